Context: an optimization exercise on an open-source flow, tuned for small area, a short achievable clock period and few clock cycles per item. The choices shown serve that exercise and are no tape-out recipe. At most, simulation tests tie the RTL to the original design; equivalence was not proved. The runs stand in the order in which they began. Some may have run side by side, so a run need not build on the results above it, and the first need not be the original design. The series may have gaps, and a smaller design here may also do less where the tests do not look. The RTL of runs 2 to 11, 13 and 26 was laid out without a check of its function. Power and IR drop assume default switching activity.

`flow/run.sh`:
```
#!/bin/bash
# synth_recipe.tcl (not shown) runs the flow's synth.tcl, then flattens the netlist and writes it again
# the make line also repeats each setting of config.mk as NAME=value (left out here)
make -C /OpenROAD-flow-scripts/flow DESIGN_CONFIG=/design/flow/config.mk WORK_HOME=/design/flow/orfs CLKGATE_MAP_FILE= SYNTH_SCRIPT=/design/flow/synth_recipe.tcl finish
```
`flow/design.v`:
```
`timescale 1ns / 1ps
module round_function (
  input  reg [31:0] input_text,      
  input reg [15:0] round_key,        
  output wire [31:0] output_text     
);
  assign output_text = 	{(({input_text[30:16],input_text[31]} & 		 
                           {input_text[23:16],input_text[31:24]}) ^ 
                          input_text[15:0] ^ 
                          {input_text[29:16],input_text[31:30]} ^ 
                          round_key),
                         input_text[31:16]};
endmodule
`timescale 1ns / 1ps
module key_schedule (
  input  reg [3:0][15:0] previous_four_keys,     
  output wire [63:0] next_key,                   
  input  reg [4:0]   round_counter               
);
  wire [15:0] temp, temp2;
  localparam z = 62'b01100111000011010100100010111110110011100001101010010001011111;
  localparam c = 64'hfffffffffffffffc;
  assign temp = {previous_four_keys[3][2:0],previous_four_keys[3][15:3]} ^ previous_four_keys[1];
  assign temp2 = temp ^ {temp[0],temp[15:1]};
  assign next_key = {temp2 ^ previous_four_keys[0] ^ (z[round_counter] & 1) ^c, previous_four_keys[3],previous_four_keys[2],previous_four_keys[1]};
endmodule
`timescale 1ns / 1ps
module SIMON_iterative_cipher_core (
  input  logic           clk,          
  input  logic           rst,          
  input  logic           load,         
  input  logic [31:0]    plaintext,    
  input  logic [63:0]    key,          
  input  logic [4:0]     count,        
  output logic [31:0]    ciphertext    
);
  reg [31:0] current_state;
  reg [63:0] current_key;
  wire[31:0] next_state;
  wire[63:0] next_key;
  always @ (posedge clk) begin
      if (!rst) begin
          current_state <= '0;
          current_key <= '0;
      end else begin
          if (load) begin
              current_state <= plaintext;
              current_key <= key;  
          end else begin
              current_state <= next_state;
              current_key <= next_key;
          end
      end
  end
  key_schedule current_keys (
    .previous_four_keys(current_key),
    .next_key (next_key),
    .round_counter(count)
  );
  round_function current_round(
    .input_text(current_state),
    .round_key(current_key[15:0]),
    .output_text(next_state)
  );
  assign ciphertext = next_state;
endmodule
`timescale 1ns / 1ps
module SIMON_iterative_cipher_core_ctrl(
   input  logic           clk,                   
   input  logic           rst,                   
   input  logic           ctrl_in_begin,         
   input  logic [10:0]    ctrl_in_num_blocks,    
   output logic           done_intr,             
   input  logic [63:0]    ctrl_in_key,           
   output logic           pt_clka,      
   output logic           pt_rsta,      
   output logic [31:0]    pt_addra,     
   output logic [31:0]    pt_wr_data,   
   input  logic [31:0]    pt_rd_data,   
   output logic           pt_ena,       
   output logic [3:0]     pt_wea,       
   output logic           ct_clka,      
   output logic           ct_rsta,      
   output logic [31:0]    ct_addra,     
   output logic [31:0]    ct_wr_data,   
   input  logic [31:0]    ct_rd_data,   
   output logic           ct_ena,       
   output logic [3:0]     ct_wea,       
   output logic           core_load,
   output logic [31:0]    core_plaintext,
   output logic [63:0]    core_key,
   output logic [4:0]     core_count,
   input  logic [31:0]    core_ciphertext
);
localparam START = 3'b000;
localparam READ  = 3'b001;
localparam LOAD  = 3'b010;
localparam COUNT = 3'b011;
localparam WRITE = 3'b100;
localparam DONE  = 3'b101;
reg [2:0]  current_state;
reg [2:0]  next_state;
reg [4:0]  cnt;
reg [10:0] current_block;
reg [31:0] current_addr;
reg        enable_counter;
reg        incr_block_count;
assign core_count     = cnt;
assign core_key       = ctrl_in_key;        
assign core_plaintext = pt_rd_data;
assign pt_clka    = clk;         
assign pt_rsta    = ~rst;      
assign pt_wr_data = '0;          
assign pt_ena     = 1'b1;        
assign pt_wea     = '0;          
assign ct_clka    = clk;         
assign ct_rsta    = ~rst;      
assign ct_ena     = 1'b1;        
always @ (posedge clk) begin
   if (rst == 1'b0) begin
       current_state <= START;
   end else begin
       current_state <= next_state;
   end
end
always @ (*) begin
   next_state = current_state;
   case (current_state)
       START: begin
           if (ctrl_in_begin == 1'b1) begin
               next_state = READ;    
           end else begin 
               next_state = START;          
           end
       end
       READ: begin
           next_state = LOAD;        
       end
       LOAD: begin
           next_state = COUNT;              
       end
       COUNT: begin
           if (cnt == 5'b11110) begin
               next_state = WRITE;   
           end else begin
               next_state = COUNT;          
           end
       end
       WRITE: begin
           if (current_block != ctrl_in_num_blocks - 1) begin
               next_state = READ;    
           end else begin
               next_state = DONE;          
           end
       end
       DONE: begin
           next_state = START;              
       end
   endcase
end
always @ (*) begin
   enable_counter   = 1'b0;
   core_load        = 1'b0;
   incr_block_count = 1'b0;
   done_intr        = 1'b0;
   pt_addra       = current_addr;
   ct_addra       = current_addr;
   ct_wr_data     = '0;
   ct_wea         = '0;
   case (current_state)
       START: begin
       end
       READ: begin
           pt_addra = current_addr;
       end
       LOAD: begin
           core_load = 1'b1;
       end
       COUNT: begin
           enable_counter = 1'b1;
       end
       WRITE: begin
           ct_addra         = current_addr;
           ct_wr_data       = core_ciphertext;
           ct_wea           = '1;
           incr_block_count = 1'b1;
       end
       DONE: begin
           done_intr = 1'b1;
       end     
   endcase
end
always @ (posedge clk) begin
   if (rst == 1'b0) begin
       cnt <= 5'b00000;
   end else if (enable_counter == 1'b0) begin
       cnt <= 5'b00000;
   end else if (enable_counter == 1'b1) begin
       cnt <= cnt + 1;
   end
end
always @ (posedge clk) begin
   if ((rst == 1'b0) || (current_state == START)) begin
       current_block <= 11'b0;
       current_addr <= 'b0;
   end else if (incr_block_count) begin
       current_block <= current_block + 1;
       current_addr <= current_addr + 4;
   end
end
endmodule
`timescale 1ns / 1ps
module simon_engine (
  input  logic           clk,                  
  input  logic           rst,                  
  input  logic           ctrl_in_begin,        
  input  logic [10:0]    ctrl_in_num_blocks,   
  input  logic [63:0]    ctrl_in_key,          
  output logic           done_intr,            
  output logic [31:0]    pt_addra,
  input  logic [31:0]    pt_rd_data,
  output logic [31:0]    ct_addra,
  output logic [31:0]    ct_wr_data,
  output logic [3:0]     ct_wea
);
  logic        core_load;
  logic [31:0] core_plaintext;
  logic [63:0] core_key;
  logic [4:0]  core_count;
  logic [31:0] core_ciphertext;
  SIMON_iterative_cipher_core_ctrl u_ctrl (
    .clk                (clk),
    .rst                (rst),
    .ctrl_in_begin      (ctrl_in_begin),
    .ctrl_in_num_blocks (ctrl_in_num_blocks),
    .done_intr          (done_intr),
    .ctrl_in_key        (ctrl_in_key),
    .pt_clka            (),
    .pt_rsta            (),
    .pt_addra           (pt_addra),
    .pt_wr_data         (),
    .pt_rd_data         (pt_rd_data),
    .pt_ena             (),
    .pt_wea             (),
    .ct_clka            (),
    .ct_rsta            (),
    .ct_addra           (ct_addra),
    .ct_wr_data         (ct_wr_data),
    .ct_rd_data         (32'h0),
    .ct_ena             (),
    .ct_wea             (ct_wea),
    .core_load          (core_load),
    .core_plaintext     (core_plaintext),
    .core_key           (core_key),
    .core_count         (core_count),
    .core_ciphertext    (core_ciphertext)
  );
  SIMON_iterative_cipher_core u_core (
    .clk        (clk),
    .rst        (rst),
    .load       (core_load),
    .plaintext  (core_plaintext),
    .key        (core_key),
    .count      (core_count),
    .ciphertext (core_ciphertext)
  );
endmodule
```
`flow/constraint.sdc`:
```
create_clock -name core_clock -period 4.0 [get_ports {clk}]
set_input_delay 0.8000 -clock core_clock [delete_from_list [all_inputs] [get_ports {clk}]]
set_output_delay 0.8000 -clock core_clock [all_outputs]
set_load 0.01 [all_outputs]
```
`flow/config.mk`:
```
export PLATFORM = sky130hd
export DESIGN_NAME = simon_engine
export DESIGN_NICKNAME = simon_engine
export VERILOG_FILES = /design/flow/design.v
export SDC_FILE = /design/flow/constraint.sdc
export NUM_CORES = 4
export LEC_CHECK = 0
export CAP_MARGIN = 20
export CORE_MARGIN = 2
export CORE_UTILIZATION = 40
export SLEW_MARGIN = 20
```
==> results of run 1 <==
[layout make-up]
type,instances,area [sq um]
Multi-Input combinational cell,655,3870
Inverter,18,67.6
Timing Repair Buffer,212,2120
Clock inverter,14,180
Tap cell,229,287
Sequential cell,145,2900
Clock buffer,18,439
Fill cell,1754,8040
[metrics by stage]
step / cells / util [%] / cell area [sq um] / setup slack (ps)
2_1_floorplan: 907 / - / 7300 / 1090
3_3_place_gp: 1259 / 51.6 / 9240 / 535
3_5_place_dp: 1259 / 51.6 / 9240 / 491
4_1_cts: 1291 / 55.1 / 9860 / 432
5_1_grt: 1291 / 55.1 / 9860 / 291
6_report: 1291 / 55.1 / 9860 / 463
[power by group through the flow]
stage	Sequential, uW	Combinational [uW]	Clock [uW]
after detailed placement	1960	1350	0
after floorplan	1850	1050	0
final	1920	1350	1650
after CTS	1930	1360	1690
after global routing	1950	1490	1750
after global placement	1950	1350	0
[state kept, by name, indices dropped and copies added, names as in the netlist]
name / cells
u_core.current_state: 32
u_ctrl.current_state: 3
u_ctrl.current_addr: 30
u_core.current_key: 64
u_ctrl.current_block: 11
u_ctrl.cnt: 5
[worst max-delay path by stage]
| stage | depth (start not counted) | slack (ps) | endpoint | from |
|---|---|---|---|---|
| CTS | 5 | 430 | ct_wr_data[9] | u_ctrl.current_state[2] |
| floorplan | 9 | 1090 | u_ctrl.current_state[2] | ctrl_in_num_blocks[0] |
| detailed placement | 8 | 490 | u_ctrl.current_state[2] | ctrl_in_num_blocks[0] |
| global placement | 8 | 530 | u_ctrl.current_state[2] | ctrl_in_num_blocks[0] |
| finish | 5 | 460 | ct_wr_data[13] | u_ctrl.current_state[2] |
| global route | 5 | 290 | ct_wr_data[13] | u_ctrl.current_state[2] |
[worst max-delay path: cells and delay by family, from the launching register on]
family        cells  cell delay (ps)
buf+inv           3             1060
flops             1              510
simple gates      2              730
[kinds of logic after synthesis]
family / share of synthesized area [%]
other cells: 0.0515
fa+ha+maj: 1.03
buf+inv: 7.54
compound gates: 10.9
simple gates: 22.1
mux: 0.739
xor+xnor: 17.8
flops: 39.8
[cell usage in the layout (no fill, tap or decap), types with 3 or more instances in the layout]
cell type / instances
ha_1: 6
clkdlybuf4s50_1: 206
nand2_1: 170
nand3_1: 13
and2_1: 17
o21ai_0: 14
clkinv_4: 6
a21oi_1: 76
nor3_1: 13
and3_1: 4
bufinv_16: 3
xnor2_1: 110
or3_1: 9
clkbuf_16: 17
or4_1: 7
nor4_1: 8
and4_1: 3
nor2_1: 95
buf_4: 5
nand4_1: 11
a211oi_1: 31
dfxtp_1: 145
conb_1: 4
inv_1: 17
xor2_1: 33
[layer usage]
layer	GRT usage [%]	wire length (um)
met4	7.39	417
met2	33.5	9420
met1	27.7	9270
met3	4.52	1190
met5	0	0
==> notes.md, run 1 <==
Outcome:
- The run finished with no timing, DRC or antenna violations.

Power:
- Power spread over the standard cell area amounts to 499 nW/um^2.
- Of the total power, the share spent switching nets is 31.0%.
- In this run, the clock network consumes between 30% and 40% of the power.
- The static leakage is 0.00341 uW.
- Across the VDD grid, the largest voltage drop is 0.000320 V.
- The internal portion of the total power is about 3400 uW.
- In this run the power spent charging and discharging nets is 1520 uW.
- The power consumption is 4920 uW.
- The part of the total power dissipated in combinational logic is between 20% and 30%.
- Sequential cells burn 39.1% of the power.

Floorplanning:
- The overall die area is 19300 sq um.
- The boundary pin count is 211.
- The standard cell core area is 17900 sq um.
- For this configuration, the core starts out at a cell density of 40.7%.
- The initialized floorplan defines 49 standard-cell rows.
- The die extent in y is 139 um.
- The floorplan die width is 139 um.

STA:
- After layout, the minimum clock period comes to between 3000 and 4000 ps.
- The final-report setup violation count is 0.
- For this run, the top clock speed supported by timing is 283 MHz.
- Setup repair after global routing left no endpoint under its margin.
- The final-report hold violation count is 0.
- The worst slew margin relative to its limit is between 40 and 50%.
- The clock arrives with 8.71 ps of skew.
- At the pin with the least slew margin, the transition time is 852 ps.
- For the final routed database, the setup TNS stands at 0 ps.
- Hold is met by 445 ps.
- The share of the clock period used by the worst path after layout is roughly nine tenths.
- The number of pins with negative max-slew slack in the final report is 0.

Critical path:
- The biggest cell delay along the critical path is 570 ps.
- The data arrival time at the worst-slack endpoint is 2740 ps.
- Measured in cells, the most critical reg-to-reg path has a length of 5.
- STA puts the critical path data required time at 3200 ps.
- The worst-path maximum fanout is 23.
- The worst register-to-register path ends at u_ctrl.current_addr[29].
- The worst flop-to-flop path startpoint is u_ctrl.current_state[2].
- The worst setup path is of the register to output pin kind.
- The startpoint type of the worst setup path is a register.
- The library cell contributing the largest single delay on the critical path is or3b_4.
- Walking the worst path, the cells encountered are or3b_4 -> inv_1 -> buf_4 -> and2_1 -> clkdlybuf4s50_1.
- The nature of the critical path endpoint is an output pin.
- The worst setup slack for register-to-register paths is roughly 1200 ps.

Worst hold path:
- The type of the most critical hold path is register to register.
- The worst hold path passes through 2 cells.
- The worst hold path startpoint is u_core.current_key[40].
- For hold timing, the worst endpoint is u_core.current_key[24].

Detailed routing:
- After detailed routing, the average wire length per cell comes to 15.7 um.
- The via count is 6352.
- Once detail routing completed, the nets flagged for antenna violations numbered 0.
- The first routing iteration left 260 violations.
- The number of optimization iterations in the first detailed-route pass is 5.
- The remaining routing DRC violations is 0.
- The wire length reported by the detailed router is 20.3 mm.
- In the routed layout, each cell is associated on average with a via count of between 4 and 5.

Synthesis:
- The commonest cells after synthesis are nand2_1, dfxtp_1, xnor2_1.
- The synthesized flop and latch total is 145.
- By instance count, the leading cell after synthesis is nand2_1.
- The leading register cell type out of synthesis is dfxtp_1.
- Sorting the synthesized cells by area gives the leading types as dfxtp_1, xnor2_1, nand2_1.
- Yosys printed 2 warnings.
- In this run the cell area of the synthesized design comes to between 7000 and 8000 sq um.
- Of all flip-flops after synthesis, the portion carrying an async set or reset was 0%.
- After synthesis, the netlist uses between 40 and 50 different library cells.
- The average cell area after synthesis is ~8 sq um.
- The fraction of the yosys area taken by sequential cells is roughly two fifths.
- The portion of synthesized cell area occupied by the leading cell type is between 30% and 40%.
- Synthesis produced a netlist whose cell count is 904.
- The cell type with the largest total area after synthesis is dfxtp_1.
- Yosys mapped a number of flops with a built-in enable equal to 0.

Global route:
- The number of global-route vias before repair is 6045.
- Entering global routing, the biggest net connects a little under 100 pins.
- The number of antenna violations at the first check in global routing is 0.
- The wire length of the first global-routing pass is 31.9 mm.
- Summed over all layers, the global routing overflow is 0.
- Across every metal layer, demand over resource in global routing totals between 20% and 30%.

Finish:
- Cells with a size suffix above 1 make up 4.80% of the layout.
- The net total in the final layout is 1165.
- The repair_antennas step left the layout with diodes totalling 0.
- The growth of design area from synthesis to finish is 35.4%.

Placement:
- The detailed-placement wirelength estimate is 15.0 mm.
- Routability-driven placement finished with a final weighted congestion of 0.825.
- During placement, the flow inserted port buffers numbering 206.

Clocking:
- Clock-pin slew was measured on the worst setup and hold paths at 70 ps.
- The clock latency at the later pin of the worst-skew pair is 420 ps.
- TritonCTS built the clock tree.
- The number of buffers created by CTS is 17.
- The clock passes through at most 2 buffers.
- Post-CTS timing repair inserted 0 buffers for setup.
- After clock tree synthesis, the flow added hold-fix buffers numbering 0.
- CTS saw about 150 sinks.
- In this run, post-CTS repair resized a total of 0 instances.
- The H-tree generated during clock tree synthesis spans 4 levels.
- Clock tree synthesis selected as its root buffer the cell clkbuf_16.

Job:
- The max-cap check violation count is 0.
Testbench counts, summed over its fixed seeds: cycles 133,434, blocks 3,917.
==> inputs of run 2 (changes only) <==
==> flow/design.v (replaced) <==
`timescale 1ns / 1ps
module simon_engine (
  input  logic           clk,                  
  input  logic           rst,                  
  input  logic           ctrl_in_begin,        
  input  logic [10:0]    ctrl_in_num_blocks,   
  input  logic [63:0]    ctrl_in_key,          
  output logic           done_intr,            
  output logic [31:0]    pt_addra,
  input  logic [31:0]    pt_rd_data,
  output logic [31:0]    ct_addra,
  output logic [31:0]    ct_wr_data,
  output logic [3:0]     ct_wea
);
  localparam int NL  = 4;          
  localparam int R   = 4;         
  localparam int NR  = 32 / R;           
  localparam int CW  = (NL > NR) ? $clog2(NL) : $clog2(NR);
  localparam logic [61:0] Z = 62'b01100111000011010100100010111110110011100001101010010001011111;
  localparam logic [1:0] IDLE = 2'd0, SHIFT = 2'd1, ROUND = 2'd2, DRAIN = 2'd3;
  logic [1:0]    st;
  logic [CW-1:0] cnt;
  logic [10:0]   rd;       
  logic [10:0]   wr;       
  logic [10:0]   left;     
  logic          hp;       
  logic          wea_r, done_r;
  logic [1:0]    st_n;
  logic [CW-1:0] cnt_n;
  logic [10:0]   rd_n, wr_n, left_n;
  logic          hp_n, wea_n, done_n;
  wire more = (left > NL);    
  always_comb begin
    st_n   = st;
    cnt_n  = cnt + 1'b1;
    rd_n   = rd;
    wr_n   = wea_r ? wr + 1'b1 : wr;
    left_n = wea_r ? left - 1'b1 : left;
    hp_n   = hp;
    wea_n  = 1'b0;
    done_n = 1'b0;
    case (st)
      IDLE: begin
        cnt_n = '0;
        rd_n  = '0;
        if (ctrl_in_begin) begin
          st_n   = SHIFT;
          rd_n   = 11'd1;
          wr_n   = '0;
          left_n = ctrl_in_num_blocks;
          hp_n   = 1'b0;
        end
      end
      SHIFT: begin
        if (cnt == CW'(NL - 1)) begin
          st_n  = ROUND;
          cnt_n = '0;
        end else begin
          rd_n  = rd + 1'b1;
          wea_n = hp;
        end
      end
      ROUND: begin
        if (cnt == CW'(NR - 1)) begin
          cnt_n = '0;
          wea_n = 1'b1;
          if (more) begin
            st_n = SHIFT;
            rd_n = rd + 1'b1;
            hp_n = 1'b1;
          end else begin
            st_n   = DRAIN;
            done_n = (left == 11'd1);
          end
        end
      end
      DRAIN: begin
        rd_n   = '0;
        wea_n  = (left != 11'd1);
        done_n = (left == 11'd2);
        if (left == 11'd1) st_n = IDLE;
      end
    endcase
  end
  always_ff @(posedge clk) begin
    if (!rst) begin
      st     <= IDLE;
      cnt    <= '0;
      rd     <= '0;
      wea_r  <= 1'b0;
      done_r <= 1'b0;
    end else begin
      st     <= st_n;
      cnt    <= cnt_n;
      rd     <= rd_n;
      wea_r  <= wea_n;
      done_r <= done_n;
    end
    wr   <= wr_n;
    left <= left_n;
    hp   <= hp_n;
  end
  wire shift = (st == SHIFT) || (st == DRAIN);
  logic [15:0] key [0:3];
  logic [15:0] kx  [0:3+R];
  function automatic logic [15:0] ror(input logic [15:0] v, input int s);
    ror = (v >> s) | (v << (16 - s));
  endfunction
  always_comb begin
    for (int j = 0; j < 4; j++) kx[j] = key[j];
    for (int j = 0; j < R; j++) begin
      logic [15:0] t;
      t = ror(kx[j+3], 3) ^ kx[j+1];
      kx[j+4] = kx[j] ^ t ^ ror(t, 1) ^ 16'hfffc ^ {15'd0, Z[R*cnt + j]};
    end
  end
  always_ff @(posedge clk) begin
    for (int j = 0; j < 4; j++)
      key[j] <= shift ? ctrl_in_key[16*j +: 16] : kx[j+R];
  end
  logic [32*NL-1:0] lanes;
  function automatic logic [31:0] rounds(input logic [31:0] b, input logic [16*R-1:0] k);
    logic [15:0] x, y, t;
    x = b[31:16];
    y = b[15:0];
    for (int j = 0; j < R; j++) begin
      t = x;
      x = y ^ ({x[14:0], x[15]} & {x[7:0], x[15:8]}) ^ {x[13:0], x[15:14]} ^ k[16*j +: 16];
      y = t;
    end
    rounds = {x, y};
  endfunction
  logic [16*R-1:0] rk;
  always_comb for (int j = 0; j < R; j++) rk[16*j +: 16] = key[j];
  for (genvar b = 0; b < NL; b++) begin : g_lane
    wire [31:0] prev = (b == 0) ? pt_rd_data : lanes[32*b-1 -: 32];
    always_ff @(posedge clk)
      lanes[32*b +: 32] <= shift ? prev : rounds(lanes[32*b +: 32], rk);
  end
  assign pt_addra   = {19'd0, rd, 2'b00};
  assign ct_addra   = {19'd0, wr, 2'b00};
  assign ct_wr_data = lanes[32*(NL-1) +: 32];
  assign ct_wea     = {4{wea_r}};
  assign done_intr  = done_r;
endmodule
==> notes.md, run 2 <==
Finish:
- The commonest non-fill, non-tap cell in the layout is xnor2_1.
- The count of fill cells added during filler insertion is 5059 (+190%).
- The number of flip-flops in the largest register is 128 (+100%).
- The multi-input logic area is 16300 sq um (+320%).
- The area growth from synthesis to layout is 14.8%.
- The register with the most flip-flops in the final layout is lanes.
- The final core utilization came to 46.5% (-8.5 points).
- The largest registers in the layout are lanes x128, key x64.
- In the layout the commonest cells are xnor2_1, nand2_1, xor2_1.
- The non-filler instance count after layout is 3077 (+140%).
- The area of all sequential standard cells came to 4670 sq um (+61%).
- The ratio of cells with drive above 1 in the final layout is 8.49% (+3.7 points).
- The net total in the final layout is 2485 (+110%).

Global route:
- The leftover overflow at the end of global routing is 0 (unchanged).
- The pin count of the biggest net entering global routing was 68 (-31%).
- The met2 track demand over resource is 48.3% (+15 points).
- The number of antenna violations at the first check in global routing is 0 (unchanged).
- The wire length of the first global-routing pass is 122 mm (+280%).
- The number of global-route vias before repair is 17100 (+180%).
- The met3 global-route usage is 5.99% (+1.5 points).
- In this run the most used layer during global routing was met2.
- The total global-route track usage is 30.2% (+9.4 points).
- The met1 routing resource usage after global routing came to 38.8% (+11 points).

Clocking:
- The number of buffers on the longest clock path is 3 (+1).
- The quantity of hold-fixing buffers added after cts is 0 (unchanged).
- TritonCTS built the clock tree.
- The H-tree depth reported by CTS is 1 (-3).
- The post-CTS resize count is 0 (unchanged).
- The clock latency at the later pin of the worst-skew pair is 600 ps (+180 ps).
- The number of setup buffers added after CTS came to 0 (unchanged).
- The clock-pin slew on the worst setup and hold paths was 60 ps (about the same).
- The master cell of the clock root buffer is clkbuf_16.
- The number of clock sinks seen by CTS is 233 (+61%).
- The number of buffers created by CTS was 29 (+12).

Floorplanning:
- The boundary pin count is 211 (unchanged).
- The initial core utilization was 40.5% (-0.15 points).
- The standard cell core area came to 53900 sq um (+200%).
- The floorplan die width was 238 um (+71%).
- The overall die area is 56500 sq um (+190%).
- The die extent in y is 238 um (+71%).
- The floorplan row count is 85 (+73%).

STA:
- The final-report hold violation count is 0 (unchanged).
- The number of pins with negative max-slew slack in the final report was 0 (unchanged).
- The worst slew margin relative to its limit was 26.9% (-16 points).
- The share of the clock period used by the worst path after layout is 91.3% (+2.8 points).
- Setup repair after global routing left no endpoint under its margin.
- The transition time at the pin with the least slew margin was 1090 ps (+243 ps).
- The final-report setup violation count is 0 (unchanged).
- The highest achievable clock rate is 274 MHz (-3.1%).
- The setup TNS is 0 ps (unchanged).
- The final critical-path required period came to 3650 ps (+113 ps).
- The setup clock skew after layout was 12.4 ps (+3.65 ps).

Placement:
- The number of placed cells counting well taps is 3023 (+140%).
- The detailed-placement wirelength estimate was 67.3 mm (+350%).
- The last weighted congestion value of the routability-driven placer is 1.00 (+21%).
- The number of I/O port buffers is 168 (-18%).

Critical path:
- The biggest cell delay along the critical path is 960 ps (+390 ps).
- The worst setup path is captured at a register.
- The dominant cell type by count on the critical path is xnor2_1.
- The required time of the worst setup path was 4480 ps (+1280 ps).
- The data arrival time at the worst-slack endpoint came to 4130 ps (+1390 ps).
- The worst setup path is launched from a register.
- The critical path class is register to register.
- The worst-path maximum fanout is 8 (-65%).
- The library cell contributing the largest single delay on the critical path is dfxtp_1.
- The critical path goes through xor3_1 -> xnor2_1 -> xnor3_1 -> xnor2_1 -> xnor2_1 -> xor2_1 -> xnor2_1 -> o21ai_1.

Synthesis:
- The yosys synthesis warning count is 3 (+1).
- Yosys attributes the largest share of cell area to xnor3_1, dfxtp_1, xnor2_1.
- The number of flops mapped to enable cells by yosys is 1 (+1).
- The post-synthesis instance area was 21900 sq um (+200%).
- The fraction of registers with async set or reset after synthesis was 0% (unchanged).
- The synthesized design spends more area on one cell type than any other, namely xnor3_1.
- The portion of synthesized cell area occupied by the leading cell type is 22.0% (-18 points).
- The average cell area after synthesis is 9.82 sq um (+22%).
- The leading register cell type out of synthesis is dfxtp_1.
- The fraction of the yosys area taken by sequential cells is 21.4% (-18 points).
- The commonest cells after synthesis are xnor2_1, nand2_1, xor2_1.
- The leading cell type by number of instances after synthesis is xnor2_1.
- The synthesized flop and latch total is 233 (+61%).
- The count of different cell masters after synthesis is 53 (+13%).
- The cell count after synthesis was 2227 (+150%).

Detailed routing:
- The routed length per instance is 28.0 um (+78%).
- The remaining routing DRC violations was 0 (unchanged).
- The number of optimization iterations in the first detailed-route pass is 5 (unchanged).
- The via count normalized by instance count was 5.49 (+12%).
- The post-detailed-route count of antenna-violating nets is 0 (unchanged).
- The number of DRC violations after detailed-routing iteration 0 is 1764 (+580%).
- The via count is 16900 (+170%).
- The wire length reported by the detailed router came to 86.1 mm (+320%).

Outcome:
- The run finished with no timing, DRC or antenna violations.

Job:
- The max-cap check violation count came to 0 (unchanged).

Worst hold path:
- The type of the most critical hold path is register to register.
==> run 2: final cells by class <==
class	instances	share of cell area, %
Clock buffer	41	3.27
Multi-Input combinational cell	1837	65.1
Sequential cell	233	18.6
Clock inverter	12	0.319
Tap cell	696	3.47
Timing Repair Buffer	239	8.97
Antenna cell	1	0.00997
Inverter	18	0.269
==> run 2: final timing paths <==
kind	startpoint	endpoint	slack, ps	cells after the start
setup / recovery	key[1][15]	key[3][4]	350	8
hold / removal	cnt[0]	cnt[0]	470	1
setup reg to reg	key[1][15]	key[3][4]	350	8
hold reg to reg	cnt[0]	cnt[0]	470	1
==> run 2: metal layers <==
layer / vias up / part of all wire (%)
met5: - / 0.15
met4: 2 / 5.6
met3: 197 / 9.0
met2: 882 / 45
met1: 8247 / 40
li1: 7574 / -
==> run 2: stage by stage <==
step	cell area (sq um)	hold WS, ps	worst slack [ps]
floorplan	22000	433	1330
global placement	24200	444	411
detailed placement	24200	457	414
CTS	25100	474	349
global route	25100	490	236
finish	25100	469	350
==> run 2: kinds of logic (layout without fill, tap and decap cells) <==
logic type / after synthesis / in the layout / share of synthesized area, %
xor gates and xnor gates: 909 / 909 / 51.8
and+or+nand+nor: 581 / 581 / 12.4
AOI/OAI and AO/OA: 234 / 234 / 5.64
DFF: 233 / 233 / 21.4
buffers and inverters: 198 / 310 / 4.96
muxes: 54 / 54 / 2.76
adders and majority gates: 17 / 17 / 0.973
other: 1 / 43 / 0.0172
==> run 2: critical path: cells and delay by family, from the launching register on <==
| family | cells | cell delay (ps) |
|---|---|---|
| AO/OA/AOI/OAI | 1 | 70 |
| XOR/XNOR | 7 | 2490 |
| flip-flops | 1 | 960 |
Power of run 2 is not shown: default switching activity piles up to over one toggle a cycle in this logic, so the estimate is an artifact.
==> inputs of run 3 (changes only) <==
--- a/flow/design.v
+++ b/flow/design.v
@@ -13,6 +13,6 @@
   output logic [3:0]     ct_wea
 );
-  localparam int NL  = 4;          
-  localparam int R   = 4;         
+  localparam int NL  = 8;          
+  localparam int R   = 2;         
   localparam int NR  = 32 / R;           
   localparam int CW  = (NL > NR) ? $clog2(NL) : $clog2(NR);
==> notes.md, run 3 <==
Outcome:
- The flow ran to the end and the layout has no timing, DRC or antenna violations.

Critical path:
- The library cell contributing the largest single delay on the critical path is dfxtp_1.
- The worst-path maximum fanout is 14 (+6).
- The required time of the worst setup path was 3200 ps (-1280 ps).
- The data arrival time at the worst-slack endpoint was 1880 ps (-2250 ps).
- Walking the worst path, the cells encountered are clkdlybuf4s50_1.
- The depth of the most critical reg-to-reg path is 7 (-1).
- STA classifies the critical path startpoint as a register.
- The biggest cell delay along the critical path is 670 ps (-290 ps).
- The buffer and inverter count on the worst path was 1 (+1).
- The nature of the critical path endpoint is an output pin.
- The kind of cell with the highest combined delay along the critical path is flip-flops.
- The cell count along the critical path is 1 (-7).
- The critical path class is register to output pin.

Detailed routing:
- The via count is 15400 (-8.9%).
- The remaining routing DRC violations is 0 (unchanged).
- The via count normalized by instance count is 5.02 (-8.6%).
- The wire length reported by the detailed router was 66.9 mm (-22%).
- The number of DRC violations after detailed-routing iteration 0 was 1065 (-40%).
- The number of optimization iterations in the first detailed-route pass is 4 (-1).
- The post-detailed-route count of antenna-violating nets is 0 (unchanged).
- The routed length per instance is 21.8 um (-22%).

Finish:
- The growth of design area from synthesis to finish is 15.6%.
- Leaving out fill and tap cells, the most frequent cells in the layout are nand2_1, dfxtp_1, xnor2_1.
- The net total in the final layout is 2455 (-1.2%).
- The register ranked first by flip-flop count is lanes.
- The largest registers in the layout are lanes x256, key x64.
- The ratio of cells with drive above 1 in the final layout is 10.9% (+2.4 points).
- The number of flip-flops in the largest register came to 256 (+100%).
- The count of fill cells added during filler insertion came to 5214 (+3.1%).
- The multi-input logic area is 14200 sq um (-13%).
- Leaving out fill and tap cells, the most frequent cell in the layout is nand2_1.
- The non-filler instance count after layout is 3067 (-0.32%).
- The area of all sequential standard cells was 7260 sq um (+55%).

Synthesis:
- The area share of fa/ha/maj cells after synthesis was 0.961% (-0.012 points).
- The multiplexer area fraction after synthesis is 8.53% (+5.8 points).
- The post-synthesis instance area came to 22100 sq um (+1.2%).
- The yosys synthesis warning count is 3 (unchanged).
- The number of flops mapped to enable cells by yosys is 1 (unchanged).
- The cell count after synthesis is 2197 (-1.3%).
- The post-synthesis compound-gate area fraction came to 4.88% (-0.76 points).
- The fraction of the yosys area taken by sequential cells was 32.8% (+11 points).
- The count of different cell masters after synthesis is 52 (-1.9%).
- The synthesized flop and latch total is 362 (+55%).
- By area the synthesized netlist is led by dfxtp_1, xnor3_1, xnor2_1.
- The simple-gate area share of the yosys netlist is 9.64% (-2.8 points).
- The portion of synthesized cell area occupied by the leading cell type is 32.7% (+11 points).
- The fraction of registers with async set or reset after synthesis is 0% (unchanged).
- The leading cell type by number of instances after synthesis is nand2_1.
- By count the netlist is led by nand2_1, dfxtp_1, xnor2_1.
- The area share of xor/xnor cells in the synthesized design was 39.3% (-12 points).
- The biggest area contributor in the post-synthesis netlist is dfxtp_1.
- The main combinational cell family by area after synthesis is XOR/XNOR gates.
- The average cell area after synthesis is 10.1 sq um (+2.6%).
- The leading register cell type out of synthesis is dfxtp_1.

Placement:
- The post-place setup slack is 1450 ps (+1040 ps).
- The number of placed cells counting well taps is 2988 (-1.2%).
- The number of I/O port buffers is 168 (unchanged).
- The last weighted congestion value of the routability-driven placer is 0.884 (-12%).
- The detailed-placement wirelength estimate is 48.7 mm (-28%).

Worst hold path:
- The type of the most critical hold path is register to register.
- The cell depth of the worst min-delay path is 1 (unchanged).

Global route:
- The number of global-route vias before repair is 15700 (-8.3%).
- The number of antenna violations at the first check in global routing is 5 (+5).
- The leftover overflow at the end of global routing was 0 (unchanged).
- The pin count of the biggest net entering global routing is 147 (+120%).
- The wire length of the first global-routing pass is 99.6 mm (-18%).
- The total global-route track usage is 23.4% (-6.7 points).

STA:
- The final-report hold violation count is 0 (unchanged).
- The final-report setup violation count came to 0 (unchanged).
- The transition time at the pin with the least slew margin is 1160 ps (+60.8 ps).
- The number of pins with negative max-slew slack in the final report came to 0 (unchanged).
- The post-layout worst setup margin came to 1320 ps (+970 ps).
- The setup clock skew after layout was 18.4 ps (+6.07 ps).
- The worst slew margin relative to its limit is 22.9% (-4.0 points).
- The share of the clock period used by the worst path after layout was 67.0% (-24 points).
- The final critical-path required period is 2680 ps (-970 ps).
- The setup TNS is 0 ps (unchanged).
- The highest achievable clock rate is 373 MHz (+36%).
- Setup repair after global routing left no endpoint under its margin.

Floorplanning:
- The die extent in y came to 239 um (+0.59%).
- The overall die area is 57200 sq um (+1.2%).
- The floorplan die width was 239 um (+0.59%).
- The standard cell core area is 54900 sq um (+1.8%).
- The floorplan row count is 86 (+1.2%).
- The initial core utilization is 40.3% (-0.23 points).
- The boundary pin count came to 211 (unchanged).

Clocking:
- The number of setup buffers added after CTS is 0 (unchanged).
- The clock-pin slew on the worst setup and hold paths was 60 ps (about the same).
- Clock tree synthesis selected as its root buffer the cell clkbuf_16.
- The post-CTS resize count is 0 (unchanged).
- The TritonCTS clock tree is yes.
- The H-tree depth reported by CTS came to 2 (+1).
- The quantity of hold-fixing buffers added after cts was 0 (unchanged).
- The number of buffers on the longest clock path is 3 (unchanged).
- The number of buffers created by CTS is 42 (+45%).
- The clock latency at the later pin of the worst-skew pair is 580 ps (-20 ps).
- The number of clock sinks seen by CTS is 362 (+55%).

Job:
- The max-cap check violation count was 0 (unchanged).
[run 3: cell types whose count changed after synthesis, moves of 48 or more]
cell     change
or3_1       -57
xnor2_1     -80
nand2_1    +122
mux2_2     +115
o21ai_1     -69
dfxtp_1    +129
nand4_1     -53
o21ai_0     +48
xnor3_1     -74
[run 3: path summary, 6_finish.rpt]
| check | from | to | slack [ps] |
|---|---|---|---|
| hold / removal | lanes[206] | lanes[238] | 500 |
| setup / recovery | wea_r | ct_wea[3] | 1320 |
| hold reg to reg | lanes[206] | lanes[238] | 500 |
| setup reg to reg | st[1] | rd[4] | 1500 |
[run 3: through the flow]
stage | hold slack, ps | instance area (sq um) | util, %
6_report | 499 | 25600 | 46.6
5_1_grt | 521 | 25600 | 46.6
4_1_cts | 508 | 25600 | 46.6
3_5_place_dp | 490 | 24200 | 44.2
3_3_place_gp | 478 | 24200 | 44.2
2_1_floorplan | 459 | 22300 | -
[run 3: final cells by class]
cell class | instances | share of cell area (%)
repair buffers | 189 | 7.39
clock buffers | 64 | 4.78
multi-input cells | 1722 | 55.4
clock inverters | 11 | 0.386
inverters | 11 | 0.161
well taps | 704 | 3.44
diodes | 4 | 0.0391
flip-flops and latches | 362 | 28.4
[run 3: per-layer routing]
layer  track usage [%]  routed length (um)  vias to the layer above
li1                  -                   -                     7375
met1              32.0               29900                     7417
met2              37.7               30800                      491
met3              3.09                3940                      107
met4              9.00                2290                        0
met5                 0                   0                        -
[run 3: kinds of logic (layout without fill, tap and decap cells)]
group           count (synthesis)  count (layout)
fa+ha+maj                      17              17
flops                         362             362
mux                           168             168
xor+xnor                      760             760
other cells                     1              46
compound gates                209             209
simple gates                  526             526
buf+inv                       154             275
Power of run 3 is left out for the same reason.
==> inputs of run 4 (changes only) <==
--- a/flow/config.mk
+++ b/flow/config.mk
@@ -6,6 +6,8 @@
 export NUM_CORES = 4
 export LEC_CHECK = 0
+export ABC_CLOCK_PERIOD_IN_PS = 1800
 export CAP_MARGIN = 20
 export CORE_MARGIN = 2
 export CORE_UTILIZATION = 40
+export SETUP_SLACK_MARGIN = 2.2
 export SLEW_MARGIN = 20
==> notes.md, run 4 <==
Critical path:
- The critical path class is register to output pin.
- The required time of the worst setup path is 3200 ps (about the same).
- The biggest cell delay along the critical path is 360 ps (-310 ps).
- The buffer and inverter count on the worst path is 2 (+1).
- The worst setup path is launched from a register.
- The signal on the critical path passes through buf_8 -> buf_6.
- The cell family contributing the most delay on the critical path is flip-flops.
- The worst setup path is captured at an output pin.
- The data arrival time at the worst-slack endpoint came to 1150 ps (-730 ps).
- The library cell contributing the largest single delay on the critical path is dfxtp_4.
- The worst-path maximum fanout is 4 (-10).

Finish:
- Leaving out fill and tap cells, the most frequent cells in the layout are nand2_1, xnor2_1, xor2_1.
- The area of all sequential standard cells is 7510 sq um (+3.4%).
- The count of fill cells added during filler insertion is 4936 (-5.3%).
- The multi-input logic area is 14600 sq um (+3.0%).
- The net total in the final layout is 2581 (+5.1%).
- Leaving out fill and tap cells, the most frequent cell in the layout is nand2_1.
- The growth of design area from synthesis to finish is 26.7%.
- The summed area of non-filler cells in the final layout is 28000 sq um (+9.6%).
- The register ranked first by flip-flop count is lanes.
- The largest registers in the layout are lanes x256, key x64.
- The number of flip-flops in the largest register is 256 (unchanged).
- The ratio of cells with drive above 1 in the final layout is 24.6% (+14 points).

Synthesis:
- The most common cell in the synthesized netlist is nand2_1.
- The fraction of registers with async set or reset after synthesis is 0% (unchanged).
- The count of different cell masters after synthesis is 52 (unchanged).
- In the synthesized netlist the dominant register cell turns out to be dfxtp_1.
- The cell count after synthesis is 2197 (unchanged).
- The yosys synthesis warning count was 3 (unchanged).
- The average cell area after synthesis is 10.1 sq um (unchanged).
- The synthesized flop and latch total is 362 (unchanged).
- The commonest cells after synthesis are nand2_1, dfxtp_1, xnor2_1.
- The synthesized design spends more area on one cell type than any other, namely dfxtp_1.
- The fraction of the yosys area taken by sequential cells is 32.8% (unchanged).
- The post-synthesis instance area is 22100 sq um (unchanged).
- In the post-synthesis netlist, the biggest area contributors are dfxtp_1, xnor3_1, xnor2_1.
- The number of flops mapped to enable cells by yosys came to 1 (unchanged).
- The portion of synthesized cell area occupied by the leading cell type is 32.7% (unchanged).

Clocking:
- The number of buffers on the longest clock path is 3 (unchanged).
- The number of clock sinks seen by CTS is 362 (unchanged).
- The clock-pin slew on the worst setup and hold paths is 60 ps (about the same).
- The H-tree depth reported by CTS is 2 (unchanged).
- The quantity of hold-fixing buffers added after cts came to 0 (unchanged).
- The number of buffers created by CTS is 42 (unchanged).
- Clock tree synthesis selected as its root buffer the cell clkbuf_16.
- The clock latency at the later pin of the worst-skew pair was 590 ps (about the same).
- TritonCTS built the clock tree.

STA:
- The number of pins with negative max-slew slack in the final report is 0 (unchanged).
- Setup repair after global routing could not meet its margin everywhere.
- The setup clock skew after layout is 25.3 ps (+6.88 ps).
- The share of the clock period used by the worst path after layout was 48.8% (-18 points).
- The transition time at the pin with the least slew margin is 653 ps (-503 ps).
- The worst slew margin relative to its limit is 56.2% (+33 points).
- The final critical-path required period is 1950 ps (-728 ps).
- The highest achievable clock rate is 512 MHz (+37%).
- The final-report hold violation count is 0 (unchanged).
- The final-report setup violation count is 0 (unchanged).
- The setup TNS came to 0 ps (unchanged).

Floorplanning:
- The die extent in y is 239 um (unchanged).
- The standard cell core area is 54900 sq um (unchanged).
- The initial core utilization is 40.3% (unchanged).
- The floorplan die width came to 239 um (unchanged).
- The floorplan row count is 86 (unchanged).
- The boundary pin count is 211 (unchanged).
- The overall die area is 57200 sq um (unchanged).

Global route:
- The layer with the highest usage is met2.
- The wire length of the first global-routing pass came to 105 mm (+5.2%).
- The total global-route track usage is 24.7% (+1.3 points).
- The met2 track demand over resource is 40.6% (+3.0 points).
- The pin count of the biggest net entering global routing is 56 (-62%).
- The number of antenna violations at the first check in global routing is 4 (-1).
- The met1 routing resource usage after global routing is 32.6% (+0.58 points).
- The leftover overflow at the end of global routing was 0 (unchanged).
- The met3 global-route usage came to 3.13% (+0.046 points).
- The number of global-route vias before repair is 16500 (+5.5%).

Detailed routing:
- The via count came to 16500 (+7.4%).
- The number of optimization iterations in the first detailed-route pass was 5 (+1).
- The post-detailed-route count of antenna-violating nets was 0 (unchanged).
- The routed length per instance is 23.5 um (+7.9%).
- The via count normalized by instance count is 5.17 (+3.1%).
- The remaining routing DRC violations is 0 (unchanged).
- The number of DRC violations after detailed-routing iteration 0 is 1284 (+21%).
- The wire length reported by the detailed router is 75.2 mm (+12%).

Placement:
- The last weighted congestion value of the routability-driven placer is 0.849 (-4.0%).
- The area of placed instances is 24300 sq um (+0.13%).
- The number of I/O port buffers was 168 (unchanged).
- The detailed-placement wirelength estimate is 48.8 mm (+0.13%).

Job:
- The max-cap check violation count is 0 (unchanged).

Worst hold path:
- The worst hold path belongs to the class register to register.

Outcome:
- The run finished with no timing, DRC or antenna violations.
-- run 4: cell type report --
| cell class | instances | area share (%) |
|---|---|---|
| multi-input combinational | 1723 | 52.1 |
| sequential | 362 | 26.8 |
| timing repair buffer | 314 | 12.7 |
| clock buffer | 63 | 4.39 |
| tap | 704 | 3.14 |
| clock inverter | 14 | 0.719 |
| inverter | 11 | 0.156 |
| antenna | 4 | 0.0357 |
-- run 4: final timing paths --
| path | startpoint | depth (start not counted) | slack (ps) | to |
|---|---|---|---|---|
| max | wea_r | 2 | 2050 | ct_wea[1] |
| min | cnt[0] | 1 | 490 | cnt[0] |
| max reg2reg | left[7] | 6 | 2080 | rd[10] |
| min reg2reg | cnt[0] | 1 | 490 | cnt[0] |
-- run 4: cell families (layout without fill, tap and decap cells) --
group	count (synthesis)	in the layout	synth area share (%)
simple gates	526	527	9.64
flops	362	362	32.8
buf+inv	154	402	3.84
xor+xnor	760	760	39.3
other cells	1	46	0.0169
fa+ha+maj	17	17	0.961
compound gates	209	209	4.88
mux	168	168	8.53
-- run 4: stage by stage --
step,std cells,setup WS (ps),hold WS (ps),util (%)
after global placement,2987,1540,475,44.2
after floorplan,2238,2190,459,-
final,3195,2050,489,51.1
after global routing,3195,2020,502,51.1
after CTS,3141,2010,481,49.2
after detailed placement,2987,1510,486,44.2
-- run 4: metal layers --
metal,vias up,part of all wire (%)
met5,-,0
li1,7648,-
met4,0,4.4
met1,8111,42
met2,610,47
met3,163,5.7
-- run 4: timing repair --
| item | 4_1_cts | 5_1_grt |
|---|---|---|
| gates resized for setup | 492 | 86 |
| buffers inserted | 72 | 23 |
| hold endpoints to repair | 0 | 0 |
| cloned | 5 | 27 |
| setup endpoints to repair | 401 | 268 |
| pin swaps | 32 | 29 |
Power of run 4 is left out for the same reason.
==> inputs of run 5 (changes only) <==
==> flow/design.v (replaced) <==
`timescale 1ns / 1ps
module simon_engine (
  input  logic           clk,                  
  input  logic           rst,                  
  input  logic           ctrl_in_begin,        
  input  logic [10:0]    ctrl_in_num_blocks,   
  input  logic [63:0]    ctrl_in_key,          
  output logic           done_intr,            
  output logic [31:0]    pt_addra,
  input  logic [31:0]    pt_rd_data,
  output logic [31:0]    ct_addra,
  output logic [31:0]    ct_wr_data,
  output logic [3:0]     ct_wea
);
  localparam int R  = 2;         
  localparam int NS = 32 / R;           
  localparam int CW = $clog2(NS);
  localparam logic [61:0] Z = 62'b01100111000011010100100010111110110011100001101010010001011111;
  logic          run;      
  logic [CW-1:0] cnt;      
  logic [10:0]   rd;       
  logic [10:0]   wr;       
  logic [10:0]   left;     
  logic          wea_r, done_r;
  logic          run_n;
  logic [CW-1:0] cnt_n;
  logic [10:0]   rd_n, wr_n, left_n;
  logic          wea_n, done_n;
  always_comb begin
    run_n  = run;
    cnt_n  = cnt;
    rd_n   = rd + 1'b1;
    wr_n   = wr + 1'b1;
    left_n = left - 1'b1;
    wea_n  = 1'b0;
    done_n = 1'b0;
    if (!run) begin
      cnt_n  = '0;
      rd_n   = '0;
      wr_n   = '0;
      left_n = ctrl_in_num_blocks;
      if (ctrl_in_begin) begin
        run_n = 1'b1;
        rd_n  = 11'd1;
      end
    end else if (wea_r) begin
      wea_n  = (left != 11'd1);
      done_n = (left == 11'd2);
      if (left == 11'd1) begin
        run_n = 1'b0;
        rd_n  = '0;
      end
    end else begin
      wr_n   = wr;
      left_n = left;
      if (cnt == CW'(NS - 1)) begin
        wea_n  = 1'b1;
        done_n = (left == 11'd1);
      end else begin
        cnt_n = cnt + 1'b1;
      end
    end
  end
  always_ff @(posedge clk) begin
    if (!rst) begin
      run    <= 1'b0;
      rd     <= '0;
      wea_r  <= 1'b0;
      done_r <= 1'b0;
    end else begin
      run    <= run_n;
      rd     <= rd_n;
      wea_r  <= wea_n;
      done_r <= done_n;
    end
    cnt  <= cnt_n;
    wr   <= wr_n;
    left <= left_n;
  end
  function automatic logic [15:0] ror(input logic [15:0] v, input int s);
    ror = (v >> s) | (v << (16 - s));
  endfunction
  function automatic logic [63:0] kstep(input logic [63:0] k, input int i);
    logic [15:0] kx [0:3+R];
    logic [15:0] t;
    for (int j = 0; j < 4; j++) kx[j] = k[16*j +: 16];
    for (int j = 0; j < R; j++) begin
      t = ror(kx[j+3], 3) ^ kx[j+1];
      kx[j+4] = kx[j] ^ t ^ ror(t, 1) ^ 16'hfffc ^ {15'd0, Z[i + j]};
    end
    for (int j = 0; j < 4; j++) kstep[16*j +: 16] = kx[j+R];
  endfunction
  logic [63:0] ks;
  logic [63:0] ks_next;
  always_comb begin
    ks_next = '0;
    for (int c = 0; c < NS; c++)
      if (cnt == CW'(c)) ks_next = kstep(ks, R * c);
  end
  always_ff @(posedge clk)
    ks <= run ? ks_next : ctrl_in_key;
  logic [16*R-1:0] rk [0:NS-1];
  assign rk[0] = ctrl_in_key[16*R-1:0];
  for (genvar s = 1; s < NS; s++) begin : g_rk
    always_ff @(posedge clk)
      if (run && !wea_r && cnt == CW'(s - 1)) rk[s] <= ks_next[16*R-1:0];
  end
  function automatic logic [31:0] rounds(input logic [31:0] b, input logic [16*R-1:0] k);
    logic [15:0] x, y, t;
    x = b[31:16];
    y = b[15:0];
    for (int j = 0; j < R; j++) begin
      t = x;
      x = y ^ ({x[14:0], x[15]} & {x[7:0], x[15:8]}) ^ {x[13:0], x[15:14]} ^ k[16*j +: 16];
      y = t;
    end
    rounds = {x, y};
  endfunction
  logic [31:0] d [0:NS];
  assign d[0] = pt_rd_data;
  for (genvar s = 0; s < NS; s++) begin : g_stage
    always_ff @(posedge clk)
      d[s+1] <= rounds(d[s], rk[s]);
  end
  assign pt_addra   = {19'd0, rd, 2'b00};
  assign ct_addra   = {19'd0, wr, 2'b00};
  assign ct_wr_data = d[NS];
  assign ct_wea     = {4{wea_r}};
  assign done_intr  = done_r;
endmodule
--- a/flow/config.mk
+++ b/flow/config.mk
@@ -6,8 +6,6 @@
 export NUM_CORES = 4
 export LEC_CHECK = 0
-export ABC_CLOCK_PERIOD_IN_PS = 1800
 export CAP_MARGIN = 20
 export CORE_MARGIN = 2
 export CORE_UTILIZATION = 40
-export SETUP_SLACK_MARGIN = 2.2
 export SLEW_MARGIN = 20
==> notes.md, run 5 <==
Clocking:
- The number of buffers created by CTS was 112 (+170%).
- The quantity of hold-fixing buffers added after cts was 0 (unchanged).
- The H-tree depth reported by CTS is 3 (+1).
- In this run the clock root is driven by a clkbuf_16.
- The number of setup buffers added after CTS is 0 (-100%).
- The clock-pin slew on the worst setup and hold paths is 60 ps (about the same).
- The number of clock sinks seen by CTS was 1096 (+200%).
- The clock latency at the later pin of the worst-skew pair is 710 ps (+120 ps).
- The number of buffers on the longest clock path is 3 (unchanged).
- The post-CTS resize count is 0 (-100%).
- TritonCTS built the clock tree.

Synthesis:
- The leading register cell type out of synthesis is dfxtp_1.
- The yosys synthesis warning count was 19 (+16).
- The fraction of the yosys area taken by sequential cells is 58.6% (+26 points).
- The count of different cell masters after synthesis is 45 (-13%).
- The fraction of registers with async set or reset after synthesis is 0% (unchanged).
- Sorting the synthesized cells by area gives the leading types as edfxtp_1, xnor2_1, dfxtp_1.
- By count the netlist is led by xnor2_1, dfxtp_1, nand2_1.
- The synthesized flop and latch total is 1096 (+200%).
- The biggest area contributor in the post-synthesis netlist is edfxtp_1.
- The cell count after synthesis is 3621 (+65%).
- The portion of synthesized cell area occupied by the leading cell type is 32.2% (-0.48 points).
- The post-synthesis instance area is 45800 sq um (+110%).
- The number of flops mapped to enable cells by yosys is 491 (+490).
- The average cell area after synthesis came to 12.7 sq um (+26%).
- The leading cell type by number of instances after synthesis is xnor2_1.

Critical path:
- The biggest cell delay along the critical path is 520 ps (+160 ps).
- STA classifies the critical path startpoint as a register.
- The critical path in this run is classified as register to register.
- The worst-path maximum fanout came to 20 (+16).
- The data arrival time at the worst-slack endpoint is 3570 ps (+2420 ps).
- Grouping stages by cell kind, the critical path spends the most delay in simple AND/OR/NAND/NOR gates.
- The worst setup path is captured at a register.
- For this design, the slowest cell found on the critical path is and2_1.
- The required time of the worst setup path came to 4580 ps (+1380 ps).
- The signal on the critical path passes through inv_1 -> ha_1 -> nor3_1 -> nand2_1 -> buf_4 -> and2_1 -> mux2_2.
- The buffer and inverter count on the worst path came to 2 (unchanged).

Finish:
- The commonest non-fill, non-tap cell in the layout is xnor2_1.
- The growth of design area from synthesis to finish is 16.3%.
- The count of fill cells added during filler insertion is 10200 (+110%).
- The multi-input logic area is 18700 sq um (+28%).
- The ratio of cells with drive above 1 in the final layout is 6.84% (-18 points).
- The area of all sequential standard cells is 26900 sq um (+260%).
- In the layout the commonest cells are xnor2_1, dfxtp_1, nand2_1.
- The register with the most flip-flops in the final layout is d.
- The number of flip-flops in the largest register is 512 (+100%).
- The summed area of non-filler cells in the final layout was 53300 sq um (+90%).
- In the final layout, the registers with the most flip-flops are d x512, rk x480, ks x64.
- The net total in the final layout is 4038 (+56%).

Global route:
- The wire length of the first global-routing pass is 181 mm (+73%).
- The pin count of the biggest net entering global routing is 46 (-18%).
- The leftover overflow at the end of global routing was 0 (unchanged).
- The total global-route track usage is 21.4% (-3.3 points).
- The number of global-route vias before repair is 25600 (+55%).
- The number of antenna violations at the first check in global routing is 9 (+5).

STA:
- The worst slew margin relative to its limit came to 21.9% (-34 points).
- The final-report hold violation count is 0 (unchanged).
- The transition time at the pin with the least slew margin was 1170 ps (+518 ps).
- The highest achievable clock rate is 335 MHz (-35%).
- The final-report setup violation count was 0 (unchanged).
- The setup clock skew after layout came to 29.1 ps (+3.80 ps).
- The share of the clock period used by the worst path after layout is 74.6% (+26 points).
- Setup repair after global routing left no endpoint under its margin.
- The number of pins with negative max-slew slack in the final report is 0 (unchanged).
- The final critical-path required period is 2990 ps (+1030 ps).

Detailed routing:
- The wire length reported by the detailed router is 126 mm (+68%).
- The highest layer touched by signal routing is met5.
- The total met2 wirelength after detailed routing came to 58.5 mm (+64%).
- The via count is 25600 (+55%).
- The wire length on met3 was 7.52 mm (+75%).
- The post-detailed-route count of antenna-violating nets is 0 (unchanged).
- The via count normalized by instance count came to 4.62 (-11%).
- The number of optimization iterations in the first detailed-route pass is 5 (unchanged).
- The routed length per instance is 22.8 um (-3.1%).
- The remaining routing DRC violations is 0 (unchanged).
- The number of DRC violations after detailed-routing iteration 0 is 2060 (+60%).
- The routed metal-1 wire length was 57.9 mm (+81%).

Worst hold path:
- The type of the most critical hold path is register to register.

Floorplanning:
- The overall die area came to 117000 sq um (+100%).
- The standard cell core area is 114000 sq um (+110%).
- The boundary pin count is 211 (unchanged).
- The floorplan row count came to 124 (+44%).
- The initial core utilization was 40.2% (-0.14 points).
- The die extent in y came to 342 um (+43%).
- The floorplan die width is 342 um (+43%).

Outcome:
- The run finished with no timing, DRC or antenna violations.

Placement:
- The number of I/O port buffers was 168 (unchanged).
- The area of placed instances is 49500 sq um (+100%).
- The last weighted congestion value of the routability-driven placer was 0.867 (+2.1%).
- The detailed-placement wirelength estimate is 89.6 mm (+84%).

Job:
- The max-cap check violation count was 0 (unchanged).
## run 5: changes by cell type in the layout (fill, tap and decap cells not counted), sizes merged, moves of 21 or more
cell           previous run  this run
xnor2                   330      1619
edfxtp                    1       491
xor2                    285        29
dfxtp                   361       605
o21ai                   180        12
buf                     185        46
xnor3                   140         9
mux2                    165        36
nand2                   436       536
clkbuf                   83       168
clkdlybuf4s50           109       168
and2                      5        40
clkinv                    8        29
o2bb2ai                   0        21
## run 5: worst register-to-register path, delay by kind of cell (launching register included)
| family | cells | cell delay (ps) |
|---|---|---|
| and+or+nand+nor | 3 | 1230 |
| muxes | 1 | 450 |
| buffers and inverters | 2 | 430 |
| DFF | 1 | 410 |
| adders and majority gates | 1 | 340 |
## run 5: cells by family (layout without fill, tap and decap cells)
family | count (synthesis) | after routing | synth area share, %
AND/OR/NAND/NOR | 669 | 669 | 5.96
other | 1 | 45 | 0.00819
AO/OA/AOI/OAI | 60 | 60 | 0.899
XOR/XNOR | 1660 | 1660 | 32.2
multiplexers | 42 | 42 | 1.02
flip-flops | 1096 | 1096 | 58.6
buffers and inverters | 84 | 441 | 1.09
adder cells (fa/ha/maj) | 9 | 9 | 0.246
## run 5: layer usage
| layer | GRT usage (%) | up-vias |
|---|---|---|
| li1 | - | 12200 |
| met5 | 0 | - |
| met4 | 4.77 | 2 |
| met3 | 3.49 | 152 |
| met2 | 34.3 | 695 |
| met1 | 30.3 | 12500 |
## run 5: cell type report
cell class	instances	area share [%]
sequential	1096	50.4
multi-input combinational	2482	35.0
clock buffer	168	6.10
timing repair buffer	214	3.80
tap	1512	3.55
clock inverter	46	1.01
inverter	13	0.0916
antenna	3	0.0141
## run 5: path summary, 6_finish.rpt
path	slack, ps	from	to	cells past startpoint
setup reg to reg	1010	cnt[0]	ks[16]	7
hold reg to reg	510	wr[5]	wr[5]	2
hold / removal	510	wr[5]	wr[5]	2
setup / recovery	1010	cnt[0]	ks[16]	7
## run 5: through the flow
stage / setup TNS (ps) / worst slack (ps) / utilization (%) / hold WS [ps] / instances
2_1_floorplan: -54530 / -568 / - / 473 / 3662
3_3_place_gp: 0 / 1090 / 43.4 / 478 / 5317
3_5_place_dp: 0 / 1070 / 43.4 / 493 / 5317
4_1_cts: 0 / 1020 / 46.7 / 506 / 5531
5_1_grt: 0 / 845 / 46.7 / 544 / 5531
6_report: 0 / 1010 / 46.7 / 508 / 5534
Power of run 5 is not shown: the default activity estimate is doubtful for this run.
==> inputs of run 6 (changes only) <==
--- a/flow/design.v
+++ b/flow/design.v
@@ -13,6 +13,7 @@
   output logic [3:0]     ct_wea
 );
-  localparam int R  = 2;         
-  localparam int NS = 32 / R;           
+  localparam int R  = 3;         
+  localparam int NS = (32 + R - 1) / R;  
+  localparam int RL = 32 - R * (NS - 1);  
   localparam int CW = $clog2(NS);
   localparam logic [61:0] Z = 62'b01100111000011010100100010111110110011100001101010010001011111;
@@ -106,9 +107,9 @@
       if (run && !wea_r && cnt == CW'(s - 1)) rk[s] <= ks_next[16*R-1:0];
   end
-  function automatic logic [31:0] rounds(input logic [31:0] b, input logic [16*R-1:0] k);
+  function automatic logic [31:0] rounds(input logic [31:0] b, input logic [16*R-1:0] k, input int n);
     logic [15:0] x, y, t;
     x = b[31:16];
     y = b[15:0];
-    for (int j = 0; j < R; j++) begin
+    for (int j = 0; j < n; j++) begin
       t = x;
       x = y ^ ({x[14:0], x[15]} & {x[7:0], x[15:8]}) ^ {x[13:0], x[15:14]} ^ k[16*j +: 16];
@@ -121,5 +122,5 @@
   for (genvar s = 0; s < NS; s++) begin : g_stage
     always_ff @(posedge clk)
-      d[s+1] <= rounds(d[s], rk[s]);
+      d[s+1] <= rounds(d[s], rk[s], (s == NS - 1) ? RL : R);
   end
   assign pt_addra   = {19'd0, rd, 2'b00};
--- a/flow/config.mk
+++ b/flow/config.mk
@@ -6,6 +6,8 @@
 export NUM_CORES = 4
 export LEC_CHECK = 0
+export ABC_CLOCK_PERIOD_IN_PS = 1800
 export CAP_MARGIN = 20
 export CORE_MARGIN = 2
 export CORE_UTILIZATION = 40
+export SETUP_SLACK_MARGIN = 2.2
 export SLEW_MARGIN = 20
==> notes.md, run 6 <==
Synthesis:
- The area share of fa/ha/maj cells after synthesis was 0.262% (+0.016 points).
- The multiplexer area fraction after synthesis is 1.55% (+0.54 points).
- By count the netlist is led by xnor2_1, nand2_1, edfxtp_1.
- The yosys synthesis warning count is 14 (-5).
- The post-synthesis instance area was 43000 sq um (-6.1%).
- The number of flops mapped to enable cells by yosys is 475 (-3.3%).
- The fraction of registers with async set or reset after synthesis is 0% (unchanged).
- The average cell area after synthesis was 12.1 sq um (-4.1%).
- By area, the combinational part of the netlist is dominated by XOR/XNOR gates.
- The area share of xor/xnor cells in the synthesized design is 36.0% (+3.8 points).
- The post-synthesis compound-gate area fraction is 0.706% (-0.19 points).
- The simple-gate area share of the yosys netlist is 6.41% (+0.45 points).
- The leading cell type by number of instances after synthesis is xnor2_1.
- The fraction of the yosys area taken by sequential cells was 53.8% (-4.8 points).
- The portion of synthesized cell area occupied by the leading cell type is 34.0% (+1.8 points).
- After synthesis, the cell types taking the most area are xnor2_1, edfxtp_1, dfxtp_1.
- The cell count after synthesis is 3548 (-2.0%).
- The leading register cell type out of synthesis is edfxtp_1.
- The cell type with the largest total area after synthesis is xnor2_1.
- The synthesized flop and latch total is 920 (-16%).
- The count of different cell masters after synthesis was 51 (+13%).

Detailed routing:
- The routed length per instance is 27.6 um (+21%).
- The via count normalized by instance count came to 5.20 (+12%).
- The number of optimization iterations in the first detailed-route pass is 5 (unchanged).
- The number of DRC violations after detailed-routing iteration 0 is 3134 (+52%).
- The post-detailed-route count of antenna-violating nets was 0 (unchanged).
- The via count was 32200 (+26%).
- The wire length reported by the detailed router was 171 mm (+36%).
- The remaining routing DRC violations is 0 (unchanged).

Global route:
- The met3 global-route usage is 4.69% (+1.2 points).
- The number of global-route vias before repair is 31000 (+21%).
- After global routing, the most crowded layer is met2.
- The wire length of the first global-routing pass is 222 mm (+23%).
- The total global-route track usage is 28.0% (+6.6 points).
- The pin count of the biggest net entering global routing is 66 (+43%).
- The met2 track demand over resource is 45.3% (+11 points).
- The number of antenna violations at the first check in global routing is 29 (+20).
- The met1 routing resource usage after global routing is 36.8% (+6.5 points).
- The leftover overflow at the end of global routing is 0 (unchanged).

Placement:
- The last weighted congestion value of the routability-driven placer came to 0.911 (+5.1%).
- The number of I/O port buffers was 168 (unchanged).
- The detailed-placement wirelength estimate is 90.9 mm (+1.4%).

Clocking:
- The number of buffers created by CTS was 100 (-11%).
- The H-tree depth reported by CTS came to 3 (unchanged).
- TritonCTS built the clock tree.
- The clock-pin slew on the worst setup and hold paths is 70 ps (about the same).
- The clock latency at the later pin of the worst-skew pair is 740 ps (+30 ps).
- The number of buffers on the longest clock path is 3 (unchanged).
- The number of clock sinks seen by CTS is 920 (-16%).
- The master cell of the clock root buffer is clkbuf_16.
- The quantity of hold-fixing buffers added after cts is 0 (unchanged).

Floorplanning:
- The floorplan die width is 332 um (-3.0%).
- The initial core utilization is 40.3% (+0.083 points).
- The die extent in y came to 332 um (-3.0%).
- The boundary pin count is 211 (unchanged).
- The floorplan row count is 120 (-3.2%).
- The overall die area is 110000 sq um (-6.0%).
- The standard cell core area is 107000 sq um (-6.3%).

STA:
- Setup repair after global routing could not meet its margin everywhere.
- The final-report setup violation count came to 0 (unchanged).
- The worst slew margin relative to its limit is 38.3% (+16 points).
- The number of pins with negative max-slew slack in the final report is 0 (unchanged).
- The setup TNS is 0 ps (unchanged).
- The highest achievable clock rate is 379 MHz (+13%).
- The share of the clock period used by the worst path after layout came to 65.9% (-8.7 points).
- The setup clock skew after layout was 70.8 ps (+41.7 ps).
- The transition time at the pin with the least slew margin is 926 ps (-245 ps).
- The final critical-path required period is 2640 ps (-349 ps).
- The final-report hold violation count is 0 (unchanged).

Worst hold path:
- The tightest min-delay check is of the input port to register type.

Finish:
- The number of flip-flops in the largest register was 464 (-9.4%).
- Leaving out fill and tap cells, the most frequent cell in the layout is xnor2_2.
- The net total in the final layout is 4812 (+19%).
- The largest registers in the layout are rk x464, d x352, ks x64.
- Leaving out fill and tap cells, the most frequent cells in the layout are xnor2_2, xnor2_1, buf_4.
- Counting flops per register, the top entry is rk.
- The ratio of cells with drive above 1 in the final layout is 57.0% (+50 points).
- From synthesis to final layout, the design area changed by 65.8%.

Critical path:
- The worst-path maximum fanout came to 3 (-85%).
- The critical path class is register to register.
- Walking the worst path, the cells encountered are xnor3_2 -> xnor2_4 -> xor2_4 -> buf_6 -> xnor2_2 -> xnor2_1 -> mux2i_1 -> mux2_4.
- The top cell family by delay on the critical path is XOR/XNOR gates.
- The biggest cell delay along the critical path is 490 ps (-30 ps).
- The buffer and inverter count on the worst path is 1 (-1).
- The data arrival time at the worst-slack endpoint was 3270 ps (-300 ps).
- The worst setup path is launched from a register.
- The required time of the worst setup path was 4640 ps (+60 ps).
- STA classifies the critical path endpoint as a register.
- The library cell contributing the largest single delay on the critical path is mux2i_1.

Job:
- The max-cap check violation count is 0 (unchanged).

Outcome:
- The run finished with no timing, DRC or antenna violations.
run 6: metal layers:
metal,wire length (um),vias up
met4,11900,8
met1,63900,16100
li1,-,13800
met3,14900,571
met5,56,-
met2,80600,1726
run 6: layout make-up:
| type | count | area (sq um) |
|---|---|---|
| fillers | 6798 | 35500 |
| multi-input cells | 2620 | 31900 |
| flip-flops and latches | 920 | 23600 |
| repair buffers | 1030 | 10500 |
| clock buffers | 144 | 2930 |
| well taps | 1403 | 1760 |
| clock inverters | 46 | 474 |
| inverters | 21 | 93.8 |
| diodes | 15 | 37.5 |
run 6: logic make-up (layout without fill, tap and decap cells):
kind of cell             after synthesis  after routing
XOR/XNOR                            1738           1738
flip-flops                           920            920
AND/OR/NAND/NOR                      674            719
buffers and inverters                 94           1241
multiplexers                          60             60
AO/OA/AOI/OAI                         52             52
adder cells (fa/ha/maj)                9              9
other                                  1             57
run 6: through the flow:
| stage | instances | utilization [%] | setup slack, ps | hold WS [ps] | cell area [sq um] |
|---|---|---|---|---|---|
| floorplan | 3589 | - | 1280 | 488 | 43700 |
| global placement | 5140 | 44.0 | 890 | 504 | 47000 |
| detailed placement | 5140 | 44.0 | 841 | 518 | 47000 |
| CTS | 5999 | 61.2 | 1620 | 353 | 65500 |
| global route | 6190 | 66.7 | 1380 | 384 | 71300 |
| finish | 6199 | 66.8 | 1360 | 393 | 71400 |
run 6: path summary, 6_finish.rpt:
check	start	endpoint	slack [ps]	cells past startpoint
min	ctrl_in_key[6]	ks[6]	390	2
max	ks[16]	ks[56]	1360	8
min reg2reg	wr[5]	wr[5]	530	2
max reg2reg	ks[16]	ks[56]	1360	8
run 6: timing repair:
| action | 4_1_cts | 5_1_grt |
|---|---|---|
| setup endpoints to repair | 1396 | 1280 |
| gates cloned | 46 | 18 |
| buffers inserted | 623 | 167 |
| resized for setup | 1970 | 786 |
| pin swaps | 765 | 733 |
Power of run 6 is left out: the tool's default activity adds up to more than one toggle a clock period on the data nets, which glitch-free logic cannot reach.
==> inputs of run 7 (changes only) <==
--- a/flow/design.v
+++ b/flow/design.v
@@ -13,5 +13,5 @@
   output logic [3:0]     ct_wea
 );
-  localparam int R  = 3;         
+  localparam int R  = 4;         
   localparam int NS = (32 + R - 1) / R;  
   localparam int RL = 32 - R * (NS - 1);  
==> notes.md, run 7 <==
Outcome:
- The run finished with no timing, DRC or antenna violations.

STA:
- The setup clock skew after layout was 58.2 ps (-12.6 ps).
- The share of the clock period used by the worst path after layout was 83.5% (+18 points).
- The post-layout worst setup margin is 661 ps (-702 ps).
- The worst slew margin relative to its limit is 37.9% (-0.40 points).
- The final worst hold slack came to 369 ps (-24.0 ps).
- The highest achievable clock rate is 300 MHz (-21%).
- The final-report hold violation count is 0 (unchanged).
- The final critical-path required period came to 3340 ps (+702 ps).
- The number of pins with negative max-slew slack in the final report is 0 (unchanged).
- The transition time at the pin with the least slew margin is 925 ps (-0.636 ps).
- The final-report setup violation count is 0 (unchanged).
- Setup repair after global routing could not meet its margin everywhere.

Placement:
- The number of I/O port buffers was 168 (unchanged).
- The post-place setup slack came to -15.7 ps (-857 ps).
- The last weighted congestion value of the routability-driven placer is 0.931 (+2.3%).
- The detailed-placement wirelength estimate is 116 mm (+28%).
- The number of placed cells counting well taps is 5140 (unchanged).

Detailed routing:
- The via count came to 38000 (+18%).
- The routed length per instance is 34.4 um (+24%).
- The via count normalized by instance count was 5.83 (+12%).
- The wire length reported by the detailed router is 224 mm (+31%).
- The number of optimization iterations in the first detailed-route pass is 6 (+1).
- The remaining routing DRC violations is 0 (unchanged).
- The number of DRC violations after detailed-routing iteration 0 is 4360 (+39%).
- The post-detailed-route count of antenna-violating nets is 0 (unchanged).

Floorplanning:
- The die extent in y is 342 um (+3.1%).
- The overall die area is 117000 sq um (+6.4%).
- The floorplan row count is 124 (+3.3%).
- The standard cell core area is 114000 sq um (+6.7%).
- The floorplan die width is 342 um (+3.1%).
- The initial core utilization is 40.2% (-0.084 points).
- The boundary pin count was 211 (unchanged).

Finish:
- The growth of design area from synthesis to finish is 75.4%.
- The largest registers in the layout are rk x448, d x256, ks x64.
- The non-filler instance count after layout is 6515 (+5.1%).
- The ratio of cells with drive above 1 in the final layout is 67.1% (+10 points).
- The count of fill cells added during filler insertion was 6092 (-10%).
- The final core utilization is 70.5% (+3.7 points).
- The net total in the final layout was 4998 (+3.9%).
- In the layout the commonest cells are buf_4, buf_6, edfxtp_1.
- The number of flip-flops in the largest register is 448 (-3.4%).
- Leaving out fill and tap cells, the most frequent cell in the layout is buf_4.
- More flip-flops sit in one register than any other, and that register is rk.

Synthesis:
- The count of different cell masters after synthesis is 46 (-9.8%).
- For this run, the leading register cell type out of synthesis is edfxtp_1.
- The average cell area after synthesis is 13.6 sq um (+12%).
- By area the synthesized netlist is led by edfxtp_1, xnor3_1, dfxtp_1.
- The leading cell type by number of instances after synthesis is xnor2_1.
- The multiplexer area fraction after synthesis is 1.60% (+0.043 points).
- The simple-gate area share of the yosys netlist is 8.25% (+1.8 points).
- The area share of xor/xnor cells in the synthesized design is 41.4% (+5.4 points).
- The portion of synthesized cell area occupied by the leading cell type is 30.1% (-3.9 points).
- The largest total area in the synthesized netlist belongs to edfxtp_1.
- The cell count after synthesis is 3370 (-5.0%).
- The post-synthesis instance area is 45800 sq um (+6.4%).
- The synthesized flop and latch total is 807 (-12%).
- After synthesis, the largest family of logic cells by area is XOR/XNOR gates.
- The fraction of the yosys area taken by sequential cells was 45.3% (-8.5 points).
- The yosys synthesis warning count is 11 (-3).
- The post-synthesis compound-gate area fraction came to 1.92% (+1.2 points).
- The fraction of registers with async set or reset after synthesis is 0% (unchanged).
- The area share of fa/ha/maj cells after synthesis is 0.300% (+0.039 points).
- The number of flops mapped to enable cells by yosys is 459 (-3.4%).
- In the synthesized netlist, the cells that appear most often are xnor2_1, edfxtp_1, xnor3_1.

Job:
- The max-cap check violation count is 0 (unchanged).

Clocking:
- The quantity of hold-fixing buffers added after cts was 0 (unchanged).
- The number of buffers on the longest clock path was 3 (unchanged).
- The number of buffers created by CTS was 87 (-13%).
- TritonCTS built the clock tree.
- The tree is rooted in a clkbuf_16.
- The number of clock sinks seen by CTS was 807 (-12%).
- The clock latency at the later pin of the worst-skew pair is 700 ps (-40 ps).
- The clock-pin slew on the worst setup and hold paths is 70 ps (about the same).
- The H-tree depth reported by CTS is 3 (unchanged).

Critical path:
- The worst setup path is launched from a register.
- The critical path class is register to register.
- The required time of the worst setup path came to 4620 ps (-20 ps).
- The worst-path maximum fanout is 4 (+1).
- The worst setup path is captured at a register.
- The data arrival time at the worst-slack endpoint is 3950 ps (+680 ps).

Worst hold path:
- In this run the worst hold path is classified as input port to register.

Global route:
- The total global-route track usage is 31.5% (+3.4 points).
- The pin count of the biggest net entering global routing is 62 (-6.1%).
- The wire length of the first global-routing pass is 260 mm (+17%).
- The number of global-route vias before repair is 34300 (+11%).
- The number of antenna violations at the first check in global routing is 40 (+38%).
- The leftover overflow at the end of global routing is 0 (unchanged).
## run 7: cell count changes after synthesis, moves of 130 or more
cell     change
and3_1     +130
nand2_1    -252
nor2_1     +151
xnor2_1   -1046
xnor3_1    +417
xor2_1     +260
## run 7: cells by family (layout without fill, tap and decap cells)
kind of cell,count (synthesis),count (layout)
DFF,807,807
adders and majority gates,11,11
other,1,94
buffers and inverters,102,1636
AOI/OAI and AO/OA,167,167
xor gates and xnor gates,1425,1425
and+or+nand+nor,791,797
muxes,66,66
## run 7: final cells by class
type | count | area (sq um) | share of cell area, %
multi-input cells | 2508 | 38300 | 47.7
well taps | 1512 | 1890 | 2.35
flip-flops and latches | 807 | 21300 | 26.5
clock inverters | 44 | 463 | 0.576
diodes | 52 | 130 | 0.162
repair buffers | 1454 | 15600 | 19.4
inverters | 19 | 86.3 | 0.107
clock buffers | 119 | 2560 | 3.18
## run 7: timing repair
item / CTS / global route
setup endpoints to repair: 1290 / 1102
pin swaps: 716 / 561
gates resized for setup: 2937 / 808
setup buffers: 668 / 475
cloned: 13 / 4
## run 7: metrics by stage
step	TNS, ps	cell area [sq um]
2_1_floorplan	0	46400
4_1_cts	0	72000
6_report	0	80300
3_5_place_dp	-15.7	50700
5_1_grt	0	80200
3_3_place_gp	0	50700
## run 7: final timing paths
kind                                      start      to  slack, ps  cells past startpoint
worst max-delay path                     ks[31]  ks[56]        660                      8
worst min register to register            wr[9]   wr[9]        510                      2
worst max register to register           ks[31]  ks[56]        660                      8
worst min-delay path            ctrl_in_key[10]  ks[10]        370                      2
## run 7: worst max-delay path: stages, from the launching register on
cell	delay, ps
dfxtp_2	430
xor2_1	630
xnor3_1	510
xnor3_2	570
xnor2_2	240
xnor2_2	150
mux2i_2	310
buf_6	250
mux2_4	170
## run 7: layer usage
layer / vias to the layer above / wire length [um] / GRT usage (%)
met5: - / 171 / 0
met4: 20 / 22000 / 17.5
met3: 1078 / 24600 / 5.68
met2: 3152 / 102000 / 50.4
met1: 19000 / 75300 / 40.4
li1: 14700 / - / -
Power of run 7 is left out for the same reason.
==> inputs of run 8 (changes only) <==
--- a/flow/design.v
+++ b/flow/design.v
@@ -13,5 +13,5 @@
   output logic [3:0]     ct_wea
 );
-  localparam int R  = 4;         
+  localparam int R  = 3;         
   localparam int NS = (32 + R - 1) / R;  
   localparam int RL = 32 - R * (NS - 1);  
@@ -82,28 +82,30 @@
     ror = (v >> s) | (v << (16 - s));
   endfunction
-  function automatic logic [63:0] kstep(input logic [63:0] k, input int i);
+  function automatic logic [R-1:0] zbits(input logic [CW-1:0] c);
+    zbits = '0;
+    for (int n = 0; n < NS; n++)
+      if (c == CW'(n)) zbits = Z[R*n +: R];
+  endfunction
+  function automatic logic [63:0] kstep(input logic [63:0] k, input logic [R-1:0] zb);
     logic [15:0] kx [0:3+R];
-    logic [15:0] t;
     for (int j = 0; j < 4; j++) kx[j] = k[16*j +: 16];
-    for (int j = 0; j < R; j++) begin
-      t = ror(kx[j+3], 3) ^ kx[j+1];
-      kx[j+4] = kx[j] ^ t ^ ror(t, 1) ^ 16'hfffc ^ {15'd0, Z[i + j]};
-    end
+    for (int j = 0; j < R; j++)
+      kx[j+4] = (kx[j] ^ kx[j+1] ^ ror(kx[j+1], 1) ^ 16'hfffc ^ {15'd0, zb[j]})
+              ^ (ror(kx[j+3], 3) ^ ror(kx[j+3], 4));
     for (int j = 0; j < 4; j++) kstep[16*j +: 16] = kx[j+R];
   endfunction
   logic [63:0] ks;
-  logic [63:0] ks_next;
-  always_comb begin
-    ks_next = '0;
-    for (int c = 0; c < NS; c++)
-      if (cnt == CW'(c)) ks_next = kstep(ks, R * c);
-  end
+  wire  [63:0] ks_next = kstep(ks, zbits(cnt));
   always_ff @(posedge clk)
     ks <= run ? ks_next : ctrl_in_key;
+  localparam int ND = 4 / R;
   logic [16*R-1:0] rk [0:NS-1];
-  assign rk[0] = ctrl_in_key[16*R-1:0];
-  for (genvar s = 1; s < NS; s++) begin : g_rk
-    always_ff @(posedge clk)
-      if (run && !wea_r && cnt == CW'(s - 1)) rk[s] <= ks_next[16*R-1:0];
+  for (genvar s = 0; s < NS; s++) begin : g_rk
+    if (s < ND) begin : g_direct
+      assign rk[s] = ctrl_in_key[16*R*s +: 16*R];
+    end else begin : g_reg
+      always_ff @(posedge clk)
+        if (run && !wea_r && cnt == CW'(s - 1)) rk[s] <= ks_next[16*R-1:0];
+    end
   end
   function automatic logic [31:0] rounds(input logic [31:0] b, input logic [16*R-1:0] k, input int n);
--- a/flow/config.mk
+++ b/flow/config.mk
@@ -6,8 +6,8 @@
 export NUM_CORES = 4
 export LEC_CHECK = 0
-export ABC_CLOCK_PERIOD_IN_PS = 1800
+export ABC_CLOCK_PERIOD_IN_PS = 2100
 export CAP_MARGIN = 20
 export CORE_MARGIN = 2
 export CORE_UTILIZATION = 40
-export SETUP_SLACK_MARGIN = 2.2
+export SETUP_SLACK_MARGIN = 1.9
 export SLEW_MARGIN = 20
==> notes.md, run 8 <==
Global route:
- The pin count of the biggest net entering global routing came to 74 (+19%).
- The number of global-route vias before repair is 25500 (-26%).
- The wire length of the first global-routing pass is 191 mm (-26%).
- The total global-route track usage is 24.4% (-7.0 points).
- The number of antenna violations at the first check in global routing is 31 (-23%).
- The leftover overflow at the end of global routing is 0 (unchanged).

STA:
- The highest achievable clock rate is 438 MHz (+46%).
- The worst slew margin relative to its limit is 41.8% (+4.0 points).
- The final-report hold violation count is 0 (unchanged).
- The final critical-path required period was 2280 ps (-1050 ps).
- The setup TNS is 0 ps (unchanged).
- Setup repair after global routing could not meet its margin everywhere.
- The share of the clock period used by the worst path after layout came to 57.1% (-26 points).
- The transition time at the pin with the least slew margin is 873 ps (-52.8 ps).
- The number of pins with negative max-slew slack in the final report is 0 (unchanged).
- The setup clock skew after layout came to 48.7 ps (-9.44 ps).
- The final-report setup violation count was 0 (unchanged).

Synthesis:
- The portion of synthesized cell area occupied by the leading cell type is 32.7% (+2.6 points).
- The synthesized flop and latch total is 920 (+14%).
- The average cell area after synthesis is 13.2 sq um (-2.7%).
- The largest total area in the synthesized netlist belongs to edfxtp_1.
- The count of different cell masters after synthesis is 47 (+2.2%).
- By area the synthesized netlist is led by edfxtp_1, xnor2_1, dfxtp_1.
- In the post-synthesis netlist, the cell with the most instances is xnor2_1.
- The fraction of registers with async set or reset after synthesis is 0% (unchanged).
- In the synthesized netlist the dominant register cell turns out to be edfxtp_1.
- The yosys synthesis warning count is 4 (-7).
- The post-synthesis instance area was 43600 sq um (-4.7%).
- The fraction of the yosys area taken by sequential cells is 53.1% (+7.8 points).
- The number of flops mapped to enable cells by yosys came to 475 (+3.5%).
- The cell count after synthesis is 3300 (-2.1%).
- The commonest cells after synthesis are xnor2_1, nand2_1, edfxtp_1.

Floorplanning:
- The overall die area is 112000 sq um (-4.7%).
- The boundary pin count is 211 (unchanged).
- The floorplan row count is 121 (-2.4%).
- The initial core utilization is 40.2% (about the same).
- The standard cell core area is 109000 sq um (-4.8%).
- The die extent in y was 334 um (-2.4%).
- The floorplan die width is 334 um (-2.4%).

Finish:
- The library cells used most frequently in the layout, excluding fill and tap cells, are xnor2_1, nand2_1, edfxtp_1.
- In the final layout, the registers with the most flip-flops are rk x464, d x352, ks x64.
- The non-filler instance count after layout is 5317 (-18%).
- Leaving out fill and tap cells, the most frequent cell in the layout is xnor2_1.
- The number of flip-flops in the largest register came to 464 (+3.6%).
- Ranked by flip-flop count, first place goes to rk.
- The growth of design area from synthesis to finish is 27.6%.
- The net total in the final layout is 3920 (-22%).
- The ratio of cells with drive above 1 in the final layout was 25.5% (-42 points).

Critical path:
- The destination of the critical timing path is rk[1][32].
- The critical path goes through ha_4 -> nand2b_1 -> a31oi_1 -> a21oi_2 -> buf_4 -> xnor2_2 -> xnor2_4 -> buf_8.
- The biggest cell delay along the critical path was 390 ps (-240 ps).
- The worst setup path is captured at a register.
- The worst setup path is launched from a register.
- The worst setup slack for register-to-register paths is 1720 ps (+1050 ps).
- The worst register-to-register path ends at rk[1][32].
- On the critical path, the stage with the largest delay is an instance of dfxtp_4.
- The depth of the most critical reg-to-reg path is 8 (unchanged).
- The worst-path maximum fanout came to 10 (+6).
- The data arrival time at the worst-slack endpoint is 2690 ps (-1260 ps).
- The required time of the worst setup path came to 4400 ps (-220 ps).
- The launching instance or port of the critical path is cnt[0].
- The worst setup path is of the register to register kind.
- The worst flop-to-flop path startpoint is cnt[0].

Placement:
- The number of I/O port buffers is 168 (unchanged).
- The number of placed cells counting well taps came to 4910 (-4.5%).
- The last weighted congestion value of the routability-driven placer came to 0.883 (-5.2%).
- The detailed-placement wirelength estimate is 90.7 mm (-22%).

Outcome:
- The flow ran to the end and the layout has no timing, DRC or antenna violations.

Detailed routing:
- The via count normalized by instance count is 4.93 (-15%).
- The routed length per instance is 26.2 um (-24%).
- The wire length reported by the detailed router is 139 mm (-38%).
- The remaining routing DRC violations is 0 (unchanged).
- The number of DRC violations after detailed-routing iteration 0 is 2662 (-39%).
- The number of optimization iterations in the first detailed-route pass was 7 (+1).
- The post-detailed-route count of antenna-violating nets is 0 (unchanged).
- The via count was 26200 (-31%).

Clocking:
- The TritonCTS clock tree is yes.
- The H-tree depth reported by CTS came to 3 (unchanged).
- The master cell of the clock root buffer is clkbuf_16.
- The number of clock sinks seen by CTS is 920 (+14%).
- The clock-pin slew on the worst setup and hold paths was 70 ps (about the same).
- The clock latency at the later pin of the worst-skew pair was 700 ps (about the same).
- The number of buffers created by CTS is 98 (+13%).
- The number of buffers on the longest clock path was 3 (unchanged).

Worst hold path:
- In this run the worst hold path is classified as input port to register.

Job:
- The max-cap check violation count is 0 (unchanged).
[run 8: final cells by class]
class / instances / area, sq um
multi-input cells: 2343 / 23100
repair inverters: 1 / 7.51
clock buffers: 132 / 2900
inverters: 18 / 96.3
flip-flops and latches: 920 / 23300
fillers: 9134 / 52900
clock inverters: 52 / 522
diodes: 18 / 45.0
repair buffers: 419 / 3970
well taps: 1414 / 1770
[run 8: through the flow]
step                      hold WS [ps]  setup slack (ps)  area [sq um]  utilization (%)
after floorplan                    477              1190         44000                -
after global placement             509               890         47500             43.8
after detailed placement           505               859         47600             43.9
after CTS                          513              1670         54000             49.7
after global routing               462              1680         55700             51.3
final                              473              1720         55700             51.3
[run 8: per-layer routing]
metal | vias up | global-route usage [%] | share of wire [%]
met5 | - | 0 | 0.029
met4 | 6 | 9.26 | 3.4
met3 | 240 | 5.99 | 8.5
met2 | 1081 | 37.8 | 46
met1 | 13100 | 33.2 | 42
li1 | 11800 | - | -
[run 8: worst min path at each step]
stage | to | from | depth (start not counted)
after global placement | rd[10] | rd[10] | 2
after CTS | rd[10] | rd[10] | 2
after detailed placement | rd[10] | rd[10] | 2
after global routing | ks[9] | ctrl_in_key[9] | 2
after floorplan | rk[10][9] | ks[57] | 0
final | ks[9] | ctrl_in_key[9] | 2
[run 8: timing repair]
item	CTS	global route
pin swaps	52	89
hold buffers	0	0
endpoints found under the setup margin	882	387
cloned	10	1
setup buffers	118	76
gates resized for setup	492	213
[run 8: logic make-up (layout without fill, tap and decap cells)]
| group | Yosys count | count (layout) | share of synthesized area [%] |
|---|---|---|---|
| DFF | 920 | 920 | 53.1 |
| muxes | 47 | 47 | 1.22 |
| xor gates and xnor gates | 1561 | 1561 | 37.9 |
| and+or+nand+nor | 632 | 640 | 5.78 |
| other | 1 | 60 | 0.00859 |
| AOI/OAI and AO/OA | 44 | 44 | 0.539 |
| adders and majority gates | 9 | 9 | 0.258 |
| buffers and inverters | 86 | 622 | 1.20 |
[run 8: worst max-delay path, delay by kind of cell (launching register included)]
family	cells	cell delay, ps
AOI/OAI and AO/OA	2	360
buffers and inverters	2	350
DFF	1	390
adders and majority gates	1	290
and+or+nand+nor	1	170
xor gates and xnor gates	2	410
Power of run 8 is left out for the same reason.
==> inputs of run 9 (changes only) <==
--- a/flow/design.v
+++ b/flow/design.v
@@ -82,8 +82,6 @@
     ror = (v >> s) | (v << (16 - s));
   endfunction
-  function automatic logic [R-1:0] zbits(input logic [CW-1:0] c);
-    zbits = '0;
-    for (int n = 0; n < NS; n++)
-      if (c == CW'(n)) zbits = Z[R*n +: R];
+  function automatic logic [R-1:0] zbits(input int n);
+    zbits = Z[R*n +: R];
   endfunction
   function automatic logic [63:0] kstep(input logic [63:0] k, input logic [R-1:0] zb);
@@ -95,8 +93,13 @@
     for (int j = 0; j < 4; j++) kstep[16*j +: 16] = kx[j+R];
   endfunction
-  logic [63:0] ks;
-  wire  [63:0] ks_next = kstep(ks, zbits(cnt));
-  always_ff @(posedge clk)
-    ks <= run ? ks_next : ctrl_in_key;
+  logic [63:0]  ks;
+  logic [R-1:0] zr;
+  always_ff @(posedge clk) begin
+    if (!run)                    ks <= kstep(ctrl_in_key, zbits(0));
+    else if (cnt < CW'(NS - 2))  ks <= kstep(ks, zr);
+    zr <= zbits(0);
+    for (int n = 0; n < NS - 1; n++)
+      if (run_n && cnt_n == CW'(n)) zr <= zbits(n + 1);
+  end
   localparam int ND = 4 / R;
   logic [16*R-1:0] rk [0:NS-1];
@@ -104,7 +107,9 @@
     if (s < ND) begin : g_direct
       assign rk[s] = ctrl_in_key[16*R*s +: 16*R];
+    end else if (s == NS - 1) begin : g_last
+      assign rk[s] = ks[16*R-1:0];
     end else begin : g_reg
       always_ff @(posedge clk)
-        if (run && !wea_r && cnt == CW'(s - 1)) rk[s] <= ks_next[16*R-1:0];
+        if (run && !wea_r && cnt == CW'(s - 1)) rk[s] <= ks[16*R-1:0];
     end
   end
--- a/flow/config.mk
+++ b/flow/config.mk
@@ -6,8 +6,8 @@
 export NUM_CORES = 4
 export LEC_CHECK = 0
-export ABC_CLOCK_PERIOD_IN_PS = 2100
+export ABC_CLOCK_PERIOD_IN_PS = 2000
 export CAP_MARGIN = 20
 export CORE_MARGIN = 2
 export CORE_UTILIZATION = 40
-export SETUP_SLACK_MARGIN = 1.9
+export SETUP_SLACK_MARGIN = 2.0
 export SLEW_MARGIN = 20
==> notes.md, run 9 <==
Detailed routing:
- The number of optimization iterations in the first detailed-route pass is 5 (-2).
- The routed length per instance is 25.5 um (-2.7%).
- The wire length reported by the detailed router was 145 mm (+4.5%).
- The post-detailed-route count of antenna-violating nets is 0 (unchanged).
- The number of DRC violations after detailed-routing iteration 0 is 2731 (+2.6%).
- The via count normalized by instance count is 4.93 (about the same).
- The via count is 28100 (+7.4%).
- The remaining routing DRC violations is 0 (unchanged).

Finish:
- The number of flip-flops in the largest register is 432 (-6.9%).
- The growth of design area from synthesis to finish is 31.7%.
- The largest registers in the layout are rk x432, d x352, ks x64.
- The register ranked first by flip-flop count is rk.
- Leaving out fill and tap cells, the most frequent cell in the layout is xnor2_1.
- The non-filler instance count after layout is 5711 (+7.4%).
- The net total in the final layout is 4235 (+8.0%).
- The ratio of cells with drive above 1 in the final layout was 34.5% (+9.0 points).
- In the layout the commonest cells are xnor2_1, nand2_1, edfxtp_1.

Global route:
- The number of antenna violations at the first check in global routing was 17 (-45%).
- The total global-route track usage came to 24.5% (+0.059 points).
- The pin count of the biggest net entering global routing is 85 (+15%).
- The leftover overflow at the end of global routing is 0 (unchanged).
- The number of global-route vias before repair is 27500 (+7.9%).
- The wire length of the first global-routing pass is 202 mm (+5.7%).

Clocking:
- The clock latency at the later pin of the worst-skew pair was 680 ps (-20 ps).
- The number of clock sinks seen by CTS is 891 (-3.2%).
- The root buffer cell chosen for the clock tree is clkbuf_16.
- The number of buffers created by CTS was 94 (-4.1%).
- The number of buffers on the longest clock path is 3 (unchanged).
- The clock-pin slew on the worst setup and hold paths is 60 ps (about the same).
- The quantity of hold-fixing buffers added after cts came to 0 (unchanged).
- The H-tree depth reported by CTS was 3 (unchanged).
- The TritonCTS clock tree is yes.

Critical path:
- The biggest cell delay along the critical path is 440 ps (+50 ps).
- The top cell family by delay on the critical path is XOR/XNOR gates.
- The data arrival time at the worst-slack endpoint is 2750 ps (+60 ps).
- The worst register-to-register path begins at ks[12].
- The slowest stage of the critical path is the edfxtp_1 cell.
- The worst-path maximum fanout is 2 (-8).
- The cell count along the critical path is 7 (-1).
- The depth of the most critical reg-to-reg path is 7 (-1).
- The endpoint identified for the worst register-to-register timing path is ks[54].
- The worst setup slack for register-to-register paths is 1660 ps (-50 ps).
- The buffer and inverter count on the worst path came to 1 (-1).
- The required time of the worst setup path is 4410 ps (about the same).
- In this design, the critical path's most frequently occurring cell is xor2_2.
- The destination of the critical timing path is ks[54].
- STA classifies the critical path startpoint as a register.
- Walking the worst path, the cells encountered are buf_12 -> xnor3_1 -> xnor2_2 -> xor2_2 -> xor2_2 -> xnor2_1 -> mux2_2.
- The critical path is of the register to register type.
- The launching instance or port of the critical path is ks[12].
- The nature of the critical path endpoint is a register.

Floorplanning:
- The overall die area is 115000 sq um (+3.1%).
- The floorplan row count is 123 (+1.7%).
- The floorplan die width is 339 um (+1.5%).
- The die extent in y is 339 um (+1.5%).
- The boundary pin count came to 211 (unchanged).
- The standard cell core area is 112000 sq um (+3.2%).
- The initial core utilization was 40.2% (about the same).

Worst hold path:
- The cell depth of the worst min-delay path came to 0 (-2).
- The min-delay analysis places its worst path in the category register to register.
- The worst hold path startpoint is ks[41].

STA:
- The transition time at the pin with the least slew margin is 1030 ps (+156 ps).
- The share of the clock period used by the worst path after layout was 58.5% (+1.3 points).
- The number of pins with negative max-slew slack in the final report came to 0 (unchanged).
- The setup clock skew after layout is 36.7 ps (-12.1 ps).
- The setup TNS is 0 ps (unchanged).
- The worst slew margin relative to its limit is 31.4% (-10 points).
- Setup repair after global routing could not meet its margin everywhere.
- The final-report hold violation count was 0 (unchanged).
- The final critical-path required period is 2340 ps (+53.6 ps).
- The highest achievable clock rate is 428 MHz (-2.3%).
- The final-report setup violation count came to 0 (unchanged).

Synthesis:
- The synthesized flop and latch total is 891 (-3.2%).
- The number of flops mapped to enable cells by yosys is 507 (+6.7%).
- The cell type with the largest total area after synthesis is edfxtp_1.
- After synthesis, the cell types taking the most area are edfxtp_1, xnor2_1, dfxtp_1.
- By instance count, the leading cell after synthesis is xnor2_1.
- The fraction of the yosys area taken by sequential cells was 50.9% (-2.2 points).
- The cell count after synthesis is 3475 (+5.3%).
- The post-synthesis instance area is 45000 sq um (+3.1%).
- The fraction of registers with async set or reset after synthesis is 0% (unchanged).
- The portion of synthesized cell area occupied by the leading cell type is 33.8% (+1.1 points).
- The average cell area after synthesis is 13.0 sq um (-2.1%).
- For this run, the leading register cell type out of synthesis is edfxtp_1.
- The count of different cell masters after synthesis is 45 (-4.3%).
- The yosys synthesis warning count is 6 (+2).
- By count the netlist is led by xnor2_1, nand2_1, edfxtp_1.

Placement:
- The number of I/O port buffers is 168 (unchanged).
- The detailed-placement wirelength estimate is 96.9 mm (+6.8%).
- The last weighted congestion value of the routability-driven placer is 0.859 (-2.7%).
- The number of placed cells counting well taps is 5164 (+5.2%).

Job:
- The max-cap check violation count is 0 (unchanged).

Outcome:
- The run finished with no timing, DRC or antenna violations.
-- run 9: cell families after synthesis --
group	Yosys count	share of synthesized area, %
AND/OR/NAND/NOR	647	5.67
adder cells (fa/ha/maj)	9	0.250
XOR/XNOR	1746	40.5
multiplexers	38	0.901
buffers and inverters	95	1.23
other	1	0.00833
AO/OA/AOI/OAI	48	0.553
flip-flops	891	50.9
-- run 9: metrics by stage --
stage	util (%)	instance area [sq um]	setup WS (ps)	hold WS [ps]
after detailed placement	43.8	49100	552	433
after floorplan	-	45700	1290	544
final	52.9	59300	1660	451
after global placement	43.8	49100	583	440
after global routing	52.9	59300	1600	459
after CTS	50.4	56500	1600	451
-- run 9: worst min path at each step --
stage,slack [ps],end
global route,460,rk[1][41]
CTS,450,rk[1][41]
floorplan,540,rd[10]
finish,450,rk[1][41]
global placement,440,rk[1][41]
detailed placement,430,rk[1][41]
-- run 9: final cells by class --
type	count	area [sq um]
diodes	13	32.5
clock buffers	135	2740
clock inverters	43	427
fillers	9465	52800
inverters	10	55.1
multi-input cells	2532	26100
flip-flops and latches	891	23100
well taps	1500	1880
repair buffers	587	4910
-- run 9: timing repair --
item	CTS	global route
setup buffers	212	141
pin swaps	179	184
setup endpoints to repair	697	479
gates cloned	0	3
resized for setup	889	399
-- run 9: routing by layer --
metal,part of all wire [%],wire length (um),GRT usage [%]
met1,42,60900,34.2
met2,47,67700,39.0
met3,7.5,10900,3.28
met4,4.0,5850,9.24
met5,0.025,37,0
Power of run 9 is left out for the same reason.
==> inputs of run 10 (changes only) <==
--- a/flow/config.mk
+++ b/flow/config.mk
@@ -6,8 +6,8 @@
 export NUM_CORES = 4
 export LEC_CHECK = 0
-export ABC_CLOCK_PERIOD_IN_PS = 2000
+export ABC_CLOCK_PERIOD_IN_PS = 2100
 export CAP_MARGIN = 20
 export CORE_MARGIN = 2
 export CORE_UTILIZATION = 40
-export SETUP_SLACK_MARGIN = 2.0
+export SETUP_SLACK_MARGIN = 1.9
 export SLEW_MARGIN = 20
==> notes.md, run 10 <==
Outcome:
- The run finished with no timing, DRC or antenna violations.

Floorplanning:
- The standard cell core area is 112000 sq um (unchanged).
- The initial core utilization is 40.2% (unchanged).
- The overall die area is 115000 sq um (unchanged).
- The floorplan row count is 123 (unchanged).
- The boundary pin count is 211 (unchanged).
- The die extent in y was 339 um (unchanged).
- The floorplan die width is 339 um (unchanged).

Detailed routing:
- The number of optimization iterations in the first detailed-route pass is 5 (unchanged).
- The post-detailed-route count of antenna-violating nets is 0 (unchanged).
- The via count normalized by instance count is 4.91 (-0.41%).
- The number of DRC violations after detailed-routing iteration 0 was 2695 (-1.3%).
- The via count is 27400 (-2.6%).
- The wire length reported by the detailed router came to 143 mm (-1.5%).
- The routed length per instance is 25.6 um (+0.73%).
- The remaining routing DRC violations was 0 (unchanged).

Finish:
- The final core utilization came to 51.4% (-1.5 points).
- The growth of design area from synthesis to finish is 27.9%.
- The multi-input logic area is 25300 sq um (-3.1%).
- The area of all sequential standard cells is 23000 sq um (-0.46%).
- The commonest non-fill, non-tap cell in the layout is xnor2_1.
- In the layout the commonest cells are xnor2_1, nand2_1, edfxtp_1.
- The net total in the final layout is 4119 (-2.7%).
- The largest registers in the layout are rk x432, d x352, ks x64.
- The summed area of non-filler cells in the final layout came to 57600 sq um (-2.9%).
- The number of flip-flops in the largest register came to 432 (unchanged).
- The count of fill cells added during filler insertion is 9641 (+1.9%).
- The register with the most flip-flops in the final layout is rk.
- The ratio of cells with drive above 1 in the final layout was 25.4% (-9.1 points).

Job:
- The max-cap check violation count came to 0 (unchanged).

Global route:
- The number of global-route vias before repair came to 27100 (-1.5%).
- The pin count of the biggest net entering global routing was 87 (+2.4%).
- The total global-route track usage is 24.3% (-0.22 points).
- The number of antenna violations at the first check in global routing was 16 (-1).
- The leftover overflow at the end of global routing is 0 (unchanged).
- The wire length of the first global-routing pass was 200 mm (-1.1%).

Clocking:
- The H-tree depth reported by CTS is 3 (unchanged).
- The clock-pin slew on the worst setup and hold paths is 70 ps (about the same).
- The number of buffers on the longest clock path is 3 (unchanged).
- TritonCTS built the clock tree.
- The quantity of hold-fixing buffers added after cts is 0 (unchanged).
- The clock latency at the later pin of the worst-skew pair was 680 ps (about the same).
- The root buffer cell chosen for the clock tree is clkbuf_16.
- The number of buffers created by CTS is 92 (-2.1%).
- The number of clock sinks seen by CTS is 891 (unchanged).

Synthesis:
- The leading register cell type out of synthesis is edfxtp_1.
- By area the synthesized netlist is led by edfxtp_1, xnor2_1, dfxtp_1.
- The fraction of the yosys area taken by sequential cells is 50.9% (unchanged).
- The average cell area after synthesis is 13.0 sq um (unchanged).
- In the post-synthesis netlist, the cell with the most instances is xnor2_1.
- The portion of synthesized cell area occupied by the leading cell type was 33.8% (unchanged).
- The post-synthesis instance area was 45000 sq um (unchanged).
- The cell count after synthesis is 3475 (unchanged).
- The number of flops mapped to enable cells by yosys was 507 (unchanged).
- The count of different cell masters after synthesis is 45 (unchanged).
- The synthesized flop and latch total came to 891 (unchanged).
- The fraction of registers with async set or reset after synthesis is 0% (unchanged).
- The cell type with the largest total area after synthesis is edfxtp_1.
- The yosys synthesis warning count is 6 (unchanged).
- The commonest cells after synthesis are xnor2_1, nand2_1, edfxtp_1.

STA:
- The number of pins with negative max-slew slack in the final report is 0 (unchanged).
- The worst slew margin relative to its limit is 31.4% (about the same).
- Setup repair after global routing could not meet its margin everywhere.
- The transition time at the pin with the least slew margin is 1030 ps (-0.124 ps).
- The final-report hold violation count is 0 (unchanged).
- The setup clock skew after layout was 42.1 ps (+5.40 ps).
- The final critical-path required period was 2310 ps (-25.2 ps).
- The final-report setup violation count is 0 (unchanged).
- The share of the clock period used by the worst path after layout is 57.8% (-0.63 points).
- The setup TNS is 0 ps (unchanged).
- The highest achievable clock rate came to 432 MHz (+1.1%).

Worst hold path:
- The cell depth of the worst min-delay path was 2 (+2).
- The worst hold path belongs to the class register to register.

Critical path:
- Traced cell by cell, the critical path runs through xnor3_1 -> xnor2_2 -> xor2_2 -> xor2_2 -> xnor2_1 -> mux2_2.
- The worst-path maximum fanout is 2 (unchanged).
- The worst setup path is launched from a register.
- The critical path class is register to register.
- The data arrival time at the worst-slack endpoint is 2720 ps (-30 ps).
- The depth of the most critical reg-to-reg path is 6 (-1).
- The dominant cell type by count on the critical path is xor2_2.
- The biggest cell delay along the critical path came to 530 ps (+90 ps).
- The worst setup path is captured at a register.
- The required time of the worst setup path came to 4400 ps (about the same).
- For this design, the slowest cell found on the critical path is edfxtp_1.

Placement:
- The detailed-placement wirelength estimate is 97.0 mm (+0.11%).
- The area of placed instances is 49100 sq um (about the same).
- The number of I/O port buffers was 168 (unchanged).
- The last weighted congestion value of the routability-driven placer was 0.874 (+1.7%).
run 10: cell counts after synthesis:
No cell type changed its count.
run 10: repair_timing:
item                       4_1_cts  5_1_grt
gates resized for setup        600      264
setup endpoints to repair      551      505
buffers inserted               161       74
pin swaps                      113      122
gates cloned                     2        3
run 10: worst paths after layout:
path | start | to | slack (ps)
hold reg to reg | wr[7] | wr[7] | 520
hold / removal | wr[7] | wr[7] | 520
setup reg to reg | ks[12] | ks[54] | 1690
setup / recovery | ks[12] | ks[54] | 1690
run 10: cells by family (layout without fill, tap and decap cells):
logic type	after synthesis	after routing	synth area share, %
compound gates	48	48	0.553
xor+xnor	1746	1746	40.5
fa+ha+maj	9	9	0.250
buf+inv	95	654	1.23
flops	891	891	50.9
mux	38	38	0.901
other cells	1	46	0.00833
simple gates	647	651	5.67
run 10: metal layers:
layer	global-route usage [%]	vias up	wire (um)
li1	-	12300	-
met1	34.1	13700	60800
met2	38.8	1113	65900
met3	3.30	242	10600
met4	8.16	0	5930
met5	0	-	0
run 10: area by class of cell:
| cell class | instances | area share, % |
|---|---|---|
| timing repair buffer | 471 | 7.25 |
| inverter | 10 | 0.0739 |
| multi-input combinational | 2534 | 44.0 |
| clock inverter | 31 | 0.626 |
| antenna | 4 | 0.0174 |
| clock buffer | 142 | 4.84 |
| sequential | 891 | 39.9 |
| tap | 1500 | 3.26 |
run 10: critical path, delay by kind of cell (launching register included):
kind      cells  cell delay [ps]
flops         1              530
xor+xnor      5             1260
mux           1              260
run 10: per-stage QoR:
step / setup slack [ps] / hold slack (ps) / instances
after CTS: 1650 / 518 / 5502
after detailed placement: 679 / 498 / 5166
after global placement: 670 / 501 / 5166
final: 1690 / 517 / 5583
after floorplan: 1290 / 544 / 3516
after global routing: 1600 / 556 / 5579
Power of run 10 is left out for the same reason.
==> inputs of run 11 (changes only) <==
--- a/flow/design.v
+++ b/flow/design.v
@@ -46,7 +46,7 @@
       end
     end else if (wea_r) begin
-      wea_n  = (left != 11'd1);
+      wea_n  = !done_r;
       done_n = (left == 11'd2);
-      if (left == 11'd1) begin
+      if (done_r) begin
         run_n = 1'b0;
         rd_n  = '0;
@@ -96,20 +96,27 @@
   logic [R-1:0] zr;
   always_ff @(posedge clk) begin
-    if (!run)                    ks <= kstep(ctrl_in_key, zbits(0));
-    else if (cnt < CW'(NS - 2))  ks <= kstep(ks, zr);
+    ks <= run ? kstep(ks, zr) : kstep(ctrl_in_key, zbits(0));
     zr <= zbits(0);
     for (int n = 0; n < NS - 1; n++)
       if (run_n && cnt_n == CW'(n)) zr <= zbits(n + 1);
   end
-  localparam int ND = 4 / R;
+  logic [15:0] rkey [0:31];
+  for (genvar j = 0; j < 32; j++) begin : g_key
+    localparam int S = j / R;
+    if (j < 4) begin : g_in
+      assign rkey[j] = ctrl_in_key[16*j +: 16];
+    end else begin : g_reg
+      always_ff @(posedge clk)
+        if (run && !wea_r && cnt == CW'(S - 1)) rkey[j] <= ks[16*(j - R*S) +: 16];
+    end
+  end
   logic [16*R-1:0] rk [0:NS-1];
   for (genvar s = 0; s < NS; s++) begin : g_rk
-    if (s < ND) begin : g_direct
-      assign rk[s] = ctrl_in_key[16*R*s +: 16*R];
-    end else if (s == NS - 1) begin : g_last
-      assign rk[s] = ks[16*R-1:0];
-    end else begin : g_reg
-      always_ff @(posedge clk)
-        if (run && !wea_r && cnt == CW'(s - 1)) rk[s] <= ks[16*R-1:0];
+    for (genvar j = 0; j < R; j++) begin : g_j
+      if (R*s + j < 32) begin : g_v
+        assign rk[s][16*j +: 16] = rkey[R*s + j];
+      end else begin : g_x
+        assign rk[s][16*j +: 16] = '0;
+      end
     end
   end
==> notes.md, run 11 <==
Finish:
- The commonest non-fill, non-tap cell in the layout is xnor2_1.
- The net total in the final layout is 4040 (-1.9%).
- The register with the most flip-flops in the final layout is rkey.
- The area of all sequential standard cells came to 22900 sq um (-0.39%).
- The ratio of cells with drive above 1 in the final layout is 22.4% (-3.0 points).
- The count of fill cells added during filler insertion is 9687 (+0.48%).
- The number of flip-flops in the largest register is 448 (+3.7%).
- From synthesis to final layout, the design area changed by 25.2%.
- The largest registers in the layout are rkey x448, d x352, ks x64.
- The top cell types in the final layout, fill and taps aside, are xnor2_1, nand2_1, edfxtp_1.
- The multi-input logic area came to 24400 sq um (-3.9%).

Synthesis:
- The most used flip-flop cell after synthesis is edfxtp_1.
- The number of flops mapped to enable cells by yosys is 459 (-9.5%).
- The fraction of the yosys area taken by sequential cells is 50.8% (-0.12 points).
- Among all cell types in the netlist, the one instantiated most often is xnor2_1.
- The post-synthesis instance area came to 44800 sq um (-0.46%).
- The fraction of registers with async set or reset after synthesis came to 0% (unchanged).
- The count of different cell masters after synthesis is 47 (+4.4%).
- The cell count after synthesis came to 3472 (-0.086%).
- The commonest cells after synthesis are xnor2_1, nand2_1, edfxtp_1.
- The portion of synthesized cell area occupied by the leading cell type was 30.8% (-3.1 points).
- The average cell area after synthesis is 12.9 sq um (-0.37%).
- After synthesis, the cell types taking the most area are edfxtp_1, xnor2_1, dfxtp_1.
- The yosys synthesis warning count came to 6 (unchanged).
- The largest total area in the synthesized netlist belongs to edfxtp_1.
- The synthesized flop and latch total is 907 (+1.8%).

STA:
- The transition time at the pin with the least slew margin is 860 ps (-169 ps).
- The final-report setup violation count was 0 (unchanged).
- The final critical-path required period is 2330 ps (+20.3 ps).
- The number of pins with negative max-slew slack in the final report is 0 (unchanged).
- The setup clock skew after layout came to 36.3 ps (-5.79 ps).
- The highest achievable clock rate is 429 MHz (-0.87%).
- The final-report hold violation count is 0 (unchanged).
- Setup repair after global routing could not meet its margin everywhere.
- The worst slew margin relative to its limit is 42.7% (+11 points).
- The share of the clock period used by the worst path after layout is 58.3% (+0.51 points).
- The setup TNS is 0 ps (unchanged).

Detailed routing:
- The remaining routing DRC violations is 0 (unchanged).
- The wire length reported by the detailed router is 139 mm (-3.0%).
- The via count normalized by instance count is 4.86 (-1.0%).
- The via count is 26700 (-2.5%).
- The routed length per instance is 25.3 um (-1.5%).
- The number of DRC violations after detailed-routing iteration 0 was 2653 (-1.6%).
- The post-detailed-route count of antenna-violating nets is 0 (unchanged).
- The number of optimization iterations in the first detailed-route pass is 7 (+2).

Worst hold path:
- The end of the worst hold path is done_r.
- The startpoint identified for the worst hold timing path is left[10].
- The cell depth of the worst min-delay path was 1 (-1).
- The type of the most critical hold path is register to register.

Floorplanning:
- The boundary pin count is 211 (unchanged).
- The floorplan die width is 339 um (-0.23%).
- The overall die area is 115000 sq um (-0.45%).
- The die extent in y is 339 um (-0.23%).
- The floorplan row count came to 122 (-0.81%).
- The initial core utilization came to 40.4% (+0.26 points).
- The standard cell core area is 111000 sq um (-1.1%).

Critical path:
- The startpoint type of the worst setup path is a register.
- The critical path in this run is classified as register to register.
- The worst setup slack for register-to-register paths is 1670 ps (-20 ps).
- The capture point of the worst reg-to-reg path is ks[57].
- The biggest cell delay along the critical path is 490 ps (-40 ps).
- The library cell contributing the largest single delay on the critical path is xor3_2.
- Walking the worst path, the cells encountered are xor3_2 -> xnor3_2 -> xor2_4 -> xnor3_1 -> xor2_1 -> mux2_4.
- The data arrival time at the worst-slack endpoint was 2880 ps (+160 ps).
- The required time of the worst setup path came to 4540 ps (+140 ps).
- The depth of the most critical reg-to-reg path is 6 (unchanged).
- The worst flop-to-flop path startpoint is ks[15].
- The worst-path maximum fanout was 2 (unchanged).
- The worst setup path is captured at a register.

Clocking:
- The number of clock sinks seen by CTS is 907 (+1.8%).
- The clock-pin slew on the worst setup and hold paths is 60 ps (about the same).
- The TritonCTS clock tree is yes.
- The clock latency at the later pin of the worst-skew pair is 690 ps (about the same).
- The H-tree depth reported by CTS is 3 (unchanged).
- The number of buffers created by CTS is 96 (+4.3%).
- The number of buffers on the longest clock path is 3 (unchanged).
- CTS placed an instance of clkbuf_16 at the clock tree root.

Global route:
- The number of antenna violations at the first check in global routing is 28 (+12).
- The total global-route track usage was 23.7% (-0.53 points).
- The wire length of the first global-routing pass is 194 mm (-3.3%).
- The leftover overflow at the end of global routing is 0 (unchanged).
- The pin count of the biggest net entering global routing came to 82 (-5.7%).
- The number of global-route vias before repair is 26100 (-3.7%).

Placement:
- The number of I/O port buffers came to 168 (unchanged).
- The last weighted congestion value of the routability-driven placer is 0.928 (+6.2%).
- The detailed-placement wirelength estimate was 94.5 mm (-2.6%).

Outcome:
- The flow ran to the end and the layout has no timing, DRC or antenna violations.

Job:
- The max-cap check violation count is 0 (unchanged).
==> run 11: worst max path at each step <==
stage,from,to,slack [ps],depth (start not counted)
floorplan,wea_r,rkey[6][0],1570,4
global placement,ctrl_in_key[48],ks[54],510,7
detailed placement,ctrl_in_key[48],ks[54],520,7
CTS,ks[15],ks[56],1710,6
global route,ks[15],ks[57],1650,6
finish,ks[15],ks[57],1670,6
==> run 11: area by class of cell <==
cell class | instances | share of cell area [%]
Antenna cell | 5 | 0.0223
Clock buffer | 156 | 5.46
Clock inverter | 26 | 0.473
Inverter | 9 | 0.107
Multi-Input combinational cell | 2522 | 43.4
Sequential cell | 907 | 40.8
Tap cell | 1488 | 3.32
Timing Repair Buffer | 385 | 6.36
==> run 11: metrics by stage <==
| stage | util (%) | cell area [sq um] | hold WS (ps) | cells | setup slack (ps) |
|---|---|---|---|---|---|
| 2_1_floorplan | - | 45400 | 438 | 3513 | 1570 |
| 3_3_place_gp | 44.1 | 48900 | 452 | 5159 | 512 |
| 3_5_place_dp | 44.1 | 48900 | 459 | 5159 | 519 |
| 4_1_cts | 49.2 | 54500 | 460 | 5408 | 1710 |
| 5_1_grt | 50.6 | 56100 | 485 | 5494 | 1650 |
| 6_report | 50.6 | 56100 | 455 | 5498 | 1670 |
==> run 11: kinds of logic (layout without fill, tap and decap cells) <==
| logic type | Yosys count | count (layout) | share of synthesized area, % |
|---|---|---|---|
| buffers and inverters | 84 | 576 | 1.09 |
| and+or+nand+nor | 646 | 646 | 5.61 |
| AOI/OAI and AO/OA | 56 | 56 | 0.681 |
| xor gates and xnor gates | 1733 | 1733 | 40.7 |
| muxes | 36 | 36 | 0.877 |
| adders and majority gates | 9 | 9 | 0.251 |
| other | 1 | 47 | 0.00837 |
| DFF | 907 | 907 | 50.8 |
==> run 11: routing by layer <==
layer / up-vias / share of wire, % / global-route usage, %
met2: 1094 / 47 / 38.1
met4: 0 / 3.4 / 7.82
met3: 237 / 7.8 / 4.46
li1: 12200 / - / -
met5: - / 0 / 0
met1: 13200 / 42 / 32.4
==> run 11: what timing repair did <==
item,4_1_cts,5_1_grt
pin swaps,78,82
setup endpoints to repair,708,504
gates resized for setup,551,246
hold buffers,0,0
buffers inserted,66,85
gates cloned,1,0
==> run 11: worst max-delay path, delay by kind of cell (launching register included) <==
kind	cells	cell delay, ps
flops	1	370
mux	1	260
xor+xnor	5	1570
Power of run 11 is left out for the same reason.
==> inputs of run 12 (changes only) <==
==> flow/design.v (replaced) <==
`timescale 1ns / 1ps
module simon_engine (
  input  logic           clk,                  
  input  logic           rst,                  
  input  logic           ctrl_in_begin,        
  input  logic [10:0]    ctrl_in_num_blocks,   
  input  logic [63:0]    ctrl_in_key,          
  output logic           done_intr,            
  output logic [31:0]    pt_addra,
  input  logic [31:0]    pt_rd_data,
  output logic [31:0]    ct_addra,
  output logic [31:0]    ct_wr_data,
  output logic [3:0]     ct_wea
);
  localparam int NL  = 8;          
  localparam int R   = 2;         
  localparam int NR  = 32 / R;           
  localparam int CW  = 4;                 
  localparam logic [61:0] Z = 62'b01100111000011010100100010111110110011100001101010010001011111;
  localparam logic [1:0] IDLE = 2'd0, SHIFT = 2'd1, ROUND = 2'd2, DRAIN = 2'd3;
  logic [1:0]    st;
  logic [CW-1:0] cnt;
  logic [10:0]   rd;       
  logic [10:0]   wr;       
  logic [10:0]   left;     
  logic          hp;       
  logic          wea_r, done_r;
  logic [1:0]    st_n;
  logic [CW-1:0] cnt_n;
  logic [10:0]   rd_n, wr_n, left_n;
  logic          hp_n, wea_n, done_n;
  wire more = (left > NL);    
  always_comb begin
    st_n   = st;
    cnt_n  = cnt + 1'b1;
    rd_n   = rd;
    wr_n   = wea_r ? wr + 1'b1 : wr;
    left_n = wea_r ? left - 1'b1 : left;
    hp_n   = hp;
    wea_n  = 1'b0;
    done_n = 1'b0;
    case (st)
      IDLE: begin
        cnt_n = '0;
        rd_n  = '0;
        if (ctrl_in_begin) begin
          st_n   = SHIFT;
          rd_n   = 11'd1;
          wr_n   = '0;
          left_n = ctrl_in_num_blocks;
          hp_n   = 1'b0;
        end
      end
      SHIFT: begin
        if (cnt == CW'(NL - 1)) begin
          st_n  = ROUND;
          cnt_n = '0;
        end else begin
          rd_n  = rd + 1'b1;
          wea_n = hp;
        end
      end
      ROUND: begin
        if (cnt == CW'(NR - 1)) begin
          cnt_n = '0;
          wea_n = 1'b1;
          if (more) begin
            st_n = SHIFT;
            rd_n = rd + 1'b1;
            hp_n = 1'b1;
          end else begin
            st_n   = DRAIN;
            done_n = (left == 11'd1);
          end
        end
      end
      DRAIN: begin
        rd_n   = '0;
        wea_n  = (left != 11'd1);
        done_n = (left == 11'd2);
        if (left == 11'd1) st_n = IDLE;
      end
    endcase
  end
  always_ff @(posedge clk) begin
    if (!rst) begin
      st     <= IDLE;
      cnt    <= '0;
      rd     <= '0;
      wea_r  <= 1'b0;
      done_r <= 1'b0;
    end else begin
      st     <= st_n;
      cnt    <= cnt_n;
      rd     <= rd_n;
      wea_r  <= wea_n;
      done_r <= done_n;
    end
    wr   <= wr_n;
    left <= left_n;
    hp   <= hp_n;
  end
  wire shift = (st == SHIFT) || (st == DRAIN);
  logic [15:0] key [0:3];
  logic [15:0] kx  [0:3+R];
  function automatic logic [15:0] ror(input logic [15:0] v, input int s);
    ror = (v >> s) | (v << (16 - s));
  endfunction
  always_comb begin
    for (int j = 0; j < 4; j++) kx[j] = key[j];
    for (int j = 0; j < R; j++) begin
      logic [15:0] t;
      t = ror(kx[j+3], 3) ^ kx[j+1];
      kx[j+4] = kx[j] ^ t ^ ror(t, 1) ^ 16'hfffc ^ {15'd0, Z[R*cnt + j]};
    end
  end
  always_ff @(posedge clk) begin
    for (int j = 0; j < 4; j++)
      key[j] <= shift ? ctrl_in_key[16*j +: 16] : kx[j+R];
  end
  logic [32*NL-1:0] lanes;
  function automatic logic [31:0] rounds(input logic [31:0] b, input logic [16*R-1:0] k);
    logic [15:0] x, y, t;
    x = b[31:16];
    y = b[15:0];
    for (int j = 0; j < R; j++) begin
      t = x;
      x = y ^ ({x[14:0], x[15]} & {x[7:0], x[15:8]}) ^ {x[13:0], x[15:14]} ^ k[16*j +: 16];
      y = t;
    end
    rounds = {x, y};
  endfunction
  logic [16*R-1:0] rk;
  always_comb for (int j = 0; j < R; j++) rk[16*j +: 16] = key[j];
  for (genvar b = 0; b < NL; b++) begin : g_lane
    wire [31:0] prev = (b == 0) ? pt_rd_data : lanes[32*b-1 -: 32];
    always_ff @(posedge clk)
      lanes[32*b +: 32] <= shift ? prev : rounds(lanes[32*b +: 32], rk);
  end
  assign pt_addra   = {19'd0, rd, 2'b00};
  assign ct_addra   = {19'd0, wr, 2'b00};
  assign ct_wr_data = lanes[32*(NL-1) +: 32];
  assign ct_wea     = {4{wea_r}};
  assign done_intr  = done_r;
endmodule
--- a/flow/config.mk
+++ b/flow/config.mk
@@ -6,8 +6,8 @@
 export NUM_CORES = 4
 export LEC_CHECK = 0
-export ABC_CLOCK_PERIOD_IN_PS = 2100
+export ABC_CLOCK_PERIOD_IN_PS = 1800
 export CAP_MARGIN = 20
 export CORE_MARGIN = 2
 export CORE_UTILIZATION = 40
-export SETUP_SLACK_MARGIN = 1.9
+export SETUP_SLACK_MARGIN = 2.2
 export SLEW_MARGIN = 20
==> notes.md, run 12 <==
Placement:
- The area of placed instances is 24300 sq um (-50%).
- The number of placed cells counting well taps came to 2987 (-42%).
- The number of I/O port buffers is 168 (unchanged).
- The detailed-placement wirelength estimate was 48.8 mm (-48%).
- The last weighted congestion value of the routability-driven placer is 0.849 (-8.5%).
- The post-place setup slack is 1510 ps (+993 ps).

STA:
- The final-report setup violation count is 0 (unchanged).
- The final-report hold violation count is 0 (unchanged).
- The setup TNS was 0 ps (unchanged).
- The final critical-path required period is 1950 ps (-381 ps).
- Setup repair after global routing could not meet its margin everywhere.
- The transition time at the pin with the least slew margin is 653 ps (-207 ps).
- The worst slew margin relative to its limit came to 56.2% (+13 points).
- The post-layout worst setup margin is 2050 ps (+381 ps).
- The number of pins with negative max-slew slack in the final report is 0 (unchanged).
- The share of the clock period used by the worst path after layout came to 48.8% (-9.5 points).
- The setup clock skew after layout was 25.3 ps (-11.0 ps).
- The highest achievable clock rate is 512 MHz (+20%).

Synthesis:
- The post-synthesis instance area was 22100 sq um (-51%).
- The fraction of the yosys area taken by sequential cells was 32.8% (-18 points).
- Yosys attributes the largest share of cell area to dfxtp_1, xnor3_1, xnor2_1.
- The cell count after synthesis is 2197 (-37%).
- The yosys synthesis warning count came to 3 (-3).
- The portion of synthesized cell area occupied by the leading cell type came to 32.7% (+1.9 points).
- The fraction of registers with async set or reset after synthesis is 0% (unchanged).
- The number of flops mapped to enable cells by yosys is 1 (-99.8%).
- The leading register cell type out of synthesis is dfxtp_1.
- The count of different cell masters after synthesis is 52 (+11%).
- The commonest cells after synthesis are nand2_1, dfxtp_1, xnor2_1.
- The biggest area contributor in the post-synthesis netlist is dfxtp_1.
- The average cell area after synthesis is 10.1 sq um (-22%).
- The leading cell type by number of instances after synthesis is nand2_1.
- The synthesized flop and latch total is 362 (-60%).

Detailed routing:
- The via count is 16500 (-38%).
- The routed length per instance was 23.5 um (-6.8%).
- The number of optimization iterations in the first detailed-route pass is 5 (-2).
- The number of DRC violations after detailed-routing iteration 0 came to 1284 (-52%).
- The wire length reported by the detailed router is 75.2 mm (-46%).
- The via count normalized by instance count is 5.17 (+6.6%).
- The post-detailed-route count of antenna-violating nets was 0 (unchanged).
- The remaining routing DRC violations is 0 (unchanged).

Critical path:
- The critical path class is register to output pin.
- The worst setup slack for register-to-register paths was 2080 ps (+410 ps).
- The required time of the worst setup path is 3200 ps (-1340 ps).
- In this run the worst setup path begins at wea_r.
- The depth of the most critical reg-to-reg path came to 6 (unchanged).
- The startpoint type of the worst setup path is a register.
- The worst setup path is captured at an output pin.
- The data arrival time at the worst-slack endpoint is 1150 ps (-1730 ps).
- The destination of the critical timing path is ct_wea[1].
- In this run the critical register-to-register path is captured at rd[10].
- The worst flop-to-flop path startpoint is left[7].
- The worst-path maximum fanout is 4 (+2).

Clocking:
- The TritonCTS clock tree is yes.
- The number of buffers created by CTS is 42 (-56%).
- The number of clock sinks seen by CTS is 362 (-60%).
- The clock latency at the later pin of the worst-skew pair is 590 ps (-100 ps).
- The clock-pin slew on the worst setup and hold paths is 60 ps (about the same).
- The quantity of hold-fixing buffers added after cts came to 0 (unchanged).
- The H-tree depth reported by CTS is 2 (-1).
- The number of buffers on the longest clock path came to 3 (unchanged).
- The master cell of the clock root buffer is clkbuf_16.

Finish:
- Leaving out fill and tap cells, the most frequent cells in the layout are nand2_1, xnor2_1, xor2_1.
- The summed area of non-filler cells in the final layout is 28000 sq um (-50%).
- The non-filler instance count after layout is 3195 (-42%).
- From synthesis to final layout, the design area changed by 26.7%.
- The ratio of cells with drive above 1 in the final layout came to 24.6% (+2.2 points).
- The register ranked first by flip-flop count is lanes.
- The commonest non-fill, non-tap cell in the layout is nand2_1.
- The number of flip-flops in the largest register is 256 (-43%).
- The net total in the final layout is 2581 (-36%).
- The largest registers in the layout are lanes x256, key x64.
- The count of fill cells added during filler insertion is 4936 (-49%).

Floorplanning:
- The initial core utilization is 40.3% (-0.11 points).
- The floorplan die width is 239 um (-29%).
- The floorplan row count is 86 (-30%).
- The boundary pin count came to 211 (unchanged).
- The overall die area came to 57200 sq um (-50%).
- The standard cell core area is 54900 sq um (-50%).
- The die extent in y is 239 um (-29%).

Job:
- The max-cap check violation count is 0 (unchanged).

Worst hold path:
- The tightest min-delay check is of the register to register type.
- In this run the most critical hold path is launched from cnt[0].

Global route:
- The total global-route track usage was 24.7% (+0.99 points).
- The leftover overflow at the end of global routing came to 0 (unchanged).
- The number of antenna violations at the first check in global routing is 4 (-86%).
- The pin count of the biggest net entering global routing is 56 (-32%).
- The number of global-route vias before repair came to 16500 (-37%).
- The wire length of the first global-routing pass is 105 mm (-46%).

Outcome:
- The run finished with no timing, DRC or antenna violations.
-- run 12: cell types whose count changed after synthesis, moves of 42 or more --
cell      previous run  this run
mux2_2              22       165
xor2_1             242       284
xnor3_1            197       140
nand2_1            538       436
o21ai_0              4       178
dfxtp_1            448       361
xnor2_1           1267       328
edfxtp_1           459         1
-- run 12: critical path: stages, from the launching register on --
cell and delay [ps]:
dfxtp_4 360, buf_8 110, buf_6 110
-- run 12: through the flow --
step,hold slack [ps],util [%]
3_3_place_gp,475,44.2
5_1_grt,502,51.1
6_report,489,51.1
3_5_place_dp,486,44.2
4_1_cts,481,49.2
2_1_floorplan,459,-
-- run 12: cell type report --
| cell class | count | area, sq um | area share [%] |
|---|---|---|---|
| Multi-Input combinational cell | 1723 | 14600 | 52.1 |
| Sequential cell | 362 | 7510 | 26.8 |
| Clock inverter | 14 | 201 | 0.719 |
| Clock buffer | 63 | 1230 | 4.39 |
| Timing Repair Buffer | 314 | 3550 | 12.7 |
| Antenna cell | 4 | 10.0 | 0.0357 |
| Tap cell | 704 | 881 | 3.14 |
| Inverter | 11 | 43.8 | 0.156 |
-- run 12: timing repair --
action	4_1_cts	5_1_grt
pin swaps	32	29
hold endpoints to repair	0	0
cloned	5	27
endpoints found under the setup margin	401	268
buffers inserted	72	23
resized for setup	492	86
-- run 12: cell families (layout without fill, tap and decap cells) --
family,count (synthesis),in the layout,synth area share [%]
other,1,46,0.0169
adders and majority gates,17,17,0.961
muxes,168,168,8.53
buffers and inverters,154,402,3.84
AOI/OAI and AO/OA,209,209,4.88
and+or+nand+nor,526,527,9.64
DFF,362,362,32.8
xor gates and xnor gates,760,760,39.3
-- run 12: how the worst min path moves through the flow --
stage / end / depth (start not counted) / slack, ps
after floorplan: cnt[0] / 1 / 460
after global placement: rd[10] / 2 / 470
after detailed placement: rd[1] / 2 / 490
after CTS: rd[1] / 2 / 480
after global routing: cnt[0] / 1 / 500
final: cnt[0] / 1 / 490
-- run 12: routing by layer --
| metal | GRT usage (%) | up-vias | wire (um) |
|---|---|---|---|
| met5 | 0 | - | 0 |
| met1 | 32.6 | 8111 | 31900 |
| li1 | - | 7648 | - |
| met4 | 10.9 | 0 | 3300 |
| met3 | 3.13 | 163 | 4310 |
| met2 | 40.6 | 610 | 35700 |
Testbench counts for the RTL of run 12, summed over its fixed seeds: cycles 13,789, blocks 3,917.
Power of run 12 is left out for the same reason.
==> inputs of run 13 (changes only) <==
==> flow/design.v (replaced) <==
`timescale 1ns / 1ps
module simon_engine (
  input  logic           clk,                  
  input  logic           rst,                  
  input  logic           ctrl_in_begin,        
  input  logic [10:0]    ctrl_in_num_blocks,   
  input  logic [63:0]    ctrl_in_key,          
  output logic           done_intr,            
  output logic [31:0]    pt_addra,
  input  logic [31:0]    pt_rd_data,
  output logic [31:0]    ct_addra,
  output logic [31:0]    ct_wr_data,
  output logic [3:0]     ct_wea
);
  localparam int R  = 3;         
  localparam int NS = (32 + R - 1) / R;  
  localparam int RL = 32 - R * (NS - 1);  
  localparam int CW = 4;                
  localparam logic [61:0] Z = 62'b01100111000011010100100010111110110011100001101010010001011111;
  logic          run;      
  logic [CW-1:0] cnt;      
  logic [10:0]   rd;       
  logic [10:0]   wr;       
  logic [10:0]   left;     
  logic          wea_r, done_r;
  logic          run_n;
  logic [CW-1:0] cnt_n;
  logic [10:0]   rd_n, wr_n, left_n;
  logic          wea_n, done_n;
  always_comb begin
    run_n  = run;
    cnt_n  = cnt;
    rd_n   = rd + 1'b1;
    wr_n   = wr + 1'b1;
    left_n = left - 1'b1;
    wea_n  = 1'b0;
    done_n = 1'b0;
    if (!run) begin
      cnt_n  = '0;
      rd_n   = '0;
      wr_n   = '0;
      left_n = ctrl_in_num_blocks;
      if (ctrl_in_begin) begin
        run_n = 1'b1;
        rd_n  = 11'd1;
      end
    end else if (wea_r) begin
      wea_n  = !done_r;
      done_n = (left == 11'd2);
      if (done_r) begin
        run_n = 1'b0;
        rd_n  = '0;
      end
    end else begin
      wr_n   = wr;
      left_n = left;
      if (cnt == CW'(NS - 1)) begin
        wea_n  = 1'b1;
        done_n = (left == 11'd1);
      end else begin
        cnt_n = cnt + 1'b1;
      end
    end
  end
  always_ff @(posedge clk) begin
    if (!rst) begin
      run    <= 1'b0;
      rd     <= '0;
      wea_r  <= 1'b0;
      done_r <= 1'b0;
    end else begin
      run    <= run_n;
      rd     <= rd_n;
      wea_r  <= wea_n;
      done_r <= done_n;
    end
    cnt  <= cnt_n;
    wr   <= wr_n;
    left <= left_n;
  end
  function automatic logic [15:0] ror(input logic [15:0] v, input int s);
    ror = (v >> s) | (v << (16 - s));
  endfunction
  function automatic logic [R-1:0] zbits(input int n);
    zbits = Z[R*n +: R];
  endfunction
  localparam logic [64*67-1:0] KM = {
    67'h8f01801401ec00a0,
    67'hc780400a00f60050,
    67'h263c02005007b0028,
    67'h231e09002803d0014,
    67'h18f04801c01e000a,
    67'h10c78a400600f0005,
    67'h63c5200b0078002,
    67'h1031e2900d8034001,
    67'h18f1480ec01a000,
    67'h80c70a40f6005000,
    67'hc06305207b002800,
    67'he03102903d801400,
    67'hf01801481ec00a00,
    67'h780c00a40f600500,
    67'h3c06005207b00280,
    67'h41e03002903d80140,
    67'ha080018014000c,
    67'h50c000400a0006,
    67'h10028600020050003,
    67'h10014300090028001,
    67'ha18004801c000,
    67'h50c00a4006000,
    67'h8002060052003000,
    67'h4001030029001800,
    67'ha000018014800c00,
    67'h500000c00a400600,
    67'h2800006005200300,
    67'h1400003002900180,
    67'ha000018014800c0,
    67'h500000c00a40060,
    67'h280000600520030,
    67'h20140000300290018,
    67'hc000080018000,
    67'h60000c0004000,
    67'h3000060002000,
    67'h8001000030001000,
    67'hc000000018000800,
    67'h600000000c000400,
    67'h3000000006000200,
    67'h1800000003000100,
    67'hc00000001800080,
    67'h600000000c00040,
    67'h300000000600020,
    67'h180000000300010,
    67'hc0000000180008,
    67'h600000000c0004,
    67'h30000000060002,
    67'h10018000000030001,
    67'h8000000000000000,
    67'h4000000000000000,
    67'h2000000000000000,
    67'h1000000000000000,
    67'h800000000000000,
    67'h400000000000000,
    67'h200000000000000,
    67'h100000000000000,
    67'h80000000000000,
    67'h40000000000000,
    67'h20000000000000,
    67'h10000000000000,
    67'h8000000000000,
    67'h4000000000000,
    67'h2000000000000,
    67'h1000000000000
  };
  localparam logic [63:0] KC = 64'ha0fcaffcfffc0000;
  function automatic logic [63:0] kstep(input logic [63:0] k, input logic [R-1:0] zb);
    for (int b = 0; b < 64; b++) kstep[b] = ^({zb, k} & KM[(R+64)*b +: R+64]) ^ KC[b];
  endfunction
  logic [63:0]  ks;
  logic [R-1:0] zr;
  always_ff @(posedge clk) begin
    ks <= kstep(run ? ks : ctrl_in_key, zr);
    zr <= zbits(0);
    for (int n = 0; n < NS - 1; n++)
      if (rst && run_n && cnt_n == CW'(n)) zr <= zbits(n + 1);
  end
  logic [15:0] rkey [0:31];
  for (genvar j = 0; j < 32; j++) begin : g_key
    localparam int S = j / R;
    if (j < 4) begin : g_in
      assign rkey[j] = ctrl_in_key[16*j +: 16];
    end else begin : g_reg
      always_ff @(posedge clk)
        if (run && !wea_r && cnt == CW'(S - 1)) rkey[j] <= ks[16*(j - R*S) +: 16];
    end
  end
  logic [16*R-1:0] rk [0:NS-1];
  for (genvar s = 0; s < NS; s++) begin : g_rk
    for (genvar j = 0; j < R; j++) begin : g_j
      if (R*s + j < 32) begin : g_v
        assign rk[s][16*j +: 16] = rkey[R*s + j];
      end else begin : g_x
        assign rk[s][16*j +: 16] = '0;
      end
    end
  end
  function automatic logic [31:0] rounds(input logic [31:0] b, input logic [16*R-1:0] k, input int n);
    logic [15:0] x, y, t;
    x = b[31:16];
    y = b[15:0];
    for (int j = 0; j < n; j++) begin
      t = x;
      x = y ^ ({x[14:0], x[15]} & {x[7:0], x[15:8]}) ^ {x[13:0], x[15:14]} ^ k[16*j +: 16];
      y = t;
    end
    rounds = {x, y};
  endfunction
  logic [31:0] d [0:NS];
  assign d[0] = pt_rd_data;
  for (genvar s = 0; s < NS; s++) begin : g_stage
    always_ff @(posedge clk)
      d[s+1] <= rounds(d[s], rk[s], (s == NS - 1) ? RL : R);
  end
  assign pt_addra   = {19'd0, rd, 2'b00};
  assign ct_addra   = {19'd0, wr, 2'b00};
  assign ct_wr_data = d[NS];
  assign ct_wea     = {4{wea_r}};
  assign done_intr  = done_r;
endmodule
--- a/flow/config.mk
+++ b/flow/config.mk
@@ -6,8 +6,8 @@
 export NUM_CORES = 4
 export LEC_CHECK = 0
-export ABC_CLOCK_PERIOD_IN_PS = 1800
+export ABC_CLOCK_PERIOD_IN_PS = 2100
 export CAP_MARGIN = 20
 export CORE_MARGIN = 2
 export CORE_UTILIZATION = 40
-export SETUP_SLACK_MARGIN = 2.2
+export SETUP_SLACK_MARGIN = 1.9
 export SLEW_MARGIN = 20
==> notes.md, run 13 <==
Outcome:
- The run finished with no timing, DRC or antenna violations.

Synthesis:
- The post-synthesis compound-gate area fraction is 0.608% (-4.3 points).
- The multiplexer area fraction after synthesis is 2.31% (-6.2 points).
- The area share of fa/ha/maj cells after synthesis came to 0.251% (-0.71 points).
- The synthesized flop and latch total is 907 (+150%).
- By count the netlist is led by xnor2_1, nand2_1, edfxtp_1.
- The main combinational cell family by area after synthesis is XOR/XNOR gates.
- The leading cell type by number of instances after synthesis is xnor2_1.
- The yosys synthesis warning count is 4 (+1).
- The area share of xor/xnor cells in the synthesized design is 38.9% (-0.43 points).
- The fraction of registers with async set or reset after synthesis came to 0% (unchanged).
- The fraction of the yosys area taken by sequential cells is 50.7% (+18 points).
- Of all cell types, the one taking the most synthesized area is edfxtp_1.
- Sorting the synthesized cells by area gives the leading types as edfxtp_1, xnor2_1, dfxtp_1.
- The simple-gate area share of the yosys netlist is 5.69% (-3.9 points).
- The number of flops mapped to enable cells by yosys came to 459 (+458).
- The post-synthesis instance area is 44900 sq um (+100%).
- The cell count after synthesis was 3526 (+60%).
- The count of different cell masters after synthesis is 48 (-7.7%).
- The average cell area after synthesis is 12.7 sq um (+26%).
- The leading register cell type out of synthesis is edfxtp_1.
- The portion of synthesized cell area occupied by the leading cell type was 30.7% (-1.9 points).

Global route:
- The pin count of the biggest net entering global routing is 36 (-36%).
- The number of global-route vias before repair is 26400 (+60%).
- The total global-route track usage is 25.1% (+0.36 points).
- The number of antenna violations at the first check in global routing came to 28 (+24).
- The wire length of the first global-routing pass is 203 mm (+94%).
- The leftover overflow at the end of global routing was 0 (unchanged).

Critical path:
- The buffer and inverter count on the worst path is 1 (-1).
- The required time of the worst setup path is 4590 ps (+1390 ps).
- STA classifies the critical path endpoint as a register.
- The dominant cell type by count on the critical path is xnor2_1.
- The setup path with the least slack is of type input port to register.
- The biggest cell delay along the critical path is 590 ps (+230 ps).
- For this design, the slowest cell found on the critical path is clkdlybuf4s50_1.
- The startpoint type of the worst setup path is an input port.
- The worst-path maximum fanout is 3 (-1).
- Walking the worst path, the cells encountered are clkdlybuf4s50_1 -> xnor2_1 -> nor2_1 -> a21oi_2 -> xnor2_1 -> xnor2_1 -> xnor2_1.
- The data arrival time at the worst-slack endpoint is 2740 ps (+1590 ps).
- The top cell family by delay on the critical path is XOR/XNOR gates.

Placement:
- The post-place setup slack is 465 ps (-1050 ps).
- The detailed-placement wirelength estimate came to 98.2 mm (+100%).
- The number of placed cells counting well taps is 5213 (+75%).
- The number of I/O port buffers is 168 (unchanged).
- The last weighted congestion value of the routability-driven placer is 0.939 (+11%).

Finish:
- The register ranked first by flip-flop count is rkey.
- The non-filler instance count after layout is 5563 (+74%).
- The growth of design area from synthesis to finish is 24.5%.
- The library cell used most frequently in the layout, excluding fill and tap cells, is xnor2_1.
- The ratio of cells with drive above 1 in the final layout was 20.9% (-3.8 points).
- The count of fill cells added during filler insertion is 9712 (+97%).
- The largest registers in the layout are rkey x448, d x352, ks x64.
- The net total in the final layout is 4094 (+59%).
- The library cells used most frequently in the layout, excluding fill and tap cells, are xnor2_1, nand2_1, edfxtp_1.
- The number of flip-flops in the largest register is 448 (+75%).

STA:
- The post-layout worst setup margin came to 1850 ps (-201 ps).
- The final worst hold slack is 485 ps (-4.11 ps).
- The transition time at the pin with the least slew margin is 876 ps (+223 ps).
- The final-report setup violation count was 0 (unchanged).
- The final-report hold violation count came to 0 (unchanged).
- The number of pins with negative max-slew slack in the final report is 0 (unchanged).
- The worst slew margin relative to its limit is 41.5% (-15 points).
- Setup repair after global routing could not meet its margin everywhere.
- The setup TNS is 0 ps (unchanged).
- The share of the clock period used by the worst path after layout is 53.8% (+5.0 points).
- The setup clock skew after layout is 25.1 ps (-0.240 ps).
- The final critical-path required period is 2150 ps (+201 ps).
- The highest achievable clock rate was 464 MHz (-9.3%).

Clocking:
- The number of buffers created by CTS is 97 (+130%).
- The clock-pin slew on the worst setup and hold paths came to 60 ps (about the same).
- The H-tree depth reported by CTS is 3 (+1).
- The clock latency at the later pin of the worst-skew pair is 690 ps (+100 ps).
- The TritonCTS clock tree is yes.
- The number of buffers on the longest clock path is 3 (unchanged).
- The master cell of the clock root buffer is clkbuf_16.
- The quantity of hold-fixing buffers added after cts was 0 (unchanged).
- The number of clock sinks seen by CTS is 907 (+150%).

Floorplanning:
- The floorplan die width is 339 um (+42%).
- The overall die area is 115000 sq um (+100%).
- The floorplan row count is 122 (+42%).
- The initial core utilization is 40.4% (+0.11 points).
- The standard cell core area is 111000 sq um (+100%).
- The boundary pin count is 211 (unchanged).
- The die extent in y is 339 um (+42%).

Detailed routing:
- The number of optimization iterations in the first detailed-route pass is 6 (+1).
- The via count normalized by instance count is 4.92 (-4.8%).
- The number of DRC violations after detailed-routing iteration 0 is 2845 (+120%).
- The via count came to 27400 (+66%).
- The remaining routing DRC violations was 0 (unchanged).
- The post-detailed-route count of antenna-violating nets was 0 (unchanged).
- The wire length reported by the detailed router is 148 mm (+96%).
- The routed length per instance is 26.6 um (+13%).

Job:
- The max-cap check violation count is 0 (unchanged).

Worst hold path:
- The worst hold path belongs to the class register to register.
-- run 13: what timing repair did --
| item | CTS | global route |
|---|---|---|
| gates cloned | 17 | 8 |
| endpoints found under the hold margin | 0 | 0 |
| setup buffers | 55 | 71 |
| setup endpoints to repair | 737 | 451 |
| pin swaps | 36 | 67 |
| gates resized for setup | 471 | 233 |
-- run 13: worst paths after layout --
path | slack (ps) | to | cells after the start | start
setup / recovery | 1850 | ks[52] | 7 | ctrl_in_key[39]
hold / removal | 480 | rd[0] | 1 | rd[0]
setup reg to reg | 1870 | rkey[30][15] | 2 | cnt[0]
hold reg to reg | 480 | rd[0] | 1 | rd[0]
-- run 13: metrics by stage --
stage                     area [sq um]  utilization [%]
after floorplan                  45100                -
after global placement           48600             43.8
after detailed placement         48600             43.8
after CTS                        54200             48.9
after global routing             55800             50.3
final                            55800             50.3
-- run 13: cell type report --
cell class | count | area (sq um) | area share (%)
well taps | 1488 | 1860 | 3.33
inverters | 21 | 81.3 | 0.146
flip-flops and latches | 907 | 22800 | 40.9
repair buffers | 371 | 3500 | 6.27
diodes | 17 | 42.5 | 0.0762
clock buffers | 133 | 2790 | 5.00
multi-input cells | 2577 | 24200 | 43.3
clock inverters | 49 | 552 | 0.988
-- run 13: cell families after synthesis --
family,Yosys count
flops,907
buf+inv,103
mux,86
compound gates,50
simple gates,641
xor+xnor,1729
fa+ha+maj,9
other cells,1
-- run 13: worst register-to-register path: cells and delay by family, from the launching register on --
| kind | cells | cell delay (ps) |
|---|---|---|
| flip-flops | 1 | 460 |
| AND/OR/NAND/NOR | 1 | 650 |
| adder cells (fa/ha/maj) | 1 | 590 |
-- run 13: routing by layer --
| layer | GRT usage [%] | wire length, um |
|---|---|---|
| met5 | 0 | 13 |
| met2 | 38.6 | 66600 |
| met1 | 34.2 | 61600 |
| met3 | 6.51 | 14500 |
| met4 | 8.64 | 5010 |
Power of run 13 is left out for the same reason.
==> inputs of run 14 (changes only) <==
--- a/flow/design.v
+++ b/flow/design.v
@@ -13,69 +13,39 @@
   output logic [3:0]     ct_wea
 );
-  localparam int R  = 3;         
-  localparam int NS = (32 + R - 1) / R;  
-  localparam int RL = 32 - R * (NS - 1);  
-  localparam int CW = 4;                
+  localparam int R  = 3;                
+  localparam int NS = (32 + R - 1) / R;         
+  localparam int R0 = 32 - R * (NS - 1);        
   localparam logic [61:0] Z = 62'b01100111000011010100100010111110110011100001101010010001011111;
   logic          run;      
-  logic [CW-1:0] cnt;      
+  logic [NS:1]   tok;      
   logic [10:0]   rd;       
   logic [10:0]   wr;       
   logic [10:0]   left;     
   logic          wea_r, done_r;
-  logic          run_n;
-  logic [CW-1:0] cnt_n;
-  logic [10:0]   rd_n, wr_n, left_n;
-  logic          wea_n, done_n;
-  always_comb begin
-    run_n  = run;
-    cnt_n  = cnt;
-    rd_n   = rd + 1'b1;
-    wr_n   = wr + 1'b1;
-    left_n = left - 1'b1;
-    wea_n  = 1'b0;
-    done_n = 1'b0;
-    if (!run) begin
-      cnt_n  = '0;
-      rd_n   = '0;
-      wr_n   = '0;
-      left_n = ctrl_in_num_blocks;
-      if (ctrl_in_begin) begin
-        run_n = 1'b1;
-        rd_n  = 11'd1;
-      end
-    end else if (wea_r) begin
-      wea_n  = !done_r;
-      done_n = (left == 11'd2);
-      if (done_r) begin
-        run_n = 1'b0;
-        rd_n  = '0;
-      end
-    end else begin
-      wr_n   = wr;
-      left_n = left;
-      if (cnt == CW'(NS - 1)) begin
-        wea_n  = 1'b1;
-        done_n = (left == 11'd1);
-      end else begin
-        cnt_n = cnt + 1'b1;
-      end
-    end
-  end
+  wire start = !run && ctrl_in_begin;
   always_ff @(posedge clk) begin
     if (!rst) begin
       run    <= 1'b0;
+      tok    <= '0;
       rd     <= '0;
       wea_r  <= 1'b0;
       done_r <= 1'b0;
     end else begin
-      run    <= run_n;
-      rd     <= rd_n;
-      wea_r  <= wea_n;
-      done_r <= done_n;
+      tok    <= {tok[NS-1:1], start};
+      if (start)
+        run <= 1'b1;
+      else if (done_r)
+        run <= 1'b0;
+      rd     <= (run && !done_r) ? rd + 1'b1 : {10'd0, start};
+      wea_r  <= tok[NS] || (wea_r && !done_r);
+      done_r <= (tok[NS] && left == 11'd1) || (wea_r && left == 11'd2);
     end
-    cnt  <= cnt_n;
-    wr   <= wr_n;
-    left <= left_n;
+    if (!run) begin
+      wr   <= '0;
+      left <= ctrl_in_num_blocks;
+    end else if (wea_r) begin
+      wr   <= wr + 1'b1;
+      left <= left - 1'b1;
+    end
   end
   function automatic logic [15:0] ror(input logic [15:0] v, input int s);
@@ -157,28 +127,26 @@
   logic [63:0]  ks;
   logic [R-1:0] zr;
+  wire  [63:0]  kn = kstep(ks, zr);
   always_ff @(posedge clk) begin
-    ks <= kstep(run ? ks : ctrl_in_key, zr);
+    ks <= run ? kn : ctrl_in_key;
     zr <= zbits(0);
-    for (int n = 0; n < NS - 1; n++)
-      if (rst && run_n && cnt_n == CW'(n)) zr <= zbits(n + 1);
+    for (int s = 1; s < NS; s++)
+      if (tok[s]) zr <= zbits(s);
   end
+  function automatic int stage_of(input int j);
+    stage_of = (j < R0) ? 0 : 1 + (j - R0) / R;
+  endfunction
   logic [15:0] rkey [0:31];
   for (genvar j = 0; j < 32; j++) begin : g_key
-    localparam int S = j / R;
+    localparam int S = stage_of(j);
+    localparam int O = j - R * (S - 1);
     if (j < 4) begin : g_in
       assign rkey[j] = ctrl_in_key[16*j +: 16];
-    end else begin : g_reg
+    end else if (O < 4) begin : g_ks
       always_ff @(posedge clk)
-        if (run && !wea_r && cnt == CW'(S - 1)) rkey[j] <= ks[16*(j - R*S) +: 16];
-    end
-  end
-  logic [16*R-1:0] rk [0:NS-1];
-  for (genvar s = 0; s < NS; s++) begin : g_rk
-    for (genvar j = 0; j < R; j++) begin : g_j
-      if (R*s + j < 32) begin : g_v
-        assign rk[s][16*j +: 16] = rkey[R*s + j];
-      end else begin : g_x
-        assign rk[s][16*j +: 16] = '0;
-      end
+        if (tok[S]) rkey[j] <= ks[16*O +: 16];
+    end else begin : g_kn
+      always_ff @(posedge clk)
+        if (tok[S]) rkey[j] <= kn[16*(O-R) +: 16];
     end
   end
@@ -197,6 +165,16 @@
   assign d[0] = pt_rd_data;
   for (genvar s = 0; s < NS; s++) begin : g_stage
+    localparam int F = (s == 0) ? 0 : R0 + R * (s - 1);    
+    localparam int N = (s == 0) ? R0 : R;                  
+    logic [16*R-1:0] k;
+    for (genvar j = 0; j < R; j++) begin : g_k
+      if (j < N) begin : g_v
+        assign k[16*j +: 16] = rkey[F + j];
+      end else begin : g_x
+        assign k[16*j +: 16] = '0;
+      end
+    end
     always_ff @(posedge clk)
-      d[s+1] <= rounds(d[s], rk[s], (s == NS - 1) ? RL : R);
+      d[s+1] <= rounds(d[s], k, N);
   end
   assign pt_addra   = {19'd0, rd, 2'b00};
--- a/flow/config.mk
+++ b/flow/config.mk
@@ -6,8 +6,8 @@
 export NUM_CORES = 4
 export LEC_CHECK = 0
-export ABC_CLOCK_PERIOD_IN_PS = 2100
+export ABC_CLOCK_PERIOD_IN_PS = 1900
 export CAP_MARGIN = 20
 export CORE_MARGIN = 2
 export CORE_UTILIZATION = 40
-export SETUP_SLACK_MARGIN = 1.9
+export SETUP_SLACK_MARGIN = 2.0
 export SLEW_MARGIN = 20
==> notes.md, run 14 <==
Outcome:
- The run finished with no timing, DRC or antenna violations.

Synthesis:
- The cell type with the largest total area after synthesis is edfxtp_1.
- The multiplexer area fraction after synthesis is 1.06% (-1.3 points).
- The post-synthesis compound-gate area fraction is 0.519% (-0.089 points).
- The simple-gate area share of the yosys netlist is 5.76% (+0.071 points).
- The count of different cell masters after synthesis came to 40 (-17%).
- The leading register cell type out of synthesis is edfxtp_1.
- The fraction of the yosys area taken by sequential cells is 52.7% (+2.0 points).
- After synthesis, the most frequently instantiated cells are xnor2_1, nand2_1, edfxtp_1.
- The post-synthesis instance area is 43400 sq um (-3.3%).
- The average cell area after synthesis came to 12.9 sq um (+1.8%).
- The number of flops mapped to enable cells by yosys came to 459 (unchanged).
- The area share of fa/ha/maj cells after synthesis is 0.144% (-0.11 points).
- The area share of xor/xnor cells in the synthesized design came to 38.7% (-0.25 points).
- The portion of synthesized cell area occupied by the leading cell type is 31.8% (+1.0 points).
- The cell count after synthesis is 3352 (-4.9%).
- By area the synthesized netlist is led by edfxtp_1, xnor2_1, dfxtp_1.
- The main combinational cell family by area after synthesis is XOR/XNOR gates.
- The fraction of registers with async set or reset after synthesis is 0% (unchanged).
- The leading cell type by number of instances after synthesis is xnor2_1.
- The synthesized flop and latch total is 914 (+0.77%).
- The yosys synthesis warning count was 3 (-1).

Global route:
- The met2 track demand over resource is 39.5% (+0.86 points).
- The met3 global-route usage is 4.09% (-2.4 points).
- The total global-route track usage is 24.2% (-0.91 points).
- After global routing, the most crowded layer is met2.
- The wire length of the first global-routing pass came to 189 mm (-6.9%).
- The leftover overflow at the end of global routing came to 0 (unchanged).
- The number of global-route vias before repair was 25100 (-5.3%).
- The met1 routing resource usage after global routing is 32.5% (-1.7 points).
- The pin count of the biggest net entering global routing came to 76 (+110%).
- The number of antenna violations at the first check in global routing was 20 (-29%).

Clocking:
- TritonCTS built the clock tree.
- The number of clock sinks seen by CTS was 914 (+0.77%).
- The clock latency at the later pin of the worst-skew pair is 680 ps (about the same).
- The quantity of hold-fixing buffers added after cts came to 0 (unchanged).
- The H-tree depth reported by CTS is 3 (unchanged).
- The master cell of the clock root buffer is clkbuf_16.
- The number of buffers created by CTS is 97 (unchanged).
- The clock-pin slew on the worst setup and hold paths is 60 ps (about the same).
- The number of buffers on the longest clock path is 3 (unchanged).

Detailed routing:
- The routed length per instance is 25.7 um (-3.4%).
- The via count is 26100 (-4.7%).
- The post-detailed-route count of antenna-violating nets came to 0 (unchanged).
- The number of DRC violations after detailed-routing iteration 0 is 2644 (-7.1%).
- The number of optimization iterations in the first detailed-route pass was 5 (-1).
- The wire length reported by the detailed router is 137 mm (-7.1%).
- The via count normalized by instance count is 4.88 (-0.85%).
- The remaining routing DRC violations is 0 (unchanged).

Critical path:
- The critical path class is register to output pin.
- The required time of the worst setup path is 3200 ps (-1390 ps).
- The worst setup slack for register-to-register paths is 2020 ps (+150 ps).
- The launching instance or port of the critical path is wea_r.
- The worst setup path is launched from a register.
- The worst setup path is captured at an output pin.
- The data arrival time at the worst-slack endpoint is 1290 ps (-1450 ps).
- In this run the critical register-to-register path is captured at ks[58].
- The depth of the most critical reg-to-reg path is 6 (+4).
- The worst-path maximum fanout is 4 (+1).
- The worst flop-to-flop path startpoint is ks[58].

Worst hold path:
- The cell depth of the worst min-delay path was 2 (+1).
- The path class of the tightest hold or removal check is input port to register.
- The end of the worst hold path is ks[33].
- The worst hold path begins at ctrl_in_key[33].

Placement:
- The number of I/O port buffers is 168 (unchanged).
- The last weighted congestion value of the routability-driven placer is 0.895 (-4.7%).
- The detailed-placement wirelength estimate is 92.6 mm (-5.7%).

Finish:
- Leaving out fill and tap cells, the most frequent cell in the layout is xnor2_1.
- The count of fill cells added during filler insertion is 9083 (-6.5%).
- The net total in the final layout is 3962 (-3.2%).
- The number of flip-flops in the largest register came to 448 (unchanged).
- The register with the most flip-flops in the final layout is rkey.
- Relative to the synthesized area, the layout overhead comes to 27.2%.
- The ratio of cells with drive above 1 in the final layout is 29.4% (+8.5 points).
- In the final layout, the registers with the most flip-flops are rkey x448, d x352, ks x64.
- In the layout the commonest cells are xnor2_1, nand2_1, edfxtp_1.

Floorplanning:
- The floorplan die width was 333 um (-1.6%).
- The boundary pin count is 211 (unchanged).
- The die extent in y is 333 um (-1.6%).
- The standard cell core area is 107000 sq um (-3.3%).
- The floorplan row count came to 120 (-1.6%).
- The overall die area is 111000 sq um (-3.2%).
- The initial core utilization is 40.4% (about the same).

STA:
- The share of the clock period used by the worst path after layout came to 52.2% (-1.6 points).
- The final-report setup violation count is 0 (unchanged).
- The setup TNS was 0 ps (unchanged).
- The final critical-path required period is 2090 ps (-65.9 ps).
- The worst slew margin relative to its limit is 23.6% (-18 points).
- The transition time at the pin with the least slew margin was 1150 ps (+270 ps).
- Setup repair after global routing could not meet its margin everywhere.
- The setup clock skew after layout is 31.9 ps (+6.85 ps).
- The final-report hold violation count is 0 (unchanged).
- The highest achievable clock rate came to 479 MHz (+3.2%).
- The number of pins with negative max-slew slack in the final report is 0 (unchanged).

Job:
- The max-cap check violation count came to 0 (unchanged).
==> run 14: critical path, stage by stage (launching register included) <==
cell     delay, ps
dfxtp_4        370
buf_6          130
buf_6          110
==> run 14: cell type report <==
class	instances	area, sq um	share of cell area (%)
sequential	914	23100	41.9
tap	1403	1760	3.18
timing repair buffer	423	3750	6.79
multi-input combinational	2405	23200	42.0
antenna	11	27.5	0.0499
clock inverter	46	400	0.725
clock buffer	138	2960	5.36
inverter	6	22.5	0.0408
==> run 14: per-layer routing <==
metal	vias to the layer above	share of wire [%]
li1	11800	-
met1	13100	42
met2	1012	48
met3	191	6.8
met4	2	3.0
met5	-	0.0095
==> run 14: cells by family after synthesis <==
family / count (synthesis)
AOI/OAI and AO/OA: 42
xor gates and xnor gates: 1642
DFF: 914
adders and majority gates: 5
and+or+nand+nor: 633
other: 1
muxes: 41
buffers and inverters: 74
==> run 14: worst max-delay path by stage <==
stage                        to  slack (ps)
global route          ct_wea[0]        1870
floorplan                 zr[1]        1900
CTS                   ct_wea[2]        1820
finish                ct_wea[0]        1910
global placement    rkey[31][4]        1120
detailed placement     d[2][24]        1080
==> run 14: timing repair <==
item | 4_1_cts | 5_1_grt
resized for setup | 592 | 281
pin swaps | 54 | 122
buffers inserted | 105 | 92
setup endpoints to repair | 430 | 188
==> run 14: stage by stage <==
| step | cells | instance area (sq um) | hold WS, ps | utilization [%] | setup WS (ps) |
|---|---|---|---|---|---|
| floorplan | 3393 | 43700 | 439 | - | 1900 |
| global placement | 4952 | 47200 | 461 | 44.0 | 1120 |
| global route | 5338 | 55200 | 449 | 51.4 | 1870 |
| detailed placement | 4953 | 47300 | 460 | 44.1 | 1080 |
| CTS | 5242 | 53200 | 464 | 49.6 | 1820 |
| finish | 5346 | 55200 | 443 | 51.4 | 1910 |
Testbench counts for the RTL of run 14, summed over its fixed seeds: cycles 5,453, blocks 3,917.
Power of run 14 is left out for the same reason.
==> inputs of run 15 (changes only) <==
--- a/flow/config.mk
+++ b/flow/config.mk
@@ -6,8 +6,8 @@
 export NUM_CORES = 4
 export LEC_CHECK = 0
-export ABC_CLOCK_PERIOD_IN_PS = 1900
+export ABC_CLOCK_PERIOD_IN_PS = 2100
 export CAP_MARGIN = 20
 export CORE_MARGIN = 2
 export CORE_UTILIZATION = 40
-export SETUP_SLACK_MARGIN = 2.0
+export SETUP_SLACK_MARGIN = 1.9
 export SLEW_MARGIN = 20
==> notes.md, run 15 <==
Global route:
- The total global-route track usage was 24.0% (-0.16 points).
- The number of global-route vias before repair is 25000 (-0.33%).
- The pin count of the biggest net entering global routing is 66 (-13%).
- The wire length of the first global-routing pass is 189 mm (-0.14%).
- The leftover overflow at the end of global routing is 0 (unchanged).
- The number of antenna violations at the first check in global routing came to 19 (-5.0%).

STA:
- The highest achievable clock rate is 479 MHz (about the same).
- The setup clock skew after layout is 29.8 ps (-2.09 ps).
- The final-report hold violation count was 0 (unchanged).
- The transition time at the pin with the least slew margin is 806 ps (-339 ps).
- The share of the clock period used by the worst path after layout is 52.2% (about the same).
- The post-layout worst setup margin was 1910 ps (-1.66 ps).
- The worst slew margin relative to its limit came to 46.3% (+23 points).
- The final-report setup violation count is 0 (unchanged).
- The setup TNS was 0 ps (unchanged).
- The number of pins with negative max-slew slack in the final report was 0 (unchanged).
- The final critical-path required period was 2090 ps (+1.66 ps).
- Setup repair after global routing could not meet its margin everywhere.

Finish:
- The top cell types in the final layout, fill and taps aside, are xnor2_1, nand2_1, edfxtp_1.
- The number of flip-flops in the largest register is 448 (unchanged).
- The non-filler instance count after layout is 5213 (-2.5%).
- Leaving out fill and tap cells, the most frequent cell in the layout is xnor2_1.
- The growth of design area from synthesis to finish is 22.1%.
- The largest registers in the layout are rkey x448, d x352, ks x64.
- The register ranked first by flip-flop count is rkey.
- The final core utilization is 49.4% (-2.1 points).
- The net total in the final layout is 3833 (-3.3%).
- The ratio of cells with drive above 1 in the final layout was 19.8% (-9.6 points).
- The count of fill cells added during filler insertion is 9361 (+3.1%).

Detailed routing:
- The wire length reported by the detailed router came to 136 mm (-0.95%).
- The number of optimization iterations in the first detailed-route pass is 5 (unchanged).
- The number of DRC violations after detailed-routing iteration 0 came to 2455 (-7.1%).
- The post-detailed-route count of antenna-violating nets is 0 (unchanged).
- The via count was 25500 (-2.4%).
- The remaining routing DRC violations is 0 (unchanged).
- The routed length per instance is 26.1 um (+1.6%).
- The via count normalized by instance count was 4.89 (+0.11%).

Synthesis:
- Yosys attributes the largest share of cell area to edfxtp_1, xnor2_1, dfxtp_1.
- The number of flops mapped to enable cells by yosys came to 459 (unchanged).
- The count of different cell masters after synthesis is 40 (unchanged).
- The average cell area after synthesis is 12.9 sq um (unchanged).
- Counting instances in the post-synthesis netlist gives the leading cell types as xnor2_1, nand2_1, edfxtp_1.
- The post-synthesis instance area is 43400 sq um (unchanged).
- The fraction of the yosys area taken by sequential cells was 52.7% (unchanged).
- The leading cell type by number of instances after synthesis is xnor2_1.
- The fraction of registers with async set or reset after synthesis is 0% (unchanged).
- The leading register cell type out of synthesis is edfxtp_1.
- The yosys synthesis warning count is 3 (unchanged).
- The portion of synthesized cell area occupied by the leading cell type came to 31.8% (unchanged).
- The synthesized flop and latch total is 914 (unchanged).
- The cell type with the largest total area after synthesis is edfxtp_1.
- The cell count after synthesis is 3352 (unchanged).

Critical path:
- The critical path class is register to register.
- The worst setup path is launched from a register.
- The nature of the critical path endpoint is a register.
- The worst-path maximum fanout is 13 (+9).
- The data arrival time at the worst-slack endpoint was 2640 ps (+1350 ps).
- The required time of the worst setup path was 4560 ps (+1360 ps).

Placement:
- The last weighted congestion value of the routability-driven placer was 0.912 (+1.9%).
- The number of I/O port buffers came to 168 (unchanged).
- The post-place setup slack is 1100 ps (+14.9 ps).
- The number of placed cells counting well taps is 4961 (+0.16%).
- The detailed-placement wirelength estimate came to 95.0 mm (+2.6%).

Floorplanning:
- The floorplan row count is 120 (unchanged).
- The boundary pin count is 211 (unchanged).
- The floorplan die width is 333 um (unchanged).
- The standard cell core area is 107000 sq um (unchanged).
- The initial core utilization is 40.4% (unchanged).
- The overall die area came to 111000 sq um (unchanged).
- The die extent in y is 333 um (unchanged).

Clocking:
- The TritonCTS clock tree is yes.
- The H-tree depth reported by CTS was 3 (unchanged).
- The tree is rooted in a clkbuf_16.
- The clock latency at the later pin of the worst-skew pair is 690 ps (about the same).
- The number of buffers created by CTS came to 98 (+1.0%).
- The number of clock sinks seen by CTS is 914 (unchanged).
- The quantity of hold-fixing buffers added after cts was 0 (unchanged).
- The number of buffers on the longest clock path came to 3 (unchanged).
- The clock-pin slew on the worst setup and hold paths is 60 ps (about the same).

Worst hold path:
- The type of the most critical hold path is register to register.

Outcome:
- The flow ran to the end and the layout has no timing, DRC or antenna violations.

Job:
- The max-cap check violation count is 0 (unchanged).
## run 15: cell count changes in the layout (fill, tap and decap cells not counted), sizes merged, moves of 4 or more
cell           previous run  this run
diode                    11         6
clkdlybuf4s50            95       109
dlygate4sd2               0        19
bufinv                    4         8
buf                     312       134
clkdlybuf4s15             0        29
dlymetal6s2s             14         0
## run 15: cell type report
cell class	instances	area (sq um)	share of cell area (%)
diodes	6	15.0	0.0283
clock buffers	136	2820	5.32
clock inverters	50	548	1.03
inverters	6	26.3	0.0496
multi-input cells	2405	22100	41.7
flip-flops and latches	914	23000	43.4
well taps	1403	1760	3.31
repair buffers	293	2710	5.11
## run 15: worst max-delay path: stages, from the launching register on
cell and delay (ps):
dfxtp_1 480, buf_8 320, xnor2_1 130, xnor2_1 230, xnor2_1 160, xor2_1 180, xnor2_1 150, mux2_2 300
## run 15: cells by family (layout without fill, tap and decap cells)
logic type	after synthesis	in the layout	synth area share [%]
xor+xnor	1642	1642	38.7
fa+ha+maj	5	5	0.144
compound gates	42	42	0.519
flops	914	914	52.7
buf+inv	74	485	1.11
mux	41	41	1.06
simple gates	633	633	5.76
other cells	1	48	0.00864
## run 15: per-stage QoR
stage,hold slack (ps),instance area [sq um]
final,469,53000
after global routing,512,53000
after CTS,477,51800
after detailed placement,464,47200
after global placement,464,47100
after floorplan,439,43600
## run 15: layer usage
| layer | part of all wire (%) | vias up | track usage, % |
|---|---|---|---|
| li1 | - | 11600 | - |
| met1 | 41 | 12600 | 32.9 |
| met2 | 48 | 1077 | 39.5 |
| met3 | 7.8 | 215 | 3.56 |
| met4 | 3.1 | 0 | 7.07 |
| met5 | 0 | - | 0 |
## run 15: path summary, 6_finish.rpt
| path | start | cells past startpoint | slack [ps] | end |
|---|---|---|---|---|
| worst max-delay path | ks[62] | 7 | 1910 | ks[62] |
| worst min-delay path | left[10] | 1 | 470 | done_r |
| worst max register to register | ks[62] | 7 | 1910 | ks[62] |
| worst min register to register | left[10] | 1 | 470 | done_r |
## run 15: timing repair
item | in CTS | in global routing
setup endpoints to repair | 349 | 203
resized for setup | 303 | 179
pin swaps | 10 | 25
buffers inserted | 27 | 33
Power of run 15 is left out for the same reason.
==> inputs of run 16 (changes only) <==
--- a/flow/config.mk
+++ b/flow/config.mk
@@ -9,5 +9,5 @@
 export CAP_MARGIN = 20
 export CORE_MARGIN = 2
-export CORE_UTILIZATION = 40
+export CORE_UTILIZATION = 60
 export SETUP_SLACK_MARGIN = 1.9
 export SLEW_MARGIN = 20
==> notes.md, run 16 <==
Outcome:
- The run finished with no timing, DRC or antenna violations.

Clocking:
- The H-tree depth reported by CTS is 3 (unchanged).
- The clock latency at the later pin of the worst-skew pair was 670 ps (-20 ps).
- The number of buffers on the longest clock path is 3 (unchanged).
- The clock-pin slew on the worst setup and hold paths is 60 ps (about the same).
- The number of buffers created by CTS is 94 (-4.1%).
- The number of clock sinks seen by CTS was 914 (unchanged).
- CTS placed an instance of clkbuf_16 at the clock tree root.
- The TritonCTS clock tree is yes.

Synthesis:
- The yosys synthesis warning count is 3 (unchanged).
- The cell count after synthesis is 3352 (unchanged).
- The synthesized flop and latch total came to 914 (unchanged).
- The simple-gate area share of the yosys netlist is 5.76% (unchanged).
- The portion of synthesized cell area occupied by the leading cell type is 31.8% (unchanged).
- In the post-synthesis netlist, the cell with the most instances is xnor2_1.
- The main combinational cell family by area after synthesis is XOR/XNOR gates.
- By count the netlist is led by xnor2_1, nand2_1, edfxtp_1.
- The post-synthesis compound-gate area fraction is 0.519% (unchanged).
- The post-synthesis instance area came to 43400 sq um (unchanged).
- The fraction of the yosys area taken by sequential cells is 52.7% (unchanged).
- The multiplexer area fraction after synthesis came to 1.06% (unchanged).
- The area share of fa/ha/maj cells after synthesis is 0.144% (unchanged).
- The area share of xor/xnor cells in the synthesized design is 38.7% (unchanged).
- The average cell area after synthesis is 12.9 sq um (unchanged).
- For this run, the leading register cell type out of synthesis is edfxtp_1.
- The cell type with the largest total area after synthesis is edfxtp_1.
- By area the synthesized netlist is led by edfxtp_1, xnor2_1, dfxtp_1.
- The count of different cell masters after synthesis is 40 (unchanged).
- The number of flops mapped to enable cells by yosys was 459 (unchanged).
- The fraction of registers with async set or reset after synthesis was 0% (unchanged).

STA:
- The worst slew margin relative to its limit is 26.5% (-20 points).
- The final critical-path required period was 2130 ps (+45.0 ps).
- The final-report setup violation count came to 0 (unchanged).
- The setup TNS was 0 ps (unchanged).
- The transition time at the pin with the least slew margin is 1100 ps (+295 ps).
- Setup repair after global routing could not meet its margin everywhere.
- The share of the clock period used by the worst path after layout is 53.3% (+1.1 points).
- The setup clock skew after layout is 40.6 ps (+10.8 ps).
- The highest achievable clock rate was 469 MHz (-2.1%).
- The final-report hold violation count is 0 (unchanged).
- The number of pins with negative max-slew slack in the final report is 0 (unchanged).

Critical path:
- The biggest cell delay along the critical path is 510 ps (+30 ps).
- The library cell contributing the largest single delay on the critical path is dfxtp_1.
- The critical path starts at d[4][27].
- The critical path class is register to register.
- Counting stages on the worst path, the most repeated cell is xnor2_1.
- The most critical setup path has its endpoint at d[5][17].
- The worst-path maximum fanout was 4 (-9).
- The worst setup slack for register-to-register paths is 1870 ps (-50 ps).
- The required time of the worst setup path is 4590 ps (+30 ps).
- In this run the critical register-to-register path is captured at d[5][17].
- The worst flop-to-flop path startpoint is d[4][27].
- The nature of the critical path endpoint is a register.
- The depth of the most critical reg-to-reg path is 7 (unchanged).
- The startpoint type of the worst setup path is a register.
- The data arrival time at the worst-slack endpoint is 2730 ps (+90 ps).
- The critical path goes through xor2_1 -> xnor3_1 -> xnor2_1 -> xnor2_2 -> buf_4 -> xnor2_1 -> xnor2_1.

Floorplanning:
- The boundary pin count came to 211 (unchanged).
- The overall die area is 74500 sq um (-33%).
- The standard cell core area is 71600 sq um (-33%).
- The floorplan row count is 98 (-18%).
- The die extent in y came to 273 um (-18%).
- The initial core utilization was 60.6% (+20 points).
- The floorplan die width was 273 um (-18%).

Finish:
- Leaving out fill and tap cells, the most frequent cells in the layout are xnor2_1, nand2_1, edfxtp_1.
- The number of flip-flops in the largest register is 448 (unchanged).
- The ratio of cells with drive above 1 in the final layout is 19.0% (-0.76 points).
- The net total in the final layout is 3811 (-0.57%).
- The library cell used most frequently in the layout, excluding fill and tap cells, is xnor2_1.
- The largest registers in the layout are rkey x448, d x352, ks x64.
- Compared with the post-synthesis result, the final layout area differs by 20.8%.
- rkey holds more flip-flops than any other register.

Job:
- The max-cap check violation count came to 0 (unchanged).

Detailed routing:
- The routed metal-1 wire length is 50.8 mm (-9.7%).
- The via count is 26000 (+2.2%).
- The routed length per instance is 27.4 um (+5.1%).
- The post-detailed-route count of antenna-violating nets is 0 (unchanged).
- The top routing layer in use is met5.
- The via count normalized by instance count is 5.50 (+13%).
- The wire length reported by the detailed router was 130 mm (-4.5%).
- The number of DRC violations after detailed-routing iteration 0 came to 2761 (+12%).
- The total met2 wirelength after detailed routing came to 63.1 mm (-2.5%).
- The number of optimization iterations in the first detailed-route pass was 5 (unchanged).
- The wire length on met3 is 10.5 mm (-1.2%).
- The remaining routing DRC violations came to 0 (unchanged).

Global route:
- The total global-route track usage was 34.8% (+11 points).
- The leftover overflow at the end of global routing came to 0 (unchanged).
- The number of antenna violations at the first check in global routing is 19 (unchanged).
- The number of global-route vias before repair is 26300 (+5.5%).
- The pin count of the biggest net entering global routing is 75 (+14%).
- The wire length of the first global-routing pass is 184 mm (-2.5%).

Placement:
- The detailed-placement wirelength estimate was 88.8 mm (-6.6%).
- The number of I/O port buffers came to 168 (unchanged).
- The last weighted congestion value of the routability-driven placer was 0.906 (-0.63%).

Worst hold path:
- In this run the worst hold path is classified as input port to register.
run 16: critical path: cells and delay by family, from the launching register on:
kind | cells | cell delay, ps
xor gates and xnor gates | 6 | 1370
DFF | 1 | 510
buffers and inverters | 1 | 170
run 16: stage by stage:
stage | util (%) | cells | cell area, sq um | setup WS (ps) | hold WS (ps)
3_5_place_dp | 65.1 | 4501 | 46700 | 945 | 464
3_3_place_gp | 65.0 | 4499 | 46600 | 943 | 466
2_1_floorplan | - | 3393 | 43600 | 1900 | 439
6_report | 73.2 | 4737 | 52400 | 1870 | 482
4_1_cts | 71.4 | 4696 | 51100 | 1890 | 488
5_1_grt | 73.2 | 4727 | 52400 | 1830 | 502
run 16: cell type report:
class	instances	area, sq um
multi-input combinational	2405	22200
clock buffer	126	2710
tap	950	1190
inverter	6	22.5
antenna	10	25.0
sequential	914	23000
clock inverter	51	694
fill	4777	19200
timing repair buffer	275	2660
run 16: per-layer routing:
metal	vias up	GRT usage (%)
met5	-	0
met4	2	13.5
met3	277	4.53
met2	1241	57.8
met1	13000	46.6
li1	11500	-
run 16: cell families after synthesis:
kind of cell | Yosys count
flip-flops | 914
buffers and inverters | 74
AO/OA/AOI/OAI | 42
adder cells (fa/ha/maj) | 5
multiplexers | 41
XOR/XNOR | 1642
AND/OR/NAND/NOR | 633
other | 1
run 16: worst min-delay path by stage:
stage	start	to	slack, ps	cells after the start
5_1_grt	ctrl_in_key[45]	ks[45]	500	2
4_1_cts	tok[11]	wea_r	490	1
3_3_place_gp	tok[11]	wea_r	470	1
2_1_floorplan	left[10]	done_r	440	1
6_report	ctrl_in_key[45]	ks[45]	480	2
3_5_place_dp	tok[11]	wea_r	460	1
run 16: repair_timing:
action	4_1_cts	5_1_grt
pin swaps	12	37
setup endpoints to repair	344	203
gates resized for setup	242	198
endpoints found under the hold margin	0	0
buffers inserted	18	31
hold buffers	0	0
Power of run 16 is left out for the same reason.
==> inputs of run 17 (changes only) <==
--- a/flow/design.v
+++ b/flow/design.v
@@ -19,9 +19,9 @@
   logic          run;      
   logic [NS:1]   tok;      
-  logic [10:0]   rd;       
+  logic [11:0]   rd;       
   logic [10:0]   wr;       
-  logic [10:0]   left;     
   logic          wea_r, done_r;
   wire start = !run && ctrl_in_begin;
+  wire [11:0] last = {1'b0, ctrl_in_num_blocks} + 12'(NS - 1);
   always_ff @(posedge clk) begin
     if (!rst) begin
@@ -37,15 +37,12 @@
       else if (done_r)
         run <= 1'b0;
-      rd     <= (run && !done_r) ? rd + 1'b1 : {10'd0, start};
+      rd     <= (run && !done_r) ? rd + 1'b1 : {11'd0, start};
       wea_r  <= tok[NS] || (wea_r && !done_r);
-      done_r <= (tok[NS] && left == 11'd1) || (wea_r && left == 11'd2);
+      done_r <= run && (rd == last);
     end
-    if (!run) begin
-      wr   <= '0;
-      left <= ctrl_in_num_blocks;
-    end else if (wea_r) begin
-      wr   <= wr + 1'b1;
-      left <= left - 1'b1;
-    end
+    if (!run)
+      wr <= '0;
+    else if (wea_r)
+      wr <= wr + 1'b1;
   end
   function automatic logic [15:0] ror(input logic [15:0] v, input int s);
@@ -178,5 +175,5 @@
       d[s+1] <= rounds(d[s], k, N);
   end
-  assign pt_addra   = {19'd0, rd, 2'b00};
+  assign pt_addra   = {19'd0, rd[10:0], 2'b00};
   assign ct_addra   = {19'd0, wr, 2'b00};
   assign ct_wr_data = d[NS];
--- a/flow/config.mk
+++ b/flow/config.mk
@@ -9,5 +9,7 @@
 export CAP_MARGIN = 20
 export CORE_MARGIN = 2
-export CORE_UTILIZATION = 60
+export CORE_UTILIZATION = 40
+export CTS_CLUSTER_DIAMETER = 120
+export CTS_CLUSTER_SIZE = 24
 export SETUP_SLACK_MARGIN = 1.9
 export SLEW_MARGIN = 20
==> notes.md, run 17 <==
Outcome:
- The flow ran to the end and the layout has no timing, DRC or antenna violations.

Clocking:
- The quantity of hold-fixing buffers added after cts is 0 (unchanged).
- The number of buffers on the longest clock path was 3 (unchanged).
- TritonCTS built the clock tree.
- The number of clock sinks seen by CTS was 904 (-1.1%).
- The master cell of the clock root buffer is clkbuf_16.
- The H-tree depth reported by CTS was 2 (-1).
- The clock latency at the later pin of the worst-skew pair came to 650 ps (-20 ps).
- The clock-pin slew on the worst setup and hold paths is 100 ps (+40 ps).
- The number of buffers created by CTS is 43 (-54%).

Critical path:
- The required time of the worst setup path is 4560 ps (-30 ps).
- The buffer and inverter count on the worst path is 1 (unchanged).
- The worst-path maximum fanout came to 4 (unchanged).
- The biggest cell delay along the critical path came to 520 ps (about the same).
- The startpoint type of the worst setup path is an input port.
- The startpoint identified for the worst register-to-register timing path is ks[49].
- The data arrival time at the worst-slack endpoint came to 2680 ps (-50 ps).
- The critical path class is input port to register.
- The worst setup slack for register-to-register paths was 1920 ps (+50 ps).
- The endpoint identified for the worst register-to-register timing path is ks[56].
- The depth of the most critical reg-to-reg path is 7 (unchanged).
- Traced cell by cell, the critical path runs through clkdlybuf4s50_1 -> xor2_1 -> xnor3_2 -> xnor2_2 -> xnor2_2 -> xnor2_1 -> xnor2_1.
- Broken down by cell family, the worst path's largest delay share belongs to XOR/XNOR gates.
- The library cell contributing the largest single delay on the critical path is clkdlybuf4s50_1.
- STA classifies the critical path endpoint as a register.

Synthesis:
- The number of flops mapped to enable cells by yosys was 448 (-2.4%).
- The count of different cell masters after synthesis is 44 (+10%).
- The area share of xor/xnor cells in the synthesized design is 40.5% (+1.9 points).
- The fraction of the yosys area taken by sequential cells came to 50.9% (-1.9 points).
- The area share of fa/ha/maj cells after synthesis was 0.0846% (-0.060 points).
- The cell count after synthesis was 3363 (+0.33%).
- The main combinational cell family by area after synthesis is XOR/XNOR gates.
- The post-synthesis instance area is 44400 sq um (+2.2%).
- The simple-gate area share of the yosys netlist was 5.64% (-0.12 points).
- The post-synthesis compound-gate area fraction is 0.623% (+0.10 points).
- Ranked by total cell area, the synthesized netlist is headed by edfxtp_1, xnor2_1, dfxtp_1.
- Yosys instantiated no cell more often than xnor2_1.
- The fraction of registers with async set or reset after synthesis is 0% (unchanged).
- Summed over all instances, the cell type with the most area after synthesis is edfxtp_1.
- In the synthesized netlist the dominant register cell turns out to be dfxtp_1.
- The average cell area after synthesis is 13.2 sq um (+1.9%).
- After synthesis, the most frequently instantiated cells are xnor2_1, nand2_1, dfxtp_1.
- The yosys synthesis warning count is 3 (unchanged).
- The synthesized flop and latch total is 904 (-1.1%).
- The multiplexer area fraction after synthesis is 1.02% (-0.040 points).
- The portion of synthesized cell area occupied by the leading cell type came to 30.3% (-1.4 points).

Detailed routing:
- The number of DRC violations after detailed-routing iteration 0 is 2339 (-15%).
- The remaining routing DRC violations is 0 (unchanged).
- The wire length on met3 is 8.98 mm (-14%).
- The routed length per instance is 25.5 um (-6.9%).
- The via count normalized by instance count came to 4.82 (-12%).
- The routed metal-1 wire length was 56.9 mm (+12%).
- The post-detailed-route count of antenna-violating nets is 0 (unchanged).
- The wire length reported by the detailed router was 133 mm (+2.3%).
- The total met2 wirelength after detailed routing is 64.1 mm (+1.5%).
- The via count came to 25100 (-3.7%).
- The number of optimization iterations in the first detailed-route pass is 5 (unchanged).
- The top routing layer in use is met5.

Global route:
- The wire length of the first global-routing pass is 184 mm (+0.26%).
- The leftover overflow at the end of global routing is 0 (unchanged).
- The total global-route track usage was 23.1% (-12 points).
- The pin count of the biggest net entering global routing is 53 (-29%).
- The number of antenna violations at the first check in global routing is 26 (+7).
- The number of global-route vias before repair is 24100 (-8.6%).

Finish:
- In the layout the commonest cells are xnor2_1, nand2_1, edfxtp_1.
- The net total in the final layout is 3788 (-0.60%).
- The count of fill cells added during filler insertion is 9896 (+110%).
- The ratio of cells with drive above 1 in the final layout is 17.3% (-1.7 points).
- The commonest non-fill, non-tap cell in the layout is xnor2_1.
- Counting flops per register, the top entry is rkey.
- The summed area of non-filler cells in the final layout is 51200 sq um (-2.4%).
- From synthesis to final layout, the design area changed by 15.4%.
- The number of flip-flops in the largest register came to 448 (unchanged).
- The largest registers in the layout are rkey x448, d x352, ks x64.
- The final core utilization is 46.4% (-27 points).

STA:
- The highest achievable clock rate is 473 MHz (+0.83%).
- The final-report setup violation count is 0 (unchanged).
- The setup clock skew after layout was 39.7 ps (-0.919 ps).
- Setup repair after global routing could not meet its margin everywhere.
- The number of pins with negative max-slew slack in the final report is 0 (unchanged).
- The worst slew margin relative to its limit is 26.3% (-0.21 points).
- The setup TNS is 0 ps (unchanged).
- The final-report hold violation count is 0 (unchanged).
- The final critical-path required period came to 2120 ps (-17.6 ps).
- The share of the clock period used by the worst path after layout came to 52.9% (-0.44 points).
- The final worst hold slack came to 474 ps (-7.58 ps).
- The transition time at the pin with the least slew margin is 1100 ps (+3.19 ps).

Floorplanning:
- The overall die area came to 114000 sq um (+53%).
- The floorplan die width was 337 um (+23%).
- The floorplan row count is 122 (+24%).
- The die extent in y came to 337 um (+23%).
- The initial core utilization is 40.2% (-20 points).
- The boundary pin count is 211 (unchanged).
- The standard cell core area is 110000 sq um (+54%).

Worst hold path:
- The worst hold path begins at tok[11].
- The type of the most critical hold path is register to register.
- The end of the worst hold path is wea_r.
- The cell depth of the worst min-delay path is 1 (-1).

Job:
- The max-cap check violation count came to 0 (unchanged).

Placement:
- The last weighted congestion value of the routability-driven placer was 0.883 (-2.5%).
- The area of placed instances was 48200 sq um (+3.2%).
- The detailed-placement wirelength estimate is 92.9 mm (+4.7%).
- The number of I/O port buffers is 168 (unchanged).
run 17: cell types whose count changed in the layout (fill, tap and decap cells not counted), moves of 12 or more:
cell and change:
dfxtp_1 -20, clkbuf_1 +18, dfxtp_2 +12, xnor3_2 -45
bufinv_16 -14, xnor2_2 +27, xnor3_1 +45, clkbuf_8 -15
clkbuf_16 -54, xor2_1 -13, buf_4 +31, clkinv_2 -17
run 17: repair_timing:
action / in CTS / in global routing
setup buffers: 30 / 47
pin swaps: 12 / 49
setup endpoints to repair: 246 / 168
gates resized for setup: 184 / 179
run 17: through the flow:
stage / worst slack (ps) / std cells
2_1_floorplan: 1900 / 3404
3_3_place_gp: 1160 / 5041
3_5_place_dp: 1110 / 5041
4_1_cts: 1900 / 5149
5_1_grt: 1860 / 5198
6_report: 1880 / 5205
run 17: cell type report:
type                       count  area [sq um]  area share (%)
clock inverter                 3          33.8          0.0660
sequential                   904         22700            44.4
antenna                        9          22.5          0.0440
timing repair buffer         307          2870            5.61
clock buffer                  75          1220            2.38
tap                         1488          1860            3.64
multi-input combinational   2414         22500            43.9
inverter                       5          22.5          0.0440
run 17: worst max-delay path by stage:
stage | cells past startpoint | from | slack (ps) | endpoint
2_1_floorplan | 2 | tok[5] | 1900 | zr[1]
3_3_place_gp | 7 | ctrl_in_key[35] | 1160 | d[2][23]
3_5_place_dp | 7 | ctrl_in_key[35] | 1110 | d[2][23]
4_1_cts | 7 | ctrl_in_key[40] | 1900 | d[2][28]
5_1_grt | 7 | ctrl_in_key[40] | 1860 | d[2][28]
6_report | 7 | ctrl_in_key[38] | 1880 | d[2][26]
run 17: per-layer routing:
layer / up-vias / global-route usage (%)
met5: - / 0
met4: 4 / 5.32
met2: 899 / 38.3
met1: 12600 / 32.5
met3: 125 / 2.54
li1: 11500 / -
run 17: cells by family after synthesis:
| group | Yosys count |
|---|---|
| AOI/OAI and AO/OA | 49 |
| other | 1 |
| DFF | 904 |
| xor gates and xnor gates | 1650 |
| muxes | 40 |
| and+or+nand+nor | 630 |
| buffers and inverters | 86 |
| adders and majority gates | 3 |
run 17: worst reg2reg max path, delay by kind of cell (launching register included):
family,cells,cell delay (ps)
buf+inv,1,270
xor+xnor,5,990
flops,1,350
compound gates,1,340
Testbench counts for the RTL of run 17, summed over its fixed seeds: cycles 5,453, blocks 3,917.
Power of run 17 is left out for the same reason.
==> inputs of run 18 (changes only) <==
--- a/flow/config.mk
+++ b/flow/config.mk
@@ -6,5 +6,5 @@
 export NUM_CORES = 4
 export LEC_CHECK = 0
-export ABC_CLOCK_PERIOD_IN_PS = 2100
+export ABC_AREA = 1
 export CAP_MARGIN = 20
 export CORE_MARGIN = 2
==> notes.md, run 18 <==
Floorplanning:
- The floorplan die width is 379 um (+12%).
- The die extent in y is 379 um (+12%).
- The standard cell core area is 140000 sq um (+26%).
- The overall die area is 144000 sq um (+26%).
- The boundary pin count is 211 (unchanged).
- The initial core utilization is 40.3% (+0.081 points).
- The floorplan row count is 137 (+12%).

Clocking:
- The number of buffers on the longest clock path is 3 (unchanged).
- The clock latency at the later pin of the worst-skew pair is 690 ps (+40 ps).
- TritonCTS built the clock tree.
- The H-tree depth reported by CTS is 2 (unchanged).
- The number of buffers created by CTS is 46 (+7.0%).
- The number of clock sinks seen by CTS came to 904 (unchanged).
- The root buffer cell chosen for the clock tree is clkbuf_16.
- The clock-pin slew on the worst setup and hold paths came to 100 ps (about the same).

Synthesis:
- The fraction of registers with async set or reset after synthesis is 0% (unchanged).
- The cell count after synthesis was 7624 (+130%).
- The fraction of the yosys area taken by sequential cells is 40.2% (-11 points).
- The cell type with the largest total area after synthesis is edfxtp_1.
- The yosys synthesis warning count is 3 (unchanged).
- The portion of synthesized cell area occupied by the leading cell type is 23.9% (-6.4 points).
- The average cell area after synthesis was 7.37 sq um (-44%).
- The count of different cell masters after synthesis was 45 (+2.3%).
- By count the netlist is led by nand2_1, inv_1, nand3_1.
- The synthesized flop and latch total is 904 (unchanged).
- By area the synthesized netlist is led by edfxtp_1, nand2_1, dfxtp_1.
- The post-synthesis instance area is 56200 sq um (+27%).
- The leading cell type by number of instances after synthesis is nand2_1.
- The number of flops mapped to enable cells by yosys was 448 (unchanged).
- The leading register cell type out of synthesis is dfxtp_1.

Finish:
- The count of fill cells added during filler insertion is 14000 (+42%).
- The final core utilization came to 44.3% (-2.1 points).
- The library cell used most frequently in the layout, excluding fill and tap cells, is nand2_1.
- The ratio of cells with drive above 1 in the final layout is 9.98% (-7.3 points).
- The multi-input logic area was 28100 sq um (+25%).
- The non-filler instance count after layout came to 9625 (+85%).
- In the final layout, the registers with the most flip-flops are rkey x448, d x352, ks x64.
- The area of all sequential standard cells came to 22900 sq um (+0.94%).
- The net total in the final layout is 7811 (+110%).
- The register with the most flip-flops in the final layout is rkey.
- The number of flip-flops in the largest register is 448 (unchanged).
- The growth of design area from synthesis to finish is 9.91%.
- In the layout the commonest cells are nand2_1, inv_1, nand3_1.

Detailed routing:
- The routed length per instance is 19.7 um (-23%).
- The post-detailed-route count of antenna-violating nets is 0 (unchanged).
- The number of DRC violations after detailed-routing iteration 0 is 4368 (+87%).
- The wire length reported by the detailed router was 190 mm (+43%).
- The via count normalized by instance count is 4.96 (+2.9%).
- The via count is 47700 (+90%).
- The remaining routing DRC violations is 0 (unchanged).
- The number of optimization iterations in the first detailed-route pass is 9 (+4).

Critical path:
- In this run the critical register-to-register path is captured at rkey[19][4].
- The biggest cell delay along the critical path came to 730 ps (+210 ps).
- The worst-path maximum fanout came to 8 (+4).
- The depth of the most critical reg-to-reg path came to 4 (-3).
- The setup path with the least slack is of type register to register.
- The worst flop-to-flop path startpoint is ks[21].
- The top cell family by delay on the critical path is XOR/XNOR gates.
- The data arrival time at the worst-slack endpoint came to 2530 ps (-150 ps).
- Traced cell by cell, the critical path runs through xnor2_4 -> xor2_1 -> xor2_2 -> buf_4.
- The worst setup slack for register-to-register paths is 1920 ps (about the same).
- Among all stages on the critical path, the largest delay is contributed by dfxtp_1.
- The required time of the worst setup path is 4440 ps (-120 ps).
- The buffer and inverter count on the worst path is 1 (unchanged).
- STA classifies the critical path startpoint as a register.
- The worst setup path is captured at a register.

STA:
- The final-report setup violation count is 0 (unchanged).
- Setup repair after global routing could not meet its margin everywhere.
- The setup clock skew after layout is 36.4 ps (-3.34 ps).
- The final critical-path required period is 2080 ps (-33.2 ps).
- The final-report hold violation count is 0 (unchanged).
- The setup TNS is 0 ps (unchanged).
- The transition time at the pin with the least slew margin is 997 ps (-107 ps).
- The worst slew margin relative to its limit is 33.5% (+7.2 points).
- The share of the clock period used by the worst path after layout is 52.1% (-0.83 points).
- The number of pins with negative max-slew slack in the final report was 0 (unchanged).
- The final worst hold slack is 464 ps (-10.0 ps).
- The highest achievable clock rate came to 480 MHz (+1.6%).

Job:
- The max-cap check violation count is 0 (unchanged).

Global route:
- The number of antenna violations at the first check in global routing is 29 (+12%).
- The number of global-route vias before repair was 43500 (+81%).
- The leftover overflow at the end of global routing was 0 (unchanged).
- The pin count of the biggest net entering global routing is 74 (+40%).
- The wire length of the first global-routing pass came to 277 mm (+50%).
- The total global-route track usage is 26.2% (+3.0 points).

Worst hold path:
- The worst hold path startpoint is wr[0].
- The end of the worst hold path is wr[0].
- The cell depth of the worst min-delay path is 1 (unchanged).
- The type of the most critical hold path is register to register.

Outcome:
- The flow ran to the end and the layout has no timing, DRC or antenna violations.

Placement:
- The detailed-placement wirelength estimate is 144 mm (+55%).
- The number of I/O port buffers came to 168 (unchanged).
- The number of placed cells counting well taps is 9493 (+88%).
- The last weighted congestion value of the routability-driven placer is 0.922 (+4.4%).
==> run 18: cell count changes after synthesis, moves of 88 or more <==
cell	delta
nand3_1	+759
xnor2_2	-163
xnor2_1	-799
nand2_1	+2467
buf_4	+88
nand3b_1	+219
xnor3_1	-145
nand2_2	+165
buf_2	+101
xor2_1	+217
inv_1	+1120
==> run 18: worst max path at each step <==
stage                          startpoint           to  slack [ps]  depth (start not counted)
after floorplan                    tok[3]        zr[2]        1910                          5
after global placement             ks[57]  rkey[22][5]        1120                          6
after detailed placement  ctrl_in_key[43]     d[2][27]        1160                         15
after CTS                           wea_r    ct_wea[2]        1810                          1
after global routing             d[6][31]     d[7][20]        1860                         14
final                              ks[21]  rkey[19][4]        1920                          4
==> run 18: worst register-to-register path, delay by kind of cell, from the launching register on <==
kind	cells	cell delay (ps)
DFF	1	730
xor gates and xnor gates	3	740
buffers and inverters	1	360
==> run 18: cell families after synthesis <==
kind of cell	count (synthesis)	share of synthesized area (%)
AO/OA/AOI/OAI	96	0.935
AND/OR/NAND/NOR	4367	33.9
flip-flops	904	40.2
other	1	0.00667
adder cells (fa/ha/maj)	3	0.0668
buffers and inverters	1443	11.0
XOR/XNOR	810	14.0
==> run 18: cell type report <==
cell class | count | area share, %
inverter | 1154 | 7.01
timing repair buffer | 274 | 4.09
clock inverter | 9 | 0.198
tap | 1876 | 3.80
sequential | 904 | 37.1
antenna | 13 | 0.0526
multi-input combinational | 5318 | 45.5
clock buffer | 77 | 2.20
==> run 18: metrics by stage <==
stage	worst slack (ps)	instance area, sq um
finish	1920	61800
global route	1860	61800
CTS	1810	61200
detailed placement	1160	59300
global placement	1120	59300
floorplan	1910	56400
==> run 18: what timing repair did <==
item / CTS / global route
gates cloned: 0 / 0
buffers inserted: 27 / 6
hold buffers: 0 / 0
pin swaps: 2 / 6
resized for setup: 230 / 263
setup endpoints to repair: 219 / 240
==> run 18: layer usage <==
layer  vias up  GRT usage [%]  wire length (um)
met5         -              0                27
met4         4           11.5              9400
met3       331           3.05             13900
met2      1775           42.9             86300
met1     22200           34.7             80400
li1      23400              -                 -
Power of run 18 is left out for the same reason.
==> inputs of run 19 (changes only) <==
--- a/flow/config.mk
+++ b/flow/config.mk
@@ -6,5 +6,5 @@
 export NUM_CORES = 4
 export LEC_CHECK = 0
-export ABC_AREA = 1
+export ABC_CLOCK_PERIOD_IN_PS = 2200
 export CAP_MARGIN = 20
 export CORE_MARGIN = 2
@@ -12,4 +12,4 @@
 export CTS_CLUSTER_DIAMETER = 120
 export CTS_CLUSTER_SIZE = 24
-export SETUP_SLACK_MARGIN = 1.9
+export SETUP_SLACK_MARGIN = 1.8
 export SLEW_MARGIN = 20
==> notes.md, run 19 <==
STA:
- The setup TNS is 0 ps (unchanged).
- The final worst hold slack is 465 ps (+0.489 ps).
- The transition time at the pin with the least slew margin is 1020 ps (+24.4 ps).
- The post-layout worst setup margin is 1800 ps (-117 ps).
- The share of the clock period used by the worst path after layout is 55.0% (+2.9 points).
- The setup clock skew after layout is 42.1 ps (+5.74 ps).
- The highest achievable clock rate was 455 MHz (-5.3%).
- The final-report hold violation count is 0 (unchanged).
- The final critical-path required period came to 2200 ps (+117 ps).
- Setup repair after global routing could not meet its margin everywhere.
- The final-report setup violation count was 0 (unchanged).
- The worst slew margin relative to its limit is 31.9% (-1.6 points).
- The number of pins with negative max-slew slack in the final report is 0 (unchanged).

Detailed routing:
- The via count came to 24900 (-48%).
- The remaining routing DRC violations came to 0 (unchanged).
- The via count normalized by instance count is 4.83 (-2.6%).
- The wire length reported by the detailed router came to 133 mm (-30%).
- The routed length per instance came to 25.8 um (+31%).
- The number of optimization iterations in the first detailed-route pass is 5 (-4).
- The number of DRC violations after detailed-routing iteration 0 is 2515 (-42%).
- The post-detailed-route count of antenna-violating nets is 0 (unchanged).

Critical path:
- The most critical setup path has its startpoint at ks[61].
- The startpoint type of the worst setup path is a register.
- STA classifies the critical path endpoint as a register.
- The critical path class is register to register.
- The cell count along the critical path is 5 (+1).
- The capture point of the worst reg-to-reg path is rkey[25][10].
- The worst setup slack for register-to-register paths is 1800 ps (-120 ps).
- The top cell family by delay on the critical path is XOR/XNOR gates.
- The signal on the critical path passes through xor2_2 -> xnor2_1 -> xnor2_1 -> clkinvlp_4 -> buf_12.
- The destination of the critical timing path is rkey[25][10].
- The depth of the most critical reg-to-reg path was 5 (+1).
- The most numerous cell type found on the critical path is xnor2_1.
- The required time of the worst setup path is 4370 ps (-70 ps).
- The worst flop-to-flop path startpoint is ks[61].
- The buffer and inverter count on the worst path is 2 (+1).
- The library cell contributing the largest single delay on the critical path is dfxtp_1.
- The biggest cell delay along the critical path is 520 ps (-210 ps).
- The worst-path maximum fanout is 10 (+2).
- The data arrival time at the worst-slack endpoint is 2570 ps (+40 ps).

Synthesis:
- The fraction of registers with async set or reset after synthesis was 0% (unchanged).
- The average cell area after synthesis is 13.2 sq um (+79%).
- The synthesized flop and latch total is 904 (unchanged).
- The count of different cell masters after synthesis is 44 (-2.2%).
- The yosys synthesis warning count is 3 (unchanged).
- The cell type with the largest total area after synthesis is edfxtp_1.
- The number of flops mapped to enable cells by yosys is 448 (unchanged).
- In the synthesized netlist, the cells that appear most often are xnor2_1, nand2_1, dfxtp_1.
- The fraction of the yosys area taken by sequential cells came to 50.9% (+11 points).
- The portion of synthesized cell area occupied by the leading cell type is 30.3% (+6.4 points).
- The leading register cell type out of synthesis is dfxtp_1.
- The leading cell type by number of instances after synthesis is xnor2_1.
- The post-synthesis instance area is 44400 sq um (-21%).
- The cell count after synthesis is 3363 (-56%).
- In the post-synthesis netlist, the biggest area contributors are edfxtp_1, xnor2_1, dfxtp_1.

Finish:
- The final core utilization is 45.3% (+1.0 points).
- The largest registers in the layout are rkey x448, d x352, ks x64.
- The growth of design area from synthesis to finish is 12.7%.
- The net total in the final layout is 3742 (-52%).
- The commonest non-fill, non-tap cell in the layout is xnor2_1.
- The register ranked first by flip-flop count is rkey.
- The number of flip-flops in the largest register is 448 (unchanged).
- The top cell types in the final layout, fill and taps aside, are xnor2_1, nand2_1, edfxtp_1.
- The ratio of cells with drive above 1 in the final layout is 11.9% (+1.9 points).

Clocking:
- The H-tree depth reported by CTS is 2 (unchanged).
- The clock-pin slew on the worst setup and hold paths is 110 ps (about the same).
- The clock latency at the later pin of the worst-skew pair came to 660 ps (-30 ps).
- The number of clock sinks seen by CTS was 904 (unchanged).
- TritonCTS built the clock tree.
- The master cell of the clock root buffer is clkbuf_16.
- The number of buffers created by CTS is 43 (-6.5%).
- The number of buffers on the longest clock path was 3 (unchanged).
- The quantity of hold-fixing buffers added after cts came to 0 (unchanged).

Placement:
- The number of I/O port buffers is 168 (unchanged).
- The post-place setup slack is 1190 ps (+29.6 ps).
- The last weighted congestion value of the routability-driven placer is 0.896 (-2.8%).
- The detailed-placement wirelength estimate came to 92.8 mm (-36%).

Global route:
- The wire length of the first global-routing pass came to 185 mm (-33%).
- The leftover overflow at the end of global routing is 0 (unchanged).
- The number of antenna violations at the first check in global routing came to 20 (-31%).
- The pin count of the biggest net entering global routing is 53 (-28%).
- The number of global-route vias before repair came to 24000 (-45%).
- The total global-route track usage is 23.2% (-3.0 points).

Floorplanning:
- The overall die area was 114000 sq um (-21%).
- The standard cell core area was 110000 sq um (-21%).
- The floorplan die width came to 337 um (-11%).
- The initial core utilization was 40.2% (-0.081 points).
- The boundary pin count came to 211 (unchanged).
- The floorplan row count is 122 (-11%).
- The die extent in y is 337 um (-11%).

Job:
- The max-cap check violation count is 0 (unchanged).

Worst hold path:
- The worst hold path belongs to the class register to register.

Outcome:
- The run finished with no timing, DRC or antenna violations.
-- run 19: layout make-up --
| class | count | area [sq um] |
|---|---|---|
| Clock buffer | 74 | 1190 |
| Multi-Input combinational cell | 2414 | 21800 |
| Timing Repair Buffer | 261 | 2400 |
| Inverter | 5 | 26.3 |
| Fill cell | 10100 | 60400 |
| Sequential cell | 904 | 22700 |
| Clock inverter | 5 | 87.6 |
| Antenna cell | 4 | 10.0 |
| Tap cell | 1488 | 1860 |
-- run 19: worst min-delay path by stage --
| stage | from | to | slack (ps) | cells after the start |
|---|---|---|---|---|
| floorplan | tok[11] | wea_r | 420 | 1 |
| global placement | tok[11] | wea_r | 440 | 1 |
| detailed placement | tok[11] | wea_r | 430 | 1 |
| CTS | tok[11] | wea_r | 470 | 1 |
| global route | tok[11] | wea_r | 500 | 1 |
| finish | tok[11] | wea_r | 460 | 1 |
-- run 19: cell families after synthesis --
family	synth area share [%]
DFF	50.9
buffers and inverters	1.23
xor gates and xnor gates	40.5
AOI/OAI and AO/OA	0.623
and+or+nand+nor	5.64
adders and majority gates	0.0846
muxes	1.02
other	0.00845
-- run 19: what timing repair did --
| item | in CTS | in global routing |
|---|---|---|
| hold endpoints to repair | 0 | 0 |
| buffers inserted | 12 | 18 |
| setup endpoints to repair | 127 | 46 |
| cloned | 0 | 0 |
| resized for setup | 105 | 43 |
| pin swaps | 4 | 12 |
-- run 19: stage by stage --
step / area [sq um] / std cells
after CTS: 49700 / 5133
after detailed placement: 48200 / 5042
after global routing: 50000 / 5152
after floorplan: 44500 / 3404
final: 50000 / 5155
after global placement: 48100 / 5041
-- run 19: layer usage --
layer | up-vias | global-route usage, % | routed length (um)
li1 | 11400 | - | -
met1 | 12500 | 33.1 | 57500
met2 | 944 | 38.1 | 63000
met4 | 0 | 4.82 | 2670
met5 | - | 0 | 0
met3 | 127 | 2.56 | 9620
Power of run 19 is left out for the same reason.
==> inputs of run 20 (changes only) <==
--- a/flow/design.v
+++ b/flow/design.v
@@ -19,9 +19,9 @@
   logic          run;      
   logic [NS:1]   tok;      
-  logic [11:0]   rd;       
+  logic [10:0]   rd;       
   logic [10:0]   wr;       
+  logic [10:0]   left;     
   logic          wea_r, done_r;
   wire start = !run && ctrl_in_begin;
-  wire [11:0] last = {1'b0, ctrl_in_num_blocks} + 12'(NS - 1);
   always_ff @(posedge clk) begin
     if (!rst) begin
@@ -37,12 +37,15 @@
       else if (done_r)
         run <= 1'b0;
-      rd     <= (run && !done_r) ? rd + 1'b1 : {11'd0, start};
+      rd     <= (run && !done_r) ? rd + 1'b1 : {10'd0, start};
       wea_r  <= tok[NS] || (wea_r && !done_r);
-      done_r <= run && (rd == last);
+      done_r <= (tok[NS] && left == 11'd1) || (wea_r && left == 11'd2);
     end
-    if (!run)
-      wr <= '0;
-    else if (wea_r)
-      wr <= wr + 1'b1;
+    if (!run) begin
+      wr   <= '0;
+      left <= ctrl_in_num_blocks;
+    end else if (wea_r) begin
+      wr   <= wr + 1'b1;
+      left <= left - 1'b1;
+    end
   end
   function automatic logic [15:0] ror(input logic [15:0] v, input int s);
@@ -175,5 +178,5 @@
       d[s+1] <= rounds(d[s], k, N);
   end
-  assign pt_addra   = {19'd0, rd[10:0], 2'b00};
+  assign pt_addra   = {19'd0, rd, 2'b00};
   assign ct_addra   = {19'd0, wr, 2'b00};
   assign ct_wr_data = d[NS];
--- a/flow/config.mk
+++ b/flow/config.mk
@@ -6,5 +6,5 @@
 export NUM_CORES = 4
 export LEC_CHECK = 0
-export ABC_CLOCK_PERIOD_IN_PS = 2200
+export ABC_CLOCK_PERIOD_IN_PS = 2100
 export CAP_MARGIN = 20
 export CORE_MARGIN = 2
@@ -12,4 +12,4 @@
 export CTS_CLUSTER_DIAMETER = 120
 export CTS_CLUSTER_SIZE = 24
-export SETUP_SLACK_MARGIN = 1.8
+export SETUP_SLACK_MARGIN = 1.9
 export SLEW_MARGIN = 20
==> notes.md, run 20 <==
Finish:
- The count of fill cells added during filler insertion is 9540 (-5.1%).
- The largest registers in the layout are rkey x448, d x352, ks x64.
- Compared with the post-synthesis result, the final layout area differs by 17.7%.
- More flip-flops sit in one register than any other, and that register is rkey.
- In the layout the commonest cells are xnor2_1, nand2_1, edfxtp_1.
- The commonest non-fill, non-tap cell in the layout is xnor2_1.
- The final core utilization came to 47.6% (+2.3 points).
- The number of flip-flops in the largest register is 448 (unchanged).
- The summed area of non-filler cells in the final layout is 51100 sq um (+2.1%).
- The net total in the final layout is 3789 (+1.3%).
- The ratio of cells with drive above 1 in the final layout is 17.7% (+5.8 points).

STA:
- The final critical-path required period is 2110 ps (-89.2 ps).
- The worst slew margin relative to its limit is 45.8% (+14 points).
- The setup TNS came to 0 ps (unchanged).
- The number of pins with negative max-slew slack in the final report is 0 (unchanged).
- The highest achievable clock rate is 474 MHz (+4.2%).
- Setup repair after global routing could not meet its margin everywhere.
- The setup clock skew after layout is 48.6 ps (+6.48 ps).
- The final worst hold slack is 471 ps (+5.93 ps).
- The final-report hold violation count was 0 (unchanged).
- The transition time at the pin with the least slew margin was 813 ps (-208 ps).
- The share of the clock period used by the worst path after layout is 52.8% (-2.2 points).
- The final-report setup violation count was 0 (unchanged).

Synthesis:
- Yosys attributes the largest share of cell area to edfxtp_1, xnor2_1, dfxtp_1.
- The count of different cell masters after synthesis was 40 (-9.1%).
- The cell count after synthesis was 3352 (-0.33%).
- The fraction of registers with async set or reset after synthesis is 0% (unchanged).
- The yosys synthesis warning count is 3 (unchanged).
- By count the netlist is led by xnor2_1, nand2_1, edfxtp_1.
- The synthesized flop and latch total is 914 (+1.1%).
- By instance count, the leading cell after synthesis is xnor2_1.
- The portion of synthesized cell area occupied by the leading cell type is 31.8% (+1.4 points).
- edfxtp_1 takes more of the synthesized area than any other cell.
- The leading register cell type out of synthesis is edfxtp_1.
- The average cell area after synthesis came to 12.9 sq um (-1.9%).
- The number of flops mapped to enable cells by yosys is 459 (+2.5%).
- The post-synthesis instance area was 43400 sq um (-2.2%).
- The fraction of the yosys area taken by sequential cells is 52.7% (+1.9 points).

Critical path:
- The top cell family by delay on the critical path is XOR/XNOR gates.
- The data arrival time at the worst-slack endpoint is 2630 ps (+60 ps).
- The library cell contributing the largest single delay on the critical path is dfxtp_1.
- The required time of the worst setup path was 4520 ps (+150 ps).
- The worst setup path is launched from a register.
- The worst-path maximum fanout is 13 (+3).
- The signal on the critical path passes through buf_8 -> xnor2_1 -> xnor2_1 -> xnor2_1 -> xor2_1 -> xnor2_1 -> mux2_2.
- The dominant cell type by count on the critical path is xnor2_1.
- The nature of the critical path endpoint is a register.
- The buffer and inverter count on the worst path is 1 (-1).
- The critical path is of the register to register type.
- The biggest cell delay along the critical path is 510 ps (about the same).
- The launching instance or port of the critical path is ks[62].
- The worst register-to-register path begins at ks[62].

Clocking:
- The quantity of hold-fixing buffers added after cts is 0 (unchanged).
- The clock latency at the later pin of the worst-skew pair is 660 ps (about the same).
- The clock-pin slew on the worst setup and hold paths is 110 ps (about the same).
- The master cell of the clock root buffer is clkbuf_16.
- The number of buffers created by CTS is 44 (+2.3%).
- TritonCTS built the clock tree.
- The H-tree depth reported by CTS came to 2 (unchanged).
- The number of clock sinks seen by CTS is 914 (+1.1%).
- The number of buffers on the longest clock path is 3 (unchanged).

Floorplanning:
- The standard cell core area is 107000 sq um (-2.7%).
- The boundary pin count is 211 (unchanged).
- The floorplan die width is 333 um (-1.1%).
- The overall die area came to 111000 sq um (-2.2%).
- The floorplan row count is 120 (-1.6%).
- The initial core utilization is 40.4% (+0.22 points).
- The die extent in y came to 333 um (-1.1%).

Job:
- The max-cap check violation count was 0 (unchanged).

Detailed routing:
- The number of DRC violations after detailed-routing iteration 0 is 2379 (-5.4%).
- The remaining routing DRC violations is 0 (unchanged).
- The number of optimization iterations in the first detailed-route pass came to 5 (unchanged).
- The wire length reported by the detailed router is 134 mm (+1.2%).
- The via count is 25000 (+0.45%).
- The post-detailed-route count of antenna-violating nets was 0 (unchanged).
- The via count normalized by instance count was 4.89 (+1.3%).
- The routed length per instance was 26.3 um (+2.0%).

Placement:
- The detailed-placement wirelength estimate is 95.0 mm (+2.3%).
- The area of placed instances was 47200 sq um (-2.0%).
- The last weighted congestion value of the routability-driven placer is 0.912 (+1.8%).
- The number of I/O port buffers is 168 (unchanged).

Outcome:
- The flow ran to the end and the layout has no timing, DRC or antenna violations.

Global route:
- The number of global-route vias before repair is 24400 (+1.6%).
- The pin count of the biggest net entering global routing is 66 (+25%).
- The wire length of the first global-routing pass came to 187 mm (+0.71%).
- The total global-route track usage is 23.7% (+0.49 points).
- The number of antenna violations at the first check in global routing was 16 (-20%).
- The leftover overflow at the end of global routing is 0 (unchanged).

Worst hold path:
- The worst hold path startpoint is left[10].
- The type of the most critical hold path is register to register.
==> run 20: cell types whose count changed after synthesis, moves of 4 or more <==
cell	delta
xor2_1	+14
edfxtp_1	+11
xnor3_1	-63
xnor2_1	+142
o21ai_0	-5
nor2_1	+9
xnor3_2	+63
buf_2	-4
a21oi_1	+4
nand4_1	-5
buf_4	-11
xnor2_2	-167
==> run 20: logic make-up (layout without fill, tap and decap cells) <==
family          after synthesis  after routing  synth area share [%]
mux                          41             41                  1.06
other cells                   1             44               0.00864
simple gates                633            633                  5.76
fa+ha+maj                     5              5                 0.144
flops                       914            914                  52.7
buf+inv                      74            390                  1.11
compound gates               42             42                 0.519
xor+xnor                   1642           1642                  38.7
==> run 20: final cells by class <==
| type | instances | area [sq um] | share of cell area, % |
|---|---|---|---|
| Sequential cell | 914 | 23000 | 45.1 |
| Tap cell | 1403 | 1760 | 3.44 |
| Inverter | 6 | 26.3 | 0.0514 |
| Clock buffer | 78 | 1240 | 2.43 |
| Timing Repair Buffer | 303 | 2770 | 5.43 |
| Antenna cell | 2 | 5.00 | 0.00980 |
| Multi-Input combinational cell | 2405 | 22200 | 43.5 |
| Clock inverter | 3 | 45.0 | 0.0882 |
==> run 20: what timing repair did <==
action / in CTS / in global routing
setup buffers: 24 / 46
gates resized for setup: 277 / 198
endpoints found under the setup margin: 349 / 212
pin swaps: 11 / 39
==> run 20: metal layers <==
metal / up-vias / global-route usage (%) / part of all wire [%]
li1: 11400 / - / -
met1: 12500 / 33.2 / 42
met2: 912 / 39.6 / 48
met3: 147 / 2.44 / 7.0
met4: 0 / 5.46 / 2.4
met5: - / 0 / 0
==> run 20: final timing paths <==
kind                                to  slack (ps)  cells after the start
worst min-delay path            done_r         470                      1
worst min register to register  done_r         470                      1
worst max-delay path            ks[62]        1890                      7
worst max register to register  ks[62]        1890                      7
==> run 20: worst register-to-register path: stages (launching register included) <==
cell	delay (ps)
dfxtp_1	510
buf_8	320
xnor2_1	150
xnor2_1	220
xnor2_1	160
xor2_1	180
xnor2_1	150
mux2_2	320
==> run 20: stage by stage <==
step | setup slack, ps | instances
after CTS | 1770 | 5066
after detailed placement | 1100 | 4961
after global routing | 1840 | 5112
after global placement | 911 | 4959
after floorplan | 1900 | 3393
final | 1890 | 5114
Testbench counts for the RTL of run 20, summed over its fixed seeds: cycles 5,453, blocks 3,917.
Power of run 20 is left out for the same reason.
==> inputs of run 21 (changes only) <==
--- a/flow/design.v
+++ b/flow/design.v
@@ -19,9 +19,9 @@
   logic          run;      
   logic [NS:1]   tok;      
-  logic [10:0]   rd;       
+  logic [11:0]   rd;       
   logic [10:0]   wr;       
-  logic [10:0]   left;     
   logic          wea_r, done_r;
   wire start = !run && ctrl_in_begin;
+  wire [11:0] last = {1'b0, ctrl_in_num_blocks} + 12'(NS - 1);
   always_ff @(posedge clk) begin
     if (!rst) begin
@@ -37,15 +37,12 @@
       else if (done_r)
         run <= 1'b0;
-      rd     <= (run && !done_r) ? rd + 1'b1 : {10'd0, start};
+      rd     <= (run && !done_r) ? rd + 1'b1 : {11'd0, start};
       wea_r  <= tok[NS] || (wea_r && !done_r);
-      done_r <= (tok[NS] && left == 11'd1) || (wea_r && left == 11'd2);
+      done_r <= run && (rd == last);
     end
-    if (!run) begin
-      wr   <= '0;
-      left <= ctrl_in_num_blocks;
-    end else if (wea_r) begin
-      wr   <= wr + 1'b1;
-      left <= left - 1'b1;
-    end
+    if (!run)
+      wr <= '0;
+    else if (wea_r)
+      wr <= wr + 1'b1;
   end
   function automatic logic [15:0] ror(input logic [15:0] v, input int s);
@@ -178,5 +175,5 @@
       d[s+1] <= rounds(d[s], k, N);
   end
-  assign pt_addra   = {19'd0, rd, 2'b00};
+  assign pt_addra   = {19'd0, rd[10:0], 2'b00};
   assign ct_addra   = {19'd0, wr, 2'b00};
   assign ct_wr_data = d[NS];
--- a/flow/config.mk
+++ b/flow/config.mk
@@ -7,5 +7,5 @@
 export LEC_CHECK = 0
 export ABC_CLOCK_PERIOD_IN_PS = 2100
-export CAP_MARGIN = 20
+export CAP_MARGIN = 0
 export CORE_MARGIN = 2
 export CORE_UTILIZATION = 40
@@ -13,3 +13,3 @@
 export CTS_CLUSTER_SIZE = 24
 export SETUP_SLACK_MARGIN = 1.9
-export SLEW_MARGIN = 20
+export SLEW_MARGIN = 0
==> notes.md, run 21 <==
Clocking:
- The number of clock sinks seen by CTS is 904 (-1.1%).
- The TritonCTS clock tree is yes.
- The clock latency at the later pin of the worst-skew pair came to 640 ps (-20 ps).
- The number of buffers on the longest clock path is 3 (unchanged).
- CTS placed an instance of clkbuf_16 at the clock tree root.
- The number of buffers created by CTS is 43 (-2.3%).
- The clock-pin slew on the worst setup and hold paths is 110 ps (about the same).
- The quantity of hold-fixing buffers added after cts came to 0 (unchanged).
- The H-tree depth reported by CTS came to 2 (unchanged).

Detailed routing:
- The wire length reported by the detailed router is 133 mm (-1.4%).
- The routed length per instance came to 25.5 um (-2.9%).
- The number of DRC violations after detailed-routing iteration 0 was 2267 (-4.7%).
- The via count normalized by instance count is 4.78 (-2.4%).
- The post-detailed-route count of antenna-violating nets came to 0 (unchanged).
- The number of optimization iterations in the first detailed-route pass is 5 (unchanged).
- The remaining routing DRC violations was 0 (unchanged).
- The via count was 24800 (-0.91%).

Synthesis:
- The synthesized flop and latch total came to 904 (-1.1%).
- The cell count after synthesis is 3363 (+0.33%).
- The count of different cell masters after synthesis is 44 (+10%).
- The main combinational cell family by area after synthesis is XOR/XNOR gates.
- The average cell area after synthesis is 13.2 sq um (+1.9%).
- The cell type with the largest total area after synthesis is edfxtp_1.
- The yosys synthesis warning count is 3 (unchanged).
- In the synthesized netlist the dominant register cell turns out to be dfxtp_1.
- The post-synthesis instance area came to 44400 sq um (+2.2%).
- The area share of xor/xnor cells in the synthesized design is 40.5% (+1.9 points).
- The area share of fa/ha/maj cells after synthesis is 0.0846% (-0.060 points).
- By count the netlist is led by xnor2_1, nand2_1, dfxtp_1.
- The fraction of the yosys area taken by sequential cells is 50.9% (-1.9 points).
- In the post-synthesis netlist, the cell with the most instances is xnor2_1.
- Yosys attributes the largest share of cell area to edfxtp_1, xnor2_1, dfxtp_1.
- The multiplexer area fraction after synthesis is 1.02% (-0.040 points).
- The post-synthesis compound-gate area fraction is 0.623% (+0.10 points).
- The fraction of registers with async set or reset after synthesis is 0% (unchanged).
- The simple-gate area share of the yosys netlist is 5.64% (-0.12 points).
- The number of flops mapped to enable cells by yosys is 448 (-2.4%).
- The portion of synthesized cell area occupied by the leading cell type came to 30.3% (-1.4 points).

Floorplanning:
- The overall die area was 114000 sq um (+2.2%).
- The boundary pin count came to 211 (unchanged).
- The floorplan row count came to 122 (+1.7%).
- The initial core utilization came to 40.2% (-0.22 points).
- The die extent in y is 337 um (+1.1%).
- The floorplan die width is 337 um (+1.1%).
- The standard cell core area came to 110000 sq um (+2.8%).

Worst hold path:
- The worst hold path startpoint is tok[11].
- The cell depth of the worst min-delay path is 1 (unchanged).
- The type of the most critical hold path is register to register.
- The worst hold path terminates at wea_r.

Critical path:
- In this run the critical register-to-register path is captured at ks[63].
- The startpoint identified for the worst register-to-register timing path is ks[34].
- The nature of the critical path endpoint is a register.
- The depth of the most critical reg-to-reg path is 7 (unchanged).
- The critical path class is register to register.
- The startpoint type of the worst setup path is a register.
- The dominant cell type by count on the critical path is xnor2_2.
- The top cell family by delay on the critical path is XOR/XNOR gates.
- The data arrival time at the worst-slack endpoint was 2630 ps (about the same).
- The biggest cell delay along the critical path is 340 ps (-170 ps).
- The required time of the worst setup path is 4490 ps (-30 ps).
- The worst setup slack for register-to-register paths came to 1870 ps (-20 ps).
- The buffer and inverter count on the worst path came to 1 (unchanged).
- The worst-path maximum fanout was 11 (-2).
- The critical path goes through buf_4 -> xnor2_2 -> xor2_1 -> xnor2_2 -> xnor2_1 -> xor2_2 -> a21oi_1.
- The library cell contributing the largest single delay on the critical path is buf_4.

STA:
- The setup clock skew after layout is 30.4 ps (-18.2 ps).
- The final-report hold violation count is 0 (unchanged).
- The setup TNS is 0 ps (unchanged).
- The final-report setup violation count is 0 (unchanged).
- The transition time at the pin with the least slew margin is 1100 ps (+287 ps).
- The final critical-path required period was 2130 ps (+23.2 ps).
- The number of pins with negative max-slew slack in the final report was 0 (unchanged).
- The highest achievable clock rate is 469 MHz (-1.1%).
- Setup repair after global routing could not meet its margin everywhere.
- The share of the clock period used by the worst path after layout is 53.3% (+0.58 points).
- The worst slew margin relative to its limit is 26.6% (-19 points).

Finish:
- The library cell used most frequently in the layout, excluding fill and tap cells, is xnor2_1.
- The register ranked first by flip-flop count is rkey.
- The largest registers in the layout are rkey x448, d x352, ks x64.
- Leaving out fill and tap cells, the most frequent cells in the layout are xnor2_1, nand2_1, edfxtp_1.
- The number of flip-flops in the largest register was 448 (unchanged).
- The net total in the final layout is 3779 (-0.26%).
- The ratio of cells with drive above 1 in the final layout was 16.9% (-0.81 points).
- Relative to the synthesized area, the layout overhead comes to 15.0%.

Global route:
- The pin count of the biggest net entering global routing is 53 (-20%).
- The number of antenna violations at the first check in global routing was 26 (+10).
- The leftover overflow at the end of global routing came to 0 (unchanged).
- The wire length of the first global-routing pass is 183 mm (-1.9%).
- The total global-route track usage was 23.2% (-0.55 points).
- The number of global-route vias before repair is 24100 (-1.2%).

Outcome:
- The flow ran to the end and the layout has no timing, DRC or antenna violations.

Job:
- The max-cap check violation count is 0 (unchanged).

Placement:
- The number of I/O port buffers is 168 (unchanged).
- The last weighted congestion value of the routability-driven placer came to 0.883 (-3.1%).
- The detailed-placement wirelength estimate is 93.0 mm (-2.1%).
[run 21: changes by cell type in the layout (fill, tap and decap cells not counted), sizes merged, moves of 5 or more]
cell | before | now
edfxtp | 459 | 448
nor2 | 56 | 47
dlymetal6s2s | 3 | 8
xnor2 | 1250 | 1272
xor2 | 231 | 217
diode | 2 | 7
buf | 138 | 133
nand4 | 2 | 7
o21ai | 2 | 7
clkdlybuf4s50 | 106 | 101
clkbuf | 88 | 82
[run 21: worst max-delay path by stage]
stage                               start  endpoint  slack, ps  cells past startpoint
after floorplan                    tok[5]     zr[1]       1900                      2
after global placement    ctrl_in_key[35]  d[2][23]       1160                      7
after detailed placement  ctrl_in_key[35]  d[2][23]       1120                      7
after CTS                          ks[53]    ks[18]       1870                      6
after global routing               ks[63]    ks[62]       1840                      7
final                              ks[34]    ks[63]       1870                      7
[run 21: logic make-up (layout without fill, tap and decap cells)]
group,after synthesis,count (layout)
buffers and inverters,86,379
multiplexers,40,40
other,1,49
XOR/XNOR,1650,1650
adder cells (fa/ha/maj),3,3
AND/OR/NAND/NOR,630,630
flip-flops,904,904
AO/OA/AOI/OAI,49,49
[run 21: layer usage]
layer,part of all wire [%],GRT usage [%],up-vias
li1,-,-,11400
met1,42,31.6,12300
met2,47,37.2,909
met3,8.1,4.05,182
met4,3.4,7.91,4
met5,0.011,0,-
[run 21: cell type report]
class	instances	area, sq um
tap	1488	1860
antenna	7	17.5
inverter	5	22.5
multi-input combinational	2414	22400
timing repair buffer	298	2770
clock buffer	75	1240
sequential	904	22700
fill	9872	59300
clock inverter	1	8.76
[run 21: repair_timing]
| action | in CTS | in global routing |
|---|---|---|
| pin swaps | 13 | 45 |
| setup endpoints to repair | 251 | 166 |
| resized for setup | 199 | 172 |
| gates cloned | 0 | 0 |
| setup buffers | 29 | 39 |
[run 21: worst reg2reg max path: stages (launching register included)]
cell and delay (ps):
dfxtp_1 320, buf_4 340, xnor2_2 220, xor2_1 280
xnor2_2 140, xnor2_1 270, xor2_2 290, a21oi_1 130
[run 21: through the flow]
stage / area (sq um) / utilization, % / std cells / setup WS, ps / hold slack [ps]
floorplan: 44500 / - / 3404 / 1900 / 418
global placement: 48100 / 43.6 / 5041 / 1160 / 441
detailed placement: 48100 / 43.6 / 5041 / 1120 / 438
CTS: 50000 / 45.3 / 5146 / 1870 / 476
global route: 51000 / 46.2 / 5186 / 1840 / 502
finish: 51000 / 46.2 / 5192 / 1870 / 482
Testbench counts for the RTL of run 21, summed over its fixed seeds: cycles 5,453, blocks 3,917.
Power of run 21 is left out for the same reason.
==> inputs of run 22 (changes only) <==
==> flow/flow/run.sh (new file) <==
#!/bin/bash
# The standard layout, with every input and output port buffered by a plain
# sky130_fd_sc_hd__buf_1 instead of the default port buffer cell. The full
# output of the ORFS make run (synthesis, floorplan, placement, CTS, routing,
# finishing) goes to flow_make.log in this folder; ORFS also keeps each
# step's own log under orfs/logs.
set -euo pipefail
export BUFFER_PORTS_ARGS="-buffer_cell sky130_fd_sc_hd__buf_1"
bash standard.sh > flow_make.log 2>&1
==> flow/standard.sh (new file) <==
#!/bin/bash
# synth_recipe.tcl (not shown) runs the flow's synth.tcl, then flattens the netlist and writes it again
# the make line also repeats each setting of config.mk as NAME=value (left out here)
make -C /OpenROAD-flow-scripts/flow DESIGN_CONFIG=/design/flow/config.mk WORK_HOME=/design/flow/orfs CLKGATE_MAP_FILE= SYNTH_SCRIPT=/design/flow/synth_recipe.tcl "${@:-finish}"
--- a/flow/config.mk
+++ b/flow/config.mk
@@ -7,5 +7,5 @@
 export LEC_CHECK = 0
 export ABC_CLOCK_PERIOD_IN_PS = 2100
-export CAP_MARGIN = 0
+export CAP_MARGIN = 20
 export CORE_MARGIN = 2
 export CORE_UTILIZATION = 40
@@ -13,3 +13,3 @@
 export CTS_CLUSTER_SIZE = 24
 export SETUP_SLACK_MARGIN = 1.9
-export SLEW_MARGIN = 0
+export SLEW_MARGIN = 20
removed: flow/run.sh
==> notes.md, run 22 <==
Clocking:
- The clock latency at the later pin of the worst-skew pair came to 660 ps (+20 ps).
- The clock-pin slew on the worst setup and hold paths is 110 ps (about the same).
- The H-tree depth reported by CTS is 2 (unchanged).
- The number of buffers created by CTS came to 43 (unchanged).
- The TritonCTS clock tree is yes.
- The number of buffers on the longest clock path came to 3 (unchanged).
- The master cell of the clock root buffer is clkbuf_16.
- The number of clock sinks seen by CTS came to 904 (unchanged).

Critical path:
- The nature of the critical path endpoint is a register.
- The worst-path maximum fanout came to 11 (unchanged).
- Walking the worst path, the cells encountered are buf_6 -> xnor2_1 -> xor2_1 -> xnor2_2 -> xor2_1 -> mux2_2.
- The buffer and inverter count on the worst path is 1 (unchanged).
- The worst setup slack for register-to-register paths was 1890 ps (+20 ps).
- The library cell contributing the largest single delay on the critical path is xor2_1.
- The critical path class is register to register.
- The data arrival time at the worst-slack endpoint is 2710 ps (+80 ps).
- The capture point of the worst reg-to-reg path is ks[33].
- The startpoint type of the worst setup path is a register.
- The depth of the most critical reg-to-reg path is 6 (-1).
- The cell count along the critical path is 6 (-1).
- The dominant cell type by count on the critical path is xor2_1.
- The biggest cell delay along the critical path is 370 ps (+30 ps).
- The worst register-to-register path begins at ks[34].
- The top cell family by delay on the critical path is XOR/XNOR gates.
- The required time of the worst setup path came to 4600 ps (+110 ps).

STA:
- The transition time at the pin with the least slew margin was 1120 ps (+17.8 ps).
- The final-report setup violation count is 0 (unchanged).
- The worst slew margin relative to its limit is 25.5% (-1.1 points).
- The final-report hold violation count is 0 (unchanged).
- The number of pins with negative max-slew slack in the final report was 0 (unchanged).
- The share of the clock period used by the worst path after layout is 52.8% (-0.58 points).
- The highest achievable clock rate is 474 MHz (+1.1%).
- The setup clock skew after layout is 45.8 ps (+15.4 ps).
- The setup TNS is 0 ps (unchanged).
- Setup repair after global routing could not meet its margin everywhere.
- The final critical-path required period is 2110 ps (-23.3 ps).

Synthesis:
- The cell count after synthesis is 3363 (unchanged).
- The fraction of registers with async set or reset after synthesis is 0% (unchanged).
- By instance count, the leading cell after synthesis is xnor2_1.
- By area, the combinational part of the netlist is dominated by XOR/XNOR gates.
- The area share of fa/ha/maj cells after synthesis is 0.0846% (unchanged).
- After synthesis, the cell types taking the most area are edfxtp_1, xnor2_1, dfxtp_1.
- The simple-gate area share of the yosys netlist is 5.64% (unchanged).
- The post-synthesis compound-gate area fraction was 0.623% (unchanged).
- The multiplexer area fraction after synthesis came to 1.02% (unchanged).
- The area share of xor/xnor cells in the synthesized design is 40.5% (unchanged).
- The leading register cell type out of synthesis is dfxtp_1.
- The number of flops mapped to enable cells by yosys came to 448 (unchanged).
- The synthesized flop and latch total is 904 (unchanged).
- By count the netlist is led by xnor2_1, nand2_1, dfxtp_1.
- The portion of synthesized cell area occupied by the leading cell type was 30.3% (unchanged).
- The post-synthesis instance area is 44400 sq um (unchanged).
- The count of different cell masters after synthesis is 44 (unchanged).
- The fraction of the yosys area taken by sequential cells is 50.9% (unchanged).
- The largest total area in the synthesized netlist belongs to edfxtp_1.
- The yosys synthesis warning count came to 3 (unchanged).
- The average cell area after synthesis was 13.2 sq um (unchanged).

Detailed routing:
- The via count normalized by instance count was 4.82 (+0.98%).
- The via count was 25000 (+0.73%).
- The post-detailed-route count of antenna-violating nets is 0 (unchanged).
- The wire length reported by the detailed router was 134 mm (+0.91%).
- The number of optimization iterations in the first detailed-route pass came to 5 (unchanged).
- The remaining routing DRC violations is 0 (unchanged).
- The routed length per instance is 25.8 um (+1.2%).
- The number of DRC violations after detailed-routing iteration 0 is 2767 (+22%).

Finish:
- The number of flip-flops in the largest register is 448 (unchanged).
- Compared with the post-synthesis result, the final layout area differs by 11.9%.
- Counting flops per register, the top entry is rkey.
- The ratio of cells with drive above 1 in the final layout came to 15.3% (-1.6 points).
- The net total in the final layout came to 3761 (-0.48%).
- In the layout the commonest cells are xnor2_1, nand2_1, edfxtp_1.
- The library cell used most frequently in the layout, excluding fill and tap cells, is xnor2_1.
- The largest registers in the layout are rkey x448, d x352, ks x64.
- The non-filler instance count after layout is 5179 (-0.25%).

Floorplanning:
- The standard cell core area is 110000 sq um (unchanged).
- The die extent in y is 337 um (unchanged).
- The overall die area was 114000 sq um (unchanged).
- The floorplan die width is 337 um (unchanged).
- The initial core utilization is 40.2% (unchanged).
- The floorplan row count is 122 (unchanged).
- The boundary pin count is 211 (unchanged).

Outcome:
- The flow ran to the end and the layout has no timing, DRC or antenna violations.

Global route:
- The wire length of the first global-routing pass is 185 mm (+1.1%).
- The number of global-route vias before repair is 24400 (+1.3%).
- The pin count of the biggest net entering global routing is 57 (+7.5%).
- The number of antenna violations at the first check in global routing is 21 (-19%).
- The leftover overflow at the end of global routing is 0 (unchanged).
- The total global-route track usage is 23.2% (+0.080 points).

Placement:
- The number of placed cells counting well taps is 5031 (-0.20%).
- The last weighted congestion value of the routability-driven placer was 0.908 (+2.8%).
- The number of I/O port buffers is 168 (unchanged).
- The detailed-placement wirelength estimate is 93.6 mm (+0.66%).

Worst hold path:
- The cell depth of the worst min-delay path is 2 (+1).
- The type of the most critical hold path is input port to register.
- For hold timing, the worst endpoint is ks[33].
- The worst hold path startpoint is ctrl_in_key[33].

Job:
- The max-cap check violation count is 0 (unchanged).
## run 22: cell counts after synthesis
Identical to the previous run, type by type.
## run 22: worst max path at each step
stage                     startpoint     endpoint
after floorplan               tok[5]        zr[1]
after global placement        ks[26]  rkey[31][9]
after detailed placement      ks[16]  rkey[25][0]
after CTS                     ks[60]   rkey[4][8]
after global routing          ks[54]       ks[58]
final                         ks[34]       ks[33]
## run 22: logic make-up (layout without fill, tap and decap cells)
group,count (synthesis),count (layout)
muxes,40,40
xor gates and xnor gates,1650,1650
buffers and inverters,86,363
other,1,52
DFF,904,904
and+or+nand+nor,630,630
adders and majority gates,3,3
AOI/OAI and AO/OA,49,49
## run 22: worst reg2reg max path, stage by stage, from the launching register on
cell     delay [ps]
dfxtp_1         340
buf_6           320
xnor2_1         280
xor2_1          320
xnor2_2         190
xor2_1          370
mux2_2          230
## run 22: layout make-up
cell class	instances	area [sq um]
repair buffers	280	1600
multi-input cells	2414	22200
fillers	10000	60700
diodes	10	25.0
inverters	5	26.3
flip-flops and latches	904	22700
well taps	1488	1860
clock inverters	3	33.8
clock buffers	75	1230
## run 22: per-layer routing
layer | share of wire, % | vias up | global-route usage, %
met5 | 0 | - | 0
met4 | 2.1 | 0 | 5.40
met3 | 7.7 | 123 | 3.16
met2 | 47 | 958 | 37.8
met1 | 43 | 12500 | 32.8
li1 | - | 11400 | -
## run 22: repair_timing
| action | 4_1_cts | 5_1_grt |
|---|---|---|
| hold buffers | 0 | 0 |
| endpoints found under the setup margin | 130 | 150 |
| gates resized for setup | 60 | 139 |
| pin swaps | 11 | 30 |
| setup buffers | 22 | 38 |
## run 22: per-stage QoR
stage	cell area (sq um)	hold slack, ps	worst slack, ps	util, %
6_report	49700	443	1890	45.0
5_1_grt	49700	443	1860	45.0
4_1_cts	48800	417	1860	44.2
3_5_place_dp	47000	442	1410	42.6
3_3_place_gp	47000	432	1220	42.6
2_1_floorplan	44500	418	1900	-
Power of run 22 is left out for the same reason.
==> inputs of run 23 (changes only) <==
--- a/flow/config.mk
+++ b/flow/config.mk
@@ -12,4 +12,4 @@
 export CTS_CLUSTER_DIAMETER = 120
 export CTS_CLUSTER_SIZE = 24
-export SETUP_SLACK_MARGIN = 1.9
+export SETUP_SLACK_MARGIN = 1.85
 export SLEW_MARGIN = 20
==> notes.md, run 23 <==
Clocking:
- Clock tree synthesis selected as its root buffer the cell clkbuf_16.
- The clock-pin slew on the worst setup and hold paths was 110 ps (about the same).
- The quantity of hold-fixing buffers added after cts was 0 (unchanged).
- The clock latency at the later pin of the worst-skew pair is 660 ps (about the same).
- The number of buffers created by CTS is 43 (unchanged).
- The H-tree depth reported by CTS is 2 (unchanged).
- TritonCTS built the clock tree.
- The number of buffers on the longest clock path is 3 (unchanged).
- The number of clock sinks seen by CTS came to 904 (unchanged).

Floorplanning:
- The overall die area is 114000 sq um (unchanged).
- The floorplan die width is 337 um (unchanged).
- The die extent in y was 337 um (unchanged).
- The standard cell core area is 110000 sq um (unchanged).
- The boundary pin count is 211 (unchanged).
- The initial core utilization is 40.2% (unchanged).
- The floorplan row count is 122 (unchanged).

Synthesis:
- The portion of synthesized cell area occupied by the leading cell type is 30.3% (unchanged).
- The average cell area after synthesis was 13.2 sq um (unchanged).
- The post-synthesis instance area is 44400 sq um (unchanged).
- Of all cell types, the one taking the most synthesized area is edfxtp_1.
- The commonest cells after synthesis are xnor2_1, nand2_1, dfxtp_1.
- xnor2_1 is the most common cell in the netlist.
- The count of different cell masters after synthesis is 44 (unchanged).
- The synthesized flop and latch total is 904 (unchanged).
- The cell count after synthesis is 3363 (unchanged).
- Ranked by total cell area, the synthesized netlist is headed by edfxtp_1, xnor2_1, dfxtp_1.
- The fraction of registers with async set or reset after synthesis is 0% (unchanged).
- The number of flops mapped to enable cells by yosys was 448 (unchanged).
- For this run, the leading register cell type out of synthesis is dfxtp_1.
- The fraction of the yosys area taken by sequential cells is 50.9% (unchanged).
- The yosys synthesis warning count is 3 (unchanged).

Detailed routing:
- The via count normalized by instance count is 4.81 (-0.19%).
- The routed length per instance came to 25.9 um (about the same).
- The remaining routing DRC violations is 0 (unchanged).
- The via count is 24800 (-0.68%).
- The post-detailed-route count of antenna-violating nets was 0 (unchanged).
- The wire length reported by the detailed router is 133 mm (-0.41%).
- The number of optimization iterations in the first detailed-route pass is 5 (unchanged).
- The number of DRC violations after detailed-routing iteration 0 is 2753 (-0.51%).

Global route:
- The leftover overflow at the end of global routing was 0 (unchanged).
- The wire length of the first global-routing pass was 185 mm (-0.10%).
- The number of global-route vias before repair is 23800 (-2.5%).
- The number of antenna violations at the first check in global routing is 20 (-4.8%).
- The pin count of the biggest net entering global routing is 69 (+21%).
- The total global-route track usage is 23.3% (+0.057 points).

Worst hold path:
- The tightest min-delay check is of the input port to register type.
- The cell depth of the worst min-delay path is 2 (unchanged).
- The worst hold path startpoint is ctrl_in_key[33].
- The end of the worst hold path is ks[33].

STA:
- Setup repair after global routing could not meet its margin everywhere.
- The share of the clock period used by the worst path after layout is 54.8% (+2.0 points).
- The final critical-path required period was 2190 ps (+81.3 ps).
- The setup clock skew after layout came to 36.2 ps (-9.65 ps).
- The transition time at the pin with the least slew margin came to 923 ps (-195 ps).
- The post-layout worst setup margin is 1810 ps (-81.3 ps).
- The worst slew margin relative to its limit is 38.5% (+13 points).
- The final-report setup violation count is 0 (unchanged).
- The final-report hold violation count is 0 (unchanged).
- The number of pins with negative max-slew slack in the final report is 0 (unchanged).
- The setup TNS was 0 ps (unchanged).
- The highest achievable clock rate is 456 MHz (-3.7%).

Critical path:
- The worst-path maximum fanout is 4 (-7).
- In this run the worst setup path begins at ks[16].
- The nature of the critical path endpoint is a register.
- The startpoint type of the worst setup path is a register.
- The worst setup slack for register-to-register paths is 1810 ps (-80 ps).
- The data arrival time at the worst-slack endpoint is 2740 ps (+30 ps).
- The worst register-to-register path ends at ks[57].
- The required time of the worst setup path was 4540 ps (-60 ps).
- The critical path class is register to register.
- The worst flop-to-flop path startpoint is ks[16].
- The depth of the most critical reg-to-reg path is 6 (unchanged).

Outcome:
- The flow ran to the end and the layout has no timing, DRC or antenna violations.

Finish:
- The largest registers in the layout are rkey x448, d x352, ks x64.
- The register ranked first by flip-flop count is rkey.
- The net total in the final layout came to 3740 (-0.56%).
- Compared with the post-synthesis result, the final layout area differs by 11.1%.
- The final core utilization came to 44.7% (-0.33 points).
- Leaving out fill and tap cells, the most frequent cells in the layout are xnor2_1, nand2_1, edfxtp_1.
- The number of flip-flops in the largest register came to 448 (unchanged).
- The ratio of cells with drive above 1 in the final layout came to 12.5% (-2.8 points).
- Leaving out fill and tap cells, the most frequent cell in the layout is xnor2_1.
- The summed area of non-filler cells in the final layout was 49300 sq um (-0.73%).

Placement:
- The number of I/O port buffers is 168 (unchanged).
- The detailed-placement wirelength estimate was 93.7 mm (+0.13%).
- The post-place setup slack was 1250 ps (-162 ps).
- The last weighted congestion value of the routability-driven placer was 0.876 (-3.6%).
- The area of placed instances came to 47200 sq um (+0.33%).

Job:
- The max-cap check violation count is 0 (unchanged).
[run 23: cell counts after synthesis]
Identical to the previous run, type by type.
[run 23: repair_timing]
item,4_1_cts,5_1_grt
setup buffers,14,22
setup endpoints to repair,119,113
pin swaps,8,14
resized for setup,36,68
[run 23: layout make-up]
class / instances / area [sq um]
Tap cell: 1488 / 1860
Timing Repair Buffer: 259 / 1510
Antenna cell: 5 / 12.5
Fill cell: 10200 / 61000
Inverter: 5 / 26.3
Multi-Input combinational cell: 2414 / 22000
Clock buffer: 76 / 1240
Clock inverter: 3 / 55.1
Sequential cell: 904 / 22600
[run 23: worst max path at each step]
stage | to | slack (ps) | cells past startpoint
final | ks[57] | 1810 | 6
after global routing | ks[57] | 1750 | 6
after CTS | ks[20] | 1810 | 4
after detailed placement | ks[21] | 1250 | 5
after global placement | rkey[7][5] | 810 | 4
after floorplan | zr[2] | 1880 | 5
[run 23: critical path: stages, from the launching register on]
cell	delay [ps]
dfxtp_1	480
xor2_2	390
xnor2_2	220
xnor2_1	190
xnor2_1	320
xnor2_1	190
mux2_2	290
[run 23: per-layer routing]
metal  wire [um]  global-route usage, %  vias to the layer above
li1            -                      -                    11300
met5          13                      0                        -
met4        3250                   5.92                        2
met2       62100                   37.1                      954
met1       57300                   33.8                    12400
met3       10600                   2.42                      132
[run 23: kinds of logic (layout without fill, tap and decap cells)]
family / after synthesis / in the layout / synth area share, %
xor+xnor: 1650 / 1650 / 40.5
buf+inv: 86 / 343 / 1.23
flops: 904 / 904 / 50.9
mux: 40 / 40 / 1.02
other cells: 1 / 47 / 0.00845
simple gates: 630 / 630 / 5.64
compound gates: 49 / 49 / 0.623
fa+ha+maj: 3 / 3 / 0.0846
[run 23: metrics by stage]
step / hold WS, ps / instances
2_1_floorplan: 418 / 3404
3_3_place_gp: 434 / 5030
3_5_place_dp: 433 / 5034
4_1_cts: 427 / 5127
5_1_grt: 448 / 5149
6_report: 452 / 5154
Power of run 23 is left out for the same reason.
==> inputs of run 24 (changes only) <==
--- a/flow/config.mk
+++ b/flow/config.mk
@@ -12,4 +12,4 @@
 export CTS_CLUSTER_DIAMETER = 120
 export CTS_CLUSTER_SIZE = 24
-export SETUP_SLACK_MARGIN = 1.85
+export SETUP_SLACK_MARGIN = 2.0
 export SLEW_MARGIN = 20
==> notes.md, run 24 <==
Clocking:
- The quantity of hold-fixing buffers added after cts was 0 (unchanged).
- The number of buffers on the longest clock path is 3 (unchanged).
- The clock-pin slew on the worst setup and hold paths is 110 ps (about the same).
- TritonCTS built the clock tree.
- In this run the clock root is driven by a clkbuf_16.
- The H-tree depth reported by CTS came to 2 (unchanged).
- The number of buffers created by CTS is 43 (unchanged).
- The clock latency at the later pin of the worst-skew pair is 650 ps (about the same).
- The number of clock sinks seen by CTS came to 904 (unchanged).

Finish:
- The commonest non-fill, non-tap cell in the layout is xnor2_1.
- From synthesis to final layout, the design area changed by 16.0%.
- The net total in the final layout is 3839 (+2.6%).
- The register ranked first by flip-flop count is rkey.
- The number of flip-flops in the largest register came to 448 (unchanged).
- The library cells used most frequently in the layout, excluding fill and tap cells, are xnor2_1, nand2_1, edfxtp_1.
- The final core utilization was 46.6% (+2.0 points).
- The count of fill cells added during filler insertion is 9952 (-2.2%).
- The ratio of cells with drive above 1 in the final layout is 23.7% (+11 points).
- The largest registers in the layout are rkey x448, d x352, ks x64.

Worst hold path:
- The worst hold path terminates at ks[33].
- The worst hold path begins at ctrl_in_key[33].
- The cell depth of the worst min-delay path is 2 (unchanged).
- The type of the most critical hold path is input port to register.

Synthesis:
- The fraction of registers with async set or reset after synthesis was 0% (unchanged).
- Ranked by total cell area, the synthesized netlist is headed by edfxtp_1, xnor2_1, dfxtp_1.
- The cell count after synthesis is 3363 (unchanged).
- The count of different cell masters after synthesis is 44 (unchanged).
- The number of flops mapped to enable cells by yosys was 448 (unchanged).
- Counting instances in the post-synthesis netlist gives the leading cell types as xnor2_1, nand2_1, dfxtp_1.
- The largest total area in the synthesized netlist belongs to edfxtp_1.
- The post-synthesis instance area came to 44400 sq um (unchanged).
- The leading cell type by number of instances after synthesis is xnor2_1.
- The yosys synthesis warning count came to 3 (unchanged).
- The average cell area after synthesis was 13.2 sq um (unchanged).
- The portion of synthesized cell area occupied by the leading cell type was 30.3% (unchanged).
- The synthesized flop and latch total is 904 (unchanged).
- In the synthesized netlist the dominant register cell turns out to be dfxtp_1.
- The fraction of the yosys area taken by sequential cells is 50.9% (unchanged).

Critical path:
- By startpoint and endpoint, the worst setup path is classified as register to register.
- The worst setup path is launched from a register.
- The required time of the worst setup path was 4530 ps (about the same).
- The worst-path maximum fanout came to 5 (+1).
- The data arrival time at the worst-slack endpoint was 2540 ps (-200 ps).
- The capture point of the worst reg-to-reg path is ks[62].
- The worst setup slack for register-to-register paths was 1990 ps (+180 ps).
- The worst setup path is captured at a register.
- The worst flop-to-flop path startpoint is ks[46].
- The depth of the most critical reg-to-reg path was 6 (unchanged).

Detailed routing:
- The via count is 25500 (+2.8%).
- The post-detailed-route count of antenna-violating nets is 0 (unchanged).
- The routed length per instance was 25.6 um (-0.86%).
- The wire length reported by the detailed router is 135 mm (+1.1%).
- The number of DRC violations after detailed-routing iteration 0 is 2768 (+0.54%).
- The number of optimization iterations in the first detailed-route pass is 7 (+2).
- The remaining routing DRC violations is 0 (unchanged).
- The via count normalized by instance count is 4.85 (+0.83%).

Floorplanning:
- The standard cell core area is 110000 sq um (unchanged).
- The initial core utilization is 40.2% (unchanged).
- The floorplan die width came to 337 um (unchanged).
- The boundary pin count is 211 (unchanged).
- The die extent in y is 337 um (unchanged).
- The floorplan row count was 122 (unchanged).
- The overall die area came to 114000 sq um (unchanged).

Outcome:
- The run finished with no timing, DRC or antenna violations.

Placement:
- The detailed-placement wirelength estimate is 95.2 mm (+1.5%).
- The number of I/O port buffers is 168 (unchanged).
- The last weighted congestion value of the routability-driven placer came to 0.914 (+4.4%).

STA:
- The final critical-path required period was 2010 ps (-185 ps).
- The setup TNS is 0 ps (unchanged).
- The worst slew margin relative to its limit is 30.2% (-8.3 points).
- Setup repair after global routing could not meet its margin everywhere.
- The setup clock skew after layout is 32.0 ps (-4.20 ps).
- The final-report setup violation count came to 0 (unchanged).
- The number of pins with negative max-slew slack in the final report is 0 (unchanged).
- The final-report hold violation count is 0 (unchanged).
- The transition time at the pin with the least slew margin is 1050 ps (+125 ps).
- The highest achievable clock rate is 498 MHz (+9.2%).
- The share of the clock period used by the worst path after layout is 50.2% (-4.6 points).

Job:
- The max-cap check violation count is 0 (unchanged).

Global route:
- The total global-route track usage is 23.4% (+0.14 points).
- The pin count of the biggest net entering global routing is 50 (-28%).
- The number of antenna violations at the first check in global routing came to 26 (+30%).
- The leftover overflow at the end of global routing came to 0 (unchanged).
- The wire length of the first global-routing pass was 187 mm (+0.93%).
- The number of global-route vias before repair came to 24400 (+2.4%).
## run 24: worst max-delay path by stage
stage | startpoint | to | slack (ps)
finish | ks[46] | ks[62] | 1990
global route | ks[16] | ks[57] | 1920
CTS | ks[59] | ks[59] | 1970
detailed placement | ctrl_in_key[46] | d[2][18] | 1460
global placement | ks[26] | rkey[22][9] | 1060
floorplan | tok[5] | zr[1] | 1900
## run 24: cell type report
cell class / instances / area, sq um / share of cell area [%]
Multi-Input combinational cell: 2414 / 23100 / 45.0
Timing Repair Buffer: 358 / 2340 / 4.55
Clock buffer: 75 / 1220 / 2.37
Sequential cell: 904 / 22800 / 44.3
Inverter: 5 / 26.3 / 0.0510
Antenna cell: 8 / 20.0 / 0.0389
Clock inverter: 4 / 36.3 / 0.0705
Tap cell: 1488 / 1860 / 3.62
## run 24: through the flow
stage	cell area, sq um	hold WS [ps]	setup slack (ps)	instances
floorplan	44500	418	1900	3404
global placement	47000	436	1060	5035
detailed placement	47100	429	1460	5037
CTS	49800	432	1970	5181
global route	51500	461	1920	5248
finish	51500	447	1990	5256
## run 24: per-layer routing
metal  vias up  track usage (%)  wire, um
met5         -                0         0
met4         0             6.06      3450
met3       155             2.46      9040
met2       988             38.0     64100
met1     12800             33.5     58100
li1      11500                -         -
## run 24: cells by family (layout without fill, tap and decap cells)
logic type | after synthesis | after routing | synth area share, %
AND/OR/NAND/NOR | 630 | 630 | 5.64
other | 1 | 50 | 0.00845
buffers and inverters | 86 | 442 | 1.23
flip-flops | 904 | 904 | 50.9
adder cells (fa/ha/maj) | 3 | 3 | 0.0846
XOR/XNOR | 1650 | 1650 | 40.5
AO/OA/AOI/OAI | 49 | 49 | 0.623
multiplexers | 40 | 40 | 1.02
## run 24: critical path, stage by stage (launching register included)
cell	delay, ps
dfxtp_2	560
xnor2_1	170
xnor2_2	300
xnor2_1	130
xnor2_1	310
xnor2_1	150
mux2_2	280
## run 24: what timing repair did
item                                    CTS  global route
pin swaps                                32            63
resized for setup                       225           269
endpoints found under the setup margin  256           200
gates cloned                              0             0
buffers inserted                         65            67
Power of run 24 is left out for the same reason.
==> inputs of run 25 (changes only) <==
--- a/flow/config.mk
+++ b/flow/config.mk
@@ -6,5 +6,5 @@
 export NUM_CORES = 4
 export LEC_CHECK = 0
-export ABC_CLOCK_PERIOD_IN_PS = 2100
+export ABC_CLOCK_PERIOD_IN_PS = 2000
 export CAP_MARGIN = 20
 export CORE_MARGIN = 2
==> notes.md, run 25 <==
Critical path:
- The required time of the worst setup path is 4530 ps (about the same).
- The library cell contributing the largest single delay on the critical path is dfxtp_2.
- The data arrival time at the worst-slack endpoint was 2540 ps (about the same).
- The kind of cell with the highest combined delay along the critical path is XOR/XNOR gates.
- The buffer and inverter count on the worst path came to 0 (unchanged).
- In this design, the critical path's most frequently occurring cell is xnor2_1.
- In this run the critical register-to-register path is launched from ks[46].
- The nature of the critical path endpoint is a register.
- The launching instance or port of the critical path is ks[46].
- The worst-path maximum fanout came to 5 (unchanged).
- The signal on the critical path passes through xnor2_1 -> xnor2_2 -> xnor2_1 -> xnor2_1 -> xnor2_1 -> mux2_2.
- The critical path class is register to register.
- The biggest cell delay along the critical path is 560 ps (about the same).
- STA classifies the critical path startpoint as a register.

Synthesis:
- The cell count after synthesis is 3363 (unchanged).
- The count of different cell masters after synthesis is 44 (unchanged).
- The post-synthesis instance area is 44400 sq um (unchanged).
- The synthesized flop and latch total is 904 (unchanged).
- The average cell area after synthesis is 13.2 sq um (unchanged).
- The leading register cell type out of synthesis is dfxtp_1.
- The number of flops mapped to enable cells by yosys is 448 (unchanged).
- Yosys instantiated no cell more often than xnor2_1.
- The yosys synthesis warning count was 3 (unchanged).
- Counting instances in the post-synthesis netlist gives the leading cell types as xnor2_1, nand2_1, dfxtp_1.
- The portion of synthesized cell area occupied by the leading cell type is 30.3% (unchanged).
- The fraction of registers with async set or reset after synthesis is 0% (unchanged).
- The fraction of the yosys area taken by sequential cells came to 50.9% (unchanged).
- Ranked by total cell area, the synthesized netlist is headed by edfxtp_1, xnor2_1, dfxtp_1.
- edfxtp_1 takes more of the synthesized area than any other cell.

Global route:
- The number of global-route vias before repair came to 24400 (unchanged).
- The wire length of the first global-routing pass is 187 mm (unchanged).
- The leftover overflow at the end of global routing is 0 (unchanged).
- The total global-route track usage came to 23.4% (unchanged).
- The number of antenna violations at the first check in global routing is 26 (unchanged).
- The pin count of the biggest net entering global routing is 50 (unchanged).

Detailed routing:
- The wire length reported by the detailed router is 135 mm (unchanged).
- The number of optimization iterations in the first detailed-route pass is 7 (unchanged).
- The routed length per instance is 25.6 um (unchanged).
- The number of DRC violations after detailed-routing iteration 0 is 2768 (unchanged).
- The post-detailed-route count of antenna-violating nets came to 0 (unchanged).
- The via count was 25500 (unchanged).
- The remaining routing DRC violations is 0 (unchanged).
- The via count normalized by instance count was 4.85 (unchanged).

Clocking:
- The H-tree depth reported by CTS is 2 (unchanged).
- The number of clock sinks seen by CTS is 904 (unchanged).
- The number of buffers created by CTS came to 43 (unchanged).
- The clock-pin slew on the worst setup and hold paths is 110 ps (about the same).
- The clock latency at the later pin of the worst-skew pair is 650 ps (about the same).
- TritonCTS built the clock tree.
- The number of buffers on the longest clock path was 3 (unchanged).
- The quantity of hold-fixing buffers added after cts came to 0 (unchanged).
- The tree is rooted in a clkbuf_16.

STA:
- The transition time at the pin with the least slew margin came to 1050 ps (unchanged).
- The final-report setup violation count is 0 (unchanged).
- The worst slew margin relative to its limit is 30.2% (unchanged).
- The number of pins with negative max-slew slack in the final report came to 0 (unchanged).
- The final-report hold violation count came to 0 (unchanged).
- The setup clock skew after layout was 32.0 ps (unchanged).
- The highest achievable clock rate was 498 MHz (unchanged).
- Setup repair after global routing could not meet its margin everywhere.
- The final worst hold slack is 447 ps (unchanged).
- The final critical-path required period is 2010 ps (unchanged).
- The setup TNS came to 0 ps (unchanged).
- The share of the clock period used by the worst path after layout came to 50.2% (unchanged).

Placement:
- The detailed-placement wirelength estimate is 95.2 mm (unchanged).
- The area of placed instances is 47100 sq um (unchanged).
- The last weighted congestion value of the routability-driven placer is 0.914 (unchanged).
- The number of I/O port buffers came to 168 (unchanged).

Floorplanning:
- The floorplan row count came to 122 (unchanged).
- The die extent in y is 337 um (unchanged).
- The initial core utilization is 40.2% (unchanged).
- The standard cell core area came to 110000 sq um (unchanged).
- The boundary pin count is 211 (unchanged).
- The overall die area was 114000 sq um (unchanged).
- The floorplan die width is 337 um (unchanged).

Finish:
- The library cell used most frequently in the layout, excluding fill and tap cells, is xnor2_1.
- The register ranked first by flip-flop count is rkey.
- The final core utilization is 46.6% (unchanged).
- The summed area of non-filler cells in the final layout is 51500 sq um (unchanged).
- Leaving out fill and tap cells, the most frequent cells in the layout are xnor2_1, nand2_1, edfxtp_1.
- The ratio of cells with drive above 1 in the final layout is 23.7% (unchanged).
- The net total in the final layout was 3839 (unchanged).
- The number of flip-flops in the largest register is 448 (unchanged).
- The growth of design area from synthesis to finish is 16.0% (unchanged).
- The largest registers in the layout are rkey x448, d x352, ks x64.

Outcome:
- The flow ran to the end and the layout has no timing, DRC or antenna violations.

Worst hold path:
- The type of the most critical hold path is input port to register.
- The worst hold path startpoint is ctrl_in_key[33].

Job:
- The max-cap check violation count is 0 (unchanged).
-- run 25: through the flow --
| stage | cells | worst slack [ps] |
|---|---|---|
| 6_report | 5256 | 1990 |
| 3_3_place_gp | 5035 | 1060 |
| 4_1_cts | 5181 | 1970 |
| 5_1_grt | 5248 | 1920 |
| 3_5_place_dp | 5037 | 1460 |
| 2_1_floorplan | 3404 | 1900 |
-- run 25: kinds of logic after synthesis --
group	Yosys count	share of synthesized area (%)
XOR/XNOR	1650	40.5
flip-flops	904	50.9
AND/OR/NAND/NOR	630	5.64
buffers and inverters	86	1.23
AO/OA/AOI/OAI	49	0.623
multiplexers	40	1.02
adder cells (fa/ha/maj)	3	0.0846
other	1	0.00845
-- run 25: final timing paths --
kind / endpoint / slack, ps / depth (start not counted)
max: ks[62] / 1990 / 6
min: ks[33] / 450 / 2
max reg2reg: ks[62] / 1990 / 6
min reg2reg: wea_r / 460 / 1
-- run 25: metal layers --
layer	routed length, um	track usage [%]	vias up
met2	64100	38.0	988
met4	3450	6.06	0
li1	-	-	11500
met5	0	0	-
met3	9040	2.46	155
met1	58100	33.5	12800
-- run 25: worst register-to-register path, cell delays in order, from the launching register on --
cell and delay [ps]:
dfxtp_2 560, xnor2_1 180, xnor2_2 300, xnor2_1 130, xnor2_1 310, xnor2_1 150, mux2_2 280
-- run 25: layout make-up --
type	count	area, sq um
Timing Repair Buffer	358	2340
Tap cell	1488	1860
Clock buffer	75	1220
Sequential cell	904	22800
Inverter	5	26.3
Multi-Input combinational cell	2414	23100
Fill cell	9952	58900
Clock inverter	4	36.3
Antenna cell	8	20.0
-- run 25: repair_timing --
item                                    4_1_cts  5_1_grt
resized for setup                           225      269
buffers inserted                             65       67
endpoints found under the hold margin         0        0
pin swaps                                    32       63
endpoints found under the setup margin      256      200
Power of run 25 is left out for the same reason.
==> inputs of run 26 (changes only) <==
--- a/flow/design.v
+++ b/flow/design.v
@@ -13,5 +13,5 @@
   output logic [3:0]     ct_wea
 );
-  localparam int R  = 3;                
+  localparam int R  = 3;                        
   localparam int NS = (32 + R - 1) / R;         
   localparam int R0 = 32 - R * (NS - 1);        
@@ -52,73 +52,20 @@
     zbits = Z[R*n +: R];
   endfunction
-  localparam logic [64*67-1:0] KM = {
-    67'h8f01801401ec00a0,
-    67'hc780400a00f60050,
-    67'h263c02005007b0028,
-    67'h231e09002803d0014,
-    67'h18f04801c01e000a,
-    67'h10c78a400600f0005,
-    67'h63c5200b0078002,
-    67'h1031e2900d8034001,
-    67'h18f1480ec01a000,
-    67'h80c70a40f6005000,
-    67'hc06305207b002800,
-    67'he03102903d801400,
-    67'hf01801481ec00a00,
-    67'h780c00a40f600500,
-    67'h3c06005207b00280,
-    67'h41e03002903d80140,
-    67'ha080018014000c,
-    67'h50c000400a0006,
-    67'h10028600020050003,
-    67'h10014300090028001,
-    67'ha18004801c000,
-    67'h50c00a4006000,
-    67'h8002060052003000,
-    67'h4001030029001800,
-    67'ha000018014800c00,
-    67'h500000c00a400600,
-    67'h2800006005200300,
-    67'h1400003002900180,
-    67'ha000018014800c0,
-    67'h500000c00a40060,
-    67'h280000600520030,
-    67'h20140000300290018,
-    67'hc000080018000,
-    67'h60000c0004000,
-    67'h3000060002000,
-    67'h8001000030001000,
-    67'hc000000018000800,
-    67'h600000000c000400,
-    67'h3000000006000200,
-    67'h1800000003000100,
-    67'hc00000001800080,
-    67'h600000000c00040,
-    67'h300000000600020,
-    67'h180000000300010,
-    67'hc0000000180008,
-    67'h600000000c0004,
-    67'h30000000060002,
-    67'h10018000000030001,
-    67'h8000000000000000,
-    67'h4000000000000000,
-    67'h2000000000000000,
-    67'h1000000000000000,
-    67'h800000000000000,
-    67'h400000000000000,
-    67'h200000000000000,
-    67'h100000000000000,
-    67'h80000000000000,
-    67'h40000000000000,
-    67'h20000000000000,
-    67'h10000000000000,
-    67'h8000000000000,
-    67'h4000000000000,
-    67'h2000000000000,
-    67'h1000000000000
-  };
-  localparam logic [63:0] KC = 64'ha0fcaffcfffc0000;
+  function automatic logic [15:0] bb(input logic [15:0] v);    
+    bb = ror(v, 6) ^ ror(v, 8);
+  endfunction
+  function automatic logic [15:0] b1(input logic [15:0] v);    
+    b1 = ror(v, 3) ^ ror(v, 4);
+  endfunction
   function automatic logic [63:0] kstep(input logic [63:0] k, input logic [R-1:0] zb);
-    for (int b = 0; b < 64; b++) kstep[b] = ^({zb, k} & KM[(R+64)*b +: R+64]) ^ KC[b];
+    logic [15:0] k0, k1, k2, k3, a0, a1, a2, k4, k5, k6;
+    {k3, k2, k1, k0} = k;
+    a0 = k0 ^ k1 ^ ror(k1, 1) ^ 16'hfffc ^ {15'd0, zb[0]};
+    a1 = k1 ^ k2 ^ ror(k2, 1) ^ 16'hfffc ^ {15'd0, zb[1]};
+    a2 = k2 ^ k3 ^ ror(k3, 1) ^ 16'hfffc ^ {15'd0, zb[2]};
+    k4 = a0 ^ b1(k3);
+    k5 = (a1 ^ b1(a0)) ^ bb(k3);
+    k6 = (a2 ^ b1(a1)) ^ (bb(a0) ^ (ror(k3, 9) ^ ror(k3, 10) ^ ror(k3, 11) ^ ror(k3, 12)));
+    kstep = {k6, k5, k4, k3};
   endfunction
   logic [63:0]  ks;
--- a/flow/config.mk
+++ b/flow/config.mk
@@ -6,5 +6,5 @@
 export NUM_CORES = 4
 export LEC_CHECK = 0
-export ABC_CLOCK_PERIOD_IN_PS = 2000
+export ABC_CLOCK_PERIOD_IN_PS = 2100
 export CAP_MARGIN = 20
 export CORE_MARGIN = 2
@@ -12,4 +12,4 @@
 export CTS_CLUSTER_DIAMETER = 120
 export CTS_CLUSTER_SIZE = 24
-export SETUP_SLACK_MARGIN = 2.0
+export SETUP_SLACK_MARGIN = 1.95
 export SLEW_MARGIN = 20
==> notes.md, run 26 <==
Finish:
- The final core utilization is 46.9% (+0.27 points).
- The non-filler instance count after layout is 5147 (-2.1%).
- From synthesis to final layout, the design area changed by 16.1%.
- The net total in the final layout is 3820 (-0.49%).
- The summed area of non-filler cells in the final layout is 50400 sq um (-2.2%).
- The number of flip-flops in the largest register was 448 (unchanged).
- In the final layout, the registers with the most flip-flops are rkey x448, d x352, ks x64.
- The ratio of cells with drive above 1 in the final layout was 21.2% (-2.5 points).
- The top cell types in the final layout, fill and taps aside, are xnor2_1, nand2_1, edfxtp_1.
- The commonest non-fill, non-tap cell in the layout is xnor2_1.
- The register ranked first by flip-flop count is rkey.

Detailed routing:
- The remaining routing DRC violations is 0 (unchanged).
- The via count normalized by instance count is 4.93 (+1.6%).
- The wire length reported by the detailed router came to 133 mm (-1.6%).
- The number of DRC violations after detailed-routing iteration 0 was 2610 (-5.7%).
- The via count is 25400 (-0.52%).
- The post-detailed-route count of antenna-violating nets is 0 (unchanged).
- The number of optimization iterations in the first detailed-route pass is 5 (-2).
- The routed length per instance is 25.7 um (+0.44%).

Outcome:
- The run finished with no timing, DRC or antenna violations.

Clocking:
- TritonCTS built the clock tree.
- The number of clock sinks seen by CTS is 904 (unchanged).
- The number of buffers on the longest clock path is 3 (unchanged).
- The master cell of the clock root buffer is clkbuf_16.
- The number of buffers created by CTS is 43 (unchanged).
- The quantity of hold-fixing buffers added after cts is 0 (unchanged).
- The H-tree depth reported by CTS is 2 (unchanged).
- The clock-pin slew on the worst setup and hold paths is 100 ps (about the same).
- The clock latency at the later pin of the worst-skew pair was 640 ps (about the same).

Critical path:
- The depth of the most critical reg-to-reg path is 6 (unchanged).
- The required time of the worst setup path is 4530 ps (about the same).
- The critical path goes through buf_4 -> xnor2_1 -> xnor2_1 -> xnor2_1 -> xnor2_1 -> a21oi_1.
- The biggest cell delay along the critical path is 690 ps (+130 ps).
- STA classifies the critical path startpoint as a register.
- The kind of cell with the highest combined delay along the critical path is XOR/XNOR gates.
- The buffer and inverter count on the worst path is 1 (+1).
- The endpoint identified for the worst register-to-register timing path is ks[50].
- The dominant cell type by count on the critical path is xnor2_1.
- The worst flop-to-flop path startpoint is ks[39].
- Among all stages on the critical path, the largest delay is contributed by dfxtp_2.
- The worst setup path is of the register to register kind.
- The nature of the critical path endpoint is a register.
- The worst setup slack for register-to-register paths is 1790 ps (-200 ps).
- The worst-path maximum fanout is 7 (+2).
- The data arrival time at the worst-slack endpoint is 2730 ps (+190 ps).

STA:
- The number of pins with negative max-slew slack in the final report came to 0 (unchanged).
- The highest achievable clock rate is 453 MHz (-9.1%).
- The transition time at the pin with the least slew margin is 850 ps (-197 ps).
- The worst slew margin relative to its limit is 43.3% (+13 points).
- Setup repair after global routing could not meet its margin everywhere.
- The final-report setup violation count came to 0 (unchanged).
- The final-report hold violation count is 0 (unchanged).
- The share of the clock period used by the worst path after layout came to 55.2% (+5.0 points).
- The setup clock skew after layout is 44.8 ps (+12.9 ps).
- The final critical-path required period is 2210 ps (+201 ps).
- The setup TNS is 0 ps (unchanged).

Global route:
- The number of global-route vias before repair is 24400 (+0.057%).
- The met3 global-route usage is 2.68% (+0.22 points).
- The met2 track demand over resource is 37.6% (-0.35 points).
- The pin count of the biggest net entering global routing is 71 (+42%).
- The total global-route track usage is 23.4% (about the same).
- The leftover overflow at the end of global routing came to 0 (unchanged).
- The wire length of the first global-routing pass is 185 mm (-0.94%).
- met2 is the most crowded layer.
- The number of antenna violations at the first check in global routing is 21 (-19%).
- The met1 routing resource usage after global routing came to 33.5% (+0.054 points).

Worst hold path:
- The type of the most critical hold path is input port to register.
- The cell depth of the worst min-delay path was 2 (unchanged).
- In this run the most critical hold path is launched from ctrl_in_key[33].
- The end of the worst hold path is ks[33].

Floorplanning:
- The die extent in y is 333 um (-1.1%).
- The overall die area is 111000 sq um (-2.3%).
- The floorplan row count was 120 (-1.6%).
- The standard cell core area came to 107000 sq um (-2.7%).
- The boundary pin count is 211 (unchanged).
- The initial core utilization is 40.4% (+0.18 points).
- The floorplan die width was 333 um (-1.1%).

Synthesis:
- By area the synthesized netlist is led by edfxtp_1, xnor2_1, dfxtp_1.
- The cell type with the largest total area after synthesis is edfxtp_1.
- The yosys synthesis warning count was 3 (unchanged).
- Among all cell types in the netlist, the one instantiated most often is xnor2_1.
- The multiplexer area fraction after synthesis is 0.863% (-0.16 points).
- The area share of fa/ha/maj cells after synthesis came to 0.0866% (+0.0020 points).
- After synthesis, the largest family of logic cells by area is XOR/XNOR gates.
- The post-synthesis instance area is 43400 sq um (-2.3%).
- The portion of synthesized cell area occupied by the leading cell type is 31.0% (+0.71 points).
- The number of flops mapped to enable cells by yosys is 448 (unchanged).
- The fraction of the yosys area taken by sequential cells is 52.1% (+1.2 points).
- The count of different cell masters after synthesis is 44 (unchanged).
- The area share of xor/xnor cells in the synthesized design is 39.0% (-1.5 points).
- The cell count after synthesis is 3373 (+0.30%).
- The post-synthesis compound-gate area fraction is 0.779% (+0.16 points).
- The fraction of registers with async set or reset after synthesis is 0% (unchanged).
- The simple-gate area share of the yosys netlist is 5.87% (+0.23 points).
- The leading register cell type out of synthesis is dfxtp_1.
- After synthesis, the most frequently instantiated cells are xnor2_1, nand2_1, dfxtp_1.
- The average cell area after synthesis is 12.9 sq um (-2.6%).
- The synthesized flop and latch total came to 904 (unchanged).

Placement:
- The number of placed cells counting well taps is 4963 (-1.5%).
- The number of I/O port buffers was 168 (unchanged).
- The last weighted congestion value of the routability-driven placer came to 0.879 (-3.9%).
- The area of placed instances was 45900 sq um (-2.6%).
- The detailed-placement wirelength estimate is 94.4 mm (-0.75%).

Job:
- The max-cap check violation count is 0 (unchanged).
-- run 26: cell count changes after synthesis, moves of 4 or more --
cell | previous run | this run
a21oi_1 | 30 | 40
and2_1 | 17 | 21
inv_1 | 5 | 17
mux2_2 | 38 | 31
nor3_1 | 1 | 6
xnor2_1 | 1102 | 1250
xnor2_2 | 170 | 12
xnor3_1 | 161 | 1
xnor3_2 | 0 | 159
xor2_1 | 214 | 208
-- run 26: metal layers --
| metal | vias to the layer above | part of all wire, % |
|---|---|---|
| li1 | 11500 | - |
| met1 | 12700 | 43 |
| met2 | 1003 | 47 |
| met3 | 160 | 7.6 |
| met4 | 0 | 2.8 |
| met5 | - | 0 |
-- run 26: cell families after synthesis --
group,Yosys count
muxes,33
other,1
DFF,904
xor gates and xnor gates,1637
AOI/OAI and AO/OA,61
adders and majority gates,3
and+or+nand+nor,638
buffers and inverters,96
-- run 26: worst max path at each step --
stage	start	endpoint	slack [ps]	cells past startpoint
3_3_place_gp	ctrl_in_key[42]	d[2][30]	1410	7
6_report	ks[39]	ks[50]	1790	6
3_5_place_dp	ctrl_in_key[42]	d[2][30]	1390	7
4_1_cts	ks[25]	ks[50]	1840	8
5_1_grt	ks[39]	ks[50]	1830	6
2_1_floorplan	ctrl_in_num_blocks[1]	done_r	1930	8
-- run 26: cell type report --
cell class	count	area (sq um)
Sequential cell	904	22800
Antenna cell	6	15.0
Timing Repair Buffer	327	1990
Inverter	17	78.8
Fill cell	9561	57000
Tap cell	1403	1760
Clock buffer	75	1250
Clock inverter	1	8.76
Multi-Input combinational cell	2414	22500
-- run 26: worst reg2reg max path, delay by kind of cell (launching register included) --
family	cells	cell delay [ps]
compound gates	1	80
xor+xnor	4	890
buf+inv	1	440
flops	1	690
-- run 26: per-stage QoR --
step,setup slack (ps),hold WS [ps]
after global routing,1830,456
after CTS,1840,427
final,1790,445
after global placement,1410,435
after floorplan,1930,418
after detailed placement,1390,428
-- run 26: timing repair --
| action | CTS | global route |
|---|---|---|
| setup endpoints to repair | 299 | 185 |
| gates resized for setup | 211 | 218 |
| buffers inserted | 41 | 61 |
| hold endpoints to repair | 0 | 0 |
| pin swaps | 17 | 59 |
Power of run 26 is left out for the same reason.
==> inputs of run 27 (changes only) <==
==> flow/design.v: back to that of run 17 <==
==> notes.md, run 27 <==
Outcome:
- The flow ran to the end and the layout has no timing, DRC or antenna violations.

Finish:
- The ratio of cells with drive above 1 in the final layout came to 19.2% (-2.0 points).
- Compared with the post-synthesis result, the final layout area differs by 13.9%.
- The number of flip-flops in the largest register is 448 (unchanged).
- The largest registers in the layout are rkey x448, d x352, ks x64.
- The library cells used most frequently in the layout, excluding fill and tap cells, are xnor2_1, nand2_1, edfxtp_1.
- The count of fill cells added during filler insertion is 9998 (+4.6%).
- The library cell used most frequently in the layout, excluding fill and tap cells, is xnor2_1.
- Ranked by flip-flop count, first place goes to rkey.
- The summed area of non-filler cells in the final layout is 50500 sq um (+0.35%).
- The net total in the final layout is 3818 (-0.052%).

Global route:
- The number of global-route vias before repair is 24300 (-0.11%).
- The pin count of the biggest net entering global routing came to 53 (-25%).
- The number of antenna violations at the first check in global routing is 25 (+19%).
- The wire length of the first global-routing pass is 186 mm (+0.39%).
- The total global-route track usage is 23.2% (-0.22 points).
- The leftover overflow at the end of global routing is 0 (unchanged).

STA:
- The highest achievable clock rate is 491 MHz (+8.3%).
- The setup clock skew after layout is 39.2 ps (-5.66 ps).
- The final-report hold violation count is 0 (unchanged).
- The transition time at the pin with the least slew margin came to 1080 ps (+232 ps).
- The share of the clock period used by the worst path after layout is 50.9% (-4.3 points).
- The setup TNS is 0 ps (unchanged).
- The worst slew margin relative to its limit is 27.8% (-15 points).
- The final critical-path required period is 2040 ps (-170 ps).
- The number of pins with negative max-slew slack in the final report is 0 (unchanged).
- Setup repair after global routing could not meet its margin everywhere.
- The final-report setup violation count came to 0 (unchanged).

Detailed routing:
- The number of optimization iterations in the first detailed-route pass is 6 (+1).
- The remaining routing DRC violations was 0 (unchanged).
- The post-detailed-route count of antenna-violating nets is 0 (unchanged).
- The via count is 25200 (-0.54%).
- The number of DRC violations after detailed-routing iteration 0 is 2560 (-1.9%).
- The via count normalized by instance count is 4.82 (-2.3%).
- The wire length reported by the detailed router was 133 mm (+0.33%).
- The routed length per instance was 25.4 um (-1.4%).

Synthesis:
- The area share of fa/ha/maj cells after synthesis is 0.0846% (-0.0020 points).
- The fraction of registers with async set or reset after synthesis is 0% (unchanged).
- The simple-gate area share of the yosys netlist was 5.64% (-0.23 points).
- The post-synthesis compound-gate area fraction is 0.623% (-0.16 points).
- The main combinational cell family by area after synthesis is XOR/XNOR gates.
- The number of flops mapped to enable cells by yosys was 448 (unchanged).
- The synthesized flop and latch total was 904 (unchanged).
- The multiplexer area fraction after synthesis came to 1.02% (+0.16 points).
- The leading cell type by number of instances after synthesis is xnor2_1.
- The biggest area contributor in the post-synthesis netlist is edfxtp_1.
- Counting instances in the post-synthesis netlist gives the leading cell types as xnor2_1, nand2_1, dfxtp_1.
- The average cell area after synthesis is 13.2 sq um (+2.6%).
- Ranked by total cell area, the synthesized netlist is headed by edfxtp_1, xnor2_1, dfxtp_1.
- The cell count after synthesis was 3363 (-0.30%).
- The leading register cell type out of synthesis is dfxtp_1.
- The fraction of the yosys area taken by sequential cells is 50.9% (-1.2 points).
- The post-synthesis instance area came to 44400 sq um (+2.3%).
- The yosys synthesis warning count is 3 (unchanged).
- The area share of xor/xnor cells in the synthesized design came to 40.5% (+1.5 points).
- The count of different cell masters after synthesis is 44 (unchanged).
- The portion of synthesized cell area occupied by the leading cell type is 30.3% (-0.71 points).

Critical path:
- The buffer and inverter count on the worst path came to 0 (-1).
- The critical path is of the register to register type.
- Traced cell by cell, the critical path runs through xnor2_2 -> xor2_1 -> xnor2_1 -> xnor2_1 -> xnor2_1 -> mux2_2.
- The worst-path maximum fanout was 4 (-3).
- The biggest cell delay along the critical path is 580 ps (-110 ps).
- The top cell family by delay on the critical path is XOR/XNOR gates.
- The library cell contributing the largest single delay on the critical path is dfxtp_1.
- STA classifies the critical path endpoint as a register.
- The startpoint type of the worst setup path is a register.
- The dominant cell type by count on the critical path is xnor2_1.
- The required time of the worst setup path was 4550 ps (+20 ps).
- The data arrival time at the worst-slack endpoint is 2580 ps (-150 ps).

Worst hold path:
- The type of the most critical hold path is input port to register.

Placement:
- The number of I/O port buffers was 168 (unchanged).
- The area of placed instances is 47100 sq um (+2.7%).
- The last weighted congestion value of the routability-driven placer is 0.889 (+1.2%).
- The detailed-placement wirelength estimate was 93.6 mm (-0.87%).

Clocking:
- The clock latency at the later pin of the worst-skew pair came to 660 ps (+20 ps).
- The H-tree depth reported by CTS was 2 (unchanged).
- The number of buffers on the longest clock path is 3 (unchanged).
- TritonCTS built the clock tree.
- The number of clock sinks seen by CTS was 904 (unchanged).
- The master cell of the clock root buffer is clkbuf_16.
- The clock-pin slew on the worst setup and hold paths was 110 ps (about the same).
- The number of buffers created by CTS is 43 (unchanged).
- The quantity of hold-fixing buffers added after cts is 0 (unchanged).

Floorplanning:
- The floorplan die width is 337 um (+1.2%).
- The overall die area is 114000 sq um (+2.3%).
- The standard cell core area is 110000 sq um (+2.8%).
- The boundary pin count was 211 (unchanged).
- The initial core utilization was 40.2% (-0.18 points).
- The die extent in y is 337 um (+1.2%).
- The floorplan row count is 122 (+1.7%).

Job:
- The max-cap check violation count is 0 (unchanged).
[run 27: cell types whose count changed in the layout (fill, tap and decap cells not counted), sizes merged, moves of 4 or more]
cell and change:
xor2 +4, mux2 +7, diode +6, inv -7
xnor2 +8, nor3 -5, and2 -4, buf +5
a21oi -10
[run 27: worst reg2reg max path: stages (launching register included)]
cell and delay [ps]:
dfxtp_1 580, xnor2_2 210, xor2_1 350, xnor2_1 170, xnor2_1 280, xnor2_1 100
mux2_2 260
[run 27: layer usage]
layer,track usage (%),wire length (um),vias up
met4,5.30,2790,0
met1,33.0,57600,12700
met3,2.77,9620,118
met5,0,0,-
li1,-,-,11500
met2,37.8,63000,973
[run 27: path summary, 6_finish.rpt]
check | start | endpoint | slack (ps) | cells past startpoint
worst max-delay path | ks[31] | ks[57] | 1960 | 6
worst min-delay path | ctrl_in_key[8] | ks[8] | 440 | 2
worst max register to register | ks[31] | ks[57] | 1960 | 6
worst min register to register | tok[11] | wea_r | 460 | 1
[run 27: cell families (layout without fill, tap and decap cells)]
logic type	after synthesis	count (layout)
fa+ha+maj	3	3
simple gates	630	630
buf+inv	86	420
compound gates	49	49
xor+xnor	1650	1650
other cells	1	54
flops	904	904
mux	40	40
[run 27: timing repair]
item,in CTS,in global routing
resized for setup,139,173
setup endpoints to repair,172,142
pin swaps,30,49
hold endpoints to repair,0,0
buffers inserted,54,59
[run 27: area by class of cell]
cell class	count	area, sq um	area share, %
clock buffer	73	1190	2.35
antenna	12	30.0	0.0594
tap	1488	1860	3.68
inverter	5	26.3	0.0520
multi-input combinational	2414	22500	44.6
clock inverter	5	61.3	0.121
timing repair buffer	337	2080	4.12
sequential	904	22700	45.0
[run 27: per-stage QoR]
step                std cells  util [%]  worst slack (ps)  hold WS, ps
finish                   5238      45.8              1960          443
global route             5226      45.8              1910          456
CTS                      5167      44.7              1920          417
detailed placement       5035      42.7              1340          446
global placement         5032      42.6              1000          434
floorplan                3404         -              1900          418
Testbench counts for the RTL of run 27, summed over its fixed seeds: cycles 5,453, blocks 3,917.
Power of run 27 is left out for the same reason.
==> inputs of run 28 (changes only) <==
--- a/flow/config.mk
+++ b/flow/config.mk
@@ -12,4 +12,5 @@
 export CTS_CLUSTER_DIAMETER = 120
 export CTS_CLUSTER_SIZE = 24
+export PLACE_DENSITY = 0.7
 export SETUP_SLACK_MARGIN = 1.95
 export SLEW_MARGIN = 20
==> notes.md, run 28 <==
Detailed routing:
- The routed length per instance was 24.4 um (-4.0%).
- The remaining routing DRC violations came to 0 (unchanged).
- The via count came to 25400 (+0.56%).
- The post-detailed-route count of antenna-violating nets is 0 (unchanged).
- The via count normalized by instance count was 4.89 (+1.6%).
- The number of DRC violations after detailed-routing iteration 0 is 2920 (+14%).
- The number of optimization iterations in the first detailed-route pass is 5 (-1).
- The wire length reported by the detailed router came to 126 mm (-5.0%).

Global route:
- The number of antenna violations at the first check in global routing is 28 (+12%).
- The total global-route track usage is 21.7% (-1.5 points).
- The number of global-route vias before repair is 24100 (-0.87%).
- The pin count of the biggest net entering global routing was 71 (+34%).
- The leftover overflow at the end of global routing is 0 (unchanged).
- The wire length of the first global-routing pass was 175 mm (-5.5%).

Finish:
- The final core utilization is 45.2% (-0.55 points).
- The growth of design area from synthesis to finish is 12.5%.
- The largest registers in the layout are rkey x448, d x352, ks x64.
- The number of flip-flops in the largest register was 448 (unchanged).
- The library cells used most frequently in the layout, excluding fill and tap cells, are xnor2_1, nand2_1, edfxtp_1.
- The count of fill cells added during filler insertion is 9868 (-1.3%).
- The net total in the final layout is 3771 (-1.2%).
- The register with the most flip-flops in the final layout is rkey.
- The commonest non-fill, non-tap cell in the layout is xnor2_1.
- The ratio of cells with drive above 1 in the final layout is 16.6% (-2.6 points).
- The summed area of non-filler cells in the final layout is 49900 sq um (-1.2%).

Clocking:
- The H-tree depth reported by CTS was 2 (unchanged).
- In this run the clock root is driven by a clkbuf_16.
- The number of clock sinks seen by CTS is 904 (unchanged).
- The clock-pin slew on the worst setup and hold paths was 100 ps (about the same).
- The number of buffers on the longest clock path is 3 (unchanged).
- The number of buffers created by CTS was 43 (unchanged).
- The clock latency at the later pin of the worst-skew pair is 630 ps (-30 ps).
- The TritonCTS clock tree is yes.

STA:
- The share of the clock period used by the worst path after layout is 51.3% (+0.33 points).
- The setup TNS is 0 ps (unchanged).
- The number of pins with negative max-slew slack in the final report came to 0 (unchanged).
- The setup clock skew after layout is 57.5 ps (+18.4 ps).
- The worst slew margin relative to its limit was 23.1% (-4.7 points).
- The final-report setup violation count is 0 (unchanged).
- The transition time at the pin with the least slew margin is 1150 ps (+69.0 ps).
- The final worst hold slack is 455 ps (+12.2 ps).
- The final-report hold violation count was 0 (unchanged).
- The highest achievable clock rate is 488 MHz (-0.64%).
- Setup repair after global routing could not meet its margin everywhere.
- The final critical-path required period is 2050 ps (+13.0 ps).

Critical path:
- The dominant cell type by count on the critical path is xnor2_1.
- The required time of the worst setup path came to 4530 ps (-20 ps).
- The slowest stage of the critical path is the dfxtp_1 cell.
- The critical path class is register to register.
- The data arrival time at the worst-slack endpoint is 2580 ps (about the same).
- The depth of the most critical reg-to-reg path is 7 (+1).
- The buffer and inverter count on the worst path is 1 (+1).
- The cell count along the critical path is 7 (+1).
- Traced cell by cell, the critical path runs through buf_6 -> xnor2_1 -> xor2_1 -> xnor2_1 -> xnor2_1 -> xnor2_1 -> mux2_2.
- The biggest cell delay along the critical path is 410 ps (-170 ps).
- The worst-path maximum fanout is 10 (+6).
- The worst setup path is captured at a register.
- On the critical path the largest part of the delay comes from XOR/XNOR gates.
- The worst setup path is launched from a register.

Placement:
- The detailed-placement wirelength estimate came to 88.9 mm (-5.0%).
- The area of placed instances is 47000 sq um (-0.18%).
- The number of I/O port buffers is 168 (unchanged).
- The last weighted congestion value of the routability-driven placer is 0.923 (+3.9%).

Worst hold path:
- The cell depth of the worst min-delay path was 1 (-1).
- The type of the most critical hold path is register to register.

Synthesis:
- The synthesized flop and latch total is 904 (unchanged).
- By count the netlist is led by xnor2_1, nand2_1, dfxtp_1.
- Among all cell types in the netlist, the one instantiated most often is xnor2_1.
- The post-synthesis instance area is 44400 sq um (unchanged).
- The fraction of the yosys area taken by sequential cells is 50.9% (unchanged).
- The leading register cell type out of synthesis is dfxtp_1.
- Ranked by total cell area, the synthesized netlist is headed by edfxtp_1, xnor2_1, dfxtp_1.
- The count of different cell masters after synthesis is 44 (unchanged).
- The number of flops mapped to enable cells by yosys is 448 (unchanged).
- The portion of synthesized cell area occupied by the leading cell type is 30.3% (unchanged).
- edfxtp_1 takes more of the synthesized area than any other cell.
- The yosys synthesis warning count came to 3 (unchanged).
- The average cell area after synthesis is 13.2 sq um (unchanged).
- The fraction of registers with async set or reset after synthesis is 0% (unchanged).
- The cell count after synthesis was 3363 (unchanged).

Floorplanning:
- The floorplan row count is 122 (unchanged).
- The floorplan die width is 337 um (unchanged).
- The overall die area is 114000 sq um (unchanged).
- The initial core utilization was 40.2% (unchanged).
- The die extent in y is 337 um (unchanged).
- The boundary pin count was 211 (unchanged).
- The standard cell core area is 110000 sq um (unchanged).

Job:
- The max-cap check violation count is 0 (unchanged).

Outcome:
- The flow ran to the end and the layout has no timing, DRC or antenna violations.
-- run 28: cell counts after synthesis --
No cell type changed its count.
-- run 28: per-layer routing --
metal	part of all wire [%]	track usage (%)	vias up	wire (um)
li1	-	-	11400	-
met1	40	30.1	12500	50700
met2	47	35.0	1284	59000
met3	9.9	3.13	197	12500
met4	3.3	6.97	6	4150
met5	0.028	0	-	35
-- run 28: area by class of cell --
class | instances | area [sq um] | area share (%)
flip-flops and latches | 904 | 22700 | 45.5
multi-input cells | 2414 | 22400 | 44.9
well taps | 1488 | 1860 | 3.73
repair buffers | 290 | 1670 | 3.34
clock buffers | 76 | 1240 | 2.49
inverters | 5 | 26.3 | 0.0526
diodes | 7 | 17.5 | 0.0351
clock inverters | 1 | 8.76 | 0.0175
-- run 28: kinds of logic after synthesis --
| logic type | after synthesis | share of synthesized area [%] |
|---|---|---|
| other | 1 | 0.00845 |
| multiplexers | 40 | 1.02 |
| AO/OA/AOI/OAI | 49 | 0.623 |
| flip-flops | 904 | 50.9 |
| buffers and inverters | 86 | 1.23 |
| XOR/XNOR | 1650 | 40.5 |
| adder cells (fa/ha/maj) | 3 | 0.0846 |
| AND/OR/NAND/NOR | 630 | 5.64 |
-- run 28: timing repair --
item	CTS	global route
gates resized for setup	80	170
buffers inserted	26	42
hold buffers	0	0
pin swaps	14	38
endpoints found under the setup margin	171	196
endpoints found under the hold margin	0	0
-- run 28: path summary, 6_finish.rpt --
path              slack [ps]  startpoint     end
setup / recovery        1950      ks[44]  ks[57]
hold / removal           460     tok[11]   wea_r
setup reg to reg        1950      ks[44]  ks[57]
hold reg to reg          460     tok[11]   wea_r
-- run 28: worst reg2reg max path: cells and delay by family, from the launching register on --
family	cells	cell delay, ps
XOR/XNOR	5	1040
multiplexers	1	260
flip-flops	1	410
buffers and inverters	1	240
-- run 28: metrics by stage --
stage,worst slack (ps),instances
6_report,1950,5185
3_3_place_gp,1420,5033
2_1_floorplan,1900,3404
5_1_grt,1900,5179
4_1_cts,1850,5136
3_5_place_dp,1470,5033
Power of run 28 is left out for the same reason.
==> inputs of run 29 (changes only) <==
--- a/flow/config.mk
+++ b/flow/config.mk
@@ -12,5 +12,5 @@
 export CTS_CLUSTER_DIAMETER = 120
 export CTS_CLUSTER_SIZE = 24
-export PLACE_DENSITY = 0.7
+export GPL_ROUTABILITY_DRIVEN = 0
 export SETUP_SLACK_MARGIN = 1.95
 export SLEW_MARGIN = 20
==> notes.md, run 29 <==
STA:
- Setup repair after global routing could not meet its margin everywhere.
- The worst slew margin relative to its limit is 27.2% (+4.1 points).
- The final worst hold slack is 452 ps (-2.86 ps).
- The post-layout worst setup margin is 1910 ps (-38.9 ps).
- The final critical-path required period came to 2090 ps (+38.9 ps).
- The final-report hold violation count is 0 (unchanged).
- The setup TNS is 0 ps (unchanged).
- The final-report setup violation count came to 0 (unchanged).
- The number of pins with negative max-slew slack in the final report is 0 (unchanged).
- The transition time at the pin with the least slew margin is 1090 ps (-61.3 ps).
- The setup clock skew after layout is 37.2 ps (-20.3 ps).
- The highest achievable clock rate was 479 MHz (-1.9%).
- The share of the clock period used by the worst path after layout was 52.2% (+0.97 points).

Global route:
- The leftover overflow at the end of global routing is 0 (unchanged).
- The pin count of the biggest net entering global routing is 78 (+9.9%).
- The number of global-route vias before repair is 23800 (-1.5%).
- The met3 global-route usage came to 4.30% (+1.2 points).
- The total global-route track usage is 22.9% (+1.1 points).
- The met2 track demand over resource is 36.3% (+1.3 points).
- The number of antenna violations at the first check in global routing is 18 (-36%).
- The layer with the highest usage is met2.
- The met1 routing resource usage after global routing is 31.7% (+1.6 points).
- The wire length of the first global-routing pass is 181 mm (+3.3%).

Finish:
- The area growth from synthesis to layout is 13.8%.
- The net total in the final layout is 3791 (+0.53%).
- The library cells used most frequently in the layout, excluding fill and tap cells, are xnor2_1, nand2_1, edfxtp_1.
- The ratio of cells with drive above 1 in the final layout came to 19.4% (+2.8 points).
- The non-filler instance count after layout was 5216 (+0.60%).
- The number of flip-flops in the largest register is 448 (unchanged).
- The multi-input logic area is 22700 sq um (+1.2%).
- The count of fill cells added during filler insertion came to 10000 (+1.4%).
- The commonest non-fill, non-tap cell in the layout is xnor2_1.
- The largest registers in the layout are rkey x448, d x352, ks x64.
- The register ranked first by flip-flop count is rkey.
- The area of all sequential standard cells is 22700 sq um (+0.17%).

Synthesis:
- By area, the combinational part of the netlist is dominated by XOR/XNOR gates.
- The cell type with the largest total area after synthesis is edfxtp_1.
- The multiplexer area fraction after synthesis is 1.02% (unchanged).
- The synthesized flop and latch total is 904 (unchanged).
- The fraction of the yosys area taken by sequential cells is 50.9% (unchanged).
- The portion of synthesized cell area occupied by the leading cell type is 30.3% (unchanged).
- The commonest cells after synthesis are xnor2_1, nand2_1, dfxtp_1.
- The number of flops mapped to enable cells by yosys is 448 (unchanged).
- The post-synthesis compound-gate area fraction is 0.623% (unchanged).
- The average cell area after synthesis is 13.2 sq um (unchanged).
- The cell count after synthesis is 3363 (unchanged).
- The fraction of registers with async set or reset after synthesis is 0% (unchanged).
- For this run, the leading register cell type out of synthesis is dfxtp_1.
- The post-synthesis instance area came to 44400 sq um (unchanged).
- The area share of fa/ha/maj cells after synthesis is 0.0846% (unchanged).
- Yosys instantiated no cell more often than xnor2_1.
- The area share of xor/xnor cells in the synthesized design came to 40.5% (unchanged).
- The count of different cell masters after synthesis came to 44 (unchanged).
- The yosys synthesis warning count is 3 (unchanged).
- The simple-gate area share of the yosys netlist is 5.64% (unchanged).
- By area the synthesized netlist is led by edfxtp_1, xnor2_1, dfxtp_1.

Placement:
- The post-place setup slack is 1310 ps (-166 ps).
- The detailed-placement wirelength estimate is 93.2 mm (+4.9%).
- The number of I/O port buffers is 168 (unchanged).
- The number of placed cells counting well taps was 5031 (-0.040%).

Critical path:
- For this design, the slowest cell found on the critical path is dfxtp_1.
- The critical path ends at rkey[25][8].
- The capture point of the worst reg-to-reg path is rkey[25][8].
- The worst setup slack for register-to-register paths is 1910 ps (-40 ps).
- The critical path class is register to register.
- The worst flop-to-flop path startpoint is ks[25].
- The buffer and inverter count on the worst path came to 1 (unchanged).
- The required time of the worst setup path is 4480 ps (-50 ps).
- The biggest cell delay along the critical path was 490 ps (+80 ps).
- The depth of the most critical reg-to-reg path is 4 (-3).
- The worst-path maximum fanout is 8 (-2).
- The data arrival time at the worst-slack endpoint is 2570 ps (about the same).
- The cell count along the critical path is 4 (-3).
- The top cell family by delay on the critical path is XOR/XNOR gates.
- STA classifies the critical path startpoint as a register.
- The critical path goes through xor2_2 -> xnor2_1 -> xnor2_4 -> buf_16.
- The most critical setup path has its startpoint at ks[25].
- STA classifies the critical path endpoint as a register.

Clocking:
- The master cell of the clock root buffer is clkbuf_16.
- The clock-pin slew on the worst setup and hold paths is 100 ps (about the same).
- The number of buffers created by CTS is 43 (unchanged).
- The number of clock sinks seen by CTS is 904 (unchanged).
- TritonCTS built the clock tree.
- The H-tree depth reported by CTS came to 2 (unchanged).
- The clock latency at the later pin of the worst-skew pair is 660 ps (+30 ps).
- The number of buffers on the longest clock path is 3 (unchanged).

Detailed routing:
- The number of DRC violations after detailed-routing iteration 0 came to 2628 (-10%).
- The wire length reported by the detailed router is 132 mm (+4.6%).
- The via count normalized by instance count is 4.80 (-1.9%).
- The routed length per instance is 25.3 um (+3.9%).
- The post-detailed-route count of antenna-violating nets was 0 (unchanged).
- The number of optimization iterations in the first detailed-route pass is 5 (unchanged).
- The via count was 25100 (-1.3%).
- The remaining routing DRC violations is 0 (unchanged).

Floorplanning:
- The floorplan die width came to 337 um (unchanged).
- The overall die area is 114000 sq um (unchanged).
- The initial core utilization is 40.2% (unchanged).
- The floorplan row count came to 122 (unchanged).
- The boundary pin count is 211 (unchanged).
- The standard cell core area is 110000 sq um (unchanged).
- The die extent in y is 337 um (unchanged).

Worst hold path:
- The type of the most critical hold path is input port to register.

Job:
- The max-cap check violation count is 0 (unchanged).

Outcome:
- The flow ran to the end and the layout has no timing, DRC or antenna violations.
[run 29: cell counts after synthesis]
No cell type changed its count.
[run 29: cells by family (layout without fill, tap and decap cells)]
kind of cell | after synthesis | in the layout
adders and majority gates | 3 | 3
AOI/OAI and AO/OA | 49 | 49
DFF | 904 | 904
other | 1 | 58
muxes | 40 | 40
and+or+nand+nor | 630 | 630
xor gates and xnor gates | 1650 | 1650
buffers and inverters | 86 | 394
[run 29: final cells by class]
cell class / count / area share, %
timing repair buffer: 310 / 3.75
sequential: 904 / 45.1
multi-input combinational: 2414 / 44.9
tap: 1488 / 3.69
inverter: 5 / 0.0520
clock inverter: 4 / 0.114
clock buffer: 75 / 2.37
antenna: 16 / 0.0793
[run 29: worst min path at each step]
| stage | startpoint | to | slack (ps) | depth (start not counted) |
|---|---|---|---|---|
| after floorplan | tok[11] | wea_r | 420 | 1 |
| after global placement | tok[11] | wea_r | 440 | 1 |
| after detailed placement | tok[11] | wea_r | 430 | 1 |
| after CTS | ctrl_in_key[7] | ks[7] | 430 | 2 |
| after global routing | ctrl_in_key[8] | ks[8] | 460 | 2 |
| final | ctrl_in_key[8] | ks[8] | 450 | 2 |
[run 29: per-stage QoR]
step	utilization (%)	area [sq um]
6_report	45.7	50500
3_5_place_dp	42.7	47100
2_1_floorplan	-	44500
4_1_cts	44.5	49100
5_1_grt	45.7	50400
3_3_place_gp	42.6	47000
[run 29: layer usage]
layer	vias up	routed length (um)
met4	6	3540
met3	163	10400
met2	903	61600
met5	-	33
li1	11500	-
met1	12500	56600
[run 29: repair_timing]
action / CTS / global route
resized for setup: 121 / 220
endpoints found under the hold margin: 0 / 0
hold buffers: 0 / 0
setup endpoints to repair: 203 / 210
setup buffers: 39 / 51
pin swaps: 24 / 45
[run 29: worst register-to-register path, cell delays in order (launching register included)]
cell	delay [ps]
dfxtp_1	490
xor2_2	450
xnor2_1	280
xnor2_4	440
buf_16	240
Power of run 29 is left out for the same reason.
==> inputs of run 30 (changes only) <==
--- a/flow/config.mk
+++ b/flow/config.mk
@@ -10,7 +10,7 @@
 export CORE_MARGIN = 2
 export CORE_UTILIZATION = 40
-export CTS_CLUSTER_DIAMETER = 120
-export CTS_CLUSTER_SIZE = 24
-export GPL_ROUTABILITY_DRIVEN = 0
+export CTS_BUF_LIST = sky130_fd_sc_hd__clkbuf_8 sky130_fd_sc_hd__clkbuf_16
+export CTS_CLUSTER_DIAMETER = 80
+export CTS_CLUSTER_SIZE = 16
 export SETUP_SLACK_MARGIN = 1.95
 export SLEW_MARGIN = 20
==> notes.md, run 30 <==
STA:
- The final-report hold violation count is 0 (unchanged).
- The final-report setup violation count is 0 (unchanged).
- The transition time at the pin with the least slew margin is 1110 ps (+23.4 ps).
- The share of the clock period used by the worst path after layout is 51.4% (-0.81 points).
- The worst slew margin relative to its limit is 25.8% (-1.5 points).
- The setup clock skew after layout was 23.1 ps (-14.1 ps).
- Setup repair after global routing could not meet its margin everywhere.
- The highest achievable clock rate was 486 MHz (+1.6%).
- The final worst hold slack is 452 ps (-0.468 ps).
- The setup TNS is 0 ps (unchanged).
- The final critical-path required period is 2060 ps (-32.4 ps).
- The number of pins with negative max-slew slack in the final report is 0 (unchanged).

Clocking:
- The quantity of hold-fixing buffers added after cts was 0 (unchanged).
- The clock latency at the later pin of the worst-skew pair is 650 ps (about the same).
- The number of clock sinks seen by CTS is 904 (unchanged).
- The master cell of the clock root buffer is clkbuf_16.
- The clock-pin slew on the worst setup and hold paths is 80 ps (-20 ps).
- The TritonCTS clock tree is yes.
- The number of buffers on the longest clock path is 3 (unchanged).
- The number of buffers created by CTS came to 67 (+56%).
- The H-tree depth reported by CTS is 3 (+1).

Synthesis:
- The fraction of registers with async set or reset after synthesis came to 0% (unchanged).
- The average cell area after synthesis is 13.2 sq um (unchanged).
- Ranked by instance count, the synthesized netlist is headed by xnor2_1, nand2_1, dfxtp_1.
- The yosys synthesis warning count is 3 (unchanged).
- The fraction of the yosys area taken by sequential cells was 50.9% (unchanged).
- The cell count after synthesis is 3363 (unchanged).
- In the synthesized netlist the dominant register cell turns out to be dfxtp_1.
- The portion of synthesized cell area occupied by the leading cell type is 30.3% (unchanged).
- Among all cell types in the netlist, the one instantiated most often is xnor2_1.
- Ranked by total cell area, the synthesized netlist is headed by edfxtp_1, xnor2_1, dfxtp_1.
- The number of flops mapped to enable cells by yosys came to 448 (unchanged).
- The count of different cell masters after synthesis is 44 (unchanged).
- The post-synthesis instance area came to 44400 sq um (unchanged).
- The cell type with the largest total area after synthesis is edfxtp_1.
- The synthesized flop and latch total is 904 (unchanged).

Finish:
- The non-filler instance count after layout came to 5264 (+0.92%).
- The net total in the final layout is 3831 (+1.1%).
- The largest registers in the layout are rkey x448, d x352, ks x64.
- In the layout the commonest cells are xnor2_1, nand2_1, edfxtp_1.
- The number of flip-flops in the largest register is 448 (unchanged).
- Leaving out fill and tap cells, the most frequent cell in the layout is xnor2_1.
- The register ranked first by flip-flop count is rkey.
- The summed area of non-filler cells in the final layout is 51200 sq um (+1.4%).
- The ratio of cells with drive above 1 in the final layout was 19.5% (+0.15 points).
- The growth of design area from synthesis to finish is 15.4%.

Critical path:
- The buffer and inverter count on the worst path came to 1 (unchanged).
- The critical path is of the register to register type.
- The biggest cell delay along the critical path is 350 ps (-140 ps).
- The launching instance or port of the critical path is ks[34].
- The data arrival time at the worst-slack endpoint is 2590 ps (+20 ps).
- The worst-path maximum fanout is 11 (+3).
- The depth of the most critical reg-to-reg path is 7 (+3).
- The top cell family by delay on the critical path is XOR/XNOR gates.
- The nature of the critical path endpoint is a register.
- The critical path goes through buf_4 -> xnor2_2 -> xnor2_1 -> xnor2_1 -> xnor2_1 -> xnor2_1 -> mux2_4.
- The worst flop-to-flop path startpoint is ks[34].
- The library cell contributing the largest single delay on the critical path is xnor2_1.
- The worst setup path is launched from a register.
- In this design, the critical path's most frequently occurring cell is xnor2_1.
- The worst setup slack for register-to-register paths is 1940 ps (+30 ps).
- The cell count along the critical path is 7 (+3).
- The destination of the critical timing path is ks[61].
- The capture point of the worst reg-to-reg path is ks[61].
- The required time of the worst setup path was 4530 ps (+50 ps).

Global route:
- The met1 routing resource usage after global routing was 33.0% (+1.3 points).
- The leftover overflow at the end of global routing is 0 (unchanged).
- The met2 track demand over resource is 37.5% (+1.2 points).
- The met3 global-route usage is 3.19% (-1.1 points).
- The number of antenna violations at the first check in global routing came to 26 (+8).
- The pin count of the biggest net entering global routing is 53 (-32%).
- The number of global-route vias before repair is 24500 (+3.2%).
- The layer with the highest usage is met2.
- The wire length of the first global-routing pass is 187 mm (+3.0%).
- The total global-route track usage is 23.4% (+0.55 points).

Detailed routing:
- The wire length reported by the detailed router is 134 mm (+1.6%).
- The remaining routing DRC violations was 0 (unchanged).
- The number of DRC violations after detailed-routing iteration 0 is 2685 (+2.2%).
- The post-detailed-route count of antenna-violating nets is 0 (unchanged).
- The number of optimization iterations in the first detailed-route pass is 5 (unchanged).
- The via count is 25400 (+1.3%).
- The routed length per instance is 25.5 um (+0.68%).
- The via count normalized by instance count is 4.82 (+0.35%).

Floorplanning:
- The boundary pin count is 211 (unchanged).
- The initial core utilization is 40.2% (unchanged).
- The standard cell core area came to 110000 sq um (unchanged).
- The floorplan die width is 337 um (unchanged).
- The overall die area came to 114000 sq um (unchanged).
- The floorplan row count came to 122 (unchanged).
- The die extent in y came to 337 um (unchanged).

Placement:
- The number of placed cells counting well taps came to 5035 (+0.080%).
- The area of placed instances was 47100 sq um (+0.13%).
- The detailed-placement wirelength estimate came to 93.6 mm (+0.41%).
- The number of I/O port buffers is 168 (unchanged).
- At the end of routability-driven placement, the weighted congestion stood at ~0.89.

Worst hold path:
- The startpoint identified for the worst hold timing path is tok[11].
- The type of the most critical hold path is register to register.

Job:
- The max-cap check violation count is 0 (unchanged).

Outcome:
- The flow ran to the end and the layout has no timing, DRC or antenna violations.
-- run 30: cell counts after synthesis --
Identical to the previous run, type by type.
-- run 30: through the flow --
step | util (%) | setup WS, ps
2_1_floorplan | - | 1900
3_3_place_gp | 42.6 | 1000
3_5_place_dp | 42.7 | 1340
4_1_cts | 45.2 | 1920
5_1_grt | 46.4 | 1860
6_report | 46.4 | 1940
-- run 30: cells by family after synthesis --
group                      after synthesis  share of synthesized area, %
muxes                                   40                          1.02
xor gates and xnor gates              1650                          40.5
AOI/OAI and AO/OA                       49                         0.623
DFF                                    904                          50.9
other                                    1                       0.00845
adders and majority gates                3                        0.0846
and+or+nand+nor                        630                          5.64
buffers and inverters                   86                          1.23
-- run 30: layout make-up --
type                    instances  area [sq um]
fillers                      9942         59100
flip-flops and latches        904         22700
multi-input cells            2414         22600
repair buffers                326          1990
well taps                    1488          1860
clock buffers                  69          1730
clock inverters                52           249
inverters                       5          26.3
diodes                          6          15.0
-- run 30: routing by layer --
metal  share of wire, %  wire length (um)
met2                 47             62900
met3                7.4              9930
met1                 43             57600
met5             0.0082                11
met4                2.7              3690
-- run 30: worst min-delay path by stage --
stage	end	slack [ps]	depth (start not counted)
after global placement	wea_r	430	1
final	wea_r	450	1
after global routing	ks[8]	460	2
after CTS	ks[8]	440	2
after floorplan	wea_r	420	1
after detailed placement	wea_r	450	1
-- run 30: repair_timing --
action | CTS | global route
resized for setup | 121 | 188
setup endpoints to repair | 163 | 180
pin swaps | 21 | 49
buffers inserted | 38 | 64
Power of run 30 is left out for the same reason.

## separate check: timing with driven ports
No port has a modelled driver above. Below, the same layouts with a new extraction and two added sets of constraints. Step 1, drivers: a clkbuf_16 drives clk and a buf_2 each remaining input, both assumed. Step 2 times the ports against the registers' clock, not the clock port: input delays grow and output delays shrink by t, the midpoint of the rising clock arrivals with the driver on. Slacks: ideal / step 1 / step 2; pairs: ideal / step 1.
| run | t (ns) | setup slack, ns | hold slack, ns |
|---|---|---|---|
| run 1 | 0.461 | 0.463 / 0.418 / 0.449 | 0.445 / 0.445 / 0.445 |
| run 2 | 0.650 | 0.350 / 0.350 / 0.350 | 0.469 / 0.469 / 0.469 |
| run 3 | 0.626 | 1.320 / 1.260 / 1.503 | 0.499 / 0.499 / 0.499 |
| run 4 | 0.643 | 2.048 / 1.984 / 1.746 | 0.489 / 0.489 / 0.489 |
| run 5 | 0.766 | 1.014 / 1.014 / 1.014 | 0.508 / 0.508 / 0.508 |
| run 6 | 0.780 | 1.364 / 1.364 / 1.364 | 0.393 / 0.336 / 0.533 |
| run 7 | 0.744 | 0.661 / 0.661 / 0.614 | 0.369 / 0.350 / 0.508 |
| run 8 | 0.751 | 1.715 / 1.715 / 1.188 | 0.473 / 0.420 / 0.512 |
| run 9 | 0.742 | 1.662 / 1.662 / 1.119 | 0.451 / 0.451 / 0.451 |
| run 10 | 0.730 | 1.687 / 1.687 / 1.050 | 0.517 / 0.517 / 0.517 |
| run 11 | 0.734 | 1.667 / 1.667 / 1.220 | 0.455 / 0.455 / 0.455 |
| run 12 | 0.643 | 2.048 / 1.984 / 1.746 | 0.489 / 0.489 / 0.489 |
| run 13 | 0.742 | 1.847 / 1.864 / 1.150 | 0.485 / 0.485 / 0.485 |
| run 14 | 0.736 | 1.913 / 1.842 / 1.326 | 0.443 / 0.437 / 0.458 |
| run 15 | 0.747 | 1.911 / 1.868 / 1.222 | 0.469 / 0.469 / 0.469 |
| run 16 | 0.722 | 1.866 / 1.850 / 1.265 | 0.482 / 0.461 / 0.486 |
| run 17 | 0.695 | 1.884 / 1.859 / 1.231 | 0.474 / 0.474 / 0.474 |
| run 18 | 0.748 | 1.917 / 1.863 / 1.229 | 0.464 / 0.464 / 0.464 |
| run 19 | 0.709 | 1.800 / 1.776 / 1.179 | 0.465 / 0.465 / 0.465 |
| run 20 | 0.708 | 1.889 / 1.873 / 1.264 | 0.471 / 0.471 / 0.471 |
| run 21 | 0.695 | 1.866 / 1.866 / 1.279 | 0.482 / 0.482 / 0.482 |
| run 22 | 0.705 | 1.889 / 1.872 / 1.398 | 0.443 / 0.399 / 0.460 |
| run 23 | 0.705 | 1.808 / 1.808 / 1.392 | 0.452 / 0.407 / 0.461 |
| run 24 | 0.700 | 1.993 / 1.969 / 1.520 | 0.447 / 0.400 / 0.456 |
| run 25 | 0.700 | 1.993 / 1.969 / 1.520 | 0.447 / 0.400 / 0.456 |
| run 26 | 0.691 | 1.792 / 1.792 / 1.561 | 0.445 / 0.412 / 0.463 |
| run 27 | 0.709 | 1.962 / 1.917 / 1.458 | 0.443 / 0.405 / 0.463 |
| run 28 | 0.670 | 1.949 / 1.924 / 1.489 | 0.455 / 0.418 / 0.455 |
| run 29 | 0.710 | 1.910 / 1.910 / 1.354 | 0.452 / 0.416 / 0.468 |
| run 30 | 0.708 | 1.943 / 1.918 / 1.412 | 0.452 / 0.420 / 0.452 |
After both steps every run listed still meets setup and hold. The setup slack of run 13, which loses most, moves by +0.017 ns with the drivers and by -0.697 ns with both steps.
